Background: an optimization exercise with open tools, aiming at small area and a short achievable clock period. Do not read the settings as production practice.
Where RTL was checked, it was by simulation tests only, not by an equivalence proof against the original.
Order is by start time. A run may have started before the one above it ended, and the first run may already hold edits.
Not every run is shown, and edits may drop behaviour that the tests do not exercise.
Only the layout flow was run in runs 7 to 16, 24, 28 to 31, 34, 35, 38 to 41, 44 to 49, 53 and 55; the RTL was not checked for function there.
Power and IR drop assume default switching activity.

File: flow/run.sh
#!/bin/bash
# synth_recipe.tcl (not shown) runs the flow's synth.tcl, then flattens the netlist and writes it again
# the make line also repeats each setting of config.mk as NAME=value (left out here)
make -C /OpenROAD-flow-scripts/flow DESIGN_CONFIG=/design/flow/config.mk WORK_HOME=/design/flow/orfs CLKGATE_MAP_FILE= SYNTH_SCRIPT=/design/flow/synth_recipe.tcl finish
File: flow/config.mk
export PLATFORM = sky130hd
export DESIGN_NAME = fir_3tap
export DESIGN_NICKNAME = fir_3tap
export VERILOG_FILES = /design/flow/design.v
export SDC_FILE = /design/flow/constraint.sdc
export NUM_CORES = 4
export LEC_CHECK = 0
export CAP_MARGIN = 20
export CORE_MARGIN = 2
export CORE_UTILIZATION = 40
export SLEW_MARGIN = 20
File: flow/constraint.sdc
create_clock -name core_clock -period 12.5 [get_ports {clk}]
set_input_delay 2.5000 -clock core_clock [delete_from_list [all_inputs] [get_ports {clk}]]
set_output_delay 2.5000 -clock core_clock [all_outputs]
set_load 0.01 [all_outputs]
File: flow/design.v
module full_adder(output sum, 
				  output carry_out, 
				  input x, 
				  input y, 
				  input carry_in);
wire prop, gen, pr_cin;
xor x1(prop,x,y);
xor x2(sum,prop,carry_in);
and a1(pr_cin, prop, carry_in);
and a2(gen, x, y);
or o1(carry_out, gen, pr_cin);
endmodule
module RCA_16bit(output [15:0] sum, 
				 output cout, 
				 input [15:0] a,b);
wire [15:1] c;
full_adder faa(sum[0], c[1], a[0], b[0], 1'b0);
full_adder fa[14:1](sum[14:1], c[15:2], a[14:1], b[14:1], c[14:1]);
full_adder fa15(sum[15], cout, a[15], b[15], c[15]);
endmodule
module braun_multiplier(input [7:0] a, 
			input [7:0] b, 
			output [15:0] prod);
wire prod_buff [62:0];   
wire carry_buff [54:0] ;  
wire sum_buff [41:0] ; 
and a1(prod[0],a[0],b[0]);   
and a2(prod_buff[0],a[1],b[0]);
and a3(prod_buff[1],a[0],b[1]);
and a4(prod_buff[2],a[2],b[0]);
and a5(prod_buff[3],a[1],b[1]);
and a6(prod_buff[4],a[0],b[2]);
and a7(prod_buff[5],a[3],b[0]);
and a8(prod_buff[6],a[2],b[1]);
and a9(prod_buff[7],a[1],b[2]);
and a10(prod_buff[8],a[0],b[3]);
and a11(prod_buff[9],a[4],b[0]);
and a12(prod_buff[10],a[3],b[1]);
and a13(prod_buff[11],a[2],b[2]);
and a14(prod_buff[12],a[1],b[3]);
and a15(prod_buff[13],a[0],b[4]);
and a16(prod_buff[14],a[5],b[0]);
and a17(prod_buff[15],a[4],b[1]);
and a18(prod_buff[16],a[3],b[2]);
and a19(prod_buff[17],a[2],b[3]);
and a20(prod_buff[18],a[1],b[4]);
and a21(prod_buff[19],a[0],b[5]);
and a22(prod_buff[20],a[6],b[0]);
and a23(prod_buff[21],a[5],b[1]);
and a24(prod_buff[22],a[4],b[2]);
and a25(prod_buff[23],a[3],b[3]);
and a26(prod_buff[24],a[2],b[4]);
and a27(prod_buff[25],a[1],b[5]);
and a28(prod_buff[26],a[0],b[6]);
and a29(prod_buff[27],a[7],b[0]);
and a30(prod_buff[28],a[6],b[1]);
and a31(prod_buff[29],a[5],b[2]);
and a32(prod_buff[30],a[4],b[3]);
and a33(prod_buff[31],a[3],b[4]);
and a34(prod_buff[32],a[2],b[5]);
and a35(prod_buff[33],a[1],b[6]);
and a36(prod_buff[34],a[0],b[7]);
and a37(prod_buff[35],a[7],b[1]);
and a38(prod_buff[36],a[6],b[2]);
and a39(prod_buff[37],a[5],b[3]);
and a40(prod_buff[38],a[4],b[4]);
and a41(prod_buff[39],a[3],b[5]);
and a42(prod_buff[40],a[2],b[6]);
and a43(prod_buff[41],a[1],b[7]);
and a44(prod_buff[42],a[7],b[2]);
and a45(prod_buff[43],a[6],b[3]);
and a46(prod_buff[44],a[5],b[4]);
and a47(prod_buff[45],a[4],b[5]);
and a48(prod_buff[46],a[3],b[6]);
and a49(prod_buff[47],a[2],b[7]);
and a50(prod_buff[48],a[7],b[3]);
and a51(prod_buff[49],a[6],b[4]);
and a52(prod_buff[50],a[5],b[5]);
and a53(prod_buff[51],a[4],b[6]);
and a54(prod_buff[52],a[3],b[7]);
and a55(prod_buff[53],a[7],b[4]);
and a56(prod_buff[54],a[6],b[5]);
and a57(prod_buff[55],a[5],b[6]);
and a58(prod_buff[56],a[4],b[7]);
and a59(prod_buff[57],a[7],b[5]);
and a60(prod_buff[58],a[6],b[6]);
and a61(prod_buff[59],a[5],b[7]);
and a62(prod_buff[60],a[7],b[6]);
and a63(prod_buff[61],a[6],b[7]);
and a64(prod_buff[62],a[7],b[7]);
full_adder fa1  (prod[1],carry_buff[0],prod_buff[0],prod_buff[1],1'b0);
full_adder fa2  (sum_buff[0],carry_buff[1],prod_buff[2],prod_buff[3],carry_buff[0]);
full_adder fa3  (sum_buff[1],carry_buff[2],prod_buff[5],prod_buff[6],carry_buff[1]);
full_adder fa4  (sum_buff[2],carry_buff[3],prod_buff[9],prod_buff[10],carry_buff[2]);
full_adder fa5  (sum_buff[3],carry_buff[4],prod_buff[14],prod_buff[15],carry_buff[3]);
full_adder fa6  (sum_buff[4],carry_buff[5],prod_buff[20],prod_buff[21],carry_buff[4]);
full_adder fa7  (sum_buff[5],carry_buff[6],prod_buff[27],prod_buff[28],carry_buff[5]);
full_adder fa8  (sum_buff[6],carry_buff[7],prod_buff[35],1'b0,carry_buff[6]);
full_adder fa9  (prod[2],carry_buff[8],sum_buff[0],prod_buff[4],1'b0);
full_adder fa10 (sum_buff[7],carry_buff[9],sum_buff[1],prod_buff[7],carry_buff[8]);
full_adder fa11 (sum_buff[8],carry_buff[10],sum_buff[2],prod_buff[11],carry_buff[9]);
full_adder fa12 (sum_buff[9],carry_buff[11],sum_buff[3],prod_buff[16],carry_buff[10]);
full_adder fa13 (sum_buff[10],carry_buff[12],sum_buff[4],prod_buff[22],carry_buff[11]);
full_adder fa14 (sum_buff[11],carry_buff[13],sum_buff[5],prod_buff[29],carry_buff[12]);
full_adder fa15 (sum_buff[12],carry_buff[14],sum_buff[6],prod_buff[36],carry_buff[13]);
full_adder fa16 (sum_buff[13],carry_buff[15],prod_buff[42],carry_buff[7],carry_buff[14]);
full_adder fa17 (prod[3],carry_buff[16],sum_buff[7],prod_buff[8],1'b0);
full_adder fa18 (sum_buff[14],carry_buff[17],sum_buff[8],prod_buff[12],carry_buff[16]);
full_adder fa19 (sum_buff[15],carry_buff[18],sum_buff[9],prod_buff[17],carry_buff[17]);
full_adder fa20 (sum_buff[16],carry_buff[19],sum_buff[10],prod_buff[23],carry_buff[18]);
full_adder fa21 (sum_buff[17],carry_buff[20],sum_buff[11],prod_buff[30],carry_buff[19]);
full_adder fa22 (sum_buff[18],carry_buff[21],sum_buff[12],prod_buff[37],carry_buff[20]);
full_adder fa23 (sum_buff[19],carry_buff[22],sum_buff[13],prod_buff[43],carry_buff[21]);
full_adder fa24 (sum_buff[20],carry_buff[23],prod_buff[48],carry_buff[15],carry_buff[22]);
full_adder fa25 (prod[4],carry_buff[24],sum_buff[14],prod_buff[13],1'b0);
full_adder fa26 (sum_buff[21],carry_buff[25],sum_buff[15],prod_buff[18],carry_buff[24]);
full_adder fa27 (sum_buff[22],carry_buff[26],sum_buff[16],prod_buff[24],carry_buff[25]);
full_adder fa28 (sum_buff[23],carry_buff[27],sum_buff[17],prod_buff[31],carry_buff[26]);
full_adder fa29 (sum_buff[24],carry_buff[28],sum_buff[18],prod_buff[38],carry_buff[27]);
full_adder fa30 (sum_buff[25],carry_buff[29],sum_buff[19],prod_buff[44],carry_buff[28]);
full_adder fa31 (sum_buff[26],carry_buff[30],sum_buff[20],prod_buff[49],carry_buff[29]);
full_adder fa32 (sum_buff[27],carry_buff[31],prod_buff[53],carry_buff[23],carry_buff[30]);
full_adder fa33 (prod[5],carry_buff[32],sum_buff[21],prod_buff[19],1'b0);
full_adder fa34 (sum_buff[28],carry_buff[33],sum_buff[22],prod_buff[25],carry_buff[32]);
full_adder fa35 (sum_buff[29],carry_buff[34],sum_buff[23],prod_buff[32],carry_buff[33]);
full_adder fa36 (sum_buff[30],carry_buff[35],sum_buff[24],prod_buff[39],carry_buff[34]);
full_adder fa37 (sum_buff[31],carry_buff[36],sum_buff[25],prod_buff[45],carry_buff[35]);
full_adder fa38 (sum_buff[32],carry_buff[37],sum_buff[26],prod_buff[50],carry_buff[36]);
full_adder fa39 (sum_buff[33],carry_buff[38],sum_buff[27],prod_buff[54],carry_buff[37]);
full_adder fa40 (sum_buff[34],carry_buff[39],prod_buff[57],carry_buff[31],carry_buff[38]);
full_adder fa41 (prod[6],carry_buff[40],sum_buff[28],prod_buff[26],1'b0);
full_adder fa42 (sum_buff[35],carry_buff[41],sum_buff[29],prod_buff[33],carry_buff[40]);
full_adder fa43 (sum_buff[36],carry_buff[42],sum_buff[30],prod_buff[40],carry_buff[41]);
full_adder fa44 (sum_buff[37],carry_buff[43],sum_buff[31],prod_buff[46],carry_buff[42]);
full_adder fa45 (sum_buff[38],carry_buff[44],sum_buff[32],prod_buff[51],carry_buff[43]);
full_adder fa46 (sum_buff[39],carry_buff[45],sum_buff[33],prod_buff[55],carry_buff[44]);
full_adder fa47 (sum_buff[40],carry_buff[46],sum_buff[34],prod_buff[58],carry_buff[45]);
full_adder fa48 (sum_buff[41],carry_buff[47],prod_buff[60],carry_buff[39],carry_buff[46]);
full_adder fa49 (prod[7],carry_buff[48],sum_buff[35],prod_buff[34],1'b0);
full_adder fa50 (prod[8],carry_buff[49],sum_buff[36],prod_buff[41],carry_buff[48]);
full_adder fa51 (prod[9],carry_buff[50],sum_buff[37],prod_buff[47],carry_buff[49]);
full_adder fa52 (prod[10],carry_buff[51],sum_buff[38],prod_buff[52],carry_buff[50]);
full_adder fa53 (prod[11],carry_buff[52],sum_buff[39],prod_buff[56],carry_buff[51]);
full_adder fa54 (prod[12],carry_buff[53],sum_buff[40],prod_buff[59],carry_buff[52]);
full_adder fa55 (prod[13],carry_buff[54],sum_buff[41],prod_buff[61],carry_buff[53]);
full_adder fa56 (prod[14],prod[15],prod_buff[62],carry_buff[47],carry_buff[54]);
endmodule
module D_flip_flop(input clk, 
				   input [15:0] D, 
				   output reg [15:0] Q);
always @(posedge clk)
Q<=D;
endmodule
module fir_3tap (input clk, 
				 input [7:0] Xin, 
				 input [7:0] H0, 
				 input [7:0] H1,
				 input [7:0] H2,
				 output reg [15:0] Yout);
wire [15:0] M0,M1,M2, add_out1, add_out2;
wire [15:0] Q1,Q2;
braun_multiplier m1(Xin,H2,M2);
braun_multiplier m2(Xin,H1,M1);
braun_multiplier m3(Xin,H0,M0);
RCA_16bit r1(.sum(add_out1),.a(Q1),.b(M1));
RCA_16bit r2(.sum(add_out2),.a(Q2),.b(M0));
D_flip_flop dff1(clk,M2,Q1);
D_flip_flop dff2(clk,add_out1,Q2);
always @(posedge clk)
Yout <= add_out2;
endmodule
==> results.toml, run 1 <==
[outcome]
status = "finished clean"

[critical_path]
reg2reg_to = "dff2.Q[15]"
start_kind = "input pin"
arrival_ns = 12.37
cp-startpoint = "H1[1]"
rrSetupSlack_ns = 5.97
crit_cells = 25
critical_path.top_delay_family = "adder cells"
crit_fanout = 2
path_class = "input pin to register"
critPathBufInv = 2
crit_end = "dff2.Q[15]"
reg2reg_from = "dff1.Q[0]"
cp.required_ns = 12.67
cpPeakStageDelay_ns = 0.59
r2r_cells = 17
critPathCaptureType = "register"
cpMaxStageDelayCell = "fa_2"

[placed_design]
place_ws_ns = -0.507
place_congestion = 0.751
port-buffer-count = 48
dp_hpwl_mm = 9.42

[routing]
postRouteWirelength_mm = 11.0
drtIter0Drc = 76
drc = 0
vias = 3801
drt-pass1-iter-count = 4
drt-wirelength-per-cell_um = 12.9
antenna_left = 0
via_per_inst = 4.48

[clock_network]
cts_setup_buffers = 0
clk_pin_slew_worst_paths_ns = 0.07
cts_buffers = 5
cts_tree = "built"
cts.sinks = 48
clock_path_buffers = 2
htreeDepth = 2
cts_root_buf = "clkbuf_16"
clock_latency_ns = 0.30

[timing]
slew_viol_final = 0
min_period_ns = 12.20
tightest_slew_ns = 0.554
setup_violations = 0
holdWs_ns = 0.455
fin_ws_ns = 0.301
hold_viol = 0
fmax_mhz = 82.0
slew_headroom = 0.629
final.setup.tns_ns = 0
skew_ns = 0.0101
fin_crit_sh = 0.976

[finish]
synthToLayoutAreaGrowth_pct = 15.0
final_cell_mix = "and2_1, fa_1, inv_1"
nFillCells = 1512
multi_input_area_um2 = 5030
register_area_um2 = 961
final_util = 0.471
drive_above_1_share = 0.118
antennaDiodeCount = 0
final_common_cell = "and2_1"
nets = 864

[run]
drv_cap = 0

[synthesis]
synthTopCellsByArea = "fa_1, dfxtp_1, and2_1"
netlist.area_leader.share = 0.529
synth_warnings = 3
synth_nets = 805
synth.distinct_cells = 11
synth.ff_latch_count = 48
ys_seq_area_frac = 0.148
synth_top_family_by_area = "adder cells"
synth_fa_ha_area_frac = 0.579
yosys.area_share.simple = 0.172
synthCells = 574
synthMuxAreaShare = 0
synth_xor_area_frac = 0.00731
synth_compound_area_frac = 0
syn_area_um2 = 6510
yosys.area.top_type = "fa_1"
syn_area_per_cell_um2 = 11.3

[die]
io_pins = 49
start_util = 0.410
num_rows = 46
die_h_um = 132
fp.dieW_um = 132
die_area_um2 = 17300
fp.coreArea_um2 = 15900

[global_routing]
grt_pass1_vias = 4565
grt_first_pass_wirelength_mm = 20.3
grtUsageTotal = 0.146
antenna_found_initial = 0
grt_remaining_overflow = 0
grt_max_degree = 17

[worst_hold_path]
hold_class = "register to register"
-- sequential cells by signal (all words and copies together) (netlist names) --
register and count:
dff1.Q 16, Yout 16, dff2.Q 16
-- kinds of logic after synthesis --
logic type | count (synthesis)
xor+xnor | 2
fa+ha+maj | 198
buf+inv | 134
flops | 48
simple gates | 192
-- worst reg2reg max path, cell delays in order, from the launching register on --
cell and delay (ns):
dfxtp_1 0.32, ha_1 0.17, fa_1 0.18, inv_1 0.06, fa_1 0.43, fa_1 0.45, fa_1 0.44, fa_1 0.43
fa_1 0.43, fa_1 0.43, fa_1 0.43, fa_2 0.38, fa_2 0.38, fa_2 0.37, fa_2 0.37, fa_2 0.38
fa_1 0.39, xor3_1 0.36
-- layer usage --
metal / track usage / part of all wire
met1: 0.160 / 0.39
met2: 0.293 / 0.57
met3: 0.0181 / 0.024
met4: 0.0356 / 0.014
met5: 0 / 0
-- per-stage QoR --
step | instance area (um2) | cells
floorplan | 6510 | 574
global placement | 7240 | 842
detailed placement | 7240 | 842
CTS | 7400 | 849
global route | 7480 | 849
finish | 7480 | 849
-- layout make-up --
| type | count | area share |
|---|---|---|
| Clock buffer | 5 | 0.0167 |
| Clock inverter | 2 | 0.00167 |
| Inverter | 118 | 0.0592 |
| Multi-Input combinational cell | 392 | 0.672 |
| Sequential cell | 48 | 0.128 |
| Tap cell | 216 | 0.0361 |
| Timing Repair Buffer | 68 | 0.0856 |
-- repair_timing --
item / CTS / global route
resized for setup: 10 / 35
endpoints found under the setup margin: 2 / 4
hold buffers: 0 / 0
cloned: 0 / 0
pin swaps: 2 / 19
-- synthesized netlist by cell type --
cell / number
xor3_1: 2
nand2_1: 38
and2_2: 8
fa_1: 172
buf_2: 1
dfxtp_1: 48
buf_6: 14
buf_4: 1
inv_1: 118
and2_1: 146
ha_1: 26
-- worst min-delay path by stage --
stage / start / end / slack, ns / depth (start not counted)
floorplan: dff2.Q[0] / Yout[0] / 0.42 / 1
global placement: dff1.Q[0] / dff2.Q[0] / 0.44 / 1
detailed placement: dff1.Q[0] / dff2.Q[0] / 0.44 / 1
CTS: dff1.Q[0] / dff2.Q[0] / 0.46 / 1
global route: dff1.Q[0] / dff2.Q[0] / 0.47 / 1
finish: dff1.Q[0] / dff2.Q[0] / 0.45 / 1
Power of run 1 is not shown: the default activity estimate is doubtful for this run.
==> run 2: too many edits to list; what changed since run 1 <==
flow/design.v: 171 -> 813 lines; modules unchanged: 0
  full_adder: edited, 12 -> 8 lines
  half_adder_n: new, 7 lines
  xnor_n: new, 3 lines
  or_n: new, 3 lines
  fir_3tap: edited, 18 -> 792 lines, not shown
  removed: RCA_16bit, braun_multiplier, D_flip_flop
==> module full_adder as of run 2 <==
module full_adder(output sum,
                  output carry_out,
                  input x,
                  input y,
                  input carry_in);
assign sum = x ^ y ^ carry_in;
assign carry_out = (x & y) | (x & carry_in) | (y & carry_in);
endmodule
==> module half_adder_n as of run 2 <==
module half_adder_n(output sum_n,
                    output carry_n,
                    input a_n,
                    input b_n);
xnor_n xs(sum_n, a_n, b_n);
or_n oc(carry_n, a_n, b_n);
endmodule
==> module xnor_n as of run 2 <==
module xnor_n(output y, input a, input b);
assign y = ~(a ^ b);
endmodule
==> module or_n as of run 2 <==
module or_n(output y, input a, input b);
assign y = a | b;
endmodule
--- a/flow/config.mk
+++ b/flow/config.mk
@@ -11 +11,3 @@
 export SLEW_MARGIN = 20
+export SYNTH_HIERARCHICAL = 1
+export SYNTH_MINIMUM_KEEP_SIZE = 0
==> results.toml, run 2 <==
[routing]
drc = 0
drt-pass1-iter-count = 5
drt-wirelength-per-cell_um = 14.9
postRouteWirelength_mm = 13.2
vias = 4434
via_per_inst = 5.02
antenna_left = 0
drtIter0Drc = 262

[clock_network]
cts_buffers = 5
clock_path_buffers = 2
htreeDepth = 2
cts_hold_buf = 0
cts_root_buf = "clkbuf_16"
ctsResizeCount = 0
cts_tree = "built"
clock_latency_ns = 0.30
cts_setup_buffers = 0
clk_pin_slew_worst_paths_ns = 0.07
cts.sinks = 48

[synthesis]
synth_warnings = 7
synth_xor_area_frac = 0.0607
synth_top_family_by_area = "adder cells"
synth_edf_count = 0
synth.top_cells.by_count = "nand2_1, fa_1, dfxtp_1, ha_1, inv_1"
yosys.area.top_type = "fa_1"
synth.ff_latch_count = 48
yosys.area_share.simple = 0.151
synthCells = 641
synthMuxAreaShare = 0
syn_area_per_cell_um2 = 10.1
synthTopCellsByArea = "fa_1, dfxtp_1, nand2_1"
ys_seq_area_frac = 0.148
syn_area_um2 = 6490
async_flop_share = 0
synth.distinct_cells = 35
synth_nets = 867
yosysMostFrequentCell = "nand2_1"
synthFlopType = "dfxtp_1"
synth_fa_ha_area_frac = 0.550
synth_compound_area_frac = 0.0491
netlist.area_leader.share = 0.475

[timing]
hold_viol = 0
rsz0062_at_grt = "no"
final.setup.tns_ns = 0
tightest_slew_ns = 1.03
slew_headroom = 0.314
skew_ns = 0.00715
min_period_ns = 7.27
setup_violations = 0
slew_viol_final = 0
fin_crit_sh = 0.581
fmax_mhz = 138

[finish]
final_common_cell = "nand2_1"
nFillCells = 1511
top_regs = "Q1n (16), Q2n (16), Yout (16)"
nets = 892
drive_above_1_share = 0.0300
synthToLayoutAreaGrowth_pct = 13.0
multi_input_area_um2 = 5270
final_cell_mix = "nand2_1, fa_1, dfxtp_1, clkdlybuf4s50_1, ha_1"
register_area_um2 = 961
antennaDiodeCount = 0

[global_routing]
met3_usage = 0.0305
grt_pass1_vias = 4960
grt_first_pass_wirelength_mm = 23.9
antenna_found_initial = 0
grtUsageMet1 = 0.233
grt_remaining_overflow = 0
busiest_layer = "met2"
grtUsageTotal = 0.169
grt_max_degree = 25
gr-usage-met2 = 0.280

[critical_path]
start_kind = "input pin"
cpMaxStageDelayCell = "clkdlybuf4s50_1"
critPathBufInv = 1
critical_path.top_delay_family = "adder cells"
path_class = "input pin to register"
critical_path.cell_chain = "clkdlybuf4s50_1 > nand2_1 > fa_1 > fa_1 > fa_1 > fa_1 > ha_1 > a21oi_1 > nor2_1 > a211oi_1 > a32oi_1 > fa_1 > xnor2_1"
cp_common_cell = "fa_1"
cp.required_ns = 12.68
critPathCaptureType = "register"
cpPeakStageDelay_ns = 1.15
rrSetupSlack_ns = 8.57
arrival_ns = 7.45
crit_fanout = 24

[die]
io_pins = 49
num_rows = 46
fp.coreArea_um2 = 15900
start_util = 0.409
fp.dieW_um = 131
die_h_um = 131
die_area_um2 = 17300

[run]
drv_cap = 0

[placed_design]
port-buffer-count = 48
dp_hpwl_mm = 10.4
place_congestion = 0.826

[worst_hold_path]
hold_class = "register to register"

[outcome]
status = "finished clean"
==> run 2: kinds of logic (layout without fill, tap and decap cells) <==
kind of cell,count (synthesis),count (layout)
AOI/OAI and AO/OA,46,46
xor gates and xnor gates,45,45
adders and majority gates,193,193
buffers and inverters,71,97
DFF,48,48
and+or+nand+nor,238,238
==> run 2: area by class of cell <==
type	count	share of cell area
clock buffers	6	0.0189
flip-flops and latches	48	0.131
inverters	35	0.0179
multi-input cells	522	0.718
clock inverters	2	0.00529
repair buffers	54	0.0721
well taps	216	0.0368
==> run 2: final timing paths <==
path / start / end / cells after the start
setup / recovery: Xin[1] / Q2n[15] / 13
hold reg to reg: Q2n[15] / Yout[15] / 1
hold / removal: Q2n[15] / Yout[15] / 1
setup reg to reg: Q2n[6] / Yout[15] / 12
==> run 2: modules after synthesis, one instance, submodules excluded, a selection <==
module | cell area (um2) | flip-flops and latches | copies in the design | cells
xnor_n | 8.76 | 0 | 23 | 1
fir_3tap | 3530 | 48 | 1 | 464
or_n | 6.26 | 0 | 23 | 1
full_adder | 20.0 | 0 | 131 | 1
==> run 2: metal layers <==
metal / part of all wire / vias up
met5: 0 / -
met4: 0.012 / 0
met3: 0.059 / 16
met2: 0.48 / 110
met1: 0.45 / 2281
li1: - / 2027
==> run 2: through the flow <==
stage	instance area, um2	hold WS, ns	utilization	instances	worst slack [ns]
finish	7340	0.445	0.462	883	5.23
global route	7340	0.471	0.462	883	4.96
CTS	7320	0.454	0.461	882	5.22
detailed placement	7150	0.437	0.450	874	4.92
global placement	7150	0.450	0.450	874	4.99
floorplan	6490	0.413	-	641	6.16
Power of run 2 is not shown: the default activity estimate is doubtful for this run.
==> run 3, diff against run 2 <==
--- a/flow/config.mk
+++ b/flow/config.mk
@@ -7,6 +7,6 @@
 export LEC_CHECK = 0
-export CAP_MARGIN = 20
+export CAP_MARGIN = 50
 export CORE_MARGIN = 2
 export CORE_UTILIZATION = 40
-export SLEW_MARGIN = 20
+export SLEW_MARGIN = 70
 export SYNTH_HIERARCHICAL = 1
==> results.toml, run 3 <==
[outcome]
status = "finished clean"

[global_routing]
grt_remaining_overflow = 0
grt_max_degree = 25
grtUsageTotal = 0.167
grt_pass1_vias = 4921
antenna_found_initial = 0
grt_first_pass_wirelength_mm = 23.9

[timing]
min_period_ns = 6.74
skew_ns = 0.00693
slew_headroom = 0.735
tightest_slew_ns = 0.396
fmax_mhz = 148
slew_viol_final = 0
rsz0062_at_grt = "no"
final.setup.tns_ns = 0
setup_violations = 0
hold_viol = 0
fin_crit_sh = 0.539

[clock_network]
clock_path_buffers = 2
ctsResizeCount = 0
cts_root_buf = "clkbuf_16"
cts_hold_buf = 0
cts_tree = "built"
cts_setup_buffers = 0
clock_latency_ns = 0.29
cts.sinks = 48
htreeDepth = 2
cts_buffers = 5
clk_pin_slew_worst_paths_ns = 0.07

[finish]
top_regs = "Q1n (16), Q2n (16), Yout (16)"
final_cell_mix = "nand2_1, fa_1, dfxtp_1"
final_util = 0.461
final_common_cell = "nand2_1"
synthToLayoutAreaGrowth_pct = 12.7
antennaDiodeCount = 0
drive_above_1_share = 0.0330
nets = 891

[routing]
antenna_left = 0
postRouteWirelength_mm = 13.0
via_per_inst = 5.01
drtIter0Drc = 257
vias = 4418
drc = 0
drt-wirelength-per-cell_um = 14.8
drt-pass1-iter-count = 4

[placed_design]
place_congestion = 0.826
dp_hpwl_mm = 10.4
port-buffer-count = 48

[synthesis]
synthFlopType = "dfxtp_1"
synth.ff_latch_count = 48
syn_area_um2 = 6490
netlist.area_leader.share = 0.475
ys_seq_area_frac = 0.148
synth_nets = 867
synth.distinct_cells = 35
synthCells = 641
syn_area_per_cell_um2 = 10.1
yosys.area.top_type = "fa_1"
synthTopCellsByArea = "fa_1, dfxtp_1, nand2_1"
synth.top_cells.by_count = "nand2_1, fa_1, dfxtp_1, ha_1, inv_1"
async_flop_share = 0
synth_edf_count = 0
yosysMostFrequentCell = "nand2_1"
synth_warnings = 7

[die]
die_h_um = 131
fp.coreArea_um2 = 15900
num_rows = 46
start_util = 0.409
fp.dieW_um = 131
io_pins = 49
die_area_um2 = 17300

[critical_path]
start_kind = "input pin"
arrival_ns = 6.92
critPathCaptureType = "register"
crit_fanout = 24
cp.required_ns = 12.68
path_class = "input pin to register"

[worst_hold_path]
hold_class = "register to register"

[run]
drv_cap = 0
==> run 3: cell count changes in the layout (fill, tap and decap cells not counted), sizes merged <==
cell	previous run	this run
clkdlybuf4s50	48	45
buf	6	8
==> run 3: layout make-up <==
cell class | count | area (um2)
Fill cell | 1526 | 8570
Multi-Input combinational cell | 522 | 5270
Sequential cell | 48 | 961
Timing Repair Buffer | 53 | 510
Tap cell | 216 | 270
Clock buffer | 6 | 139
Inverter | 35 | 131
Clock inverter | 2 | 38.8
==> run 3: logic make-up (layout without fill, tap and decap cells) <==
group | count (synthesis) | in the layout | share of synthesized area
AND/OR/NAND/NOR | 238 | 238 | 0.151
adder cells (fa/ha/maj) | 193 | 193 | 0.550
buffers and inverters | 71 | 96 | 0.0410
flip-flops | 48 | 48 | 0.148
AO/OA/AOI/OAI | 46 | 46 | 0.0491
XOR/XNOR | 45 | 45 | 0.0607
==> run 3: path summary, 6_finish.rpt <==
path / from / endpoint / depth (start not counted) / slack [ns]
worst max-delay path: Xin[2] / Q2n[15] / 14 / 5.76
worst max register to register: Q2n[6] / Yout[15] / 12 / 8.57
worst min-delay path: Q2n[15] / Yout[15] / 1 / 0.45
worst min register to register: Q2n[15] / Yout[15] / 1 / 0.45
==> run 3: per-stage QoR <==
stage	hold WS, ns	cell area, um2	setup WS (ns)	instances
5_1_grt	0.470	7320	5.52	882
2_1_floorplan	0.413	6490	6.16	641
4_1_cts	0.461	7320	5.74	882
6_report	0.453	7320	5.76	882
3_5_place_dp	0.439	7140	5.44	874
3_3_place_gp	0.450	7150	4.99	874
==> run 3: per-module statistics from Yosys, one instance, submodules excluded, a selection <==
module,copies in the design,cells inside
fir_3tap,1,464
full_adder,131,1
xnor_n,23,1
or_n,23,1
==> run 3: critical path: stages <==
cell	delay (ns)
clkdlybuf4s50_1	0.45
buf_4	0.30
nand2_1	0.12
fa_1	0.52
fa_1	0.47
fa_1	0.58
fa_1	0.43
ha_1	0.33
a21oi_1	0.21
nor2_1	0.07
a211oi_1	0.25
a32oi_1	0.16
fa_1	0.39
xnor2_1	0.13
==> run 3: routing by layer <==
layer / vias to the layer above / share of wire / global-route usage
met5: - / 0 / 0
met3: 9 / 0.060 / 0.0324
met1: 2263 / 0.45 / 0.233
met4: 0 / 0.0064 / 0.0199
li1: 2024 / - / -
met2: 122 / 0.49 / 0.278
Power of run 3 is not shown: the default activity estimate is doubtful for this run.
==> run 4, diff against run 3 <==
--- a/flow/config.mk
+++ b/flow/config.mk
@@ -7,6 +7,7 @@
 export LEC_CHECK = 0
-export CAP_MARGIN = 50
+export CAP_MARGIN = 20
 export CORE_MARGIN = 2
 export CORE_UTILIZATION = 40
-export SLEW_MARGIN = 70
+export SETUP_SLACK_MARGIN = 5
+export SLEW_MARGIN = 20
 export SYNTH_HIERARCHICAL = 1
==> results.toml, run 4 <==
[clock_network]
cts_setup_buffers = 0
cts_root_buf = "clkbuf_16"
cts.sinks = 48
clock_latency_ns = 0.30
htreeDepth = 2
cts_tree = "built"
clk_pin_slew_worst_paths_ns = 0.07
clock_path_buffers = 2
cts_buffers = 5

[finish]
drive_above_1_share = 0.0300
antennaDiodeCount = 0
nets = 892
synthToLayoutAreaGrowth_pct = 13.0
top_regs = "Q1n (16), Q2n (16), Yout (16)"
final_cell_mix = "nand2_1, fa_1, dfxtp_1"
final_common_cell = "nand2_1"
nFillCells = 1511

[run]
drv_cap = 0

[timing]
rsz0062_at_grt = "no"
slew_viol_final = 0
slew_headroom = 0.313
final.setup.tns_ns = 0
fin_crit_sh = 0.550
min_period_ns = 6.88
fmax_mhz = 145
setup_violations = 0
tightest_slew_ns = 1.03
hold_viol = 0
skew_ns = 0.00782

[critical_path]
reg2reg_to = "Yout[15]"
crit_end = "Q2n[15]"
crit_fanout = 24
start_kind = "input pin"
rrSetupSlack_ns = 8.57
cp.required_ns = 12.68
r2r_cells = 12
reg2reg_from = "Q2n[6]"
arrival_ns = 7.06
cp-startpoint = "Xin[1]"
critPathCaptureType = "register"
path_class = "input pin to register"

[routing]
drt-wirelength-per-cell_um = 14.9
via_per_inst = 5.04
antenna_left = 0
wirelength_met1_mm = 5.94
drc = 0
vias = 4448
routed.top_layer = "met4"
met2_length_mm = 6.29
drtIter0Drc = 244
wl_met3_um = 780
postRouteWirelength_mm = 13.2
drt-pass1-iter-count = 4

[global_routing]
grt_remaining_overflow = 0
grt_first_pass_wirelength_mm = 23.9
antenna_found_initial = 0
grt_pass1_vias = 4960
grtUsageTotal = 0.169
grt_max_degree = 25

[die]
num_rows = 46
die_area_um2 = 17300
die_h_um = 131
fp.dieW_um = 131
start_util = 0.409
fp.coreArea_um2 = 15900
io_pins = 49

[synthesis]
synthMuxAreaShare = 0
yosysMostFrequentCell = "nand2_1"
yosys.area_share.simple = 0.151
synth.top_cells.by_count = "nand2_1, fa_1, dfxtp_1, ha_1, inv_1"
synth_compound_area_frac = 0.0491
async_flop_share = 0
netlist.area_leader.share = 0.475
synth.ff_latch_count = 48
synth_nets = 867
synth_edf_count = 0
synth.distinct_cells = 35
synthCells = 641
synth_top_family_by_area = "adder cells"
synth_xor_area_frac = 0.0607
ys_seq_area_frac = 0.148
synthTopCellsByArea = "fa_1, dfxtp_1, nand2_1"
synthFlopType = "dfxtp_1"
synth_fa_ha_area_frac = 0.550
syn_area_per_cell_um2 = 10.1
syn_area_um2 = 6490
synth_warnings = 7
yosys.area.top_type = "fa_1"

[outcome]
status = "finished clean"

[placed_design]
dp_hpwl_mm = 10.4
port-buffer-count = 48
place_congestion = 0.826

[worst_hold_path]
hold_class = "register to register"
## run 4: cell types whose count changed in the layout (fill, tap and decap cells not counted)
cell / before / now
clkdlybuf4s50_1: 45 / 46
buf_4: 8 / 5
dlymetal6s2s_1: 0 / 2
buf_6: 0 / 1
## run 4: worst max-delay path: stages
cell            delay, ns
dlymetal6s2s_1       0.76
nand2_1              0.20
fa_1                 0.57
fa_1                 0.46
fa_1                 0.58
fa_1                 0.43
ha_1                 0.33
a21oi_1              0.21
nor2_1               0.07
a211oi_1             0.25
a32oi_1              0.16
fa_1                 0.39
xnor2_1              0.13
## run 4: cell type report
cell class	count	area, um2	share of cell area
Clock buffer	6	139	0.0189
Clock inverter	2	38.8	0.00528
Inverter	35	131	0.0179
Multi-Input combinational cell	522	5270	0.717
Sequential cell	48	961	0.131
Tap cell	216	270	0.0368
Timing Repair Buffer	54	534	0.0728
## run 4: worst min path at each step
stage / from / end / slack, ns / depth (start not counted)
after floorplan: Q2n[15] / Yout[15] / 0.41 / 1
after global placement: Q2n[15] / Yout[15] / 0.45 / 1
after detailed placement: Q2n[15] / Yout[15] / 0.44 / 1
after CTS: Q2n[15] / Yout[15] / 0.45 / 1
after global routing: Q2n[15] / Yout[15] / 0.47 / 1
final: Q2n[15] / Yout[15] / 0.44 / 1
## run 4: cells by family after synthesis
group | after synthesis
DFF | 48
AOI/OAI and AO/OA | 46
buffers and inverters | 71
adders and majority gates | 193
and+or+nand+nor | 238
xor gates and xnor gates | 45
## run 4: timing repair
action                     4_1_cts  5_1_grt
gates resized for setup          0        2
hold buffers                     0        0
setup endpoints to repair        0        3
## run 4: layer usage
metal  GRT usage  up-vias
li1            -     2027
met1       0.233     2288
met2       0.280      117
met3      0.0305       16
met4      0.0332        0
met5           0        -
## run 4: metrics by stage
| step | util | area [um2] | setup WS, ns | hold WS [ns] | instances |
|---|---|---|---|---|---|
| after floorplan | - | 6490 | 6.16 | 0.413 | 641 |
| after global placement | 0.450 | 7150 | 4.99 | 0.450 | 874 |
| after detailed placement | 0.450 | 7150 | 4.92 | 0.437 | 874 |
| after CTS | 0.461 | 7320 | 5.22 | 0.454 | 882 |
| after global routing | 0.462 | 7340 | 5.36 | 0.471 | 883 |
| final | 0.462 | 7340 | 5.62 | 0.444 | 883 |
Power of run 4 is not shown: the default activity estimate is doubtful for this run.
==> run 5, diff against run 4 <==
==> flow/flow/run.sh (new file) <==
#!/bin/bash
cp standard.sh standard_sh_copy.txt
cp config.mk config_mk_copy.txt
export SETUP_SLACK_MARGIN=7
bash standard.sh > standard.log 2>&1
==> flow/standard.sh (new file) <==
#!/bin/bash
# synth_recipe.tcl (not shown) runs the flow's synth.tcl, then flattens the netlist and writes it again
# the make line also repeats each setting of config.mk as NAME=value (left out here)
make -C /OpenROAD-flow-scripts/flow DESIGN_CONFIG=/design/flow/config.mk WORK_HOME=/design/flow/orfs CLKGATE_MAP_FILE= SYNTH_SCRIPT=/design/flow/synth_recipe.tcl "${@:-finish}"
--- a/flow/config.mk
+++ b/flow/config.mk
@@ -10,3 +10,2 @@
 export CORE_UTILIZATION = 40
-export SETUP_SLACK_MARGIN = 5
 export SLEW_MARGIN = 20
removed: flow/run.sh
==> results.toml, run 5 <==
[routing]
drc = 0
drt-wirelength-per-cell_um = 16.5
drtIter0Drc = 182
vias = 4638
via_per_inst = 5.00
postRouteWirelength_mm = 15.3
wl_met3_um = 748
met2_length_mm = 7.87
antenna_left = 0
drt-pass1-iter-count = 4
wirelength_met1_mm = 6.52
routed.top_layer = "met4"

[critical_path]
critPathBufInv = 2
start_kind = "input pin"
cp.required_ns = 12.69
critPathCaptureType = "register"
crit_fanout = 6
critical_path.cell_chain = "buf_12 > buf_12 > nand2_1 > fa_2 > fa_2 > fa_1 > fa_1 > ha_4 > o211ai_1 > nor2_2 > o2111ai_2 > a32oi_2 > fa_2"
cpPeakStageDelay_ns = 0.50
arrival_ns = 6.10
r2r_cells = 10
cp_common_cell = "fa_2"
crit_cells = 13
critical_path.top_delay_family = "adder cells"
path_class = "input pin to register"
cpMaxStageDelayCell = "fa_1"

[synthesis]
syn_area_per_cell_um2 = 10.1
synth_edf_count = 0
async_flop_share = 0
synth_warnings = 7
yosys.area.top_type = "fa_1"
synth.ff_latch_count = 48
yosysMostFrequentCell = "nand2_1"
synthCells = 641
synth_nets = 867
netlist.area_leader.share = 0.475
synth.distinct_cells = 35
synthTopCellsByArea = "fa_1, dfxtp_1, nand2_1"
synthFlopType = "dfxtp_1"
ys_seq_area_frac = 0.148
synth.top_cells.by_count = "nand2_1, fa_1, dfxtp_1, ha_1, inv_1"
syn_area_um2 = 6490

[global_routing]
grt_max_degree = 25
grt_pass1_vias = 5193
grt_first_pass_wirelength_mm = 26.1
antenna_found_initial = 0
grt_remaining_overflow = 0
grtUsageTotal = 0.190

[clock_network]
clock_path_buffers = 2
cts_root_buf = "clkbuf_16"
clk_pin_slew_worst_paths_ns = 0.07
htreeDepth = 2
cts_buffers = 5
cts.sinks = 48
cts_tree = "built"
clock_latency_ns = 0.31

[finish]
final_common_cell = "nand2_1"
top_regs = "Q1n (16), Q2n (16), Yout (16)"
drive_above_1_share = 0.294
antennaDiodeCount = 0
final_cell_mix = "nand2_1, fa_1, dfxtp_1"
synthToLayoutAreaGrowth_pct = 31.3
nFillCells = 1414
nets = 936
stdcell_count = 927

[timing]
slew_headroom = 0.781
skew_ns = 0.00629
fmax_mhz = 169
tightest_slew_ns = 0.326
hold_viol = 0
slew_viol_final = 0
setup_violations = 0
rsz0062_at_grt = "yes"
fin_ws_ns = 6.59
min_period_ns = 5.91
fin_crit_sh = 0.473
holdWs_ns = 0.464
final.setup.tns_ns = 0

[die]
fp.coreArea_um2 = 15900
io_pins = 49
die_area_um2 = 17300
fp.dieW_um = 131
die_h_um = 131
start_util = 0.409
num_rows = 46

[placed_design]
port-buffer-count = 48
dp_hpwl_mm = 10.3
place_ws_ns = 5.08
place_congestion = 0.809
dp.cells = 874

[run]
drv_cap = 0

[worst_hold_path]
hold_class = "register to register"
hold_path_depth = 1

[outcome]
status = "finished clean"
## run 5: cell counts after synthesis
No cell type changed its count.
## run 5: worst reg2reg max path: cells and delay by family, from the launching register on
family,cells,cell delay [ns]
DFF,1,0.33
and+or+nand+nor,1,0.15
AOI/OAI and AO/OA,3,0.52
adders and majority gates,6,2.66
## run 5: worst paths after layout
kind | from | endpoint | slack [ns]
min reg2reg | Q2n[15] | Yout[15] | 0.46
min | Q2n[15] | Yout[15] | 0.46
max | Xin[1] | Q2n[14] | 6.59
max reg2reg | Q1n[7] | Q2n[14] | 8.72
## run 5: kinds of logic after synthesis
group                    Yosys count  synth area share
XOR/XNOR                          45            0.0607
adder cells (fa/ha/maj)          193             0.550
flip-flops                        48             0.148
buffers and inverters             71            0.0410
AO/OA/AOI/OAI                     46            0.0491
AND/OR/NAND/NOR                  238             0.151
## run 5: final cells by class
type                            instances  area (um2)  area share
Clock buffer                            6         139      0.0163
Clock inverter                          2        38.8     0.00455
Inverter                               35         131      0.0154
Multi-Input combinational cell        522        5800       0.680
Sequential cell                        48         961       0.113
Tap cell                              216         270      0.0317
Timing Repair Buffer                   98        1190       0.139
## run 5: metrics by stage
step,cell area (um2),utilization
3_5_place_dp,7470,0.470
4_1_cts,8300,0.523
6_report,8530,0.537
5_1_grt,8530,0.537
2_1_floorplan,7080,-
3_3_place_gp,7480,0.471
## run 5: timing repair
| action | CTS | global route |
|---|---|---|
| pin swaps | 70 | 56 |
| cloned | 9 | 1 |
| hold buffers | 0 | 0 |
| gates resized for setup | 219 | 35 |
| endpoints found under the setup margin | 35 | 26 |
| buffers inserted | 24 | 11 |
## run 5: routing by layer
layer	GRT usage	vias to the layer above
met2	0.325	113
li1	-	2125
met3	0.0370	12
met4	0.0489	0
met1	0.248	2388
met5	0	-
## run 5: Yosys stat by module (local to each module, per instance), a selection
module | flip-flops and latches | times used
fir_3tap | 48 | 1
full_adder | 0 | 131
or_n | 0 | 23
xnor_n | 0 | 23
Power of run 5 is not shown: the default activity estimate is doubtful for this run.
==> run 6, diff against run 5 <==
==> flow/flow/run.sh (replaced) <==
#!/bin/bash
cp standard.sh standard_sh_copy.txt
cp config.mk config_mk_copy.txt
export SETUP_SLACK_MARGIN=6
bash standard.sh > standard.log 2>&1
==> results.toml, run 6 <==
[outcome]
status = "finished clean"

[synthesis]
synth_nets = 867
synth.top_cells.by_count = "nand2_1, fa_1, dfxtp_1, ha_1, inv_1"
async_flop_share = 0
netlist.area_leader.share = 0.475
yosys.area.top_type = "fa_1"
synthCells = 641
synthFlopType = "dfxtp_1"
ys_seq_area_frac = 0.148
synth_warnings = 7
yosysMostFrequentCell = "nand2_1"
synth_edf_count = 0
synthTopCellsByArea = "fa_1, dfxtp_1, nand2_1"
synth.distinct_cells = 35
syn_area_um2 = 6490
syn_area_per_cell_um2 = 10.1
synth.ff_latch_count = 48

[routing]
drt-pass1-iter-count = 4
via_per_inst = 5.07
antenna_left = 0
routed.top_layer = "met4"
wirelength_met1_mm = 6.24
drc = 0
vias = 4494
wl_met3_um = 703
drtIter0Drc = 212
drt-wirelength-per-cell_um = 15.7
met2_length_mm = 6.79
postRouteWirelength_mm = 13.9

[worst_hold_path]
worstHoldStart = "Q2n[15]"
min_to = "Yout[15]"
hold_path_depth = 1
hold_class = "register to register"

[critical_path]
critical_path.top_delay_family = "adder cells"
critical_path.cell_chain = "clkdlybuf4s15_1 > nand2_1 > fa_1 > fa_1 > fa_1 > fa_1 > ha_1 > o211ai_1 > a211oi_2 > o41ai_2 > fa_1 > xnor2_2 > xnor2_1"
arrival_ns = 6.51
path_class = "input pin to register"
reg2reg_to = "Yout[15]"
start_kind = "input pin"
cp.required_ns = 12.69
critPathBufInv = 1
reg2reg_from = "Q2n[6]"
cpMaxStageDelayCell = "fa_1"
cpPeakStageDelay_ns = 0.57
rrSetupSlack_ns = 8.58
crit_fanout = 8
cp_common_cell = "fa_1"
r2r_cells = 12
critPathCaptureType = "register"

[timing]
min_period_ns = 6.32
fin_crit_sh = 0.506
fmax_mhz = 158
slew_headroom = 0.738
skew_ns = 0.00926
setup_violations = 0
hold_viol = 0
slew_viol_final = 0
fin_ws_ns = 6.18
rsz0062_at_grt = "no"
final.setup.tns_ns = 0
tightest_slew_ns = 0.393

[clock_network]
cts_root_buf = "clkbuf_16"
cts_hold_buf = 0
clock_latency_ns = 0.30
cts_tree = "built"
cts_buffers = 5
clock_path_buffers = 2
htreeDepth = 2
clk_pin_slew_worst_paths_ns = 0.07
cts.sinks = 48

[power_and_ir_drop]
power_density_nw_per_um2 = 273
ir_drop_mv = 0.136
leakagePower_nw = 2.99

[finish]
drive_above_1_share = 0.0522
final_cell_mix = "nand2_1, fa_1, dfxtp_1"
top_regs = "Q1n (16), Q2n (16), Yout (16)"
nets = 896
stdcell_count = 887
register_area_um2 = 961
multi_input_area_um2 = 5300
synthToLayoutAreaGrowth_pct = 16.3
nFillCells = 1486
antennaDiodeCount = 0
final_common_cell = "nand2_1"

[global_routing]
grt_remaining_overflow = 0
grt_max_degree = 25
met3_usage = 0.0336
grtUsageTotal = 0.174
grt_first_pass_wirelength_mm = 24.4
grtUsageMet1 = 0.237
grt_pass1_vias = 4988
gr-usage-met2 = 0.290
antenna_found_initial = 0
busiest_layer = "met2"

[die]
die_area_um2 = 17300
start_util = 0.409
io_pins = 49
fp.coreArea_um2 = 15900
die_h_um = 131
fp.dieW_um = 131
num_rows = 46

[run]
drv_cap = 0

[placed_design]
place_ws_ns = 4.92
dp.cells = 874
place_congestion = 0.826
dp_hpwl_mm = 10.4
port-buffer-count = 48
## run 6: cell counts after synthesis
No cell type changed its count.
## run 6: timing repair
action | 4_1_cts | 5_1_grt
pin swaps | 1 | 1
resized for setup | 50 | 28
setup buffers | 0 | 0
setup endpoints to repair | 24 | 9
gates cloned | 3 | 2
hold endpoints to repair | 0 | 0
## run 6: layout make-up
type / instances / area share
clock inverters: 2 / 0.00514
clock buffers: 6 / 0.0184
repair buffers: 58 / 0.0943
inverters: 35 / 0.0174
multi-input cells: 522 / 0.702
well taps: 216 / 0.0358
flip-flops and latches: 48 / 0.127
## run 6: worst reg2reg max path, cell delays in order (launching register included)
cell	delay (ns)
dfxtp_1	0.31
fa_1	0.45
fa_1	0.44
fa_1	0.49
fa_1	0.51
ha_4	0.31
o21a_1	0.12
o211ai_1	0.11
a211oi_2	0.26
o41ai_2	0.11
fa_1	0.41
xnor2_2	0.15
xnor2_1	0.13
## run 6: cells by family after synthesis
logic type | Yosys count | synth area share
simple gates | 238 | 0.151
buf+inv | 71 | 0.0410
compound gates | 46 | 0.0491
flops | 48 | 0.148
xor+xnor | 45 | 0.0607
fa+ha+maj | 193 | 0.550
## run 6: stage by stage
stage                     power [mW]   util  hold WS, ns  cell area (um2)
final                           2.06  0.475        0.449             7550
after global placement          1.85  0.450        0.450             7150
after CTS                       2.10  0.470        0.454             7470
after detailed placement        1.88  0.450        0.437             7150
after floorplan                 1.50      -        0.413             6490
after global routing            2.34  0.475        0.472             7550
## run 6: power breakdown
group	total, mW	switching, mW	internal (mW)
Sequential	0.295	0.0284	0.266
Combinational	1.60	0.841	0.761
Clock	0.165	0.0641	0.100
## run 6: how the worst max path moves through the flow
stage,from,end,depth (start not counted)
6_report,H0[4],Yout[15],13
5_1_grt,H1[5],Q2n[15],12
4_1_cts,H2[7],Q1n[14],12
3_5_place_dp,Xin[1],Q2n[15],13
3_3_place_gp,Xin[1],Q2n[15],13
2_1_floorplan,Xin[1],Q2n[15],13
## run 6: modules after synthesis (local to each module, per instance), a selection
module,area [um2],times used,flops+latches,cells inside
fir_3tap,3530,1,48,464
full_adder,20.0,131,0,1
xnor_n,8.76,23,0,1
or_n,6.26,23,0,1
==> run 7: too many edits to list; what changed since run 6 <==
flow/design.v: 813 -> 795 lines; modules unchanged: 4
  fir_3tap: edited, 792 -> 774 lines, not shown
==> flow/flow/run.sh (replaced) <==
#!/bin/bash
# The standard layout (standard.sh), with two changes to how it is made:
# - ports are buffered with buf_1 instead of the default delay buffer;
# - repair_timing aims for 6 ns of setup slack instead of 0.
set -euo pipefail
export SETUP_SLACK_MARGIN=6
export BUFFER_PORTS_ARGS="-buffer_cell sky130_fd_sc_hd__buf_1"
bash standard.sh > standard.log 2>&1
==> results.toml, run 7 <==
[critical_path]
path_class = "input pin to register"
crit_fanout = 24
cp.required_ns = 12.68
reg2reg_from = "Q2n[8]"
arrival_ns = 6.50
cp-startpoint = "Xin[1]"
reg2reg_to = "Yout[14]"
start_kind = "input pin"
crit_end = "Q1n[12]"
r2r_cells = 12
critPathCaptureType = "register"
rrSetupSlack_ns = 8.67

[finish]
nets = 880
nFillCells = 1546
antennaDiodeCount = 0
final_common_cell = "nand2_1"
drive_above_1_share = 0.0274
top_regs = "Q1n (16), Q2n (16), Yout (16)"
synthToLayoutAreaGrowth_pct = 8.59
final_util = 0.441
final_cell_mix = "nand2_1, fa_1, dfxtp_1"
final_area_um2 = 6930

[routing]
drtIter0Drc = 197
drc = 0
antenna_left = 0
postRouteWirelength_mm = 12.7
met2_length_mm = 6.29
vias = 4281
via_per_inst = 4.90
routed.top_layer = "met4"
drt-pass1-iter-count = 4
wirelength_met1_mm = 5.72
drt-wirelength-per-cell_um = 14.5
wl_met3_um = 633

[worst_hold_path]
min_to = "Yout[0]"
hold_class = "register to register"
hold_path_depth = 2
worstHoldStart = "Q2n[0]"

[die]
io_pins = 49
num_rows = 46
die_area_um2 = 17000
fp.dieW_um = 130
die_h_um = 130
start_util = 0.406
fp.coreArea_um2 = 15700

[timing]
fmax_mhz = 158
slew_viol_final = 0
min_period_ns = 6.32
tightest_slew_ns = 0.458
hold_viol = 0
fin_crit_sh = 0.506
slew_headroom = 0.695
fin_ws_ns = 6.18
skew_ns = 0.00548
final.setup.tns_ns = 0
setup_violations = 0
rsz0062_at_grt = "yes"

[run]
drv_cap = 0

[synthesis]
synthFlopType = "dfxtp_1"
synth_top_family_by_area = "adder cells"
async_flop_share = 0
synth.distinct_cells = 26
synth_compound_area_frac = 0.0308
synth.ff_latch_count = 48
synth.top_cells.by_count = "nand2_1, fa_1, dfxtp_1, inv_1"
yosys.area_share.simple = 0.159
synth_xor_area_frac = 0.0577
synthTopCellsByArea = "fa_1, dfxtp_1, nand2_1"
synthCells = 631
synth_nets = 854
syn_area_per_cell_um2 = 10.1
synth_fa_ha_area_frac = 0.557
synth_edf_count = 0
syn_area_um2 = 6380
synthMuxAreaShare = 0
synth_warnings = 7
yosysMostFrequentCell = "nand2_1"
yosys.area.top_type = "fa_1"
netlist.area_leader.share = 0.493
ys_seq_area_frac = 0.151

[global_routing]
grtUsageTotal = 0.167
grt_first_pass_wirelength_mm = 22.3
grt_remaining_overflow = 0
antenna_found_initial = 0
grt_pass1_vias = 4723
grt_max_degree = 25

[placed_design]
port-buffer-count = 48
dp_hpwl_mm = 10.1
place_congestion = 0.774
placed_area_um2 = 6750
place_ws_ns = 5.26

[outcome]
status = "finished clean"

[clock_network]
htreeDepth = 2
clock_path_buffers = 2
clk_pin_slew_worst_paths_ns = 0.06
clock_latency_ns = 0.29
cts_tree = "built"
cts_root_buf = "clkbuf_16"
cts_buffers = 5
cts.sinks = 48
run 7: cell count changes in the layout (fill, tap and decap cells not counted), sizes merged, moves of 5 or more:
| cell | before | now |
|---|---|---|
| dlymetal6s2s | 7 | 0 |
| clkdlybuf4s15 | 8 | 0 |
| ha | 39 | 33 |
| xor2 | 15 | 9 |
| buf | 6 | 53 |
| dlygate4sd2 | 5 | 0 |
| a21oi | 14 | 9 |
| clkdlybuf4s50 | 21 | 0 |
run 7: layer usage:
layer	global-route usage	vias to the layer above
met3	0.0299	2
li1	-	1958
met4	0.0209	0
met2	0.286	100
met1	0.229	2221
met5	0	-
run 7: modules after synthesis (local to each module, per instance), excerpt:
module      cell area (um2)  cells inside  times used
fir_3tap               3410           454           1
full_adder             20.0             1         131
xnor_n                 8.76             1          23
or_n                   6.26             1          23
run 7: what timing repair did:
| action | in CTS | in global routing |
|---|---|---|
| endpoints found under the setup margin | 19 | 6 |
| buffers inserted | 0 | 0 |
| resized for setup | 4 | 9 |
| gates cloned | 0 | 0 |
| hold buffers | 0 | 0 |
run 7: cell type report:
| class | count | area, um2 | area share |
|---|---|---|---|
| multi-input combinational | 508 | 5150 | 0.743 |
| sequential | 48 | 961 | 0.139 |
| tap | 216 | 270 | 0.0390 |
| timing repair buffer | 55 | 253 | 0.0365 |
| clock buffer | 8 | 146 | 0.0211 |
| inverter | 39 | 146 | 0.0211 |
run 7: critical path, cell delays in order:
cell and delay (ns):
buf_1 0.07, buf_4 0.30, nand2_1 0.13, xnor2_1 0.17
fa_1 0.42, fa_1 0.50, fa_1 0.58, ha_1 0.25
and2_1 0.16, a311o_1 0.31, a21o_1 0.22, a21o_1 0.18
a21o_1 0.18, fa_1 0.37, xor2_1 0.15
run 7: per-stage QoR:
stage / hold slack (ns) / std cells
6_report: 0.501 / 874
5_1_grt: 0.537 / 874
4_1_cts: 0.511 / 874
3_5_place_dp: 0.494 / 866
3_3_place_gp: 0.474 / 866
2_1_floorplan: 0.457 / 631
Power of run 7 is not shown: the default activity estimate is doubtful for this run.
==> run 8, diff against run 7 <==
==> flow/flow/run.sh (replaced) <==
#!/bin/bash
# The standard layout (standard.sh), with two changes to how it is made:
# - ports are buffered with buf_1 instead of the default delay buffer;
# - repair_timing aims for 6.5 ns of setup slack instead of 0.
set -euo pipefail
export SETUP_SLACK_MARGIN=6.5
export BUFFER_PORTS_ARGS="-buffer_cell sky130_fd_sc_hd__buf_1"
bash standard.sh > standard.log 2>&1
==> results.toml, run 8 <==
[outcome]
status = "finished clean"

[finish]
final_cell_mix = "nand2_1, fa_1, dfxtp_1"
register_area_um2 = 961
drive_above_1_share = 0.185
synthToLayoutAreaGrowth_pct = 23.5
antennaDiodeCount = 0
top_regs = "Q1n (16), Q2n (16), Yout (16)"
final_common_cell = "nand2_1"
multi_input_area_um2 = 5370
nFillCells = 1435
nets = 913

[global_routing]
grt_max_degree = 16
grtUsageTotal = 0.187
grt_pass1_vias = 5017
met3_usage = 0.0316
grt_first_pass_wirelength_mm = 24.5
grtUsageMet1 = 0.252
grt_remaining_overflow = 0
gr-usage-met2 = 0.328
busiest_layer = "met2"
antenna_found_initial = 0

[die]
die_h_um = 130
start_util = 0.406
num_rows = 46
fp.dieW_um = 130
io_pins = 49
fp.coreArea_um2 = 15700
die_area_um2 = 17000

[synthesis]
yosys.area.top_type = "fa_1"
synthTopCellsByArea = "fa_1, dfxtp_1, nand2_1"
synth_warnings = 7
synth_nets = 854
synth.top_cells.by_count = "nand2_1, fa_1, dfxtp_1, inv_1"
ys_seq_area_frac = 0.151
synth_edf_count = 0
async_flop_share = 0
netlist.area_leader.share = 0.493
synth.distinct_cells = 26
synth.ff_latch_count = 48
yosysMostFrequentCell = "nand2_1"
syn_area_um2 = 6380
syn_area_per_cell_um2 = 10.1
synthFlopType = "dfxtp_1"
synthCells = 631

[timing]
final.setup.tns_ns = 0
min_period_ns = 5.90
tightest_slew_ns = 0.406
slew_viol_final = 0
rsz0062_at_grt = "yes"
fin_crit_sh = 0.472
setup_violations = 0
skew_ns = 0.00761
hold_viol = 0
slew_headroom = 0.729
fmax_mhz = 169

[critical_path]
cpMaxStageDelayCell = "fa_1"
critPathBufInv = 4
critical_path.cell_chain = "buf_4 > buf_12 > buf_12 > nand2_2 > fa_1 > fa_2 > fa_1 > fa_1 > ha_4 > a21oi_4 > o21a_1 > a31oi_4 > nand3_1 > nand2_1 > fa_2 > inv_1"
critPathCaptureType = "register"
cpPeakStageDelay_ns = 0.58
path_class = "input pin to register"
crit_fanout = 6
arrival_ns = 6.10
cp.required_ns = 12.70
rrSetupSlack_ns = 8.80
cp_common_cell = "fa_1"
critical_path.top_delay_family = "adder cells"
start_kind = "input pin"

[clock_network]
cts_buffers = 5
ctsResizeCount = 56
cts_tree = "built"
cts_setup_buffers = 13
htreeDepth = 2
cts_root_buf = "clkbuf_16"
clock_latency_ns = 0.29
clock_path_buffers = 2
clk_pin_slew_worst_paths_ns = 0.07
cts_hold_buf = 0
cts.sinks = 48

[worst_hold_path]
hold_class = "register to register"

[placed_design]
port-buffer-count = 48
dp_hpwl_mm = 9.74
place_congestion = 0.825

[routing]
antenna_left = 0
drc = 0
drt-wirelength-per-cell_um = 15.7
postRouteWirelength_mm = 14.2
drtIter0Drc = 262
drt-pass1-iter-count = 4
vias = 4420
via_per_inst = 4.87

[run]
drv_cap = 0
## run 8: changes by cell type in the layout (fill, tap and decap cells not counted), moves of 5 or more
| cell | change |
|---|---|
| buf_2 | +19 |
| bufbuf_16 | +7 |
| nand2_2 | +5 |
| fa_2 | +27 |
| ha_1 | -7 |
| buf_4 | +17 |
| buf_12 | +10 |
| buf_1 | -28 |
| nand2_1 | -6 |
| fa_1 | -27 |
| ha_4 | +6 |
## run 8: per-module statistics from Yosys, one instance, submodules excluded, excerpt
module / flip-flops and latches / cells inside / copies in the design
xnor_n: 0 / 1 / 23
or_n: 0 / 1 / 23
full_adder: 0 / 1 / 131
fir_3tap: 48 / 454 / 1
## run 8: worst reg2reg max path: stages (launching register included)
cell and delay, ns:
dfxtp_1 0.32, fa_1 0.51, fa_2 0.38, fa_1 0.53, fa_1 0.44, ha_1 0.29, o21a_1 0.16, o31ai_4 0.11
a31oi_4 0.23, nand3_1 0.10, nand2_1 0.09, fa_2 0.42, inv_1 0.06
## run 8: kinds of logic after synthesis
kind of cell,after synthesis,synth area share
and+or+nand+nor,244,0.159
adders and majority gates,190,0.557
buffers and inverters,75,0.0441
DFF,48,0.151
xor gates and xnor gates,42,0.0577
AOI/OAI and AO/OA,32,0.0308
## run 8: through the flow
stage	hold slack (ns)	worst slack, ns	cells	cell area, um2	util
floorplan	0.457	6.48	631	6600	-
global placement	0.475	6.01	867	6850	0.436
detailed placement	0.492	6.00	867	6850	0.436
CTS	0.509	6.50	898	7630	0.486
global route	0.543	6.46	907	7880	0.501
finish	0.499	6.60	907	7880	0.501
## run 8: layout make-up
cell class	count	area share
multi-input cells	508	0.682
clock buffers	6	0.0176
flip-flops and latches	48	0.122
repair buffers	88	0.121
clock inverters	2	0.00493
inverters	39	0.0186
well taps	216	0.0343
## run 8: metal layers
layer	part of all wire	wire length (um)	vias up
met1	0.44	6290	2269
met5	0	0	-
met2	0.50	7070	118
met4	0.0050	71	0
li1	-	-	2026
met3	0.055	776	7
## run 8: final timing paths
check          from  endpoint  depth (start not counted)
max          Xin[5]  Yout[13]                         16
min          Q2n[0]   Yout[0]                          2
max reg2reg  Q2n[6]  Yout[13]                         12
min reg2reg  Q2n[0]   Yout[0]                          2
Power of run 8 is not shown: the default activity estimate is doubtful for this run.
==> run 9: too many edits to list; what changed since run 8 <==
flow/design.v: 795 -> 846 lines; modules unchanged: 4
  fir_3tap: edited, 774 -> 825 lines, not shown
==> flow/flow/run.sh (replaced) <==
#!/bin/bash
# The standard layout (standard.sh), with two changes to how it is made:
# - ports are buffered with buf_1 instead of the default delay buffer;
# - repair_timing aims for 6 ns of setup slack instead of 0.
set -euo pipefail
export SETUP_SLACK_MARGIN=6
export BUFFER_PORTS_ARGS="-buffer_cell sky130_fd_sc_hd__buf_1"
bash standard.sh > standard.log 2>&1
==> results.toml, run 9 <==
[placed_design]
dp_hpwl_mm = 10.7
place_congestion = 0.837
placed_area_um2 = 7000
place_ws_ns = 5.29
port-buffer-count = 48

[synthesis]
syn_area_per_cell_um2 = 9.83
yosys.area.top_type = "fa_1"
syn_area_um2 = 6630
synth_nets = 891
async_flop_share = 0
synth.distinct_cells = 51
synthFlopType = "dfxtp_1"
synth_edf_count = 0
ys_seq_area_frac = 0.145
synthCells = 674
synth.top_cells.by_count = "nand2_1, fa_1, dfxtp_1, ha_1, xnor2_1"
synthTopCellsByArea = "fa_1, dfxtp_1, nand2_1"
synth.ff_latch_count = 48
synth_warnings = 7
yosysMostFrequentCell = "nand2_1"
netlist.area_leader.share = 0.429

[critical_path]
crit_fanout = 24
rrSetupSlack_ns = 8.60
cpPeakStageDelay_ns = 0.57
path_class = "input pin to register"
critPathBufInv = 2
reg2reg_from = "Q2n[8]"
arrival_ns = 6.49
start_kind = "input pin"
r2r_cells = 11
cp_common_cell = "fa_1"
critical_path.top_delay_family = "adder cells"
reg2reg_to = "Yout[15]"
cpMaxStageDelayCell = "fa_1"
cp.required_ns = 12.68
critPathCaptureType = "register"
critical_path.cell_chain = "buf_1 > buf_6 > nand2_1 > fa_1 > fa_1 > fa_1 > fa_1 > ha_1 > a21oi_1 > nor2_1 > a211oi_2 > a31oi_4 > o21a_2 > o41ai_1"

[finish]
multi_input_area_um2 = 5410
drive_above_1_share = 0.0443
synthToLayoutAreaGrowth_pct = 8.44
register_area_um2 = 961
nFillCells = 1580
final_area_um2 = 7190
final_common_cell = "nand2_1"
final_util = 0.438
final_cell_mix = "nand2_1, fa_1, dfxtp_1"
nets = 917
top_regs = "Q1n (16), Q2n (16), Yout (16)"
antennaDiodeCount = 0

[timing]
rsz0062_at_grt = "no"
fmax_mhz = 158
min_period_ns = 6.31
skew_ns = 0.00777
final.setup.tns_ns = 0
tightest_slew_ns = 0.594
slew_headroom = 0.599
fin_crit_sh = 0.505
setup_violations = 0
slew_viol_final = 0
fin_ws_ns = 6.19
hold_viol = 0

[global_routing]
grt_remaining_overflow = 0
grt_max_degree = 25
antenna_found_initial = 0
met3_usage = 0.0241
grt_pass1_vias = 5203
busiest_layer = "met2"
gr-usage-met2 = 0.290
grtUsageMet1 = 0.240
grtUsageTotal = 0.172
grt_first_pass_wirelength_mm = 24.9

[routing]
vias = 4654
antenna_left = 0
postRouteWirelength_mm = 13.6
via_per_inst = 5.06
drt-pass1-iter-count = 4
drtIter0Drc = 244
drt-wirelength-per-cell_um = 14.8
drc = 0

[die]
die_area_um2 = 17600
num_rows = 47
die_h_um = 133
fp.coreArea_um2 = 16400
start_util = 0.404
io_pins = 49
fp.dieW_um = 133

[worst_hold_path]
hold_path_depth = 2
worstHoldStart = "Q2n[0]"
min_to = "Yout[0]"
hold_class = "register to register"

[clock_network]
cts_root_buf = "clkbuf_16"
cts_buffers = 5
htreeDepth = 2
clock_path_buffers = 2
clock_latency_ns = 0.29
cts_hold_buf = 0
clk_pin_slew_worst_paths_ns = 0.06
cts_tree = "built"
cts.sinks = 48

[outcome]
status = "finished clean"

[run]
drv_cap = 0
run 9: cell count changes in the layout (fill, tap and decap cells not counted), sizes merged, moves of 7 or more:
cell	previous run	this run
buf	75	51
fa	157	142
a21oi	9	17
ha	33	42
bufbuf	7	0
run 9: routing by layer:
metal | share of wire | up-vias
li1 | - | 2173
met1 | 0.46 | 2379
met2 | 0.49 | 93
met3 | 0.036 | 9
met4 | 0.0068 | 0
met5 | 0 | -
run 9: area by class of cell:
type | instances | area share
Sequential cell | 48 | 0.134
Inverter | 33 | 0.0172
Tap cell | 220 | 0.0383
Clock buffer | 7 | 0.0212
Timing Repair Buffer | 55 | 0.0366
Multi-Input combinational cell | 557 | 0.753
run 9: worst max-delay path by stage:
stage / endpoint / cells past startpoint / start / slack, ns
after global routing: Q1n[15] / 14 / Xin[2] / 6.00
after global placement: Yout[13] / 12 / Xin[0] / 5.43
after floorplan: Q1n[14] / 13 / Xin[2] / 6.18
final: Yout[15] / 14 / Xin[1] / 6.19
after CTS: Yout[15] / 13 / Xin[0] / 6.10
after detailed placement: Yout[15] / 13 / Xin[0] / 5.29
run 9: logic make-up after synthesis:
group,count (synthesis),synth area share
and+or+nand+nor,261,0.170
adders and majority gates,184,0.508
buffers and inverters,69,0.0391
AOI/OAI and AO/OA,60,0.0685
xor gates and xnor gates,52,0.0687
DFF,48,0.145
run 9: repair_timing:
action,CTS,global route
endpoints found under the setup margin,16,8
gates cloned,0,0
resized for setup,4,11
buffers inserted,0,0
run 9: stage by stage:
step,hold slack [ns],cells
after global placement,0.477,913
after floorplan,0.457,674
final,0.502,920
after detailed placement,0.493,913
after CTS,0.510,920
after global routing,0.556,920
run 9: worst min-delay path: cells and delay by family (launching register included):
| kind | cells | cell delay [ns] |
|---|---|---|
| adders and majority gates | 1 | 0.12 |
| buffers and inverters | 1 | 0.05 |
| DFF | 1 | 0.30 |
run 9: Yosys stat by module, one instance, submodules excluded, a selection:
module | copies in the design | cells inside | flops+latches | cell area, um2
fir_3tap | 1 | 497 | 48 | 3660
full_adder | 131 | 1 | 0 | 20.0
or_n | 23 | 1 | 0 | 6.26
xnor_n | 23 | 1 | 0 | 8.76
Power of run 9 is not shown: the default activity estimate is doubtful for this run.
## Run 10: large edit since run 9, in outline
flow/design.v: 846 -> 807 lines; modules unchanged: 4
  fir_3tap: edited, 825 -> 786 lines, not shown
==> results.toml, run 10 <==
[clock_network]
clk_pin_slew_worst_paths_ns = 0.07
cts_root_buf = "clkbuf_16"
cts_hold_buf = 0
htreeDepth = 2
cts.sinks = 48
cts_buffers = 5
cts_tree = "built"
clock_latency_ns = 0.31
clock_path_buffers = 2

[critical_path]
reg2reg_to = "Yout[12]"
critPathBufInv = 2
critPathCaptureType = "register"
cp_common_cell = "fa_1"
critical_path.cell_chain = "clkbuf_2 > buf_12 > nand2_1 > fa_1 > fa_1 > fa_1 > fa_1 > ha_4 > and2_1 > a221oi_2 > a21boi_1 > o21ai_1 > nand2b_1 > fa_1 > xnor2_1"
rrSetupSlack_ns = 8.49
arrival_ns = 6.52
cp.required_ns = 12.69
path_class = "input pin to register"
cpPeakStageDelay_ns = 0.56
cpMaxStageDelayCell = "fa_1"
start_kind = "input pin"
critical_path.top_delay_family = "adder cells"
r2r_cells = 12
reg2reg_from = "Q2n[7]"
crit_fanout = 12

[synthesis]
netlist.area_leader.share = 0.470
synthTopCellsByArea = "fa_1, dfxtp_1, nand2_1"
synthCells = 646
ys_seq_area_frac = 0.149
syn_area_um2 = 6440
synth.ff_latch_count = 48
synth.distinct_cells = 42
synthFlopType = "dfxtp_1"
synth.top_cells.by_count = "nand2_1, fa_1, dfxtp_1, inv_1, xnor2_1"
yosysMostFrequentCell = "nand2_1"
async_flop_share = 0
synth_edf_count = 0
syn_area_per_cell_um2 = 9.97
synth_nets = 863
yosys.area.top_type = "fa_1"
synth_warnings = 7

[die]
fp.coreArea_um2 = 15800
io_pins = 49
die_area_um2 = 17100
num_rows = 46
fp.dieW_um = 131
start_util = 0.407
die_h_um = 131

[timing]
setup_violations = 0
tightest_slew_ns = 0.466
hold_viol = 0
final.setup.tns_ns = 0
slew_viol_final = 0
rsz0062_at_grt = "yes"
fin_crit_sh = 0.507
fmax_mhz = 158
skew_ns = 0.00754
min_period_ns = 6.33
fin_ws_ns = 6.17
slew_headroom = 0.687

[worst_hold_path]
hold_path_depth = 2
worstHoldStart = "Q2n[0]"
hold_class = "register to register"
min_to = "Yout[0]"

[finish]
top_regs = "Q1n (16), Q2n (16), Yout (16)"
final_cell_mix = "nand2_1, fa_1, dfxtp_1"
final_common_cell = "nand2_1"
antennaDiodeCount = 0
drive_above_1_share = 0.0722
nets = 895
synthToLayoutAreaGrowth_pct = 11.7

[placed_design]
port-buffer-count = 48
dp_hpwl_mm = 10.9
place_ws_ns = 5.11
place_congestion = 0.813

[global_routing]
grtUsageTotal = 0.182
met3_usage = 0.0301
grtUsageMet1 = 0.239
busiest_layer = "met2"
grt_pass1_vias = 5060
gr-usage-met2 = 0.319
grt_max_degree = 25
grt_remaining_overflow = 0
antenna_found_initial = 0
grt_first_pass_wirelength_mm = 24.2

[routing]
vias = 4557
drtIter0Drc = 258
drt-wirelength-per-cell_um = 16.1
antenna_left = 0
postRouteWirelength_mm = 14.4
drt-pass1-iter-count = 4
via_per_inst = 5.09
drc = 0

[run]
drv_cap = 0

[outcome]
status = "finished clean"
[run 10: cells by family after synthesis]
family	synth area share
AND/OR/NAND/NOR	0.170
flip-flops	0.149
buffers and inverters	0.0437
XOR/XNOR	0.0585
adder cells (fa/ha/maj)	0.534
AO/OA/AOI/OAI	0.0449
[run 10: layer usage]
metal	up-vias	part of all wire
li1	2047	-
met1	2359	0.42
met2	140	0.51
met3	11	0.057
met4	0	0.010
met5	-	0
[run 10: final cells by class]
cell class / instances / area [um2]
clock buffers: 5 / 125
clock inverters: 3 / 18.8
fillers: 1530 / 8640
inverters: 39 / 146
multi-input cells: 523 / 5240
flip-flops and latches: 48 / 961
well taps: 216 / 270
repair buffers: 61 / 429
[run 10: stage by stage]
stage	hold WS [ns]	area, um2	util	instances
6_report	0.488	7190	0.454	895
5_1_grt	0.526	7190	0.454	895
4_1_cts	0.496	6970	0.440	889
3_5_place_dp	0.479	6810	0.430	881
3_3_place_gp	0.474	6810	0.430	881
2_1_floorplan	0.457	6440	-	646
[run 10: modules after synthesis (local to each module, per instance), a selection]
| module | flip-flops and latches | cells inside | times used |
|---|---|---|---|
| fir_3tap | 48 | 469 | 1 |
| full_adder | 0 | 1 | 131 |
| or_n | 0 | 1 | 23 |
| xnor_n | 0 | 1 | 23 |
[run 10: repair_timing]
| action | CTS | global route |
|---|---|---|
| buffers inserted | 0 | 2 |
| hold endpoints to repair | 0 | 0 |
| cloned | 0 | 4 |
| pin swaps | 0 | 4 |
| resized for setup | 11 | 31 |
| endpoints found under the setup margin | 18 | 9 |
[run 10: worst register-to-register path, stage by stage, from the launching register on]
cell	delay, ns
dfxtp_1	0.32
fa_1	0.47
fa_1	0.46
fa_1	0.51
fa_1	0.56
ha_4	0.22
and2_1	0.16
a221oi_2	0.28
a21boi_1	0.12
o21ai_1	0.18
nand2b_1	0.09
fa_1	0.38
xnor2_1	0.13
[run 10: worst max path at each step]
stage	start	slack, ns	cells after the start	to
floorplan	H2[7]	6.00	13	Q1n[12]
global placement	Xin[0]	5.20	14	Yout[11]
detailed placement	Xin[0]	5.11	14	Yout[11]
CTS	Xin[1]	6.00	14	Q1n[12]
global route	Xin[3]	5.98	15	Yout[12]
finish	Xin[4]	6.17	15	Yout[12]
Power of run 10 is not shown: the default activity estimate is doubtful for this run.
--- run 11: outline of the changes from run 10 ---
flow/design.v: 807 -> 1138 lines; modules unchanged: 4
  g_and2: new, 3 lines
  g_aoi21: new, 3 lines, not shown
  g_inv: new, 3 lines
  g_nand2: new, 3 lines, not shown
  g_nor2: new, 3 lines, not shown
  g_oai21: new, 3 lines, not shown
  g_or2: new, 3 lines
  g_xnor2: new, 3 lines, not shown
  g_xor2: new, 3 lines
  fir_3tap: edited, 786 -> 1090 lines, shown in part
==> module g_and2 as of run 11 <==
module g_and2(output y, input a, input b);
assign y = a & b;
endmodule
==> module g_inv as of run 11 <==
module g_inv(output y, input a);
assign y = ~a;
endmodule
==> module g_or2 as of run 11 <==
module g_or2(output y, input a, input b);
assign y = a | b;
endmodule
==> module g_xor2 as of run 11 <==
module g_xor2(output y, input a, input b);
assign y = a ^ b;
endmodule
==> module fir_3tap as of run 11, first 12 of 1090 lines <==
module fir_3tap (input clk,
                 input [7:0] Xin,
                 input [7:0] H0,
                 input [7:0] H1,
                 input [7:0] H2,
                 output reg [15:0] Yout);
reg [15:0] Q1n, Q2n;
wire t2_p0_0 = ~(Xin[0] & H2[0]);
wire t2_p0_1 = ~(Xin[0] & H2[1]);
wire t2_p0_2 = ~(Xin[0] & H2[2]);
wire t2_p0_3 = ~(Xin[0] & H2[3]);
wire t2_p0_4 = ~(Xin[0] & H2[4]);
==> flow/flow/run.sh (replaced) <==
#!/bin/bash
# The standard layout (standard.sh), with two changes to how it is made:
# - ports are buffered with buf_1 instead of the default delay buffer;
# - repair_timing aims for 6.3 ns of setup slack instead of 0.
set -euo pipefail
export SETUP_SLACK_MARGIN=6.3
export BUFFER_PORTS_ARGS="-buffer_cell sky130_fd_sc_hd__buf_1"
bash standard.sh > standard.log 2>&1
==> results.toml, run 11 <==
[global_routing]
gr-usage-met2 = 0.253
grtUsageTotal = 0.152
grtUsageMet1 = 0.217
met3_usage = 0.0245
antenna_found_initial = 0
grt_pass1_vias = 4745
grt_remaining_overflow = 0
grt_max_degree = 25
grt_first_pass_wirelength_mm = 22.2
busiest_layer = "met2"

[synthesis]
yosysMostFrequentCell = "nand2_1"
synth_warnings = 7
synthCells = 717
synth.distinct_cells = 14
synth_edf_count = 0
synth.ff_latch_count = 48
async_flop_share = 0
ys_seq_area_frac = 0.146
synth.top_cells.by_count = "nand2_1, fa_1, xor2_1, dfxtp_1, xnor2_1"
syn_area_per_cell_um2 = 9.20
netlist.area_leader.share = 0.398
synthFlopType = "dfxtp_1"
synthTopCellsByArea = "fa_1, dfxtp_1, nand2_1"
syn_area_um2 = 6600
synth_nets = 881
yosys.area.top_type = "fa_1"

[routing]
vias = 4589
drtIter0Drc = 205
postRouteWirelength_mm = 12.4
wirelength_met1_mm = 5.93
wl_met3_um = 584
antenna_left = 0
drt-wirelength-per-cell_um = 12.9
drc = 0
drt-pass1-iter-count = 4
routed.top_layer = "met4"
met2_length_mm = 5.80
via_per_inst = 4.80

[finish]
nets = 904
final_cell_mix = "nand2_1, fa_1, xor2_1"
final_common_cell = "nand2_1"
antennaDiodeCount = 0
nFillCells = 1619
top_regs = "Q1n (16), Q2n (16), Yout (16)"
drive_above_1_share = 0.0540
multi_input_area_um2 = 5330
register_area_um2 = 961
synthToLayoutAreaGrowth_pct = 6.20

[critical_path]
crit_fanout = 24
critPathCaptureType = "register"
path_class = "input pin to register"
cp_common_cell = "fa_1"
critical_path.cell_chain = "buf_1 > buf_4 > nand2_1 > fa_1 > fa_1 > fa_1 > fa_1 > nor2_1 > o21ai_1 > a21oi_2 > o21ai_1 > a21oi_2 > xor2_1"
start_kind = "input pin"
cpMaxStageDelayCell = "fa_1"
critical_path.top_delay_family = "adder cells"
cpPeakStageDelay_ns = 0.57
arrival_ns = 6.02
cp.required_ns = 12.67
critPathBufInv = 2

[power_and_ir_drop]
p_switching_mw = 0.866
power_density_nw_per_um2 = 271
p_total_mw = 1.90
p_seq_frac = 0.150
leakagePower_nw = 2.45
internal_power_mw = 1.03
swShare = 0.456
combPwrFrac = 0.765
ir_drop_mv = 0.204
power.share.clock = 0.085

[die]
die_area_um2 = 17500
num_rows = 46
io_pins = 49
start_util = 0.412
fp.coreArea_um2 = 16000
fp.dieW_um = 132
die_h_um = 132

[worst_hold_path]
hold_class = "register to register"

[timing]
hold_viol = 0
setup_violations = 0
fin_crit_sh = 0.468
final.setup.tns_ns = 0
fmax_mhz = 171
skew_ns = 0.00428
slew_viol_final = 0
slew_headroom = 0.688
rsz0062_at_grt = "no"
min_period_ns = 5.85
tightest_slew_ns = 0.468

[clock_network]
cts_root_buf = "clkbuf_16"
clock_path_buffers = 2
htreeDepth = 2
cts_setup_buffers = 0
cts_tree = "built"
cts_buffers = 5
ctsResizeCount = 0
clk_pin_slew_worst_paths_ns = 0.07
cts.sinks = 48
clock_latency_ns = 0.29
cts_hold_buf = 0

[placed_design]
port-buffer-count = 48
place_congestion = 0.788
dp_hpwl_mm = 9.65

[run]
drv_cap = 0

[outcome]
status = "finished clean"
run 11: cell types whose count changed after synthesis, moves of 12 or more:
cell      delta
xor2_1      +57
o21ai_1     +25
fa_1        -20
clkbuf_1    -20
nor2_1      +36
xnor2_1     +12
inv_1       -32
a21oi_2     +24
buf_6       +16
or2_1       +16
ha_1        -33
nand2_1     +31
run 11: cell type report:
type	instances	area share
Multi-Input combinational cell	622	0.761
Sequential cell	48	0.137
Tap cell	216	0.0386
Timing Repair Buffer	56	0.0343
Clock buffer	6	0.0198
Clock inverter	2	0.00554
Inverter	7	0.00375
run 11: logic make-up after synthesis:
logic type,after synthesis,synth area share
and+or+nand+nor,326,0.208
adders and majority gates,131,0.398
xor gates and xnor gates,112,0.149
AOI/OAI and AO/OA,53,0.0539
DFF,48,0.146
buffers and inverters,47,0.0463
run 11: worst paths after layout:
path,start,end,slack [ns],cells past startpoint
setup / recovery,Xin[0],Yout[15],6.65,13
hold / removal,Q2n[0],Yout[0],0.45,1
setup reg to reg,Q2n[6],Yout[15],9.10,10
hold reg to reg,Q2n[0],Yout[0],0.45,1
run 11: per-module statistics from Yosys (local to each module, per instance), excerpt:
module / area (um2) / flip-flops and latches / cells
fir_3tap: 1960 / 48 / 280
full_adder: 20.0 / 0 / 1
g_and2: 6.26 / 0 / 1
g_aoi21: 8.76 / 0 / 1
g_nor2: 3.75 / 0 / 1
g_xor2: 8.76 / 0 / 1
or_n: 6.26 / 0 / 1
xnor_n: 8.76 / 0 / 1
run 11: through the flow:
step	worst slack, ns	hold slack, ns	cells	util	cell area, um2
after floorplan	6.70	0.427	717	-	6600
after global placement	6.34	0.453	949	0.427	6830
after detailed placement	6.30	0.445	949	0.427	6830
after CTS	6.60	0.455	957	0.438	7010
after global routing	6.44	0.490	957	0.438	7010
final	6.65	0.452	957	0.438	7010
run 11: power groups by stage:
stage               Sequential [mW]  Clock, mW  Combinational, mW
global placement              0.292          0               1.44
CTS                           0.287      0.168               1.48
detailed placement            0.289          0               1.46
finish                        0.285      0.161               1.45
global route                  0.292      0.175               1.67
floorplan                     0.297          0               1.23
==> run 12, diff against run 11 <==
==> flow/flow/run.sh (replaced) <==
#!/bin/bash
# The standard layout (standard.sh), with two changes to how it is made:
# - ports are buffered with buf_1 instead of the default delay buffer;
# - repair_timing aims for 5 ns of setup slack instead of 0.
set -euo pipefail
export SETUP_SLACK_MARGIN=5
export BUFFER_PORTS_ARGS="-buffer_cell sky130_fd_sc_hd__buf_1"
bash standard.sh > standard.log 2>&1
==> results.toml, run 12 <==
[placed_design]
dp_hpwl_mm = 9.65
place_congestion = 0.788
port-buffer-count = 48

[synthesis]
synth.top_cells.by_count = "nand2_1, fa_1, xor2_1, dfxtp_1, xnor2_1"
async_flop_share = 0
synthTopCellsByArea = "fa_1, dfxtp_1, nand2_1"
ys_seq_area_frac = 0.146
synth_nets = 881
synthFlopType = "dfxtp_1"
synth.ff_latch_count = 48
synth_edf_count = 0
netlist.area_leader.share = 0.398
synth.distinct_cells = 14
yosys.area.top_type = "fa_1"
syn_area_um2 = 6600
yosysMostFrequentCell = "nand2_1"
synth_warnings = 7
syn_area_per_cell_um2 = 9.20
synthCells = 717

[critical_path]
cpPeakStageDelay_ns = 0.57
crit_fanout = 24
r2r_cells = 10
critical_path.cell_chain = "buf_1 > buf_4 > nand2_1 > fa_1 > fa_1 > fa_1 > fa_1 > nor2_1 > o21ai_1 > a21oi_2 > o21ai_1 > a21oi_2 > xor2_1"
arrival_ns = 6.02
reg2reg_to = "Yout[15]"
critPathCaptureType = "register"
reg2reg_from = "Q2n[6]"
cp.required_ns = 12.67
path_class = "input pin to register"
rrSetupSlack_ns = 9.10
critical_path.top_delay_family = "adder cells"
critPathBufInv = 2
start_kind = "input pin"
cpMaxStageDelayCell = "fa_1"
cp_common_cell = "fa_1"

[timing]
fmax_mhz = 171
min_period_ns = 5.85
slew_viol_final = 0
fin_crit_sh = 0.468
hold_viol = 0
slew_headroom = 0.688
rsz0062_at_grt = "no"
holdWs_ns = 0.452
tightest_slew_ns = 0.468
skew_ns = 0.00428
setup_violations = 0
final.setup.tns_ns = 0

[power_and_ir_drop]
ir_drop_mv = 0.204
power.group.top = "combinational cells"
leakagePower_nw = 2.45
p_total_mw = 1.90
p_switching_mw = 0.866
comb_power_mw = 1.45
combPwrFrac = 0.765
power.share.clock = 0.085
sequentialPower_mw = 0.285
internal_power_mw = 1.03
power_density_nw_per_um2 = 271
swShare = 0.456
clk-power_mw = 0.161
p_seq_frac = 0.150

[die]
fp.dieW_um = 132
io_pins = 49
start_util = 0.412
fp.coreArea_um2 = 16000
die_area_um2 = 17500
die_h_um = 132
num_rows = 46

[clock_network]
cts.sinks = 48
ctsResizeCount = 0
cts_setup_buffers = 0
cts_root_buf = "clkbuf_16"
clock_latency_ns = 0.29
clock_path_buffers = 2
cts_tree = "built"
htreeDepth = 2
cts_buffers = 5
clk_pin_slew_worst_paths_ns = 0.07
cts_hold_buf = 0

[worst_hold_path]
worstHoldStart = "Q2n[0]"
hold_path_depth = 1
hold_class = "register to register"
min_to = "Yout[0]"

[routing]
drc = 0
drtIter0Drc = 205
antenna_left = 0
postRouteWirelength_mm = 12.4
vias = 4589
via_per_inst = 4.80
drt-pass1-iter-count = 4
drt-wirelength-per-cell_um = 12.9

[finish]
synthToLayoutAreaGrowth_pct = 6.20
final_common_cell = "nand2_1"
nets = 904
nFillCells = 1619
antennaDiodeCount = 0
top_regs = "Q1n (16), Q2n (16), Yout (16)"
drive_above_1_share = 0.0540
final_cell_mix = "nand2_1, fa_1, xor2_1"

[run]
drv_cap = 0

[global_routing]
antenna_found_initial = 0
grt_remaining_overflow = 0
grt_pass1_vias = 4745
grt_first_pass_wirelength_mm = 22.2
grt_max_degree = 25
grtUsageTotal = 0.152

[outcome]
status = "finished clean"
run 12: cell counts in the layout (fill, tap and decap cells not counted):
No cell type changed its count.
run 12: how the worst max path moves through the flow:
stage	start	end	slack (ns)	cells after the start
after floorplan	H0[6]	Yout[15]	6.70	12
after global placement	Xin[0]	Yout[15]	6.34	13
after detailed placement	Xin[0]	Yout[15]	6.30	13
after CTS	Xin[0]	Yout[15]	6.60	13
after global routing	Xin[1]	Yout[15]	6.44	13
final	Xin[0]	Yout[15]	6.65	13
run 12: cell type report:
| class | instances | area, um2 | share of cell area |
|---|---|---|---|
| clock buffer | 6 | 139 | 0.0198 |
| clock inverter | 2 | 38.8 | 0.00554 |
| inverter | 7 | 26.3 | 0.00375 |
| multi-input combinational | 622 | 5330 | 0.761 |
| sequential | 48 | 961 | 0.137 |
| tap | 216 | 270 | 0.0386 |
| timing repair buffer | 56 | 240 | 0.0343 |
run 12: logic make-up (layout without fill, tap and decap cells):
logic type / count (synthesis) / after routing / share of synthesized area
XOR/XNOR: 112 / 112 / 0.149
AO/OA/AOI/OAI: 53 / 53 / 0.0539
AND/OR/NAND/NOR: 326 / 326 / 0.208
adder cells (fa/ha/maj): 131 / 131 / 0.398
buffers and inverters: 47 / 71 / 0.0463
flip-flops: 48 / 48 / 0.146
run 12: metrics by stage:
stage	worst slack, ns	area, um2	util	cells
after floorplan	6.70	6600	-	717
after global placement	6.34	6830	0.427	949
after detailed placement	6.30	6830	0.427	949
after CTS	6.60	7010	0.438	957
after global routing	6.44	7010	0.438	957
final	6.65	7010	0.438	957
run 12: Yosys stat by module (local to each module, per instance), a selection:
module / times used / flops+latches
full_adder: 131 / 0
g_aoi21: 24 / 0
g_or2: 18 / 0
g_oai21: 29 / 0
fir_3tap: 1 / 48
xnor_n: 23 / 0
g_xor2: 66 / 0
g_xnor2: 23 / 0
g_nand2: 34 / 0
g_and2: 18 / 0
run 12: layer usage:
metal | up-vias | global-route usage | part of all wire
met1 | 2283 | 0.217 | 0.48
met4 | 0 | 0.0173 | 0.0041
met5 | - | 0 | 0
met2 | 93 | 0.253 | 0.47
li1 | 2209 | - | -
met3 | 4 | 0.0245 | 0.047
==> run 13, diff against run 12 <==
==> flow/flow/run.sh (replaced) <==
#!/bin/bash
# The standard layout (standard.sh), with two changes to how it is made:
# - ports are buffered with buf_1 instead of the default delay buffer;
# - repair_timing aims for 6.8 ns of setup slack instead of 0.
set -euo pipefail
export SETUP_SLACK_MARGIN=6.8
export BUFFER_PORTS_ARGS="-buffer_cell sky130_fd_sc_hd__buf_1"
bash standard.sh > standard.log 2>&1
==> results.toml, run 13 <==
[outcome]
status = "finished clean"

[timing]
fmax_mhz = 179
hold_viol = 0
tightest_slew_ns = 0.433
slew_viol_final = 0
slew_headroom = 0.711
rsz0062_at_grt = "yes"
fin_crit_sh = 0.446
min_period_ns = 5.57
setup_violations = 0
final.setup.tns_ns = 0
skew_ns = 0.00833

[routing]
drt-pass1-iter-count = 4
drtIter0Drc = 211
met2_length_mm = 6.07
via_per_inst = 4.83
postRouteWirelength_mm = 12.7
wl_met3_um = 621
routed.top_layer = "met4"
drt-wirelength-per-cell_um = 13.1
wirelength_met1_mm = 5.87
antenna_left = 0
vias = 4660
drc = 0

[synthesis]
synthCells = 717
synth_nets = 881
netlist.area_leader.share = 0.398
synth_warnings = 7
synth.top_cells.by_count = "nand2_1, fa_1, xor2_1, dfxtp_1, xnor2_1"
syn_area_per_cell_um2 = 9.20
synthFlopType = "dfxtp_1"
synth_edf_count = 0
synth.ff_latch_count = 48
yosys.area.top_type = "fa_1"
synthTopCellsByArea = "fa_1, dfxtp_1, nand2_1"
yosysMostFrequentCell = "nand2_1"
async_flop_share = 0
syn_area_um2 = 6600
ys_seq_area_frac = 0.146
synth.distinct_cells = 14

[finish]
final_common_cell = "nand2_1"
antennaDiodeCount = 0
nets = 912
top_regs = "Q1n (16), Q2n (16), Yout (16)"
drive_above_1_share = 0.115
synthToLayoutAreaGrowth_pct = 9.43
final_util = 0.451
final_cell_mix = "nand2_1, fa_1, xor2_1"
final_area_um2 = 7220

[placed_design]
place_congestion = 0.766
port-buffer-count = 48
placed_area_um2 = 6840
dp_hpwl_mm = 9.60

[clock_network]
cts_root_buf = "clkbuf_16"
clock_latency_ns = 0.29
cts_tree = "built"
clock_path_buffers = 2
htreeDepth = 2
clk_pin_slew_worst_paths_ns = 0.07
cts_hold_buf = 0
cts.sinks = 48
cts_buffers = 5

[global_routing]
grt_first_pass_wirelength_mm = 22.7
antenna_found_initial = 0
grtUsageMet1 = 0.219
grt_remaining_overflow = 0
grtUsageTotal = 0.155
met3_usage = 0.0268
busiest_layer = "met2"
grt_pass1_vias = 4822
grt_max_degree = 25
gr-usage-met2 = 0.257

[die]
fp.coreArea_um2 = 16000
die_h_um = 132
start_util = 0.412
fp.dieW_um = 132
io_pins = 49
die_area_um2 = 17500
num_rows = 46

[critical_path]
start_kind = "input pin"
cpPeakStageDelay_ns = 0.52
cp_common_cell = "fa_1"
critPathCaptureType = "register"
cpMaxStageDelayCell = "fa_1"
critical_path.cell_chain = "buf_2 > buf_12 > nand2_1 > fa_1 > fa_1 > fa_1 > fa_1 > nor2_1 > o21ai_2 > a21oi_2 > o21ai_2 > a21oi_2 > xor2_1"
arrival_ns = 5.80
r2r_cells = 10
crit_fanout = 12
cp.required_ns = 12.72
path_class = "input pin to register"

[worst_hold_path]
hold_class = "register to register"
hold_path_depth = 1

[power_and_ir_drop]
p_total_mw = 1.99
power_density_nw_per_um2 = 275
ir_drop_mv = 0.191
leakagePower_nw = 2.57

[run]
drv_cap = 0
## run 13: cell counts after synthesis
Identical to the previous run, type by type.
## run 13: what timing repair did
action	in CTS	in global routing
pin swaps	0	9
endpoints found under the setup margin	3	15
cloned	0	2
setup buffers	0	6
resized for setup	11	44
## run 13: cell type report
type                    count  area, um2
multi-input cells         622       5390
inverters                   7       26.3
clock inverters             3       18.8
well taps                 216        270
fillers                  1610       8780
repair buffers             64        428
clock buffers               5        125
flip-flops and latches     48        961
## run 13: cell families (layout without fill, tap and decap cells)
family,after synthesis,after routing,synth area share
and+or+nand+nor,326,326,0.208
buffers and inverters,47,79,0.0463
adders and majority gates,131,131,0.398
DFF,48,48,0.146
AOI/OAI and AO/OA,53,53,0.0539
xor gates and xnor gates,112,112,0.149
## run 13: worst paths after layout
kind | startpoint | endpoint | slack (ns)
worst max-delay path | Xin[0] | Yout[15] | 6.93
worst min-delay path | Q1n[0] | Q2n[0] | 0.46
worst min register to register | Q1n[0] | Q2n[0] | 0.46
worst max register to register | Q2n[6] | Yout[15] | 9.29
## run 13: modules after synthesis, one instance, submodules excluded, excerpt
module | cell area [um2] | flops+latches | cells | times used
xnor_n | 8.76 | 0 | 1 | 23
g_nand2 | 3.75 | 0 | 1 | 34
full_adder | 20.0 | 0 | 1 | 131
fir_3tap | 1960 | 48 | 280 | 1
g_xnor2 | 8.76 | 0 | 1 | 23
g_and2 | 6.26 | 0 | 1 | 18
g_aoi21 | 8.76 | 0 | 1 | 24
or_n | 6.26 | 0 | 1 | 23
## run 13: report_power, final
part	internal [mW]	switching [mW]	total, mW
clock network	0.0739	0.0620	0.136
logic	0.756	0.810	1.57
registers	0.256	0.0288	0.285
## run 13: per-stage QoR
step | worst slack (ns) | instances | hold WS (ns)
3_3_place_gp | 6.45 | 949 | 0.454
3_5_place_dp | 6.39 | 949 | 0.460
5_1_grt | 6.74 | 965 | 0.485
2_1_floorplan | 6.82 | 717 | 0.427
6_report | 6.93 | 965 | 0.457
4_1_cts | 6.80 | 957 | 0.471
## run 13: worst max-delay path: cells and delay by family
family / cells / cell delay [ns]
AND/OR/NAND/NOR: 2 / 0.23
adder cells (fa/ha/maj): 4 / 1.94
XOR/XNOR: 1 / 0.14
AO/OA/AOI/OAI: 4 / 0.63
buffers and inverters: 2 / 0.33
==> run 14, diff against run 13 <==
==> flow/flow/run.sh (replaced) <==
#!/bin/bash
# The standard layout (standard.sh), with two changes to how it is made:
# - ports are buffered with buf_1 instead of the default delay buffer;
# - repair_timing aims for 7.1 ns of setup slack instead of 0.
set -euo pipefail
export SETUP_SLACK_MARGIN=7.1
export BUFFER_PORTS_ARGS="-buffer_cell sky130_fd_sc_hd__buf_1"
bash standard.sh > standard.log 2>&1
==> results.toml, run 14 <==
[synthesis]
synthCells = 717
synth_warnings = 7
synthFlopType = "dfxtp_1"
yosys.area.top_type = "fa_1"
synth_nets = 881
ys_seq_area_frac = 0.146
syn_area_um2 = 6600
synth.ff_latch_count = 48
async_flop_share = 0
synthTopCellsByArea = "fa_1, dfxtp_1, nand2_1"
synth_edf_count = 0
yosysMostFrequentCell = "nand2_1"
syn_area_per_cell_um2 = 9.20
synth.distinct_cells = 14
netlist.area_leader.share = 0.398
synth.top_cells.by_count = "nand2_1, fa_1, xor2_1, dfxtp_1, xnor2_1"

[critical_path]
path_class = "input pin to register"
reg2reg_from = "Q1n[6]"
critical_path.top_delay_family = "adder cells"
critPathBufInv = 2
critical_path.cell_chain = "buf_12 > buf_12 > nand2_4 > fa_1 > fa_2 > fa_1 > fa_2 > nor2_4 > o21ai_2 > a21oi_4 > o21ai_4 > a21oi_2 > xnor2_1"
cp.required_ns = 12.73
arrival_ns = 5.59
crit_fanout = 6
cpPeakStageDelay_ns = 0.53
reg2reg_to = "Q2n[13]"
cpMaxStageDelayCell = "fa_1"
rrSetupSlack_ns = 9.33
critPathCaptureType = "register"
start_kind = "input pin"
r2r_cells = 10

[finish]
synthToLayoutAreaGrowth_pct = 25.1
antennaDiodeCount = 0
top_regs = "Q1n (16), Q2n (16), Yout (16)"
stdcell_count = 1004
final_common_cell = "nand2_1"
drive_above_1_share = 0.261
final_cell_mix = "nand2_1, fa_1, xor2_1"
nets = 951

[routing]
via_per_inst = 5.03
drt-wirelength-per-cell_um = 15.9
drt-pass1-iter-count = 5
vias = 5054
postRouteWirelength_mm = 15.9
antenna_left = 0
drtIter0Drc = 241
drc = 0

[timing]
holdWs_ns = 0.459
slew_headroom = 0.759
rsz0062_at_grt = "yes"
min_period_ns = 5.37
setup_violations = 0
final.setup.tns_ns = 0
slew_viol_final = 0
skew_ns = 0.00268
hold_viol = 0
tightest_slew_ns = 0.361
fin_crit_sh = 0.429
fmax_mhz = 186

[die]
num_rows = 46
die_h_um = 132
start_util = 0.412
io_pins = 49
die_area_um2 = 17500
fp.coreArea_um2 = 16000
fp.dieW_um = 132

[clock_network]
cts_root_buf = "clkbuf_16"
htreeDepth = 2
cts_tree = "built"
clock_latency_ns = 0.29
clock_path_buffers = 2
cts_buffers = 5
cts.sinks = 48
clk_pin_slew_worst_paths_ns = 0.07

[global_routing]
grt_first_pass_wirelength_mm = 25.3
antenna_found_initial = 0
grt_remaining_overflow = 0
grtUsageTotal = 0.180
grt_pass1_vias = 5230
grt_max_degree = 25

[worst_hold_path]
hold_path_depth = 1
min_to = "Yout[0]"
worstHoldStart = "Q2n[0]"
hold_class = "register to register"

[placed_design]
port-buffer-count = 48
dp_hpwl_mm = 10.1
dp.cells = 949
place_congestion = 0.824

[run]
drv_cap = 0

[outcome]
status = "finished clean"
[run 14: cell count changes in the layout (fill, tap and decap cells not counted), moves of 10 or more]
cell / previous run / this run
buf_4: 7 / 28
fa_1: 123 / 93
buf_1: 29 / 17
clkbuf_2: 14 / 3
nor2_1: 39 / 23
buf_2: 5 / 19
fa_2: 8 / 38
o21ai_1: 20 / 10
nor2_2: 2 / 14
[run 14: kinds of logic after synthesis]
kind of cell / Yosys count / share of synthesized area
simple gates: 326 / 0.208
buf+inv: 47 / 0.0463
compound gates: 53 / 0.0539
fa+ha+maj: 131 / 0.398
flops: 48 / 0.146
xor+xnor: 112 / 0.149
[run 14: worst max-delay path by stage]
| stage | start | endpoint | slack, ns | cells past startpoint |
|---|---|---|---|---|
| floorplan | H0[7] | Yout[15] | 7.09 | 12 |
| global placement | Xin[0] | Yout[15] | 6.63 | 15 |
| detailed placement | Xin[0] | Q2n[13] | 6.55 | 14 |
| CTS | Xin[0] | Q2n[15] | 7.09 | 15 |
| global route | Xin[2] | Q1n[13] | 7.02 | 13 |
| finish | Xin[2] | Q1n[13] | 7.13 | 13 |
[run 14: cell type report]
type,count,area [um2]
timing repair buffer,103,1140
sequential,48,961
multi-input combinational,622,5700
inverter,7,26.3
tap,216,270
clock buffer,6,139
fill,1474,7750
clock inverter,2,10.0
[run 14: Yosys stat by module, one instance, submodules excluded, excerpt]
module / area [um2] / cells
fir_3tap: 1960 / 280
or_n: 6.26 / 1
g_aoi21: 8.76 / 1
full_adder: 20.0 / 1
xnor_n: 8.76 / 1
g_inv: 3.75 / 1
[run 14: layer usage]
metal,up-vias,wire (um),GRT usage
li1,2324,-,-
met1,2550,6620,0.239
met2,155,8090,0.307
met3,25,917,0.0330
met4,0,283,0.0424
met5,-,0,0
[run 14: what timing repair did]
| item | CTS | global route |
|---|---|---|
| setup endpoints to repair | 16 | 18 |
| hold buffers | 0 | 0 |
| cloned | 8 | 8 |
| resized for setup | 84 | 85 |
| pin swaps | 36 | 77 |
| buffers inserted | 16 | 15 |
[run 14: stage by stage]
step                      cell area (um2)  setup WS (ns)  utilization
after floorplan                      6700           7.09            -
after global routing                 8250           7.02        0.516
final                                8250           7.13        0.516
after detailed placement             6900           6.55        0.431
after global placement               6900           6.63        0.431
after CTS                            7640           7.09        0.477
Power of run 14 is not shown: the default activity estimate is doubtful for this run.
==> run 15, diff against run 14 <==
==> flow/flow/run.sh (replaced) <==
#!/bin/bash
# The standard layout (standard.sh), with two changes to how it is made:
# - ports are buffered with buf_1 instead of the default delay buffer;
# - repair_timing aims for 6.8 ns of setup slack instead of 0.
set -euo pipefail
export SETUP_SLACK_MARGIN=6.8
export BUFFER_PORTS_ARGS="-buffer_cell sky130_fd_sc_hd__buf_1"
bash standard.sh > standard.log 2>&1
--- a/flow/config.mk
+++ b/flow/config.mk
@@ -9,3 +9,3 @@
 export CORE_MARGIN = 2
-export CORE_UTILIZATION = 40
+export CORE_UTILIZATION = 65
 export SLEW_MARGIN = 20
==> results.toml, run 15 <==
[critical_path]
path_class = "input pin to register"
critPathCaptureType = "register"
cpMaxStageDelayCell = "fa_2"
cp_common_cell = "fa_1"
cpPeakStageDelay_ns = 0.60
arrival_ns = 5.77
critical_path.cell_chain = "clkbuf_2 > buf_12 > nand2_1 > fa_1 > fa_1 > fa_1 > fa_2 > nor2_1 > nor2_1 > a21oi_4 > o21ai_2 > a21oi_2 > xnor2_1"
critical_path.top_delay_family = "adder cells"
cp.required_ns = 12.73
crit_fanout = 12
critPathBufInv = 2
start_kind = "input pin"

[global_routing]
antenna_found_initial = 0
grt_remaining_overflow = 0
grtUsageTotal = 0.256
grt_first_pass_wirelength_mm = 22.7
grt_pass1_vias = 5004
grt_max_degree = 25

[timing]
fmax_mhz = 180
rsz0062_at_grt = "yes"
min_period_ns = 5.54
tightest_slew_ns = 0.440
skew_ns = 0.00674
hold_viol = 0
slew_headroom = 0.707
final.setup.tns_ns = 0
fin_crit_sh = 0.443
setup_violations = 0
slew_viol_final = 0

[routing]
postRouteWirelength_mm = 13.2
vias = 4810
antenna_left = 0
drc = 0
via_per_inst = 5.47
drtIter0Drc = 304
drt-wirelength-per-cell_um = 15.0
drt-pass1-iter-count = 5

[finish]
final_common_cell = "nand2_1"
nets = 910
synthToLayoutAreaGrowth_pct = 7.72
antennaDiodeCount = 0
final_cell_mix = "nand2_1, fa_1, xor2_1"
top_regs = "Q1n (16), Q2n (16), Yout (16)"
final_util = 0.724
nFillCells = 802
drive_above_1_share = 0.115

[clock_network]
cts_hold_buf = 0
cts_tree = "built"
clock_path_buffers = 2
clock_latency_ns = 0.31
htreeDepth = 2
cts_buffers = 5
clk_pin_slew_worst_paths_ns = 0.09
cts_root_buf = "clkbuf_8"
cts.sinks = 48

[run]
drv_cap = 0

[synthesis]
synth.top_cells.by_count = "nand2_1, fa_1, xor2_1, dfxtp_1, xnor2_1"
synth.distinct_cells = 14
synth_nets = 881
synthCells = 717
synth_top_family_by_area = "adder cells"
synthFlopType = "dfxtp_1"
yosys.area_share.simple = 0.208
yosysMostFrequentCell = "nand2_1"
syn_area_per_cell_um2 = 9.20
yosys.area.top_type = "fa_1"
synth.ff_latch_count = 48
ys_seq_area_frac = 0.146
synth_xor_area_frac = 0.149
synth_compound_area_frac = 0.0539
async_flop_share = 0
synth_warnings = 7
synthTopCellsByArea = "fa_1, dfxtp_1, nand2_1"
synthMuxAreaShare = 0
netlist.area_leader.share = 0.398
synth_fa_ha_area_frac = 0.398
syn_area_um2 = 6600
synth_edf_count = 0

[placed_design]
port-buffer-count = 48
dp_hpwl_mm = 9.83
place_congestion = 0.852

[die]
die_h_um = 105
fp.coreArea_um2 = 9820
die_area_um2 = 11000
io_pins = 49
start_util = 0.672
fp.dieW_um = 105
num_rows = 36

[outcome]
status = "finished clean"

[worst_hold_path]
hold_class = "register to register"
==> run 15: cell counts after synthesis <==
Identical to the previous run, type by type.
==> run 15: modules after synthesis, one instance, submodules excluded, a selection <==
module      cells inside  times used
fir_3tap             280           1
full_adder             1         131
g_xor2                 1          66
xnor_n                 1          23
g_aoi21                1          24
g_and2                 1          18
g_oai21                1          29
g_nor2                 1          41
g_inv                  1           7
g_nand2                1          34
==> run 15: cells by family after synthesis <==
kind of cell,after synthesis
adder cells (fa/ha/maj),131
buffers and inverters,47
flip-flops,48
AO/OA/AOI/OAI,53
AND/OR/NAND/NOR,326
XOR/XNOR,112
==> run 15: per-stage QoR <==
| stage | hold slack [ns] | cells | cell area [um2] | setup WS (ns) |
|---|---|---|---|---|
| after global placement | 0.437 | 864 | 6720 | 5.91 |
| after CTS | 0.458 | 875 | 6850 | 6.79 |
| after detailed placement | 0.445 | 866 | 6740 | 6.19 |
| final | 0.453 | 880 | 7110 | 6.96 |
| after global routing | 0.483 | 880 | 7110 | 6.78 |
| after floorplan | 0.427 | 717 | 6610 | 6.82 |
==> run 15: worst paths after layout <==
check / startpoint / endpoint / slack, ns / cells after the start
setup / recovery: Xin[0] / Q1n[13] / 6.96 / 13
hold / removal: Q1n[0] / Q2n[0] / 0.45 / 1
setup reg to reg: Q2n[8] / Yout[15] / 9.29 / 10
hold reg to reg: Q1n[0] / Q2n[0] / 0.45 / 1
==> run 15: timing repair <==
item,4_1_cts,5_1_grt
endpoints found under the setup margin,15,16
pin swaps,2,9
gates resized for setup,5,54
gates cloned,0,3
buffers inserted,1,2
==> run 15: layout make-up <==
cell class / instances / area (um2) / share of cell area
multi-input combinational: 622 / 5420 / 0.763
sequential: 48 / 961 / 0.135
timing repair buffer: 62 / 434 / 0.0611
tap: 133 / 166 / 0.0234
clock buffer: 7 / 86.3 / 0.0122
inverter: 7 / 26.3 / 0.00370
clock inverter: 1 / 7.51 / 0.00106
==> run 15: metal layers <==
metal / global-route usage / share of wire
met3: 0.0393 / 0.072
met2: 0.439 / 0.50
met5: 0 / 0
met4: 0.0724 / 0.020
met1: 0.340 / 0.41
Power of run 15 is not shown: the default activity estimate is doubtful for this run.
==> run 16, diff against run 15 <==
--- a/flow/config.mk
+++ b/flow/config.mk
@@ -9,3 +9,4 @@
 export CORE_MARGIN = 2
-export CORE_UTILIZATION = 65
+export CORE_UTILIZATION = 40
+export CTS_BUF_LIST = sky130_fd_sc_hd__clkbuf_8
 export SLEW_MARGIN = 20
==> results.toml, run 16 <==
[clock_network]
clk_pin_slew_worst_paths_ns = 0.10
cts_hold_buf = 0
cts_buffers = 5
cts_tree = "built"
ctsResizeCount = 8
clock_path_buffers = 2
clock_latency_ns = 0.32
cts_root_buf = "clkbuf_8"
cts.sinks = 48
htreeDepth = 2
cts_setup_buffers = 0

[synthesis]
netlist.area_leader.share = 0.398
yosysMostFrequentCell = "nand2_1"
yosys.area.top_type = "fa_1"
synthCells = 717
synth.ff_latch_count = 48
syn_area_um2 = 6600
ys_seq_area_frac = 0.146
synth_nets = 881
synth_warnings = 7
synthFlopType = "dfxtp_1"
syn_area_per_cell_um2 = 9.20
synthTopCellsByArea = "fa_1, dfxtp_1, nand2_1"
synth.top_cells.by_count = "nand2_1, fa_1, xor2_1, dfxtp_1, xnor2_1"
synth_edf_count = 0
async_flop_share = 0
synth.distinct_cells = 14

[timing]
slew_headroom = 0.715
fin_ws_ns = 6.93
setup_violations = 0
slew_viol_final = 0
final.setup.tns_ns = 0
fmax_mhz = 179
tightest_slew_ns = 0.428
hold_viol = 0
min_period_ns = 5.57
fin_crit_sh = 0.446
rsz0062_at_grt = "yes"
holdWs_ns = 0.461
skew_ns = 0.0125

[global_routing]
grt_max_degree = 25
grt_remaining_overflow = 0
antenna_found_initial = 0
grt_first_pass_wirelength_mm = 22.7
grt_pass1_vias = 4814
grtUsageTotal = 0.155

[die]
start_util = 0.412
die_area_um2 = 17500
die_h_um = 132
fp.dieW_um = 132
io_pins = 49
num_rows = 46
fp.coreArea_um2 = 16000

[critical_path]
cp_common_cell = "fa_1"
cpPeakStageDelay_ns = 0.57
critPathCaptureType = "register"
critical_path.cell_chain = "buf_2 > buf_12 > nand2_1 > fa_1 > fa_1 > fa_1 > fa_1 > nor2_1 > o21ai_2 > a21oi_2 > buf_4 > o21ai_2 > a21oi_2 > xnor2_1"
cpMaxStageDelayCell = "fa_1"
start_kind = "input pin"
path_class = "input pin to register"
crit_fanout = 12
cp.required_ns = 12.71
arrival_ns = 5.78

[power_and_ir_drop]
p_total_mw = 1.95
swShare = 0.461
internal_power_mw = 1.05
p_seq_frac = 0.146
leakagePower_nw = 2.54
ir_drop_mv = 0.191
power_density_nw_per_um2 = 272
p_switching_mw = 0.896
combPwrFrac = 0.803
power.share.clock = 0.050

[finish]
final_area_um2 = 7150
drive_above_1_share = 0.111
nets = 912
nFillCells = 1620
synthToLayoutAreaGrowth_pct = 8.46
final_common_cell = "nand2_1"
final_util = 0.447
stdcell_count = 965
top_regs = "Q1n (16), Q2n (16), Yout (16)"
final_cell_mix = "nand2_1, fa_1, xor2_1"
antennaDiodeCount = 0

[routing]
vias = 4694
via_per_inst = 4.86
drt-wirelength-per-cell_um = 13.1
drc = 0
antenna_left = 0
drt-pass1-iter-count = 4
postRouteWirelength_mm = 12.7
drtIter0Drc = 246

[placed_design]
dp_hpwl_mm = 9.60
port-buffer-count = 48
place_ws_ns = 6.39
place_congestion = 0.766
placed_area_um2 = 6840
dp.cells = 949

[run]
drv_cap = 0

[outcome]
status = "finished clean"

[worst_hold_path]
hold_class = "register to register"
## run 16: per-module statistics from Yosys, one instance, submodules excluded, excerpt
| module | cells inside | cell area (um2) | copies in the design | flip-flops and latches |
|---|---|---|---|---|
| g_xor2 | 1 | 8.76 | 66 | 0 |
| full_adder | 1 | 20.0 | 131 | 0 |
| g_nor2 | 1 | 3.75 | 41 | 0 |
| fir_3tap | 280 | 1960 | 1 | 48 |
| xnor_n | 1 | 8.76 | 23 | 0 |
| g_or2 | 1 | 6.26 | 18 | 0 |
| g_xnor2 | 1 | 8.76 | 23 | 0 |
| g_and2 | 1 | 6.26 | 18 | 0 |
## run 16: area by class of cell
class | count | area [um2] | share of cell area
Sequential cell | 48 | 961 | 0.134
Inverter | 7 | 26.3 | 0.00367
Clock inverter | 3 | 18.8 | 0.00262
Clock buffer | 5 | 68.8 | 0.00962
Tap cell | 216 | 270 | 0.0378
Timing Repair Buffer | 64 | 427 | 0.0596
Multi-Input combinational cell | 622 | 5380 | 0.752
## run 16: worst paths after layout
kind,start,endpoint,slack [ns],cells past startpoint
max reg2reg,Q1n[6],Q2n[15],9.24,11
min,Q1n[0],Q2n[0],0.46,1
max,Xin[0],Q2n[15],6.93,14
min reg2reg,Q1n[0],Q2n[0],0.46,1
## run 16: power groups by stage
stage          Sequential, mW  Combinational, mW  Clock [mW]
6_report                0.285               1.56      0.0980
5_1_grt                 0.292               1.78       0.111
4_1_cts                 0.287               1.47       0.105
3_5_place_dp            0.289               1.46           0
3_3_place_gp            0.291               1.45           0
2_1_floorplan           0.297               1.24           0
## run 16: layer usage
layer	vias to the layer above	routed length [um]	track usage
li1	2238	-	-
met1	2360	5930	0.220
met2	88	6060	0.257
met3	8	614	0.0253
met4	0	78	0.0239
met5	-	0	0
## run 16: worst max-delay path, delay by kind of cell
family	cells	cell delay, ns
simple gates	2	0.15
compound gates	4	0.50
fa+ha+maj	4	2.02
xor+xnor	1	0.12
buf+inv	3	0.49
## run 16: cell families after synthesis
family                   after synthesis  share of synthesized area
AO/OA/AOI/OAI                         53                     0.0539
XOR/XNOR                             112                      0.149
adder cells (fa/ha/maj)              131                      0.398
buffers and inverters                 47                     0.0463
flip-flops                            48                      0.146
AND/OR/NAND/NOR                      326                      0.208
## Run 17: large edit since run 16, in outline
flow/design.v: 1138 -> 1078 lines; modules unchanged: 13
  fir_3tap: edited, 1090 -> 1030 lines, not shown
--- a/flow/config.mk
+++ b/flow/config.mk
@@ -9,3 +9,3 @@
 export CORE_MARGIN = 2
-export CORE_UTILIZATION = 40
+export CORE_UTILIZATION = 65
 export CTS_BUF_LIST = sky130_fd_sc_hd__clkbuf_8
==> results.toml, run 17 <==
[critical_path]
rrSetupSlack_ns = 9.26
cpPeakStageDelay_ns = 0.60
path_class = "input pin to register"
cp_common_cell = "fa_1"
critical_path.top_delay_family = "adder cells"
reg2reg_from = "Q2n[7]"
start_kind = "input pin"
critPathCaptureType = "register"
arrival_ns = 5.80
reg2reg_to = "Yout[13]"
cp.required_ns = 12.71
crit_fanout = 24
critical_path.cell_chain = "buf_1 > buf_12 > nand2_1 > fa_1 > fa_1 > fa_1 > fa_2 > nand2_1 > o21ai_2 > a21oi_4 > o21ai_2 > a21oi_2 > xor2_1"
r2r_cells = 10
cpMaxStageDelayCell = "fa_2"
critPathBufInv = 2

[finish]
final_common_cell = "nand2_1"
antennaDiodeCount = 0
synthToLayoutAreaGrowth_pct = 8.21
nFillCells = 759
drive_above_1_share = 0.119
final_util = 0.724
top_regs = "Q1n (16), Q2n (16), Yout (16)"
final_cell_mix = "nand2_1, fa_1, xor2_1"
nets = 891
stdcell_count = 853
final_area_um2 = 7040

[routing]
drt-wirelength-per-cell_um = 14.9
postRouteWirelength_mm = 12.7
vias = 4644
drtIter0Drc = 234
drc = 0
via_per_inst = 5.44
antenna_left = 0
drt-pass1-iter-count = 5

[timing]
tightest_slew_ns = 0.401
hold_viol = 0
min_period_ns = 5.59
fin_crit_sh = 0.447
fmax_mhz = 179
skew_ns = 0.0112
fin_ws_ns = 6.91
slew_viol_final = 0
holdWs_ns = 0.466
rsz0062_at_grt = "no"
final.setup.tns_ns = 0
setup_violations = 0
slew_headroom = 0.733

[synthesis]
synth_xor_area_frac = 0.129
syn_area_per_cell_um2 = 9.47
synth_warnings = 7
synthMuxAreaShare = 0
synthCells = 687
synth_nets = 859
ys_seq_area_frac = 0.148
synthTopCellsByArea = "fa_1, dfxtp_1, nand2_1"
yosys.area.top_type = "fa_1"
async_flop_share = 0
synth_compound_area_frac = 0.0467
synth_top_family_by_area = "adder cells"
synth.top_cells.by_count = "nand2_1, fa_1, xor2_1, dfxtp_1, xnor2_1"
syn_area_um2 = 6500
synth.ff_latch_count = 48
yosys.area_share.simple = 0.199
netlist.area_leader.share = 0.428
synth_edf_count = 0
synth_fa_ha_area_frac = 0.428
synthFlopType = "dfxtp_1"
synth.distinct_cells = 14
yosysMostFrequentCell = "nand2_1"

[placed_design]
place_congestion = 0.826
port-buffer-count = 48
placed_area_um2 = 6640
dp_hpwl_mm = 9.57
dp.cells = 836
place_ws_ns = 6.19

[run]
drv_cap = 0

[global_routing]
grt_first_pass_wirelength_mm = 22.4
grt_max_degree = 25
grtUsageTotal = 0.254
antenna_found_initial = 0
grt_remaining_overflow = 0
grt_pass1_vias = 4850

[die]
die_h_um = 104
io_pins = 49
fp.dieW_um = 104
num_rows = 36
start_util = 0.669
fp.coreArea_um2 = 9730
die_area_um2 = 10800

[clock_network]
cts_buffers = 5
cts.sinks = 48
clk_pin_slew_worst_paths_ns = 0.10
cts_hold_buf = 0
htreeDepth = 2
clock_latency_ns = 0.32
cts_tree = "built"
clock_path_buffers = 2
cts_root_buf = "clkbuf_8"

[worst_hold_path]
hold_class = "register to register"
hold_path_depth = 1
min_to = "Q2n[0]"
worstHoldStart = "Q1n[0]"

[outcome]
status = "finished clean"
## run 17: changes by cell type in the layout (fill, tap and decap cells not counted), sizes merged
cell    delta
nand2      -7
fa         +8
buf        -4
and2       -3
nor2       -8
xor2      -13
o21ai      -5
xnor2      -3
inv        +4
bufinv     +1
clkinv     -3
clkbuf     +7
a21oi      -3
## run 17: worst max path at each step
| stage | slack (ns) | cells after the start | end | start |
|---|---|---|---|---|
| after floorplan | 6.82 | 12 | Yout[15] | H0[5] |
| after global placement | 5.92 | 13 | Yout[15] | Xin[2] |
| after detailed placement | 6.19 | 14 | Yout[15] | Xin[2] |
| after CTS | 6.76 | 14 | Yout[15] | Xin[2] |
| after global routing | 6.77 | 15 | Q2n[11] | Xin[0] |
| final | 6.91 | 13 | Yout[13] | Xin[0] |
## run 17: worst register-to-register path, cell delays in order, from the launching register on
cell     delay, ns
dfxtp_1       0.32
fa_1          0.46
fa_1          0.48
fa_1          0.52
fa_2          0.60
nand2_1       0.08
o21ai_2       0.18
a21oi_4       0.07
o21ai_2       0.20
a21oi_2       0.08
xor2_1        0.16
## run 17: metal layers
metal	wire length, um	GRT usage
met2	6550	0.430
met5	0	0
met4	191	0.0579
met3	726	0.0376
met1	5230	0.353
## run 17: layout make-up
| type | instances | area [um2] | area share |
|---|---|---|---|
| repair buffers | 65 | 432 | 0.0613 |
| inverters | 11 | 41.3 | 0.00587 |
| clock buffers | 7 | 96.3 | 0.0137 |
| flip-flops and latches | 48 | 961 | 0.137 |
| well taps | 133 | 166 | 0.0236 |
| multi-input cells | 588 | 5310 | 0.755 |
| clock inverters | 1 | 30.0 | 0.00427 |
## run 17: per-module statistics from Yosys, one instance, submodules excluded, excerpt
| module | flip-flops and latches | cells |
|---|---|---|
| or_n | 0 | 1 |
| g_xnor2 | 0 | 1 |
| g_nand2 | 0 | 1 |
| g_xor2 | 0 | 1 |
| g_and2 | 0 | 1 |
| full_adder | 0 | 1 |
| g_or2 | 0 | 1 |
| g_inv | 0 | 1 |
| g_nor2 | 0 | 1 |
| xnor_n | 0 | 1 |
| fir_3tap | 48 | 280 |
| g_oai21 | 0 | 1 |
| g_aoi21 | 0 | 1 |
## run 17: timing repair
action	in CTS	in global routing
gates resized for setup	4	56
setup buffers	2	6
pin swaps	1	6
cloned	0	1
setup endpoints to repair	11	15
hold endpoints to repair	0	0
Power of run 17 is not shown: the default activity estimate is doubtful for this run.
==> run 18, diff against run 17 <==
==> flow/flow/run.sh (replaced) <==
#!/bin/bash
# The standard layout (standard.sh), with two changes to how it is made:
# - ports are buffered with buf_1 instead of the default delay buffer;
# - repair_timing aims for 7.0 ns of setup slack instead of 0.
set -euo pipefail
export SETUP_SLACK_MARGIN=7.0
export BUFFER_PORTS_ARGS="-buffer_cell sky130_fd_sc_hd__buf_1"
bash standard.sh > standard.log 2>&1
==> results.toml, run 18 <==
[outcome]
status = "finished clean"

[timing]
setup_violations = 0
skew_ns = 0.00941
fin_crit_sh = 0.434
rsz0062_at_grt = "yes"
fmax_mhz = 184
final.setup.tns_ns = 0
fin_ws_ns = 7.08
slew_viol_final = 0
hold_viol = 0
tightest_slew_ns = 0.380
slew_headroom = 0.747
min_period_ns = 5.42

[synthesis]
synth_nets = 859
synth_warnings = 7
synthCells = 687
syn_area_per_cell_um2 = 9.47
synth.top_cells.by_count = "nand2_1, fa_1, xor2_1, dfxtp_1, xnor2_1"
yosysMostFrequentCell = "nand2_1"
yosys.area.top_type = "fa_1"
synthFlopType = "dfxtp_1"
synth.ff_latch_count = 48
synth.distinct_cells = 14
ys_seq_area_frac = 0.148
syn_area_um2 = 6500
async_flop_share = 0
synth_edf_count = 0
netlist.area_leader.share = 0.428
synthTopCellsByArea = "fa_1, dfxtp_1, nand2_1"

[global_routing]
grtUsageTotal = 0.264
grt_pass1_vias = 5119
grtUsageMet1 = 0.333
antenna_found_initial = 0
grt_remaining_overflow = 0
grt_max_degree = 25
grt_first_pass_wirelength_mm = 23.2
met3_usage = 0.0351
busiest_layer = "met2"
gr-usage-met2 = 0.482

[critical_path]
arrival_ns = 5.63
cp.required_ns = 12.71
reg2reg_from = "Q2n[8]"
critPathCaptureType = "register"
start_kind = "input pin"
path_class = "input pin to register"
crit_fanout = 6
r2r_cells = 10
rrSetupSlack_ns = 9.26
reg2reg_to = "Yout[14]"

[clock_network]
htreeDepth = 2
cts_tree = "built"
cts_buffers = 5
clock_path_buffers = 2
cts.sinks = 48
clock_latency_ns = 0.31
cts_root_buf = "clkbuf_8"
clk_pin_slew_worst_paths_ns = 0.10

[die]
num_rows = 36
die_h_um = 104
start_util = 0.669
fp.coreArea_um2 = 9730
io_pins = 49
fp.dieW_um = 104
die_area_um2 = 10800

[placed_design]
dp_hpwl_mm = 10.0
port-buffer-count = 48
dp.cells = 835
place_congestion = 0.822
place_ws_ns = 5.96

[finish]
nets = 919
final_cell_mix = "nand2_1, fa_1, xor2_1"
stdcell_count = 881
antennaDiodeCount = 0
top_regs = "Q1n (16), Q2n (16), Yout (16)"
final_common_cell = "nand2_1"
final_util = 0.797
synthToLayoutAreaGrowth_pct = 19.2
drive_above_1_share = 0.237

[routing]
postRouteWirelength_mm = 15.4
drt-wirelength-per-cell_um = 17.4
vias = 4900
drtIter0Drc = 231
via_per_inst = 5.56
drt-pass1-iter-count = 5
drc = 0
antenna_left = 0

[worst_hold_path]
worstHoldStart = "Q1n[0]"
hold_class = "register to register"
hold_path_depth = 1
min_to = "Q2n[0]"

[run]
drv_cap = 0
run 18: Yosys stat by module, one instance, submodules excluded, a selection:
module | flip-flops and latches | times used
g_nor2 | 0 | 33
g_aoi21 | 0 | 21
or_n | 0 | 23
full_adder | 0 | 139
g_xnor2 | 0 | 20
g_and2 | 0 | 15
g_or2 | 0 | 18
xnor_n | 0 | 23
g_inv | 0 | 11
fir_3tap | 48 | 1
g_xor2 | 0 | 53
g_nand2 | 0 | 27
g_oai21 | 0 | 24
run 18: timing repair:
item / in CTS / in global routing
hold buffers: 0 / 0
gates resized for setup: 49 / 106
endpoints found under the setup margin: 26 / 16
pin swaps: 9 / 55
cloned: 1 / 10
setup buffers: 3 / 24
run 18: cell families (layout without fill, tap and decap cells):
logic type                 Yosys count  after routing  share of synthesized area
DFF                                 48             48                      0.148
AOI/OAI and AO/OA                   45             45                     0.0467
and+or+nand+nor                    308            308                      0.199
xor gates and xnor gates            96             96                      0.129
adders and majority gates          139            139                      0.428
buffers and inverters               51            112                     0.0492
run 18: worst max-delay path by stage:
stage	depth (start not counted)	slack [ns]	start	end
floorplan	12	7.00	H0[6]	Yout[13]
global placement	13	5.97	Xin[2]	Yout[13]
detailed placement	12	5.96	Xin[1]	Q2n[13]
CTS	13	7.00	Xin[0]	Q2n[13]
global route	13	6.98	Xin[6]	Yout[13]
finish	13	7.08	Xin[0]	Q2n[13]
run 18: through the flow:
stage / area [um2] / hold slack, ns
after detailed placement: 6670 / 0.452
after CTS: 6990 / 0.464
after floorplan: 6560 / 0.418
after global routing: 7750 / 0.496
after global placement: 6660 / 0.428
final: 7750 / 0.460
run 18: final cells by class:
class,count,area [um2]
repair buffers,93,937
fillers,658,1980
flip-flops and latches,48,961
well taps,133,166
clock buffers,7,96.3
inverters,11,41.3
multi-input cells,588,5520
clock inverters,1,30.0
run 18: metal layers:
layer / vias up / part of all wire
li1: 2195 / -
met1: 2476 / 0.38
met2: 191 / 0.53
met3: 38 / 0.059
met4: 0 / 0.030
met5: - / 0
run 18: critical path, cell delays in order:
cell       delay, ns
buf_4           0.15
clkbuf_16       0.17
nand2_1         0.10
fa_1            0.50
fa_2            0.39
fa_1            0.48
fa_2            0.60
nor2_4          0.05
o21ai_4         0.19
a21oi_4         0.11
o21ai_2         0.18
a21oi_2         0.08
xnor2_1         0.12
Power of run 18 is not shown: the default activity estimate is doubtful for this run.
==> run 19, diff against run 18 <==
==> flow/flow/run.sh (replaced) <==
#!/bin/bash
# The standard layout (standard.sh), with two changes to how it is made:
# - ports are buffered with buf_1 instead of the default delay buffer;
# - repair_timing aims for 6.6 ns of setup slack instead of 0.
set -euo pipefail
export SETUP_SLACK_MARGIN=6.6
export BUFFER_PORTS_ARGS="-buffer_cell sky130_fd_sc_hd__buf_1"
bash standard.sh > standard.log 2>&1
==> results.toml, run 19 <==
[routing]
antenna_left = 0
drt-pass1-iter-count = 6
drtIter0Drc = 252
drc = 0
vias = 4530
postRouteWirelength_mm = 12.3
drt-wirelength-per-cell_um = 14.6
via_per_inst = 5.37

[timing]
min_period_ns = 5.76
holdWs_ns = 0.455
fin_crit_sh = 0.461
skew_ns = 0.00924
final.setup.tns_ns = 0
slew_headroom = 0.672
slew_viol_final = 0
setup_violations = 0
tightest_slew_ns = 0.493
fmax_mhz = 174
rsz0062_at_grt = "yes"
fin_ws_ns = 6.74
hold_viol = 0

[critical_path]
cpPeakStageDelay_ns = 0.50
cpMaxStageDelayCell = "fa_1"
cp.required_ns = 12.74
critPathCaptureType = "register"
reg2reg_from = "Q2n[2]"
critical_path.cell_chain = "buf_1 > buf_8 > nand2_1 > xnor2_2 > fa_1 > fa_1 > fa_1 > a21oi_2 > o21ai_1 > a21oi_2 > o21ai_2 > a21oi_2 > o21ai_1 > a21oi_2 > xor2_1"
rrSetupSlack_ns = 9.09
arrival_ns = 6.00
r2r_cells = 12
reg2reg_to = "Yout[13]"
start_kind = "input pin"
crit_end = "Yout[13]"
cp_common_cell = "a21oi_2"
cp-startpoint = "Xin[0]"
path_class = "input pin to register"
crit_fanout = 24

[die]
die_h_um = 104
fp.coreArea_um2 = 9730
die_area_um2 = 10800
io_pins = 49
start_util = 0.669
fp.dieW_um = 104
num_rows = 36

[power_and_ir_drop]
power.share.clock = 0.048
leakagePower_nw = 2.42
combPwrFrac = 0.798
swShare = 0.471
ir_drop_mv = 0.280
p_seq_frac = 0.154
p_switching_mw = 0.877
internal_power_mw = 0.985
p_total_mw = 1.86
power_density_nw_per_um2 = 275

[global_routing]
grt_remaining_overflow = 0
grtUsageTotal = 0.254
antenna_found_initial = 0
grt_pass1_vias = 4975
grt_max_degree = 25
grt_first_pass_wirelength_mm = 22.4

[finish]
final_common_cell = "nand2_1"
drive_above_1_share = 0.0676
stdcell_count = 843
antennaDiodeCount = 0
top_regs = "Q1n (16), Q2n (16), Yout (16)"
nets = 882
final_cell_mix = "nand2_1, fa_1, xor2_1"
final_area_um2 = 6770
synthToLayoutAreaGrowth_pct = 4.08
final_util = 0.696

[clock_network]
cts_setup_buffers = 1
clk_pin_slew_worst_paths_ns = 0.09
cts_buffers = 5
cts_root_buf = "clkbuf_8"
cts_tree = "built"
clock_path_buffers = 2
cts_hold_buf = 0
clock_latency_ns = 0.31
htreeDepth = 2
cts.sinks = 48
ctsResizeCount = 7

[synthesis]
synth.distinct_cells = 14
netlist.area_leader.share = 0.428
synth_warnings = 7
synthTopCellsByArea = "fa_1, dfxtp_1, nand2_1"
synth_edf_count = 0
syn_area_um2 = 6500
ys_seq_area_frac = 0.148
synth_nets = 859
synth.top_cells.by_count = "nand2_1, fa_1, xor2_1, dfxtp_1, xnor2_1"
yosysMostFrequentCell = "nand2_1"
synth_top_family_by_area = "adder cells"
yosys.area_share.simple = 0.199
syn_area_per_cell_um2 = 9.47
synthMuxAreaShare = 0
synthFlopType = "dfxtp_1"
synth_compound_area_frac = 0.0467
synth_fa_ha_area_frac = 0.428
async_flop_share = 0
synth_xor_area_frac = 0.129
synthCells = 687
yosys.area.top_type = "fa_1"
synth.ff_latch_count = 48

[run]
drv_cap = 0

[placed_design]
dp_hpwl_mm = 9.53
place_ws_ns = 5.71
placed_area_um2 = 6630
dp.cells = 835
port-buffer-count = 48
place_congestion = 0.847

[outcome]
status = "finished clean"

[worst_hold_path]
hold_class = "register to register"
## run 19: cell families (layout without fill, tap and decap cells)
| group | after synthesis | in the layout |
|---|---|---|
| buffers and inverters | 51 | 74 |
| xor gates and xnor gates | 96 | 96 |
| adders and majority gates | 139 | 139 |
| DFF | 48 | 48 |
| and+or+nand+nor | 308 | 308 |
| AOI/OAI and AO/OA | 45 | 45 |
## run 19: metal layers
metal,up-vias,share of wire,wire length (um),global-route usage
li1,2107,-,-,-
met1,2290,0.42,5210,0.337
met2,113,0.51,6330,0.445
met3,20,0.042,519,0.0226
met4,0,0.020,252,0.0830
met5,-,0,0,0
## run 19: how the worst min path moves through the flow
stage / cells past startpoint / startpoint / to
global route: 1 / Q1n[0] / Q2n[0]
CTS: 1 / Q1n[0] / Q2n[0]
floorplan: 1 / Q1n[0] / Q2n[0]
detailed placement: 1 / Q1n[0] / Q2n[0]
global placement: 1 / Q1n[0] / Q2n[0]
finish: 1 / Q1n[0] / Q2n[0]
## run 19: final cells by class
cell class | count | area (um2)
inverter | 11 | 41.3
clock inverter | 2 | 8.76
multi-input combinational | 588 | 5250
fill | 843 | 2960
tap | 133 | 166
clock buffer | 5 | 68.8
sequential | 48 | 961
timing repair buffer | 56 | 278
## run 19: Yosys stat by module, one instance, submodules excluded, excerpt
module	area [um2]	cells	copies in the design	flip-flops and latches
g_inv	3.75	1	11	0
fir_3tap	1960	280	1	48
g_nand2	3.75	1	27	0
xnor_n	8.76	1	23	0
g_xnor2	8.76	1	20	0
g_and2	6.26	1	15	0
or_n	6.26	1	23	0
full_adder	20.0	1	139	0
g_aoi21	8.76	1	21	0
g_nor2	3.75	1	33	0
g_oai21	5.00	1	24	0
g_xor2	8.76	1	53	0
g_or2	6.26	1	18	0
## run 19: critical path: cells and delay by family
kind,cells,cell delay [ns]
adders and majority gates,3,1.47
AOI/OAI and AO/OA,7,1.19
buffers and inverters,2,0.30
xor gates and xnor gates,2,0.37
and+or+nand+nor,1,0.14
## run 19: power groups by stage
stage	clock [mW]	sequential, mW	combinational, mW
CTS	0.0920	0.289	1.48
detailed placement	0	0.290	1.45
global route	0.100	0.294	1.69
finish	0.0890	0.288	1.48
floorplan	0	0.297	1.22
global placement	0	0.292	1.40
==> run 20, diff against run 19 <==
==> flow/flow/run.sh (replaced) <==
#!/bin/bash
# The standard layout (standard.sh), with two changes to how it is made:
# - ports are buffered with buf_1 instead of the default delay buffer;
# - repair_timing aims for 6.8 ns of setup slack instead of 0.
set -euo pipefail
export SETUP_SLACK_MARGIN=6.8
export BUFFER_PORTS_ARGS="-buffer_cell sky130_fd_sc_hd__buf_1"
bash standard.sh > standard.log 2>&1
--- a/flow/config.mk
+++ b/flow/config.mk
@@ -14 +14,2 @@
 export SYNTH_MINIMUM_KEEP_SIZE = 0
+export TNS_END_PERCENT = 20
==> results.toml, run 20 <==
[global_routing]
grt_max_degree = 25
grt_first_pass_wirelength_mm = 22.0
grt_pass1_vias = 4831
antenna_found_initial = 0
grt_remaining_overflow = 0
grtUsageTotal = 0.252

[worst_hold_path]
hold_class = "register to register"

[timing]
fmax_mhz = 179
holdWs_ns = 0.456
fin_crit_sh = 0.447
slew_headroom = 0.704
tightest_slew_ns = 0.445
skew_ns = 0.0105
slew_viol_final = 0
hold_viol = 0
min_period_ns = 5.59
setup_violations = 0
final.setup.tns_ns = 0
rsz0062_at_grt = "no"

[placed_design]
place_congestion = 0.823
dp_hpwl_mm = 9.68
port-buffer-count = 48

[routing]
via_per_inst = 5.38
drt-wirelength-per-cell_um = 14.9
postRouteWirelength_mm = 12.6
drtIter0Drc = 217
drt-pass1-iter-count = 5
drc = 0
antenna_left = 0
vias = 4562

[finish]
final_common_cell = "nand2_1"
drive_above_1_share = 0.112
nets = 886
synthToLayoutAreaGrowth_pct = 7.12
final_util = 0.716
final_cell_mix = "nand2_1, fa_1, xor2_1"
top_regs = "Q1n (16), Q2n (16), Yout (16)"
antennaDiodeCount = 0

[clock_network]
cts_tree = "built"
cts.sinks = 48
clock_latency_ns = 0.31
cts_buffers = 5
htreeDepth = 2
cts_root_buf = "clkbuf_8"
cts_hold_buf = 0
clock_path_buffers = 2
clk_pin_slew_worst_paths_ns = 0.10

[synthesis]
netlist.area_leader.share = 0.428
yosysMostFrequentCell = "nand2_1"
synth_edf_count = 0
synth.ff_latch_count = 48
ys_seq_area_frac = 0.148
synth_nets = 859
synthFlopType = "dfxtp_1"
synthTopCellsByArea = "fa_1, dfxtp_1, nand2_1"
synth_warnings = 7
async_flop_share = 0
synth.distinct_cells = 14
yosys.area.top_type = "fa_1"
syn_area_um2 = 6500
synth.top_cells.by_count = "nand2_1, fa_1, xor2_1, dfxtp_1, xnor2_1"
syn_area_per_cell_um2 = 9.47
synthCells = 687

[die]
die_h_um = 104
fp.dieW_um = 104
num_rows = 36
fp.coreArea_um2 = 9730
io_pins = 49
die_area_um2 = 10800
start_util = 0.669

[critical_path]
cp.required_ns = 12.75
cpMaxStageDelayCell = "fa_1"
cpPeakStageDelay_ns = 0.56
start_kind = "input pin"
critPathCaptureType = "register"
arrival_ns = 5.85
cp_common_cell = "fa_1"
crit_fanout = 15
path_class = "input pin to register"
critical_path.cell_chain = "clkbuf_4 > buf_8 > nand2_1 > fa_1 > fa_1 > fa_1 > fa_1 > nor2_2 > nor2_2 > a21oi_4 > o21ai_2 > a21oi_2 > xnor2_1"

[run]
drv_cap = 0

[outcome]
status = "finished clean"
run 20: cell counts after synthesis:
Identical to the previous run, type by type.
run 20: cell families after synthesis:
family,Yosys count,share of synthesized area
and+or+nand+nor,308,0.199
adders and majority gates,139,0.428
xor gates and xnor gates,96,0.129
buffers and inverters,51,0.0492
DFF,48,0.148
AOI/OAI and AO/OA,45,0.0467
run 20: routing by layer:
metal	vias up	global-route usage	wire, um
met2	125	0.435	6480
met5	-	0	0
met4	0	0.0637	233
met3	19	0.0338	623
met1	2296	0.340	5260
li1	2122	-	-
run 20: worst paths after layout:
| kind | startpoint | to | depth (start not counted) | slack (ns) |
|---|---|---|---|---|
| setup reg to reg | Q1n[7] | Q2n[13] | 10 | 9.24 |
| hold reg to reg | Q1n[0] | Q2n[0] | 1 | 0.46 |
| setup / recovery | Xin[2] | Q2n[13] | 13 | 6.91 |
| hold / removal | Q1n[0] | Q2n[0] | 1 | 0.46 |
run 20: per-stage QoR:
stage	area (um2)	worst slack, ns	std cells
floorplan	6510	6.79	687
global route	6970	6.76	848
finish	6970	6.91	848
CTS	6780	6.80	846
global placement	6630	5.92	835
detailed placement	6640	6.19	836
run 20: repair_timing:
action,CTS,global route
endpoints found under the setup margin,11,16
gates resized for setup,7,51
buffers inserted,2,2
pin swaps,2,8
run 20: final cells by class:
cell class	count	area, um2
fill	753	2760
timing repair buffer	60	362
tap	133	166
sequential	48	961
clock inverter	3	38.8
clock buffer	5	68.8
multi-input combinational	588	5330
inverter	11	41.3
run 20: modules after synthesis, one instance, submodules excluded, excerpt:
module	area, um2	cells inside
fir_3tap	1960	280
g_aoi21	8.76	1
g_xor2	8.76	1
g_xnor2	8.76	1
g_or2	6.26	1
g_and2	6.26	1
g_oai21	5.00	1
g_inv	3.75	1
g_nor2	3.75	1
g_nand2	3.75	1
run 20: worst max-delay path, delay by kind of cell:
family | cells | cell delay, ns
AO/OA/AOI/OAI | 3 | 0.51
adder cells (fa/ha/maj) | 4 | 2.00
AND/OR/NAND/NOR | 3 | 0.33
XOR/XNOR | 1 | 0.12
buffers and inverters | 2 | 0.39
Power of run 20 is not shown: the default activity estimate is doubtful for this run.
==> run 21, diff against run 20 <==
--- a/flow/config.mk
+++ b/flow/config.mk
@@ -14,2 +14,2 @@
 export SYNTH_MINIMUM_KEEP_SIZE = 0
-export TNS_END_PERCENT = 20
+export TNS_END_PERCENT = 0
==> results.toml, run 21 <==
[outcome]
status = "finished clean"

[placed_design]
place_ws_ns = 6.19
dp_hpwl_mm = 9.68
port-buffer-count = 48
place_congestion = 0.823
placed_area_um2 = 6640
dp.cells = 836

[critical_path]
critPathCaptureType = "register"
path_class = "input pin to register"
reg2reg_to = "Q2n[13]"
r2r_cells = 10
cp.required_ns = 12.72
crit_end = "Q2n[13]"
rrSetupSlack_ns = 9.23
crit_fanout = 24
reg2reg_from = "Q1n[7]"
cp-startpoint = "Xin[0]"
arrival_ns = 5.82
start_kind = "input pin"

[global_routing]
grt_remaining_overflow = 0
grt_first_pass_wirelength_mm = 22.0
grt_max_degree = 25
grt_pass1_vias = 4831
grtUsageTotal = 0.252
antenna_found_initial = 0

[die]
fp.coreArea_um2 = 9730
die_area_um2 = 10800
fp.dieW_um = 104
io_pins = 49
die_h_um = 104
num_rows = 36
start_util = 0.669

[synthesis]
synth_warnings = 7
synth_edf_count = 0
netlist.area_leader.share = 0.428
yosysMostFrequentCell = "nand2_1"
synth.top_cells.by_count = "nand2_1, fa_1, xor2_1, dfxtp_1, xnor2_1"
synthCells = 687
synth.ff_latch_count = 48
synth_nets = 859
synthFlopType = "dfxtp_1"
async_flop_share = 0
synth.distinct_cells = 14
ys_seq_area_frac = 0.148
synthTopCellsByArea = "fa_1, dfxtp_1, nand2_1"
syn_area_um2 = 6500
yosys.area.top_type = "fa_1"
syn_area_per_cell_um2 = 9.47

[routing]
drt-wirelength-per-cell_um = 14.7
vias = 4552
antenna_left = 0
drt-pass1-iter-count = 5
via_per_inst = 5.37
postRouteWirelength_mm = 12.5
drtIter0Drc = 232
drc = 0

[worst_hold_path]
hold_class = "register to register"

[timing]
min_period_ns = 5.60
tightest_slew_ns = 0.455
fmax_mhz = 178
holdWs_ns = 0.458
final.setup.tns_ns = 0
slew_headroom = 0.696
fin_ws_ns = 6.90
rsz0062_at_grt = "yes"
hold_viol = 0
skew_ns = 0.0111
slew_viol_final = 0
fin_crit_sh = 0.448
setup_violations = 0

[clock_network]
htreeDepth = 2
cts_buffers = 5
cts_tree = "built"
cts.sinks = 48
clk_pin_slew_worst_paths_ns = 0.10
clock_path_buffers = 2
clock_latency_ns = 0.32
cts_hold_buf = 0
cts_root_buf = "clkbuf_8"

[finish]
final_area_um2 = 6950
final_cell_mix = "nand2_1, fa_1, xor2_1"
final_common_cell = "nand2_1"
synthToLayoutAreaGrowth_pct = 6.89
nFillCells = 758
stdcell_count = 848
antennaDiodeCount = 0
drive_above_1_share = 0.108
final_util = 0.715
nets = 886
top_regs = "Q1n (16), Q2n (16), Yout (16)"

[run]
drv_cap = 0
-- run 21: changes by cell type in the layout (fill, tap and decap cells not counted), sizes merged --
cell	change
clkbuf	+1
buf	-1
-- run 21: worst max-delay path, cell delays in order --
cell and delay [ns]:
buf_1 0.12, buf_12 0.19, nand2_1 0.10, fa_1 0.51, fa_1 0.48, fa_1 0.51
fa_1 0.61, nor2_1 0.08, nor2_2 0.18, a21oi_4 0.11, o21ai_2 0.21, a21oi_2 0.08
xnor2_1 0.12
-- run 21: timing repair --
action / 4_1_cts / 5_1_grt
setup buffers: 2 / 2
pin swaps: 2 / 8
gates resized for setup: 5 / 49
setup endpoints to repair: 11 / 17
-- run 21: cell families after synthesis --
kind of cell | after synthesis | share of synthesized area
compound gates | 45 | 0.0467
xor+xnor | 96 | 0.129
fa+ha+maj | 139 | 0.428
buf+inv | 51 | 0.0492
flops | 48 | 0.148
simple gates | 308 | 0.199
-- run 21: per-module statistics from Yosys, one instance, submodules excluded, excerpt --
module | flip-flops and latches | area [um2] | cells inside
g_and2 | 0 | 6.26 | 1
fir_3tap | 48 | 1960 | 280
xnor_n | 0 | 8.76 | 1
full_adder | 0 | 20.0 | 1
g_inv | 0 | 3.75 | 1
g_or2 | 0 | 6.26 | 1
g_aoi21 | 0 | 8.76 | 1
g_nor2 | 0 | 3.75 | 1
or_n | 0 | 6.26 | 1
g_xnor2 | 0 | 8.76 | 1
g_nand2 | 0 | 3.75 | 1
g_xor2 | 0 | 8.76 | 1
-- run 21: how the worst min path moves through the flow --
stage,startpoint,cells after the start,endpoint
after floorplan,Q1n[0],1,Q2n[0]
after global placement,Q1n[0],1,Q2n[0]
after detailed placement,Q1n[0],1,Q2n[0]
after CTS,Q1n[0],1,Q2n[0]
after global routing,Q1n[0],1,Q2n[0]
final,Q1n[0],1,Q2n[0]
-- run 21: metal layers --
layer  track usage  wire length, um
met5             0                0
met4        0.0637              216
met3        0.0338              659
met2         0.435             6440
met1         0.340             5190
-- run 21: final cells by class --
type,instances,area (um2),share of cell area
clock inverters,3,38.8,0.00558
inverters,11,41.3,0.00594
multi-input cells,588,5320,0.765
flip-flops and latches,48,961,0.138
repair buffers,60,357,0.0513
well taps,133,166,0.0239
clock buffers,5,68.8,0.00990
Power of run 21 is not shown: the default activity estimate is doubtful for this run.
==> run 22, diff against run 21 <==
==> flow/flow/run.sh (replaced) <==
#!/bin/bash
# The standard layout (standard.sh), with two changes to how it is made:
# - ports are buffered with buf_1 instead of the default delay buffer;
# - repair_timing aims for 7.2 ns of setup slack instead of 0.
set -euo pipefail
export SETUP_SLACK_MARGIN=7.2
export BUFFER_PORTS_ARGS="-buffer_cell sky130_fd_sc_hd__buf_1"
bash standard.sh > standard.log 2>&1
==> results.toml, run 22 <==
[outcome]
status = "finished clean"

[routing]
drc = 0
postRouteWirelength_mm = 13.6
drt-wirelength-per-cell_um = 16.0
drtIter0Drc = 276
antenna_left = 0
vias = 4656
via_per_inst = 5.46
drt-pass1-iter-count = 5

[global_routing]
grt_pass1_vias = 5182
grt_first_pass_wirelength_mm = 22.9
antenna_found_initial = 0
grt_remaining_overflow = 0
grt_max_degree = 25
grtUsageTotal = 0.260

[finish]
multi_input_area_um2 = 5500
antennaDiodeCount = 0
top_regs = "Q1n (16), Q2n (16), Yout (16)"
final_common_cell = "nand2_1"
drive_above_1_share = 0.196
nFillCells = 735
nets = 891
stdcell_count = 853
final_util = 0.743
synthToLayoutAreaGrowth_pct = 11.2
register_area_um2 = 961
final_cell_mix = "nand2_1, fa_1, xor2_1"

[timing]
hold_viol = 0
tightest_slew_ns = 0.326
final.setup.tns_ns = 0
skew_ns = 0.00436
rsz0062_at_grt = "yes"
setup_violations = 0
fin_crit_sh = 0.435
slew_viol_final = 0
min_period_ns = 5.44
fmax_mhz = 184
slew_headroom = 0.783

[synthesis]
synth.ff_latch_count = 48
yosys.area.top_type = "fa_1"
synth_edf_count = 0
yosysMostFrequentCell = "nand2_1"
async_flop_share = 0
synth_warnings = 7
syn_area_per_cell_um2 = 9.47
synth.top_cells.by_count = "nand2_1, fa_1, xor2_1, dfxtp_1, xnor2_1"
synthTopCellsByArea = "fa_1, dfxtp_1, nand2_1"
synthCells = 687
netlist.area_leader.share = 0.428
ys_seq_area_frac = 0.148
syn_area_um2 = 6500
synthFlopType = "dfxtp_1"
synth_nets = 859
synth.distinct_cells = 14

[critical_path]
critPathCaptureType = "register"
cp.required_ns = 12.70
crit_fanout = 12
start_kind = "input pin"
path_class = "input pin to register"
arrival_ns = 5.64

[clock_network]
clk_pin_slew_worst_paths_ns = 0.09
clock_path_buffers = 2
cts_tree = "built"
cts.sinks = 48
cts_setup_buffers = 0
ctsResizeCount = 42
clock_latency_ns = 0.30
cts_buffers = 5
htreeDepth = 2
cts_hold_buf = 0
cts_root_buf = "clkbuf_8"

[worst_hold_path]
hold_class = "register to register"

[placed_design]
dp.cells = 836
place_congestion = 0.851
port-buffer-count = 48
dp_hpwl_mm = 9.77

[die]
die_h_um = 104
num_rows = 36
io_pins = 49
fp.dieW_um = 104
die_area_um2 = 10800
fp.coreArea_um2 = 9730
start_util = 0.669

[run]
drv_cap = 0
## run 22: worst paths after layout
kind / startpoint / cells after the start / slack, ns / endpoint
max: Xin[2] / 13 / 7.06 / Q2n[13]
min: Q1n[0] / 1 / 0.46 / Q2n[0]
max reg2reg: Q2n[7] / 10 / 9.37 / Yout[13]
min reg2reg: Q1n[0] / 1 / 0.46 / Q2n[0]
## run 22: layout make-up
class,count,share of cell area
Multi-Input combinational cell,588,0.760
Sequential cell,48,0.133
Timing Repair Buffer,65,0.0647
Tap cell,133,0.0230
Clock buffer,6,0.0114
Inverter,11,0.00571
Clock inverter,2,0.00208
## run 22: logic make-up (layout without fill, tap and decap cells)
logic type                 Yosys count  count (layout)  share of synthesized area
AOI/OAI and AO/OA                   45              45                     0.0467
xor gates and xnor gates            96              96                      0.129
adders and majority gates          139             139                      0.428
buffers and inverters               51              84                     0.0492
DFF                                 48              48                      0.148
and+or+nand+nor                    308             308                      0.199
## run 22: worst max-delay path, stage by stage
cell     delay [ns]
buf_2          0.16
buf_12         0.17
nand2_2        0.09
fa_1           0.54
fa_2           0.39
fa_1           0.47
fa_2           0.60
nand2_1        0.08
o21ai_2        0.18
a21oi_4        0.07
o21ai_2        0.19
a21oi_2        0.08
xnor2_1        0.12
## run 22: per-stage QoR
step | hold slack (ns) | setup slack, ns | instance area (um2)
after floorplan | 0.418 | 7.18 | 6800
after global placement | 0.429 | 6.61 | 6810
after detailed placement | 0.447 | 6.52 | 6810
after CTS | 0.462 | 7.10 | 7050
after global routing | 0.465 | 6.97 | 7230
final | 0.460 | 7.06 | 7230
## run 22: layer usage
layer | part of all wire | track usage | routed length (um)
met5 | 0 | 0 | 0
met2 | 0.54 | 0.474 | 7310
met4 | 0.0095 | 0.0705 | 129
met3 | 0.071 | 0.0320 | 964
met1 | 0.38 | 0.328 | 5230
## run 22: per-module statistics from Yosys (local to each module, per instance), a selection
| module | cell area [um2] | times used |
|---|---|---|
| fir_3tap | 1960 | 1 |
| full_adder | 20.0 | 139 |
| xnor_n | 8.76 | 23 |
| g_xnor2 | 8.76 | 20 |
| g_aoi21 | 8.76 | 21 |
| g_or2 | 6.26 | 18 |
| g_and2 | 6.26 | 15 |
| g_oai21 | 5.00 | 24 |
| g_nor2 | 3.75 | 33 |
| g_inv | 3.75 | 11 |
Power of run 22 is not shown: the default activity estimate is doubtful for this run.
==> run 23, diff against run 22 <==
==> flow/flow/run.sh (replaced) <==
#!/bin/bash
# The standard layout (standard.sh), with two changes to how it is made:
# - ports are buffered with buf_1 instead of the default delay buffer;
# - repair_timing aims for 7.0 ns of setup slack instead of 0.
set -euo pipefail
export SETUP_SLACK_MARGIN=7.0
export BUFFER_PORTS_ARGS="-buffer_cell sky130_fd_sc_hd__buf_1"
bash standard.sh > standard.log 2>&1
==> results.toml, run 23 <==
[outcome]
status = "finished clean"

[timing]
slew_headroom = 0.761
setup_violations = 0
min_period_ns = 5.41
fmax_mhz = 185
fin_crit_sh = 0.433
tightest_slew_ns = 0.359
final.setup.tns_ns = 0
rsz0062_at_grt = "yes"
fin_ws_ns = 7.09
skew_ns = 0.0118
slew_viol_final = 0
hold_viol = 0

[synthesis]
synth_nets = 859
synth_edf_count = 0
synth_warnings = 7
synth.ff_latch_count = 48
ys_seq_area_frac = 0.148
netlist.area_leader.share = 0.428
syn_area_um2 = 6500
yosysMostFrequentCell = "nand2_1"
synthFlopType = "dfxtp_1"
synthCells = 687
synthTopCellsByArea = "fa_1, dfxtp_1, nand2_1"
synth.top_cells.by_count = "nand2_1, fa_1, xor2_1, dfxtp_1, xnor2_1"
syn_area_per_cell_um2 = 9.47
async_flop_share = 0
yosys.area.top_type = "fa_1"
synth.distinct_cells = 14

[global_routing]
grtUsageTotal = 0.265
grt_first_pass_wirelength_mm = 23.0
grt_max_degree = 25
antenna_found_initial = 0
grt_pass1_vias = 5053
grt_remaining_overflow = 0

[clock_network]
cts_tree = "built"
clock_latency_ns = 0.31
cts.sinks = 48
clock_path_buffers = 2
clk_pin_slew_worst_paths_ns = 0.10
htreeDepth = 2
cts_buffers = 5
cts_hold_buf = 0
cts_root_buf = "clkbuf_8"

[routing]
vias = 4798
drt-wirelength-per-cell_um = 16.3
via_per_inst = 5.52
postRouteWirelength_mm = 14.1
antenna_left = 0
drc = 0
drtIter0Drc = 175
drt-pass1-iter-count = 5

[placed_design]
port-buffer-count = 48
place_ws_ns = 5.87
dp_hpwl_mm = 9.68
placed_area_um2 = 6650
place_congestion = 0.816

[critical_path]
rrSetupSlack_ns = 9.28
cpMaxStageDelayCell = "fa_2"
reg2reg_from = "Q2n[7]"
path_class = "input pin to register"
critPathBufInv = 2
cp_common_cell = "fa_2"
reg2reg_to = "Yout[15]"
cpPeakStageDelay_ns = 0.59
start_kind = "input pin"
critical_path.cell_chain = "clkbuf_4 > buf_12 > nand2_1 > fa_1 > fa_2 > fa_2 > fa_2 > nor2_2 > nor2_2 > a21oi_4 > o21ai_2 > a21oi_2 > xor2_1"
critPathCaptureType = "register"
r2r_cells = 10
critical_path.top_delay_family = "adder cells"
arrival_ns = 5.66
crit_fanout = 12
cp.required_ns = 12.75
crit_cells = 13

[worst_hold_path]
min_to = "Q2n[0]"
hold_path_depth = 1
hold_class = "register to register"
worstHoldStart = "Q1n[0]"

[finish]
nets = 907
final_area_um2 = 7450
synthToLayoutAreaGrowth_pct = 14.6
final_cell_mix = "nand2_1, fa_1, xor2_1"
drive_above_1_share = 0.200
nFillCells = 700
final_common_cell = "nand2_1"
antennaDiodeCount = 0
top_regs = "Q1n (16), Q2n (16), Yout (16)"

[die]
io_pins = 49
die_h_um = 104
start_util = 0.669
fp.coreArea_um2 = 9730
die_area_um2 = 10800
fp.dieW_um = 104
num_rows = 36

[run]
drv_cap = 0
run 23: cell type report:
class	count	area [um2]	area share
tap	133	166	0.0223
sequential	48	961	0.129
clock inverter	2	11.3	0.00151
clock buffer	6	82.6	0.0111
timing repair buffer	81	739	0.0992
inverter	11	41.3	0.00554
multi-input combinational	588	5450	0.731
run 23: metrics by stage:
step,hold slack (ns),utilization,instances
floorplan,0.418,-,687
global placement,0.428,0.684,834
detailed placement,0.440,0.684,834
CTS,0.454,0.720,847
global route,0.479,0.766,869
finish,0.453,0.766,869
run 23: Yosys stat by module, one instance, submodules excluded, a selection:
module / times used / flops+latches / cells
g_aoi21: 21 / 0 / 1
full_adder: 139 / 0 / 1
g_or2: 18 / 0 / 1
g_and2: 15 / 0 / 1
g_xor2: 53 / 0 / 1
fir_3tap: 1 / 48 / 280
g_nor2: 33 / 0 / 1
g_nand2: 27 / 0 / 1
xnor_n: 23 / 0 / 1
g_inv: 11 / 0 / 1
g_xnor2: 20 / 0 / 1
or_n: 23 / 0 / 1
g_oai21: 24 / 0 / 1
run 23: timing repair:
action,in CTS,in global routing
buffers inserted,2,17
endpoints found under the hold margin,0,0
endpoints found under the setup margin,26,16
cloned,3,5
resized for setup,53,68
pin swaps,7,52
run 23: cell families (layout without fill, tap and decap cells):
group                      Yosys count  count (layout)  synth area share
AOI/OAI and AO/OA                   45              45            0.0467
xor gates and xnor gates            96              96             0.129
adders and majority gates          139             139             0.428
buffers and inverters               51             100            0.0492
DFF                                 48              48             0.148
and+or+nand+nor                    308             308             0.199
run 23: routing by layer:
metal | vias to the layer above | share of wire | track usage
li1 | 2177 | - | -
met1 | 2414 | 0.40 | 0.336
met2 | 175 | 0.52 | 0.460
met3 | 32 | 0.055 | 0.0470
met4 | 0 | 0.023 | 0.0936
met5 | - | 0 | 0
run 23: how the worst max path moves through the flow:
stage           start  endpoint  slack [ns]
2_1_floorplan   H1[6]   Q2n[13]        6.98
3_3_place_gp   Xin[2]  Yout[13]        5.97
3_5_place_dp   Xin[1]  Yout[15]        5.87
4_1_cts         H2[3]   Q1n[13]        6.99
5_1_grt        Xin[0]  Yout[15]        6.93
6_report       Xin[3]  Yout[15]        7.09
Power of run 23 is not shown: the default activity estimate is doubtful for this run.
## Run 24: large edit since run 23, in outline
flow/design.v: 1078 -> 1048 lines; modules unchanged: 13
  fir_3tap: edited, 1030 -> 1000 lines, not shown
==> flow/flow/run.sh (replaced) <==
#!/bin/bash
# The standard layout (standard.sh), with two changes to how it is made:
# - ports are buffered with buf_1 instead of the default delay buffer;
# - repair_timing aims for 6.6 ns of setup slack instead of 0.
set -euo pipefail
export SETUP_SLACK_MARGIN=6.6
export BUFFER_PORTS_ARGS="-buffer_cell sky130_fd_sc_hd__buf_1"
bash standard.sh > standard.log 2>&1
==> results.toml, run 24 <==
[placed_design]
place_congestion = 0.805
port-buffer-count = 48
dp_hpwl_mm = 9.53
placed_area_um2 = 6590

[synthesis]
synthCells = 675
synth_edf_count = 0
async_flop_share = 0
synth.distinct_cells = 14
synth_nets = 850
yosysMostFrequentCell = "nand2_1"
synthTopCellsByArea = "fa_1, dfxtp_1, nand2_1"
ys_seq_area_frac = 0.149
synth.ff_latch_count = 48
yosys.area.top_type = "fa_1"
syn_area_per_cell_um2 = 9.55
synthFlopType = "dfxtp_1"
netlist.area_leader.share = 0.441
synth.top_cells.by_count = "nand2_1, fa_1, dfxtp_1, xor2_1, xnor2_1"
synth_warnings = 7
syn_area_um2 = 6450

[timing]
skew_ns = 0.00953
hold_viol = 0
rsz0062_at_grt = "yes"
tightest_slew_ns = 0.422
min_period_ns = 5.77
slew_viol_final = 0
fmax_mhz = 173
slew_headroom = 0.719
fin_crit_sh = 0.461
final.setup.tns_ns = 0
setup_violations = 0

[finish]
synthToLayoutAreaGrowth_pct = 7.28
antennaDiodeCount = 0
final_area_um2 = 6920
multi_input_area_um2 = 5250
top_regs = "Q1n (16), Q2n (16), Yout (16)"
register_area_um2 = 961
final_common_cell = "nand2_1"
drive_above_1_share = 0.105
final_cell_mix = "nand2_1, fa_1, dfxtp_1, xor2_1, xnor2_1"
nets = 880
nFillCells = 772

[global_routing]
grtUsageTotal = 0.254
met3_usage = 0.0340
grt_first_pass_wirelength_mm = 22.1
grt_remaining_overflow = 0
gr-usage-met2 = 0.430
antenna_found_initial = 0
busiest_layer = "met2"
grt_pass1_vias = 4827
grt_max_degree = 25
grtUsageMet1 = 0.348

[critical_path]
cpMaxStageDelayCell = "fa_1"
critPathCaptureType = "register"
cpPeakStageDelay_ns = 0.56
path_class = "input pin to register"
cp_common_cell = "a21oi_2"
arrival_ns = 6.01
cp.required_ns = 12.74
critical_path.cell_chain = "clkbuf_2 > buf_12 > nand2_1 > fa_1 > fa_1 > fa_2 > fa_2 > a21oi_2 > o21ai_2 > a21oi_2 > o21ai_4 > a21oi_4 > o21ai_2 > a21oi_2 > xor2_1"
crit_fanout = 12
start_kind = "input pin"

[clock_network]
clock_latency_ns = 0.31
cts.sinks = 48
htreeDepth = 2
clock_path_buffers = 2
cts_hold_buf = 0
clk_pin_slew_worst_paths_ns = 0.10
cts_root_buf = "clkbuf_8"
cts_buffers = 5
cts_tree = "built"

[die]
die_area_um2 = 10700
fp.dieW_um = 104
io_pins = 49
fp.coreArea_um2 = 9680
start_util = 0.666
num_rows = 36
die_h_um = 104

[routing]
via_per_inst = 5.43
postRouteWirelength_mm = 12.6
wirelength_met1_mm = 5.29
met2_length_mm = 6.51
antenna_left = 0
drc = 0
routed.top_layer = "met4"
drtIter0Drc = 206
drt-pass1-iter-count = 4
wl_met3_um = 589
vias = 4552
drt-wirelength-per-cell_um = 15.1

[power_and_ir_drop]
ir_drop_mv = 0.307
leakagePower_nw = 2.51
power_density_nw_per_um2 = 279

[worst_hold_path]
hold_class = "register to register"

[run]
drv_cap = 0

[outcome]
status = "finished clean"
==> run 24: cell types whose count changed in the layout (fill, tap and decap cells not counted), sizes merged, moves of 3 or more <==
cell,previous run,this run
a21oi,21,18
and2,15,12
buf,64,51
clkbuf,22,17
fa,139,142
or2,41,38
xor2,53,48
==> run 24: cells by family after synthesis <==
logic type               after synthesis  synth area share
buffers and inverters                 51            0.0497
AND/OR/NAND/NOR                      302             0.195
XOR/XNOR                              90             0.122
AO/OA/AOI/OAI                         42            0.0431
flip-flops                            48             0.149
adder cells (fa/ha/maj)              142             0.441
==> run 24: worst max-delay path, delay by kind of cell <==
family,cells,cell delay (ns)
compound gates,7,1.11
xor+xnor,1,0.15
fa+ha+maj,4,1.83
buf+inv,2,0.32
simple gates,1,0.08
==> run 24: area by class of cell <==
cell class / count / share of cell area
tap: 133 / 0.0241
inverter: 11 / 0.00597
timing repair buffer: 63 / 0.0577
multi-input combinational: 576 / 0.759
sequential: 48 / 0.139
clock buffer: 6 / 0.0119
clock inverter: 2 / 0.00199
==> run 24: power breakdown <==
part	internal (mW)	switching (mW)
Clock	0.0454	0.0571
Sequential	0.257	0.0318
Combinational	0.730	0.806
Total	1.03	0.895
==> run 24: final timing paths <==
| check | slack, ns | depth (start not counted) | from | to |
|---|---|---|---|---|
| setup reg to reg | 8.99 | 13 | Q2n[2] | Yout[14] |
| hold reg to reg | 0.46 | 1 | Q1n[0] | Q2n[0] |
| setup / recovery | 6.73 | 15 | Xin[2] | Yout[14] |
| hold / removal | 0.46 | 1 | Q1n[0] | Q2n[0] |
==> run 24: per-stage QoR <==
step / utilization / setup WS, ns / power, mW / hold WS [ns] / instances
3_3_place_gp: 0.680 / 5.71 / 1.69 / 0.431 / 823
3_5_place_dp: 0.680 / 5.57 / 1.73 / 0.450 / 823
6_report: 0.714 / 6.73 / 1.93 / 0.461 / 839
2_1_floorplan: - / 6.59 / 1.50 / 0.418 / 675
4_1_cts: 0.701 / 6.58 / 1.90 / 0.468 / 835
5_1_grt: 0.714 / 6.58 / 2.16 / 0.497 / 839
==> run 24: repair_timing <==
item                       4_1_cts  5_1_grt
setup buffers                    3        3
pin swaps                        3       13
setup endpoints to repair       21       12
gates cloned                     1        1
gates resized for setup         19       27
hold endpoints to repair         0        0
--- run 25: outline of the changes from run 24 ---
flow/design.v: 1048 -> 1104 lines; modules unchanged: 13
  fir_3tap: edited, 1000 -> 1056 lines, not shown
==> results.toml, run 25 <==
[placed_design]
place_congestion = 0.826
port-buffer-count = 48
placed_area_um2 = 6620
place_ws_ns = 5.61
dp_hpwl_mm = 9.87

[die]
num_rows = 36
die_h_um = 104
start_util = 0.669
io_pins = 49
fp.dieW_um = 104
fp.coreArea_um2 = 9730
die_area_um2 = 10800

[finish]
register_area_um2 = 961
synthToLayoutAreaGrowth_pct = 4.09
antennaDiodeCount = 0
final_util = 0.697
multi_input_area_um2 = 5240
final_common_cell = "nand2_1"
final_cell_mix = "nand2_1, fa_1, xor2_1"
nets = 886
top_regs = "Q1n (16), Q2n (16), Yout (16)"
nFillCells = 806
final_area_um2 = 6780
drive_above_1_share = 0.0710

[critical_path]
cp_common_cell = "fa_1"
crit_fanout = 24
start_kind = "input pin"
cpPeakStageDelay_ns = 0.52
r2r_cells = 10
rrSetupSlack_ns = 9.09
reg2reg_to = "Yout[15]"
reg2reg_from = "Q2n[6]"
arrival_ns = 5.99
critPathCaptureType = "register"
critical_path.cell_chain = "buf_1 > buf_8 > nand2_1 > fa_1 > fa_1 > fa_1 > fa_1 > or2_1 > a21oi_2 > o21ai_2 > a21oi_2 > o21ai_1 > xnor2_1"
path_class = "input pin to register"
critical_path.top_delay_family = "adder cells"
cpMaxStageDelayCell = "fa_1"
critPathBufInv = 2
cp.required_ns = 12.74

[clock_network]
cts_root_buf = "clkbuf_8"
cts.sinks = 48
cts_hold_buf = 0
cts_setup_buffers = 0
cts_buffers = 5
cts_tree = "built"
ctsResizeCount = 17
htreeDepth = 2
clk_pin_slew_worst_paths_ns = 0.09
clock_path_buffers = 2
clock_latency_ns = 0.31

[timing]
tightest_slew_ns = 0.424
setup_violations = 0
slew_headroom = 0.718
slew_viol_final = 0
final.setup.tns_ns = 0
fmax_mhz = 174
fin_crit_sh = 0.460
skew_ns = 0.0102
rsz0062_at_grt = "yes"
min_period_ns = 5.76
fin_ws_ns = 6.74
hold_viol = 0

[routing]
wirelength_met1_mm = 5.32
drt-wirelength-per-cell_um = 14.8
vias = 4586
antenna_left = 0
drc = 0
drt-pass1-iter-count = 5
met2_length_mm = 6.52
wl_met3_um = 654
routed.top_layer = "met4"
postRouteWirelength_mm = 12.6
drtIter0Drc = 256
via_per_inst = 5.39

[global_routing]
grt_pass1_vias = 4928
antenna_found_initial = 0
grt_max_degree = 25
grt_remaining_overflow = 0
grtUsageTotal = 0.261
grt_first_pass_wirelength_mm = 22.9

[synthesis]
synth_warnings = 7
synth.top_cells.by_count = "nand2_1, fa_1, xor2_1, dfxtp_1, xnor2_1"
syn_area_um2 = 6510
synth_edf_count = 0
synthCells = 697
synth_nets = 866
async_flop_share = 0
syn_area_per_cell_um2 = 9.34
synthTopCellsByArea = "fa_1, dfxtp_1, nand2_1"
synthFlopType = "dfxtp_1"
synth.ff_latch_count = 48
yosys.area.top_type = "fa_1"
ys_seq_area_frac = 0.148
yosysMostFrequentCell = "nand2_1"
synth.distinct_cells = 14
netlist.area_leader.share = 0.418

[worst_hold_path]
hold_class = "register to register"
worstHoldStart = "Q1n[0]"
hold_path_depth = 1
min_to = "Q2n[0]"

[outcome]
status = "finished clean"

[run]
drv_cap = 0
run 25: changes by cell type after synthesis, sizes merged:
cell,change
nand2,+3
inv,+4
nor2,+3
xnor2,+3
fa,-6
o21ai,+3
a21oi,+3
xor2,+9
run 25: worst max-delay path by stage:
stage	depth (start not counted)	slack [ns]	end	startpoint
final	13	6.74	Yout[15]	Xin[0]
after global routing	13	6.58	Yout[15]	Xin[0]
after CTS	14	6.60	Yout[15]	Xin[4]
after detailed placement	13	5.61	Q2n[13]	Xin[2]
after global placement	12	5.75	Q2n[15]	Xin[1]
after floorplan	12	6.63	Q2n[13]	H1[6]
run 25: final cells by class:
class,count,share of cell area
inverter,15,0.00831
tap,133,0.0245
sequential,48,0.142
clock buffer,6,0.0122
clock inverter,2,0.00166
multi-input combinational,594,0.773
timing repair buffer,53,0.0382
run 25: Yosys stat by module, one instance, submodules excluded, excerpt:
| module | area, um2 | copies in the design | cells | flops+latches |
|---|---|---|---|---|
| fir_3tap | 1960 | 1 | 280 | 48 |
| g_xor2 | 8.76 | 57 | 1 | 0 |
| g_oai21 | 5.00 | 27 | 1 | 0 |
| xnor_n | 8.76 | 23 | 1 | 0 |
| g_and2 | 6.26 | 12 | 1 | 0 |
| g_or2 | 6.26 | 15 | 1 | 0 |
| g_inv | 3.75 | 15 | 1 | 0 |
run 25: routing by layer:
| layer | track usage | vias up |
|---|---|---|
| li1 | - | 2137 |
| met1 | 0.352 | 2312 |
| met2 | 0.464 | 131 |
| met3 | 0.0345 | 6 |
| met4 | 0.0386 | 0 |
| met5 | 0 | - |
run 25: cell families (layout without fill, tap and decap cells):
group | Yosys count | count (layout) | synth area share
adder cells (fa/ha/maj) | 136 | 136 | 0.418
buffers and inverters | 55 | 76 | 0.0515
AO/OA/AOI/OAI | 48 | 48 | 0.0490
AND/OR/NAND/NOR | 308 | 308 | 0.197
XOR/XNOR | 102 | 102 | 0.137
flip-flops | 48 | 48 | 0.148
run 25: stage by stage:
step | hold slack [ns] | instances
6_report | 0.452 | 851
5_1_grt | 0.491 | 851
4_1_cts | 0.452 | 851
3_5_place_dp | 0.436 | 843
3_3_place_gp | 0.435 | 843
2_1_floorplan | 0.418 | 697
Power of run 25 is not shown: the default activity estimate is doubtful for this run.
==> run 26, diff against run 25 <==
==> flow/run.sh (new file) <==
#!/bin/bash
# synth_recipe.tcl (not shown) runs the flow's synth.tcl, then flattens the netlist and writes it again
# the make line also repeats each setting of config.mk as NAME=value (left out here)
make -C /OpenROAD-flow-scripts/flow DESIGN_CONFIG=/design/flow/config.mk WORK_HOME=/design/flow/orfs CLKGATE_MAP_FILE= SYNTH_SCRIPT=/design/flow/synth_recipe.tcl finish
--- a/flow/config.mk
+++ b/flow/config.mk
@@ -11,2 +11,3 @@
 export CTS_BUF_LIST = sky130_fd_sc_hd__clkbuf_8
+export SETUP_SLACK_MARGIN = 5
 export SLEW_MARGIN = 20
removed: flow/flow/run.sh
removed: flow/standard.sh
==> results.toml, run 26 <==
[outcome]
status = "finished clean"

[routing]
via_per_inst = 5.42
postRouteWirelength_mm = 12.5
drt-pass1-iter-count = 4
drt-wirelength-per-cell_um = 14.8
vias = 4596
drc = 0
drtIter0Drc = 225
antenna_left = 0

[die]
die_h_um = 104
io_pins = 49
fp.dieW_um = 104
start_util = 0.669
num_rows = 36
fp.coreArea_um2 = 9730
die_area_um2 = 10800

[power_and_ir_drop]
p_total_mw = 1.89
power_density_nw_per_um2 = 270
ir_drop_mv = 0.277
leakagePower_nw = 2.50

[clock_network]
htreeDepth = 2
clock_latency_ns = 0.32
cts.sinks = 48
cts_hold_buf = 0
clock_path_buffers = 2
cts_root_buf = "clkbuf_8"
ctsResizeCount = 0
cts_buffers = 5
cts_tree = "built"
clk_pin_slew_worst_paths_ns = 0.10
cts_setup_buffers = 0

[synthesis]
synth.distinct_cells = 14
synth_warnings = 7
syn_area_per_cell_um2 = 9.34
ys_seq_area_frac = 0.148
synthFlopType = "dfxtp_1"
synthTopCellsByArea = "fa_1, dfxtp_1, nand2_1"
yosysMostFrequentCell = "nand2_1"
synth.ff_latch_count = 48
async_flop_share = 0
synthCells = 697
syn_area_um2 = 6510
synth_nets = 866
synth_edf_count = 0
netlist.area_leader.share = 0.418
yosys.area.top_type = "fa_1"
synth.top_cells.by_count = "nand2_1, fa_1, xor2_1, dfxtp_1, xnor2_1"

[critical_path]
path_class = "input pin to register"
cp_common_cell = "fa_1"
cpPeakStageDelay_ns = 1.20
cpMaxStageDelayCell = "clkdlybuf4s50_1"
start_kind = "input pin"
critical_path.cell_chain = "clkdlybuf4s50_1 > nand2_1 > fa_1 > fa_1 > fa_1 > fa_1 > nor2_1 > nor2_1 > inv_1 > o21ai_1 > a21oi_2 > o21ai_1 > xnor2_1"
cp.required_ns = 12.75
critical_path.top_delay_family = "adder cells"
arrival_ns = 7.10
crit_fanout = 24
critPathBufInv = 2
critPathCaptureType = "register"

[global_routing]
antenna_found_initial = 0
grt_max_degree = 25
grtUsageTotal = 0.263
grt_remaining_overflow = 0
grt_first_pass_wirelength_mm = 23.3
grt_pass1_vias = 5135

[finish]
top_regs = "Q1n (16), Q2n (16), Yout (16)"
final_util = 0.717
synthToLayoutAreaGrowth_pct = 7.15
final_cell_mix = "nand2_1, fa_1, xor2_1"
nFillCells = 776
multi_input_area_um2 = 5220
nets = 883
final_area_um2 = 6980
antennaDiodeCount = 0
drive_above_1_share = 0.0448
stdcell_count = 848
final_common_cell = "nand2_1"
register_area_um2 = 961

[timing]
fin_ws_ns = 5.66
holdWs_ns = 0.451
skew_ns = 0.0119
min_period_ns = 6.84
slew_headroom = 0.256
fmax_mhz = 146
slew_viol_final = 0
tightest_slew_ns = 1.11
final.setup.tns_ns = 0
rsz0062_at_grt = "no"
fin_crit_sh = 0.547
hold_viol = 0
setup_violations = 0

[placed_design]
port-buffer-count = 48
place_congestion = 0.828
dp_hpwl_mm = 9.73
place_ws_ns = 5.34
placed_area_um2 = 6900
dp.cells = 840

[worst_hold_path]
hold_class = "register to register"

[run]
drv_cap = 0
-- run 26: cell counts after synthesis --
Identical to the previous run, type by type.
-- run 26: worst reg2reg max path: cells and delay by family, from the launching register on --
| kind | cells | cell delay, ns |
|---|---|---|
| AND/OR/NAND/NOR | 1 | 0.26 |
| flip-flops | 1 | 0.36 |
| adder cells (fa/ha/maj) | 4 | 1.91 |
| XOR/XNOR | 1 | 0.16 |
| AO/OA/AOI/OAI | 4 | 0.77 |
-- run 26: path summary, 6_finish.rpt --
kind	depth (start not counted)	endpoint	slack, ns	start
worst max register to register	10	Q2n[13]	8.93	Q1n[6]
worst min register to register	1	Q2n[0]	0.45	Q1n[0]
worst max-delay path	13	Yout[15]	5.66	Xin[4]
worst min-delay path	1	Q2n[0]	0.45	Q1n[0]
-- run 26: logic make-up (layout without fill, tap and decap cells) --
kind of cell    count (synthesis)  after routing  synth area share
compound gates                 48             48            0.0490
fa+ha+maj                     136            136             0.418
buf+inv                        55             73            0.0515
simple gates                  308            308             0.197
flops                          48             48             0.148
xor+xnor                      102            102             0.137
-- run 26: per-layer routing --
| layer | up-vias | GRT usage | wire [um] |
|---|---|---|---|
| met5 | - | 0 | 0 |
| met4 | 0 | 0.0512 | 111 |
| met3 | 13 | 0.0376 | 562 |
| met2 | 123 | 0.461 | 6530 |
| met1 | 2322 | 0.353 | 5310 |
| li1 | 2138 | - | - |
-- run 26: power breakdown --
group	internal [mW]	leakage (nW)	total [mW]	switching, mW
Clock	0.0392	0.0479	0.0970	0.0578
Combinational	0.709	2.05	1.50	0.793
Sequential	0.256	0.405	0.287	0.0301
-- run 26: final cells by class --
type,instances,area share
multi-input cells,594,0.748
flip-flops and latches,48,0.138
repair buffers,50,0.0703
well taps,133,0.0238
clock buffers,5,0.00986
inverters,15,0.00807
clock inverters,3,0.00269
-- run 26: Yosys stat by module (local to each module, per instance), excerpt --
module	cell area, um2	flops+latches	cells
g_xnor2	8.76	0	1
g_and2	6.26	0	1
g_xor2	8.76	0	1
g_or2	6.26	0	1
fir_3tap	1960	48	280
xnor_n	8.76	0	1
g_oai21	5.00	0	1
full_adder	20.0	0	1
or_n	6.26	0	1
g_nand2	3.75	0	1
g_nor2	3.75	0	1
g_inv	3.75	0	1
g_aoi21	8.76	0	1
==> run 27, diff against run 26 <==
==> flow/flow/run.sh (new file) <==
#!/bin/bash
# The standard layout (standard.sh), with two changes to how it is made:
# - ports are buffered with buf_1 instead of the default delay buffer;
# - repair_timing aims for 6.6 ns of setup slack instead of 0.
set -euo pipefail
export SETUP_SLACK_MARGIN=6.6
export BUFFER_PORTS_ARGS="-buffer_cell sky130_fd_sc_hd__buf_1"
bash standard.sh > standard.log 2>&1
==> flow/standard.sh (new file) <==
#!/bin/bash
# synth_recipe.tcl (not shown) runs the flow's synth.tcl, then flattens the netlist and writes it again
# the make line also repeats each setting of config.mk as NAME=value (left out here)
make -C /OpenROAD-flow-scripts/flow DESIGN_CONFIG=/design/flow/config.mk WORK_HOME=/design/flow/orfs CLKGATE_MAP_FILE= SYNTH_SCRIPT=/design/flow/synth_recipe.tcl "${@:-finish}"
--- a/flow/config.mk
+++ b/flow/config.mk
@@ -10,4 +10,4 @@
 export CORE_UTILIZATION = 65
-export CTS_BUF_LIST = sky130_fd_sc_hd__clkbuf_8
-export SETUP_SLACK_MARGIN = 5
+export CTS_BUF_LIST = sky130_fd_sc_hd__clkbuf_16
+export CTS_CLUSTER_SIZE = 50
 export SLEW_MARGIN = 20
removed: flow/run.sh
==> results.toml, run 27 <==
[finish]
nets = 886
nFillCells = 785
drive_above_1_share = 0.0710
final_area_um2 = 6860
synthToLayoutAreaGrowth_pct = 5.36
final_cell_mix = "nand2_1, fa_1, xor2_1"
antennaDiodeCount = 0
top_regs = "Q1n (16), Q2n (16), Yout (16)"
final_common_cell = "nand2_1"

[synthesis]
syn_area_um2 = 6510
synth_nets = 866
synth_compound_area_frac = 0.0490
async_flop_share = 0
synthCells = 697
synth_edf_count = 0
ys_seq_area_frac = 0.148
synth.distinct_cells = 14
yosys.area.top_type = "fa_1"
synth_fa_ha_area_frac = 0.418
synth.ff_latch_count = 48
syn_area_per_cell_um2 = 9.34
synth_xor_area_frac = 0.137
synth.top_cells.by_count = "nand2_1, fa_1, xor2_1, dfxtp_1, xnor2_1"
netlist.area_leader.share = 0.418
synth_top_family_by_area = "adder cells"
synthMuxAreaShare = 0
synth_warnings = 7
yosys.area_share.simple = 0.197
synthTopCellsByArea = "fa_1, dfxtp_1, nand2_1"
yosysMostFrequentCell = "nand2_1"
synthFlopType = "dfxtp_1"

[clock_network]
cts_buffers = 5
cts_root_buf = "clkbuf_16"
htreeDepth = 2
cts.sinks = 48
clock_latency_ns = 0.29
cts_hold_buf = 0
clock_path_buffers = 2
clk_pin_slew_worst_paths_ns = 0.06
cts_tree = "built"

[timing]
final.setup.tns_ns = 0
tightest_slew_ns = 0.413
fin_ws_ns = 6.77
slew_headroom = 0.724
fmax_mhz = 175
hold_viol = 0
rsz0062_at_grt = "yes"
setup_violations = 0
fin_crit_sh = 0.458
slew_viol_final = 0
skew_ns = 0.00523
min_period_ns = 5.73

[global_routing]
grtUsageTotal = 0.261
grt_first_pass_wirelength_mm = 22.9
grt_max_degree = 25
grt_pass1_vias = 4961
antenna_found_initial = 0
grt_remaining_overflow = 0

[critical_path]
path_class = "input pin to register"
r2r_cells = 10
critical_path.top_delay_family = "adder cells"
arrival_ns = 5.89
cp.required_ns = 12.66
critical_path.cell_chain = "buf_1 > buf_12 > nand2_1 > fa_1 > fa_1 > fa_1 > fa_1 > or2_1 > a21oi_4 > o21ai_4 > a21oi_2 > o21ai_1 > xor2_1"
cpMaxStageDelayCell = "fa_1"
critPathBufInv = 2
start_kind = "input pin"
rrSetupSlack_ns = 9.13
crit_fanout = 24
critPathCaptureType = "register"
cpPeakStageDelay_ns = 0.54
reg2reg_from = "Q1n[6]"
cp_common_cell = "fa_1"
reg2reg_to = "Q2n[13]"

[die]
num_rows = 36
start_util = 0.669
die_area_um2 = 10800
fp.coreArea_um2 = 9730
fp.dieW_um = 104
io_pins = 49
die_h_um = 104

[routing]
drtIter0Drc = 236
postRouteWirelength_mm = 12.6
drt-wirelength-per-cell_um = 14.8
vias = 4590
drc = 0
via_per_inst = 5.39
antenna_left = 0
drt-pass1-iter-count = 5

[worst_hold_path]
hold_path_depth = 1
hold_class = "register to register"
min_to = "Q2n[0]"
worstHoldStart = "Q1n[0]"

[placed_design]
placed_area_um2 = 6620
dp_hpwl_mm = 9.87
port-buffer-count = 48
place_congestion = 0.826
place_ws_ns = 5.61

[outcome]
status = "finished clean"

[run]
drv_cap = 0
run 27: cell types whose count changed in the layout (fill, tap and decap cells not counted), sizes merged:
cell	delta
clkbuf	+13
clkdlybuf4s50	-47
inv	+1
clkinvlp	+1
buf	+37
clkinv	-2
run 27: worst max-delay path by stage:
stage	start	end	slack, ns	depth (start not counted)
5_1_grt	Xin[4]	Q2n[13]	6.59	14
4_1_cts	H1[6]	Q2n[13]	6.65	12
6_report	Xin[0]	Q2n[13]	6.77	13
3_3_place_gp	Xin[1]	Q2n[15]	5.75	12
2_1_floorplan	H1[6]	Q2n[13]	6.63	12
3_5_place_dp	Xin[2]	Q2n[13]	5.61	13
run 27: kinds of logic (layout without fill, tap and decap cells):
group,after synthesis,after routing
XOR/XNOR,102,102
adder cells (fa/ha/maj),136,136
flip-flops,48,48
buffers and inverters,55,76
AO/OA/AOI/OAI,48,48
AND/OR/NAND/NOR,308,308
run 27: routing by layer:
metal / wire length [um] / GRT usage
met1: 5400 / 0.349
met5: 0 / 0
met2: 6530 / 0.465
met4: 99 / 0.0396
met3: 552 / 0.0357
run 27: metrics by stage:
| step | utilization | hold slack [ns] | instances |
|---|---|---|---|
| after CTS | 0.697 | 0.448 | 851 |
| after floorplan | - | 0.418 | 697 |
| after global routing | 0.705 | 0.484 | 851 |
| after detailed placement | 0.680 | 0.436 | 843 |
| final | 0.705 | 0.450 | 851 |
| after global placement | 0.680 | 0.435 | 843 |
run 27: Yosys stat by module, one instance, submodules excluded, a selection:
module	cell area (um2)	cells
fir_3tap	1960	280
full_adder	20.0	1
g_aoi21	8.76	1
g_xnor2	8.76	1
g_xor2	8.76	1
xnor_n	8.76	1
g_and2	6.26	1
g_or2	6.26	1
or_n	6.26	1
g_oai21	5.00	1
g_inv	3.75	1
g_nand2	3.75	1
g_nor2	3.75	1
run 27: layout make-up:
type | count | area, um2 | area share
clock inverter | 3 | 15.0 | 0.00219
sequential | 48 | 961 | 0.140
tap | 133 | 166 | 0.0243
timing repair buffer | 53 | 273 | 0.0398
clock buffer | 5 | 125 | 0.0182
inverter | 15 | 56.3 | 0.00821
multi-input combinational | 594 | 5270 | 0.767
run 27: repair_timing:
action | CTS | global route
buffers inserted | 0 | 0
gates resized for setup | 18 | 25
pin swaps | 0 | 1
setup endpoints to repair | 22 | 10
Power of run 27 is not shown: the default activity estimate is doubtful for this run.
==> run 28: too many edits to list; what changed since run 27 <==
flow/design.v: 1104 -> 1126 lines; modules unchanged: 13
  fir_3tap: edited, 1056 -> 1078 lines, not shown
--- a/flow/config.mk
+++ b/flow/config.mk
@@ -10,4 +10,3 @@
 export CORE_UTILIZATION = 65
-export CTS_BUF_LIST = sky130_fd_sc_hd__clkbuf_16
-export CTS_CLUSTER_SIZE = 50
+export CTS_BUF_LIST = sky130_fd_sc_hd__clkbuf_8
 export SLEW_MARGIN = 20
==> results.toml, run 28 <==
[outcome]
status = "finished clean"

[routing]
postRouteWirelength_mm = 13.3
drt-pass1-iter-count = 4
antenna_left = 0
drt-wirelength-per-cell_um = 14.8
vias = 4902
drtIter0Drc = 272
via_per_inst = 5.46
drc = 0

[critical_path]
reg2reg_from = "Q1n[7]"
rrSetupSlack_ns = 9.17
crit_fanout = 24
arrival_ns = 5.92
reg2reg_to = "Q2n[14]"
r2r_cells = 10
critical_path.top_delay_family = "adder cells"
cpMaxStageDelayCell = "fa_1"
critical_path.cell_chain = "buf_1 > buf_4 > nand2_1 > fa_1 > fa_1 > fa_1 > fa_1 > nor2_1 > nor2_1 > nand2_1 > o21ai_2 > a21oi_2 > xor2_1"
critPathCaptureType = "register"
start_kind = "input pin"
path_class = "input pin to register"
cp.required_ns = 12.71
cp_common_cell = "fa_1"
critPathBufInv = 2
cpPeakStageDelay_ns = 0.62

[finish]
final_cell_mix = "nand2_1, fa_1, xor2_1"
stdcell_count = 898
final_common_cell = "nand2_1"
drive_above_1_share = 0.0682
top_regs = "Q1n (16), Q2n (16), Yout (16)"
synthToLayoutAreaGrowth_pct = 4.07
antennaDiodeCount = 0
nets = 933

[die]
fp.coreArea_um2 = 10200
io_pins = 49
num_rows = 37
fp.dieW_um = 106
die_area_um2 = 11200
start_util = 0.661
die_h_um = 106

[clock_network]
cts.sinks = 48
clk_pin_slew_worst_paths_ns = 0.09
clock_latency_ns = 0.32
clock_path_buffers = 2
cts_tree = "built"
cts_root_buf = "clkbuf_8"
cts_buffers = 5
htreeDepth = 2

[synthesis]
yosys.area.top_type = "fa_1"
synth.ff_latch_count = 48
synth_edf_count = 0
synthCells = 738
synth.distinct_cells = 14
ys_seq_area_frac = 0.142
netlist.area_leader.share = 0.412
yosysMostFrequentCell = "nand2_1"
syn_area_um2 = 6760
synth_nets = 910
synth.top_cells.by_count = "nand2_1, fa_1, xor2_1, nor2_1, dfxtp_1"
async_flop_share = 0
syn_area_per_cell_um2 = 9.16
synth_warnings = 7
synthTopCellsByArea = "fa_1, dfxtp_1, nand2_1"
synthFlopType = "dfxtp_1"

[timing]
fmax_mhz = 175
final.setup.tns_ns = 0
setup_violations = 0
fin_crit_sh = 0.457
slew_viol_final = 0
slew_headroom = 0.692
skew_ns = 0.0139
tightest_slew_ns = 0.461
rsz0062_at_grt = "yes"
hold_viol = 0
holdWs_ns = 0.452
min_period_ns = 5.72

[global_routing]
grt_pass1_vias = 5235
grt_max_degree = 25
grtUsageTotal = 0.261
grt_first_pass_wirelength_mm = 23.4
grt_remaining_overflow = 0
antenna_found_initial = 0

[worst_hold_path]
hold_path_depth = 1
min_to = "Q2n[0]"
hold_class = "register to register"
worstHoldStart = "Q1n[0]"

[placed_design]
place_congestion = 0.808
dp.cells = 889
port-buffer-count = 48
dp_hpwl_mm = 10.3

[run]
drv_cap = 0
[run 28: changes by cell type in the layout (fill, tap and decap cells not counted), moves of 5 or more]
cell	before	now
a21oi_2	19	28
and2_1	12	18
buf_1	32	42
clkbuf_16	5	0
clkbuf_2	13	5
clkbuf_8	0	5
inv_1	16	4
nand2_1	222	236
nor2_1	36	49
o21ai_1	24	34
or2_1	38	44
[run 28: final cells by class]
| cell class | instances | area (um2) |
|---|---|---|
| Inverter | 4 | 15.0 |
| Tap cell | 136 | 170 |
| Multi-Input combinational cell | 646 | 5510 |
| Sequential cell | 48 | 961 |
| Clock buffer | 5 | 68.8 |
| Fill cell | 854 | 3190 |
| Timing Repair Buffer | 56 | 265 |
| Clock inverter | 3 | 42.5 |
[run 28: cells by family after synthesis]
kind of cell               count (synthesis)  share of synthesized area
xor gates and xnor gates                  96                      0.124
DFF                                       48                      0.142
buffers and inverters                     44                     0.0435
and+or+nand+nor                          347                      0.216
adders and majority gates                139                      0.412
AOI/OAI and AO/OA                         64                     0.0629
[run 28: timing repair]
item                                    CTS  global route
endpoints found under the setup margin    2             7
gates resized for setup                   1            11
buffers inserted                          0             1
hold buffers                              0             0
pin swaps                                 0             1
[run 28: worst max path at each step]
stage                    end  depth (start not counted)    from  slack (ns)
global placement    Yout[15]                         13  Xin[2]        5.78
floorplan           Yout[14]                         12   H0[6]        6.75
CTS                 Yout[15]                         13  Xin[3]        6.67
finish              Yout[15]                         13  Xin[5]        6.78
detailed placement  Yout[15]                         13  Xin[2]        6.25
global route        Yout[14]                         13  Xin[3]        6.55
[run 28: per-stage QoR]
stage	area (um2)	util	worst slack, ns
2_1_floorplan	6760	-	6.75
3_3_place_gp	6890	0.673	5.78
3_5_place_dp	6890	0.673	6.25
4_1_cts	7000	0.684	6.67
5_1_grt	7040	0.688	6.55
6_report	7040	0.688	6.78
[run 28: layer usage]
| metal | up-vias | global-route usage | share of wire |
|---|---|---|---|
| met5 | - | 0 | 0 |
| met4 | 0 | 0.0742 | 0.014 |
| met3 | 13 | 0.0343 | 0.040 |
| met2 | 117 | 0.461 | 0.51 |
| met1 | 2479 | 0.339 | 0.43 |
| li1 | 2293 | - | - |
Power of run 28 is not shown: the default activity estimate is doubtful for this run.
## Run 29: large edit since run 28, in outline
flow/design.v: 1126 -> 1206 lines; modules unchanged: 13
  fir_3tap: edited, 1078 -> 1158 lines, not shown
==> results.toml, run 29 <==
[finish]
multi_input_area_um2 = 5720
final_common_cell = "nand2_1"
nets = 971
antennaDiodeCount = 0
nFillCells = 874
final_cell_mix = "nand2_1, fa_1, xor2_1"
stdcell_count = 939
top_regs = "Q1n (16), Q2n (16), Yout (16)"
drive_above_1_share = 0.0735
register_area_um2 = 961
synthToLayoutAreaGrowth_pct = 4.75

[critical_path]
cp.required_ns = 12.70
critical_path.top_delay_family = "adder cells"
r2r_cells = 10
arrival_ns = 5.92
cpMaxStageDelayCell = "fa_1"
reg2reg_from = "Q1n[7]"
critical_path.cell_chain = "buf_1 > buf_6 > nand2_1 > fa_1 > fa_1 > fa_1 > or2_1 > a21oi_2 > o21ai_1 > inv_1 > o21ai_1 > a21oi_2 > o21ai_4 > a21oi_4 > o21ai_1 > xor2_1"
reg2reg_to = "Q2n[14]"
crit_end = "Q1n[14]"
cp-startpoint = "Xin[3]"
rrSetupSlack_ns = 9.16
critPathCaptureType = "register"
crit_cells = 16
critPathBufInv = 3
path_class = "input pin to register"
crit_fanout = 24
cpPeakStageDelay_ns = 0.57
start_kind = "input pin"

[timing]
hold_viol = 0
min_period_ns = 5.72
final.setup.tns_ns = 0
slew_headroom = 0.710
fmax_mhz = 175
fin_crit_sh = 0.458
rsz0062_at_grt = "yes"
setup_violations = 0
skew_ns = 0.00650
tightest_slew_ns = 0.436
slew_viol_final = 0

[synthesis]
yosys.area_share.simple = 0.225
synth_compound_area_frac = 0.0727
synth.ff_latch_count = 48
yosys.area.top_type = "fa_1"
synthMuxAreaShare = 0
synth_nets = 947
async_flop_share = 0
synth.distinct_cells = 14
synth_top_family_by_area = "adder cells"
syn_area_um2 = 6950
syn_area_per_cell_um2 = 8.93
synth_warnings = 7
synthCells = 778
synth_edf_count = 0
synth_fa_ha_area_frac = 0.392
synthTopCellsByArea = "fa_1, dfxtp_1, nand2_1"
ys_seq_area_frac = 0.138
netlist.area_leader.share = 0.392
synth_xor_area_frac = 0.129
synthFlopType = "dfxtp_1"
yosysMostFrequentCell = "nand2_1"
synth.top_cells.by_count = "nand2_1, fa_1, xor2_1, nor2_1, or2_1"

[die]
die_area_um2 = 11500
fp.coreArea_um2 = 10400
io_pins = 49
fp.dieW_um = 107
num_rows = 37
start_util = 0.670
die_h_um = 107

[global_routing]
grt_max_degree = 25
grtUsageTotal = 0.267
grtUsageMet1 = 0.390
gr-usage-met2 = 0.435
grt_remaining_overflow = 0
antenna_found_initial = 0
met3_usage = 0.0375
grt_first_pass_wirelength_mm = 24.6
grt_pass1_vias = 5295
busiest_layer = "met2"

[outcome]
status = "finished clean"

[routing]
met2_length_mm = 6.68
drt-pass1-iter-count = 5
via_per_inst = 5.42
drc = 0
drtIter0Drc = 231
postRouteWirelength_mm = 13.7
vias = 5087
routed.top_layer = "met4"
wirelength_met1_mm = 6.33
antenna_left = 0
wl_met3_um = 668
drt-wirelength-per-cell_um = 14.6

[placed_design]
place_congestion = 0.846
dp_hpwl_mm = 10.6
port-buffer-count = 48
dp.cells = 929

[worst_hold_path]
hold_path_depth = 1
hold_class = "register to register"

[run]
drv_cap = 0

[clock_network]
cts.sinks = 48
clk_pin_slew_worst_paths_ns = 0.09
clock_latency_ns = 0.31
htreeDepth = 2
cts_hold_buf = 0
cts_buffers = 5
clock_path_buffers = 2
cts_root_buf = "clkbuf_8"
cts_tree = "built"
==> run 29: cell count changes after synthesis, sizes merged <==
| cell | previous run | this run |
|---|---|---|
| nor2 | 49 | 53 |
| or2 | 44 | 49 |
| xor2 | 55 | 61 |
| a21oi | 28 | 32 |
| o21ai | 36 | 45 |
| nand2 | 236 | 244 |
| inv | 4 | 6 |
| fa | 139 | 136 |
| and2 | 18 | 23 |
==> run 29: worst min path at each step <==
stage               startpoint      to  slack (ns)
floorplan               Q1n[0]  Q2n[0]        0.42
global placement        Q1n[0]  Q2n[0]        0.43
detailed placement      Q1n[0]  Q2n[0]        0.44
CTS                     Q1n[0]  Q2n[0]        0.46
global route            Q1n[0]  Q2n[0]        0.48
finish                  Q1n[0]  Q2n[0]        0.45
==> run 29: cell families (layout without fill, tap and decap cells) <==
group / after synthesis / in the layout
AO/OA/AOI/OAI: 77 / 77
XOR/XNOR: 102 / 102
adder cells (fa/ha/maj): 136 / 136
buffers and inverters: 46 / 71
flip-flops: 48 / 48
AND/OR/NAND/NOR: 369 / 369
==> run 29: area by class of cell <==
type                    count  area share
repair buffers             57      0.0383
clock inverters             1     0.00413
clock buffers               7      0.0132
inverters                   6     0.00309
multi-input cells         684       0.786
well taps                 136      0.0234
flip-flops and latches     48       0.132
==> run 29: timing repair <==
| action | in CTS | in global routing |
|---|---|---|
| gates cloned | 0 | 0 |
| hold endpoints to repair | 0 | 0 |
| endpoints found under the setup margin | 23 | 12 |
| pin swaps | 0 | 2 |
| resized for setup | 5 | 17 |
| setup buffers | 0 | 2 |
==> run 29: worst register-to-register path, cell delays in order, from the launching register on <==
cell     delay [ns]
dfxtp_1        0.32
fa_1           0.47
fa_1           0.48
fa_1           0.58
fa_1           0.47
nor2_1         0.17
nor2_1         0.07
a21oi_2        0.27
o21ai_2        0.15
a21oi_2        0.16
xnor2_1        0.14
==> run 29: metrics by stage <==
| step | hold slack, ns | utilization | cell area, um2 | worst slack, ns |
|---|---|---|---|---|
| floorplan | 0.418 | - | 6950 | 6.75 |
| finish | 0.449 | 0.702 | 7280 | 6.78 |
| detailed placement | 0.438 | 0.682 | 7070 | 5.68 |
| CTS | 0.455 | 0.695 | 7200 | 6.61 |
| global route | 0.484 | 0.702 | 7280 | 6.59 |
| global placement | 0.428 | 0.682 | 7070 | 5.89 |
Power of run 29 is not shown: the default activity estimate is doubtful for this run.
--- run 30: outline of the changes from run 29 ---
flow/design.v: 1206 -> 1130 lines; modules unchanged: 13
  fir_3tap: edited, 1158 -> 1082 lines, not shown
==> results.toml, run 30 <==
[timing]
hold_viol = 0
rsz0062_at_grt = "yes"
setup_violations = 0
fin_crit_sh = 0.457
holdWs_ns = 0.452
final.setup.tns_ns = 0
slew_headroom = 0.707
min_period_ns = 5.71
fmax_mhz = 175
tightest_slew_ns = 0.439
slew_viol_final = 0
skew_ns = 0.0106

[placed_design]
dp_hpwl_mm = 9.81
dp.cells = 858
placed_area_um2 = 6710
port-buffer-count = 48
place_congestion = 0.850

[die]
fp.coreArea_um2 = 9820
die_h_um = 105
die_area_um2 = 11000
start_util = 0.671
num_rows = 36
fp.dieW_um = 105
io_pins = 49

[routing]
drc = 0
drt-wirelength-per-cell_um = 14.6
vias = 4675
drtIter0Drc = 225
antenna_left = 0
drt-pass1-iter-count = 4
via_per_inst = 5.40
postRouteWirelength_mm = 12.6

[clock_network]
cts_setup_buffers = 0
clk_pin_slew_worst_paths_ns = 0.09
cts.sinks = 48
cts_buffers = 5
clock_path_buffers = 2
htreeDepth = 2
clock_latency_ns = 0.30
cts_tree = "built"
cts_root_buf = "clkbuf_8"

[synthesis]
synth_nets = 879
netlist.area_leader.share = 0.413
syn_area_per_cell_um2 = 9.28
async_flop_share = 0
syn_area_um2 = 6590
yosysMostFrequentCell = "nand2_1"
synthFlopType = "dfxtp_1"
synthTopCellsByArea = "fa_1, dfxtp_1, nand2_1"
synth.ff_latch_count = 48
synth.distinct_cells = 14
synth_warnings = 7
synth.top_cells.by_count = "nand2_1, fa_1, xor2_1, dfxtp_1, xnor2_1"
ys_seq_area_frac = 0.146
synthCells = 710
synth_edf_count = 0
yosys.area.top_type = "fa_1"

[critical_path]
path_class = "input pin to register"
critPathCaptureType = "register"
start_kind = "input pin"
crit_fanout = 24
arrival_ns = 5.90
cp.required_ns = 12.69

[finish]
top_regs = "Q1n (16), Q2n (16), Yout (16)"
final_common_cell = "nand2_1"
multi_input_area_um2 = 5320
final_area_um2 = 6830
stdcell_count = 866
final_cell_mix = "nand2_1, fa_1, xor2_1"
register_area_um2 = 961
drive_above_1_share = 0.0559
synthToLayoutAreaGrowth_pct = 3.64
nFillCells = 818
nets = 901
antennaDiodeCount = 0

[outcome]
status = "finished clean"

[global_routing]
grt_remaining_overflow = 0
grt_max_degree = 25
antenna_found_initial = 0
grt_pass1_vias = 5006
grt_first_pass_wirelength_mm = 22.7
grtUsageTotal = 0.254

[run]
drv_cap = 0

[worst_hold_path]
hold_class = "register to register"
## run 30: Yosys stat by module, one instance, submodules excluded, a selection
module,flops+latches,area (um2)
fir_3tap,48,1960
xnor_n,0,8.76
g_xor2,0,8.76
or_n,0,6.26
g_or2,0,6.26
g_and2,0,6.26
g_nand2,0,3.75
g_inv,0,3.75
g_nor2,0,3.75
## run 30: worst paths after layout
| kind | from | slack, ns | to | depth (start not counted) |
|---|---|---|---|---|
| worst min-delay path | Q1n[0] | 0.45 | Q2n[0] | 1 |
| worst min register to register | Q1n[0] | 0.45 | Q2n[0] | 1 |
| worst max-delay path | Xin[5] | 6.79 | Q2n[14] | 13 |
| worst max register to register | Q2n[7] | 9.16 | Yout[12] | 10 |
## run 30: final cells by class
cell class,count,area share
Multi-Input combinational cell,612,0.779
Sequential cell,48,0.141
Tap cell,133,0.0244
Clock inverter,2,0.00165
Clock buffer,6,0.0121
Inverter,10,0.00549
Timing Repair Buffer,55,0.0368
## run 30: cell families after synthesis
| logic type | Yosys count | share of synthesized area |
|---|---|---|
| AOI/OAI and AO/OA | 51 | 0.0524 |
| xor gates and xnor gates | 102 | 0.136 |
| adders and majority gates | 136 | 0.413 |
| buffers and inverters | 50 | 0.0480 |
| DFF | 48 | 0.146 |
| and+or+nand+nor | 323 | 0.205 |
## run 30: per-layer routing
metal  routed length [um]  track usage  part of all wire  vias to the layer above
met5                    0            0                 0                        -
met3                  692       0.0349             0.055                       10
met2                 6400        0.434              0.51                      146
li1                     -            -                 -                     2190
met1                 5470        0.354              0.43                     2329
met4                   93       0.0457            0.0074                        0
## run 30: per-stage QoR
step	setup slack (ns)	util
2_1_floorplan	6.76	-
5_1_grt	6.53	0.696
6_report	6.79	0.696
3_5_place_dp	6.28	0.684
4_1_cts	6.62	0.693
3_3_place_gp	5.87	0.683
## run 30: critical path: stages
cell     delay, ns
buf_1         0.06
buf_4         0.31
nand2_1       0.15
fa_1          0.53
fa_1          0.48
fa_1          0.50
fa_1          0.59
nor2_1        0.09
nor2_1        0.13
nand2_1       0.09
o21ai_2       0.23
a21oi_2       0.10
xnor2_1       0.13
## run 30: what timing repair did
item	CTS	global route
gates resized for setup	0	7
setup endpoints to repair	0	13
hold buffers	0	0
Power of run 30 is not shown: the default activity estimate is doubtful for this run.
==> run 31: too many edits to list; what changed since run 30 <==
flow/design.v: 1130 -> 1146 lines; modules unchanged: 13
  fir_3tap: edited, 1082 -> 1098 lines, not shown
==> results.toml, run 31 <==
[routing]
drt-pass1-iter-count = 6
vias = 4727
via_per_inst = 5.41
postRouteWirelength_mm = 12.7
drt-wirelength-per-cell_um = 14.5
drc = 0
drtIter0Drc = 265
antenna_left = 0

[global_routing]
busiest_layer = "met2"
grtUsageMet1 = 0.344
grt_remaining_overflow = 0
grt_first_pass_wirelength_mm = 22.6
antenna_found_initial = 0
grt_max_degree = 25
met3_usage = 0.0231
gr-usage-met2 = 0.449
grtUsageTotal = 0.252
grt_pass1_vias = 5004

[critical_path]
critPathCaptureType = "register"
critical_path.top_delay_family = "adder cells"
cp_common_cell = "fa_1"
crit_fanout = 8
path_class = "input pin to register"
start_kind = "input pin"
critical_path.cell_chain = "buf_1 > nand2_1 > fa_1 > fa_1 > fa_1 > fa_1 > nor2_1 > nor2_1 > inv_1 > o21ai_4 > a21oi_2 > o21ai_1 > xor2_1"
cp.required_ns = 12.74
cpMaxStageDelayCell = "fa_1"
cpPeakStageDelay_ns = 0.59
arrival_ns = 5.98
critPathBufInv = 2

[finish]
final_cell_mix = "nand2_1, fa_1, xor2_1"
synthToLayoutAreaGrowth_pct = 4.89
nFillCells = 858
antennaDiodeCount = 0
nets = 909
drive_above_1_share = 0.0823
stdcell_count = 874
top_regs = "Q1n (16), Q2n (16), Yout (16)"
final_common_cell = "nand2_1"

[outcome]
status = "finished clean"

[synthesis]
synth.top_cells.by_count = "nand2_1, fa_1, xor2_1, dfxtp_1, xnor2_1"
yosys.area.top_type = "fa_1"
syn_area_per_cell_um2 = 9.26
synthCells = 715
yosysMostFrequentCell = "nand2_1"
synth.ff_latch_count = 48
synthTopCellsByArea = "fa_1, dfxtp_1, nand2_1"
async_flop_share = 0
synth_edf_count = 0
synth_warnings = 7
synth.distinct_cells = 14
syn_area_um2 = 6620
netlist.area_leader.share = 0.411
ys_seq_area_frac = 0.145
synth_nets = 884
synthFlopType = "dfxtp_1"

[die]
fp.dieW_um = 105
die_h_um = 105
die_area_um2 = 11000
io_pins = 49
start_util = 0.674
fp.coreArea_um2 = 9820
num_rows = 36

[timing]
slew_viol_final = 0
min_period_ns = 5.74
hold_viol = 0
setup_violations = 0
final.setup.tns_ns = 0
fin_ws_ns = 6.76
skew_ns = 0.00565
fin_crit_sh = 0.459
fmax_mhz = 174
rsz0062_at_grt = "yes"
slew_headroom = 0.703
tightest_slew_ns = 0.445

[clock_network]
clk_pin_slew_worst_paths_ns = 0.10
htreeDepth = 2
cts_tree = "built"
cts_buffers = 5
cts_hold_buf = 0
clock_latency_ns = 0.30
cts_root_buf = "clkbuf_8"
cts.sinks = 48
clock_path_buffers = 2

[placed_design]
place_congestion = 0.824
dp.cells = 862
place_ws_ns = 5.57
dp_hpwl_mm = 9.73
port-buffer-count = 48

[run]
drv_cap = 0

[worst_hold_path]
hold_class = "register to register"
==> run 31: cell types whose count changed in the layout (fill, tap and decap cells not counted), moves of 2 or more <==
cell | before | now
a21oi_4 | 0 | 2
buf_1 | 47 | 37
buf_4 | 3 | 8
buf_6 | 4 | 1
buf_8 | 0 | 3
clkbuf_2 | 0 | 9
clkinv_2 | 0 | 2
inv_1 | 11 | 21
nor2_1 | 42 | 36
o21ai_1 | 25 | 19
o21ai_4 | 0 | 2
==> run 31: kinds of logic after synthesis <==
family	after synthesis	synth area share
AOI/OAI and AO/OA	51	0.0539
xor gates and xnor gates	102	0.135
adders and majority gates	136	0.411
buffers and inverters	61	0.0540
DFF	48	0.145
and+or+nand+nor	317	0.201
==> run 31: path summary, 6_finish.rpt <==
path	from	to	slack [ns]	cells past startpoint
hold / removal	Q1n[0]	Q2n[0]	0.46	1
setup reg to reg	Q1n[6]	Q2n[15]	9.10	10
hold reg to reg	Q1n[0]	Q2n[0]	0.46	1
setup / recovery	H1[3]	Q2n[15]	6.76	13
==> run 31: metal layers <==
metal  vias up  wire, um
met3        12       582
met1      2399      5440
met5         -         0
met2       117      6550
met4         0       123
li1       2199         -
==> run 31: repair_timing <==
action	4_1_cts	5_1_grt
buffers inserted	0	4
pin swaps	0	2
endpoints found under the setup margin	20	19
resized for setup	7	29
==> run 31: per-module statistics from Yosys, one instance, submodules excluded, excerpt <==
module / cells / area, um2
g_xnor2: 1 / 8.76
g_inv: 1 / 3.75
g_oai21: 1 / 5.00
g_and2: 1 / 6.26
g_xor2: 1 / 8.76
full_adder: 1 / 20.0
==> run 31: cell type report <==
cell class,instances,area (um2),area share
Multi-Input combinational cell,606,5350,0.770
Sequential cell,48,961,0.138
Timing Repair Buffer,58,300,0.0432
Tap cell,133,166,0.0240
Inverter,21,78.8,0.0113
Clock buffer,5,68.8,0.00991
Clock inverter,3,18.8,0.00270
==> run 31: metrics by stage <==
| step | cell area (um2) | hold slack, ns | util |
|---|---|---|---|
| global placement | 6740 | 0.430 | 0.686 |
| floorplan | 6630 | 0.418 | - |
| finish | 6950 | 0.456 | 0.707 |
| global route | 6950 | 0.483 | 0.707 |
| CTS | 6850 | 0.459 | 0.697 |
| detailed placement | 6740 | 0.442 | 0.686 |
Power of run 31 is not shown: the default activity estimate is doubtful for this run.
==> run 32, diff against run 31 <==
==> flow/design.v: back to that of run 25 <==
--- a/flow/config.mk
+++ b/flow/config.mk
@@ -9,3 +9,3 @@
 export CORE_MARGIN = 2
-export CORE_UTILIZATION = 65
+export CORE_UTILIZATION = 78
 export CTS_BUF_LIST = sky130_fd_sc_hd__clkbuf_8
==> results.toml, run 32 <==
[timing]
min_period_ns = 5.83
fin_crit_sh = 0.467
slew_viol_final = 0
final.setup.tns_ns = 0
hold_viol = 0
skew_ns = 0.00416
tightest_slew_ns = 0.437
fmax_mhz = 171
slew_headroom = 0.709
setup_violations = 0
rsz0062_at_grt = "yes"

[synthesis]
syn_area_um2 = 6510
syn_area_per_cell_um2 = 9.34
synth_fa_ha_area_frac = 0.418
ys_seq_area_frac = 0.148
synth_top_family_by_area = "adder cells"
synth.top_cells.by_count = "nand2_1, fa_1, xor2_1, dfxtp_1, xnor2_1"
synthTopCellsByArea = "fa_1, dfxtp_1, nand2_1"
synth_nets = 866
synthFlopType = "dfxtp_1"
synth.ff_latch_count = 48
yosys.area.top_type = "fa_1"
synth_compound_area_frac = 0.0490
yosys.area_share.simple = 0.197
synth_xor_area_frac = 0.137
synth_edf_count = 0
synth.distinct_cells = 14
synth_warnings = 7
yosysMostFrequentCell = "nand2_1"
synthCells = 697
async_flop_share = 0
synthMuxAreaShare = 0
netlist.area_leader.share = 0.418

[clock_network]
cts_buffers = 5
cts_setup_buffers = 0
cts_root_buf = "clkbuf_8"
clock_path_buffers = 2
cts_hold_buf = 0
cts_tree = "built"
cts.sinks = 48
clock_latency_ns = 0.30
clk_pin_slew_worst_paths_ns = 0.09
htreeDepth = 2

[global_routing]
grt_first_pass_wirelength_mm = 22.8
antenna_found_initial = 0
busiest_layer = "met2"
grt_max_degree = 25
grt_pass1_vias = 5131
met3_usage = 0.0419
grtUsageMet1 = 0.418
grtUsageTotal = 0.325
grt_remaining_overflow = 0
gr-usage-met2 = 0.569

[routing]
antenna_left = 0
drt-pass1-iter-count = 5
via_per_inst = 5.78
drt-wirelength-per-cell_um = 15.9
vias = 4754
drc = 0
drtIter0Drc = 242
postRouteWirelength_mm = 13.1

[worst_hold_path]
hold_class = "register to register"

[critical_path]
path_class = "input pin to register"
cpPeakStageDelay_ns = 0.58
arrival_ns = 6.07
cp_common_cell = "fa_1"
critical_path.cell_chain = "buf_1 > buf_4 > nand2_1 > fa_1 > fa_1 > fa_1 > fa_1 > nor2_1 > nor2_1 > inv_1 > o21ai_2 > a21oi_2 > o21ai_1 > xnor2_1"
crit_fanout = 24
critPathCaptureType = "register"
rrSetupSlack_ns = 8.99
cpMaxStageDelayCell = "fa_1"
cp.required_ns = 12.74
critical_path.top_delay_family = "adder cells"
critPathBufInv = 3
start_kind = "input pin"

[die]
start_util = 0.801
io_pins = 49
fp.coreArea_um2 = 8130
die_area_um2 = 9100
fp.dieW_um = 95.4
die_h_um = 95.4
num_rows = 33

[placed_design]
placed_area_um2 = 6580
port-buffer-count = 48
dp_hpwl_mm = 10.2
place_congestion = 0.826

[finish]
synthToLayoutAreaGrowth_pct = 3.52
antennaDiodeCount = 0
final_cell_mix = "nand2_1, fa_1, xor2_1"
nets = 885
nFillCells = 499
top_regs = "Q1n (16), Q2n (16), Yout (16)"
drive_above_1_share = 0.0628
final_common_cell = "nand2_1"
final_util = 0.829
final_area_um2 = 6740

[run]
drv_cap = 0

[outcome]
status = "finished clean"
[run 32: cell count changes after synthesis, sizes merged]
cell	before	now
nand2	225	222
inv	21	15
and2	15	12
or2	41	38
xnor2	46	45
xor2	56	57
a21oi	27	21
o21ai	24	27
[run 32: per-module statistics from Yosys, one instance, submodules excluded, a selection]
module,copies in the design,cells inside
fir_3tap,1,280
full_adder,136,1
g_and2,12,1
g_aoi21,21,1
g_inv,15,1
g_nand2,30,1
g_nor2,36,1
g_oai21,27,1
g_or2,15,1
g_xnor2,22,1
g_xor2,57,1
or_n,23,1
xnor_n,23,1
[run 32: metal layers]
| metal | up-vias | wire length [um] | part of all wire |
|---|---|---|---|
| met5 | - | 0 | 0 |
| met4 | 0 | 380 | 0.029 |
| met3 | 35 | 751 | 0.057 |
| met2 | 195 | 6980 | 0.53 |
| met1 | 2393 | 5000 | 0.38 |
| li1 | 2131 | - | - |
[run 32: kinds of logic (layout without fill, tap and decap cells)]
logic type	Yosys count	in the layout
DFF	48	48
adders and majority gates	136	136
AOI/OAI and AO/OA	48	48
xor gates and xnor gates	102	102
buffers and inverters	55	75
and+or+nand+nor	308	308
[run 32: what timing repair did]
action	4_1_cts	5_1_grt
setup endpoints to repair	21	15
endpoints found under the hold margin	0	0
cloned	0	0
gates resized for setup	20	9
[run 32: final cells by class]
type / instances / area (um2) / share of cell area
clock buffer: 7 / 96.3 / 0.0143
clock inverter: 1 / 30.0 / 0.00445
inverter: 15 / 56.3 / 0.00835
multi-input combinational: 594 / 5240 / 0.777
sequential: 48 / 961 / 0.143
tap: 105 / 131 / 0.0195
timing repair buffer: 52 / 231 / 0.0343
[run 32: per-stage QoR]
stage	std cells	worst slack, ns	hold WS (ns)
floorplan	697	6.63	0.418
global route	822	6.52	0.487
detailed placement	814	5.49	0.444
global placement	814	5.78	0.429
finish	822	6.67	0.453
CTS	822	6.57	0.458
[run 32: worst paths after layout]
kind,start,to,depth (start not counted)
max,Xin[4],Yout[13],14
max reg2reg,Q1n[6],Q2n[13],10
min reg2reg,Q1n[0],Q2n[0],1
min,Q1n[0],Q2n[0],1
Power of run 32 is not shown: the default activity estimate is doubtful for this run.
==> run 33, diff against run 32 <==
--- a/flow/config.mk
+++ b/flow/config.mk
@@ -9,3 +9,3 @@
 export CORE_MARGIN = 2
-export CORE_UTILIZATION = 78
+export CORE_UTILIZATION = 55
 export CTS_BUF_LIST = sky130_fd_sc_hd__clkbuf_8
==> results.toml, run 33 <==
[worst_hold_path]
hold_class = "register to register"
worstHoldStart = "Q1n[0]"
min_to = "Q2n[0]"
hold_path_depth = 1

[global_routing]
grt_max_degree = 25
grt_remaining_overflow = 0
grt_first_pass_wirelength_mm = 22.7
grt_pass1_vias = 4921
antenna_found_initial = 0
grtUsageTotal = 0.219

[clock_network]
clk_pin_slew_worst_paths_ns = 0.10
htreeDepth = 2
cts_root_buf = "clkbuf_8"
cts_buffers = 5
clock_latency_ns = 0.31
cts.sinks = 48
cts_setup_buffers = 0
clock_path_buffers = 2
ctsResizeCount = 1
cts_tree = "built"
cts_hold_buf = 0

[critical_path]
critPathCaptureType = "register"
arrival_ns = 5.91
cp_common_cell = "fa_1"
start_kind = "input pin"
critical_path.cell_chain = "buf_1 > buf_8 > nand2_1 > fa_1 > fa_1 > fa_1 > fa_1 > or2_1 > a21oi_4 > o21ai_2 > a21oi_2 > o21ai_1 > xnor2_1"
cp.required_ns = 12.71
r2r_cells = 10
cpPeakStageDelay_ns = 0.51
path_class = "input pin to register"
critPathBufInv = 2
reg2reg_from = "Q1n[6]"
reg2reg_to = "Q2n[13]"
cpMaxStageDelayCell = "fa_1"
rrSetupSlack_ns = 9.09
critical_path.top_delay_family = "adder cells"
crit_fanout = 24

[routing]
via_per_inst = 5.33
drtIter0Drc = 253
drt-pass1-iter-count = 4
antenna_left = 0
vias = 4607
postRouteWirelength_mm = 12.5
drc = 0
drt-wirelength-per-cell_um = 14.4

[die]
num_rows = 39
fp.dieW_um = 113
die_h_um = 113
die_area_um2 = 12700
io_pins = 49
start_util = 0.568
fp.coreArea_um2 = 11500

[synthesis]
syn_area_um2 = 6510
synth_nets = 866
yosysMostFrequentCell = "nand2_1"
async_flop_share = 0
synthCells = 697
synth.top_cells.by_count = "nand2_1, fa_1, xor2_1, dfxtp_1, xnor2_1"
synthTopCellsByArea = "fa_1, dfxtp_1, nand2_1"
netlist.area_leader.share = 0.418
synthFlopType = "dfxtp_1"
syn_area_per_cell_um2 = 9.34
synth_warnings = 7
synth.distinct_cells = 14
synth_edf_count = 0
synth.ff_latch_count = 48
ys_seq_area_frac = 0.148
yosys.area.top_type = "fa_1"

[timing]
skew_ns = 0.00954
hold_viol = 0
tightest_slew_ns = 0.428
fin_ws_ns = 6.80
slew_headroom = 0.715
setup_violations = 0
final.setup.tns_ns = 0
fin_crit_sh = 0.456
slew_viol_final = 0
min_period_ns = 5.70
holdWs_ns = 0.452
rsz0062_at_grt = "yes"
fmax_mhz = 175

[finish]
final_common_cell = "nand2_1"
nets = 889
antennaDiodeCount = 0
top_regs = "Q1n (16), Q2n (16), Yout (16)"
final_cell_mix = "nand2_1, fa_1, xor2_1"
nFillCells = 1039
drive_above_1_share = 0.0680
synthToLayoutAreaGrowth_pct = 4.78

[outcome]
status = "finished clean"

[placed_design]
dp_hpwl_mm = 9.75
port-buffer-count = 48
place_ws_ns = 6.22
place_congestion = 0.840

[run]
drv_cap = 0
[run 33: cell counts after synthesis]
No cell type changed its count.
[run 33: how the worst max path moves through the flow]
stage | depth (start not counted) | slack (ns) | to | start
2_1_floorplan | 12 | 6.63 | Q2n[13] | H1[6]
3_3_place_gp | 14 | 6.31 | Yout[15] | Xin[0]
3_5_place_dp | 14 | 6.22 | Q2n[13] | Xin[1]
4_1_cts | 14 | 6.60 | Yout[15] | Xin[0]
5_1_grt | 13 | 6.57 | Yout[13] | Xin[0]
6_report | 13 | 6.80 | Yout[13] | Xin[0]
[run 33: through the flow]
stage          area, um2  instances  utilization
2_1_floorplan       6510        697            -
3_3_place_gp        6650        856        0.580
3_5_place_dp        6650        856        0.580
4_1_cts             6750        864        0.589
5_1_grt             6820        864        0.595
6_report            6820        864        0.595
[run 33: final cells by class]
| type | count | area (um2) | share of cell area |
|---|---|---|---|
| tap | 143 | 179 | 0.0262 |
| timing repair buffer | 56 | 282 | 0.0413 |
| clock inverter | 2 | 13.8 | 0.00202 |
| sequential | 48 | 961 | 0.141 |
| clock buffer | 6 | 82.6 | 0.0121 |
| multi-input combinational | 594 | 5250 | 0.769 |
| inverter | 15 | 56.3 | 0.00825 |
[run 33: worst register-to-register path, stage by stage, from the launching register on]
cell and delay, ns:
dfxtp_1 0.38, fa_1 0.45, fa_1 0.42, fa_1 0.54, fa_1 0.45, or2_1 0.28
a21oi_4 0.22, o21ai_4 0.12, a21oi_2 0.18, o21ai_1 0.11, xor2_1 0.16
[run 33: logic make-up after synthesis]
group,synth area share
adder cells (fa/ha/maj),0.418
AO/OA/AOI/OAI,0.0490
buffers and inverters,0.0515
flip-flops,0.148
AND/OR/NAND/NOR,0.197
XOR/XNOR,0.137
[run 33: per-layer routing]
layer | up-vias | GRT usage | part of all wire
li1 | 2145 | - | -
met1 | 2351 | 0.298 | 0.45
met2 | 100 | 0.386 | 0.50
met3 | 11 | 0.0316 | 0.043
met4 | 0 | 0.0317 | 0.0080
met5 | - | 0 | 0
Power of run 33 is not shown: the default activity estimate is doubtful for this run.
--- run 34: outline of the changes from run 33 ---
flow/design.v: 1104 -> 1103 lines; modules unchanged: 12
  fir_3tap: edited, 1056 -> 1058 lines, not shown
  removed: g_and2
==> results.toml, run 34 <==
[synthesis]
synth_nets = 867
synthFlopType = "dfxtp_1"
async_flop_share = 0
synth_edf_count = 0
synth.ff_latch_count = 48
synthCells = 695
netlist.area_leader.share = 0.434
yosys.area.top_type = "fa_1"
syn_area_per_cell_um2 = 9.22
synthTopCellsByArea = "fa_1, dfxtp_1, nand2_1"
synth.top_cells.by_count = "nand2_1, fa_1, xor2_1, dfxtp_1, nor2_1"
synth.distinct_cells = 13
syn_area_um2 = 6400
ys_seq_area_frac = 0.150
yosysMostFrequentCell = "nand2_1"
synth_warnings = 7

[timing]
skew_ns = 0.0137
final.setup.tns_ns = 0
fin_crit_sh = 0.458
slew_headroom = 0.728
slew_viol_final = 0
rsz0062_at_grt = "yes"
setup_violations = 0
fmax_mhz = 175
hold_viol = 0
min_period_ns = 5.73
fin_ws_ns = 6.77
tightest_slew_ns = 0.408

[critical_path]
critPathBufInv = 2
cp-startpoint = "H2[6]"
cpPeakStageDelay_ns = 0.60
r2r_cells = 16
path_class = "input pin to register"
cp_common_cell = "fa_1"
crit_fanout = 8
rrSetupSlack_ns = 9.13
start_kind = "input pin"
critical_path.top_delay_family = "adder cells"
critical_path.cell_chain = "buf_1 > nand2_1 > fa_1 > fa_1 > fa_1 > fa_1 > nor2_1 > nor2_1 > a21oi_2 > o21ai_1 > inv_1 > o21ai_1 > xor2_1"
cp.required_ns = 12.73
cpMaxStageDelayCell = "fa_1"
arrival_ns = 5.95
crit_end = "Q1n[13]"
reg2reg_to = "Q2n[13]"
reg2reg_from = "Q1n[3]"
crit_cells = 13
critPathCaptureType = "register"

[finish]
synthToLayoutAreaGrowth_pct = 7.01
final_common_cell = "nand2_1"
nets = 894
antennaDiodeCount = 0
register_area_um2 = 961
drive_above_1_share = 0.0747
final_cell_mix = "nand2_1, fa_1, xor2_1"
nFillCells = 1017
top_regs = "Q1n (16), Q2n (16), Yout (16)"
multi_input_area_um2 = 5110

[die]
io_pins = 49
start_util = 0.563
fp.coreArea_um2 = 11400
die_h_um = 112
num_rows = 39
fp.dieW_um = 112
die_area_um2 = 12500

[global_routing]
grt_pass1_vias = 4833
grt_remaining_overflow = 0
grt_max_degree = 25
grt_first_pass_wirelength_mm = 22.2
antenna_found_initial = 0
grtUsageTotal = 0.218

[clock_network]
cts_root_buf = "clkbuf_8"
cts_buffers = 5
clock_latency_ns = 0.31
htreeDepth = 2
cts_hold_buf = 0
cts_tree = "built"
cts.sinks = 48
clk_pin_slew_worst_paths_ns = 0.10
clock_path_buffers = 2

[outcome]
status = "finished clean"

[placed_design]
dp_hpwl_mm = 9.69
port-buffer-count = 48
place_ws_ns = 6.19
place_congestion = 0.819

[routing]
drtIter0Drc = 197
postRouteWirelength_mm = 12.5
drc = 0
drt-pass1-iter-count = 5
antenna_left = 0
vias = 4494
drt-wirelength-per-cell_um = 14.4
via_per_inst = 5.19

[run]
drv_cap = 0

[worst_hold_path]
hold_class = "register to register"
[run 34: area by class of cell]
cell class,instances,share of cell area
sequential,48,0.140
multi-input combinational,576,0.746
inverter,31,0.0170
timing repair buffer,60,0.0528
clock inverter,2,0.00566
clock buffer,6,0.0120
tap,143,0.0261
[run 34: worst min path at each step]
stage	startpoint	end	cells past startpoint
floorplan	Q1n[0]	Q2n[0]	1
global placement	Q1n[0]	Q2n[0]	1
detailed placement	Q1n[0]	Q2n[0]	1
CTS	Q1n[0]	Q2n[0]	1
global route	Q1n[0]	Q2n[0]	1
finish	Q1n[0]	Q2n[0]	1
[run 34: Yosys stat by module, one instance, submodules excluded, a selection]
| module | copies in the design | cells inside | area [um2] |
|---|---|---|---|
| full_adder | 139 | 1 | 20.0 |
| g_aoi21 | 6 | 1 | 8.76 |
| g_inv | 31 | 1 | 3.75 |
| g_nand2 | 36 | 1 | 3.75 |
| g_nor2 | 42 | 1 | 3.75 |
| g_oai21 | 39 | 1 | 5.00 |
| g_or2 | 3 | 1 | 6.26 |
| xnor_n | 23 | 1 | 8.76 |
[run 34: repair_timing]
| item | 4_1_cts | 5_1_grt |
|---|---|---|
| pin swaps | 0 | 3 |
| buffers inserted | 0 | 3 |
| gates resized for setup | 1 | 43 |
| gates cloned | 0 | 1 |
| setup endpoints to repair | 4 | 13 |
[run 34: logic make-up (layout without fill, tap and decap cells)]
kind of cell,count (synthesis),count (layout),synth area share
compound gates,45,45,0.0387
xor+xnor,96,96,0.131
fa+ha+maj,139,139,0.434
buf+inv,71,99,0.0619
flops,48,48,0.150
simple gates,296,296,0.184
[run 34: metal layers]
metal	GRT usage	share of wire	wire, um	up-vias
li1	-	-	-	2135
met1	0.294	0.44	5490	2239
met2	0.373	0.50	6240	102
met3	0.0305	0.043	533	18
met4	0.0576	0.019	232	0
met5	0	0	0	-
[run 34: per-stage QoR]
stage | util | std cells | hold WS (ns) | instance area, um2
2_1_floorplan | - | 695 | 0.418 | 6400
3_3_place_gp | 0.576 | 854 | 0.429 | 6540
6_report | 0.603 | 866 | 0.465 | 6850
4_1_cts | 0.587 | 862 | 0.465 | 6670
3_5_place_dp | 0.576 | 854 | 0.451 | 6540
5_1_grt | 0.603 | 866 | 0.505 | 6850
Power of run 34 is not shown: the default activity estimate is doubtful for this run.
## Run 35: large edit since run 34, in outline
flow/design.v: 1103 -> 1131 lines; modules unchanged: 12
  fir_3tap: edited, 1058 -> 1086 lines, not shown
==> results.toml, run 35 <==
[outcome]
status = "finished clean"

[finish]
multi_input_cells = 588
drive_above_1_share = 0.0778
register_area_um2 = 961
sequential_cell_total = 48
inv_count = 33
top_regs = "Q1n (16), Q2n (16), Yout (16)"
seq-cell-share = 0.139
n_all_buffers = 58
synthToLayoutAreaGrowth_pct = 6.97
largest_class = "multi-input combinational cells"
clkbuf_count = 5
final_cell_mix = "nand2_1, fa_1, xor2_1"
final_common_cell = "nand2_1"
buf_share = 0.0543
antennaDiodeCount = 0
nFillCells = 1054
multi_input_area_share = 0.748
clkCellAreaFrac = 0.0143
multi_input_area_um2 = 5150
nets = 903

[routing]
drtIter0Drc = 209
wl_met3_um = 520
via_per_inst = 5.20
antenna_left = 0
drt-pass1-iter-count = 5
met2_length_mm = 6.59
routed.top_layer = "met4"
vias = 4557
drt-wirelength-per-cell_um = 14.7
postRouteWirelength_mm = 12.9
wirelength_met1_mm = 5.68
drc = 0

[clock_network]
cts_tree = "built"
htreeDepth = 2
cts.sinks = 48
cts_hold_buf = 0
clk_pin_slew_worst_paths_ns = 0.09
cts_buffers = 5
clock_latency_ns = 0.30
clock_path_buffers = 2
cts_root_buf = "clkbuf_8"
cts_setup_buffers = 0

[global_routing]
grt_max_degree = 25
antenna_found_initial = 0
grt_pass1_vias = 4940
grt_first_pass_wirelength_mm = 22.6
grt_remaining_overflow = 0
grtUsageTotal = 0.220
grtUsageMet1 = 0.297
gr-usage-met2 = 0.386
met3_usage = 0.0313
busiest_layer = "met2"

[synthesis]
synth_edf_count = 0
synthCells = 709
syn_area_per_cell_um2 = 9.09
ys_seq_area_frac = 0.149
synthTopCellsByArea = "fa_1, dfxtp_1, nand2_1"
netlist.area_leader.share = 0.423
synth_warnings = 7
synth.top_cells.by_count = "nand2_1, fa_1, xor2_1, dfxtp_1, nor2_1"
synth.ff_latch_count = 48
synthFlopType = "dfxtp_1"
synth_nets = 878
yosysMostFrequentCell = "nand2_1"
synth.distinct_cells = 13
yosys.area.top_type = "fa_1"
async_flop_share = 0
syn_area_um2 = 6440

[critical_path]
cpPeakStageDelay_ns = 0.58
path_class = "input pin to register"
rrSetupSlack_ns = 9.11
start_kind = "input pin"
reg2reg_from = "Q1n[7]"
cp.required_ns = 12.70
critPathBufInv = 2
crit_fanout = 8
cp_common_cell = "fa_1"
cpMaxStageDelayCell = "fa_1"
arrival_ns = 5.96
reg2reg_to = "Q2n[13]"
critPathCaptureType = "register"
r2r_cells = 11
critical_path.top_delay_family = "adder cells"
critical_path.cell_chain = "buf_1 > nand2_1 > fa_1 > fa_1 > fa_1 > fa_1 > nor2_1 > nor2_1 > a21oi_2 > o21ai_2 > inv_1 > o21ai_1 > xor2_1"

[timing]
holdWs_ns = 0.441
min_period_ns = 5.76
fin_crit_sh = 0.461
setup_violations = 0
final.setup.tns_ns = 0
tightest_slew_ns = 0.414
skew_ns = 0.0116
slew_headroom = 0.724
hold_viol = 0
rsz0062_at_grt = "yes"
fmax_mhz = 174
slew_viol_final = 0

[placed_design]
dp_hpwl_mm = 9.83
port-buffer-count = 48
place_congestion = 0.826

[power_and_ir_drop]
p_switching_mw = 0.891
combPwrFrac = 0.789
swShare = 0.474
ir_drop_mv = 0.238
p_seq_frac = 0.152
power_density_nw_per_um2 = 273
internal_power_mw = 0.989
power.share.clock = 0.059
leakagePower_nw = 2.69

[worst_hold_path]
min_to = "Q2n[0]"
hold_path_depth = 1
worstHoldStart = "Q1n[0]"
hold_class = "register to register"

[die]
well_tap_count = 143
io_pins = 49
start_util = 0.564
die_area_um2 = 12600
die_h_um = 112
num_rows = 39
fp.dieW_um = 112
fp.coreArea_um2 = 11400

[run]
drv_cap = 0
-- run 35: cell types whose count changed after synthesis, sizes merged --
cell,previous run,this run
nor2,42,45
fa,139,136
nand2,228,231
inv,31,33
o21ai,39,42
xnor2,39,40
xor2,57,62
-- run 35: stage by stage --
stage               std cells  total power [mW]  setup WS (ns)  utilization  area, um2
global route              876              2.12           6.51        0.604       6890
CTS                       874              1.83           6.59        0.587       6710
floorplan                 709              1.48           6.67            -       6440
finish                    876              1.88           6.74        0.604       6890
detailed placement        868              1.70           5.95        0.577       6590
global placement          867              1.66           5.73        0.576       6570
-- run 35: modules after synthesis (local to each module, per instance), excerpt --
module / flip-flops and latches / cells inside / times used / cell area [um2]
g_aoi21: 0 / 1 / 6 / 8.76
or_n: 0 / 1 / 23 / 6.26
full_adder: 0 / 1 / 136 / 20.0
g_xnor2: 0 / 1 / 17 / 8.76
g_or2: 0 / 1 / 3 / 6.26
xnor_n: 0 / 1 / 23 / 8.76
g_xor2: 0 / 1 / 62 / 8.76
g_oai21: 0 / 1 / 42 / 5.00
g_inv: 0 / 1 / 33 / 3.75
fir_3tap: 48 / 280 / 1 / 1960
g_nand2: 0 / 1 / 39 / 3.75
g_nor2: 0 / 1 / 45 / 3.75
-- run 35: how the worst max path moves through the flow --
stage,endpoint,cells after the start,slack [ns],from
CTS,Q2n[13],19,6.59,Xin[0]
global route,Yout[15],20,6.51,Xin[2]
finish,Q2n[13],13,6.74,H1[4]
global placement,Yout[15],19,5.73,Xin[1]
floorplan,Yout[15],16,6.67,H0[3]
detailed placement,Yout[13],20,5.95,Xin[1]
-- run 35: cells by family (layout without fill, tap and decap cells) --
logic type	after synthesis	in the layout	share of synthesized area
compound gates	48	48	0.0408
buf+inv	73	97	0.0627
xor+xnor	102	102	0.139
flops	48	48	0.149
simple gates	302	302	0.186
fa+ha+maj	136	136	0.423
-- run 35: power groups by stage --
stage,registers (mW),logic (mW),clock network [mW]
after floorplan,0.297,1.18,0
after global placement,0.291,1.37,0
after detailed placement,0.290,1.41,0
after CTS,0.288,1.43,0.116
after global routing,0.294,1.71,0.120
final,0.286,1.48,0.110
-- run 35: what timing repair did --
action | 4_1_cts | 5_1_grt
endpoints found under the setup margin | 9 | 11
pin swaps | 0 | 2
cloned | 0 | 2
gates resized for setup | 6 | 45
==> run 36, diff against run 35 <==
==> flow/design.v: back to that of run 25 <==
--- a/flow/config.mk
+++ b/flow/config.mk
@@ -11,2 +11,3 @@
 export CTS_BUF_LIST = sky130_fd_sc_hd__clkbuf_8
+export PLACE_DENSITY = 0.8
 export SLEW_MARGIN = 20
==> results.toml, run 36 <==
[synthesis]
synth_nets = 866
synthCells = 697
async_flop_share = 0
synth_edf_count = 0
synth.ff_latch_count = 48
synthFlopType = "dfxtp_1"
syn_area_um2 = 6510
synth.top_cells.by_count = "nand2_1, fa_1, xor2_1, dfxtp_1, xnor2_1"
synth.distinct_cells = 14
netlist.area_leader.share = 0.418
yosys.area.top_type = "fa_1"
syn_area_per_cell_um2 = 9.34
yosysMostFrequentCell = "nand2_1"
ys_seq_area_frac = 0.148
synth_warnings = 7
synthTopCellsByArea = "fa_1, dfxtp_1, nand2_1"

[routing]
drtIter0Drc = 272
drt-pass1-iter-count = 5
via_per_inst = 5.42
antenna_left = 0
drc = 0
drt-wirelength-per-cell_um = 14.7
vias = 4665
postRouteWirelength_mm = 12.6

[placed_design]
dp_hpwl_mm = 9.78
place_congestion = 0.817
place_ws_ns = 5.59
port-buffer-count = 48

[clock_network]
htreeDepth = 2
cts_root_buf = "clkbuf_8"
cts.sinks = 48
cts_buffers = 5
cts_hold_buf = 0
cts_tree = "built"
ctsResizeCount = 21
clock_latency_ns = 0.32
clk_pin_slew_worst_paths_ns = 0.09
clock_path_buffers = 2
cts_setup_buffers = 0

[critical_path]
critPathCaptureType = "register"
r2r_cells = 10
critical_path.top_delay_family = "adder cells"
crit_fanout = 24
cp.required_ns = 12.75
path_class = "input pin to register"
critPathBufInv = 3
cpPeakStageDelay_ns = 0.58
crit_cells = 14
arrival_ns = 6.08
start_kind = "input pin"
cp_common_cell = "fa_1"
cpMaxStageDelayCell = "fa_1"
critical_path.cell_chain = "buf_1 > buf_4 > nand2_1 > fa_1 > fa_1 > fa_1 > fa_1 > nor2_1 > nor2_1 > inv_1 > o21ai_2 > a21oi_2 > o21ai_1 > xor2_1"

[finish]
drive_above_1_share = 0.0544
final_cell_mix = "nand2_1, fa_1, xor2_1"
synthToLayoutAreaGrowth_pct = 3.54
top_regs = "Q1n (16), Q2n (16), Yout (16)"
final_common_cell = "nand2_1"
nets = 885
antennaDiodeCount = 0

[timing]
fmax_mhz = 172
slew_viol_final = 0
min_period_ns = 5.83
skew_ns = 0.00877
rsz0062_at_grt = "yes"
fin_crit_sh = 0.466
final.setup.tns_ns = 0
tightest_slew_ns = 0.452
slew_headroom = 0.699
hold_viol = 0
setup_violations = 0
fin_ws_ns = 6.67

[die]
start_util = 0.568
die_area_um2 = 12700
num_rows = 39
fp.coreArea_um2 = 11500
die_h_um = 113
io_pins = 49
fp.dieW_um = 113

[global_routing]
antenna_found_initial = 0
grt_first_pass_wirelength_mm = 22.7
grt_remaining_overflow = 0
grtUsageTotal = 0.219
grt_max_degree = 25
grt_pass1_vias = 5083

[outcome]
status = "finished clean"

[worst_hold_path]
hold_path_depth = 1
hold_class = "register to register"

[run]
drv_cap = 0
==> run 36: changes by cell type in the layout (fill, tap and decap cells not counted), moves of 12 or more <==
cell	change
buf_1	+16
a21oi_2	+16
clkbuf_2	-18
or2_1	+12
and2_1	+12
inv_1	-17
==> run 36: worst reg2reg max path, stage by stage, from the launching register on <==
cell and delay, ns:
dfxtp_1 0.32, fa_1 0.46, fa_1 0.43, fa_1 0.49
fa_1 0.52, or2_1 0.26, a21oi_2 0.23, o21ai_2 0.16
a21oi_2 0.21, o21ai_1 0.11, xor2_1 0.16
==> run 36: cell type report <==
cell class	instances	area, um2
clock buffers	6	82.6
clock inverters	2	11.3
fillers	1017	4720
inverters	15	56.3
multi-input cells	594	5230
flip-flops and latches	48	961
well taps	143	179
repair buffers	52	225
==> run 36: path summary, 6_finish.rpt <==
| path | start | endpoint | slack, ns |
|---|---|---|---|
| worst max-delay path | Xin[4] | Q2n[13] | 6.67 |
| worst min-delay path | Q1n[0] | Q2n[0] | 0.45 |
| worst max register to register | Q1n[6] | Q2n[13] | 9.04 |
| worst min register to register | Q1n[0] | Q2n[0] | 0.45 |
==> run 36: stage by stage <==
step                cell area, um2   util  std cells  hold slack [ns]
floorplan                     6510      -        697            0.418
global placement              6620  0.578        852            0.436
detailed placement            6620  0.578        852            0.441
CTS                           6740  0.587        860            0.456
global route                  6740  0.588        860            0.464
finish                        6740  0.588        860            0.453
==> run 36: cell families after synthesis <==
logic type               count (synthesis)  synth area share
AO/OA/AOI/OAI                           48            0.0490
AND/OR/NAND/NOR                        308             0.197
adder cells (fa/ha/maj)                136             0.418
buffers and inverters                   55            0.0515
flip-flops                              48             0.148
XOR/XNOR                               102             0.137
==> run 36: per-module statistics from Yosys, one instance, submodules excluded, excerpt <==
module	cells	cell area (um2)
fir_3tap	280	1960
g_xor2	1	8.76
g_xnor2	1	8.76
or_n	1	6.26
g_or2	1	6.26
g_and2	1	6.26
g_nand2	1	3.75
g_nor2	1	3.75
g_inv	1	3.75
==> run 36: layer usage <==
layer,vias up,global-route usage,share of wire
li1,2134,-,-
met2,147,0.389,0.51
met5,-,0,0
met3,18,0.0359,0.055
met1,2366,0.281,0.42
met4,0,0.0545,0.014
Power of run 36 is not shown: the default activity estimate is doubtful for this run.
==> run 37, diff against run 36 <==
==> flow/flow/run.sh (replaced) <==
#!/bin/bash
# The standard layout (standard.sh), with two changes to how it is made:
# - ports are buffered with buf_1 instead of the default delay buffer;
# - repair_timing aims for 6.75 ns of setup slack instead of 0.
set -euo pipefail
export SETUP_SLACK_MARGIN=6.75
export BUFFER_PORTS_ARGS="-buffer_cell sky130_fd_sc_hd__buf_1"
bash standard.sh > standard.log 2>&1
--- a/flow/config.mk
+++ b/flow/config.mk
@@ -11,3 +11,2 @@
 export CTS_BUF_LIST = sky130_fd_sc_hd__clkbuf_8
-export PLACE_DENSITY = 0.8
 export SLEW_MARGIN = 20
==> results.toml, run 37 <==
[critical_path]
arrival_ns = 5.88
path_class = "input pin to register"
start_kind = "input pin"
cp_common_cell = "fa_1"
critPathCaptureType = "register"
cp.required_ns = 12.72
critical_path.cell_chain = "clkbuf_2 > buf_12 > nand2_1 > fa_1 > fa_1 > fa_1 > fa_1 > nor2_1 > nor2_1 > inv_1 > o21ai_2 > a21oi_2 > buf_4 > xor2_1"
cpMaxStageDelayCell = "fa_1"
cpPeakStageDelay_ns = 0.57
crit_fanout = 12

[synthesis]
synth_nets = 866
async_flop_share = 0
syn_area_um2 = 6510
synth_warnings = 7
syn_area_per_cell_um2 = 9.34
synthTopCellsByArea = "fa_1, dfxtp_1, nand2_1"
synth.top_cells.by_count = "nand2_1, fa_1, xor2_1, dfxtp_1, xnor2_1"
synth_edf_count = 0
synth.distinct_cells = 14
yosys.area.top_type = "fa_1"
synthFlopType = "dfxtp_1"
netlist.area_leader.share = 0.418
ys_seq_area_frac = 0.148
yosysMostFrequentCell = "nand2_1"
synth.ff_latch_count = 48
synthCells = 697

[worst_hold_path]
hold_class = "register to register"

[global_routing]
grt_max_degree = 25
antenna_found_initial = 0
grt_pass1_vias = 4787
grtUsageTotal = 0.219
grt_first_pass_wirelength_mm = 22.5
grt_remaining_overflow = 0

[clock_network]
cts_tree = "built"
cts_setup_buffers = 0
cts_root_buf = "clkbuf_8"
cts_buffers = 5
ctsResizeCount = 10
cts_hold_buf = 0
clock_path_buffers = 2
clk_pin_slew_worst_paths_ns = 0.10
htreeDepth = 2
clock_latency_ns = 0.33
cts.sinks = 48

[timing]
tightest_slew_ns = 0.431
skew_ns = 0.0122
rsz0062_at_grt = "yes"
fmax_mhz = 177
holdWs_ns = 0.449
hold_viol = 0
fin_ws_ns = 6.84
fin_crit_sh = 0.452
min_period_ns = 5.66
final.setup.tns_ns = 0
setup_violations = 0
slew_viol_final = 0
slew_headroom = 0.713

[routing]
antenna_left = 0
via_per_inst = 5.27
drtIter0Drc = 264
postRouteWirelength_mm = 12.5
drt-wirelength-per-cell_um = 14.4
drc = 0
drt-pass1-iter-count = 5
vias = 4563

[finish]
nets = 891
final_area_um2 = 6890
synthToLayoutAreaGrowth_pct = 5.84
drive_above_1_share = 0.0802
final_cell_mix = "nand2_1, fa_1, xor2_1"
nFillCells = 1047
top_regs = "Q1n (16), Q2n (16), Yout (16)"
final_util = 0.601
stdcell_count = 866
antennaDiodeCount = 0
final_common_cell = "nand2_1"

[die]
die_area_um2 = 12700
die_h_um = 113
num_rows = 39
io_pins = 49
start_util = 0.568
fp.coreArea_um2 = 11500
fp.dieW_um = 113

[placed_design]
dp.cells = 854
place_congestion = 0.805
dp_hpwl_mm = 9.55
place_ws_ns = 6.20
port-buffer-count = 48
placed_area_um2 = 6640

[run]
drv_cap = 0

[outcome]
status = "finished clean"
## run 37: cell counts after synthesis
Identical to the previous run, type by type.
## run 37: kinds of logic (layout without fill, tap and decap cells)
kind of cell    count (synthesis)  in the layout  share of synthesized area
compound gates                 48             48                     0.0490
xor+xnor                      102            102                      0.137
fa+ha+maj                     136            136                      0.418
buf+inv                        55             81                     0.0515
flops                          48             48                      0.148
simple gates                  308            308                      0.197
## run 37: worst paths after layout
| check | end | slack, ns | from | cells past startpoint |
|---|---|---|---|---|
| worst max-delay path | Yout[12] | 6.84 | Xin[0] | 14 |
| worst min-delay path | Q2n[0] | 0.45 | Q1n[0] | 1 |
| worst min register to register | Q2n[0] | 0.45 | Q1n[0] | 1 |
| worst max register to register | Q2n[13] | 9.13 | Q1n[6] | 10 |
## run 37: cell type report
| class | count | area, um2 | area share |
|---|---|---|---|
| clock buffer | 6 | 82.6 | 0.0120 |
| timing repair buffer | 58 | 344 | 0.0499 |
| sequential | 48 | 961 | 0.139 |
| clock inverter | 2 | 13.8 | 0.00200 |
| inverter | 15 | 56.3 | 0.00817 |
| tap | 143 | 179 | 0.0260 |
| multi-input combinational | 594 | 5260 | 0.763 |
## run 37: Yosys stat by module (local to each module, per instance), a selection
module,times used,flip-flops and latches,cells,area [um2]
g_nor2,36,0,1,3.75
g_or2,15,0,1,6.26
g_and2,12,0,1,6.26
g_aoi21,21,0,1,8.76
g_xnor2,22,0,1,8.76
xnor_n,23,0,1,8.76
full_adder,136,0,1,20.0
g_nand2,30,0,1,3.75
g_inv,15,0,1,3.75
fir_3tap,1,48,280,1960
g_oai21,27,0,1,5.00
or_n,23,0,1,6.26
g_xor2,57,0,1,8.76
## run 37: layer usage
layer / track usage / vias to the layer above / routed length, um
li1: - / 2145 / -
met1: 0.304 / 2285 / 5560
met2: 0.370 / 125 / 6110
met3: 0.0316 / 8 / 713
met4: 0.0472 / 0 / 95
met5: 0 / - / 0
## run 37: critical path: cells and delay by family
| kind | cells | cell delay, ns |
|---|---|---|
| AO/OA/AOI/OAI | 2 | 0.38 |
| XOR/XNOR | 1 | 0.14 |
| adder cells (fa/ha/maj) | 4 | 2.06 |
| buffers and inverters | 4 | 0.53 |
| AND/OR/NAND/NOR | 3 | 0.26 |
Power of run 37 is not shown: the default activity estimate is doubtful for this run.
--- run 38: outline of the changes from run 37 ---
flow/design.v: 1104 -> 942 lines; modules unchanged: 13
  fir_3tap: edited, 1056 -> 894 lines, not shown
==> flow/flow/run.sh (replaced) <==
#!/bin/bash
# The standard layout (standard.sh), with two changes to how it is made:
# - ports are buffered with buf_1 instead of the default delay buffer;
# - repair_timing aims for 6.6 ns of setup slack instead of 0.
set -euo pipefail
export SETUP_SLACK_MARGIN=6.6
export BUFFER_PORTS_ARGS="-buffer_cell sky130_fd_sc_hd__buf_1"
bash standard.sh > standard.log 2>&1
==> results.toml, run 38 <==
[routing]
via_per_inst = 5.26
antenna_left = 0
postRouteWirelength_mm = 12.5
vias = 4239
drc = 0
drt-wirelength-per-cell_um = 15.6
drt-pass1-iter-count = 5
drtIter0Drc = 256

[clock_network]
cts_hold_buf = 0
clock_path_buffers = 2
cts_buffers = 5
htreeDepth = 2
clock_latency_ns = 0.33
clk_pin_slew_worst_paths_ns = 0.11
cts_root_buf = "clkbuf_8"
cts.sinks = 56
cts_tree = "built"

[timing]
setup_violations = 0
skew_ns = 0.0129
slew_viol_final = 0
slew_headroom = 0.680
fmax_mhz = 176
final.setup.tns_ns = 0
min_period_ns = 5.67
fin_crit_sh = 0.454
rsz0062_at_grt = "no"
hold_viol = 0
holdWs_ns = 0.512
fin_ws_ns = 6.83
tightest_slew_ns = 0.480

[global_routing]
grt_first_pass_wirelength_mm = 22.9
grt_pass1_vias = 4692
grt_remaining_overflow = 0
grtUsageTotal = 0.230
antenna_found_initial = 0
grt_max_degree = 17

[critical_path]
crit_fanout = 8
path_class = "input pin to register"
arrival_ns = 5.94
cp.required_ns = 12.77
start_kind = "input pin"
critPathCaptureType = "register"
r2r_cells = 16

[finish]
final_area_um2 = 6860
final_util = 0.598
nFillCells = 987
synthToLayoutAreaGrowth_pct = 5.36
drive_above_1_share = 0.109
final_cell_mix = "nand2_1, fa_1, dfxtp_1"
top_regs = "Pn (16), Yout (16)"
final_common_cell = "nand2_1"
stdcell_count = 806
antennaDiodeCount = 0
nets = 847

[die]
num_rows = 39
die_h_um = 113
fp.dieW_um = 113
fp.coreArea_um2 = 11500
io_pins = 49
die_area_um2 = 12700
start_util = 0.568

[synthesis]
netlist.area_leader.share = 0.464
ys_seq_area_frac = 0.172
synthCells = 644
synth.ff_latch_count = 56
synth_nets = 828
synthFlopType = "dfxtp_1"
async_flop_share = 0
syn_area_um2 = 6510
synth_edf_count = 0
syn_area_per_cell_um2 = 10.1
synth_warnings = 7
synthTopCellsByArea = "fa_1, dfxtp_1, nand2_1"
synth.top_cells.by_count = "nand2_1, fa_1, dfxtp_1, xnor2_1, or2_1"
yosys.area.top_type = "fa_1"
yosysMostFrequentCell = "nand2_1"
synth.distinct_cells = 15

[worst_hold_path]
hold_class = "register to register"
hold_path_depth = 1

[placed_design]
place_ws_ns = 6.05
placed_area_um2 = 6530
dp.cells = 787
port-buffer-count = 48
place_congestion = 0.838
dp_hpwl_mm = 10.1

[run]
drv_cap = 0

[outcome]
status = "finished clean"
-- run 38: cell families (layout without fill, tap and decap cells) --
family                   count (synthesis)  in the layout  share of synthesized area
AO/OA/AOI/OAI                           30             30                     0.0311
XOR/XNOR                                72             72                     0.0968
adder cells (fa/ha/maj)                151            151                      0.464
buffers and inverters                   57             76                     0.0574
flip-flops                              56             56                      0.172
AND/OR/NAND/NOR                        278            278                      0.178
-- run 38: critical path: stages --
cell	delay, ns
clkbuf_4	0.16
nand2_1	0.10
fa_1	0.57
fa_1	0.45
fa_1	0.46
fa_2	0.39
a21oi_2	0.19
o21ai_1	0.14
a21oi_2	0.21
o21ai_2	0.14
a21oi_4	0.24
o21ai_2	0.11
a21oi_2	0.13
xor2_1	0.15
-- run 38: layout make-up --
| class | count | area, um2 | area share |
|---|---|---|---|
| clock inverters | 2 | 60.1 | 0.00875 |
| well taps | 143 | 179 | 0.0261 |
| flip-flops and latches | 56 | 1170 | 0.170 |
| repair buffers | 60 | 294 | 0.0429 |
| clock buffers | 5 | 68.8 | 0.0100 |
| inverters | 9 | 33.8 | 0.00492 |
| multi-input cells | 531 | 5060 | 0.737 |
-- run 38: repair_timing --
action	CTS	global route
pin swaps	0	3
resized for setup	26	28
setup endpoints to repair	6	6
buffers inserted	0	12
-- run 38: layer usage --
metal  wire, um  global-route usage  part of all wire  up-vias
li1           -                   -                 -     1946
met1       5160               0.305              0.41     2168
met2       6560               0.397              0.52      107
met3        564              0.0332             0.045       18
met4        247              0.0667             0.020        0
met5          0                   0                 0        -
-- run 38: path summary, 6_finish.rpt --
path | from | endpoint | slack, ns
worst min register to register | H2d[0] | Pn[0] | 0.51
worst min-delay path | H2d[0] | Pn[0] | 0.51
worst max register to register | H1d[7] | Yout[15] | 6.89
worst max-delay path | H0[2] | Yout[13] | 6.83
-- run 38: modules after synthesis, one instance, submodules excluded, a selection --
module,flip-flops and latches,cell area [um2],cells inside
fir_3tap,56,2180,296
g_aoi21,0,8.76,1
g_nand2,0,3.75,1
g_nor2,0,3.75,1
g_oai21,0,5.00,1
g_or2,0,6.26,1
g_xnor2,0,8.76,1
g_xor2,0,8.76,1
or_n,0,6.26,1
xnor_n,0,8.76,1
Power of run 38 is not shown: default switching activity piles up to over one toggle a cycle in this logic, so the estimate is an artifact.
==> run 39: too many edits to list; what changed since run 38 <==
flow/design.v: 942 -> 958 lines; modules unchanged: 13
  fir_3tap: edited, 894 -> 910 lines, not shown
==> results.toml, run 39 <==
[synthesis]
yosysMostFrequentCell = "nand2_1"
async_flop_share = 0
synthCells = 650
syn_area_per_cell_um2 = 10.0
synth_warnings = 7
yosys.area.top_type = "fa_1"
ys_seq_area_frac = 0.172
synth_edf_count = 0
netlist.area_leader.share = 0.458
synth.top_cells.by_count = "nand2_1, fa_1, dfxtp_1, xnor2_1, xor2_1"
synth_nets = 832
syn_area_um2 = 6510
synth.distinct_cells = 15
synthFlopType = "dfxtp_1"
synthTopCellsByArea = "fa_1, dfxtp_1, nand2_1"
synth.ff_latch_count = 56

[critical_path]
critPathCaptureType = "register"
reg2reg_from = "H1d[3]"
arrival_ns = 5.96
cp-startpoint = "Xin[4]"
start_kind = "input pin"
crit_fanout = 9
path_class = "input pin to register"
cp.required_ns = 12.76

[die]
die_area_um2 = 12700
fp.dieW_um = 113
start_util = 0.568
fp.coreArea_um2 = 11500
io_pins = 49
die_h_um = 113
num_rows = 39

[routing]
vias = 4288
via_per_inst = 5.25
drt-pass1-iter-count = 4
drt-wirelength-per-cell_um = 15.2
postRouteWirelength_mm = 12.4
antenna_left = 0
drc = 0
drtIter0Drc = 159

[clock_network]
cts_hold_buf = 0
cts_tree = "built"
clk_pin_slew_worst_paths_ns = 0.10
cts_buffers = 5
clock_path_buffers = 2
cts_root_buf = "clkbuf_8"
htreeDepth = 2
cts.sinks = 56
clock_latency_ns = 0.33

[finish]
stdcell_count = 816
drive_above_1_share = 0.0981
antennaDiodeCount = 0
nets = 855
final_common_cell = "nand2_1"
top_regs = "Pn (16), Yout (16)"
nFillCells = 990
register_area_um2 = 1160
final_cell_mix = "nand2_1, fa_1, dfxtp_1"
synthToLayoutAreaGrowth_pct = 5.24
multi_input_area_um2 = 5030

[timing]
slew_viol_final = 0
setup_violations = 0
tightest_slew_ns = 0.521
final.setup.tns_ns = 0
slew_headroom = 0.653
fin_ws_ns = 6.81
fin_crit_sh = 0.456
skew_ns = 0.00694
min_period_ns = 5.69
holdWs_ns = 0.534
rsz0062_at_grt = "no"
fmax_mhz = 176
hold_viol = 0

[placed_design]
dp_hpwl_mm = 10.0
place_ws_ns = 6.07
dp.cells = 793
place_congestion = 0.827
port-buffer-count = 48

[global_routing]
grt_first_pass_wirelength_mm = 21.8
grtUsageTotal = 0.218
grt_remaining_overflow = 0
grt_pass1_vias = 4696
grt_max_degree = 17
antenna_found_initial = 0

[worst_hold_path]
worstHoldStart = "H2d[0]"
hold_class = "register to register"

[run]
drv_cap = 0

[outcome]
status = "finished clean"
## run 39: final timing paths
check	to	slack, ns	cells after the start
worst max-delay path	Yout[13]	6.81	13
worst min-delay path	Pn[0]	0.53	1
worst max register to register	Yout[13]	6.88	17
worst min register to register	Pn[0]	0.53	1
## run 39: logic make-up after synthesis
| kind of cell | share of synthesized area |
|---|---|
| and+or+nand+nor | 0.177 |
| adders and majority gates | 0.458 |
| DFF | 0.172 |
| xor gates and xnor gates | 0.102 |
| buffers and inverters | 0.0586 |
| AOI/OAI and AO/OA | 0.0326 |
## run 39: final cells by class
cell class / count / share of cell area
inverter: 11 / 0.00602
clock buffer: 5 / 0.0100
multi-input combinational: 535 / 0.734
clock inverter: 2 / 0.00876
timing repair buffer: 64 / 0.0453
tap: 143 / 0.0261
sequential: 56 / 0.170
## run 39: routing by layer
metal / part of all wire / vias up / wire length (um) / track usage
li1: - / 1977 / - / -
met5: 0 / - / 0 / 0
met1: 0.42 / 2193 / 5150 / 0.279
met2: 0.52 / 99 / 6420 / 0.386
met4: 0.017 / 0 / 214 / 0.0691
met3: 0.047 / 19 / 583 / 0.0305
## run 39: per-stage QoR
step	utilization	area, um2
3_5_place_dp	0.570	6530
5_1_grt	0.598	6860
4_1_cts	0.585	6700
2_1_floorplan	-	6520
3_3_place_gp	0.570	6530
6_report	0.598	6860
## run 39: worst max-delay path: stages
cell and delay [ns]:
buf_1 0.39, nand2_1 0.15, fa_1 0.50, fa_1 0.46
fa_1 0.51, fa_1 0.57, nor2_1 0.08, nor2_1 0.10
inv_1 0.07, o21ai_4 0.23, a21oi_2 0.10, o21ai_1 0.16
xnor2_1 0.13
## run 39: repair_timing
action	CTS	global route
pin swaps	0	4
gates resized for setup	21	18
endpoints found under the hold margin	0	0
endpoints found under the setup margin	6	5
buffers inserted	0	16
Power of run 39 is left out for the same reason.
==> run 40, diff against run 39 <==
==> flow/design.v: back to that of run 38 <==
==> flow/flow/run.sh (replaced) <==
#!/bin/bash
# The standard layout (standard.sh), with two changes to how it is made:
# - ports are buffered with buf_1 instead of the default delay buffer;
# - repair_timing aims for 6.9 ns of setup slack instead of 0.
set -euo pipefail
export SETUP_SLACK_MARGIN=6.9
export BUFFER_PORTS_ARGS="-buffer_cell sky130_fd_sc_hd__buf_1"
bash standard.sh > standard.log 2>&1
==> results.toml, run 40 <==
[outcome]
status = "finished clean"

[routing]
via_per_inst = 5.19
drtIter0Drc = 187
antenna_left = 0
postRouteWirelength_mm = 12.9
drt-wirelength-per-cell_um = 15.7
drt-pass1-iter-count = 5
drc = 0
vias = 4242

[timing]
min_period_ns = 5.56
final.setup.tns_ns = 0
rsz0062_at_grt = "yes"
tightest_slew_ns = 0.390
slew_headroom = 0.740
skew_ns = 0.00822
hold_viol = 0
fmax_mhz = 180
setup_violations = 0
slew_viol_final = 0
fin_crit_sh = 0.445

[synthesis]
synth.top_cells.by_count = "nand2_1, fa_1, dfxtp_1, xnor2_1, or2_1"
netlist.area_leader.share = 0.464
syn_area_um2 = 6510
syn_area_per_cell_um2 = 10.1
synth_warnings = 7
synth_nets = 828
yosysMostFrequentCell = "nand2_1"
ys_seq_area_frac = 0.172
synthFlopType = "dfxtp_1"
synthCells = 644
synth_edf_count = 0
yosys.area.top_type = "fa_1"
synth.ff_latch_count = 56
synthTopCellsByArea = "fa_1, dfxtp_1, nand2_1"
async_flop_share = 0
synth.distinct_cells = 15

[global_routing]
grt_pass1_vias = 4719
grt_first_pass_wirelength_mm = 23.0
grt_remaining_overflow = 0
grt_max_degree = 19
grtUsageTotal = 0.230
antenna_found_initial = 0

[die]
num_rows = 39
start_util = 0.568
io_pins = 49
fp.coreArea_um2 = 11500
fp.dieW_um = 113
die_area_um2 = 12700
die_h_um = 113

[critical_path]
critPathCaptureType = "register"
path_class = "input pin to register"
arrival_ns = 5.84
crit_fanout = 8
start_kind = "input pin"
cp.required_ns = 12.77

[clock_network]
clock_latency_ns = 0.34
cts_hold_buf = 0
cts_tree = "built"
cts_root_buf = "clkbuf_8"
cts.sinks = 56
cts_buffers = 5
htreeDepth = 2
clk_pin_slew_worst_paths_ns = 0.11
clock_path_buffers = 2

[finish]
final_common_cell = "nand2_1"
top_regs = "Pn (16), Yout (16)"
antennaDiodeCount = 0
synthToLayoutAreaGrowth_pct = 6.74
final_area_um2 = 6950
drive_above_1_share = 0.147
final_cell_mix = "nand2_1, fa_1, dfxtp_1"
nets = 858

[placed_design]
port-buffer-count = 48
placed_area_um2 = 6560
place_congestion = 0.844
dp_hpwl_mm = 10.1

[run]
drv_cap = 0

[worst_hold_path]
hold_class = "register to register"
run 40: critical path: stages:
cell and delay (ns):
buf_2 0.18, nand2_1 0.10, fa_1 0.47, fa_2 0.36, fa_1 0.52, fa_1 0.44, or2_1 0.26, a21oi_2 0.18
o21ai_2 0.12, a21oi_4 0.26, o21ai_2 0.11, a21oi_2 0.15, xor2_1 0.15
run 40: area by class of cell:
class                   instances  area, um2
clock buffers                   5       68.8
clock inverters                 3       21.3
fillers                      1012       4520
inverters                       9       33.8
multi-input cells             531       5100
flip-flops and latches         56       1170
well taps                     143        179
repair buffers                 71        377
run 40: routing by layer:
layer,vias up,share of wire,global-route usage
met5,-,0,0
met3,14,0.039,0.0316
met2,87,0.51,0.397
met1,2173,0.43,0.307
li1,1968,-,-
met4,0,0.018,0.0675
run 40: Yosys stat by module, one instance, submodules excluded, excerpt:
| module | flip-flops and latches | cells inside | area (um2) |
|---|---|---|---|
| g_xnor2 | 0 | 1 | 8.76 |
| xnor_n | 0 | 1 | 8.76 |
| fir_3tap | 56 | 296 | 2180 |
| g_and2 | 0 | 1 | 6.26 |
| g_xor2 | 0 | 1 | 8.76 |
| g_or2 | 0 | 1 | 6.26 |
run 40: per-stage QoR:
stage	hold WS [ns]	setup WS, ns	utilization	cells
final	0.534	6.94	0.606	818
after global routing	0.552	6.71	0.606	818
after CTS	0.534	6.90	0.596	810
after detailed placement	0.505	6.28	0.572	787
after global placement	0.512	6.32	0.572	787
after floorplan	0.495	6.90	-	644
run 40: what timing repair did:
item / CTS / global route
setup buffers: 15 / 8
pin swaps: 5 / 24
gates resized for setup: 42 / 21
setup endpoints to repair: 7 / 6
gates cloned: 0 / 0
run 40: worst paths after layout:
path	start	endpoint	slack, ns	depth (start not counted)
setup / recovery	H0[5]	Yout[13]	6.94	13
setup reg to reg	Xd[2]	Yout[13]	6.98	17
hold / removal	H2d[0]	Pn[0]	0.53	1
hold reg to reg	H2d[0]	Pn[0]	0.53	1
run 40: logic make-up (layout without fill, tap and decap cells):
logic type                 Yosys count  after routing  synth area share
and+or+nand+nor                    278            278             0.178
adders and majority gates          151            151             0.464
xor gates and xnor gates            72             72            0.0968
buffers and inverters               57             88            0.0574
DFF                                 56             56             0.172
AOI/OAI and AO/OA                   30             30            0.0311
Power of run 40 is left out for the same reason.
==> run 41, diff against run 40 <==
==> flow/flow/run.sh (replaced) <==
#!/bin/bash
# The standard layout (standard.sh), with two changes to how it is made:
# - ports are buffered with buf_1 instead of the default delay buffer;
# - repair_timing aims for 7.1 ns of setup slack instead of 0.
set -euo pipefail
export SETUP_SLACK_MARGIN=7.1
export BUFFER_PORTS_ARGS="-buffer_cell sky130_fd_sc_hd__buf_1"
bash standard.sh > standard.log 2>&1
==> results.toml, run 41 <==
[worst_hold_path]
min_to = "Pn[0]"
worstHoldStart = "H2d[0]"
hold_class = "register to register"
hold_path_depth = 1

[routing]
vias = 4288
drtIter0Drc = 215
antenna_left = 0
drc = 0
drt-pass1-iter-count = 4
via_per_inst = 5.24
postRouteWirelength_mm = 12.9
drt-wirelength-per-cell_um = 15.7

[synthesis]
async_flop_share = 0
synth.top_cells.by_count = "nand2_1, fa_1, dfxtp_1, xnor2_1, or2_1"
yosys.area.top_type = "fa_1"
synth_xor_area_frac = 0.0968
yosys.area_share.simple = 0.178
synth_edf_count = 0
syn_area_per_cell_um2 = 10.1
yosysMostFrequentCell = "nand2_1"
synth.ff_latch_count = 56
synthFlopType = "dfxtp_1"
synth_top_family_by_area = "adder cells"
synthCells = 644
synthMuxAreaShare = 0
ys_seq_area_frac = 0.172
synth_warnings = 7
synth_nets = 828
synth_fa_ha_area_frac = 0.464
syn_area_um2 = 6510
synthTopCellsByArea = "fa_1, dfxtp_1, nand2_1"
synth_compound_area_frac = 0.0311
synth.distinct_cells = 15
netlist.area_leader.share = 0.464

[global_routing]
grt_max_degree = 17
grt_remaining_overflow = 0
grt_pass1_vias = 4826
antenna_found_initial = 0
grt_first_pass_wirelength_mm = 23.2
grtUsageTotal = 0.233

[finish]
antennaDiodeCount = 0
register_area_um2 = 1170
drive_above_1_share = 0.160
top_regs = "Pn (16), Yout (16)"
multi_input_area_um2 = 5120
nets = 859
final_common_cell = "nand2_1"
nFillCells = 982
synthToLayoutAreaGrowth_pct = 8.09
final_cell_mix = "nand2_1, fa_1, dfxtp_1"

[clock_network]
cts_root_buf = "clkbuf_8"
clock_latency_ns = 0.34
cts_tree = "built"
clock_path_buffers = 2
clk_pin_slew_worst_paths_ns = 0.11
cts_buffers = 5
cts.sinks = 56
htreeDepth = 2

[timing]
setup_violations = 0
hold_viol = 0
fmax_mhz = 182
slew_viol_final = 0
skew_ns = 0.0129
fin_ws_ns = 7.01
fin_crit_sh = 0.439
rsz0062_at_grt = "yes"
final.setup.tns_ns = 0
tightest_slew_ns = 0.384
min_period_ns = 5.49
slew_headroom = 0.742

[critical_path]
cp.required_ns = 12.77
r2r_cells = 17
reg2reg_from = "H1d[5]"
rrSetupSlack_ns = 7.04
path_class = "input pin to register"
arrival_ns = 5.76
critPathCaptureType = "register"
crit_fanout = 8
reg2reg_to = "Yout[15]"
start_kind = "input pin"

[placed_design]
place_congestion = 0.835
place_ws_ns = 6.24
port-buffer-count = 48
dp_hpwl_mm = 9.95

[die]
start_util = 0.568
die_area_um2 = 12700
fp.dieW_um = 113
fp.coreArea_um2 = 11500
die_h_um = 113
io_pins = 49
num_rows = 39

[outcome]
status = "finished clean"

[run]
drv_cap = 0
-- run 41: area by class of cell --
type / instances / area share
Multi-Input combinational cell: 531 / 0.728
Sequential cell: 56 / 0.167
Timing Repair Buffer: 72 / 0.0569
Tap cell: 143 / 0.0254
Clock buffer: 5 / 0.00978
Clock inverter: 2 / 0.00853
Inverter: 9 / 0.00480
-- run 41: worst max path at each step --
stage	endpoint	slack (ns)	from	cells after the start
2_1_floorplan	Yout[13]	6.97	Xin[1]	14
3_3_place_gp	Yout[13]	6.38	Xin[1]	14
3_5_place_dp	Yout[13]	6.24	Xin[1]	14
4_1_cts	Yout[15]	7.00	H1d[5]	17
5_1_grt	Yout[13]	6.83	H1d[7]	17
6_report	Yout[13]	7.01	H0[5]	14
-- run 41: repair_timing --
item	in CTS	in global routing
endpoints found under the setup margin	8	6
hold buffers	0	0
endpoints found under the hold margin	0	0
gates resized for setup	57	10
pin swaps	28	11
buffers inserted	21	3
-- run 41: worst max-delay path, cell delays in order --
cell and delay (ns):
buf_2 0.20, nand2_2 0.08, fa_1 0.48, fa_2 0.36, fa_1 0.50, fa_1 0.45
or2_1 0.24, a21oi_2 0.18, o21ai_2 0.12, a21oi_2 0.14, buf_6 0.14, o21ai_4 0.06
a21oi_2 0.14, xor2_1 0.16
-- run 41: logic make-up (layout without fill, tap and decap cells) --
kind of cell,count (synthesis),in the layout
adder cells (fa/ha/maj),151,151
buffers and inverters,57,88
AND/OR/NAND/NOR,278,278
flip-flops,56,56
XOR/XNOR,72,72
AO/OA/AOI/OAI,30,30
-- run 41: stage by stage --
stage	area, um2	utilization	std cells	hold WS (ns)
after floorplan	6630	-	644	0.495
after global placement	6580	0.574	787	0.514
after detailed placement	6580	0.574	787	0.511
after CTS	6990	0.609	815	0.532
after global routing	7040	0.614	818	0.554
final	7040	0.614	818	0.529
-- run 41: per-layer routing --
metal / vias up / wire length [um] / GRT usage / share of wire
li1: 1972 / - / - / -
met1: 2204 / 5430 / 0.309 / 0.42
met2: 98 / 6560 / 0.401 / 0.51
met3: 14 / 634 / 0.0396 / 0.049
met4: 0 / 240 / 0.0634 / 0.019
met5: - / 0 / 0 / 0
Power of run 41 is left out for the same reason.
==> run 42, diff against run 41 <==
--- a/flow/design.v
+++ b/flow/design.v
@@ -212,12 +212,24 @@
 full_adder t2_rfa3 (t2_rs3, t2_rc3, t2_c30, t2_s31, t2_rc2);
+wire t2_rs4, t2_rc4;
+full_adder t2_rfa4 (t2_rs4, t2_rc4, t2_c31, t2_s32, t2_rc3);
+wire t2_rs5, t2_rc5;
+full_adder t2_rfa5 (t2_rs5, t2_rc5, t2_c32, t2_s33, t2_rc4);
+wire t2_rs6, t2_rc6;
+full_adder t2_rfa6 (t2_rs6, t2_rc6, t2_c33, t2_s34, t2_rc5);
+wire t2_rs7, t2_rc7;
+full_adder t2_rfa7 (t2_rs7, t2_rc7, t2_c34, t2_s35, t2_rc6);
+wire t2_rs8, t2_rc8;
+full_adder t2_rfa8 (t2_rs8, t2_rc8, t2_c35, t2_s36, t2_rc7);
+wire t2_rs9, t2_rc9;
+full_adder t2_rfa9 (t2_rs9, t2_rc9, t2_c36, t2_s37, t2_rc8);
 wire n3;
-g_or2 u3 (n3, t2_c31, t2_s32);
+g_or2 u3 (n3, t2_c37, t2_s38);
 wire n4;
-g_and2 u4 (n4, t2_c31, t2_s32);
+g_and2 u4 (n4, t2_c37, t2_s38);
 wire n5;
-g_aoi21 u5 (n5, n3, t2_rc3, n4);
+g_aoi21 u5 (n5, n3, t2_rc9, n4);
 wire n6;
-g_nor2 u6 (n6, t2_c32, t2_s33);
+g_nor2 u6 (n6, t2_c38, t2_s39);
 wire n7;
-g_nand2 u7 (n7, t2_c32, t2_s33);
+g_nand2 u7 (n7, t2_c38, t2_s39);
 wire n8;
@@ -225,5 +237,5 @@
 wire n9;
-g_or2 u9 (n9, t2_c33, t2_s34);
+g_or2 u9 (n9, t2_c39, t2_s40);
 wire n10;
-g_and2 u10 (n10, t2_c33, t2_s34);
+g_and2 u10 (n10, t2_c39, t2_s40);
 wire n11;
@@ -231,5 +243,5 @@
 wire n12;
-g_nor2 u12 (n12, t2_c34, t2_s35);
+g_nor2 u12 (n12, t2_c40, t2_s41);
 wire n13;
-g_nand2 u13 (n13, t2_c34, t2_s35);
+g_nand2 u13 (n13, t2_c40, t2_s41);
 wire n14;
@@ -237,136 +249,30 @@
 wire n15;
-g_nor2 u15 (n15, t2_c36, t2_s37);
+g_or2 u15 (n15, t2_c41, t2_p7_7);
 wire n16;
-g_nand2 u16 (n16, t2_c35, t2_s36);
+g_and2 u16 (n16, t2_c41, t2_p7_7);
 wire n17;
-g_nand2 u17 (n17, t2_c36, t2_s37);
+g_aoi21 u17 (n17, n15, n14, n16);
 wire n18;
-g_oai21 u18 (n18, n15, n16, n17);
+g_xor2 u18 (n18, t2_c37, t2_s38);
 wire n19;
-g_nor2 u19 (n19, t2_c35, t2_s36);
+g_xor2 u19 (n19, n18, t2_rc9);
 wire n20;
-g_nor2 u20 (n20, n15, n19);
+g_xor2 u20 (n20, t2_c38, t2_s39);
 wire n21;
-g_nor2 u21 (n21, t2_c38, t2_s39);
+g_xnor2 u21 (n21, n20, n5);
 wire n22;
-g_nand2 u22 (n22, t2_c37, t2_s38);
+g_xor2 u22 (n22, t2_c39, t2_s40);
 wire n23;
-g_nand2 u23 (n23, t2_c38, t2_s39);
+g_xor2 u23 (n23, n22, n8);
 wire n24;
-g_oai21 u24 (n24, n21, n22, n23);
+g_xor2 u24 (n24, t2_c40, t2_s41);
 wire n25;
-g_nor2 u25 (n25, t2_c37, t2_s38);
+g_xnor2 u25 (n25, n24, n11);
 wire n26;
-g_nor2 u26 (n26, n21, n25);
+g_xor2 u26 (n26, t2_c41, t2_p7_7);
 wire n27;
-g_nor2 u27 (n27, t2_c40, t2_s41);
+g_xor2 u27 (n27, n26, n14);
 wire n28;
-g_nand2 u28 (n28, t2_c39, t2_s40);
-wire n29;
-g_nand2 u29 (n29, t2_c40, t2_s41);
-wire n30;
-g_oai21 u30 (n30, n27, n28, n29);
-wire n31;
-g_nor2 u31 (n31, t2_c39, t2_s40);
-wire n32;
-g_nor2 u32 (n32, n27, n31);
-wire n33;
-g_aoi21 u33 (n33, n20, n14, n18);
-wire n34;
-g_or2 u34 (n34, t2_c34, t2_s35);
-wire n35;
-g_nand2 u35 (n35, n20, n34);
-wire n36;
-g_aoi21 u36 (n36, n32, n24, n30);
-wire n37;
-g_nand2 u37 (n37, n32, n26);
-wire n38;
-g_oai21 u38 (n38, n37, n33, n36);
-wire n39;
-g_nor2 u39 (n39, n37, n35);
-wire n40;
-g_inv u40 (n40, n26);
-wire n41;
-g_inv u41 (n41, n24);
-wire n42;
-g_oai21 u42 (n42, n40, n33, n41);
-wire n43;
-g_inv u43 (n43, n26);
-wire n44;
-g_nor2 u44 (n44, n43, n35);
-wire n45;
-g_or2 u45 (n45, t2_c35, t2_s36);
-wire n46;
-g_and2 u46 (n46, t2_c35, t2_s36);
-wire n47;
-g_aoi21 u47 (n47, n45, n14, n46);
-wire n48;
-g_nand2 u48 (n48, n45, n34);
-wire n49;
-g_oai21 u49 (n49, n25, n33, n22);
-wire n50;
-g_nor2 u50 (n50, n25, n35);
-wire n51;
-g_or2 u51 (n51, t2_c39, t2_s40);
-wire n52;
-g_and2 u52 (n52, t2_c39, t2_s40);
-wire n53;
-g_aoi21 u53 (n53, n51, n42, n52);
-wire n54;
-g_nand2 u54 (n54, n51, n44);
-wire n55;
-g_or2 u55 (n55, t2_c41, t2_p7_7);
-wire n56;
-g_and2 u56 (n56, t2_c41, t2_p7_7);
-wire n57;
-g_aoi21 u57 (n57, n55, n38, n56);
-wire n58;
-g_nand2 u58 (n58, n55, n39);
-wire n59;
-g_xor2 u59 (n59, t2_c31, t2_s32);
-wire n60;
-g_xor2 u60 (n60, n59, t2_rc3);
-wire n61;
-g_xor2 u61 (n61, t2_c32, t2_s33);
-wire n62;
-g_xnor2 u62 (n62, n61, n5);
-wire n63;
-g_xor2 u63 (n63, t2_c33, t2_s34);
-wire n64;
-g_xor2 u64 (n64, n63, n8);
-wire n65;
-g_xor2 u65 (n65, t2_c34, t2_s35);
-wire n66;
-g_xnor2 u66 (n66, n65, n11);
-wire n67;
-g_xor2 u67 (n67, t2_c35, t2_s36);
-wire n68;
-g_xor2 u68 (n68, n67, n14);
-wire n69;
-g_xor2 u69 (n69, t2_c36, t2_s37);
-wire n70;
-g_xnor2 u70 (n70, n69, n47);
-wire n71;
-g_xor2 u71 (n71, t2_c37, t2_s38);
-wire n72;
-g_xnor2 u72 (n72, n71, n33);
-wire n73;
-g_xor2 u73 (n73, t2_c38, t2_s39);
-wire n74;
-g_xor2 u74 (n74, n73, n49);
-wire n75;
-g_xor2 u75 (n75, t2_c39, t2_s40);
-wire n76;
-g_xor2 u76 (n76, n75, n42);
-wire n77;
-g_xor2 u77 (n77, t2_c40, t2_s41);
-wire n78;
-g_xnor2 u78 (n78, n77, n53);
-wire n79;
-g_xor2 u79 (n79, t2_c41, t2_p7_7);
-wire n80;
-g_xor2 u80 (n80, n79, n38);
-wire n81;
-g_inv u81 (n81, n57);
-wire [15:0] t2_sn = {n81, n80, n78, n76, n74, n72, n70, n68, n66, n64, n62, n60, t2_rs3, t2_rs2, n1, t2_p0_0};
+g_inv u28 (n28, n17);
+wire [15:0] t2_sn = {n28, n27, n25, n23, n21, n19, t2_rs9, t2_rs8, t2_rs7, t2_rs6, t2_rs5, t2_rs4, t2_rs3, t2_rs2, n1, t2_p0_0};
 wire t1_p0_0 = ~(Xd[0] & H1d[0]);
@@ -755,8 +661,8 @@
 full_adder t0_fa69 (t0_s69, t0_c69, Pn[15], t1_c55, t0_c53);
-wire n82;
-g_xnor2 u82 (n82, t0_s54, t0_p0_0);
-wire n83;
-g_or2 u83 (n83, t0_s54, t0_p0_0);
+wire n29;
+g_xnor2 u29 (n29, t0_s54, t0_p0_0);
+wire n30;
+g_or2 u30 (n30, t0_s54, t0_p0_0);
 wire t0_rs1, t0_rc1;
-full_adder t0_rfa1 (t0_rs1, t0_rc1, t0_c54, t0_s55, n83);
+full_adder t0_rfa1 (t0_rs1, t0_rc1, t0_c54, t0_s55, n30);
 wire t0_rs2, t0_rc2;
@@ -765,171 +671,171 @@
 full_adder t0_rfa3 (t0_rs3, t0_rc3, t0_c56, t0_s57, t0_rc2);
+wire n31;
+g_or2 u31 (n31, t0_c57, t0_s58);
+wire n32;
+g_and2 u32 (n32, t0_c57, t0_s58);
+wire n33;
+g_aoi21 u33 (n33, n31, t0_rc3, n32);
+wire n34;
+g_nor2 u34 (n34, t0_c58, t0_s59);
+wire n35;
+g_nand2 u35 (n35, t0_c58, t0_s59);
+wire n36;
+g_oai21 u36 (n36, n34, n33, n35);
+wire n37;
+g_or2 u37 (n37, t0_c59, t0_s60);
+wire n38;
+g_and2 u38 (n38, t0_c59, t0_s60);
+wire n39;
+g_aoi21 u39 (n39, n37, n36, n38);
+wire n40;
+g_nor2 u40 (n40, t0_c60, t0_s61);
+wire n41;
+g_nand2 u41 (n41, t0_c60, t0_s61);
+wire n42;
+g_oai21 u42 (n42, n40, n39, n41);
+wire n43;
+g_nor2 u43 (n43, t0_c62, t0_s63);
+wire n44;
+g_nand2 u44 (n44, t0_c61, t0_s62);
+wire n45;
+g_nand2 u45 (n45, t0_c62, t0_s63);
+wire n46;
+g_oai21 u46 (n46, n43, n44, n45);
+wire n47;
+g_nor2 u47 (n47, t0_c61, t0_s62);
+wire n48;
+g_nor2 u48 (n48, n43, n47);
+wire n49;
+g_nor2 u49 (n49, t0_c64, t0_s65);
+wire n50;
+g_nand2 u50 (n50, t0_c63, t0_s64);
+wire n51;
+g_nand2 u51 (n51, t0_c64, t0_s65);
+wire n52;
+g_oai21 u52 (n52, n49, n50, n51);
+wire n53;
+g_nor2 u53 (n53, t0_c63, t0_s64);
+wire n54;
+g_nor2 u54 (n54, n49, n53);
+wire n55;
+g_nor2 u55 (n55, t0_c66, t0_s67);
+wire n56;
+g_nand2 u56 (n56, t0_c65, t0_s66);
+wire n57;
+g_nand2 u57 (n57, t0_c66, t0_s67);
+wire n58;
+g_oai21 u58 (n58, n55, n56, n57);
+wire n59;
+g_nor2 u59 (n59, t0_c65, t0_s66);
+wire n60;
+g_nor2 u60 (n60, n55, n59);
+wire n61;
+g_aoi21 u61 (n61, n48, n42, n46);
+wire n62;
+g_or2 u62 (n62, t0_c60, t0_s61);
+wire n63;
+g_nand2 u63 (n63, n48, n62);
+wire n64;
+g_aoi21 u64 (n64, n60, n52, n58);
+wire n65;
+g_nand2 u65 (n65, n60, n54);
+wire n66;
+g_oai21 u66 (n66, n65, n61, n64);
+wire n67;
+g_nor2 u67 (n67, n65, n63);
+wire n68;
+g_inv u68 (n68, n54);
+wire n69;
+g_inv u69 (n69, n52);
+wire n70;
+g_oai21 u70 (n70, n68, n61, n69);
+wire n71;
+g_inv u71 (n71, n54);
+wire n72;
+g_nor2 u72 (n72, n71, n63);
+wire n73;
+g_or2 u73 (n73, t0_c61, t0_s62);
+wire n74;
+g_and2 u74 (n74, t0_c61, t0_s62);
+wire n75;
+g_aoi21 u75 (n75, n73, n42, n74);
+wire n76;
+g_nand2 u76 (n76, n73, n62);
+wire n77;
+g_oai21 u77 (n77, n53, n61, n50);
+wire n78;
+g_nor2 u78 (n78, n53, n63);
+wire n79;
+g_or2 u79 (n79, t0_c65, t0_s66);
+wire n80;
+g_and2 u80 (n80, t0_c65, t0_s66);
+wire n81;
+g_aoi21 u81 (n81, n79, n70, n80);
+wire n82;
+g_nand2 u82 (n82, n79, n72);
+wire n83;
+g_or2 u83 (n83, t0_c67, t0_s68);
 wire n84;
-g_or2 u84 (n84, t0_c57, t0_s58);
+g_and2 u84 (n84, t0_c67, t0_s68);
 wire n85;
-g_and2 u85 (n85, t0_c57, t0_s58);
+g_aoi21 u85 (n85, n83, n66, n84);
 wire n86;
-g_aoi21 u86 (n86, n84, t0_rc3, n85);
+g_nand2 u86 (n86, n83, n67);
 wire n87;
-g_nor2 u87 (n87, t0_c58, t0_s59);
+g_inv u87 (n87, n29);
 wire n88;
-g_nand2 u88 (n88, t0_c58, t0_s59);
+g_inv u88 (n88, t0_rs1);
 wire n89;
-g_oai21 u89 (n89, n87, n86, n88);
+g_inv u89 (n89, t0_rs2);
 wire n90;
-g_or2 u90 (n90, t0_c59, t0_s60);
+g_inv u90 (n90, t0_rs3);
 wire n91;
-g_and2 u91 (n91, t0_c59, t0_s60);
+g_xor2 u91 (n91, t0_c57, t0_s58);
 wire n92;
-g_aoi21 u92 (n92, n90, n89, n91);
+g_xnor2 u92 (n92, n91, t0_rc3);
 wire n93;
-g_nor2 u93 (n93, t0_c60, t0_s61);
+g_xor2 u93 (n93, t0_c58, t0_s59);
 wire n94;
-g_nand2 u94 (n94, t0_c60, t0_s61);
+g_xor2 u94 (n94, n93, n33);
 wire n95;
-g_oai21 u95 (n95, n93, n92, n94);
+g_xor2 u95 (n95, t0_c59, t0_s60);
 wire n96;
-g_nor2 u96 (n96, t0_c62, t0_s63);
+g_xnor2 u96 (n96, n95, n36);
 wire n97;
-g_nand2 u97 (n97, t0_c61, t0_s62);
+g_xor2 u97 (n97, t0_c60, t0_s61);
 wire n98;
-g_nand2 u98 (n98, t0_c62, t0_s63);
+g_xor2 u98 (n98, n97, n39);
 wire n99;
-g_oai21 u99 (n99, n96, n97, n98);
+g_xor2 u99 (n99, t0_c61, t0_s62);
 wire n100;
-g_nor2 u100 (n100, t0_c61, t0_s62);
+g_xnor2 u100 (n100, n99, n42);
 wire n101;
-g_nor2 u101 (n101, n96, n100);
+g_xor2 u101 (n101, t0_c62, t0_s63);
 wire n102;
-g_nor2 u102 (n102, t0_c64, t0_s65);
+g_xor2 u102 (n102, n101, n75);
 wire n103;
-g_nand2 u103 (n103, t0_c63, t0_s64);
+g_xor2 u103 (n103, t0_c63, t0_s64);
 wire n104;
-g_nand2 u104 (n104, t0_c64, t0_s65);
+g_xor2 u104 (n104, n103, n61);
 wire n105;
-g_oai21 u105 (n105, n102, n103, n104);
+g_xor2 u105 (n105, t0_c64, t0_s65);
 wire n106;
-g_nor2 u106 (n106, t0_c63, t0_s64);
+g_xnor2 u106 (n106, n105, n77);
 wire n107;
-g_nor2 u107 (n107, n102, n106);
+g_xor2 u107 (n107, t0_c65, t0_s66);
 wire n108;
-g_nor2 u108 (n108, t0_c66, t0_s67);
+g_xnor2 u108 (n108, n107, n70);
 wire n109;
-g_nand2 u109 (n109, t0_c65, t0_s66);
+g_xor2 u109 (n109, t0_c66, t0_s67);
 wire n110;
-g_nand2 u110 (n110, t0_c66, t0_s67);
+g_xor2 u110 (n110, n109, n81);
 wire n111;
-g_oai21 u111 (n111, n108, n109, n110);
+g_xor2 u111 (n111, t0_c67, t0_s68);
 wire n112;
-g_nor2 u112 (n112, t0_c65, t0_s66);
+g_xnor2 u112 (n112, n111, n66);
 wire n113;
-g_nor2 u113 (n113, n108, n112);
+g_xor2 u113 (n113, t0_c68, t0_s69);
 wire n114;
-g_aoi21 u114 (n114, n101, n95, n99);
-wire n115;
-g_or2 u115 (n115, t0_c60, t0_s61);
-wire n116;
-g_nand2 u116 (n116, n101, n115);
-wire n117;
-g_aoi21 u117 (n117, n113, n105, n111);
-wire n118;
-g_nand2 u118 (n118, n113, n107);
-wire n119;
-g_oai21 u119 (n119, n118, n114, n117);
-wire n120;
-g_nor2 u120 (n120, n118, n116);
-wire n121;
-g_inv u121 (n121, n107);
-wire n122;
-g_inv u122 (n122, n105);
-wire n123;
-g_oai21 u123 (n123, n121, n114, n122);
-wire n124;
-g_inv u124 (n124, n107);
-wire n125;
-g_nor2 u125 (n125, n124, n116);
-wire n126;
-g_or2 u126 (n126, t0_c61, t0_s62);
-wire n127;
-g_and2 u127 (n127, t0_c61, t0_s62);
-wire n128;
-g_aoi21 u128 (n128, n126, n95, n127);
-wire n129;
-g_nand2 u129 (n129, n126, n115);
-wire n130;
-g_oai21 u130 (n130, n106, n114, n103);
-wire n131;
-g_nor2 u131 (n131, n106, n116);
-wire n132;
-g_or2 u132 (n132, t0_c65, t0_s66);
-wire n133;
-g_and2 u133 (n133, t0_c65, t0_s66);
-wire n134;
-g_aoi21 u134 (n134, n132, n123, n133);
-wire n135;
-g_nand2 u135 (n135, n132, n125);
-wire n136;
-g_or2 u136 (n136, t0_c67, t0_s68);
-wire n137;
-g_and2 u137 (n137, t0_c67, t0_s68);
-wire n138;
-g_aoi21 u138 (n138, n136, n119, n137);
-wire n139;
-g_nand2 u139 (n139, n136, n120);
-wire n140;
-g_inv u140 (n140, n82);
-wire n141;
-g_inv u141 (n141, t0_rs1);
-wire n142;
-g_inv u142 (n142, t0_rs2);
-wire n143;
-g_inv u143 (n143, t0_rs3);
-wire n144;
-g_xor2 u144 (n144, t0_c57, t0_s58);
-wire n145;
-g_xnor2 u145 (n145, n144, t0_rc3);
-wire n146;
-g_xor2 u146 (n146, t0_c58, t0_s59);
-wire n147;
-g_xor2 u147 (n147, n146, n86);
-wire n148;
-g_xor2 u148 (n148, t0_c59, t0_s60);
-wire n149;
-g_xnor2 u149 (n149, n148, n89);
-wire n150;
-g_xor2 u150 (n150, t0_c60, t0_s61);
-wire n151;
-g_xor2 u151 (n151, n150, n92);
-wire n152;
-g_xor2 u152 (n152, t0_c61, t0_s62);
-wire n153;
-g_xnor2 u153 (n153, n152, n95);
-wire n154;
-g_xor2 u154 (n154, t0_c62, t0_s63);
-wire n155;
-g_xor2 u155 (n155, n154, n128);
-wire n156;
-g_xor2 u156 (n156, t0_c63, t0_s64);
-wire n157;
-g_xor2 u157 (n157, n156, n114);
-wire n158;
-g_xor2 u158 (n158, t0_c64, t0_s65);
-wire n159;
-g_xnor2 u159 (n159, n158, n130);
-wire n160;
-g_xor2 u160 (n160, t0_c65, t0_s66);
-wire n161;
-g_xnor2 u161 (n161, n160, n123);
-wire n162;
-g_xor2 u162 (n162, t0_c66, t0_s67);
-wire n163;
-g_xor2 u163 (n163, n162, n134);
-wire n164;
-g_xor2 u164 (n164, t0_c67, t0_s68);
-wire n165;
-g_xnor2 u165 (n165, n164, n119);
-wire n166;
-g_xor2 u166 (n166, t0_c68, t0_s69);
-wire n167;
-g_xor2 u167 (n167, n166, n138);
-wire [15:0] t0_sn = {n167, n165, n163, n161, n159, n157, n155, n153, n151, n149, n147, n145, n143, n142, n141, n140};
+g_xor2 u114 (n114, n113, n85);
+wire [15:0] t0_sn = {n114, n112, n110, n108, n106, n104, n102, n100, n98, n96, n94, n92, n90, n89, n88, n87};
 always @(posedge clk) begin
==> results.toml, run 42 <==
[finish]
drive_above_1_share = 0.172
nets = 829
top_regs = "Pn (16), Yout (16)"
final_common_cell = "nand2_1"
synthToLayoutAreaGrowth_pct = 8.78
antennaDiodeCount = 0
final_cell_mix = "nand2_1, fa_1, dfxtp_1"

[synthesis]
synth_xor_area_frac = 0.0825
synthCells = 606
yosysMostFrequentCell = "nand2_1"
synth_warnings = 7
yosys.area.top_type = "fa_1"
synthTopCellsByArea = "fa_1, dfxtp_1, nand2_1"
synth_nets = 796
synth_top_family_by_area = "adder cells"
ys_seq_area_frac = 0.176
synth_compound_area_frac = 0.0216
synth.ff_latch_count = 56
synth_fa_ha_area_frac = 0.493
syn_area_um2 = 6370
synth_edf_count = 0
synthMuxAreaShare = 0
yosys.area_share.simple = 0.169
synth.distinct_cells = 15
synthFlopType = "dfxtp_1"
synth.top_cells.by_count = "nand2_1, fa_1, dfxtp_1, or2_1, xnor2_1"
syn_area_per_cell_um2 = 10.5
netlist.area_leader.share = 0.493
async_flop_share = 0

[clock_network]
cts_buffers = 5
cts_tree = "built"
clk_pin_slew_worst_paths_ns = 0.11
clock_path_buffers = 2
cts.sinks = 56
htreeDepth = 2
clock_latency_ns = 0.33
cts_hold_buf = 0
cts_root_buf = "clkbuf_8"

[global_routing]
busiest_layer = "met2"
grtUsageTotal = 0.239
grt_pass1_vias = 4799
grt_max_degree = 19
antenna_found_initial = 0
grt_first_pass_wirelength_mm = 23.2
gr-usage-met2 = 0.429
met3_usage = 0.0370
grt_remaining_overflow = 0
grtUsageMet1 = 0.298

[routing]
via_per_inst = 5.30
met2_length_mm = 7.19
wl_met3_um = 589
routed.top_layer = "met4"
drt-wirelength-per-cell_um = 17.1
postRouteWirelength_mm = 13.4
drc = 0
wirelength_met1_mm = 5.25
drt-pass1-iter-count = 4
vias = 4147
drtIter0Drc = 142
antenna_left = 0

[timing]
holdWs_ns = 0.531
tightest_slew_ns = 0.370
rsz0062_at_grt = "yes"
fin_crit_sh = 0.442
hold_viol = 0
final.setup.tns_ns = 0
min_period_ns = 5.53
slew_headroom = 0.753
slew_viol_final = 0
setup_violations = 0
fmax_mhz = 181
skew_ns = 0.00742

[critical_path]
start_kind = "input pin"
arrival_ns = 5.79
cpMaxStageDelayCell = "fa_1"
reg2reg_to = "Yout[15]"
critPathCaptureType = "register"
cp_common_cell = "a21oi_2"
cpPeakStageDelay_ns = 0.55
rrSetupSlack_ns = 7.01
path_class = "input pin to register"
cp.required_ns = 12.76
r2r_cells = 17
critical_path.cell_chain = "clkbuf_4 > nand2_2 > fa_1 > fa_1 > fa_1 > or2_1 > a21oi_2 > o21ai_2 > a21oi_2 > o21ai_2 > a21oi_2 > buf_6 > o21ai_4 > a21oi_2 > xor2_1"
reg2reg_from = "H1d[6]"
crit_fanout = 9

[die]
start_util = 0.560
num_rows = 39
die_h_um = 112
fp.dieW_um = 112
die_area_um2 = 12500
io_pins = 49
fp.coreArea_um2 = 11400

[worst_hold_path]
hold_class = "register to register"
min_to = "Pn[0]"
worstHoldStart = "H2d[0]"
hold_path_depth = 1

[placed_design]
dp_hpwl_mm = 10.2
port-buffer-count = 48
place_congestion = 0.806

[outcome]
status = "finished clean"

[run]
drv_cap = 0
run 42: how the worst max path moves through the flow:
stage / to / from / slack [ns]
after global routing: Yout[13] / H1d[4] / 6.76
after CTS: Yout[15] / Xd[2] / 6.94
after global placement: Yout[13] / Xin[1] / 6.34
after detailed placement: Yout[13] / Xin[1] / 6.21
final: Yout[13] / Xin[1] / 6.97
after floorplan: Yout[13] / Xin[1] / 6.97
run 42: modules after synthesis (local to each module, per instance), excerpt:
| module | cells | cell area (um2) | copies in the design |
|---|---|---|---|
| fir_3tap | 296 | 2180 | 1 |
| full_adder | 1 | 20.0 | 157 |
| g_xnor2 | 1 | 8.76 | 10 |
| g_xor2 | 1 | 8.76 | 26 |
| g_aoi21 | 1 | 8.76 | 10 |
| xnor_n | 1 | 8.76 | 24 |
| g_or2 | 1 | 6.26 | 10 |
| or_n | 1 | 6.26 | 24 |
| g_inv | 1 | 3.75 | 7 |
| g_nand2 | 1 | 3.75 | 11 |
| g_nor2 | 1 | 3.75 | 13 |
run 42: cell families after synthesis:
group	Yosys count
xor+xnor	60
buf+inv	55
compound gates	20
simple gates	258
flops	56
fa+ha+maj	157
run 42: what timing repair did:
| item | CTS | global route |
|---|---|---|
| endpoints found under the setup margin | 11 | 9 |
| resized for setup | 57 | 14 |
| buffers inserted | 23 | 2 |
| pin swaps | 20 | 10 |
| gates cloned | 0 | 0 |
run 42: layout make-up:
cell class                      count  area, um2
Fill cell                        1014       4440
Clock inverter                      3       47.5
Multi-Input combinational cell    495       5020
Sequential cell                    56       1170
Tap cell                          143        179
Timing Repair Buffer               74        414
Clock buffer                        5       68.8
Inverter                            7       26.3
run 42: through the flow:
stage	cell area (um2)	cells	utilization	setup WS, ns
CTS	6860	781	0.604	6.94
floorplan	6480	606	-	6.97
global placement	6450	750	0.567	6.34
detailed placement	6450	750	0.567	6.21
finish	6930	783	0.609	6.97
global route	6930	783	0.609	6.76
run 42: worst max-delay path, delay by kind of cell:
| family | cells | cell delay (ns) |
|---|---|---|
| adder cells (fa/ha/maj) | 3 | 1.48 |
| XOR/XNOR | 1 | 0.15 |
| AO/OA/AOI/OAI | 7 | 0.95 |
| AND/OR/NAND/NOR | 2 | 0.33 |
| buffers and inverters | 2 | 0.36 |
Power of run 42 is left out for the same reason.
==> run 43, diff against run 42 <==
==> flow/flow/run.sh (replaced) <==
#!/bin/bash
# The standard layout (standard.sh), with two changes to how it is made:
# - ports are buffered with buf_1 instead of the default delay buffer;
# - repair_timing aims for 6.9 ns of setup slack instead of 0.
set -euo pipefail
export SETUP_SLACK_MARGIN=6.9
export BUFFER_PORTS_ARGS="-buffer_cell sky130_fd_sc_hd__buf_1"
bash standard.sh > standard.log 2>&1
==> results.toml, run 43 <==
[outcome]
status = "finished clean"

[synthesis]
synthCells = 606
yosys.area.top_type = "fa_1"
yosysMostFrequentCell = "nand2_1"
synthFlopType = "dfxtp_1"
synth_edf_count = 0
synth_warnings = 7
netlist.area_leader.share = 0.493
async_flop_share = 0
syn_area_per_cell_um2 = 10.5
synth.ff_latch_count = 56
synth.top_cells.by_count = "nand2_1, fa_1, dfxtp_1, or2_1, xnor2_1"
synthTopCellsByArea = "fa_1, dfxtp_1, nand2_1"
ys_seq_area_frac = 0.176
synth_nets = 796
syn_area_um2 = 6370
synth.distinct_cells = 15

[finish]
drive_above_1_share = 0.174
final_common_cell = "nand2_1"
final_cell_mix = "nand2_1, fa_1, dfxtp_1"
synthToLayoutAreaGrowth_pct = 8.82
nets = 837
nFillCells = 995
multi_input_area_um2 = 4990
antennaDiodeCount = 0
register_area_um2 = 1170
top_regs = "Pn (16), Yout (16)"

[die]
num_rows = 39
die_area_um2 = 12500
io_pins = 49
fp.coreArea_um2 = 11400
start_util = 0.560
fp.dieW_um = 112
die_h_um = 112

[global_routing]
grt_pass1_vias = 4776
grt_max_degree = 19
grt_first_pass_wirelength_mm = 22.9
antenna_found_initial = 0
grtUsageTotal = 0.233
grt_remaining_overflow = 0

[timing]
slew_headroom = 0.767
fin_crit_sh = 0.438
hold_viol = 0
slew_viol_final = 0
tightest_slew_ns = 0.349
min_period_ns = 5.48
fmax_mhz = 182
setup_violations = 0
rsz0062_at_grt = "yes"
final.setup.tns_ns = 0
skew_ns = 0.00871

[clock_network]
cts_root_buf = "clkbuf_8"
clock_path_buffers = 2
clock_latency_ns = 0.34
cts.sinks = 56
clk_pin_slew_worst_paths_ns = 0.11
cts_tree = "built"
cts_hold_buf = 0
htreeDepth = 2
cts_buffers = 5

[routing]
via_per_inst = 5.19
drt-wirelength-per-cell_um = 15.8
drt-pass1-iter-count = 4
drc = 0
drtIter0Drc = 161
antenna_left = 0
postRouteWirelength_mm = 12.5
vias = 4106

[worst_hold_path]
hold_class = "register to register"

[run]
drv_cap = 0

[critical_path]
cp.required_ns = 12.78
critPathCaptureType = "register"
crit_fanout = 9
arrival_ns = 5.76
start_kind = "input pin"
rrSetupSlack_ns = 7.05
path_class = "input pin to register"

[placed_design]
dp_hpwl_mm = 9.64
port-buffer-count = 48
place_congestion = 0.813
run 43: repair_timing:
action,in CTS,in global routing
pin swaps,5,27
setup buffers,13,21
setup endpoints to repair,9,8
resized for setup,46,30
run 43: worst paths after layout:
check | from | depth (start not counted) | to
max | Xin[5] | 13 | Yout[15]
min | H2d[0] | 1 | Pn[0]
max reg2reg | Xd[3] | 17 | Yout[15]
min reg2reg | H2d[0] | 1 | Pn[0]
run 43: logic make-up after synthesis:
group                      after synthesis  synth area share
and+or+nand+nor                        258             0.169
adders and majority gates              157             0.493
xor gates and xnor gates                60            0.0825
DFF                                     56             0.176
buffers and inverters                   55            0.0576
AOI/OAI and AO/OA                       20            0.0216
run 43: layer usage:
layer,part of all wire,global-route usage
met2,0.54,0.423
met3,0.044,0.0392
met1,0.40,0.292
met5,0,0
met4,0.015,0.0609
run 43: worst max-delay path, cell delays in order:
cell and delay, ns:
buf_2 0.21, nand2_1 0.12, xnor2_1 0.22, fa_1 0.48, fa_1 0.57, fa_1 0.45, or2_1 0.26, a21oi_2 0.18
o21ai_2 0.12, a21oi_4 0.23, o21ai_2 0.10, a21oi_2 0.15, xor2_1 0.14
run 43: per-stage QoR:
step                      hold slack (ns)  area (um2)  utilization  setup WS, ns  std cells
after floorplan                     0.495        6410            -          6.90        606
after global placement              0.497        6410        0.564          6.35        749
after detailed placement            0.487        6410        0.564          6.27        749
after CTS                           0.518        6690        0.588          6.92        770
after global routing                0.540        6930        0.610          6.83        791
final                               0.522        6930        0.610          7.02        791
run 43: layout make-up:
cell class / instances / area share
inverter: 7 / 0.00379
tap: 143 / 0.0258
timing repair buffer: 82 / 0.0688
clock buffer: 5 / 0.00993
sequential: 56 / 0.169
clock inverter: 3 / 0.00325
multi-input combinational: 495 / 0.719
Power of run 43 is left out for the same reason.
==> run 44, diff against run 43 <==
--- a/flow/design.v
+++ b/flow/design.v
@@ -669,14 +669,12 @@
 full_adder t0_rfa2 (t0_rs2, t0_rc2, t0_c55, t0_s56, t0_rc1);
-wire t0_rs3, t0_rc3;
-full_adder t0_rfa3 (t0_rs3, t0_rc3, t0_c56, t0_s57, t0_rc2);
 wire n31;
-g_or2 u31 (n31, t0_c57, t0_s58);
+g_or2 u31 (n31, t0_c56, t0_s57);
 wire n32;
-g_and2 u32 (n32, t0_c57, t0_s58);
+g_and2 u32 (n32, t0_c56, t0_s57);
 wire n33;
-g_aoi21 u33 (n33, n31, t0_rc3, n32);
+g_aoi21 u33 (n33, n31, t0_rc2, n32);
 wire n34;
-g_nor2 u34 (n34, t0_c58, t0_s59);
+g_nor2 u34 (n34, t0_c57, t0_s58);
 wire n35;
-g_nand2 u35 (n35, t0_c58, t0_s59);
+g_nand2 u35 (n35, t0_c57, t0_s58);
 wire n36;
@@ -684,5 +682,5 @@
 wire n37;
-g_or2 u37 (n37, t0_c59, t0_s60);
+g_or2 u37 (n37, t0_c58, t0_s59);
 wire n38;
-g_and2 u38 (n38, t0_c59, t0_s60);
+g_and2 u38 (n38, t0_c58, t0_s59);
 wire n39;
@@ -690,5 +688,5 @@
 wire n40;
-g_nor2 u40 (n40, t0_c60, t0_s61);
+g_nor2 u40 (n40, t0_c59, t0_s60);
 wire n41;
-g_nand2 u41 (n41, t0_c60, t0_s61);
+g_nand2 u41 (n41, t0_c59, t0_s60);
 wire n42;
@@ -696,7 +694,7 @@
 wire n43;
-g_nor2 u43 (n43, t0_c62, t0_s63);
+g_nor2 u43 (n43, t0_c61, t0_s62);
 wire n44;
-g_nand2 u44 (n44, t0_c61, t0_s62);
+g_nand2 u44 (n44, t0_c60, t0_s61);
 wire n45;
-g_nand2 u45 (n45, t0_c62, t0_s63);
+g_nand2 u45 (n45, t0_c61, t0_s62);
 wire n46;
@@ -704,3 +702,3 @@
 wire n47;
-g_nor2 u47 (n47, t0_c61, t0_s62);
+g_nor2 u47 (n47, t0_c60, t0_s61);
 wire n48;
@@ -708,7 +706,7 @@
 wire n49;
-g_nor2 u49 (n49, t0_c64, t0_s65);
+g_nor2 u49 (n49, t0_c63, t0_s64);
 wire n50;
-g_nand2 u50 (n50, t0_c63, t0_s64);
+g_nand2 u50 (n50, t0_c62, t0_s63);
 wire n51;
-g_nand2 u51 (n51, t0_c64, t0_s65);
+g_nand2 u51 (n51, t0_c63, t0_s64);
 wire n52;
@@ -716,3 +714,3 @@
 wire n53;
-g_nor2 u53 (n53, t0_c63, t0_s64);
+g_nor2 u53 (n53, t0_c62, t0_s63);
 wire n54;
@@ -720,7 +718,7 @@
 wire n55;
-g_nor2 u55 (n55, t0_c66, t0_s67);
+g_nor2 u55 (n55, t0_c65, t0_s66);
 wire n56;
-g_nand2 u56 (n56, t0_c65, t0_s66);
+g_nand2 u56 (n56, t0_c64, t0_s65);
 wire n57;
-g_nand2 u57 (n57, t0_c66, t0_s67);
+g_nand2 u57 (n57, t0_c65, t0_s66);
 wire n58;
@@ -728,3 +726,3 @@
 wire n59;
-g_nor2 u59 (n59, t0_c65, t0_s66);
+g_nor2 u59 (n59, t0_c64, t0_s65);
 wire n60;
@@ -732,110 +730,128 @@
 wire n61;
-g_aoi21 u61 (n61, n48, n42, n46);
+g_nor2 u61 (n61, t0_c67, t0_s68);
 wire n62;
-g_or2 u62 (n62, t0_c60, t0_s61);
+g_nand2 u62 (n62, t0_c66, t0_s67);
 wire n63;
-g_nand2 u63 (n63, n48, n62);
+g_nand2 u63 (n63, t0_c67, t0_s68);
 wire n64;
-g_aoi21 u64 (n64, n60, n52, n58);
+g_oai21 u64 (n64, n61, n62, n63);
 wire n65;
-g_nand2 u65 (n65, n60, n54);
+g_nor2 u65 (n65, t0_c66, t0_s67);
 wire n66;
-g_oai21 u66 (n66, n65, n61, n64);
+g_nor2 u66 (n66, n61, n65);
 wire n67;
-g_nor2 u67 (n67, n65, n63);
+g_aoi21 u67 (n67, n48, n42, n46);
 wire n68;
-g_inv u68 (n68, n54);
+g_or2 u68 (n68, t0_c59, t0_s60);
 wire n69;
-g_inv u69 (n69, n52);
+g_nand2 u69 (n69, n48, n68);
 wire n70;
-g_oai21 u70 (n70, n68, n61, n69);
+g_aoi21 u70 (n70, n60, n52, n58);
 wire n71;
-g_inv u71 (n71, n54);
+g_nand2 u71 (n71, n60, n54);
 wire n72;
-g_nor2 u72 (n72, n71, n63);
+g_oai21 u72 (n72, n71, n67, n70);
 wire n73;
-g_or2 u73 (n73, t0_c61, t0_s62);
+g_nor2 u73 (n73, n71, n69);
 wire n74;
-g_and2 u74 (n74, t0_c61, t0_s62);
+g_inv u74 (n74, n54);
 wire n75;
-g_aoi21 u75 (n75, n73, n42, n74);
+g_inv u75 (n75, n52);
 wire n76;
-g_nand2 u76 (n76, n73, n62);
+g_oai21 u76 (n76, n74, n67, n75);
 wire n77;
-g_oai21 u77 (n77, n53, n61, n50);
+g_inv u77 (n77, n54);
 wire n78;
-g_nor2 u78 (n78, n53, n63);
+g_nor2 u78 (n78, n77, n69);
 wire n79;
-g_or2 u79 (n79, t0_c65, t0_s66);
+g_aoi21 u79 (n79, n66, n72, n64);
 wire n80;
-g_and2 u80 (n80, t0_c65, t0_s66);
+g_nand2 u80 (n80, n66, n73);
 wire n81;
-g_aoi21 u81 (n81, n79, n70, n80);
+g_or2 u81 (n81, t0_c60, t0_s61);
 wire n82;
-g_nand2 u82 (n82, n79, n72);
+g_and2 u82 (n82, t0_c60, t0_s61);
 wire n83;
-g_or2 u83 (n83, t0_c67, t0_s68);
+g_aoi21 u83 (n83, n81, n42, n82);
 wire n84;
-g_and2 u84 (n84, t0_c67, t0_s68);
+g_nand2 u84 (n84, n81, n68);
 wire n85;
-g_aoi21 u85 (n85, n83, n66, n84);
+g_oai21 u85 (n85, n53, n67, n50);
 wire n86;
-g_nand2 u86 (n86, n83, n67);
+g_nor2 u86 (n86, n53, n69);
 wire n87;
-g_inv u87 (n87, n29);
+g_or2 u87 (n87, t0_c64, t0_s65);
 wire n88;
-g_inv u88 (n88, t0_rs1);
+g_and2 u88 (n88, t0_c64, t0_s65);
 wire n89;
-g_inv u89 (n89, t0_rs2);
+g_aoi21 u89 (n89, n87, n76, n88);
 wire n90;
-g_inv u90 (n90, t0_rs3);
+g_nand2 u90 (n90, n87, n78);
 wire n91;
-g_xor2 u91 (n91, t0_c57, t0_s58);
+g_or2 u91 (n91, t0_c66, t0_s67);
 wire n92;
-g_xnor2 u92 (n92, n91, t0_rc3);
+g_and2 u92 (n92, t0_c66, t0_s67);
 wire n93;
-g_xor2 u93 (n93, t0_c58, t0_s59);
+g_aoi21 u93 (n93, n91, n72, n92);
 wire n94;
-g_xor2 u94 (n94, n93, n33);
+g_nand2 u94 (n94, n91, n73);
 wire n95;
-g_xor2 u95 (n95, t0_c59, t0_s60);
+g_inv u95 (n95, n29);
 wire n96;
-g_xnor2 u96 (n96, n95, n36);
+g_inv u96 (n96, t0_rs1);
 wire n97;
-g_xor2 u97 (n97, t0_c60, t0_s61);
+g_inv u97 (n97, t0_rs2);
 wire n98;
-g_xor2 u98 (n98, n97, n39);
+g_xor2 u98 (n98, t0_c56, t0_s57);
 wire n99;
-g_xor2 u99 (n99, t0_c61, t0_s62);
+g_xnor2 u99 (n99, n98, t0_rc2);
 wire n100;
-g_xnor2 u100 (n100, n99, n42);
+g_xor2 u100 (n100, t0_c57, t0_s58);
 wire n101;
-g_xor2 u101 (n101, t0_c62, t0_s63);
+g_xor2 u101 (n101, n100, n33);
 wire n102;
-g_xor2 u102 (n102, n101, n75);
+g_xor2 u102 (n102, t0_c58, t0_s59);
 wire n103;
-g_xor2 u103 (n103, t0_c63, t0_s64);
+g_xnor2 u103 (n103, n102, n36);
 wire n104;
-g_xor2 u104 (n104, n103, n61);
+g_xor2 u104 (n104, t0_c59, t0_s60);
 wire n105;
-g_xor2 u105 (n105, t0_c64, t0_s65);
+g_xor2 u105 (n105, n104, n39);
 wire n106;
-g_xnor2 u106 (n106, n105, n77);
+g_xor2 u106 (n106, t0_c60, t0_s61);
 wire n107;
-g_xor2 u107 (n107, t0_c65, t0_s66);
+g_xnor2 u107 (n107, n106, n42);
 wire n108;
-g_xnor2 u108 (n108, n107, n70);
+g_xor2 u108 (n108, t0_c61, t0_s62);
 wire n109;
-g_xor2 u109 (n109, t0_c66, t0_s67);
+g_xor2 u109 (n109, n108, n83);
 wire n110;
-g_xor2 u110 (n110, n109, n81);
+g_xor2 u110 (n110, t0_c62, t0_s63);
 wire n111;
-g_xor2 u111 (n111, t0_c67, t0_s68);
+g_xor2 u111 (n111, n110, n67);
 wire n112;
-g_xnor2 u112 (n112, n111, n66);
+g_xor2 u112 (n112, t0_c63, t0_s64);
 wire n113;
-g_xor2 u113 (n113, t0_c68, t0_s69);
+g_xnor2 u113 (n113, n112, n85);
 wire n114;
-g_xor2 u114 (n114, n113, n85);
-wire [15:0] t0_sn = {n114, n112, n110, n108, n106, n104, n102, n100, n98, n96, n94, n92, n90, n89, n88, n87};
+g_xor2 u114 (n114, t0_c64, t0_s65);
+wire n115;
+g_xnor2 u115 (n115, n114, n76);
+wire n116;
+g_xor2 u116 (n116, t0_c65, t0_s66);
+wire n117;
+g_xor2 u117 (n117, n116, n89);
+wire n118;
+g_xor2 u118 (n118, t0_c66, t0_s67);
+wire n119;
+g_xnor2 u119 (n119, n118, n72);
+wire n120;
+g_xor2 u120 (n120, t0_c67, t0_s68);
+wire n121;
+g_xor2 u121 (n121, n120, n93);
+wire n122;
+g_xor2 u122 (n122, t0_c68, t0_s69);
+wire n123;
+g_xor2 u123 (n123, n122, n79);
+wire [15:0] t0_sn = {n123, n121, n119, n117, n115, n113, n111, n109, n107, n105, n103, n101, n99, n97, n96, n95};
 always @(posedge clk) begin
==> results.toml, run 44 <==
[outcome]
status = "finished clean"

[critical_path]
arrival_ns = 5.74
cpMaxStageDelayCell = "fa_1"
critPathCaptureType = "register"
cpPeakStageDelay_ns = 0.58
r2r_cells = 18
start_kind = "input pin"
cp.required_ns = 12.73
cp_common_cell = "fa_1"
path_class = "input pin to register"
crit_fanout = 8
critical_path.cell_chain = "buf_2 > nand2_1 > fa_1 > fa_1 > fa_1 > fa_1 > nor2_1 > o21ai_2 > a21oi_2 > buf_4 > o21ai_4 > a21oi_2 > xor2_1"

[clock_network]
cts_root_buf = "clkbuf_8"
clk_pin_slew_worst_paths_ns = 0.11
cts_buffers = 5
clock_latency_ns = 0.34
htreeDepth = 2
cts.sinks = 56
cts_tree = "built"
cts_hold_buf = 0
clock_path_buffers = 2

[placed_design]
place_ws_ns = 6.29
place_congestion = 0.808
dp_hpwl_mm = 9.71
port-buffer-count = 48

[finish]
drive_above_1_share = 0.162
final_cell_mix = "nand2_1, fa_1, dfxtp_1"
synthToLayoutAreaGrowth_pct = 7.65
nFillCells = 997
final_util = 0.606
nets = 835
multi_input_area_um2 = 5010
top_regs = "Pn (16), Yout (16)"
final_common_cell = "nand2_1"
antennaDiodeCount = 0
register_area_um2 = 1170

[synthesis]
synthFlopType = "dfxtp_1"
synthTopCellsByArea = "fa_1, dfxtp_1, nand2_1"
yosys.area.top_type = "fa_1"
syn_area_per_cell_um2 = 10.4
netlist.area_leader.share = 0.488
synth.distinct_cells = 15
synth_warnings = 7
synth_nets = 802
synth_edf_count = 0
synth.ff_latch_count = 56
async_flop_share = 0
yosysMostFrequentCell = "nand2_1"
syn_area_um2 = 6400
synth.top_cells.by_count = "nand2_1, fa_1, dfxtp_1, or2_1, xnor2_1"
synth_fa_ha_area_frac = 0.488
synth_compound_area_frac = 0.0237
yosys.area_share.simple = 0.171
synthMuxAreaShare = 0
synthCells = 613
synth_xor_area_frac = 0.0849
ys_seq_area_frac = 0.175
synth_top_family_by_area = "adder cells"

[global_routing]
grt_max_degree = 19
grt_pass1_vias = 4714
met3_usage = 0.0343
busiest_layer = "met2"
grt_first_pass_wirelength_mm = 21.9
grt_remaining_overflow = 0
grtUsageTotal = 0.223
grtUsageMet1 = 0.278
gr-usage-met2 = 0.403
antenna_found_initial = 0

[timing]
min_period_ns = 5.51
slew_headroom = 0.773
tightest_slew_ns = 0.340
hold_viol = 0
fin_crit_sh = 0.441
fin_ws_ns = 6.99
slew_viol_final = 0
rsz0062_at_grt = "yes"
setup_violations = 0
fmax_mhz = 181
skew_ns = 0.00882
final.setup.tns_ns = 0

[routing]
drc = 0
antenna_left = 0
postRouteWirelength_mm = 12.5
via_per_inst = 5.34
drtIter0Drc = 149
drt-wirelength-per-cell_um = 15.8
vias = 4216
drt-pass1-iter-count = 5

[die]
start_util = 0.563
fp.coreArea_um2 = 11400
die_h_um = 112
die_area_um2 = 12500
num_rows = 39
io_pins = 49
fp.dieW_um = 112

[worst_hold_path]
hold_path_depth = 1
hold_class = "register to register"

[run]
drv_cap = 0
[run 44: changes by cell type after synthesis]
cell / delta
inv_1: -1
xor2_1: +2
fa_1: -1
nand2_1: +2
a21oi_2: +1
o21ai_1: +1
nor2_1: +3
[run 44: worst paths after layout]
path	startpoint	to	slack (ns)
setup / recovery	H0[5]	Yout[15]	6.99
hold reg to reg	H2d[0]	Pn[0]	0.53
setup reg to reg	Xd[3]	Yout[15]	7.03
hold / removal	H2d[0]	Pn[0]	0.53
[run 44: critical path, delay by kind of cell]
kind	cells	cell delay, ns
adder cells (fa/ha/maj)	4	2.00
XOR/XNOR	1	0.16
AO/OA/AOI/OAI	4	0.57
buffers and inverters	2	0.33
AND/OR/NAND/NOR	2	0.18
[run 44: metal layers]
metal / share of wire / wire length, um / vias to the layer above
met5: 0 / 0 / -
met4: 0.020 / 246 / 0
met3: 0.047 / 585 / 27
met2: 0.54 / 6690 / 125
met1: 0.40 / 4940 / 2181
li1: - / - / 1883
[run 44: final cells by class]
class                           count  area share
Sequential cell                    56       0.170
Tap cell                          143      0.0260
Clock inverter                      3     0.00327
Multi-Input combinational cell    503       0.728
Timing Repair Buffer               74      0.0596
Clock buffer                        5     0.00999
Inverter                            6     0.00327
[run 44: kinds of logic after synthesis]
kind of cell / after synthesis
fa+ha+maj: 156
compound gates: 22
flops: 56
simple gates: 263
buf+inv: 54
xor+xnor: 62
[run 44: stage by stage]
stage                     cells  hold WS [ns]  instance area [um2]
final                       790         0.530                 6890
after global placement      757         0.509                 6430
after detailed placement    757         0.509                 6430
after CTS                   779         0.535                 6700
after global routing        790         0.556                 6890
after floorplan             613         0.495                 6400
[run 44: what timing repair did]
action | CTS | global route
pin swaps | 8 | 23
endpoints found under the setup margin | 9 | 9
gates resized for setup | 43 | 33
buffers inserted | 14 | 11
[run 44: per-module statistics from Yosys, one instance, submodules excluded, excerpt]
| module | area [um2] | flops+latches |
|---|---|---|
| xnor_n | 8.76 | 0 |
| g_inv | 3.75 | 0 |
| g_xor2 | 8.76 | 0 |
| g_or2 | 6.26 | 0 |
| g_aoi21 | 8.76 | 0 |
| full_adder | 20.0 | 0 |
| fir_3tap | 2180 | 56 |
| g_oai21 | 5.00 | 0 |
| or_n | 6.26 | 0 |
| g_nor2 | 3.75 | 0 |
Power of run 44 is left out for the same reason.
==> run 45, diff against run 44 <==
--- a/flow/design.v
+++ b/flow/design.v
@@ -669,12 +669,16 @@
 full_adder t0_rfa2 (t0_rs2, t0_rc2, t0_c55, t0_s56, t0_rc1);
+wire t0_rs3, t0_rc3;
+full_adder t0_rfa3 (t0_rs3, t0_rc3, t0_c56, t0_s57, t0_rc2);
+wire t0_rs4, t0_rc4;
+full_adder t0_rfa4 (t0_rs4, t0_rc4, t0_c57, t0_s58, t0_rc3);
 wire n31;
-g_or2 u31 (n31, t0_c56, t0_s57);
+g_or2 u31 (n31, t0_c58, t0_s59);
 wire n32;
-g_and2 u32 (n32, t0_c56, t0_s57);
+g_and2 u32 (n32, t0_c58, t0_s59);
 wire n33;
-g_aoi21 u33 (n33, n31, t0_rc2, n32);
+g_aoi21 u33 (n33, n31, t0_rc4, n32);
 wire n34;
-g_nor2 u34 (n34, t0_c57, t0_s58);
+g_nor2 u34 (n34, t0_c59, t0_s60);
 wire n35;
-g_nand2 u35 (n35, t0_c57, t0_s58);
+g_nand2 u35 (n35, t0_c59, t0_s60);
 wire n36;
@@ -682,5 +686,5 @@
 wire n37;
-g_or2 u37 (n37, t0_c58, t0_s59);
+g_or2 u37 (n37, t0_c60, t0_s61);
 wire n38;
-g_and2 u38 (n38, t0_c58, t0_s59);
+g_and2 u38 (n38, t0_c60, t0_s61);
 wire n39;
@@ -688,5 +692,5 @@
 wire n40;
-g_nor2 u40 (n40, t0_c59, t0_s60);
+g_nor2 u40 (n40, t0_c61, t0_s62);
 wire n41;
-g_nand2 u41 (n41, t0_c59, t0_s60);
+g_nand2 u41 (n41, t0_c61, t0_s62);
 wire n42;
@@ -694,7 +698,7 @@
 wire n43;
-g_nor2 u43 (n43, t0_c61, t0_s62);
+g_nor2 u43 (n43, t0_c63, t0_s64);
 wire n44;
-g_nand2 u44 (n44, t0_c60, t0_s61);
+g_nand2 u44 (n44, t0_c62, t0_s63);
 wire n45;
-g_nand2 u45 (n45, t0_c61, t0_s62);
+g_nand2 u45 (n45, t0_c63, t0_s64);
 wire n46;
@@ -702,3 +706,3 @@
 wire n47;
-g_nor2 u47 (n47, t0_c60, t0_s61);
+g_nor2 u47 (n47, t0_c62, t0_s63);
 wire n48;
@@ -706,7 +710,7 @@
 wire n49;
-g_nor2 u49 (n49, t0_c63, t0_s64);
+g_nor2 u49 (n49, t0_c65, t0_s66);
 wire n50;
-g_nand2 u50 (n50, t0_c62, t0_s63);
+g_nand2 u50 (n50, t0_c64, t0_s65);
 wire n51;
-g_nand2 u51 (n51, t0_c63, t0_s64);
+g_nand2 u51 (n51, t0_c65, t0_s66);
 wire n52;
@@ -714,3 +718,3 @@
 wire n53;
-g_nor2 u53 (n53, t0_c62, t0_s63);
+g_nor2 u53 (n53, t0_c64, t0_s65);
 wire n54;
@@ -718,7 +722,7 @@
 wire n55;
-g_nor2 u55 (n55, t0_c65, t0_s66);
+g_nor2 u55 (n55, t0_c67, t0_s68);
 wire n56;
-g_nand2 u56 (n56, t0_c64, t0_s65);
+g_nand2 u56 (n56, t0_c66, t0_s67);
 wire n57;
-g_nand2 u57 (n57, t0_c65, t0_s66);
+g_nand2 u57 (n57, t0_c67, t0_s68);
 wire n58;
@@ -726,3 +730,3 @@
 wire n59;
-g_nor2 u59 (n59, t0_c64, t0_s65);
+g_nor2 u59 (n59, t0_c66, t0_s67);
 wire n60;
@@ -730,128 +734,100 @@
 wire n61;
-g_nor2 u61 (n61, t0_c67, t0_s68);
+g_aoi21 u61 (n61, n48, n42, n46);
 wire n62;
-g_nand2 u62 (n62, t0_c66, t0_s67);
+g_or2 u62 (n62, t0_c61, t0_s62);
 wire n63;
-g_nand2 u63 (n63, t0_c67, t0_s68);
+g_nand2 u63 (n63, n48, n62);
 wire n64;
-g_oai21 u64 (n64, n61, n62, n63);
+g_aoi21 u64 (n64, n60, n52, n58);
 wire n65;
-g_nor2 u65 (n65, t0_c66, t0_s67);
+g_nand2 u65 (n65, n60, n54);
 wire n66;
-g_nor2 u66 (n66, n61, n65);
+g_oai21 u66 (n66, n65, n61, n64);
 wire n67;
-g_aoi21 u67 (n67, n48, n42, n46);
+g_nor2 u67 (n67, n65, n63);
 wire n68;
-g_or2 u68 (n68, t0_c59, t0_s60);
+g_inv u68 (n68, n54);
 wire n69;
-g_nand2 u69 (n69, n48, n68);
+g_inv u69 (n69, n52);
 wire n70;
-g_aoi21 u70 (n70, n60, n52, n58);
+g_oai21 u70 (n70, n68, n61, n69);
 wire n71;
-g_nand2 u71 (n71, n60, n54);
+g_inv u71 (n71, n54);
 wire n72;
-g_oai21 u72 (n72, n71, n67, n70);
+g_nor2 u72 (n72, n71, n63);
 wire n73;
-g_nor2 u73 (n73, n71, n69);
+g_or2 u73 (n73, t0_c62, t0_s63);
 wire n74;
-g_inv u74 (n74, n54);
+g_and2 u74 (n74, t0_c62, t0_s63);
 wire n75;
-g_inv u75 (n75, n52);
+g_aoi21 u75 (n75, n73, n42, n74);
 wire n76;
-g_oai21 u76 (n76, n74, n67, n75);
+g_nand2 u76 (n76, n73, n62);
 wire n77;
-g_inv u77 (n77, n54);
+g_oai21 u77 (n77, n53, n61, n50);
 wire n78;
-g_nor2 u78 (n78, n77, n69);
+g_nor2 u78 (n78, n53, n63);
 wire n79;
-g_aoi21 u79 (n79, n66, n72, n64);
+g_or2 u79 (n79, t0_c66, t0_s67);
 wire n80;
-g_nand2 u80 (n80, n66, n73);
+g_and2 u80 (n80, t0_c66, t0_s67);
 wire n81;
-g_or2 u81 (n81, t0_c60, t0_s61);
+g_aoi21 u81 (n81, n79, n70, n80);
 wire n82;
-g_and2 u82 (n82, t0_c60, t0_s61);
+g_nand2 u82 (n82, n79, n72);
 wire n83;
-g_aoi21 u83 (n83, n81, n42, n82);
+g_inv u83 (n83, n29);
 wire n84;
-g_nand2 u84 (n84, n81, n68);
+g_inv u84 (n84, t0_rs1);
 wire n85;
-g_oai21 u85 (n85, n53, n67, n50);
+g_inv u85 (n85, t0_rs2);
 wire n86;
-g_nor2 u86 (n86, n53, n69);
+g_inv u86 (n86, t0_rs3);
 wire n87;
-g_or2 u87 (n87, t0_c64, t0_s65);
+g_inv u87 (n87, t0_rs4);
 wire n88;
-g_and2 u88 (n88, t0_c64, t0_s65);
+g_xor2 u88 (n88, t0_c58, t0_s59);
 wire n89;
-g_aoi21 u89 (n89, n87, n76, n88);
+g_xnor2 u89 (n89, n88, t0_rc4);
 wire n90;
-g_nand2 u90 (n90, n87, n78);
+g_xor2 u90 (n90, t0_c59, t0_s60);
 wire n91;
-g_or2 u91 (n91, t0_c66, t0_s67);
+g_xor2 u91 (n91, n90, n33);
 wire n92;
-g_and2 u92 (n92, t0_c66, t0_s67);
+g_xor2 u92 (n92, t0_c60, t0_s61);
 wire n93;
-g_aoi21 u93 (n93, n91, n72, n92);
+g_xnor2 u93 (n93, n92, n36);
 wire n94;
-g_nand2 u94 (n94, n91, n73);
+g_xor2 u94 (n94, t0_c61, t0_s62);
 wire n95;
-g_inv u95 (n95, n29);
+g_xor2 u95 (n95, n94, n39);
 wire n96;
-g_inv u96 (n96, t0_rs1);
+g_xor2 u96 (n96, t0_c62, t0_s63);
 wire n97;
-g_inv u97 (n97, t0_rs2);
+g_xnor2 u97 (n97, n96, n42);
 wire n98;
-g_xor2 u98 (n98, t0_c56, t0_s57);
+g_xor2 u98 (n98, t0_c63, t0_s64);
 wire n99;
-g_xnor2 u99 (n99, n98, t0_rc2);
+g_xor2 u99 (n99, n98, n75);
 wire n100;
-g_xor2 u100 (n100, t0_c57, t0_s58);
+g_xor2 u100 (n100, t0_c64, t0_s65);
 wire n101;
-g_xor2 u101 (n101, n100, n33);
+g_xor2 u101 (n101, n100, n61);
 wire n102;
-g_xor2 u102 (n102, t0_c58, t0_s59);
+g_xor2 u102 (n102, t0_c65, t0_s66);
 wire n103;
-g_xnor2 u103 (n103, n102, n36);
+g_xnor2 u103 (n103, n102, n77);
 wire n104;
-g_xor2 u104 (n104, t0_c59, t0_s60);
+g_xor2 u104 (n104, t0_c66, t0_s67);
 wire n105;
-g_xor2 u105 (n105, n104, n39);
+g_xnor2 u105 (n105, n104, n70);
 wire n106;
-g_xor2 u106 (n106, t0_c60, t0_s61);
+g_xor2 u106 (n106, t0_c67, t0_s68);
 wire n107;
-g_xnor2 u107 (n107, n106, n42);
+g_xor2 u107 (n107, n106, n81);
 wire n108;
-g_xor2 u108 (n108, t0_c61, t0_s62);
+g_xor2 u108 (n108, t0_c68, t0_s69);
 wire n109;
-g_xor2 u109 (n109, n108, n83);
-wire n110;
-g_xor2 u110 (n110, t0_c62, t0_s63);
-wire n111;
-g_xor2 u111 (n111, n110, n67);
-wire n112;
-g_xor2 u112 (n112, t0_c63, t0_s64);
-wire n113;
-g_xnor2 u113 (n113, n112, n85);
-wire n114;
-g_xor2 u114 (n114, t0_c64, t0_s65);
-wire n115;
-g_xnor2 u115 (n115, n114, n76);
-wire n116;
-g_xor2 u116 (n116, t0_c65, t0_s66);
-wire n117;
-g_xor2 u117 (n117, n116, n89);
-wire n118;
-g_xor2 u118 (n118, t0_c66, t0_s67);
-wire n119;
-g_xnor2 u119 (n119, n118, n72);
-wire n120;
-g_xor2 u120 (n120, t0_c67, t0_s68);
-wire n121;
-g_xor2 u121 (n121, n120, n93);
-wire n122;
-g_xor2 u122 (n122, t0_c68, t0_s69);
-wire n123;
-g_xor2 u123 (n123, n122, n79);
-wire [15:0] t0_sn = {n123, n121, n119, n117, n115, n113, n111, n109, n107, n105, n103, n101, n99, n97, n96, n95};
+g_xnor2 u109 (n109, n108, n66);
+wire [15:0] t0_sn = {n109, n107, n105, n103, n101, n99, n97, n95, n93, n91, n89, n87, n86, n85, n84, n83};
 always @(posedge clk) begin
==> results.toml, run 45 <==
[timing]
holdWs_ns = 0.526
setup_violations = 0
fin_ws_ns = 6.76
fin_crit_sh = 0.459
fmax_mhz = 174
tightest_slew_ns = 0.426
slew_headroom = 0.716
rsz0062_at_grt = "yes"
min_period_ns = 5.74
slew_viol_final = 0
final.setup.tns_ns = 0
hold_viol = 0
skew_ns = 0.0129

[synthesis]
syn_area_per_cell_um2 = 10.5
yosys.area.top_type = "fa_1"
synth_edf_count = 0
synthTopCellsByArea = "fa_1, dfxtp_1, nand2_1"
synth.ff_latch_count = 56
synthCells = 603
syn_area_um2 = 6350
synthFlopType = "dfxtp_1"
ys_seq_area_frac = 0.176
synth.top_cells.by_count = "nand2_1, fa_1, dfxtp_1, xnor2_1, or2_1"
async_flop_share = 0
yosysMostFrequentCell = "nand2_1"
netlist.area_leader.share = 0.498
synth_nets = 794
synth_warnings = 7
synth.distinct_cells = 15

[global_routing]
grt_max_degree = 20
grt_first_pass_wirelength_mm = 21.6
antenna_found_initial = 0
grt_remaining_overflow = 0
grt_pass1_vias = 4583
grtUsageTotal = 0.220

[clock_network]
clock_latency_ns = 0.34
clk_pin_slew_worst_paths_ns = 0.11
cts.sinks = 56
cts_root_buf = "clkbuf_8"
cts_buffers = 5
cts_hold_buf = 0
clock_path_buffers = 2
htreeDepth = 2
cts_tree = "built"

[finish]
nets = 817
stdcell_count = 770
drive_above_1_share = 0.121
final_area_um2 = 6750
final_cell_mix = "nand2_1, fa_1, dfxtp_1"
final_common_cell = "nand2_1"
top_regs = "Pn (16), Yout (16)"
nFillCells = 1002
antennaDiodeCount = 0
synthToLayoutAreaGrowth_pct = 6.14
final_util = 0.593
multi_input_area_um2 = 4940
register_area_um2 = 1170

[critical_path]
path_class = "input pin to register"
cpPeakStageDelay_ns = 0.56
cpMaxStageDelayCell = "fa_1"
arrival_ns = 6.00
r2r_cells = 16
reg2reg_to = "Yout[14]"
cp_common_cell = "fa_2"
cp.required_ns = 12.76
rrSetupSlack_ns = 6.91
critPathCaptureType = "register"
start_kind = "input pin"
reg2reg_from = "H1d[7]"
crit_fanout = 9
critical_path.cell_chain = "buf_4 > nand2_4 > fa_1 > fa_1 > fa_2 > fa_2 > fa_2 > a21oi_4 > o21ai_2 > a21oi_2 > o21ai_4 > a21oi_4 > o21ai_2 > a21oi_2 > xor2_1"

[die]
die_h_um = 111
fp.dieW_um = 111
num_rows = 39
io_pins = 49
die_area_um2 = 12400
start_util = 0.559
fp.coreArea_um2 = 11400

[placed_design]
placed_area_um2 = 6400
place_congestion = 0.836
dp_hpwl_mm = 9.56
port-buffer-count = 48
dp.cells = 746
place_ws_ns = 5.96

[worst_hold_path]
worstHoldStart = "H2d[0]"
hold_path_depth = 1
min_to = "Pn[0]"
hold_class = "register to register"

[routing]
vias = 4074
postRouteWirelength_mm = 12.1
drc = 0
via_per_inst = 5.29
drtIter0Drc = 170
antenna_left = 0
drt-wirelength-per-cell_um = 15.7
drt-pass1-iter-count = 4

[outcome]
status = "finished clean"

[run]
drv_cap = 0
-- run 45: cell count changes after synthesis, sizes merged --
cell   before  now
fa        156  158
or2        34   33
and2        8    7
inv         6    8
xor2       28   24
nor2       16   13
a21oi      11    9
o21ai      11   10
nand2     205  203
-- run 45: final cells by class --
type	instances	share of cell area
sequential	56	0.173
clock inverter	3	0.00390
tap	143	0.0265
clock buffer	5	0.0102
inverter	8	0.00445
timing repair buffer	64	0.0501
multi-input combinational	491	0.732
-- run 45: worst max-delay path by stage --
stage / start / to / slack, ns / cells past startpoint
2_1_floorplan: H0[1] / Yout[14] / 6.65 / 15
3_3_place_gp: Xin[1] / Yout[14] / 6.11 / 15
3_5_place_dp: Xin[1] / Yout[14] / 5.96 / 15
4_1_cts: H0[5] / Yout[14] / 6.81 / 14
5_1_grt: H0[5] / Yout[15] / 6.66 / 14
6_report: Xin[1] / Yout[14] / 6.76 / 15
-- run 45: cells by family (layout without fill, tap and decap cells) --
logic type               Yosys count  count (layout)  share of synthesized area
AND/OR/NAND/NOR                  256             256                      0.167
adder cells (fa/ha/maj)          158             158                      0.498
XOR/XNOR                          58              58                     0.0799
flip-flops                        56              56                      0.176
buffers and inverters             56              80                     0.0583
AO/OA/AOI/OAI                     19              19                     0.0203
-- run 45: repair_timing --
action,CTS,global route
setup buffers,12,4
pin swaps,5,5
resized for setup,44,12
setup endpoints to repair,9,8
-- run 45: modules after synthesis, one instance, submodules excluded, excerpt --
module	area, um2	cells
fir_3tap	2180	296
g_nor2	3.75	1
g_xnor2	8.76	1
g_inv	3.75	1
g_or2	6.26	1
g_oai21	5.00	1
xnor_n	8.76	1
g_nand2	3.75	1
g_aoi21	8.76	1
or_n	6.26	1
full_adder	20.0	1
g_and2	6.26	1
g_xor2	8.76	1
-- run 45: worst max-delay path: cells and delay by family --
| family | cells | cell delay [ns] |
|---|---|---|
| fa+ha+maj | 5 | 2.07 |
| simple gates | 1 | 0.06 |
| buf+inv | 1 | 0.17 |
| compound gates | 7 | 1.00 |
| xor+xnor | 1 | 0.17 |
-- run 45: metal layers --
metal | wire, um | global-route usage | part of all wire
met5 | 0 | 0 | 0
met4 | 307 | 0.0749 | 0.025
met3 | 561 | 0.0332 | 0.047
met2 | 6230 | 0.381 | 0.52
met1 | 4950 | 0.286 | 0.41
Power of run 45 is left out for the same reason.
==> run 46, diff against run 45 <==
==> flow/design.v: back to that of run 44 <==
--- a/flow/flow/run.sh
+++ b/flow/flow/run.sh
@@ -6,2 +6,3 @@
 export SETUP_SLACK_MARGIN=6.9
+export SETUP_MOVE_SEQUENCE=unbuffer,sizeup,swap
 export BUFFER_PORTS_ARGS="-buffer_cell sky130_fd_sc_hd__buf_1"
==> results.toml, run 46 <==
[clock_network]
cts_tree = "built"
htreeDepth = 2
cts.sinks = 56
clk_pin_slew_worst_paths_ns = 0.11
clock_path_buffers = 2
cts_setup_buffers = 0
clock_latency_ns = 0.34
cts_buffers = 5
cts_root_buf = "clkbuf_8"

[synthesis]
yosysMostFrequentCell = "nand2_1"
synth_top_family_by_area = "adder cells"
syn_area_um2 = 6400
synth_compound_area_frac = 0.0237
synth.distinct_cells = 15
synth_warnings = 7
synthTopCellsByArea = "fa_1, dfxtp_1, nand2_1"
syn_area_per_cell_um2 = 10.4
yosys.area.top_type = "fa_1"
synth.top_cells.by_count = "nand2_1, fa_1, dfxtp_1, or2_1, xnor2_1"
synthMuxAreaShare = 0
synthFlopType = "dfxtp_1"
synth_fa_ha_area_frac = 0.488
netlist.area_leader.share = 0.488
ys_seq_area_frac = 0.175
synth_edf_count = 0
synth_nets = 802
async_flop_share = 0
yosys.area_share.simple = 0.171
synth.ff_latch_count = 56
synthCells = 613
synth_xor_area_frac = 0.0849

[routing]
drt-wirelength-per-cell_um = 15.7
drtIter0Drc = 149
drc = 0
antenna_left = 0
vias = 4070
via_per_inst = 5.32
postRouteWirelength_mm = 12.0
drt-pass1-iter-count = 5

[global_routing]
grtUsageTotal = 0.218
gr-usage-met2 = 0.392
grt_first_pass_wirelength_mm = 21.5
grt_max_degree = 19
grt_pass1_vias = 4645
antenna_found_initial = 0
grt_remaining_overflow = 0
grtUsageMet1 = 0.273
busiest_layer = "met2"
met3_usage = 0.0327

[timing]
fin_crit_sh = 0.445
rsz0062_at_grt = "yes"
min_period_ns = 5.57
slew_headroom = 0.706
final.setup.tns_ns = 0
fmax_mhz = 180
setup_violations = 0
tightest_slew_ns = 0.440
hold_viol = 0
holdWs_ns = 0.531
skew_ns = 0.00877
slew_viol_final = 0

[finish]
final_cell_mix = "nand2_1, fa_1, dfxtp_1"
stdcell_count = 765
nets = 810
antennaDiodeCount = 0
synthToLayoutAreaGrowth_pct = 3.76
top_regs = "Pn (16), Yout (16)"
final_area_um2 = 6640
drive_above_1_share = 0.106
nFillCells = 1017
final_common_cell = "nand2_1"

[die]
fp.dieW_um = 112
num_rows = 39
fp.coreArea_um2 = 11400
die_area_um2 = 12500
die_h_um = 112
io_pins = 49
start_util = 0.563

[critical_path]
path_class = "input pin to register"
cpMaxStageDelayCell = "fa_1"
critPathCaptureType = "register"
crit_fanout = 9
arrival_ns = 5.84
cpPeakStageDelay_ns = 0.57
cp_common_cell = "fa_1"
cp.required_ns = 12.77
start_kind = "input pin"
critical_path.cell_chain = "buf_1 > nand2_1 > fa_1 > fa_1 > fa_1 > fa_1 > nor2_2 > o21ai_2 > a21oi_4 > o21ai_2 > a21oi_2 > xor2_1"

[placed_design]
place_congestion = 0.808
dp.cells = 757
placed_area_um2 = 6430
dp_hpwl_mm = 9.71
port-buffer-count = 48

[worst_hold_path]
hold_class = "register to register"

[run]
drv_cap = 0

[outcome]
status = "finished clean"
-- run 46: cell types whose count changed after synthesis --
cell	previous run	this run
fa_1	158	156
nand2_1	202	204
inv_1	8	6
and2_1	7	8
a21oi_2	9	11
xor2_1	24	28
o21ai_1	10	11
or2_1	33	34
nor2_1	13	16
-- run 46: per-module statistics from Yosys, one instance, submodules excluded, a selection --
module    times used  area (um2)  flip-flops and latches  cells inside
g_nor2            16        3.75                       0             1
xnor_n            24        8.76                       0             1
g_inv              6        3.75                       0             1
g_xor2            28        8.76                       0             1
g_or2             10        6.26                       0             1
or_n              24        6.26                       0             1
g_and2             8        6.26                       0             1
fir_3tap           1        2180                      56           296
g_nand2           13        3.75                       0             1
-- run 46: logic make-up (layout without fill, tap and decap cells) --
family | Yosys count | count (layout)
adders and majority gates | 156 | 156
and+or+nand+nor | 263 | 263
buffers and inverters | 54 | 63
AOI/OAI and AO/OA | 22 | 22
xor gates and xnor gates | 62 | 62
DFF | 56 | 56
-- run 46: worst paths after layout --
check        startpoint        to  slack [ns]  cells past startpoint
max              Xin[7]  Yout[12]        6.93                     12
min              H2d[0]     Pn[0]        0.53                      1
max reg2reg       Xd[0]  Yout[15]        6.94                     16
min reg2reg      H2d[0]     Pn[0]        0.53                      1
-- run 46: routing by layer --
metal	vias to the layer above	share of wire
met4	0	0.020
met5	-	0
met2	112	0.54
met3	22	0.045
met1	2104	0.40
li1	1832	-
-- run 46: layout make-up --
cell class              count  area (um2)  share of cell area
clock buffers               5        68.8              0.0104
clock inverters             3        22.5             0.00339
inverters                   6        22.5             0.00339
multi-input cells         503        4980               0.751
flip-flops and latches     56        1150               0.174
well taps                 143         179              0.0270
repair buffers             49         205              0.0309
-- run 46: through the flow --
stage	setup WS, ns	utilization
after floorplan	6.90	-
after global placement	6.33	0.566
after detailed placement	6.29	0.566
after CTS	6.90	0.582
after global routing	6.69	0.584
final	6.93	0.584
-- run 46: worst max-delay path: cells and delay by family --
family	cells	cell delay [ns]
AND/OR/NAND/NOR	2	0.32
XOR/XNOR	1	0.13
adder cells (fa/ha/maj)	4	1.97
AO/OA/AOI/OAI	4	0.55
buffers and inverters	1	0.34
-- run 46: repair_timing --
item / in CTS / in global routing
pin swaps: 20 / 0
hold endpoints to repair: 0 / 0
setup endpoints to repair: 9 / 8
hold buffers: 0 / 0
resized for setup: 46 / 6
Power of run 46 is left out for the same reason.
==> run 47, diff against run 46 <==
--- a/flow/flow/run.sh
+++ b/flow/flow/run.sh
@@ -5,3 +5,3 @@
 set -euo pipefail
-export SETUP_SLACK_MARGIN=6.9
+export SETUP_SLACK_MARGIN=7.2
 export SETUP_MOVE_SEQUENCE=unbuffer,sizeup,swap
==> results.toml, run 47 <==
[outcome]
status = "finished clean"

[placed_design]
place_congestion = 0.820
dp_hpwl_mm = 9.68
port-buffer-count = 48

[routing]
drt-wirelength-per-cell_um = 15.7
drc = 0
wl_met3_um = 413
met2_length_mm = 6.44
via_per_inst = 5.30
postRouteWirelength_mm = 12.0
routed.top_layer = "met4"
antenna_left = 0
vias = 4061
wirelength_met1_mm = 5.02
drt-pass1-iter-count = 5
drtIter0Drc = 185

[synthesis]
yosysMostFrequentCell = "nand2_1"
async_flop_share = 0
synthFlopType = "dfxtp_1"
synth_edf_count = 0
synthTopCellsByArea = "fa_1, dfxtp_1, nand2_1"
synth_nets = 802
synth.top_cells.by_count = "nand2_1, fa_1, dfxtp_1, or2_1, xnor2_1"
synthCells = 613
ys_seq_area_frac = 0.175
yosys.area.top_type = "fa_1"
synth.distinct_cells = 15
synth_warnings = 7
synth.ff_latch_count = 56
syn_area_um2 = 6400
netlist.area_leader.share = 0.488
syn_area_per_cell_um2 = 10.4

[clock_network]
clock_latency_ns = 0.34
htreeDepth = 2
cts_root_buf = "clkbuf_8"
clock_path_buffers = 2
cts_buffers = 5
cts.sinks = 56
clk_pin_slew_worst_paths_ns = 0.12
cts_tree = "built"
cts_setup_buffers = 0

[finish]
synthToLayoutAreaGrowth_pct = 5.18
top_regs = "Pn (16), Yout (16)"
nets = 810
register_area_um2 = 1160
final_cell_mix = "nand2_1, fa_1, dfxtp_1"
drive_above_1_share = 0.143
multi_input_area_um2 = 5040
nFillCells = 985
final_common_cell = "nand2_1"

[critical_path]
path_class = "register to register"
crit_fanout = 16
cp_common_cell = "fa_1"
crit_end = "Yout[14]"
reg2reg_to = "Yout[14]"
critical_path.cell_chain = "nand2_2 > fa_1 > fa_2 > fa_1 > fa_1 > or2_1 > fa_2 > fa_1 > fa_2 > fa_1 > nand2_1 > o21ai_1 > a21oi_2 > o21ai_4 > a21oi_2 > xor2_1"
r2r_cells = 16
reg2reg_from = "Xd[3]"
rrSetupSlack_ns = 6.97
start_kind = "register"
arrival_ns = 5.80
cpPeakStageDelay_ns = 0.55
critPathCaptureType = "register"
cp-startpoint = "Xd[3]"
cp.required_ns = 12.78
cpMaxStageDelayCell = "fa_2"

[worst_hold_path]
hold_class = "register to register"

[timing]
hold_viol = 0
holdWs_ns = 0.524
final.setup.tns_ns = 0
skew_ns = 0.0158
setup_violations = 0
min_period_ns = 5.53
fmax_mhz = 181
slew_viol_final = 0
slew_headroom = 0.697
tightest_slew_ns = 0.454
fin_crit_sh = 0.442
rsz0062_at_grt = "yes"

[global_routing]
grtUsageTotal = 0.220
grt_max_degree = 19
grt_pass1_vias = 4554
grt_first_pass_wirelength_mm = 21.8
grt_remaining_overflow = 0
antenna_found_initial = 1

[die]
fp.coreArea_um2 = 11400
num_rows = 39
io_pins = 49
die_h_um = 112
start_util = 0.563
fp.dieW_um = 112
die_area_um2 = 12500

[run]
drv_cap = 0
-- run 47: timing repair --
item / 4_1_cts / 5_1_grt
setup endpoints to repair: 12 / 11
gates resized for setup: 37 / 5
pin swaps: 16 / 2
hold buffers: 0 / 0
-- run 47: how the worst min path moves through the flow --
| stage | cells past startpoint | startpoint | slack (ns) | endpoint |
|---|---|---|---|---|
| floorplan | 2 | H2d[0] | 0.49 | Pn[0] |
| global route | 1 | Xd[0] | 0.57 | Pn[0] |
| CTS | 1 | H2d[0] | 0.52 | Pn[0] |
| finish | 1 | H2d[0] | 0.52 | Pn[0] |
| global placement | 1 | H2d[0] | 0.50 | Pn[0] |
| detailed placement | 1 | H2d[0] | 0.50 | Pn[0] |
-- run 47: through the flow --
stage,util,setup WS (ns),cells,cell area [um2]
after CTS,0.590,6.93,765,6710
final,0.592,6.97,766,6730
after global placement,0.574,6.48,757,6530
after global routing,0.592,6.73,766,6730
after detailed placement,0.574,6.43,757,6530
after floorplan,-,7.10,613,6590
-- run 47: layout make-up --
type                    count  share of cell area
multi-input cells         503               0.750
flip-flops and latches     56               0.172
diodes                      1            0.000372
repair buffers             49              0.0307
clock buffers               5              0.0102
inverters                   6             0.00335
well taps                 143              0.0266
clock inverters             3             0.00707
-- run 47: cells by family after synthesis --
kind of cell,count (synthesis),synth area share
simple gates,263,0.171
fa+ha+maj,156,0.488
xor+xnor,62,0.0849
flops,56,0.175
buf+inv,54,0.0567
compound gates,22,0.0237
-- run 47: routing by layer --
| layer | up-vias | global-route usage |
|---|---|---|
| met5 | - | 0 |
| met4 | 0 | 0.0568 |
| met3 | 12 | 0.0327 |
| met2 | 80 | 0.390 |
| met1 | 2135 | 0.286 |
| li1 | 1834 | - |
-- run 47: worst max-delay path: cells and delay by family (launching register included) --
kind | cells | cell delay (ns)
AO/OA/AOI/OAI | 4 | 0.55
AND/OR/NAND/NOR | 3 | 0.45
adder cells (fa/ha/maj) | 8 | 3.83
flip-flops | 1 | 0.51
XOR/XNOR | 1 | 0.14
-- run 47: Yosys stat by module, one instance, submodules excluded, excerpt --
module	copies in the design	flops+latches
fir_3tap	1	56
full_adder	156	0
g_xnor2	10	0
xnor_n	24	0
g_aoi21	11	0
g_and2	8	0
g_or2	10	0
g_oai21	11	0
g_nand2	13	0
g_nor2	16	0
Power of run 47 is left out for the same reason.
==> run 48, diff against run 47 <==
--- a/flow/flow/run.sh
+++ b/flow/flow/run.sh
@@ -5,3 +5,3 @@
 set -euo pipefail
-export SETUP_SLACK_MARGIN=7.2
+export SETUP_SLACK_MARGIN=6.6
 export SETUP_MOVE_SEQUENCE=unbuffer,sizeup,swap
==> results.toml, run 48 <==
[routing]
via_per_inst = 5.27
drt-pass1-iter-count = 4
drc = 0
drt-wirelength-per-cell_um = 15.7
drtIter0Drc = 216
vias = 4031
postRouteWirelength_mm = 12.0
antenna_left = 0

[run]
drv_cap = 0

[die]
fp.dieW_um = 112
io_pins = 49
die_area_um2 = 12500
fp.coreArea_um2 = 11400
die_h_um = 112
start_util = 0.563
num_rows = 39

[critical_path]
path_class = "register to register"
cpMaxStageDelayCell = "fa_1"
critPathCaptureType = "register"
crit_fanout = 16
cpPeakStageDelay_ns = 0.61
cp.required_ns = 12.73
critical_path.cell_chain = "nand2_1 > fa_1 > fa_2 > fa_1 > fa_1 > or2_1 > fa_2 > fa_1 > fa_2 > fa_1 > nor2_1 > nor2_1 > nand2_1 > o21ai_4 > a21oi_2 > xor2_1"
start_kind = "register"
arrival_ns = 5.91
critical_path.top_delay_family = "adder cells"
critPathBufInv = 0
cp_common_cell = "fa_1"

[global_routing]
grt_max_degree = 20
antenna_found_initial = 0
grtUsageTotal = 0.225
grt_first_pass_wirelength_mm = 22.0
grt_remaining_overflow = 0
grt_pass1_vias = 4599

[timing]
min_period_ns = 5.68
fin_crit_sh = 0.454
hold_viol = 0
rsz0062_at_grt = "yes"
slew_viol_final = 0
setup_violations = 0
slew_headroom = 0.692
final.setup.tns_ns = 0
fmax_mhz = 176
tightest_slew_ns = 0.462
skew_ns = 0.00785

[synthesis]
synth.ff_latch_count = 56
synth.top_cells.by_count = "nand2_1, fa_1, dfxtp_1, or2_1, xnor2_1"
synthFlopType = "dfxtp_1"
synthCells = 613
yosys.area.top_type = "fa_1"
synthTopCellsByArea = "fa_1, dfxtp_1, nand2_1"
netlist.area_leader.share = 0.488
synth_warnings = 7
synth_fa_ha_area_frac = 0.488
ys_seq_area_frac = 0.175
synth_nets = 802
syn_area_um2 = 6400
yosysMostFrequentCell = "nand2_1"
synth_xor_area_frac = 0.0849
synth.distinct_cells = 15
synthMuxAreaShare = 0
synth_top_family_by_area = "adder cells"
async_flop_share = 0
synth_compound_area_frac = 0.0237
synth_edf_count = 0
yosys.area_share.simple = 0.171
syn_area_per_cell_um2 = 10.4

[placed_design]
dp_hpwl_mm = 9.71
place_congestion = 0.830
port-buffer-count = 48

[clock_network]
cts.sinks = 56
htreeDepth = 2
cts_hold_buf = 0
clk_pin_slew_worst_paths_ns = 0.11
cts_setup_buffers = 0
cts_buffers = 5
clock_path_buffers = 2
cts_tree = "built"
clock_latency_ns = 0.34
cts_root_buf = "clkbuf_8"

[finish]
register_area_um2 = 1150
final_cell_mix = "nand2_1, fa_1, dfxtp_1"
final_common_cell = "nand2_1"
synthToLayoutAreaGrowth_pct = 3.36
drive_above_1_share = 0.0852
multi_input_area_um2 = 4970
nets = 810
antennaDiodeCount = 0
nFillCells = 1024
top_regs = "Pn (16), Yout (16)"

[outcome]
status = "finished clean"

[worst_hold_path]
hold_class = "register to register"
-- run 48: worst register-to-register path, delay by kind of cell, from the launching register on --
kind | cells | cell delay [ns]
XOR/XNOR | 1 | 0.16
flip-flops | 1 | 0.48
AO/OA/AOI/OAI | 2 | 0.31
adder cells (fa/ha/maj) | 8 | 3.92
AND/OR/NAND/NOR | 5 | 0.70
-- run 48: repair_timing --
action                                 CTS  global route
endpoints found under the hold margin    0             0
setup endpoints to repair                5             6
resized for setup                       15            24
pin swaps                                0             8
gates cloned                             0             0
-- run 48: layer usage --
layer,global-route usage,routed length (um)
met2,0.408,6450
met1,0.285,4950
met4,0.0568,204
met3,0.0338,408
met5,0,0
-- run 48: cell families (layout without fill, tap and decap cells) --
kind of cell    after synthesis  count (layout)
compound gates               22              22
xor+xnor                     62              62
fa+ha+maj                   156             156
buf+inv                      54              63
flops                        56              56
simple gates                263             263
-- run 48: Yosys stat by module, one instance, submodules excluded, excerpt --
module / copies in the design / area, um2
g_inv: 6 / 3.75
xnor_n: 24 / 8.76
g_xnor2: 10 / 8.76
g_xor2: 28 / 8.76
g_aoi21: 11 / 8.76
or_n: 24 / 6.26
g_and2: 8 / 6.26
fir_3tap: 1 / 2180
-- run 48: path summary, 6_finish.rpt --
path | depth (start not counted) | slack (ns) | startpoint | to
max | 16 | 6.82 | Xd[1] | Yout[15]
min | 1 | 0.53 | Xd[0] | Pn[0]
max reg2reg | 16 | 6.82 | Xd[1] | Yout[15]
min reg2reg | 1 | 0.53 | Xd[0] | Pn[0]
-- run 48: per-stage QoR --
stage	instances	hold slack, ns	worst slack, ns	util	instance area, um2
global route	765	0.553	6.60	0.581	6610
floorplan	613	0.495	6.75	-	6400
finish	765	0.525	6.82	0.581	6610
global placement	757	0.499	6.22	0.565	6420
CTS	765	0.526	6.60	0.576	6540
detailed placement	757	0.510	6.15	0.565	6420
-- run 48: cell type report --
cell class,count,area share
Timing Repair Buffer,49,0.0295
Tap cell,143,0.0271
Multi-Input combinational cell,503,0.752
Clock inverter,3,0.00397
Inverter,6,0.00341
Sequential cell,56,0.174
Clock buffer,5,0.0104
Power of run 48 is left out for the same reason.
==> run 49, diff against run 48 <==
--- a/flow/flow/run.sh
+++ b/flow/flow/run.sh
@@ -5,3 +5,3 @@
 set -euo pipefail
-export SETUP_SLACK_MARGIN=6.6
+export SETUP_SLACK_MARGIN=7.6
 export SETUP_MOVE_SEQUENCE=unbuffer,sizeup,swap
==> results.toml, run 49 <==
[critical_path]
arrival_ns = 5.80
cp.required_ns = 12.78
critPathCaptureType = "register"
critPathBufInv = 0
path_class = "register to register"
cp_common_cell = "fa_1"
reg2reg_from = "Xd[3]"
cpMaxStageDelayCell = "fa_2"
critical_path.top_delay_family = "adder cells"
start_kind = "register"
cpPeakStageDelay_ns = 0.55
critical_path.cell_chain = "nand2_2 > fa_1 > fa_2 > fa_1 > fa_1 > or2_1 > fa_2 > fa_1 > fa_2 > fa_1 > nand2_1 > o21ai_1 > a21oi_2 > o21ai_4 > a21oi_2 > xor2_1"
reg2reg_to = "Yout[14]"
r2r_cells = 16
rrSetupSlack_ns = 6.97
crit_fanout = 16

[routing]
wl_met3_um = 413
drt-wirelength-per-cell_um = 15.7
vias = 4061
drc = 0
drt-pass1-iter-count = 5
postRouteWirelength_mm = 12.0
met2_length_mm = 6.44
routed.top_layer = "met4"
antenna_left = 0
drtIter0Drc = 185
via_per_inst = 5.30
wirelength_met1_mm = 5.02

[worst_hold_path]
min_to = "Pn[0]"
hold_path_depth = 1
worstHoldStart = "H2d[0]"
hold_class = "register to register"

[placed_design]
dp_hpwl_mm = 9.68
place_congestion = 0.820
placed_area_um2 = 6530
dp.cells = 757
place_ws_ns = 6.43
port-buffer-count = 48

[synthesis]
syn_area_um2 = 6400
synth_fa_ha_area_frac = 0.488
synth.ff_latch_count = 56
synthCells = 613
synthTopCellsByArea = "fa_1, dfxtp_1, nand2_1"
synth.distinct_cells = 15
synthFlopType = "dfxtp_1"
ys_seq_area_frac = 0.175
synthMuxAreaShare = 0
syn_area_per_cell_um2 = 10.4
synth_nets = 802
netlist.area_leader.share = 0.488
yosys.area.top_type = "fa_1"
synth_compound_area_frac = 0.0237
synth.top_cells.by_count = "nand2_1, fa_1, dfxtp_1, or2_1, xnor2_1"
synth_edf_count = 0
synth_top_family_by_area = "adder cells"
yosysMostFrequentCell = "nand2_1"
synth_xor_area_frac = 0.0849
yosys.area_share.simple = 0.171
synth_warnings = 7
async_flop_share = 0

[die]
fp.coreArea_um2 = 11400
io_pins = 49
fp.dieW_um = 112
num_rows = 39
die_area_um2 = 12500
start_util = 0.563
die_h_um = 112

[run]
drv_cap = 0

[clock_network]
clock_path_buffers = 2
cts_tree = "built"
cts_setup_buffers = 0
cts_buffers = 5
cts_hold_buf = 0
htreeDepth = 2
cts_root_buf = "clkbuf_8"
cts.sinks = 56
clock_latency_ns = 0.34
clk_pin_slew_worst_paths_ns = 0.12

[finish]
final_area_um2 = 6730
top_regs = "Pn (16), Yout (16)"
drive_above_1_share = 0.143
synthToLayoutAreaGrowth_pct = 5.18
nets = 810
final_cell_mix = "nand2_1, fa_1, dfxtp_1"
stdcell_count = 766
final_common_cell = "nand2_1"

[timing]
hold_viol = 0
setup_violations = 0
fin_crit_sh = 0.442
min_period_ns = 5.53
fmax_mhz = 181
fin_ws_ns = 6.97
rsz0062_at_grt = "yes"
tightest_slew_ns = 0.454
skew_ns = 0.0158
slew_headroom = 0.697
final.setup.tns_ns = 0
slew_viol_final = 0

[outcome]
status = "finished clean"

[global_routing]
antenna_found_initial = 1
grt_pass1_vias = 4554
grtUsageTotal = 0.220
gr-usage-met2 = 0.390
met3_usage = 0.0327
grtUsageMet1 = 0.286
grt_max_degree = 19
busiest_layer = "met2"
grt_remaining_overflow = 0
grt_first_pass_wirelength_mm = 21.8
[run 49: changes by cell type in the layout (fill, tap and decap cells not counted), sizes merged]
cell	change
clkbuf	-6
clkinvlp	-2
inv	-1
diode	+1
buf	+6
bufinv	+1
clkinv	+2
[run 49: cells by family after synthesis]
group,count (synthesis)
buf+inv,54
compound gates,22
xor+xnor,62
flops,56
fa+ha+maj,156
simple gates,263
[run 49: worst max-delay path by stage]
stage               end  depth (start not counted)   start  slack, ns
5_1_grt        Yout[14]                         16   Xd[3]       6.73
2_1_floorplan  Yout[14]                         12   H0[5]       7.10
3_3_place_gp   Yout[15]                         12  Xin[3]       6.48
4_1_cts        Yout[14]                         16   Xd[2]       6.93
3_5_place_dp   Yout[14]                         14  Xin[2]       6.43
6_report       Yout[14]                         16   Xd[3]       6.97
[run 49: cell type report]
cell class | count | area (um2)
Antenna cell | 1 | 2.50
Tap cell | 143 | 179
Fill cell | 985 | 4640
Clock inverter | 3 | 47.5
Sequential cell | 56 | 1160
Clock buffer | 5 | 68.8
Multi-Input combinational cell | 503 | 5040
Inverter | 6 | 22.5
Timing Repair Buffer | 49 | 206
[run 49: worst register-to-register path: cells and delay by family, from the launching register on]
kind	cells	cell delay [ns]
adders and majority gates	8	3.83
AOI/OAI and AO/OA	4	0.55
DFF	1	0.51
and+or+nand+nor	3	0.45
xor gates and xnor gates	1	0.14
[run 49: timing repair]
item,in CTS,in global routing
pin swaps,16,2
gates cloned,0,0
setup endpoints to repair,16,15
resized for setup,37,5
hold endpoints to repair,0,0
[run 49: per-stage QoR]
| stage | utilization | hold WS, ns |
|---|---|---|
| 6_report | 0.592 | 0.524 |
| 5_1_grt | 0.592 | 0.566 |
| 4_1_cts | 0.590 | 0.524 |
| 3_5_place_dp | 0.574 | 0.497 |
| 3_3_place_gp | 0.574 | 0.498 |
| 2_1_floorplan | - | 0.495 |
[run 49: per-module statistics from Yosys, one instance, submodules excluded, a selection]
module,times used,flip-flops and latches,area [um2],cells
full_adder,156,0,20.0,1
g_oai21,11,0,5.00,1
fir_3tap,1,56,2180,296
g_aoi21,11,0,8.76,1
xnor_n,24,0,8.76,1
g_nor2,16,0,3.75,1
g_xor2,28,0,8.76,1
g_xnor2,10,0,8.76,1
g_inv,6,0,3.75,1
Power of run 49 is left out for the same reason.
==> run 50, diff against run 49 <==
==> flow/design.v: back to that of run 25 <==
--- a/flow/flow/run.sh
+++ b/flow/flow/run.sh
@@ -5,3 +5,3 @@
 set -euo pipefail
-export SETUP_SLACK_MARGIN=7.6
+export SETUP_SLACK_MARGIN=6.9
 export SETUP_MOVE_SEQUENCE=unbuffer,sizeup,swap
==> results.toml, run 50 <==
[outcome]
status = "finished clean"

[clock_network]
htreeDepth = 2
clk_pin_slew_worst_paths_ns = 0.10
cts.sinks = 48
cts_root_buf = "clkbuf_8"
clock_path_buffers = 2
cts_hold_buf = 0
cts_setup_buffers = 0
cts_buffers = 5
cts_tree = "built"
clock_latency_ns = 0.31

[synthesis]
synth_compound_area_frac = 0.0490
synthMuxAreaShare = 0
synthCells = 697
synth_edf_count = 0
syn_area_um2 = 6510
synth.top_cells.by_count = "nand2_1, fa_1, xor2_1, dfxtp_1, xnor2_1"
netlist.area_leader.share = 0.418
synth_xor_area_frac = 0.137
synth.distinct_cells = 14
yosys.area_share.simple = 0.197
synth_top_family_by_area = "adder cells"
synth_nets = 866
synthTopCellsByArea = "fa_1, dfxtp_1, nand2_1"
ys_seq_area_frac = 0.148
synth.ff_latch_count = 48
synth_fa_ha_area_frac = 0.418
yosys.area.top_type = "fa_1"
synthFlopType = "dfxtp_1"
yosysMostFrequentCell = "nand2_1"
async_flop_share = 0
syn_area_per_cell_um2 = 9.34
synth_warnings = 7

[finish]
antennaDiodeCount = 0
nets = 889
top_regs = "Q1n (16), Q2n (16), Yout (16)"
final_cell_mix = "nand2_1, fa_1, xor2_1"
stdcell_count = 864
nFillCells = 1012
synthToLayoutAreaGrowth_pct = 9.74
final_util = 0.623
final_common_cell = "nand2_1"
final_area_um2 = 7150
drive_above_1_share = 0.157

[routing]
postRouteWirelength_mm = 13.0
drt-wirelength-per-cell_um = 15.0
antenna_left = 0
drtIter0Drc = 205
drc = 0
via_per_inst = 5.23
drt-pass1-iter-count = 4
vias = 4520

[timing]
setup_violations = 0
holdWs_ns = 0.467
hold_viol = 0
fin_ws_ns = 7.00
fmax_mhz = 182
skew_ns = 0.0142
tightest_slew_ns = 0.436
slew_headroom = 0.709
fin_crit_sh = 0.440
min_period_ns = 5.50
rsz0062_at_grt = "yes"
final.setup.tns_ns = 0
slew_viol_final = 0

[global_routing]
grt_max_degree = 25
grtUsageTotal = 0.226
grt_pass1_vias = 5014
antenna_found_initial = 0
grt_remaining_overflow = 0
grt_first_pass_wirelength_mm = 23.2

[worst_hold_path]
hold_class = "register to register"

[critical_path]
start_kind = "input pin"
arrival_ns = 5.71
critical_path.cell_chain = "clkbuf_2 > buf_12 > nand2_1 > or2_1 > fa_1 > fa_1 > fa_1 > or2_1 > a21oi_4 > o21ai_4 > a21oi_2 > o21ai_1 > xor2_1"
cp_common_cell = "fa_1"
cpMaxStageDelayCell = "fa_1"
path_class = "input pin to register"
cp.required_ns = 12.71
cpPeakStageDelay_ns = 0.58
crit_fanout = 24
critPathCaptureType = "register"

[placed_design]
dp_hpwl_mm = 9.86
dp.cells = 856
place_congestion = 0.813
place_ws_ns = 6.15
placed_area_um2 = 6670
port-buffer-count = 48

[die]
fp.coreArea_um2 = 11500
fp.dieW_um = 113
io_pins = 49
die_h_um = 113
die_area_um2 = 12700
start_util = 0.568
num_rows = 39

[run]
drv_cap = 0
[run 50: cell count changes in the layout (fill, tap and decap cells not counted), moves of 11 or more]
cell | before | now
xor2_1 | 28 | 57
fa_1 | 132 | 114
nand2_1 | 194 | 209
nor2_1 | 16 | 31
clkbuf_2 | 0 | 11
xnor2_1 | 33 | 44
[run 50: worst max-delay path: cells and delay by family]
family                   cells  cell delay [ns]
adder cells (fa/ha/maj)      3             1.52
XOR/XNOR                     1             0.16
AO/OA/AOI/OAI                4             0.59
buffers and inverters        2             0.28
AND/OR/NAND/NOR              3             0.63
[run 50: per-module statistics from Yosys (local to each module, per instance), excerpt]
module	flops+latches	cells inside	copies in the design	cell area [um2]
fir_3tap	48	280	1	1960
g_xnor2	0	1	22	8.76
xnor_n	0	1	23	8.76
g_xor2	0	1	57	8.76
g_or2	0	1	15	6.26
g_and2	0	1	12	6.26
or_n	0	1	23	6.26
g_oai21	0	1	27	5.00
g_nand2	0	1	30	3.75
g_nor2	0	1	36	3.75
g_inv	0	1	15	3.75
[run 50: layer usage]
| layer | share of wire | global-route usage |
|---|---|---|
| met5 | 0 | 0 |
| met4 | 0.0082 | 0.0333 |
| met3 | 0.047 | 0.0343 |
| met2 | 0.51 | 0.400 |
| met1 | 0.43 | 0.303 |
[run 50: worst paths after layout]
check | start | end | slack (ns) | cells past startpoint
max | Xin[3] | Q2n[13] | 7.00 | 13
min | Q1n[0] | Q2n[0] | 0.47 | 1
min reg2reg | Q1n[0] | Q2n[0] | 0.47 | 1
max reg2reg | Q1n[8] | Q2n[13] | 9.18 | 11
[run 50: layout make-up]
type	instances	area, um2	share of cell area
flip-flops and latches	48	961	0.134
multi-input cells	594	5460	0.764
clock inverters	2	13.8	0.00193
well taps	143	179	0.0250
inverters	15	56.3	0.00788
clock buffers	6	82.6	0.0116
repair buffers	56	395	0.0553
[run 50: cell families (layout without fill, tap and decap cells)]
| kind of cell | count (synthesis) | in the layout |
|---|---|---|
| compound gates | 48 | 48 |
| xor+xnor | 102 | 102 |
| fa+ha+maj | 136 | 136 |
| buf+inv | 55 | 79 |
| flops | 48 | 48 |
| simple gates | 308 | 308 |
[run 50: what timing repair did]
action | in CTS | in global routing
gates resized for setup | 35 | 82
endpoints found under the setup margin | 17 | 15
pin swaps | 12 | 71
Power of run 50 is not shown: the default activity estimate is doubtful for this run.
==> run 51, diff against run 50 <==
==> flow/design.v: back to that of run 42 <==
==> results.toml, run 51 <==
[synthesis]
yosysMostFrequentCell = "nand2_1"
async_flop_share = 0
synthFlopType = "dfxtp_1"
synth.distinct_cells = 15
synthCells = 606
synth_nets = 796
synth.ff_latch_count = 56
synth_edf_count = 0
ys_seq_area_frac = 0.176
synthTopCellsByArea = "fa_1, dfxtp_1, nand2_1"
syn_area_um2 = 6370
synth_warnings = 7
syn_area_per_cell_um2 = 10.5
netlist.area_leader.share = 0.493
synth.top_cells.by_count = "nand2_1, fa_1, dfxtp_1, or2_1, xnor2_1"
yosys.area.top_type = "fa_1"

[clock_network]
cts.sinks = 56
htreeDepth = 2
cts_tree = "built"
clock_latency_ns = 0.34
cts_setup_buffers = 0
cts_buffers = 5
cts_root_buf = "clkbuf_8"
clk_pin_slew_worst_paths_ns = 0.11
clock_path_buffers = 2

[global_routing]
grt_pass1_vias = 4683
grtUsageTotal = 0.226
grt_remaining_overflow = 0
antenna_found_initial = 0
grt_first_pass_wirelength_mm = 22.3
grt_max_degree = 19

[die]
fp.coreArea_um2 = 11400
die_area_um2 = 12500
num_rows = 39
die_h_um = 112
io_pins = 49
start_util = 0.560
fp.dieW_um = 112

[routing]
postRouteWirelength_mm = 12.0
routed.top_layer = "met4"
drt-pass1-iter-count = 4
wl_met3_um = 489
vias = 3991
antenna_left = 0
met2_length_mm = 6.39
drtIter0Drc = 141
drc = 0
wirelength_met1_mm = 4.91
drt-wirelength-per-cell_um = 15.8
via_per_inst = 5.27

[timing]
fin_ws_ns = 6.93
final.setup.tns_ns = 0
hold_viol = 0
fin_crit_sh = 0.445
tightest_slew_ns = 0.431
slew_viol_final = 0
skew_ns = 0.00929
min_period_ns = 5.57
slew_headroom = 0.713
rsz0062_at_grt = "yes"
fmax_mhz = 180
setup_violations = 0
holdWs_ns = 0.527

[finish]
top_regs = "Pn (16), Yout (16)"
final_util = 0.583
synthToLayoutAreaGrowth_pct = 4.12
nets = 803
nFillCells = 1026
final_cell_mix = "nand2_1, fa_1, dfxtp_1"
drive_above_1_share = 0.114
antennaDiodeCount = 0
final_common_cell = "nand2_1"

[critical_path]
cp.required_ns = 12.73
crit_fanout = 9
arrival_ns = 5.80
critPathCaptureType = "register"
start_kind = "input pin"
r2r_cells = 16
path_class = "input pin to register"

[worst_hold_path]
hold_path_depth = 1
hold_class = "register to register"

[placed_design]
port-buffer-count = 48
dp_hpwl_mm = 9.64
place_ws_ns = 6.27
place_congestion = 0.813

[run]
drv_cap = 0

[outcome]
status = "finished clean"
-- run 51: changes by cell type after synthesis, sizes merged, moves of 6 or more --
cell | before | now
inv | 15 | 7
a21oi | 21 | 10
nor2 | 36 | 13
clkbuf | 0 | 6
o21ai | 27 | 10
fa | 136 | 157
xnor2 | 45 | 34
xor2 | 57 | 26
dfxtp | 48 | 56
nand2 | 222 | 203
-- run 51: worst max-delay path, cell delays in order --
cell and delay [ns]:
buf_1 0.33, nand2_1 0.14, fa_1 0.50, fa_1 0.43, fa_1 0.53, fa_2 0.61, nand2_1 0.08, o21ai_2 0.18
a21oi_4 0.07, o21ai_2 0.18, a21oi_2 0.08, xor2_1 0.15
-- run 51: metal layers --
layer | track usage | vias to the layer above
li1 | - | 1799
met1 | 0.284 | 2100
met2 | 0.409 | 80
met3 | 0.0365 | 12
met4 | 0.0617 | 0
met5 | 0 | -
-- run 51: cells by family (layout without fill, tap and decap cells) --
group,Yosys count,in the layout,share of synthesized area
and+or+nand+nor,258,258,0.169
xor gates and xnor gates,60,60,0.0825
AOI/OAI and AO/OA,20,20,0.0216
DFF,56,56,0.176
buffers and inverters,55,63,0.0576
adders and majority gates,157,157,0.493
-- run 51: path summary, 6_finish.rpt --
| path | from | end | slack, ns |
|---|---|---|---|
| max reg2reg | Xd[1] | Yout[15] | 7.00 |
| min reg2reg | H2d[0] | Pn[0] | 0.53 |
| max | Xin[7] | Yout[15] | 6.93 |
| min | H2d[0] | Pn[0] | 0.53 |
-- run 51: layout make-up --
type / instances / area, um2 / area share
tap: 143 / 179 / 0.0270
inverter: 7 / 26.3 / 0.00396
clock buffer: 5 / 68.8 / 0.0104
multi-input combinational: 495 / 4970 / 0.750
sequential: 56 / 1150 / 0.174
timing repair buffer: 48 / 208 / 0.0313
clock inverter: 3 / 22.5 / 0.00340
-- run 51: per-stage QoR --
step | instance area (um2) | std cells
finish | 6630 | 757
global route | 6630 | 757
CTS | 6580 | 757
detailed placement | 6410 | 749
global placement | 6410 | 749
floorplan | 6410 | 606
-- run 51: repair_timing --
| action | 4_1_cts | 5_1_grt |
|---|---|---|
| hold buffers | 0 | 0 |
| setup endpoints to repair | 9 | 7 |
| pin swaps | 14 | 9 |
| resized for setup | 42 | 15 |
Power of run 51 is not shown: default switching activity piles up to over one toggle a cycle in this logic, so the estimate is an artifact.
==> run 52, diff against run 51 <==
==> flow/flow/run.sh (replaced) <==
#!/bin/bash
# The standard layout (standard.sh), with three changes to how it is made:
# - ports are buffered with buf_1 instead of the default delay buffer;
# - repair_timing aims for 6.9 ns of setup slack instead of 0;
# - repair_timing fixes setup by resizing and pin swapping only (no new buffers).
set -euo pipefail
export SETUP_SLACK_MARGIN=6.9
export SETUP_MOVE_SEQUENCE=unbuffer,sizeup,swap
export BUFFER_PORTS_ARGS="-buffer_cell sky130_fd_sc_hd__buf_1"
bash standard.sh > standard.log 2>&1
==> results.toml, run 52 <==
[outcome]
status = "finished clean"

[routing]
drt-wirelength-per-cell_um = 15.8
drc = 0
via_per_inst = 5.27
drt-pass1-iter-count = 4
drtIter0Drc = 141
antenna_left = 0
vias = 3991
postRouteWirelength_mm = 12.0

[clock_network]
cts_hold_buf = 0
clk_pin_slew_worst_paths_ns = 0.11
cts_setup_buffers = 0
cts_root_buf = "clkbuf_8"
cts.sinks = 56
cts_buffers = 5
cts_tree = "built"
clock_path_buffers = 2
clock_latency_ns = 0.34
htreeDepth = 2

[timing]
rsz0062_at_grt = "yes"
fmax_mhz = 180
tightest_slew_ns = 0.431
skew_ns = 0.00929
slew_viol_final = 0
fin_crit_sh = 0.445
setup_violations = 0
final.setup.tns_ns = 0
hold_viol = 0
min_period_ns = 5.57
slew_headroom = 0.713

[synthesis]
syn_area_per_cell_um2 = 10.5
synth_nets = 796
async_flop_share = 0
netlist.area_leader.share = 0.493
synth.distinct_cells = 15
synth_top_family_by_area = "adder cells"
ys_seq_area_frac = 0.176
yosys.area.top_type = "fa_1"
synth_warnings = 7
yosys.area_share.simple = 0.169
synthTopCellsByArea = "fa_1, dfxtp_1, nand2_1"
synth_edf_count = 0
yosysMostFrequentCell = "nand2_1"
syn_area_um2 = 6370
synth_xor_area_frac = 0.0825
synthCells = 606
synth.ff_latch_count = 56
synth_compound_area_frac = 0.0216
synthMuxAreaShare = 0
synthFlopType = "dfxtp_1"
synth.top_cells.by_count = "nand2_1, fa_1, dfxtp_1, or2_1, xnor2_1"
synth_fa_ha_area_frac = 0.493

[finish]
register_area_um2 = 1150
antennaDiodeCount = 0
drive_above_1_share = 0.114
stdcell_count = 757
nets = 803
nFillCells = 1026
final_common_cell = "nand2_1"
synthToLayoutAreaGrowth_pct = 4.12
top_regs = "Pn (16), Yout (16)"
final_cell_mix = "nand2_1, fa_1, dfxtp_1"
multi_input_area_um2 = 4970

[placed_design]
port-buffer-count = 48
dp.cells = 749
place_congestion = 0.813
dp_hpwl_mm = 9.64

[global_routing]
grtUsageTotal = 0.226
met3_usage = 0.0365
grt_first_pass_wirelength_mm = 22.3
grt_pass1_vias = 4683
grt_max_degree = 19
grtUsageMet1 = 0.284
gr-usage-met2 = 0.409
antenna_found_initial = 0
grt_remaining_overflow = 0
busiest_layer = "met2"

[die]
die_area_um2 = 12500
io_pins = 49
fp.coreArea_um2 = 11400
start_util = 0.560
die_h_um = 112
fp.dieW_um = 112
num_rows = 39

[worst_hold_path]
hold_class = "register to register"
hold_path_depth = 1

[critical_path]
arrival_ns = 5.80
critPathCaptureType = "register"
crit_fanout = 9
path_class = "input pin to register"
cp.required_ns = 12.73
start_kind = "input pin"
r2r_cells = 16

[run]
drv_cap = 0
## run 52: cell counts after synthesis
No cell type changed its count.
## run 52: worst paths after layout
path,from,to,slack (ns)
worst min-delay path,H2d[0],Pn[0],0.53
worst max register to register,Xd[1],Yout[15],7.00
worst max-delay path,Xin[7],Yout[15],6.93
worst min register to register,H2d[0],Pn[0],0.53
## run 52: metrics by stage
step                      setup WS [ns]  utilization  area [um2]  hold WS, ns
after detailed placement           6.27        0.564        6410        0.487
after floorplan                    6.90            -        6410        0.495
after global routing               6.75        0.583        6630        0.538
after global placement             6.35        0.564        6410        0.497
after CTS                          6.91        0.579        6580        0.519
final                              6.93        0.583        6630        0.527
## run 52: critical path: stages
cell     delay, ns
buf_1         0.33
nand2_1       0.14
fa_1          0.50
fa_1          0.43
fa_1          0.53
fa_2          0.61
nand2_1       0.08
o21ai_2       0.18
a21oi_4       0.07
o21ai_2       0.18
a21oi_2       0.08
xor2_1        0.15
## run 52: Yosys stat by module, one instance, submodules excluded, excerpt
| module | cells inside | cell area (um2) | flops+latches |
|---|---|---|---|
| fir_3tap | 296 | 2180 | 56 |
| full_adder | 1 | 20.0 | 0 |
| xnor_n | 1 | 8.76 | 0 |
| g_and2 | 1 | 6.26 | 0 |
| g_xor2 | 1 | 8.76 | 0 |
| g_nor2 | 1 | 3.75 | 0 |
| g_xnor2 | 1 | 8.76 | 0 |
| g_or2 | 1 | 6.26 | 0 |
| or_n | 1 | 6.26 | 0 |
| g_aoi21 | 1 | 8.76 | 0 |
| g_oai21 | 1 | 5.00 | 0 |
| g_inv | 1 | 3.75 | 0 |
## run 52: metal layers
layer / up-vias / routed length (um)
met2: 80 / 6390
li1: 1799 / -
met1: 2100 / 4910
met4: 0 / 194
met3: 12 / 489
met5: - / 0
## run 52: timing repair
item | CTS | global route
setup endpoints to repair | 9 | 7
cloned | 0 | 0
pin swaps | 14 | 9
resized for setup | 42 | 15
## run 52: layout make-up
type,count,share of cell area
inverter,7,0.00396
clock buffer,5,0.0104
sequential,56,0.174
clock inverter,3,0.00340
timing repair buffer,48,0.0313
multi-input combinational,495,0.750
tap,143,0.0270
Power of run 52 is left out for the same reason.
==> run 53, diff against run 52 <==
--- a/flow/design.v
+++ b/flow/design.v
@@ -669,14 +669,12 @@
 full_adder t0_rfa2 (t0_rs2, t0_rc2, t0_c55, t0_s56, t0_rc1);
-wire t0_rs3, t0_rc3;
-full_adder t0_rfa3 (t0_rs3, t0_rc3, t0_c56, t0_s57, t0_rc2);
 wire n31;
-g_or2 u31 (n31, t0_c57, t0_s58);
+g_or2 u31 (n31, t0_c56, t0_s57);
 wire n32;
-g_and2 u32 (n32, t0_c57, t0_s58);
+g_and2 u32 (n32, t0_c56, t0_s57);
 wire n33;
-g_aoi21 u33 (n33, n31, t0_rc3, n32);
+g_aoi21 u33 (n33, n31, t0_rc2, n32);
 wire n34;
-g_nor2 u34 (n34, t0_c58, t0_s59);
+g_nor2 u34 (n34, t0_c57, t0_s58);
 wire n35;
-g_nand2 u35 (n35, t0_c58, t0_s59);
+g_nand2 u35 (n35, t0_c57, t0_s58);
 wire n36;
@@ -684,19 +682,19 @@
 wire n37;
-g_or2 u37 (n37, t0_c59, t0_s60);
+g_nor2 u37 (n37, t0_c59, t0_s60);
 wire n38;
-g_and2 u38 (n38, t0_c59, t0_s60);
+g_nand2 u38 (n38, t0_c58, t0_s59);
 wire n39;
-g_aoi21 u39 (n39, n37, n36, n38);
+g_nand2 u39 (n39, t0_c59, t0_s60);
 wire n40;
-g_nor2 u40 (n40, t0_c60, t0_s61);
+g_oai21 u40 (n40, n37, n38, n39);
 wire n41;
-g_nand2 u41 (n41, t0_c60, t0_s61);
+g_nor2 u41 (n41, t0_c58, t0_s59);
 wire n42;
-g_oai21 u42 (n42, n40, n39, n41);
+g_nor2 u42 (n42, n37, n41);
 wire n43;
-g_nor2 u43 (n43, t0_c62, t0_s63);
+g_nor2 u43 (n43, t0_c61, t0_s62);
 wire n44;
-g_nand2 u44 (n44, t0_c61, t0_s62);
+g_nand2 u44 (n44, t0_c60, t0_s61);
 wire n45;
-g_nand2 u45 (n45, t0_c62, t0_s63);
+g_nand2 u45 (n45, t0_c61, t0_s62);
 wire n46;
@@ -704,3 +702,3 @@
 wire n47;
-g_nor2 u47 (n47, t0_c61, t0_s62);
+g_nor2 u47 (n47, t0_c60, t0_s61);
 wire n48;
@@ -708,7 +706,7 @@
 wire n49;
-g_nor2 u49 (n49, t0_c64, t0_s65);
+g_nor2 u49 (n49, t0_c63, t0_s64);
 wire n50;
-g_nand2 u50 (n50, t0_c63, t0_s64);
+g_nand2 u50 (n50, t0_c62, t0_s63);
 wire n51;
-g_nand2 u51 (n51, t0_c64, t0_s65);
+g_nand2 u51 (n51, t0_c63, t0_s64);
 wire n52;
@@ -716,3 +714,3 @@
 wire n53;
-g_nor2 u53 (n53, t0_c63, t0_s64);
+g_nor2 u53 (n53, t0_c62, t0_s63);
 wire n54;
@@ -720,7 +718,7 @@
 wire n55;
-g_nor2 u55 (n55, t0_c66, t0_s67);
+g_nor2 u55 (n55, t0_c65, t0_s66);
 wire n56;
-g_nand2 u56 (n56, t0_c65, t0_s66);
+g_nand2 u56 (n56, t0_c64, t0_s65);
 wire n57;
-g_nand2 u57 (n57, t0_c66, t0_s67);
+g_nand2 u57 (n57, t0_c65, t0_s66);
 wire n58;
@@ -728,3 +726,3 @@
 wire n59;
-g_nor2 u59 (n59, t0_c65, t0_s66);
+g_nor2 u59 (n59, t0_c64, t0_s65);
 wire n60;
@@ -732,110 +730,164 @@
 wire n61;
-g_aoi21 u61 (n61, n48, n42, n46);
+g_nor2 u61 (n61, t0_c67, t0_s68);
 wire n62;
-g_or2 u62 (n62, t0_c60, t0_s61);
+g_nand2 u62 (n62, t0_c66, t0_s67);
 wire n63;
-g_nand2 u63 (n63, n48, n62);
+g_nand2 u63 (n63, t0_c67, t0_s68);
 wire n64;
-g_aoi21 u64 (n64, n60, n52, n58);
+g_oai21 u64 (n64, n61, n62, n63);
 wire n65;
-g_nand2 u65 (n65, n60, n54);
+g_nor2 u65 (n65, t0_c66, t0_s67);
 wire n66;
-g_oai21 u66 (n66, n65, n61, n64);
+g_nor2 u66 (n66, n61, n65);
 wire n67;
-g_nor2 u67 (n67, n65, n63);
+g_or2 u67 (n67, t0_c58, t0_s59);
 wire n68;
-g_inv u68 (n68, n54);
+g_and2 u68 (n68, t0_c58, t0_s59);
 wire n69;
-g_inv u69 (n69, n52);
+g_aoi21 u69 (n69, n67, n36, n68);
 wire n70;
-g_oai21 u70 (n70, n68, n61, n69);
+g_or2 u70 (n70, t0_c57, t0_s58);
 wire n71;
-g_inv u71 (n71, n54);
+g_nand2 u71 (n71, n67, n70);
 wire n72;
-g_nor2 u72 (n72, n71, n63);
+g_aoi21 u72 (n72, n42, n36, n40);
 wire n73;
-g_or2 u73 (n73, t0_c61, t0_s62);
+g_nand2 u73 (n73, n42, n70);
 wire n74;
-g_and2 u74 (n74, t0_c61, t0_s62);
+g_or2 u74 (n74, t0_c62, t0_s63);
 wire n75;
-g_aoi21 u75 (n75, n73, n42, n74);
+g_and2 u75 (n75, t0_c62, t0_s63);
 wire n76;
-g_nand2 u76 (n76, n73, n62);
+g_aoi21 u76 (n76, n74, n46, n75);
 wire n77;
-g_oai21 u77 (n77, n53, n61, n50);
+g_nand2 u77 (n77, n74, n48);
 wire n78;
-g_nor2 u78 (n78, n53, n63);
+g_aoi21 u78 (n78, n54, n46, n52);
 wire n79;
-g_or2 u79 (n79, t0_c65, t0_s66);
+g_nand2 u79 (n79, n54, n48);
 wire n80;
-g_and2 u80 (n80, t0_c65, t0_s66);
+g_or2 u80 (n80, t0_c66, t0_s67);
 wire n81;
-g_aoi21 u81 (n81, n79, n70, n80);
+g_and2 u81 (n81, t0_c66, t0_s67);
 wire n82;
-g_nand2 u82 (n82, n79, n72);
+g_aoi21 u82 (n82, n80, n58, n81);
 wire n83;
-g_or2 u83 (n83, t0_c67, t0_s68);
+g_nand2 u83 (n83, n80, n60);
 wire n84;
-g_and2 u84 (n84, t0_c67, t0_s68);
+g_aoi21 u84 (n84, n66, n58, n64);
 wire n85;
-g_aoi21 u85 (n85, n83, n66, n84);
+g_nand2 u85 (n85, n66, n60);
 wire n86;
-g_nand2 u86 (n86, n83, n67);
+g_oai21 u86 (n86, n47, n72, n44);
 wire n87;
-g_inv u87 (n87, n29);
+g_nor2 u87 (n87, n47, n73);
 wire n88;
-g_inv u88 (n88, t0_rs1);
+g_inv u88 (n88, n48);
 wire n89;
-g_inv u89 (n89, t0_rs2);
+g_inv u89 (n89, n46);
 wire n90;
-g_inv u90 (n90, t0_rs3);
+g_oai21 u90 (n90, n88, n72, n89);
 wire n91;
-g_xor2 u91 (n91, t0_c57, t0_s58);
+g_inv u91 (n91, n48);
 wire n92;
-g_xnor2 u92 (n92, n91, t0_rc3);
+g_nor2 u92 (n92, n91, n73);
 wire n93;
-g_xor2 u93 (n93, t0_c58, t0_s59);
+g_oai21 u93 (n93, n77, n72, n76);
 wire n94;
-g_xor2 u94 (n94, n93, n33);
+g_nor2 u94 (n94, n77, n73);
 wire n95;
-g_xor2 u95 (n95, t0_c59, t0_s60);
+g_oai21 u95 (n95, n79, n72, n78);
 wire n96;
-g_xnor2 u96 (n96, n95, n36);
+g_nor2 u96 (n96, n79, n73);
 wire n97;
-g_xor2 u97 (n97, t0_c60, t0_s61);
+g_or2 u97 (n97, t0_c64, t0_s65);
 wire n98;
-g_xor2 u98 (n98, n97, n39);
+g_and2 u98 (n98, t0_c64, t0_s65);
 wire n99;
-g_xor2 u99 (n99, t0_c61, t0_s62);
+g_aoi21 u99 (n99, n97, n95, n98);
 wire n100;
-g_xnor2 u100 (n100, n99, n42);
+g_nand2 u100 (n100, n97, n96);
 wire n101;
-g_xor2 u101 (n101, t0_c62, t0_s63);
+g_aoi21 u101 (n101, n60, n95, n58);
 wire n102;
-g_xor2 u102 (n102, n101, n75);
+g_nand2 u102 (n102, n60, n96);
 wire n103;
-g_xor2 u103 (n103, t0_c63, t0_s64);
+g_inv u103 (n103, n83);
 wire n104;
-g_xor2 u104 (n104, n103, n61);
+g_inv u104 (n104, n82);
 wire n105;
-g_xor2 u105 (n105, t0_c64, t0_s65);
+g_aoi21 u105 (n105, n103, n95, n104);
 wire n106;
-g_xnor2 u106 (n106, n105, n77);
+g_inv u106 (n106, n83);
 wire n107;
-g_xor2 u107 (n107, t0_c65, t0_s66);
+g_nand2 u107 (n107, n106, n96);
 wire n108;
-g_xnor2 u108 (n108, n107, n70);
+g_inv u108 (n108, n85);
 wire n109;
-g_xor2 u109 (n109, t0_c66, t0_s67);
+g_inv u109 (n109, n84);
 wire n110;
-g_xor2 u110 (n110, n109, n81);
+g_aoi21 u110 (n110, n108, n95, n109);
 wire n111;
-g_xor2 u111 (n111, t0_c67, t0_s68);
+g_inv u111 (n111, n85);
 wire n112;
-g_xnor2 u112 (n112, n111, n66);
+g_nand2 u112 (n112, n111, n96);
 wire n113;
-g_xor2 u113 (n113, t0_c68, t0_s69);
+g_inv u113 (n113, n29);
 wire n114;
-g_xor2 u114 (n114, n113, n85);
-wire [15:0] t0_sn = {n114, n112, n110, n108, n106, n104, n102, n100, n98, n96, n94, n92, n90, n89, n88, n87};
+g_inv u114 (n114, t0_rs1);
+wire n115;
+g_inv u115 (n115, t0_rs2);
+wire n116;
+g_xor2 u116 (n116, t0_c56, t0_s57);
+wire n117;
+g_xnor2 u117 (n117, n116, t0_rc2);
+wire n118;
+g_xor2 u118 (n118, t0_c57, t0_s58);
+wire n119;
+g_xor2 u119 (n119, n118, n33);
+wire n120;
+g_xor2 u120 (n120, t0_c58, t0_s59);
+wire n121;
+g_xnor2 u121 (n121, n120, n36);
+wire n122;
+g_xor2 u122 (n122, t0_c59, t0_s60);
+wire n123;
+g_xor2 u123 (n123, n122, n69);
+wire n124;
+g_xor2 u124 (n124, t0_c60, t0_s61);
+wire n125;
+g_xor2 u125 (n125, n124, n72);
+wire n126;
+g_xor2 u126 (n126, t0_c61, t0_s62);
+wire n127;
+g_xnor2 u127 (n127, n126, n86);
+wire n128;
+g_xor2 u128 (n128, t0_c62, t0_s63);
+wire n129;
+g_xnor2 u129 (n129, n128, n90);
+wire n130;
+g_xor2 u130 (n130, t0_c63, t0_s64);
+wire n131;
+g_xnor2 u131 (n131, n130, n93);
+wire n132;
+g_xor2 u132 (n132, t0_c64, t0_s65);
+wire n133;
+g_xnor2 u133 (n133, n132, n95);
+wire n134;
+g_xor2 u134 (n134, t0_c65, t0_s66);
+wire n135;
+g_xor2 u135 (n135, n134, n99);
+wire n136;
+g_xor2 u136 (n136, t0_c66, t0_s67);
+wire n137;
+g_xor2 u137 (n137, n136, n101);
+wire n138;
+g_xor2 u138 (n138, t0_c67, t0_s68);
+wire n139;
+g_xor2 u139 (n139, n138, n105);
+wire n140;
+g_xor2 u140 (n140, t0_c68, t0_s69);
+wire n141;
+g_xor2 u141 (n141, n140, n110);
+wire [15:0] t0_sn = {n141, n139, n137, n135, n133, n131, n129, n127, n125, n123, n121, n119, n117, n115, n114, n113};
 always @(posedge clk) begin
==> results.toml, run 53 <==
[worst_hold_path]
hold_class = "register to register"

[finish]
synthToLayoutAreaGrowth_pct = 3.39
drive_above_1_share = 0.104
antennaDiodeCount = 0
nFillCells = 1018
final_cell_mix = "nand2_1, fa_1, dfxtp_1"
nets = 823
final_common_cell = "nand2_1"
stdcell_count = 778
top_regs = "Pn (16), Yout (16)"

[global_routing]
grtUsageTotal = 0.221
antenna_found_initial = 0
grt_remaining_overflow = 0
grt_first_pass_wirelength_mm = 21.9
grt_pass1_vias = 4526
grt_max_degree = 20

[timing]
final.setup.tns_ns = 0
fin_crit_sh = 0.457
fmax_mhz = 175
slew_headroom = 0.668
min_period_ns = 5.71
holdWs_ns = 0.521
rsz0062_at_grt = "yes"
skew_ns = 0.0117
tightest_slew_ns = 0.498
slew_viol_final = 0
hold_viol = 0
setup_violations = 0

[critical_path]
cp.required_ns = 12.72
cp_common_cell = "fa_1"
crit_fanout = 8
critPathCaptureType = "register"
arrival_ns = 5.93
path_class = "input pin to register"
start_kind = "input pin"
cpMaxStageDelayCell = "fa_1"
critical_path.cell_chain = "buf_1 > nand2_1 > fa_1 > fa_1 > fa_1 > fa_1 > nor2_1 > nor2_1 > nand2_2 > o21ai_4 > a21oi_2 > xor2_1"
cpPeakStageDelay_ns = 0.60

[synthesis]
yosysMostFrequentCell = "nand2_1"
synth_warnings = 7
synthTopCellsByArea = "fa_1, dfxtp_1, nand2_1"
netlist.area_leader.share = 0.483
ys_seq_area_frac = 0.173
synth.top_cells.by_count = "nand2_1, fa_1, dfxtp_1, or2_1, xnor2_1"
synthCells = 627
async_flop_share = 0
synth.ff_latch_count = 56
synth_edf_count = 0
yosys.area.top_type = "fa_1"
syn_area_um2 = 6460
synthFlopType = "dfxtp_1"
synth_nets = 816
synth.distinct_cells = 15
syn_area_per_cell_um2 = 10.3

[clock_network]
cts_root_buf = "clkbuf_8"
cts_hold_buf = 0
htreeDepth = 2
cts_buffers = 5
clock_latency_ns = 0.34
clk_pin_slew_worst_paths_ns = 0.12
cts_tree = "built"
cts_setup_buffers = 0
clock_path_buffers = 2
cts.sinks = 56

[die]
die_area_um2 = 12600
fp.dieW_um = 112
fp.coreArea_um2 = 11500
io_pins = 49
num_rows = 39
die_h_um = 112
start_util = 0.564

[routing]
drt-pass1-iter-count = 4
postRouteWirelength_mm = 12.2
via_per_inst = 5.21
vias = 4056
drt-wirelength-per-cell_um = 15.6
drtIter0Drc = 159
drc = 0
antenna_left = 0

[placed_design]
port-buffer-count = 48
dp_hpwl_mm = 9.83
dp.cells = 770
place_congestion = 0.817

[run]
drv_cap = 0

[outcome]
status = "finished clean"
==> run 53: changes by cell type after synthesis <==
| cell | previous run | this run |
|---|---|---|
| a21oi_2 | 10 | 14 |
| fa_1 | 157 | 156 |
| nand2_1 | 202 | 208 |
| xor2_1 | 26 | 28 |
| inv_1 | 7 | 10 |
| nor2_1 | 13 | 18 |
| o21ai_1 | 10 | 12 |
==> run 53: path summary, 6_finish.rpt <==
check	startpoint	end	slack (ns)	depth (start not counted)
min reg2reg	H2d[0]	Pn[0]	0.52	1
max	H0[6]	Yout[14]	6.79	12
min	H2d[0]	Pn[0]	0.52	1
max reg2reg	Xd[2]	Yout[14]	6.85	16
==> run 53: what timing repair did <==
item                       4_1_cts  5_1_grt
gates resized for setup         34        6
pin swaps                        6       14
setup endpoints to repair       10        9
==> run 53: cells by family after synthesis <==
kind of cell | count (synthesis) | synth area share
adder cells (fa/ha/maj) | 156 | 0.483
XOR/XNOR | 62 | 0.0840
flip-flops | 56 | 0.173
AO/OA/AOI/OAI | 26 | 0.0283
AND/OR/NAND/NOR | 269 | 0.173
buffers and inverters | 58 | 0.0584
==> run 53: per-layer routing <==
| layer | global-route usage | up-vias | routed length [um] |
|---|---|---|---|
| li1 | - | 1867 | - |
| met1 | 0.289 | 2083 | 5110 |
| met4 | 0.0496 | 0 | 160 |
| met2 | 0.396 | 93 | 6330 |
| met3 | 0.0324 | 13 | 554 |
| met5 | 0 | - | 0 |
==> run 53: layout make-up <==
type,instances,area [um2],area share
Inverter,10,37.5,0.00562
Timing Repair Buffer,48,190,0.0285
Tap cell,143,179,0.0268
Clock inverter,3,25.0,0.00374
Multi-Input combinational cell,513,5030,0.752
Sequential cell,56,1160,0.173
Clock buffer,5,68.8,0.0103
==> run 53: stage by stage <==
stage | area, um2 | setup slack, ns | utilization
6_report | 6680 | 6.79 | 0.583
5_1_grt | 6680 | 6.62 | 0.583
4_1_cts | 6670 | 6.81 | 0.582
3_5_place_dp | 6520 | 6.29 | 0.568
3_3_place_gp | 6520 | 6.35 | 0.568
2_1_floorplan | 6500 | 6.91 | -
==> run 53: worst max-delay path, delay by kind of cell <==
kind | cells | cell delay, ns
xor+xnor | 1 | 0.16
fa+ha+maj | 4 | 2.00
simple gates | 4 | 0.53
buf+inv | 1 | 0.35
compound gates | 2 | 0.37
Power of run 53 is left out for the same reason.
==> run 54, diff against run 53 <==
==> flow/design.v: back to that of run 42 <==
--- a/flow/config.mk
+++ b/flow/config.mk
@@ -9,3 +9,3 @@
 export CORE_MARGIN = 2
-export CORE_UTILIZATION = 55
+export CORE_UTILIZATION = 45
 export CTS_BUF_LIST = sky130_fd_sc_hd__clkbuf_8
==> results.toml, run 54 <==
[clock_network]
cts_tree = "built"
clk_pin_slew_worst_paths_ns = 0.11
clock_latency_ns = 0.34
cts.sinks = 56
cts_buffers = 5
htreeDepth = 2
cts_root_buf = "clkbuf_8"
clock_path_buffers = 2
cts_hold_buf = 0

[placed_design]
port-buffer-count = 48
dp_hpwl_mm = 9.73
place_congestion = 0.790
dp.cells = 787

[timing]
slew_headroom = 0.739
rsz0062_at_grt = "yes"
skew_ns = 0.00990
min_period_ns = 5.55
setup_violations = 0
hold_viol = 0
final.setup.tns_ns = 0
fmax_mhz = 180
fin_crit_sh = 0.444
slew_viol_final = 0
holdWs_ns = 0.526
tightest_slew_ns = 0.392

[critical_path]
cpMaxStageDelayCell = "fa_1"
r2r_cells = 16
cp.required_ns = 12.76
critPathBufInv = 0
critical_path.top_delay_family = "adder cells"
critical_path.cell_chain = "nand2_2 > fa_2 > fa_1 > fa_1 > fa_1 > or2_1 > fa_1 > fa_1 > fa_1 > fa_1 > nor2_2 > nor2_2 > a21oi_4 > o21ai_2 > a21oi_2 > xor2_1"
crit_fanout = 16
crit_cells = 16
critPathCaptureType = "register"
cpPeakStageDelay_ns = 0.54
cp_common_cell = "fa_1"
path_class = "register to register"
start_kind = "register"
arrival_ns = 5.81

[global_routing]
grt_max_degree = 19
grt_pass1_vias = 4554
grt_first_pass_wirelength_mm = 21.6
grt_remaining_overflow = 0
grtUsageTotal = 0.185
antenna_found_initial = 0

[synthesis]
yosys.area_share.simple = 0.169
yosys.area.top_type = "fa_1"
synth_warnings = 7
ys_seq_area_frac = 0.176
netlist.area_leader.share = 0.493
synth.ff_latch_count = 56
synthMuxAreaShare = 0
synthTopCellsByArea = "fa_1, dfxtp_1, nand2_1"
synth_edf_count = 0
syn_area_per_cell_um2 = 10.5
synth_xor_area_frac = 0.0825
synth_top_family_by_area = "adder cells"
async_flop_share = 0
synth_nets = 796
yosysMostFrequentCell = "nand2_1"
synth_compound_area_frac = 0.0216
synth.distinct_cells = 15
synthCells = 606
syn_area_um2 = 6370
synth_fa_ha_area_frac = 0.493
synthFlopType = "dfxtp_1"
synth.top_cells.by_count = "nand2_1, fa_1, dfxtp_1, or2_1, xnor2_1"

[finish]
nets = 804
synthToLayoutAreaGrowth_pct = 4.30
drive_above_1_share = 0.104
final_common_cell = "nand2_1"
final_cell_mix = "nand2_1, fa_1, dfxtp_1"
final_util = 0.481
antennaDiodeCount = 0
stdcell_count = 795
top_regs = "Pn (16), Yout (16)"

[die]
fp.dieW_um = 123
io_pins = 49
num_rows = 43
die_area_um2 = 15100
fp.coreArea_um2 = 13800
die_h_um = 123
start_util = 0.461

[routing]
drt-pass1-iter-count = 4
via_per_inst = 5.02
antenna_left = 0
drtIter0Drc = 134
drc = 0
vias = 3987
drt-wirelength-per-cell_um = 15.0
postRouteWirelength_mm = 11.9

[outcome]
status = "finished clean"

[worst_hold_path]
hold_class = "register to register"
hold_path_depth = 1

[run]
drv_cap = 0
==> run 54: kinds of logic (layout without fill, tap and decap cells) <==
| family | after synthesis | in the layout |
|---|---|---|
| adders and majority gates | 157 | 157 |
| buffers and inverters | 55 | 64 |
| and+or+nand+nor | 258 | 258 |
| DFF | 56 | 56 |
| xor gates and xnor gates | 60 | 60 |
| AOI/OAI and AO/OA | 20 | 20 |
==> run 54: modules after synthesis, one instance, submodules excluded, excerpt <==
| module | copies in the design | flip-flops and latches | cells inside |
|---|---|---|---|
| g_xnor2 | 10 | 0 | 1 |
| g_inv | 7 | 0 | 1 |
| g_aoi21 | 10 | 0 | 1 |
| xnor_n | 24 | 0 | 1 |
| g_nor2 | 13 | 0 | 1 |
| g_or2 | 10 | 0 | 1 |
| full_adder | 157 | 0 | 1 |
| fir_3tap | 1 | 56 | 296 |
| g_nand2 | 11 | 0 | 1 |
| g_oai21 | 10 | 0 | 1 |
| g_and2 | 8 | 0 | 1 |
==> run 54: per-stage QoR <==
step,instance area (um2),setup WS (ns)
2_1_floorplan,6410,6.90
3_3_place_gp,6470,6.37
3_5_place_dp,6470,6.28
4_1_cts,6640,6.90
5_1_grt,6640,6.68
6_report,6640,6.95
==> run 54: cell type report <==
class | instances | area (um2)
fill | 1312 | 7180
multi-input combinational | 495 | 4940
sequential | 56 | 1150
tap | 180 | 225
timing repair buffer | 49 | 209
clock buffer | 5 | 68.8
inverter | 7 | 26.3
clock inverter | 3 | 22.5
==> run 54: layer usage <==
layer  track usage  wire length (um)
met1         0.235              4970
met2         0.335              6250
met3        0.0258               529
met4        0.0462               153
met5             0                 0
==> run 54: final timing paths <==
path,end,slack (ns),startpoint
min,Pn[0],0.53,Xd[0]
max reg2reg,Yout[15],6.95,Xd[1]
max,Yout[15],6.95,Xd[1]
min reg2reg,Pn[0],0.53,Xd[0]
==> run 54: repair_timing <==
| item | 4_1_cts | 5_1_grt |
|---|---|---|
| setup endpoints to repair | 9 | 7 |
| pin swaps | 18 | 0 |
| hold endpoints to repair | 0 | 0 |
| setup buffers | 0 | 0 |
| gates resized for setup | 45 | 0 |
Power of run 54 is left out for the same reason.
==> run 55, diff against run 54 <==
==> flow/design.v: back to that of run 44 <==
==> results.toml, run 55 <==
[timing]
tightest_slew_ns = 0.392
slew_headroom = 0.739
fmax_mhz = 180
fin_ws_ns = 6.94
skew_ns = 0.0186
fin_crit_sh = 0.445
slew_viol_final = 0
rsz0062_at_grt = "yes"
setup_violations = 0
min_period_ns = 5.56
final.setup.tns_ns = 0
hold_viol = 0

[finish]
top_regs = "Pn (16), Yout (16)"
antennaDiodeCount = 0
drive_above_1_share = 0.124
stdcell_count = 801
nets = 809
final_util = 0.483
synthToLayoutAreaGrowth_pct = 4.79
register_area_um2 = 1160
final_cell_mix = "nand2_1, fa_1, dfxtp_1"
nFillCells = 1321
final_common_cell = "nand2_1"
multi_input_area_um2 = 5010

[synthesis]
synth_nets = 802
yosysMostFrequentCell = "nand2_1"
synth_edf_count = 0
netlist.area_leader.share = 0.488
synthFlopType = "dfxtp_1"
syn_area_um2 = 6400
syn_area_per_cell_um2 = 10.4
synth_warnings = 7
ys_seq_area_frac = 0.175
synth.top_cells.by_count = "nand2_1, fa_1, dfxtp_1, or2_1, xnor2_1"
synthCells = 613
synth.distinct_cells = 15
synth.ff_latch_count = 56
async_flop_share = 0
synthTopCellsByArea = "fa_1, dfxtp_1, nand2_1"
yosys.area.top_type = "fa_1"

[clock_network]
clk_pin_slew_worst_paths_ns = 0.11
cts_setup_buffers = 0
htreeDepth = 2
cts_root_buf = "clkbuf_8"
clock_path_buffers = 2
cts_tree = "built"
cts_buffers = 5
cts.sinks = 56
clock_latency_ns = 0.34

[critical_path]
cp-startpoint = "H0[7]"
crit_fanout = 8
critPathCaptureType = "register"
path_class = "input pin to register"
rrSetupSlack_ns = 6.98
arrival_ns = 5.83
cp.required_ns = 12.76
reg2reg_from = "Xd[0]"
start_kind = "input pin"

[placed_design]
dp.cells = 793
port-buffer-count = 48
dp_hpwl_mm = 9.92
place_congestion = 0.833
place_ws_ns = 6.24

[routing]
drt-wirelength-per-cell_um = 15.4
antenna_left = 0
vias = 4045
drtIter0Drc = 126
drt-pass1-iter-count = 4
via_per_inst = 5.05
drc = 0
postRouteWirelength_mm = 12.3

[die]
die_h_um = 123
num_rows = 43
die_area_um2 = 15200
fp.coreArea_um2 = 13900
fp.dieW_um = 123
start_util = 0.461
io_pins = 49

[worst_hold_path]
hold_class = "register to register"
worstHoldStart = "H2d[0]"

[global_routing]
antenna_found_initial = 0
grt_first_pass_wirelength_mm = 21.8
grt_max_degree = 19
grt_remaining_overflow = 0
grt_pass1_vias = 4648
grtUsageTotal = 0.188

[run]
drv_cap = 0

[outcome]
status = "finished clean"
==> run 55: path summary, 6_finish.rpt <==
path / cells past startpoint / endpoint
setup reg to reg: 16 / Yout[14]
hold / removal: 1 / Pn[0]
setup / recovery: 12 / Yout[14]
hold reg to reg: 1 / Pn[0]
==> run 55: worst max-delay path, stage by stage <==
cell and delay, ns:
buf_1 0.31, nand2_1 0.14, fa_1 0.53, fa_1 0.41, fa_1 0.56, fa_1 0.47, nor2_2 0.18, nor2_2 0.06
a21oi_4 0.25, o21ai_4 0.11, a21oi_2 0.14, xor2_1 0.15
==> run 55: metrics by stage <==
step	instance area [um2]	hold WS [ns]
after global placement	6470	0.502
final	6700	0.524
after CTS	6660	0.529
after global routing	6700	0.554
after floorplan	6400	0.495
after detailed placement	6470	0.505
==> run 55: logic make-up (layout without fill, tap and decap cells) <==
kind of cell	after synthesis	after routing	synth area share
XOR/XNOR	62	62	0.0849
adder cells (fa/ha/maj)	156	156	0.488
buffers and inverters	54	62	0.0567
flip-flops	56	56	0.175
AO/OA/AOI/OAI	22	22	0.0237
AND/OR/NAND/NOR	263	263	0.171
==> run 55: what timing repair did <==
item                       4_1_cts  5_1_grt
setup endpoints to repair        9        8
pin swaps                       18       18
gates resized for setup         50       14
hold buffers                     0        0
==> run 55: cell type report <==
class                      count  area share
inverter                       6     0.00336
sequential                    56       0.172
tap                          180      0.0336
clock buffer                   5      0.0103
timing repair buffer          48      0.0297
multi-input combinational    503       0.747
clock inverter                 3     0.00336
==> run 55: modules after synthesis (local to each module, per instance), excerpt <==
| module | cells inside | times used | flip-flops and latches |
|---|---|---|---|
| fir_3tap | 296 | 1 | 56 |
| xnor_n | 1 | 24 | 0 |
| or_n | 1 | 24 | 0 |
| g_and2 | 1 | 8 | 0 |
| g_nand2 | 1 | 13 | 0 |
| g_xnor2 | 1 | 10 | 0 |
| g_inv | 1 | 6 | 0 |
| g_nor2 | 1 | 16 | 0 |
| g_or2 | 1 | 10 | 0 |
| g_aoi21 | 1 | 11 | 0 |
| g_xor2 | 1 | 28 | 0 |
| full_adder | 1 | 156 | 0 |
| g_oai21 | 1 | 11 | 0 |
==> run 55: routing by layer <==
layer | GRT usage | share of wire
met1 | 0.236 | 0.42
met2 | 0.336 | 0.52
met3 | 0.0268 | 0.044
met4 | 0.0554 | 0.020
met5 | 0 | 0
Power of run 55 is left out for the same reason.

[re-timing with driven ports]
The results above use ideal ports. As a check the final layouts listed here were re-extracted and re-timed, cells and wires unchanged.
Step 1: set_driving_cell puts a clkbuf_16 on clk and a buf_2 on each other input, an assumption about the parent block.
Step 2 adds t to the input delays and takes it off the output delays; t is the mean of the earliest and latest rising clock arrival at the registers after step 1. Input paths then give back, and output paths get back, about the clock's delay inside the block.
Three values: no drivers, after step 1, after step 2; two values: the first two.
| run | shift t [ns] | setup slack, ns | worst setup path at the end | worst slew at a driven data input, ns | pins driven straight from the clock port |
|---|---|---|---|---|---|
| run 1 | 0.330 | 0.301 / 0.312 / -0.018 | input to register | 0.05 | 1 |
| run 2 | 0.331 | 5.235 / 5.242 / 4.912 | input to register | 0.04 | 1 |
| run 3 | 0.327 | 5.764 / 5.763 / 5.437 | input to register | 0.04 | 1 |
| run 4 | 0.331 | 5.619 / 5.629 / 5.299 | input to register | 0.04 | 1 |
| run 5 | 0.342 | 6.592 / 6.563 / 6.222 | input to register | 0.14 | 1 |
| run 6 | 0.332 | 6.177 / 6.179 / 5.847 | input to register | 0.04 | 1 |
| run 7 | 0.320 | 6.176 / 6.188 / 5.868 | input to register | 0.04 | 1 |
| run 8 | 0.323 | 6.596 / 6.595 / 6.272 | input to register | 0.05 | 1 |
| run 9 | 0.327 | 6.191 / 6.206 / 5.879 | input to register | 0.04 | 1 |
| run 10 | 0.340 | 6.168 / 6.181 / 5.841 | input to register | 0.05 | 1 |
| run 11 | 0.322 | 6.653 / 6.669 / 6.348 | input to register | 0.04 | 1 |
| run 12 | 0.322 | 6.653 / 6.669 / 6.348 | input to register | 0.04 | 1 |
| run 13 | 0.329 | 6.928 / 6.940 / 6.611 | input to register | 0.03 | 1 |
| run 14 | 0.329 | 7.135 / 7.111 / 6.782 | input to register | 0.06 | 1 |
| run 15 | 0.345 | 6.957 / 6.971 / 6.626 | input to register | 0.04 | 1 |
| run 16 | 0.346 | 6.927 / 6.934 / 6.588 | input to register | 0.03 | 1 |
| run 17 | 0.344 | 6.908 / 6.919 / 6.576 | input to register | 0.04 | 1 |
| run 18 | 0.339 | 7.078 / 7.054 / 6.715 | input to register | 0.17 | 1 |
| run 19 | 0.337 | 6.742 / 6.753 / 6.417 | input to register | 0.04 | 1 |
| run 20 | 0.342 | 6.906 / 6.916 / 6.574 | input to register | 0.03 | 1 |
| run 21 | 0.342 | 6.896 / 6.906 / 6.564 | input to register | 0.03 | 1 |
| run 22 | 0.337 | 7.057 / 7.068 / 6.731 | input to register | 0.03 | 1 |
| run 23 | 0.336 | 7.089 / 7.084 / 6.748 | input to register | 0.07 | 1 |
| run 24 | 0.336 | 6.732 / 6.739 / 6.403 | input to register | 0.04 | 1 |
| run 25 | 0.335 | 6.745 / 6.756 / 6.421 | input to register | 0.03 | 1 |
| run 26 | 0.343 | 5.657 / 5.665 / 5.322 | input to register | 0.04 | 1 |
| run 27 | 0.324 | 6.770 / 6.787 / 6.463 | input to register | 0.03 | 1 |
| run 28 | 0.346 | 6.783 / 6.799 / 6.453 | input to register | 0.03 | 1 |
| run 29 | 0.341 | 6.775 / 6.783 / 6.442 | input to register | 0.03 | 1 |
| run 30 | 0.332 | 6.789 / 6.795 / 6.463 | input to register | 0.04 | 1 |
| run 31 | 0.334 | 6.758 / 6.764 / 6.431 | input to register | 0.04 | 1 |
| run 32 | 0.336 | 6.665 / 6.680 / 6.345 | input to register | 0.03 | 1 |
| run 33 | 0.338 | 6.799 / 6.804 / 6.467 | input to register | 0.03 | 1 |
| run 34 | 0.339 | 6.775 / 6.787 / 6.448 | input to register | 0.04 | 1 |
| run 35 | 0.333 | 6.739 / 6.741 / 6.408 | input to register | 0.04 | 1 |
| run 36 | 0.346 | 6.672 / 6.678 / 6.333 | input to register | 0.04 | 1 |
| run 37 | 0.353 | 6.844 / 6.853 / 6.500 | input to register | 0.04 | 1 |
| run 38 | 0.360 | 6.826 / 6.795 / 6.434 | input to register | 0.07 | 1 |
| run 39 | 0.366 | 6.806 / 6.814 / 6.448 | input to register | 0.03 | 1 |
| run 40 | 0.370 | 6.937 / 6.948 / 6.577 | input to register | 0.03 | 1 |
| run 41 | 0.366 | 7.014 / 7.028 / 6.662 | input to register | 0.03 | 1 |
| run 42 | 0.368 | 6.970 / 6.985 / 6.617 | input to register | 0.04 | 1 |
| run 43 | 0.372 | 7.020 / 7.034 / 6.662 | input to register | 0.03 | 1 |
| run 44 | 0.367 | 6.987 / 6.992 / 6.625 | input to register | 0.03 | 1 |
| run 45 | 0.366 | 6.762 / 6.771 / 6.404 | input to register | 0.03 | 1 |
| run 46 | 0.364 | 6.932 / 6.935 / 6.580 | input to register | 0.03 | 1 |
| run 47 | 0.362 | 6.974 / 6.974 / 6.637 | input to register | 0.06 | 1 |
| run 48 | 0.375 | 6.824 / 6.824 / 6.462 | input to register | 0.03 | 1 |
| run 49 | 0.362 | 6.974 / 6.974 / 6.637 | input to register | 0.06 | 1 |
| run 50 | 0.343 | 7.003 / 6.985 / 6.642 | input to register | 0.06 | 1 |
| run 51 | 0.373 | 6.931 / 6.943 / 6.570 | input to register | 0.03 | 1 |
| run 52 | 0.373 | 6.931 / 6.943 / 6.570 | input to register | 0.03 | 1 |
| run 53 | 0.369 | 6.793 / 6.803 / 6.434 | input to register | 0.03 | 1 |
| run 54 | 0.370 | 6.949 / 6.949 / 6.592 | input to register | 0.03 | 1 |
| run 55 | 0.367 | 6.938 / 6.947 / 6.580 | input to register | 0.04 | 1 |
Met with ideal ports but missed after step 2: setup timing in run 1. For run 38, which loses most, drivers alone change the setup slack by -0.031 ns; drivers and shift together by -0.392 ns.
